From an optimization exercise on the open Yosys and OpenROAD flow, aimed at a short achievable clock period and few clock cycles; shortcuts taken in it are not production practice. RTL that was checked went through simulation tests only; none was proved equivalent to the original. Order is by start time. A run may have started before the one above it ended, and the first run may already hold edits. Not every run is shown, and edits may drop behaviour that the tests do not exercise. For runs 4 to 7, 9, 11 to 15, 17, 18, 20, 22 to 25, 27, 28 and 31 to 36, only the layout was checked, not whether the RTL still works. In runs 10, 14 and 18 the design's own scripts or RTL, not TritonCTS, make the clock network. The clock port is modelled as an ideal driver, which makes a skipped or thinned clock tree look cheaper than it is; a real chip needs a root buffer or a tree. Power and IR drop assume default switching activity.

==> design/flow/design.v <==
module TinyMIPS(
    input wire clk,
    input wire rst,
    input wire [15:0] data_fromRAM,
    output reg wrEn,
    output reg [7:0] addr_toRAM,
    output reg [15:0] data_toRAM
);
    reg [2:0] st, stN;
    reg [7:0] PC, PCN;
    reg [15:0] IW, IWN;
    reg [15:0] T1, T1N, T2, T2N;
    reg [15:0] RF [7:0];
    reg rfWe;
    reg [2:0] rfWa;
    reg [15:0] rfWd;
    always @(posedge clk or posedge rst) begin
        if (rst) begin
            st <= 3'd0;
            PC <= 8'd0;
            IW <= 16'd0;
            T1 <= 16'd0;
            T2 <= 16'd0;
        end else begin
            st <= stN;
            PC <= PCN;
            IW <= IWN;
            T1 <= T1N;
            T2 <= T2N;
        end
    end
    always @(posedge clk) begin
        if (rfWe)
            RF[rfWa] <= rfWd;
    end
    always @* begin
        wrEn = 1'b0;
        PCN = PC;
        IWN = IW;
        stN = st;
        addr_toRAM = 8'd0;
        data_toRAM = 16'd0;
        T1N = T1;
        T2N = T2;
        rfWe = 1'b0;
        rfWa = 3'd0;
        rfWd = 16'd0;
        case (st)
            3'd0: begin  
                addr_toRAM = PC;
                stN = 3'd1;
            end
            3'd1: begin  
                IWN = data_fromRAM;
                case (data_fromRAM[15:12])
                    4'b0000: begin  
                        T1N = RF[data_fromRAM[8:6]];
                        stN = 3'd2;
                    end
                    4'b0001: begin  
                        T1N = RF[data_fromRAM[8:6]];
                        stN = 3'd2;
                    end
                    4'b0010: begin  
                        T1N = RF[data_fromRAM[8:6]];
                        stN = 3'd2;
                    end
                    4'b0011: begin  
                        T1N = RF[data_fromRAM[8:6]];
                        stN = 3'd2;
                    end
                    4'b0100: begin  
                        T1N = RF[data_fromRAM[8:6]];
                        stN = 3'd2;
                    end
                    4'b0101: begin  
                        T1N = RF[data_fromRAM[8:6]];
                        stN = 3'd2;
                    end
                    4'b0110: begin  
                        rfWe = 1'b1; rfWa = data_fromRAM[11:9]; rfWd = RF[data_fromRAM[8:6]];
                        PCN = PC + 8'd1;
                        stN = 3'd0;
                    end
                    4'b0111: begin  
                        rfWe = 1'b1; rfWa = data_fromRAM[11:9]; rfWd = {7'd0, data_fromRAM[8:0]};
                        PCN = PC + 8'd1;
                        stN = 3'd0;
                    end
                    4'b1000: begin  
                        T1N = RF[data_fromRAM[11:9]];
                        stN = 3'd2;
                    end
                    4'b1001: begin  
                        T1N = RF[data_fromRAM[11:9]];
                        stN = 3'd2;
                    end
                    4'b1010: begin  
                        T1N = RF[data_fromRAM[11:9]];
                        stN = 3'd2;
                    end
                    default: stN = 3'd0;
                endcase
            end
            3'd2: begin  
                case (IW[15:12])
                    4'b0000: begin  
                        T1N = T1;
                        T2N = RF[IW[5:3]];
                        stN = 3'd3;
                    end
                    4'b0001: begin  
                        rfWe = 1'b1; rfWa = IW[11:9]; rfWd = T1 + {{10{IW[5]}}, IW[5:0]};
                        PCN = PC + 8'd1;
                        stN = 3'd0;
                    end
                    4'b0010: begin  
                        T1N = T1;
                        T2N = RF[IW[5:3]];
                        stN = 3'd3;
                    end
                    4'b0011: begin  
                        T1N = T1;
                        T2N = RF[IW[5:3]];
                        stN = 3'd3;
                    end
                    4'b0100: begin  
                        addr_toRAM = T1 + IW[5:0];
                        stN = 3'd3;
                    end
                    4'b0101: begin  
                        addr_toRAM = T1 + IW[5:0];
                        data_toRAM = RF[IW[11:9]];
                        wrEn = 1'b1;
                        PCN = PC + 8'd1;
                        stN = 3'd0;
                    end
                    4'b1000: begin  
                        T2N = RF[IW[8:6]];
                        stN = 3'd3;
                    end
                    4'b1001: begin  
                        T2N = RF[IW[8:6]];
                        stN = 3'd3;
                    end
                    4'b1010: begin  
                        T2N = RF[IW[8:6]];
                        stN = 3'd3;
                    end
                    default: stN = 3'd0;
                endcase
            end
            3'd3: begin  
                case (IW[15:12])
                    4'b0000: begin  
                        rfWe = 1'b1; rfWa = IW[11:9]; rfWd = T1 + T2;
                        PCN = PC + 8'd1;
                        stN = 3'd0;
                    end
                    4'b0010: begin  
                        rfWe = 1'b1; rfWa = IW[11:9]; rfWd = T1 * T2;
                        PCN = PC + 8'd1;
                        stN = 3'd0;
                    end
                    4'b0011: begin  
                        rfWe = 1'b1; rfWa = IW[11:9]; rfWd = (T2 < 32) ? (T1 >> T2) : (T1 << (T2 - 32));
                        PCN = PC + 8'd1;
                        stN = 3'd0;
                    end
                    4'b0100: begin  
                        rfWe = 1'b1; rfWa = IW[11:9]; rfWd = data_fromRAM;
                        PCN = PC + 8'd1;
                        stN = 3'd0;
                    end
                    4'b1000: begin  
                        PCN = (T1 == T2) ? (PC + {{2{IW[5]}}, IW[5:0]}) : (PC + 8'd1);
                        stN = 3'd0;
                    end
                    4'b1001: begin  
                        PCN = (T1 < T2) ? (PC + {{2{IW[5]}}, IW[5:0]}) : (PC + 8'd1);
                        stN = 3'd0;
                    end
                    4'b1010: begin  
                        PCN = (T1 > T2) ? (PC + {{2{IW[5]}}, IW[5:0]}) : (PC + 8'd1);
                        stN = 3'd0;
                    end
                    default: stN = 3'd0;
                endcase
            end
            default: stN = 3'd0;
        endcase
    end
endmodule
==> design/flow/run.sh <==
#!/bin/bash
# synth_recipe.tcl (not shown) runs the flow's synth.tcl, then flattens the netlist and writes it again
# the make line also repeats each setting of config.mk as NAME=value (left out here)
make -C /OpenROAD-flow-scripts/flow DESIGN_CONFIG=/design/flow/config.mk WORK_HOME=/design/flow/orfs CLKGATE_MAP_FILE= SYNTH_SCRIPT=/design/flow/synth_recipe.tcl finish
==> design/flow/config.mk <==
export PLATFORM = sky130hd
export DESIGN_NAME = TinyMIPS
export DESIGN_NICKNAME = TinyMIPS
export VERILOG_FILES = /design/flow/design.v
export SDC_FILE = /design/flow/constraint.sdc
export NUM_CORES = 8
export LEC_CHECK = 0
export CAP_MARGIN = 20
export CORE_MARGIN = 2
export CORE_UTILIZATION = 40
export SLEW_MARGIN = 20
==> design/flow/constraint.sdc <==
create_clock -name core_clock -period 8.0 [get_ports {clk}]
set_input_delay 1.6000 -clock core_clock [delete_from_list [all_inputs] [get_ports {clk}]]
set_output_delay 1.6000 -clock core_clock [all_outputs]
set_load 0.01 [all_outputs]
==> results of run 1 <==
[logic make-up after synthesis]
group           Yosys count  synth area share
compound gates          342            0.1169
flops                   186            0.2691
mux                     296            0.2690
simple gates            424            0.1023
xor+xnor                 77           0.03498
fa+ha+maj               187            0.1502
buf+inv                 285           0.05743
[cells in the final DEF, fill, tap and decap left out, types with 25 or more instances in the layout]
cell type                         count
sky130_fd_sc_hd__mux2i_1             63
sky130_fd_sc_hd__fa_1                82
sky130_fd_sc_hd__o211ai_1            25
sky130_fd_sc_hd__mux4_2             181
sky130_fd_sc_hd__xnor2_1             56
sky130_fd_sc_hd__clkdlybuf4s50_1     38
sky130_fd_sc_hd__o21ai_0             97
sky130_fd_sc_hd__nor2_1              79
sky130_fd_sc_hd__mux2_2              52
sky130_fd_sc_hd__ha_1               105
sky130_fd_sc_hd__buf_4               45
sky130_fd_sc_hd__edfxtp_1           128
sky130_fd_sc_hd__nand2_1            174
sky130_fd_sc_hd__inv_1              145
sky130_fd_sc_hd__and2_1              60
sky130_fd_sc_hd__dfrtp_1             53
sky130_fd_sc_hd__a21oi_1             56
[area by class of cell]
class	count	area (um^2)	area share
multi-input cells	1326	13280	0.6230
flip-flops and latches	186	5301	0.2488
well taps	664	830.8	0.03899
repair buffers	87	738.2	0.03464
inverters	149	559.3	0.02624
clock buffers	17	425.4	0.01996
clock inverters	15	178.9	0.008396
[sequential cells by signal (all words and copies together) (netlist names)]
signal / cells
RF: 128
IW: 16
T1: 16
T2: 16
PC: 8
st: 2
[cell usage after synthesis (6+ instances only)]
cell type,count,area (um^2)
sky130_fd_sc_hd__and3_1,6,37.54
sky130_fd_sc_hd__ha_1,105,1314
sky130_fd_sc_hd__o211ai_1,25,187.7
sky130_fd_sc_hd__clkbuf_1,97,364.1
sky130_fd_sc_hd__o22ai_1,12,75.07
sky130_fd_sc_hd__a31oi_1,12,75.07
sky130_fd_sc_hd__edfxtp_1,128,3844
sky130_fd_sc_hd__nor2_1,83,311.6
sky130_fd_sc_hd__o21ai_0,97,485.5
sky130_fd_sc_hd__buf_1,14,52.55
sky130_fd_sc_hd__xnor2_1,56,490.5
sky130_fd_sc_hd__a221oi_1,9,78.83
sky130_fd_sc_hd__dfrtp_1,58,1451
sky130_fd_sc_hd__o21bai_1,9,67.56
sky130_fd_sc_hd__mux2_2,52,585.6
sky130_fd_sc_hd__nand2_1,174,653.1
sky130_fd_sc_hd__a211o_1,10,87.58
sky130_fd_sc_hd__a22o_1,11,96.34
sky130_fd_sc_hd__and2_1,60,375.4
sky130_fd_sc_hd__nor2b_1,8,50.05
sky130_fd_sc_hd__nand2b_1,11,68.82
sky130_fd_sc_hd__mux4_2,181,4076
sky130_fd_sc_hd__nand3_1,14,70.07
sky130_fd_sc_hd__a22oi_1,15,112.6
sky130_fd_sc_hd__nor3_1,21,105.1
sky130_fd_sc_hd__a21o_1,17,127.6
sky130_fd_sc_hd__buf_2,20,100.1
sky130_fd_sc_hd__fa_1,82,1642
sky130_fd_sc_hd__o22a_1,8,70.07
sky130_fd_sc_hd__a21oi_1,56,280.3
sky130_fd_sc_hd__nand4_1,10,62.56
sky130_fd_sc_hd__mux2i_1,63,630.6
sky130_fd_sc_hd__xor2_1,20,175.2
sky130_fd_sc_hd__or3_1,9,56.30
sky130_fd_sc_hd__inv_1,146,548.0
sky130_fd_sc_hd__a211oi_1,12,90.09
[final timing paths]
check	slack (ns)	endpoint
min	0.57	PC[5]
max in group asynchronous	5.67	T2[1]
min in group asynchronous	1.71	IW[9]
min reg2reg	0.57	PC[5]
max	1.01	RF[4][14]
max reg2reg	1.01	RF[4][14]
[critical path: cells and delay by family, from the launching register on]
kind | cells | cell delay (ns)
xor+xnor | 1 | 0.36
fa+ha+maj | 7 | 3.38
buf+inv | 3 | 0.13
flops | 1 | 0.80
simple gates | 3 | 0.37
compound gates | 5 | 1.64
[stage by stage]
stage | util | std cells | setup WS (ns) | hold WS, ns
after floorplan | - | 1797 | 1.157 | 0.5116
after global routing | 0.4372 | 2444 | 0.6133 | 0.5864
final | 0.4372 | 2444 | 1.012 | 0.5671
after global placement | 0.4247 | 2412 | 1.257 | 0.5556
after detailed placement | 0.4247 | 2412 | 1.091 | 0.5498
after CTS | 0.4371 | 2444 | 1.060 | 0.5660
[layer usage]
metal,track usage,share of wire,up-vias
met5,0,0,-
met4,0.08310,0.029,0
met3,0.05660,0.099,118
met2,0.4021,0.47,742
met1,0.3366,0.40,7685
li1,-,-,6636
==> impl_metrics.prom, run 1 <==
# TYPE chip_impl_metric gauge
chip_impl_metric{name="ys.warnings.count",unit=""} 1
chip_impl_info{name="cts_root_buffer",value="sky130_fd_sc_hd__clkbuf_16"} 1
chip_impl_metric{name="grt_usage",unit=""} 0.2507
chip_impl_metric{name="initial_utilization",unit=""} 0.4036
chip_impl_info{name="worstSetupStartpoint",value="T1[10]"} 1
chip_impl_info{name="run_status",value="complete, no violations"} 1
chip_impl_info{name="crit_top_cell",value="sky130_fd_sc_hd__fa_1"} 1
chip_impl_metric{name="vias",unit=""} 15181
chip_impl_metric{name="post_synth.cell_area_avg",unit="um^2"} 10.95
chip_impl_metric{name="mappedNetlistArea",unit="um^2"} 19670
chip_impl_metric{name="die_width",unit="um"} 225.8
chip_impl_info{name="critical_path_class",value="reg2reg"} 1
chip_impl_metric{name="final_layout_size_suffix_gt1_frac",unit=""} 0.1904
chip_impl_metric{name="post_cts_hold_buffer_count",unit=""} 0
chip_impl_metric{name="area_delta_synth_final",unit="%"} 8.318
chip_impl_metric{name="sequential_area_share_after_synthesis",unit=""} 0.2691
chip_impl_metric{name="grt_pass1_vias",unit=""} 15077
chip_impl_info{name="regToRegStartpoint",value="T1[10]"} 1
chip_impl_metric{name="num_io_pins",unit=""} 43
chip_impl_metric{name="postRouteWirelength",unit="um"} 62710
chip_impl_metric{name="place_congestion",unit=""} 0.9192
chip_impl_metric{name="yosysUniqueCellTypes",unit=""} 79
chip_impl_metric{name="detailedRoute.firstIterationViolations",unit=""} 1729
chip_impl_info{name="critPathCaptureType",value="flip-flop"} 1
chip_impl_metric{name="rr_worst_depth",unit=""} 19
chip_impl_metric{name="fin_worst_skew",unit="ns"} 0.01822
chip_impl_metric{name="worst-slew-pin-transition",unit="ns"} 1.154
chip_impl_metric{name="hold_viol_final",unit=""} 0
chip_impl_metric{name="cpPeakStageDelay",unit="ns"} 0.80
chip_impl_metric{name="final_net_count",unit=""} 1972
chip_impl_metric{name="max-cap-violations",unit=""} 0
chip_impl_info{name="min_delay_path_class",value="reg2reg"} 1
chip_impl_metric{name="timing.slew.headroom",unit=""} 0.2308
chip_impl_metric{name="floorplan.rows",unit=""} 81
chip_impl_metric{name="finalSetupViolCount",unit=""} 0
chip_impl_metric{name="drt-vias-per-instance",unit=""} 6.212
chip_impl_metric{name="grt_max_degree",unit=""} 59
chip_impl_metric{name="highest_clock_rate",unit="GHz"} 0.1431
chip_impl_metric{name="cts_htree_levels",unit=""} 4
chip_impl_info{name="slowest_stage",value="sky130_fd_sc_hd__dfrtp_1"} 1
chip_impl_metric{name="synth_enable_flop_cells",unit=""} 128
chip_impl_metric{name="layout.cell_area.non_filler",unit="um^2"} 21310
chip_impl_metric{name="ctsResizeCount",unit=""} 0
chip_impl_metric{name="cts_setup_buffers",unit=""} 0
chip_impl_metric{name="timing.hold.worst_path_depth",unit=""} 1
chip_impl_info{name="timing.critical_path.cells",value="nand2_1, fa_1, fa_1, fa_1, fa_1, inv_1, fa_1, inv_1, fa_1, inv_1, ha_1, nand2_1, a211oi_1, a2111oi_0, nand2_1, o311a_1, xor2_1, a221oi_1, o221ai_1"} 1
chip_impl_metric{name="number_of_routed_nets_with_antenna_violations",unit=""} 0
chip_impl_info{name="start_kind",value="flip-flop"} 1
chip_impl_metric{name="first_pass_grt_wire_length",unit="um"} 94390
chip_impl_metric{name="path_max_fanout",unit=""} 19
chip_impl_metric{name="dp_hpwl",unit="um"} 44220
chip_impl_metric{name="drc_errors",unit=""} 0
chip_impl_metric{name="required",unit="ns"} 8.15
chip_impl_metric{name="synth_seq_cells",unit=""} 186
chip_impl_metric{name="drt_first_pass_iters",unit=""} 8
chip_impl_metric{name="coreArea",unit="um^2"} 48750
chip_impl_metric{name="layout_min_cycle_time",unit="ns"} 6.988
chip_impl_metric{name="numPortBuffers",unit=""} 42
chip_impl_metric{name="fin_tns_setup",unit="ns"} 0
chip_impl_metric{name="final_max_slew_viol_count",unit=""} 0
chip_impl_metric{name="fp.dieH",unit="um"} 225.8
chip_impl_metric{name="worst_skew_pair.late_latency",unit="ns"} 0.46
chip_impl_metric{name="clk_path_buf_depth",unit=""} 2
chip_impl_metric{name="antenna_violations_before_repair",unit=""} 0
chip_impl_metric{name="globalRouteOverflowTotal",unit=""} 0
chip_impl_metric{name="clk_transition_reported_paths",unit="ns"} 0.07
chip_impl_metric{name="detailed_place.area",unit="um^2"} 20700
chip_impl_metric{name="wire_per_inst",unit="um"} 25.66
chip_impl_metric{name="async_sr_flop_fraction",unit=""} 0.3118
chip_impl_metric{name="antenna_cells",unit=""} 0
chip_impl_metric{name="clock-sinks",unit=""} 186
chip_impl_metric{name="portion_of_the_clock_cycle_consumed_by_the_worst_path_in_the_final_layout",unit=""} 0.8735
chip_impl_info{name="hp-start",value="PC[5]"} 1
chip_impl_metric{name="fillerInstances",unit=""} 4590
chip_impl_metric{name="die_area",unit="um^2"} 50970
chip_impl_metric{name="netlist_instances",unit=""} 1797
chip_impl_info{name="ys_flop_type",value="sky130_fd_sc_hd__edfxtp_1"} 1
chip_impl_info{name="cts_tree",value="built"} 1
chip_impl_metric{name="worst_ep_arrival_time",unit="ns"} 7.14
chip_impl_info{name="grt_setup_unrepaired",value="false"} 1
chip_impl_metric{name="tritoncts_buffers",unit=""} 17
Testbench counts, summed over its fixed seeds: cycles 295,731.
Power of run 1 is not shown: the default activity estimate is doubtful for this run.
==> run 2: too many edits to list; what changed since run 1 <==
design/flow/design.v: 193 -> 329 lines; modules unchanged: 0
  TinyMIPS: edited, 193 -> 329 lines, shown in part
==> module TinyMIPS, changes in run 2, first 44 of 512 lines <==
@@ -1,193 +1,329 @@
 module TinyMIPS(
-    input wire clk,
-    input wire rst,
-    input wire [15:0] data_fromRAM,
-    output reg wrEn,
-    output reg [7:0] addr_toRAM,
-    output reg [15:0] data_toRAM
+    input  wire        clk,
+    input  wire        rst,
+    input  wire [15:0] data_fromRAM,
+    output wire        wrEn,
+    output wire [7:0]  addr_toRAM,
+    output wire [15:0] data_toRAM
 );
-    reg [2:0] st, stN;
-    reg [7:0] PC, PCN;
-    reg [15:0] IW, IWN;
-    reg [15:0] T1, T1N, T2, T2N;
-    reg [15:0] RF [7:0];
-    reg rfWe;
-    reg [2:0] rfWa;
-    reg [15:0] rfWd;
+    function [15:0] add16;               
+        input [15:0] a, b;
+        reg   [15:0] g, p;
+        integer i, k;
+        begin
+            g = a & b;
+            p = a ^ b;
+            for (k = 1; k < 16; k = k * 2)
+                for (i = 15; i >= k; i = i - 1) begin
+                    g[i] = g[i] | (p[i] & g[i-k]);
+                    p[i] = p[i] & p[i-k];
+                end
+            add16 = (a ^ b) ^ {g[14:0], 1'b0};
+        end
+    endfunction
+    function lt16;                       
+        input [15:0] a, b;
+        reg   [15:0] g, p;
+        integer i, k;
+        begin
+            g = ~a & b;
--- a/design/flow/config.mk
+++ b/design/flow/config.mk
@@ -8,4 +8,6 @@
 export CAP_MARGIN = 20
 export CORE_MARGIN = 2
-export CORE_UTILIZATION = 40
+export CORE_UTILIZATION = 60
+export PLACE_DENSITY = 0.7
+export SETUP_SLACK_MARGIN = 5
 export SLEW_MARGIN = 20
==> run 2 against run 1 <==
Still clean on timing, DRC and antenna; design area rose by 77%; maximum frequency rose by 130%; setup slack improved by 4.0 ns; sequential share of layout area rose by 19 points; synthesized area rose by 69%; final cell count rose by 50%; count of clock-buffer cells in the layout rose by 85; non-clock buffer count rose by 72; die area rose by 12%; register-to-register slack improved by 4.0 ns; largest cell class is now registers.
==> impl_metrics.prom, run 2 <==
# TYPE chip_impl_metric gauge
chip_impl_metric{name="met2_usage",unit=""} 0.5034
chip_impl_metric{name="area_delta_synth_final",unit="%"} 13.41
chip_impl_metric{name="largest_register_ff_count",unit=""} 128
chip_impl_metric{name="synth_largest_type_area_fraction",unit=""} 0.2782
chip_impl_metric{name="final_max_slew_viol_count",unit=""} 0
chip_impl_metric{name="clk_path_buf_depth",unit=""} 3
chip_impl_metric{name="synth_enable_flop_cells",unit=""} 308
chip_impl_info{name="cts_root_buffer",value="sky130_fd_sc_hd__clkbuf_16"} 1
chip_impl_info{name="synth_area_leader_cell",value="sky130_fd_sc_hd__edfxtp_1"} 1
chip_impl_metric{name="die_width",unit="um"} 239.4
chip_impl_metric{name="post_synth_mux_area_share",unit=""} 0.1778
chip_impl_metric{name="async_sr_flop_fraction",unit=""} 0.04747
chip_impl_metric{name="drc_errors",unit=""} 0
chip_impl_metric{name="yosysUniqueCellTypes",unit=""} 84
chip_impl_metric{name="drt_first_pass_iters",unit=""} 6
chip_impl_metric{name="layout_min_cycle_time",unit="ns"} 2.989
chip_impl_info{name="worstSetupStartpoint",value="fyr"} 1
chip_impl_metric{name="drt-vias-per-instance",unit=""} 6.272
chip_impl_metric{name="synth_seq_cells",unit=""} 653
chip_impl_metric{name="post_synth.cell_area_avg",unit="um^2"} 11.74
chip_impl_metric{name="clock-sinks",unit=""} 653
chip_impl_metric{name="globalRouteOverflowTotal",unit=""} 0
chip_impl_metric{name="tritoncts_buffers",unit=""} 69
chip_impl_metric{name="grt_usage",unit=""} 0.3184
chip_impl_info{name="netlist_top_cells_area",value="sky130_fd_sc_hd__edfxtp_1 28%, sky130_fd_sc_hd__dfxtp_1 19%, sky130_fd_sc_hd__mux2_2 7.5%"} 1
chip_impl_metric{name="worst_skew_pair.late_latency",unit="ns"} 0.64
chip_impl_metric{name="postRouteWirelength",unit="um"} 91450
chip_impl_metric{name="worst-slew-pin-transition",unit="ns"} 1.041
chip_impl_metric{name="numPortBuffers",unit=""} 42
chip_impl_metric{name="coreArea",unit="um^2"} 54990
chip_impl_metric{name="highest_clock_rate",unit="GHz"} 0.3345
chip_impl_metric{name="timing.reg2reg.setup_slack",unit="ns"} 5.01
chip_impl_metric{name="initial_utilization",unit=""} 0.6047
chip_impl_metric{name="dp_hpwl",unit="um"} 61250
chip_impl_metric{name="yosys.area_share.xor_xnor",unit=""} 0.05475
chip_impl_metric{name="mappedNetlistArea",unit="um^2"} 33250
chip_impl_metric{name="max-cap-violations",unit=""} 0
chip_impl_metric{name="timing.hold.worst_path_depth",unit=""} 0
chip_impl_metric{name="global_route.usage.met1",unit=""} 0.4347
chip_impl_metric{name="post_synth_and_or_nand_nor_area_fraction",unit=""} 0.07346
chip_impl_info{name="main_combinational_cell_family_by_area_after_synthesis",value="multiplexers"} 1
chip_impl_metric{name="required",unit="ns"} 8.51
chip_impl_metric{name="detailedRoute.firstIterationViolations",unit=""} 2368
chip_impl_info{name="grt_setup_unrepaired",value="true"} 1
chip_impl_metric{name="final_net_count",unit=""} 3011
chip_impl_metric{name="cts_htree_levels",unit=""} 3
chip_impl_metric{name="number_of_routed_nets_with_antenna_violations",unit=""} 0
chip_impl_metric{name="portion_of_the_clock_cycle_consumed_by_the_worst_path_in_the_final_layout",unit=""} 0.3737
chip_impl_metric{name="final_util",unit=""} 0.6858
chip_impl_info{name="crit-reg2reg-capture",value="b_tk"} 1
chip_impl_metric{name="place_congestion",unit=""} 0.9597
chip_impl_metric{name="num_io_pins",unit=""} 43
chip_impl_info{name="regToRegStartpoint",value="fyr"} 1
chip_impl_metric{name="first_pass_grt_wire_length",unit="um"} 137800
chip_impl_metric{name="ys.warnings.count",unit=""} 6
chip_impl_info{name="run_status",value="complete, no violations"} 1
chip_impl_metric{name="groute.layer.met3.usage",unit=""} 0.06350
chip_impl_info{name="commonest_non_fill_non_tap_cells_in_the_layout",value="308 x sky130_fd_sc_hd__edfxtp_1, 272 x sky130_fd_sc_hd__dfxtp_1, 219 x sky130_fd_sc_hd__mux2_2"} 1
chip_impl_info{name="ys_flop_type",value="sky130_fd_sc_hd__dfxtp_1"} 1
chip_impl_info{name="synth_most_common_cell",value="sky130_fd_sc_hd__dfxtp_1"} 1
chip_impl_metric{name="floorplan.rows",unit=""} 86
chip_impl_metric{name="synth_compound_gate_area_share",unit=""} 0.1006
chip_impl_metric{name="worst_ep_arrival_time",unit="ns"} 3.50
chip_impl_metric{name="final_layout_size_suffix_gt1_frac",unit=""} 0.2356
chip_impl_metric{name="sequential_area_share_after_synthesis",unit=""} 0.4907
chip_impl_metric{name="final_hold_slack",unit="ns"} 0.3151
chip_impl_info{name="critPathCaptureType",value="flip-flop"} 1
chip_impl_info{name="start_kind",value="flip-flop"} 1
chip_impl_info{name="critical_path_class",value="reg2reg"} 1
chip_impl_info{name="min_delay_path_class",value="reg2reg"} 1
chip_impl_info{name="min_to",value="b_tgt[2]"} 1
chip_impl_metric{name="vias",unit=""} 22979
chip_impl_info{name="synth_top_cells_by_count",value="314 x sky130_fd_sc_hd__dfxtp_1, 308 x sky130_fd_sc_hd__edfxtp_1, 220 x sky130_fd_sc_hd__mux2_2"} 1
chip_impl_metric{name="grt_pass1_vias",unit=""} 22683
chip_impl_metric{name="netlist_instances",unit=""} 2833
chip_impl_info{name="hp-start",value="e_tgt[2]"} 1
chip_impl_metric{name="die_area",unit="um^2"} 57310
chip_impl_metric{name="clk_transition_reported_paths",unit="ns"} 0.06
chip_impl_metric{name="fin_tns_setup",unit="ns"} 0
chip_impl_metric{name="timing.slew.headroom",unit=""} 0.3050
chip_impl_metric{name="fp.dieH",unit="um"} 239.4
chip_impl_info{name="layout_commonest_cell",value="sky130_fd_sc_hd__edfxtp_1"} 1
chip_impl_metric{name="hold_viol_final",unit=""} 0
chip_impl_metric{name="finalSetupViolCount",unit=""} 0
chip_impl_metric{name="fin_worst_skew",unit="ns"} 0.02356
chip_impl_metric{name="rr_worst_depth",unit=""} 10
chip_impl_metric{name="antenna_cells",unit=""} 0
chip_impl_metric{name="post_synth_fa_ha_maj_area_fraction",unit=""} 0.05991
chip_impl_metric{name="wire_per_inst",unit="um"} 24.96
chip_impl_metric{name="grt_max_degree",unit=""} 49
chip_impl_info{name="grt_busiest_layer",value="met2"} 1
chip_impl_metric{name="path_max_fanout",unit=""} 11
chip_impl_info{name="cts_tree",value="built"} 1
chip_impl_metric{name="antenna_violations_before_repair",unit=""} 1
run 2: cell types whose count changed after synthesis, moves of 43 or more:
cell / before / now
sky130_fd_sc_hd__mux2_4: 0 / 43
sky130_fd_sc_hd__and2_1: 60 / 9
sky130_fd_sc_hd__a21oi_1: 56 / 106
sky130_fd_sc_hd__mux4_2: 181 / 70
sky130_fd_sc_hd__dfxtp_1: 0 / 314
sky130_fd_sc_hd__mux2_2: 52 / 220
sky130_fd_sc_hd__edfxtp_1: 128 / 308
sky130_fd_sc_hd__nor2_1: 83 / 142
sky130_fd_sc_hd__clkbuf_1: 97 / 143
sky130_fd_sc_hd__mux2i_1: 63 / 121
sky130_fd_sc_hd__xnor2_1: 56 / 155
run 2: worst max-delay path by stage:
stage / to / slack [ns]
after floorplan: qI[0][0] / 4.86
after global placement: flip-flop / 4.23
after detailed placement: flip-flop / 4.11
after CTS: Rres[15] / 4.90
after global routing: Rres[15] / 4.95
final: b_tk / 5.01
run 2: cell type report:
class                           count  area, um^2
Sequential cell                   653       16440
Fill cell                        3897       17280
Multi-Input combinational cell   1832       15930
Clock inverter                     26       351.6
Clock buffer                      102        1982
Timing Repair Buffer              159        1526
Tap cell                          748       935.9
Inverter                          144       548.0
run 2: cells by family after synthesis:
| family | after synthesis |
|---|---|
| flip-flops | 653 |
| AND/OR/NAND/NOR | 519 |
| AO/OA/AOI/OAI | 518 |
| multiplexers | 454 |
| buffers and inverters | 348 |
| XOR/XNOR | 207 |
| adder cells (fa/ha/maj) | 134 |
run 2: per-stage QoR:
step / instances / area (um^2) / worst slack, ns
after floorplan: 2833 / 33270 / 4.859
after global placement: 3462 / 34140 / 4.230
after detailed placement: 3462 / 34140 / 4.109
after CTS: 3613 / 37090 / 4.896
after global routing: 3664 / 37710 / 4.954
final: 3664 / 37710 / 5.011
run 2: repair_timing:
item	CTS	global route
hold buffers	0	0
endpoints found under the hold margin	0	0
pin swaps	2	18
gates cloned	6	0
setup endpoints to repair	356	220
setup buffers	17	51
gates resized for setup	145	66
run 2: worst max-delay path, stage by stage, from the launching register on:
cell                        delay (ns)
sky130_fd_sc_hd__dfxtp_4          0.40
sky130_fd_sc_hd__buf_12           0.17
sky130_fd_sc_hd__buf_4            0.13
sky130_fd_sc_hd__mux2i_2          0.39
sky130_fd_sc_hd__inv_1            0.15
sky130_fd_sc_hd__ha_1             0.40
sky130_fd_sc_hd__nand4_1          0.21
sky130_fd_sc_hd__nor2_1           0.10
sky130_fd_sc_hd__a2111oi_0        0.45
sky130_fd_sc_hd__o221ai_1         0.25
sky130_fd_sc_hd__and3_1           0.22
run 2: routing by layer:
layer | routed length [um] | vias to the layer above
li1 | - | 10328
met3 | 7362 | 225
met2 | 42720 | 1027
met1 | 37980 | 11399
met5 | 0 | -
met4 | 3390 | 0
Testbench counts for the RTL of run 2, summed over its fixed seeds: cycles 122,544.
Power of run 2 is not shown: the default activity estimate is doubtful for this run.
==> inputs of run 3 (changes only) <==
--- a/design/flow/config.mk
+++ b/design/flow/config.mk
@@ -8,6 +8,5 @@
 export CAP_MARGIN = 20
 export CORE_MARGIN = 2
-export CORE_UTILIZATION = 60
-export PLACE_DENSITY = 0.7
+export CORE_UTILIZATION = 40
 export SETUP_SLACK_MARGIN = 5
 export SLEW_MARGIN = 20
==> run 3 against run 2 <==
Synthesized cell count is the same; register-to-register slack better by 0.11 ns; maximum frequency up 1.1%; critical path depth is 3 lower; critical endpoint is now LAtgt[7]; utilization shrank 22 points; still clean; worst hold slack worse by 0.0065 ns; count of clock-buffer cells in the layout rose by 4.
==> impl_metrics.prom, run 3 <==
# TYPE chip_impl_metric gauge
chip_impl_metric{name="met2_usage",unit=""} 0.3449
chip_impl_info{name="critPathCaptureType",value="flip-flop"} 1
chip_impl_metric{name="drt-vias-per-instance",unit=""} 5.707
chip_impl_info{name="cts_tree",value="built"} 1
chip_impl_metric{name="required",unit="ns"} 8.53
chip_impl_metric{name="portion_of_the_clock_cycle_consumed_by_the_worst_path_in_the_final_layout",unit=""} 0.3697
chip_impl_metric{name="largest_register_ff_count",unit=""} 128
chip_impl_metric{name="yosysUniqueCellTypes",unit=""} 84
chip_impl_metric{name="drc_errors",unit=""} 0
chip_impl_metric{name="place_congestion",unit=""} 0.9067
chip_impl_info{name="cts_root_buffer",value="sky130_fd_sc_hd__clkbuf_16"} 1
chip_impl_metric{name="max-cap-violations",unit=""} 0
chip_impl_info{name="layout_commonest_cell",value="sky130_fd_sc_hd__edfxtp_1"} 1
chip_impl_metric{name="dp_worst_setup_slack",unit="ns"} 4.071
chip_impl_metric{name="fin_worst_skew",unit="ns"} 0.05490
chip_impl_metric{name="coreArea",unit="um^2"} 82240
chip_impl_metric{name="final_layout_size_suffix_gt1_frac",unit=""} 0.2364
chip_impl_metric{name="timing.hold.worst_path_depth",unit=""} 0
chip_impl_metric{name="antenna_violations_before_repair",unit=""} 4
chip_impl_metric{name="worst-slew-pin-transition",unit="ns"} 1.000
chip_impl_metric{name="dp_hpwl",unit="um"} 63780
chip_impl_metric{name="netlist_instances",unit=""} 2833
chip_impl_metric{name="vias",unit=""} 22698
chip_impl_metric{name="mappedNetlistArea",unit="um^2"} 33250
chip_impl_metric{name="initial_utilization",unit=""} 0.4043
chip_impl_metric{name="ys.warnings.count",unit=""} 6
chip_impl_metric{name="drt_first_pass_iters",unit=""} 9
chip_impl_metric{name="die_area",unit="um^2"} 85450
chip_impl_metric{name="grt_usage",unit=""} 0.2166
chip_impl_metric{name="worst_ep_arrival_time",unit="ns"} 3.49
chip_impl_metric{name="finalSetupViolCount",unit=""} 0
chip_impl_metric{name="sequential_area_share_after_synthesis",unit=""} 0.4907
chip_impl_metric{name="post-place-cells",unit=""} 3785
chip_impl_metric{name="synth_seq_cells",unit=""} 653
chip_impl_metric{name="final_net_count",unit=""} 3000
chip_impl_metric{name="fin_tns_setup",unit="ns"} 0
chip_impl_metric{name="groute.layer.met3.usage",unit=""} 0.02868
chip_impl_metric{name="clk_path_buf_depth",unit=""} 3
chip_impl_metric{name="area_delta_synth_final",unit="%"} 14.88
chip_impl_metric{name="hold_viol_final",unit=""} 0
chip_impl_info{name="synth_most_common_cell",value="sky130_fd_sc_hd__dfxtp_1"} 1
chip_impl_metric{name="tritoncts_buffers",unit=""} 73
chip_impl_metric{name="timing.reg2reg.setup_slack",unit="ns"} 5.12
chip_impl_info{name="synth_top_cells_by_count",value="314 x sky130_fd_sc_hd__dfxtp_1, 308 x sky130_fd_sc_hd__edfxtp_1, 220 x sky130_fd_sc_hd__mux2_2"} 1
chip_impl_info{name="grt_setup_unrepaired",value="false"} 1
chip_impl_info{name="run_status",value="complete, no violations"} 1
chip_impl_metric{name="clock-sinks",unit=""} 653
chip_impl_metric{name="post_synth.cell_area_avg",unit="um^2"} 11.74
chip_impl_metric{name="die_width",unit="um"} 292.3
chip_impl_info{name="critical_path_class",value="in2reg"} 1
chip_impl_metric{name="worst_slack",unit="ns"} 5.042
chip_impl_metric{name="clk_transition_reported_paths",unit="ns"} 0.07
chip_impl_metric{name="postRouteWirelength",unit="um"} 93910
chip_impl_metric{name="final_max_slew_viol_count",unit=""} 0
chip_impl_metric{name="final_util",unit=""} 0.4645
chip_impl_metric{name="global_route.usage.met1",unit=""} 0.3059
chip_impl_info{name="grt_busiest_layer",value="met2"} 1
chip_impl_metric{name="rr_worst_depth",unit=""} 9
chip_impl_metric{name="fp.dieH",unit="um"} 292.3
chip_impl_metric{name="synth_enable_flop_cells",unit=""} 308
chip_impl_info{name="synth_area_leader_cell",value="sky130_fd_sc_hd__edfxtp_1"} 1
chip_impl_metric{name="first_pass_grt_wire_length",unit="um"} 141500
chip_impl_info{name="regToRegStartpoint",value="fyr"} 1
chip_impl_metric{name="highest_clock_rate",unit="GHz"} 0.3381
chip_impl_metric{name="num_io_pins",unit=""} 43
chip_impl_metric{name="stdcell_count",unit=""} 3977
chip_impl_info{name="hp-start",value="e_pc1[0]"} 1
chip_impl_metric{name="worst_skew_pair.late_latency",unit="ns"} 0.65
chip_impl_metric{name="numPortBuffers",unit=""} 42
chip_impl_metric{name="grt_max_degree",unit=""} 49
chip_impl_metric{name="post_cts_hold_buffer_count",unit=""} 0
chip_impl_metric{name="detailedRoute.firstIterationViolations",unit=""} 2301
chip_impl_info{name="netlist_top_cells_area",value="sky130_fd_sc_hd__edfxtp_1 28%, sky130_fd_sc_hd__dfxtp_1 19%, sky130_fd_sc_hd__mux2_2 7.5%"} 1
chip_impl_metric{name="floorplan.rows",unit=""} 105
chip_impl_metric{name="globalRouteOverflowTotal",unit=""} 0
chip_impl_metric{name="number_of_routed_nets_with_antenna_violations",unit=""} 0
chip_impl_metric{name="layout_min_cycle_time",unit="ns"} 2.958
chip_impl_info{name="start_kind",value="input port"} 1
chip_impl_info{name="min_to",value="b_pc1[0]"} 1
chip_impl_info{name="ys_flop_type",value="sky130_fd_sc_hd__dfxtp_1"} 1
chip_impl_info{name="commonest_non_fill_non_tap_cells_in_the_layout",value="308 x sky130_fd_sc_hd__edfxtp_1, 265 x sky130_fd_sc_hd__dfxtp_1, 219 x sky130_fd_sc_hd__mux2_2"} 1
chip_impl_metric{name="timing.slew.headroom",unit=""} 0.3321
chip_impl_info{name="min_delay_path_class",value="reg2reg"} 1
chip_impl_metric{name="path_max_fanout",unit=""} 7
chip_impl_metric{name="cts_htree_levels",unit=""} 3
chip_impl_metric{name="grt_pass1_vias",unit=""} 22624
chip_impl_metric{name="async_sr_flop_fraction",unit=""} 0.04747
chip_impl_info{name="crit-reg2reg-capture",value="b_tk"} 1
chip_impl_metric{name="synth_largest_type_area_fraction",unit=""} 0.2782
chip_impl_metric{name="wire_per_inst",unit="um"} 23.61
==> run 3: per-layer routing <==
layer / up-vias / share of wire
li1: 10312 / -
met5: - / 0
met2: 913 / 0.46
met1: 11304 / 0.45
met3: 169 / 0.064
met4: 0 / 0.029
==> run 3: worst max-delay path by stage <==
stage / from / to / cells past startpoint
3_5_place_dp: data_fromRAM[13] / eX[13] / 5
6_report: data_fromRAM[3] / LAtgt[7] / 7
5_1_grt: data_fromRAM[3] / LAtgt[7] / 7
4_1_cts: pDO[5] / data_toRAM[5] / 1
3_3_place_gp: fyr / Rres[14] / 8
2_1_floorplan: qXS[0][2] / qI[0][0] / 9
==> run 3: kinds of logic after synthesis <==
logic type | after synthesis | synth area share
AO/OA/AOI/OAI | 518 | 0.1006
multiplexers | 454 | 0.1778
buffers and inverters | 348 | 0.04282
adder cells (fa/ha/maj) | 134 | 0.05991
XOR/XNOR | 207 | 0.05475
AND/OR/NAND/NOR | 519 | 0.07346
flip-flops | 653 | 0.4907
==> run 3: stage by stage <==
stage                     cell area (um^2)  hold WS (ns)
after floorplan                      33270        0.3096
after global placement               34550        0.3097
after detailed placement             34550        0.3121
after CTS                            37670        0.3144
after global routing                 38200        0.3174
final                                38200        0.3086
==> run 3: layout make-up <==
| class | count | area, um^2 |
|---|---|---|
| antenna | 1 | 2.502 |
| clock inverter | 27 | 390.4 |
| fill | 7433 | 44040 |
| multi-input combinational | 1832 | 15940 |
| inverter | 144 | 548.0 |
| timing repair buffer | 144 | 1425 |
| clock buffer | 106 | 2102 |
| tap | 1070 | 1339 |
| sequential | 653 | 16450 |
==> run 3: critical path: stages <==
cell and delay, ns:
sky130_fd_sc_hd__clkdlybuf4s50_1 0.83, sky130_fd_sc_hd__ha_1 0.36, sky130_fd_sc_hd__inv_1 0.09, sky130_fd_sc_hd__o21bai_1 0.07, sky130_fd_sc_hd__a21oi_1 0.22, sky130_fd_sc_hd__o21ai_0 0.16, sky130_fd_sc_hd__xnor2_1 0.16
==> run 3: what timing repair did <==
action,in CTS,in global routing
endpoints found under the setup margin,296,82
pin swaps,4,14
hold endpoints to repair,0,0
buffers inserted,17,35
gates resized for setup,146,67
cloned,5,1
Power of run 3 is not shown: the default activity estimate is doubtful for this run.
==> inputs of run 4 (changes only) <==
--- a/design/flow/design.v
+++ b/design/flow/design.v
@@ -91,7 +91,8 @@
     wire [15:0] X = fxr ? Rres : eX;
     wire [15:0] Y = fyr ? Rres : eY;
-    wire [15:0] sum = add16(X, Y);
-    wire        c_eq  = (X == Y);
-    wire        c_lt  = lt16(X, Y);
+    wire [15:0] sum;
+    add16m u_sum (.a(X), .b(Y), .s(sum));
+    wire        c_eq, c_lt;
+    cmp16m u_cmp (.a(X), .b(Y), .eq(c_eq), .lt(c_lt));
     wire        taken = e_beq ? c_eq : c_lt;
     wire        misB  = bV & (b_tk ? ~b_pnt : ~b_pnp);
@@ -105,5 +106,6 @@
     wire [15:0] m_s = M0 ^ M1 ^ M2;
     wire [15:0] m_c = (M0 & M1) | (M0 & M2) | (M1 & M2);
-    wire [15:0] mres = add16(m_s, {m_c[14:0], 1'b0});
+    wire [15:0] mres;
+    add16m u_mres (.a(m_s), .b({m_c[14:0], 1'b0}), .s(mres));
     wire [15:0] lres = s2_ld ? data_fromRAM : mres;
     wire [16:0] yb = {Y, 1'b0};
@@ -328,2 +330,31 @@
     end
 endmodule
+module add16m(input wire [15:0] a, input wire [15:0] b, output wire [15:0] s);
+    reg [15:0] g, p;
+    integer i, k;
+    always @* begin
+        g = a & b;
+        p = a ^ b;
+        for (k = 1; k < 16; k = k * 2)
+            for (i = 15; i >= k; i = i - 1) begin
+                g[i] = g[i] | (p[i] & g[i-k]);
+                p[i] = p[i] & p[i-k];
+            end
+    end
+    assign s = (a ^ b) ^ {g[14:0], 1'b0};
+endmodule
+module cmp16m(input wire [15:0] a, input wire [15:0] b, output wire eq, output wire lt);
+    reg [15:0] g, p;
+    integer i, k;
+    always @* begin
+        g = ~a & b;
+        p = ~(a ^ b);
+        for (k = 1; k < 16; k = k * 2)
+            for (i = 15; i >= k; i = i - 1) begin
+                g[i] = g[i] | (p[i] & g[i-k]);
+                p[i] = p[i] & p[i-k];
+            end
+    end
+    assign lt = g[15];
+    assign eq = (a == b);
+endmodule
==> design/flow/flow/run.sh (new file) <==
#!/bin/bash
# Standard layout, with the timing repair aiming at a larger setup margin.
bash standard.sh SETUP_SLACK_MARGIN=5.3 > standard_flow.log 2>&1
==> design/flow/standard.sh (new file) <==
#!/bin/bash
# synth_recipe.tcl (not shown) runs the flow's synth.tcl, then flattens the netlist and writes it again
# the make line also repeats each setting of config.mk as NAME=value (left out here)
make -C /OpenROAD-flow-scripts/flow DESIGN_CONFIG=/design/flow/config.mk WORK_HOME=/design/flow/orfs CLKGATE_MAP_FILE= SYNTH_SCRIPT=/design/flow/synth_recipe.tcl "${@:-finish}"
--- a/design/flow/config.mk
+++ b/design/flow/config.mk
@@ -11,2 +11,3 @@
 export SETUP_SLACK_MARGIN = 5
 export SLEW_MARGIN = 20
+export SYNTH_HIERARCHICAL = 1
removed: design/flow/run.sh
==> run 4 against run 3 <==
Still clean on timing, DRC and antenna; clock skew decreased by 0.018 ns; via count increased by 1.7%; critical path depth increased by 4; global-route usage increased by 0.15 points; first-iteration DRC count decreased by 5.0%; design area increased by 3.7%; wire length increased by 1.1%.
==> impl_metrics.prom, run 4 <==
# TYPE chip_impl_metric gauge
chip_impl_info{name="critical_path_class",value="reg2reg"} 1
chip_impl_metric{name="worst_ep_arrival_time",unit="ns"} 3.39
chip_impl_info{name="cts_root_buffer",value="sky130_fd_sc_hd__clkbuf_16"} 1
chip_impl_metric{name="drc_errors",unit=""} 0
chip_impl_metric{name="post-place-cells",unit=""} 3807
chip_impl_metric{name="post_cts_hold_buffer_count",unit=""} 0
chip_impl_metric{name="stdcell_count",unit=""} 4063
chip_impl_metric{name="first_pass_grt_wire_length",unit="um"} 142500
chip_impl_metric{name="tritoncts_buffers",unit=""} 71
chip_impl_info{name="commonest_non_fill_non_tap_cells_in_the_layout",value="308 x sky130_fd_sc_hd__edfxtp_1, 255 x sky130_fd_sc_hd__dfxtp_1, 229 x sky130_fd_sc_hd__mux2_2"} 1
chip_impl_metric{name="finalSetupViolCount",unit=""} 0
chip_impl_metric{name="clock-sinks",unit=""} 653
chip_impl_metric{name="final_max_slew_viol_count",unit=""} 0
chip_impl_metric{name="grt_max_degree",unit=""} 47
chip_impl_metric{name="clk_transition_reported_paths",unit="ns"} 0.06
chip_impl_metric{name="antenna_violations_before_repair",unit=""} 4
chip_impl_metric{name="floorplan.rows",unit=""} 105
chip_impl_metric{name="hold_viol_final",unit=""} 0
chip_impl_metric{name="ys.warnings.count",unit=""} 14
chip_impl_metric{name="synth_compound_gate_area_share",unit=""} 0.1019
chip_impl_metric{name="place_congestion",unit=""} 0.9063
chip_impl_metric{name="post_synth_fa_ha_maj_area_fraction",unit=""} 0.06153
chip_impl_metric{name="die_width",unit="um"} 292.6
chip_impl_metric{name="async_sr_flop_fraction",unit=""} 0.04747
chip_impl_metric{name="worst_slack",unit="ns"} 5.133
chip_impl_info{name="critPathCaptureType",value="flip-flop"} 1
chip_impl_metric{name="number_of_routed_nets_with_antenna_violations",unit=""} 0
chip_impl_metric{name="postRouteWirelength",unit="um"} 94970
chip_impl_metric{name="drt-vias-per-instance",unit=""} 5.683
chip_impl_metric{name="fin_tns_setup",unit="ns"} 0
chip_impl_metric{name="globalRouteOverflowTotal",unit=""} 0
chip_impl_metric{name="dp_worst_setup_slack",unit="ns"} 4.165
chip_impl_metric{name="portion_of_the_clock_cycle_consumed_by_the_worst_path_in_the_final_layout",unit=""} 0.3584
chip_impl_metric{name="die_area",unit="um^2"} 85590
chip_impl_metric{name="fp.dieH",unit="um"} 292.6
chip_impl_info{name="synth_area_leader_cell",value="sky130_fd_sc_hd__edfxtp_1"} 1
chip_impl_metric{name="sequential_area_share_after_synthesis",unit=""} 0.4898
chip_impl_metric{name="mappedNetlistArea",unit="um^2"} 33310
chip_impl_metric{name="netlist_instances",unit=""} 2844
chip_impl_info{name="main_combinational_cell_family_by_area_after_synthesis",value="multiplexers"} 1
chip_impl_metric{name="drt_first_pass_iters",unit=""} 6
chip_impl_info{name="ys_flop_type",value="sky130_fd_sc_hd__dfxtp_1"} 1
chip_impl_info{name="synth_most_common_cell",value="sky130_fd_sc_hd__dfxtp_1"} 1
chip_impl_metric{name="worst-slew-pin-transition",unit="ns"} 1.127
chip_impl_metric{name="grt_pass1_vias",unit=""} 23059
chip_impl_metric{name="synth_largest_type_area_fraction",unit=""} 0.2777
chip_impl_metric{name="post_synth.cell_area_avg",unit="um^2"} 11.71
chip_impl_metric{name="wire_per_inst",unit="um"} 23.37
chip_impl_metric{name="required",unit="ns"} 8.52
chip_impl_metric{name="layout_min_cycle_time",unit="ns"} 2.867
chip_impl_metric{name="yosys.area_share.xor_xnor",unit=""} 0.05785
chip_impl_info{name="netlist_top_cells_area",value="sky130_fd_sc_hd__edfxtp_1 28%, sky130_fd_sc_hd__dfxtp_1 19%, sky130_fd_sc_hd__mux2_2 8.0%"} 1
chip_impl_metric{name="highest_clock_rate",unit="GHz"} 0.3488
chip_impl_metric{name="timing.slew.headroom",unit=""} 0.2476
chip_impl_metric{name="post_synth_mux_area_share",unit=""} 0.1761
chip_impl_metric{name="largest_register_ff_count",unit=""} 128
chip_impl_info{name="start_kind",value="flip-flop"} 1
chip_impl_metric{name="num_io_pins",unit=""} 43
chip_impl_metric{name="path_max_fanout",unit=""} 8
chip_impl_metric{name="cts_htree_levels",unit=""} 3
chip_impl_metric{name="max-cap-violations",unit=""} 0
chip_impl_info{name="grt_setup_unrepaired",value="true"} 1
chip_impl_metric{name="final_util",unit=""} 0.4818
chip_impl_metric{name="vias",unit=""} 23091
chip_impl_metric{name="yosysUniqueCellTypes",unit=""} 78
chip_impl_metric{name="final_layout_size_suffix_gt1_frac",unit=""} 0.3001
chip_impl_metric{name="dp_hpwl",unit="um"} 62640
chip_impl_metric{name="synth_seq_cells",unit=""} 653
chip_impl_info{name="synth_top_cells_by_count",value="314 x sky130_fd_sc_hd__dfxtp_1, 308 x sky130_fd_sc_hd__edfxtp_1, 238 x sky130_fd_sc_hd__mux2_2"} 1
chip_impl_info{name="run_status",value="complete, no violations"} 1
chip_impl_metric{name="numPortBuffers",unit=""} 42
chip_impl_metric{name="clk_path_buf_depth",unit=""} 3
chip_impl_metric{name="worst_skew_pair.late_latency",unit="ns"} 0.65
chip_impl_metric{name="initial_utilization",unit=""} 0.4050
chip_impl_metric{name="area_delta_synth_final",unit="%"} 18.95
chip_impl_metric{name="synth_enable_flop_cells",unit=""} 308
chip_impl_info{name="cts_tree",value="built"} 1
chip_impl_info{name="layout_commonest_cell",value="sky130_fd_sc_hd__edfxtp_1"} 1
chip_impl_metric{name="final_net_count",unit=""} 3091
chip_impl_metric{name="coreArea",unit="um^2"} 82240
chip_impl_info{name="min_delay_path_class",value="reg2reg"} 1
chip_impl_metric{name="fin_worst_skew",unit="ns"} 0.03701
chip_impl_metric{name="detailedRoute.firstIterationViolations",unit=""} 2187
chip_impl_metric{name="grt_usage",unit=""} 0.2181
chip_impl_metric{name="post_synth_and_or_nand_nor_area_fraction",unit=""} 0.07344
-- run 4: changes by cell type after synthesis, sizes merged, moves of 9 or more --
cell,before,now
a21oi,106,124
a221oi,17,5
mux2,263,287
o22ai,29,17
inv,142,114
clkbuf,145,131
nand3,37,46
o21ai,145,179
o211ai,20,11
o31ai,15,1
a211oi,31,49
nor2,143,152
mux2i,121,105
-- run 4: metal layers --
layer,track usage,vias up,part of all wire,routed length (um)
met2,0.3555,893,0.47,45090
met3,0.03574,183,0.069,6545
met1,0.2983,11503,0.43,40610
met5,0,-,0,0
li1,-,10512,-,-
met4,0.06642,0,0.029,2730
-- run 4: critical path, cell delays in order, from the launching register on --
cell                       delay [ns]
sky130_fd_sc_hd__dfxtp_2         0.33
sky130_fd_sc_hd__buf_12          0.14
sky130_fd_sc_hd__buf_4           0.15
sky130_fd_sc_hd__nor2b_4         0.24
sky130_fd_sc_hd__a22oi_2         0.10
sky130_fd_sc_hd__xnor2_1         0.15
sky130_fd_sc_hd__fa_1            0.49
sky130_fd_sc_hd__inv_1           0.05
sky130_fd_sc_hd__fa_1            0.48
sky130_fd_sc_hd__inv_1           0.05
sky130_fd_sc_hd__fa_1            0.43
sky130_fd_sc_hd__o21bai_1        0.16
-- run 4: worst paths after layout --
| check | start | to | slack (ns) | cells after the start |
|---|---|---|---|---|
| max in group asynchronous | rst | fpc[7] | 5.79 | 2 |
| min in group asynchronous | rst | pNX[7] | 1.66 | 3 |
| max | Btwo[0] | M0[10] | 5.13 | 11 |
| min reg2reg | e_tgt[0] | b_tgt[0] | 0.32 | 0 |
| min | e_tgt[0] | b_tgt[0] | 0.32 | 0 |
| max reg2reg | Btwo[0] | M0[10] | 5.13 | 11 |
-- run 4: metrics by stage --
step,hold slack [ns],area [um^2]
finish,0.3242,39620
global route,0.3284,39620
CTS,0.3261,38800
detailed placement,0.3121,34770
global placement,0.3102,34760
floorplan,0.3096,33660
-- run 4: final cells by class --
type	instances	area, um^2
fillers	7243	42620
multi-input cells	1887	16830
flip-flops and latches	653	16490
repair buffers	206	2059
clock buffers	96	2053
well taps	1070	1339
inverters	115	439.2
clock inverters	34	401.6
repair inverters	1	5.005
diodes	1	2.502
-- run 4: what timing repair did --
action | 4_1_cts | 5_1_grt
setup buffers | 68 | 46
pin swaps | 42 | 41
gates resized for setup | 351 | 128
gates cloned | 11 | 0
setup endpoints to repair | 415 | 344
-- run 4: cell families (layout without fill, tap and decap cells) --
logic type / count (synthesis) / after routing
multiplexers: 456 / 456
flip-flops: 653 / 653
XOR/XNOR: 220 / 220
buffers and inverters: 311 / 452
other: 1 / 6
adder cells (fa/ha/maj): 138 / 138
AND/OR/NAND/NOR: 523 / 526
AO/OA/AOI/OAI: 542 / 542
-- run 4: Yosys stat by module (local to each module, per instance) --
module    times used  flops+latches
TinyMIPS           1            653
add16m             2              0
cmp16m             1              0
Power of run 4 is not shown: the default activity estimate is doubtful for this run.
==> inputs of run 5 (changes only) <==
==> design/flow/flow/run.sh (replaced) <==
#!/bin/bash
# Standard layout, with the timing repair aiming at a larger setup margin.
bash standard.sh SETUP_SLACK_MARGIN=5.5 > standard_flow.log 2>&1
==> run 5 against run 4 <==
Count of clock-buffer cells in the layout rose by 8; non-clock buffer count rose by 120; first-iteration DRC count fell by 3.1%; setup slack got worse by 0.038 ns; clock skew fell by 0.0030 ns; synthesized cell count did not move; global-route usage rose by 1.5 points; critical path type unchanged; via count rose by 4.4%; largest cell class unchanged; flip-flop and latch count did not move; synthesized area did not move.
==> impl_metrics.prom, run 5 <==
# TYPE chip_impl_metric gauge
chip_impl_info{name="run_status",value="complete, no violations"} 1
chip_impl_metric{name="layout_min_cycle_time",unit="ns"} 2.905
chip_impl_metric{name="timing.slew.headroom",unit=""} 0.2360
chip_impl_metric{name="multi_input_area",unit="um^2"} 17880
chip_impl_metric{name="portion_of_the_clock_cycle_consumed_by_the_worst_path_in_the_final_layout",unit=""} 0.3631
chip_impl_metric{name="numPortBuffers",unit=""} 42
chip_impl_metric{name="initial_utilization",unit=""} 0.4050
chip_impl_metric{name="grt_pass1_vias",unit=""} 24125
chip_impl_metric{name="wire_per_inst",unit="um"} 24.66
chip_impl_metric{name="finalSetupViolCount",unit=""} 0
chip_impl_metric{name="drt-vias-per-instance",unit=""} 5.757
chip_impl_metric{name="post_synth.cell_area_avg",unit="um^2"} 11.71
chip_impl_metric{name="detailedRoute.firstIterationViolations",unit=""} 2120
chip_impl_info{name="netlist_top_cells_area",value="sky130_fd_sc_hd__edfxtp_1 28%, sky130_fd_sc_hd__dfxtp_1 19%, sky130_fd_sc_hd__mux2_2 8.0%"} 1
chip_impl_metric{name="fp.dieH",unit="um"} 292.6
chip_impl_metric{name="grt_usage",unit=""} 0.2336
chip_impl_metric{name="highest_clock_rate",unit="GHz"} 0.3443
chip_impl_metric{name="worst-slew-pin-transition",unit="ns"} 1.144
chip_impl_metric{name="final_net_count",unit=""} 3210
chip_impl_metric{name="fin_worst_skew",unit="ns"} 0.03403
chip_impl_metric{name="worst_skew_pair.late_latency",unit="ns"} 0.64
chip_impl_metric{name="max-cap-violations",unit=""} 0
chip_impl_metric{name="largest_register_ff_count",unit=""} 128
chip_impl_metric{name="async_sr_flop_fraction",unit=""} 0.04747
chip_impl_info{name="synth_most_common_cell",value="sky130_fd_sc_hd__dfxtp_1"} 1
chip_impl_metric{name="required",unit="ns"} 8.55
chip_impl_metric{name="worst_ep_arrival_time",unit="ns"} 3.46
chip_impl_metric{name="fillerInstances",unit=""} 6889
chip_impl_metric{name="die_area",unit="um^2"} 85590
chip_impl_metric{name="area_delta_synth_final",unit="%"} 27.13
chip_impl_metric{name="drt_first_pass_iters",unit=""} 6
chip_impl_info{name="synth_area_leader_cell",value="sky130_fd_sc_hd__edfxtp_1"} 1
chip_impl_metric{name="globalRouteOverflowTotal",unit=""} 0
chip_impl_metric{name="synth_enable_flop_cells",unit=""} 308
chip_impl_metric{name="synth_seq_cells",unit=""} 653
chip_impl_metric{name="tritoncts_buffers",unit=""} 73
chip_impl_metric{name="synth_largest_type_area_fraction",unit=""} 0.2777
chip_impl_metric{name="first_pass_grt_wire_length",unit="um"} 151600
chip_impl_info{name="cts_tree",value="built"} 1
chip_impl_metric{name="antenna_violations_before_repair",unit=""} 4
chip_impl_metric{name="area.sequential",unit="um^2"} 16510
chip_impl_metric{name="final_max_slew_viol_count",unit=""} 0
chip_impl_metric{name="hold_viol_final",unit=""} 0
chip_impl_info{name="min_delay_path_class",value="reg2reg"} 1
chip_impl_metric{name="number_of_routed_nets_with_antenna_violations",unit=""} 0
chip_impl_info{name="grt_setup_unrepaired",value="true"} 1
chip_impl_metric{name="postRouteWirelength",unit="um"} 103300
chip_impl_metric{name="sequential_area_share_after_synthesis",unit=""} 0.4898
chip_impl_metric{name="die_width",unit="um"} 292.6
chip_impl_metric{name="post_cts_hold_buffer_count",unit=""} 0
chip_impl_metric{name="fin_tns_setup",unit="ns"} 0
chip_impl_info{name="commonest_non_fill_non_tap_cells_in_the_layout",value="308 x sky130_fd_sc_hd__edfxtp_1, 241 x sky130_fd_sc_hd__dfxtp_1, 186 x sky130_fd_sc_hd__buf_4"} 1
chip_impl_metric{name="clock-sinks",unit=""} 653
chip_impl_metric{name="num_io_pins",unit=""} 43
chip_impl_metric{name="ys.warnings.count",unit=""} 14
chip_impl_metric{name="place_congestion",unit=""} 0.8885
chip_impl_metric{name="yosysUniqueCellTypes",unit=""} 78
chip_impl_metric{name="final_layout_size_suffix_gt1_frac",unit=""} 0.3766
chip_impl_metric{name="dp_hpwl",unit="um"} 63880
chip_impl_metric{name="path_max_fanout",unit=""} 3
chip_impl_metric{name="coreArea",unit="um^2"} 82240
chip_impl_metric{name="clk_transition_reported_paths",unit="ns"} 0.06
chip_impl_metric{name="clk_path_buf_depth",unit=""} 3
chip_impl_info{name="synth_top_cells_by_count",value="314 x sky130_fd_sc_hd__dfxtp_1, 308 x sky130_fd_sc_hd__edfxtp_1, 238 x sky130_fd_sc_hd__mux2_2"} 1
chip_impl_info{name="layout_commonest_cell",value="sky130_fd_sc_hd__edfxtp_1"} 1
chip_impl_metric{name="cts_htree_levels",unit=""} 3
chip_impl_metric{name="floorplan.rows",unit=""} 105
chip_impl_metric{name="vias",unit=""} 24106
chip_impl_info{name="critPathCaptureType",value="flip-flop"} 1
chip_impl_info{name="ys_flop_type",value="sky130_fd_sc_hd__dfxtp_1"} 1
chip_impl_info{name="start_kind",value="flip-flop"} 1
chip_impl_info{name="cts_root_buffer",value="sky130_fd_sc_hd__clkbuf_16"} 1
chip_impl_metric{name="mappedNetlistArea",unit="um^2"} 33310
chip_impl_metric{name="drc_errors",unit=""} 0
chip_impl_info{name="critical_path_class",value="reg2reg"} 1
chip_impl_metric{name="netlist_instances",unit=""} 2844
chip_impl_metric{name="grt_max_degree",unit=""} 42
run 5: cell types whose count changed in the layout (fill, tap and decap cells not counted), moves of 28 or more:
cell	previous run	this run
sky130_fd_sc_hd__buf_4	127	186
sky130_fd_sc_hd__buf_6	33	61
sky130_fd_sc_hd__mux2_2	229	161
sky130_fd_sc_hd__mux2_4	50	126
run 5: cell type report:
type | instances | area share
multi-input combinational | 1884 | 0.4223
sequential | 653 | 0.3898
clock inverter | 32 | 0.007978
tap | 1070 | 0.03162
inverter | 115 | 0.01049
antenna | 2 | 0.0001182
clock buffer | 104 | 0.05124
timing repair buffer | 326 | 0.08634
timing repair inverter | 1 | 0.0001182
run 5: per-stage QoR:
step	cells	hold WS (ns)	util	instance area [um^2]	worst slack (ns)
6_report	4187	0.3086	0.5149	42340	5.095
5_1_grt	4185	0.3287	0.5148	42340	5.062
4_1_cts	4111	0.3118	0.4948	40690	5.139
3_5_place_dp	3803	0.3121	0.4242	34880	4.143
3_3_place_gp	3803	0.3097	0.4241	34880	4.240
2_1_floorplan	2848	0.3096	-	33950	5.166
run 5: routing by layer:
metal  part of all wire  vias to the layer above  GRT usage
met5            0.00011                        -          0
met4              0.039                        2    0.08981
met3              0.067                      231    0.04173
met2               0.48                      993     0.3812
met1               0.41                    12128     0.3095
li1                   -                    10752          -
run 5: worst paths after layout:
check | start | endpoint | slack (ns) | cells past startpoint
hold reg to reg | e_pc[1] | b_pc[1] | 0.31 | 0
min in group asynchronous | rst | pNX[3] | 1.24 | 3
setup reg to reg | M2[11] | eY[14] | 5.10 | 12
max in group asynchronous | rst | ev | 6.13 | 2
hold / removal | e_pc[1] | b_pc[1] | 0.31 | 0
setup / recovery | M2[11] | eY[14] | 5.10 | 12
run 5: what timing repair did:
action	CTS	global route
pin swaps	73	112
resized for setup	524	280
endpoints found under the setup margin	468	426
setup buffers	145	73
cloned	27	1
run 5: per-module statistics from Yosys (local to each module, per instance):
module    cell area, um^2  flip-flops and latches  cells  copies in the design
cmp16m              391.6                       0     57                     1
add16m              694.4                       0     91                     2
TinyMIPS            31530                     653   2605                     1
run 5: critical path, stage by stage (launching register included):
cell,delay [ns]
sky130_fd_sc_hd__dfxtp_2,0.32
sky130_fd_sc_hd__fa_1,0.59
sky130_fd_sc_hd__ha_4,0.23
sky130_fd_sc_hd__a21o_1,0.19
sky130_fd_sc_hd__a21o_1,0.17
sky130_fd_sc_hd__a21oi_1,0.15
sky130_fd_sc_hd__o21ai_1,0.12
sky130_fd_sc_hd__xor2_2,0.39
sky130_fd_sc_hd__mux2_4,0.30
sky130_fd_sc_hd__nand3_2,0.09
sky130_fd_sc_hd__nand2_2,0.10
sky130_fd_sc_hd__o21ai_1,0.06
sky130_fd_sc_hd__nand2_1,0.12
run 5: cell families (layout without fill, tap and decap cells):
family | Yosys count | count (layout) | synth area share
xor+xnor | 220 | 220 | 0.05785
flops | 653 | 653 | 0.4898
buf+inv | 311 | 578 | 0.03925
mux | 456 | 456 | 0.1761
simple gates | 523 | 523 | 0.07344
fa+ha+maj | 138 | 138 | 0.06153
other cells | 1 | 7 | 0.0001126
compound gates | 542 | 542 | 0.1019
Power of run 5 is not shown: the default activity estimate is doubtful for this run.
==> inputs of run 6 (changes only) <==
--- a/design/flow/design.v
+++ b/design/flow/design.v
@@ -69,5 +69,8 @@
     reg         e_srl, e_ld, e_st, e_br, e_beq, e_halt;
     reg  [15:0] eX, eY;
-    reg         fxr, fyr;   
+    reg         fxa, fya;   
+    reg         fxc, fyc;   
+    reg         fxm, fym;   
+    reg         fxu, fyu;   
     reg  [5:0]  e_imm;
     reg  [7:0]  e_pc, e_tgt, e_pc1, e_tgt1, e_pc2;
@@ -78,5 +81,5 @@
     reg  [15:0] Rres;       
     reg  [15:0] LR;         
-    reg         s1v, s1_long, s1_ld, s1_wr, s1_srl;
+    reg         s1v, s1_long, s1_ld, s1_wr;
     reg  [2:0]  s1_rd;
     reg         s2v, s2_long, s2_ld, s2_kill;
@@ -84,15 +87,19 @@
     reg         s3v, s3_kill;
     reg  [2:0]  s3_rd;
-    reg  [15:0] MA;
-    reg  [7:0]  Bone, Btwo, Bneg;    
-    reg  [5:0]  SA;                  
-    reg         SZ;                  
-    reg  [15:0] M0, M1, M2;          
-    wire [15:0] X = fxr ? Rres : eX;
-    wire [15:0] Y = fyr ? Rres : eY;
+    reg  [15:0] MR0, MR1, MR2, MR3, MR4, MR5;    
+    reg  [15:0] SR;                              
+    reg  [15:0] M0, M1;                          
+    wire [15:0] Xa = fxa ? Rres : eX;
+    wire [15:0] Ya = fya ? Rres : eY;
+    wire [15:0] Xc = fxc ? Rres : eX;
+    wire [15:0] Yc = fyc ? Rres : eY;
+    wire [15:0] Xm = fxm ? Rres : eX;
+    wire [15:0] Ym = fym ? Rres : eY;
+    wire [15:0] Xu = fxu ? Rres : eX;
+    wire [15:0] Yu = fyu ? Rres : eY;
     wire [15:0] sum;
-    add16m u_sum (.a(X), .b(Y), .s(sum));
+    add16m u_sum (.a(Xa), .b(Ya), .s(sum));
     wire        c_eq, c_lt;
-    cmp16m u_cmp (.a(X), .b(Y), .eq(c_eq), .lt(c_lt));
+    cmp16m u_cmp (.a(Xc), .b(Yc), .eq(c_eq), .lt(c_lt));
     wire        taken = e_beq ? c_eq : c_lt;
     wire        misB  = bV & (b_tk ? ~b_pnt : ~b_pnp);
@@ -103,42 +110,13 @@
     wire        e_mem    = e_ok & (e_ld | e_st);
     wire        sq       = misB | e_halt_v;
-    wire [7:0]  maddr    = X[7:0] + {2'b00, e_imm};
-    wire [15:0] m_s = M0 ^ M1 ^ M2;
-    wire [15:0] m_c = (M0 & M1) | (M0 & M2) | (M1 & M2);
+    wire [7:0]  maddr    = Xm[7:0] + {2'b00, e_imm};
+    wire [15:0] r0, r1, r2, r3, r4, r5, shres, m0n, m1n;
+    mul_e  u_mul_e  (.x(Xu), .y(Yu), .srl(e_srl), .r0(r0), .r1(r1), .r2(r2), .r3(r3),
+                     .r4(r4), .r5(r5), .sh(shres));
+    mul_e2 u_mul_e2 (.r0(MR0), .r1(MR1), .r2(MR2), .r3(MR3), .r4(MR4), .r5(MR5), .sh(SR),
+                     .s(m0n), .c(m1n));
     wire [15:0] mres;
-    add16m u_mres (.a(m_s), .b({m_c[14:0], 1'b0}), .s(mres));
+    add16m u_mres (.a(M0), .b(M1), .s(mres));
     wire [15:0] lres = s2_ld ? data_fromRAM : mres;
-    wire [16:0] yb = {Y, 1'b0};
-    wire [7:0]  b_one, b_two, b_neg;
-    wire [15:0] pp [0:7];
-    wire [15:0] pk;
-    genvar g;
-    generate
-        for (g = 0; g < 8; g = g + 1) begin : booth
-            assign b_one[g] = yb[2*g+1] ^ yb[2*g];
-            assign b_two[g] = (yb[2*g+2] & ~yb[2*g+1] & ~yb[2*g]) | (~yb[2*g+2] & yb[2*g+1] & yb[2*g]);
-            assign b_neg[g] = yb[2*g+2];
-            wire [15:0] m  = Btwo[g] ? {MA[14:0], 1'b0} : Bone[g] ? MA : 16'd0;
-            wire [15:0] mm = Bneg[g] ? ~m : m;
-            assign pp[g] = mm << (2*g);
-            assign pk[2*g]   = Bneg[g];
-            assign pk[2*g+1] = 1'b0;
-        end
-    endgenerate
-    wire [15:0] t1s0 = pp[0] ^ pp[1] ^ pp[2];
-    wire [15:0] t1c0 = ((pp[0] & pp[1]) | (pp[0] & pp[2]) | (pp[1] & pp[2])) << 1;
-    wire [15:0] t1s1 = pp[3] ^ pp[4] ^ pp[5];
-    wire [15:0] t1c1 = ((pp[3] & pp[4]) | (pp[3] & pp[5]) | (pp[4] & pp[5])) << 1;
-    wire [15:0] t1s2 = pp[6] ^ pp[7] ^ pk;
-    wire [15:0] t1c2 = ((pp[6] & pp[7]) | (pp[6] & pk) | (pp[7] & pk)) << 1;
-    wire [15:0] t2s0 = t1s0 ^ t1c0 ^ t1s1;
-    wire [15:0] t2c0 = ((t1s0 & t1c0) | (t1s0 & t1s1) | (t1c0 & t1s1)) << 1;
-    wire [15:0] t2s1 = t1c1 ^ t1s2 ^ t1c2;
-    wire [15:0] t2c1 = ((t1c1 & t1s2) | (t1c1 & t1c2) | (t1s2 & t1c2)) << 1;
-    wire [15:0] t3s  = t2s0 ^ t2c0 ^ t2s1;
-    wire [15:0] t3c  = ((t2s0 & t2c0) | (t2s0 & t2s1) | (t2c0 & t2s1)) << 1;
-    wire [15:0] shr = MA >> SA[3:0];
-    wire [15:0] shl = MA << SA[3:0];
-    wire [15:0] shres = (s1_srl & ~SZ) ? (SA[5] ? shl : shr) : 16'd0;
     wire [15:0] ri = data_fromRAM;
     wire [3:0]  rop = ri[15:12];
@@ -234,5 +212,5 @@
             pWE <= e_mem & e_st;
         end
-        pDO <= Y;
+        pDO <= Ym;
     end
     integer i;
@@ -292,6 +270,12 @@
         eX     <= d_cpi ? {7'd0, di[8:0]} : rx;
         eY     <= d_addi ? {{10{di[5]}}, di[5:0]} : (d_cp | d_cpi) ? 16'd0 : ry;
-        fxr    <= needx & x0;
-        fyr    <= needy & y0;
+        fxa    <= needx & x0 & d_wr;
+        fya    <= needy & y0 & d_wr;
+        fxc    <= needx & x0 & d_br;
+        fyc    <= needy & y0 & d_br;
+        fxm    <= needx & x0 & (d_ld | d_st);
+        fym    <= needy & y0 & d_st;
+        fxu    <= needx & x0 & (d_mul | d_srl);
+        fyu    <= needy & y0 & (d_mul | d_srl);
         e_imm  <= di[5:0];
         e_bk   <= di[5];
@@ -314,15 +298,10 @@
         Rres <= sum;
         s1_long <= e_long; s1_ld <= e_ld; s1_wr <= e_wr; s1_rd <= e_rd;
-        s1_srl <= e_srl;
         s2_long <= s1_long; s2_ld <= s1_ld; s2_rd <= s1_rd;
         s2_kill <= e_ok & e_wr & (e_rd == s1_rd);
         s3_kill <= s2_kill; s3_rd <= s2_rd;
-        MA   <= X;
-        Bone <= e_srl ? 8'd0 : b_one;
-        Btwo <= e_srl ? 8'd0 : b_two;
-        Bneg <= e_srl ? 8'd0 : b_neg;
-        SA   <= Y[5:0];
-        SZ   <= (|Y[15:6]) | Y[4];
-        M0 <= t3s | shres; M1 <= t3c; M2 <= t2c1;
+        MR0 <= r0; MR1 <= r1; MR2 <= r2; MR3 <= r3; MR4 <= r4; MR5 <= r5;
+        SR  <= shres;
+        M0  <= m0n; M1 <= m1n;
         LR <= lres;
         if (s3v & ~s3_kill) RF[s3_rd] <= LR;
@@ -359,2 +338,45 @@
     assign eq = (a == b);
 endmodule
+module mul_e(input wire [15:0] x, input wire [15:0] y, input wire srl,
+             output wire [15:0] r0, output wire [15:0] r1, output wire [15:0] r2,
+             output wire [15:0] r3, output wire [15:0] r4, output wire [15:0] r5,
+             output wire [15:0] sh);
+    wire [16:0] yb = {y, 1'b0};
+    wire [15:0] pp [0:7];
+    wire [15:0] pk;
+    genvar g;
+    generate
+        for (g = 0; g < 8; g = g + 1) begin : booth
+            wire one = ~srl & (yb[2*g+1] ^ yb[2*g]);
+            wire two = ~srl & ((yb[2*g+2] & ~yb[2*g+1] & ~yb[2*g]) | (~yb[2*g+2] & yb[2*g+1] & yb[2*g]));
+            wire neg = ~srl & yb[2*g+2];
+            wire [15:0] m  = two ? {x[14:0], 1'b0} : one ? x : 16'd0;
+            wire [15:0] mm = neg ? ~m : m;
+            assign pp[g] = mm << (2*g);
+            assign pk[2*g]   = neg;
+            assign pk[2*g+1] = 1'b0;
+        end
+    endgenerate
+    assign r0 = pp[0] ^ pp[1] ^ pp[2];
+    assign r1 = ((pp[0] & pp[1]) | (pp[0] & pp[2]) | (pp[1] & pp[2])) << 1;
+    assign r2 = pp[3] ^ pp[4] ^ pp[5];
+    assign r3 = ((pp[3] & pp[4]) | (pp[3] & pp[5]) | (pp[4] & pp[5])) << 1;
+    assign r4 = pp[6] ^ pp[7] ^ pk;
+    assign r5 = ((pp[6] & pp[7]) | (pp[6] & pk) | (pp[7] & pk)) << 1;
+    wire        zero = (|y[15:6]) | y[4];
+    wire [15:0] shr = x >> y[3:0];
+    wire [15:0] shl = x << y[3:0];
+    assign sh = (srl & ~zero) ? (y[5] ? shl : shr) : 16'd0;
+endmodule
+module mul_e2(input wire [15:0] r0, input wire [15:0] r1, input wire [15:0] r2,
+              input wire [15:0] r3, input wire [15:0] r4, input wire [15:0] r5,
+              input wire [15:0] sh, output wire [15:0] s, output wire [15:0] c);
+    wire [15:0] a0 = r0 ^ r1 ^ r2;
+    wire [15:0] b0 = ((r0 & r1) | (r0 & r2) | (r1 & r2)) << 1;
+    wire [15:0] a1 = r3 ^ r4 ^ r5;
+    wire [15:0] b1 = ((r3 & r4) | (r3 & r5) | (r4 & r5)) << 1;
+    wire [15:0] a2 = a0 ^ b0 ^ a1;
+    wire [15:0] b2 = ((a0 & b0) | (a0 & a1) | (b0 & a1)) << 1;
+    assign s = (a2 ^ b2 ^ b1) | sh;
+    assign c = ((a2 & b2) | (a2 & b1) | (b2 & b1)) << 1;
+endmodule
==> design/flow/flow/run.sh (replaced) <==
#!/bin/bash
# Standard layout, with the timing repair aiming at a larger setup margin.
bash standard.sh SETUP_SLACK_MARGIN=5.3 > standard_flow.log 2>&1
--- a/design/flow/config.mk
+++ b/design/flow/config.mk
@@ -8,5 +8,6 @@
 export CAP_MARGIN = 20
 export CORE_MARGIN = 2
-export CORE_UTILIZATION = 40
+export CORE_UTILIZATION = 65
+export PLACE_DENSITY = 0.8
 export SETUP_SLACK_MARGIN = 5
 export SLEW_MARGIN = 20
==> run 6 against run 5 <==
Count of clock-buffer cells in the layout down 7; highest routed layer is now met4; setup slack improved by 0.11 ns; still clean on timing, DRC and antenna; die area down 28%; global-route usage is 11 points higher; utilization up 22 points; synthesized area increased by 17%; critical path depth is 3 lower; design area is 2.2% higher; maximum frequency rose by 3.8%; worst hold slack got worse by 0.012 ns; register-to-register slack gained 0.11 ns.
==> impl_metrics.prom, run 6 <==
# TYPE chip_impl_metric gauge
chip_impl_metric{name="netlist_instances",unit=""} 3338
chip_impl_metric{name="clock-sinks",unit=""} 728
chip_impl_metric{name="die_width",unit="um"} 248.7
chip_impl_info{name="layout_commonest_cell",value="sky130_fd_sc_hd__dfxtp_1"} 1
chip_impl_info{name="cts_root_buffer",value="sky130_fd_sc_hd__clkbuf_16"} 1
chip_impl_metric{name="cp_num_buf_inv",unit=""} 4
chip_impl_metric{name="final_net_count",unit=""} 3479
chip_impl_metric{name="antenna_violations_before_repair",unit=""} 3
chip_impl_metric{name="portion_of_the_clock_cycle_consumed_by_the_worst_path_in_the_final_layout",unit=""} 0.3498
chip_impl_metric{name="path_max_fanout",unit=""} 6
chip_impl_metric{name="post-place-cells",unit=""} 3909
chip_impl_info{name="regToRegStartpoint",value="e_rd[1]"} 1
chip_impl_metric{name="post_synth.cell_area_avg",unit="um^2"} 11.66
chip_impl_metric{name="stdcell_count",unit=""} 4138
chip_impl_metric{name="timing.hold.worst_path_depth",unit=""} 0
chip_impl_info{name="synth_area_leader_cell",value="sky130_fd_sc_hd__edfxtp_1"} 1
chip_impl_info{name="crit_top_cell",value="sky130_fd_sc_hd__buf_6"} 1
chip_impl_metric{name="wl_met3",unit="um"} 14890
chip_impl_metric{name="area.sequential",unit="um^2"} 17920
chip_impl_metric{name="wl_met2",unit="um"} 50200
chip_impl_metric{name="drc_errors",unit=""} 0
chip_impl_metric{name="die_area",unit="um^2"} 61830
chip_impl_metric{name="drt-vias-per-instance",unit=""} 6.885
chip_impl_info{name="netlist_top_cells_area",value="sky130_fd_sc_hd__edfxtp_1 24%, sky130_fd_sc_hd__dfxtp_1 20%, sky130_fd_sc_hd__mux2_2 10%"} 1
chip_impl_metric{name="multi_input_area",unit="um^2"} 20040
chip_impl_info{name="crit-reg2reg-capture",value="qN[1][3]"} 1
chip_impl_metric{name="clk_transition_reported_paths",unit="ns"} 0.07
chip_impl_metric{name="rr_worst_depth",unit=""} 9
chip_impl_metric{name="sequential_area_share_after_synthesis",unit=""} 0.4579
chip_impl_metric{name="worst-slew-pin-transition",unit="ns"} 1.200
chip_impl_metric{name="detailedRoute.firstIterationViolations",unit=""} 4320
chip_impl_metric{name="fin_tns_setup",unit="ns"} 0
chip_impl_info{name="grt_setup_unrepaired",value="true"} 1
chip_impl_metric{name="fillerInstances",unit=""} 3758
chip_impl_metric{name="highest_clock_rate",unit="GHz"} 0.3573
chip_impl_metric{name="largest_register_ff_count",unit=""} 128
chip_impl_metric{name="synth_largest_type_area_fraction",unit=""} 0.2377
chip_impl_metric{name="layout_min_cycle_time",unit="ns"} 2.798
chip_impl_info{name="synth_most_common_cell",value="sky130_fd_sc_hd__dfxtp_1"} 1
chip_impl_info{name="ys_flop_type",value="sky130_fd_sc_hd__dfxtp_1"} 1
chip_impl_info{name="critical_path.top_delay_family",value="compound AO/OA/AOI/OAI gates"} 1
chip_impl_metric{name="number_of_routed_nets_with_antenna_violations",unit=""} 0
chip_impl_metric{name="max-cap-violations",unit=""} 0
chip_impl_metric{name="final_layout_size_suffix_gt1_frac",unit=""} 0.2736
chip_impl_metric{name="hold_viol_final",unit=""} 0
chip_impl_metric{name="fp.dieH",unit="um"} 248.7
chip_impl_info{name="min_delay_path_class",value="reg2reg"} 1
chip_impl_metric{name="wire_per_inst",unit="um"} 27.62
chip_impl_metric{name="required",unit="ns"} 8.39
chip_impl_metric{name="worst_ep_arrival_time",unit="ns"} 3.19
chip_impl_metric{name="cts_htree_levels",unit=""} 3
chip_impl_info{name="min_to",value="b_tgt1[5]"} 1
chip_impl_info{name="slowest_stage",value="sky130_fd_sc_hd__dfxtp_1"} 1
chip_impl_metric{name="yosysUniqueCellTypes",unit=""} 95
chip_impl_metric{name="area_delta_synth_final",unit="%"} 11.22
chip_impl_metric{name="globalRouteOverflowTotal",unit=""} 0
chip_impl_info{name="start_kind",value="flip-flop"} 1
chip_impl_metric{name="grt_max_degree",unit=""} 76
chip_impl_metric{name="mappedNetlistArea",unit="um^2"} 38900
chip_impl_info{name="critical_path_class",value="reg2reg"} 1
chip_impl_metric{name="async_sr_flop_fraction",unit=""} 0.04258
chip_impl_metric{name="grt_pass1_vias",unit=""} 27318
chip_impl_info{name="highest-signal-layer",value="met4"} 1
chip_impl_metric{name="post_cts_hold_buffer_count",unit=""} 0
chip_impl_metric{name="route.layer.met1.wl",unit="um"} 43280
chip_impl_info{name="hp-start",value="e_tgt1[5]"} 1
chip_impl_metric{name="drt_first_pass_iters",unit=""} 10
chip_impl_metric{name="tritoncts_buffers",unit=""} 75
chip_impl_info{name="commonest_non_fill_non_tap_cells_in_the_layout",value="350 x sky130_fd_sc_hd__dfxtp_1, 327 x sky130_fd_sc_hd__mux2_2, 308 x sky130_fd_sc_hd__edfxtp_1"} 1
chip_impl_metric{name="initial_utilization",unit=""} 0.6579
chip_impl_metric{name="timing.reg2reg.setup_slack",unit="ns"} 5.20
chip_impl_metric{name="floorplan.rows",unit=""} 89
chip_impl_metric{name="dp_hpwl",unit="um"} 69200
chip_impl_info{name="critPathCaptureType",value="flip-flop"} 1
chip_impl_metric{name="postRouteWirelength",unit="um"} 114300
chip_impl_metric{name="timing.slew.headroom",unit=""} 0.2003
chip_impl_metric{name="place_congestion",unit=""} 0.9730
chip_impl_metric{name="first_pass_grt_wire_length",unit="um"} 164900
chip_impl_info{name="timing.critical_path.cells",value="xor2_1, o41ai_2, o32ai_4, buf_4, a211oi_4, buf_6, buf_6, buf_12, mux2_2"} 1
chip_impl_metric{name="final_max_slew_viol_count",unit=""} 0
chip_impl_metric{name="num_io_pins",unit=""} 43
chip_impl_metric{name="cpPeakStageDelay",unit="ns"} 0.49
chip_impl_metric{name="coreArea",unit="um^2"} 59130
chip_impl_metric{name="worst_skew_pair.late_latency",unit="ns"} 0.65
chip_impl_metric{name="grt_usage",unit=""} 0.3481
chip_impl_metric{name="vias",unit=""} 28489
chip_impl_metric{name="clk_path_buf_depth",unit=""} 3
chip_impl_metric{name="synth_seq_cells",unit=""} 728
chip_impl_metric{name="finalSetupViolCount",unit=""} 0
chip_impl_metric{name="numPortBuffers",unit=""} 42
chip_impl_metric{name="fin_worst_skew",unit="ns"} 0.03398
chip_impl_metric{name="ys.warnings.count",unit=""} 15
chip_impl_info{name="run_status",value="complete, no violations"} 1
chip_impl_metric{name="synth_enable_flop_cells",unit=""} 308
chip_impl_info{name="cts_tree",value="built"} 1
chip_impl_info{name="synth_top_cells_by_count",value="389 x sky130_fd_sc_hd__dfxtp_1, 345 x sky130_fd_sc_hd__mux2_2, 308 x sky130_fd_sc_hd__edfxtp_1"} 1
==> run 6: changes by cell type in the layout (fill, tap and decap cells not counted), sizes merged, moves of 16 or more <==
cell	previous run	this run
mux4	64	82
conb	5	40
fa	43	79
a22oi	44	14
nor2	152	203
mux2	287	417
xnor2	160	100
ha	95	77
buf	305	139
or2	5	21
inv	119	75
a21oi	124	157
dfxtp	314	389
==> run 6: modules after synthesis (local to each module, per instance) <==
module | copies in the design | cells | flops+latches
TinyMIPS | 1 | 2171 | 728
mul_e | 1 | 834 | 0
mul_e2 | 1 | 94 | 0
add16m | 2 | 91 | 0
cmp16m | 1 | 57 | 0
==> run 6: area by class of cell <==
cell class	instances	share of cell area
Antenna cell	2	0.0001157
Clock buffer	97	0.04936
Clock inverter	38	0.01003
Inverter	71	0.006708
Multi-Input combinational cell	2270	0.4630
Sequential cell	728	0.4141
Tap cell	773	0.02235
Timing Repair Buffer	157	0.03401
Timing Repair inverter	2	0.0002892
==> run 6: kinds of logic after synthesis <==
family,Yosys count,synth area share
compound gates,640,0.1088
xor+xnor,169,0.03879
fa+ha+maj,171,0.06927
buf+inv,389,0.04895
flops,728,0.4579
mux,589,0.1971
other cells,2,0.0001930
simple gates,650,0.07892
==> run 6: per-stage QoR <==
| stage | area, um^2 | hold WS (ns) | setup WS [ns] | utilization |
|---|---|---|---|---|
| final | 43270 | 0.2967 | 5.202 | 0.7318 |
| after global routing | 43270 | 0.3114 | 5.089 | 0.7317 |
| after CTS | 42600 | 0.3070 | 5.253 | 0.7204 |
| after detailed placement | 39250 | 0.3121 | 3.991 | 0.6637 |
| after global placement | 39250 | 0.3100 | 4.125 | 0.6637 |
| after floorplan | 39200 | 0.3096 | 5.152 | - |
==> run 6: how the worst max path moves through the flow <==
stage                               end  cells after the start  startpoint  slack [ns]
after CTS                 addr_toRAM[1]                      1       pA[1]        5.25
final                          qN[1][3]                      9     e_rd[1]        5.20
after global routing           qP[0][7]                      6   qXS[0][2]        5.09
after global placement         qI[3][3]                      5   qXS[0][1]        4.13
after detailed placement       qI[3][4]                      5   qXS[0][1]        3.99
after floorplan                qI[0][0]                      8   qXS[0][0]        5.15
==> run 6: repair_timing <==
| action | in CTS | in global routing |
|---|---|---|
| resized for setup | 273 | 69 |
| setup endpoints to repair | 446 | 321 |
| pin swaps | 9 | 15 |
| cloned | 8 | 14 |
| setup buffers | 40 | 30 |
| hold endpoints to repair | 0 | 0 |
==> run 6: metal layers <==
metal / vias up / GRT usage
met1: 13880 / 0.4758
met2: 2034 / 0.5331
li1: 12100 / -
met5: - / 0
met3: 475 / 0.08249
met4: 0 / 0.1524
Power of run 6 is not shown: the default activity estimate is doubtful for this run.
==> inputs of run 7 (changes only) <==
--- a/design/flow/design.v
+++ b/design/flow/design.v
@@ -7,59 +7,57 @@
     output wire [15:0] data_toRAM
 );
-    function [15:0] add16;               
-        input [15:0] a, b;
-        reg   [15:0] g, p;
-        integer i, k;
+    function [7:0] predec;
+        input [15:0] w;
+        reg   [3:0]  op;
+        reg          ab, br;
+        reg   [2:0]  xs, ys;
         begin
-            g = a & b;
-            p = a ^ b;
-            for (k = 1; k < 16; k = k * 2)
-                for (i = 15; i >= k; i = i - 1) begin
-                    g[i] = g[i] | (p[i] & g[i-k]);
-                    p[i] = p[i] & p[i-k];
-                end
-            add16 = (a ^ b) ^ {g[14:0], 1'b0};
-        end
-    endfunction
-    function lt16;                       
-        input [15:0] a, b;
-        reg   [15:0] g, p;
-        integer i, k;
-        begin
-            g = ~a & b;
-            p = ~(a ^ b);
-            for (k = 1; k < 16; k = k * 2)
-                for (i = 15; i >= k; i = i - 1) begin
-                    g[i] = g[i] | (p[i] & g[i-k]);
-                    p[i] = p[i] & p[i-k];
-                end
-            lt16 = g[15];
+            op = w[15:12];
+            ab = (op == 4'd8) | (op == 4'd9);
+            br = ab | (op == 4'd10);
+            xs = ab ? w[11:9] : w[8:6];
+            ys = (op == 4'd5) ? w[11:9] : ab ? w[8:6] : (op == 4'd10) ? w[11:9] : w[5:3];
+            predec = {xs, ys, (op != 4'd7) & (op <= 4'd10),
+                      (op == 4'd0) | (op == 4'd2) | (op == 4'd3) | (op == 4'd5) | br};
         end
     endfunction
+    localparam QW = 42;
     reg  [7:0]  pA;         
     reg         pWE;
+    reg  [7:0]  pAi;        
+    reg         pWEi;
     reg  [15:0] pDO;
     reg         pF;         
+    reg         pH;         
+    reg  [15:0] pSD;        
+    reg  [7:0]  pPC;        
     reg  [7:0]  pNX;        
     reg         pBP;        
+    reg         pPF;        
     assign addr_toRAM = pA;
     assign wrEn       = pWE;
     assign data_toRAM = pDO;
-    reg         rV, rBP;
-    reg  [7:0]  rPC, rNX;
+    reg         rV, rBP, rH, rFill;
+    reg  [15:0] rD;
+    reg  [7:0]  rPC, rPC1, rPC2, rPC3, rNX, rFA;
     reg         LAbb;
-    reg  [7:0]  LAtgt;
+    reg  [7:0]  LAtgt, LA1, LA2, LA3;
+    reg  [15:0] LAoh, LA1oh;     
     reg  [7:0]  fpc;        
+    reg         hF;         
     reg         halted;
     reg         bv;         
     reg  [7:0]  bpc, btg;
-    reg  [3:0]  qv;
-    reg  [15:0] qI  [0:3];
-    reg  [7:0]  qP  [0:3];
-    reg  [7:0]  qN  [0:3];
-    reg  [2:0]  qXS [0:3];
-    reg  [2:0]  qYS [0:3];
-    reg  [3:0]  qNX, qNY;   
-    reg  [3:0]  qRB;        
+    localparam IB = 3;                   
+    localparam CN = 1 << IB;             
+    reg  [CN-1:0] cv;
+    reg  [7-IB:0] ctag [0:CN-1];
+    reg  [15:0] cdat [0:CN-1];
+    reg  [3:0]  qh, qt, qn;
+    reg  [QW-1:0] Q [0:3];
+    wire        q_ne  = qn[0];
+    wire        q_ge2 = qn[1];
+    wire        q_ge3 = qn[2];
+    wire        q_full = qn[3];
     reg  [15:0] RF [0:7];
     reg         ev;
@@ -74,9 +72,14 @@
     reg         fxu, fyu;   
     reg  [5:0]  e_imm;
-    reg  [7:0]  e_pc, e_tgt, e_pc1, e_tgt1, e_pc2;
-    reg         e_pnt, e_pnp;    
+    reg  [7:0]  e_pc, e_tgt, e_pc1, e_alt;
+    reg  [15:0] e_aoh, e_a1oh;    
+    reg         e_ptk, e_rb;     
+    reg  [7:0]  e_pn;            
     reg         e_bk;            
-    reg         bV, b_tk, b_pnt, b_pnp, b_bk;
-    reg  [7:0]  b_pc, b_tgt, b_pc1, b_tgt1, b_pc2;
+    reg         bV, b_tk, b_ptk, b_sane, b_bk;
+    reg  [7:0]  b_pc, b_tgt, b_pc1;
+    reg  [7:0]  b_alt, b_alt1, b_alt2, b_alt3;    
+    reg         b_h0, b_h1;                       
+    reg  [15:0] b_w0, b_w1;
     reg  [15:0] Rres;       
     reg  [15:0] LR;         
@@ -103,7 +106,6 @@
     cmp16m u_cmp (.a(Xc), .b(Yc), .eq(c_eq), .lt(c_lt));
     wire        taken = e_beq ? c_eq : c_lt;
-    wire        misB  = bV & (b_tk ? ~b_pnt : ~b_pnp);
-    wire [7:0]  redir  = b_tk ? b_tgt  : b_pc1;
-    wire [7:0]  redir1 = b_tk ? b_tgt1 : b_pc2;
+    wire        misB  = bV & (~b_sane | (b_tk != b_ptk));
+    wire [7:0]  redir = b_tk ? b_tgt : b_pc1;    
     wire        e_ok     = ev & ~misB;
     wire        e_halt_v = e_ok & e_halt;
@@ -111,4 +113,24 @@
     wire        sq       = misB | e_halt_v;
     wire [7:0]  maddr    = Xm[7:0] + {2'b00, e_imm};
+    wire [7:0]  e_alt1 = e_alt + 8'd1;
+    reg  [15:0] ew0, ew1, wl0, wl1;
+    reg         eh0r, eh1r, hL0r, hL1r;
+    integer j;
+    always @* begin
+        ew0 = 16'd0; ew1 = 16'd0; wl0 = 16'd0; wl1 = 16'd0;
+        eh0r = 1'b0; eh1r = 1'b0; hL0r = 1'b0; hL1r = 1'b0;
+        for (j = 0; j < CN; j = j + 1) begin
+            ew0 = ew0 | (cdat[j] & {16{e_aoh[j]}});
+            ew1 = ew1 | (cdat[j] & {16{e_a1oh[j]}});
+            wl0 = wl0 | (cdat[j] & {16{LAoh[j]}});
+            wl1 = wl1 | (cdat[j] & {16{LA1oh[j]}});
+            eh0r = eh0r | (e_aoh[j]  & cv[j] & (ctag[j] == e_alt[7:IB]));
+            eh1r = eh1r | (e_a1oh[j] & cv[j] & (ctag[j] == e_alt1[7:IB]));
+            hL0r = hL0r | (LAoh[j]   & cv[j] & (ctag[j] == LAtgt[7:IB]));
+            hL1r = hL1r | (LA1oh[j]  & cv[j] & (ctag[j] == LA1[7:IB]));
+        end
+    end
+    wire        eh0 = eh0r & ~(pWEi & (pAi == e_alt));
+    wire        eh1 = eh1r & ~(pWEi & (pAi == e_alt1));
     wire [15:0] r0, r1, r2, r3, r4, r5, shres, m0n, m1n;
     mul_e  u_mul_e  (.x(Xu), .y(Yu), .srl(e_srl), .r0(r0), .r1(r1), .r2(r2), .r3(r3),
@@ -119,17 +141,25 @@
     add16m u_mres (.a(M0), .b(M1), .s(mres));
     wire [15:0] lres = s2_ld ? data_fromRAM : mres;
-    wire [15:0] ri = data_fromRAM;
+    wire [15:0] ri  = rH ? rD : data_fromRAM;
+    wire [7:0]  rpd = predec(ri);
     wire [3:0]  rop = ri[15:12];
     wire        r_br  = (rop == 4'd8) | (rop == 4'd9) | (rop == 4'd10);
     wire        r_ok  = rV & ~LAbb;                      
     wire        r_bb  = r_ok & r_br & ri[5] & ~rBP;      
-    wire [7:0]  r_tgt = rPC + {{2{ri[5]}}, ri[5:0]};
-    wire        r_ab  = (rop == 4'd8) | (rop == 4'd9);   
-    wire [2:0]  r_xs  = r_ab ? ri[11:9] : ri[8:6];
-    wire [2:0]  r_ys  = (rop == 4'd5) ? ri[11:9] : r_ab ? ri[8:6] :
-                        (rop == 4'd10) ? ri[11:9] : ri[5:3];
-    wire        r_nx  = (rop != 4'd7) & (rop <= 4'd10);
-    wire        r_ny  = (rop == 4'd0) | (rop == 4'd2) | (rop == 4'd3) | (rop == 4'd5) | r_br;
-    wire [15:0] di = qI[0];
+    wire [7:0]  r_tgt  = rPC  + {{2{ri[5]}}, ri[5:0]};
+    wire [7:0]  r_tgt1 = rPC1 + {{2{ri[5]}}, ri[5:0]};
+    wire [7:0]  r_tgt2 = rPC2 + {{2{ri[5]}}, ri[5:0]};
+    wire [7:0]  r_tgt3 = rPC3 + {{2{ri[5]}}, ri[5:0]};
+    wire [QW-1:0] q0 = ({QW{qh[0]}} & Q[0]) | ({QW{qh[1]}} & Q[1]) |
+                       ({QW{qh[2]}} & Q[2]) | ({QW{qh[3]}} & Q[3]);
+    wire [15:0] di   = q0[41:26];
+    wire [7:0]  d_pc = q0[25:18];
+    wire [7:0]  d_pn = q0[17:10];
+    wire [2:0]  xs   = q0[9:7];
+    wire [2:0]  ys   = q0[6:4];
+    wire        needx = q0[3];
+    wire        needy = q0[2];
+    wire        d_rb  = q0[1];
+    wire        d_bp  = q0[0];
     wire [3:0]  dop = di[15:12];
     wire [2:0]  da = di[11:9];
@@ -144,8 +174,4 @@
     wire        d_br   = (dop == 4'd8) | (dop == 4'd9) | (dop == 4'd10);
     wire        d_halt = (dop >= 4'd11);
-    wire [2:0]  xs = qXS[0];
-    wire [2:0]  ys = qYS[0];
-    wire        needx = qNX[0];
-    wire        needy = qNY[0];
     wire        d_wr  = d_add | d_addi | d_cp | d_cpi;
     wire        d_long = d_ld | d_mul | d_srl;
@@ -160,48 +186,84 @@
     wire        y2 = s2v & s2_long & (s2_rd == ys);
     wire        y3 = s3v & ~s3_kill & (s3_rd == ys);
-    wire        xstall = needx & ((x0 & e_long) | (~x0 & x1 & s1_long));
-    wire        ystall = needy & ((y0 & e_long) | (~y0 & y1 & s1_long));
-    wire        issue = qv[0] & ~xstall & ~ystall & ~halted;
+    wire        xstall = needx & ((x0 & e_long) | (~x0 & x1 & s1_long) | (~x0 & ~x1 & x2 & ~s2_ld));
+    wire        ystall = needy & ((y0 & e_long) | (~y0 & y1 & s1_long) | (~y0 & ~y1 & y2 & ~s2_ld));
+    wire        issue = q_ne & ~xstall & ~ystall & ~halted;
     wire [15:0] rx0 = (~x1 & x3) ? LR : RF[xs];
     wire [15:0] ry0 = (~y1 & y3) ? LR : RF[ys];
     wire [15:0] rx1 = x1 ? Rres : rx0;
     wire [15:0] ry1 = y1 ? Rres : ry0;
-    wire [15:0] rx = (~x1 & x2) ? lres : rx1;
-    wire [15:0] ry = (~y1 & y2) ? lres : ry1;
-    wire [7:0]  d_pc = qP[0];
-    wire [7:0]  d_pn = qN[0];
+    wire [15:0] rx = (~x1 & x2) ? data_fromRAM : rx1;
+    wire [15:0] ry = (~y1 & y2) ? data_fromRAM : ry1;
     wire [7:0]  d_tgt = d_pc + {{2{di[5]}}, di[5:0]};
     wire [7:0]  d_pc1 = d_pc + 8'd1;
+    wire [7:0]  d_pc2 = d_pc + 8'd2;
+    wire [7:0]  d_tgt1 = d_pc1 + {{2{di[5]}}, di[5:0]};
+    wire        d_ptk = d_br & (d_rb | d_bp);
     wire        bhit  = bv & (bpc == fpc);
     wire [7:0]  fpred = bhit ? btg : fpc + 8'd1;
-    wire        room  = ~(qv[3] | (qv[2] & (rV | pF)) | (qv[1] & rV & pF));
-    wire [7:0]  la_tgt1 = LAtgt + 8'd1;
-    reg  [7:0]  nA, nNX, nfpc;
-    reg         nF, nBP;
-    reg  [3:0]  nqv;
+    wire        room  = ~(q_full | (q_ge3 & (rV | pF)) | (q_ge2 & rV & pF));
+    wire [IB-1:0] fi = fpc[IB-1:0];
+    wire        hitF = hF & ~(pWEi & (pAi[IB-1:0] == fi));
+    wire [7:0]  fpc1 = fpc + 8'd1;
+    wire        hC = cv[fi] & (ctag[fi] == fpc[7:IB]) & ~(rFill & (rFA[IB-1:0] == fi));
+    wire        hA = cv[fpc1[IB-1:0]] & (ctag[fpc1[IB-1:0]] == fpc1[7:IB]) & ~(rFill & (rFA[IB-1:0] == fpc1[IB-1:0]));
+    wire        hB = cv[btg[IB-1:0]] & (ctag[btg[IB-1:0]] == btg[7:IB]) & ~(rFill & (rFA[IB-1:0] == btg[IB-1:0]));
+    wire        hL0 = hL0r & ~(pWEi & (pAi == LAtgt));
+    wire        hL1 = hL1r & ~(pWEi & (pAi == LA1));
+    wire        ltry  = ~q_ge3;                     
+    wire        lslot = ~q_ge2 & ~e_mem;            
+    wire        lf2   = ltry & hL0 & hL1;
+    wire        bf2 = b_sane & b_h0 & b_h1;
+    wire        bf1 = b_sane & b_h0 & ~b_h1;
+    wire [7:0]  b_s  = ~b_sane ? redir : bf2 ? b_alt2 : bf1 ? b_alt1 : b_alt;
+    wire [7:0]  b_s1 = ~b_sane ? redir + 8'd1 : bf2 ? b_alt3 : bf1 ? b_alt2 : b_alt1;
+    wire [QW-1:0] a_r  = {ri, rPC, rNX, rpd, r_bb, rBP};
+    wire [QW-1:0] a_b0 = {b_w0, b_alt, b_alt1, predec(b_w0), 2'b00};
+    wire [QW-1:0] a_b1 = {b_w1, b_alt1, b_alt2, predec(b_w1), 2'b00};
+    wire [QW-1:0] a_l0 = {wl0, LAtgt, LA1, predec(wl0), 2'b00};
+    wire [QW-1:0] a_l1 = {wl1, LA1, LA2, predec(wl1), 2'b00};
+    wire [QW-1:0] A0 = misB ? a_b0 : LAbb ? a_l0 : a_r;
+    wire [QW-1:0] A1 = misB ? a_b1 : a_l1;
+    wire [1:0]  am = misB ? (bf2 ? 2'd2 : bf1 ? 2'd1 : 2'd0) :
+                     e_halt_v ? 2'd0 :
+                     LAbb ? (lf2 ? 2'd2 : 2'd0) : {1'b0, r_ok};
+    reg  [7:0]  nA, nNX, nfpc, nPC;
+    reg         nF, nBP, nH, nPF, pfree, nhF;
     always @* begin
-        nA = pA; nNX = pNX; nfpc = fpc; nF = 1'b0; nBP = 1'b0;
+        nA = pAi; nNX = pNX; nfpc = fpc; nPC = pPC;
+        nF = 1'b0; nBP = 1'b0; nH = 1'b0; nPF = 1'b0; pfree = 1'b1;
+        nhF = hC & ~pWEi;
         if (misB) begin
-            nA = redir; nF = 1'b1; nNX = redir1; nfpc = redir1;
-        end else if (e_mem) begin
-            nA = maddr;
-            if (LAbb) nfpc = LAtgt;
+            nA = b_s; nF = 1'b1; nPF = 1'b1; nPC = b_s; nNX = b_s1; nfpc = b_s1;
+            pfree = 1'b0; nhF = 1'b0;
         end else if (e_halt_v | halted) begin
-            nF = 1'b0;
-        end else if (LAbb) begin
-            if (room) begin
-                nA = LAtgt; nF = 1'b1; nNX = la_tgt1; nfpc = la_tgt1;
-            end else
-                nfpc = LAtgt;
-        end else if (room) begin
-            nA = fpc; nF = 1'b1; nNX = fpred; nfpc = fpred; nBP = bhit;
+            pfree = 1'b0;
+        end else begin
+            if (e_mem) begin
+                nA = maddr; pfree = 1'b0;
+            end
+            if (LAbb) begin
+                nhF = 1'b0;
+                if (ltry & lslot) begin
+                    nA = LA2; nF = lf2; nPF = 1'b1; nPC = LA2; nNX = LA3;
+                    nfpc = lf2 ? LA3 : LAtgt;
+                    pfree = 1'b0;
+                end else
+                    nfpc = lf2 ? LA2 : LAtgt;
+            end else if (room & hitF) begin
+                nF = 1'b1; nH = 1'b1; nPC = fpc; nNX = fpred; nfpc = fpred; nBP = bhit;
+                nhF = (bhit ? hB : hA) & ~pWEi;
+            end else if (room & ~e_mem) begin
+                nA = fpc; nF = 1'b1; nPF = 1'b1; nPC = fpc; nNX = fpred; nfpc = fpred; nBP = bhit;
+                pfree = 1'b0;
+                nhF = (bhit ? hB : hA) & ~pWEi;
+            end
         end
-        if (sq) nqv = 4'd0;
-        else case ({issue, r_ok})
-            2'b01:   nqv = {qv[2:0], 1'b1};
-            2'b10:   nqv = {1'b0, qv[3:1]};
-            default: nqv = qv;
-        endcase
     end
+    wire [3:0]  nqh = sq ? qt : issue ? {qh[2:0], qh[3]} : qh;
+    wire [3:0]  nqt = am[1] ? {qt[1:0], qt[3:2]} : am[0] ? {qt[2:0], qt[3]} : qt;
+    wire [3:0]  qn1 = sq ? 4'd0 : issue ? {1'b0, qn[3:1]} : qn;
+    wire [3:0]  nqn = am[1] ? {qn1[1:0], 2'b11} : am[0] ? {qn1[2:0], 1'b1} : qn1;
+    wire [3:0]  qt1 = {qt[2:0], qt[3]};
     always @(posedge clk) begin
         if (rst) begin
@@ -214,15 +276,33 @@
         pDO <= Ym;
     end
-    integer i;
     always @(posedge clk or posedge rst) begin
         if (rst) begin
-            pF <= 1'b1; pNX <= 8'd1; pBP <= 1'b0;
-            rV <= 1'b0; LAbb <= 1'b0;
-            fpc <= 8'd1; halted <= 1'b0; bv <= 1'b0;
-            qv <= 4'd0;
+            pAi  <= 8'd0;
+            pWEi <= 1'b0;
+        end else begin
+            pAi  <= nA;
+            pWEi <= e_mem & e_st;
+        end
+    end
+    integer i;
+    always @(posedge clk) begin
+        if (rst) begin
+            pF <= 1'b1; pH <= 1'b0; pPF <= 1'b1; pPC <= 8'd0; pBP <= 1'b0;
+            pNX <= 8'd1; fpc <= 8'd1;
+            rV <= 1'b0; LAbb <= 1'b0; rFill <= 1'b0;
+            halted <= 1'b0; bv <= 1'b0;
+            hF <= 1'b0;
+            cv <= {CN{1'b0}};
+            qh <= 4'd1; qt <= 4'd1; qn <= 4'd0;
             ev <= 1'b0; bV <= 1'b0; s1v <= 1'b0; s2v <= 1'b0; s3v <= 1'b0;
         end else begin
-            pNX <= nNX; fpc <= nfpc; pF <= nF; pBP <= nBP;
-            qv <= nqv;
+            pF <= nF; pBP <= nBP;
+            pNX <= nNX; fpc <= nfpc;
+            pH <= nH; pPF <= nPF; pPC <= nPC;
+            hF <= nhF;
+            rFill <= pPF;
+            if (rFill) cv[rFA[IB-1:0]] <= 1'b1;
+            if (pWEi) cv[pAi[IB-1:0]] <= 1'b0;
+            qh <= nqh; qt <= nqt; qn <= nqn;
             rV <= pF & ~sq & ~LAbb;
             LAbb <= r_bb & ~sq;
@@ -237,25 +317,32 @@
     end
     always @(posedge clk) begin
-        rPC <= pA;
+        rPC  <= pPC;
+        rPC1 <= pPC + 8'd1;
+        rPC2 <= pPC + 8'd2;
+        rPC3 <= pPC + 8'd3;
         LAtgt <= r_tgt;
+        LAoh  <= 16'd1 << r_tgt[IB-1:0];
+        LA1oh <= 16'd1 << r_tgt1[IB-1:0];
+        LA1   <= r_tgt1;
+        LA2   <= r_tgt2;
+        LA3   <= r_tgt3;
         rNX <= pNX;
         rBP <= pBP;
+        rH  <= pH;
+        rD  <= pSD;
+        rFA <= pAi;
+        pSD <= cdat[fi];
+        if (rFill) begin
+            cdat[rFA[IB-1:0]] <= data_fromRAM;
+            ctag[rFA[IB-1:0]] <= rFA[7:IB];
+        end
         if (bV & b_tk & b_bk) begin
             bpc <= b_pc; btg <= b_tgt;
         end
         for (i = 0; i < 4; i = i + 1) begin
-            if ((issue && i < 3 && qv[(i < 3) ? i + 1 : i])) begin
-                qI[i]  <= qI[(i < 3) ? i + 1 : i];
-                qP[i]  <= qP[(i < 3) ? i + 1 : i];
-                qN[i]  <= qN[(i < 3) ? i + 1 : i];
-                qXS[i] <= qXS[(i < 3) ? i + 1 : i];
-                qYS[i] <= qYS[(i < 3) ? i + 1 : i];
-                qNX[i] <= qNX[(i < 3) ? i + 1 : i];
-                qNY[i] <= qNY[(i < 3) ? i + 1 : i];
-                qRB[i] <= qRB[(i < 3) ? i + 1 : i];
-            end else if (issue ? 1'b1 : !qv[i]) begin
-                qI[i] <= ri; qP[i] <= rPC; qN[i] <= rNX; qRB[i] <= r_bb;
-                qXS[i] <= r_xs; qYS[i] <= r_ys; qNX[i] <= r_nx; qNY[i] <= r_ny;
-            end
+            if ((misB | ~q_full) & qt[i])
+                Q[i] <= A0;
+            else if ((misB | ~q_ge3) & qt1[i])
+                Q[i] <= A1;
         end
         e_wr   <= d_wr;
@@ -283,17 +370,25 @@
         e_tgt  <= d_tgt;
         e_pc1  <= d_pc1;
-        e_tgt1 <= d_tgt + 8'd1;
-        e_pc2  <= d_pc + 8'd2;
-        e_pnt  <= qRB[0] | (d_pn == d_tgt);
-        e_pnp  <= ~qRB[0] & (d_pn == d_pc1);
+        e_ptk  <= d_ptk;
+        e_rb   <= d_rb;
+        e_pn   <= d_pn;
+        e_alt  <= d_ptk ? d_pc1 : d_tgt;
+        e_aoh  <= 16'd1 << (d_ptk ? d_pc1[IB-1:0] : d_tgt[IB-1:0]);
+        e_a1oh <= 16'd1 << (d_ptk ? d_pc2[IB-1:0] : d_tgt1[IB-1:0]);
         b_tk   <= e_br & taken;
-        b_pnt  <= e_br & e_pnt;
-        b_pnp  <= e_pnp;
+        b_ptk  <= e_ptk;
+        b_sane <= e_rb | (e_ptk ? (e_pn == e_tgt) : (e_pn == e_pc1));
         b_bk   <= e_br & e_bk;
         b_pc   <= e_pc;
         b_tgt  <= e_tgt;
         b_pc1  <= e_pc1;
-        b_tgt1 <= e_tgt1;
-        b_pc2  <= e_pc2;
+        b_alt  <= e_alt;
+        b_alt1 <= e_alt1;
+        b_alt2 <= e_alt + 8'd2;
+        b_alt3 <= e_alt + 8'd3;
+        b_h0   <= eh0;
+        b_h1   <= eh1;
+        b_w0   <= ew0;
+        b_w1   <= ew1;
         Rres <= sum;
         s1_long <= e_long; s1_ld <= e_ld; s1_wr <= e_wr; s1_rd <= e_rd;
==> design/flow/flow/run.sh (replaced) <==
#!/bin/bash
# Standard layout, with the timing repair aiming at a larger setup margin.
bash standard.sh SETUP_SLACK_MARGIN=5.35 > standard_flow.log 2>&1
--- a/design/flow/config.mk
+++ b/design/flow/config.mk
@@ -8,6 +8,6 @@
 export CAP_MARGIN = 20
 export CORE_MARGIN = 2
-export CORE_UTILIZATION = 65
-export PLACE_DENSITY = 0.8
+export CORE_UTILIZATION = 60
+export PLACE_DENSITY = 0.75
 export SETUP_SLACK_MARGIN = 5
 export SLEW_MARGIN = 20
==> run 7 against run 6 <==
Maximum frequency fell by 11%; clock skew decreased by 0.0068 ns; wire length rose by 110%; design area increased by 70%; setup slack got worse by 0.34 ns; sequential share of layout area fell by 4.4 points; still clean; die area up 69%; count of clock-buffer cells in the layout up 59.
==> impl_metrics.prom, run 7 <==
# TYPE chip_impl_metric gauge
chip_impl_metric{name="post_synth.cell_area_avg",unit="um^2"} 10.11
chip_impl_metric{name="floorplan.rows",unit=""} 117
chip_impl_metric{name="num_io_pins",unit=""} 43
chip_impl_metric{name="yosysUniqueCellTypes",unit=""} 103
chip_impl_metric{name="sequential_area_share_after_synthesis",unit=""} 0.4398
chip_impl_metric{name="worst-slew-pin-transition",unit="ns"} 1.271
chip_impl_metric{name="fin_worst_skew",unit="ns"} 0.02720
chip_impl_metric{name="fillerInstances",unit=""} 6971
chip_impl_metric{name="worst_ep_arrival_time",unit="ns"} 3.75
chip_impl_info{name="grt_setup_unrepaired",value="true"} 1
chip_impl_metric{name="clock-sinks",unit=""} 1104
chip_impl_metric{name="max-cap-violations",unit=""} 0
chip_impl_metric{name="dp_hpwl",unit="um"} 139000
chip_impl_metric{name="grt_pass1_vias",unit=""} 51368
chip_impl_metric{name="place_congestion",unit=""} 1.004
chip_impl_metric{name="clk_transition_reported_paths",unit="ns"} 0.07
chip_impl_metric{name="ys.warnings.count",unit=""} 11
chip_impl_metric{name="synth_enable_flop_cells",unit=""} 480
chip_impl_metric{name="cpPeakStageDelay",unit="ns"} 0.57
chip_impl_info{name="min_to",value="rBP"} 1
chip_impl_info{name="netlist_top_cells_area",value="sky130_fd_sc_hd__edfxtp_1 24%, sky130_fd_sc_hd__dfxtp_1 20%, sky130_fd_sc_hd__mux2_2 5.9%"} 1
chip_impl_info{name="ys_flop_type",value="sky130_fd_sc_hd__dfxtp_1"} 1
chip_impl_metric{name="detailedRoute.firstIterationViolations",unit=""} 9648
chip_impl_metric{name="cts_htree_levels",unit=""} 3
chip_impl_metric{name="post_cts_hold_buffer_count",unit=""} 0
chip_impl_metric{name="number_of_routed_nets_with_antenna_violations",unit=""} 0
chip_impl_info{name="slowest_stage",value="sky130_fd_sc_hd__or4_4"} 1
chip_impl_metric{name="multi_input_area",unit="um^2"} 34670
chip_impl_metric{name="clk_path_buf_depth",unit=""} 3
chip_impl_metric{name="rr_worst_depth",unit=""} 12
chip_impl_metric{name="dp_worst_setup_slack",unit="ns"} 3.493
chip_impl_info{name="critical_path_class",value="reg2reg"} 1
chip_impl_metric{name="grt_usage",unit=""} 0.4313
chip_impl_metric{name="netlist_instances",unit=""} 6060
chip_impl_metric{name="layout_min_cycle_time",unit="ns"} 3.143
chip_impl_info{name="cts_root_buffer",value="sky130_fd_sc_hd__clkbuf_16"} 1
chip_impl_metric{name="numPortBuffers",unit=""} 42
chip_impl_metric{name="synth_largest_type_area_fraction",unit=""} 0.2352
chip_impl_info{name="hp-start",value="pBP"} 1
chip_impl_info{name="critPathCaptureType",value="flip-flop"} 1
chip_impl_metric{name="first_pass_grt_wire_length",unit="um"} 333400
chip_impl_metric{name="final_net_count",unit=""} 6392
chip_impl_info{name="min_delay_path_class",value="reg2reg"} 1
chip_impl_metric{name="area_delta_synth_final",unit="%"} 19.80
chip_impl_metric{name="die_area",unit="um^2"} 104700
chip_impl_metric{name="antenna_violations_before_repair",unit=""} 12
chip_impl_info{name="layout_commonest_cell",value="sky130_fd_sc_hd__dfxtp_1"} 1
chip_impl_info{name="crit_top_cell",value="sky130_fd_sc_hd__buf_6"} 1
chip_impl_metric{name="timing.slew.headroom",unit=""} 0.1513
chip_impl_metric{name="die_width",unit="um"} 323.6
chip_impl_metric{name="globalRouteOverflowTotal",unit=""} 0
chip_impl_metric{name="fin_tns_setup",unit="ns"} 0
chip_impl_metric{name="wire_per_inst",unit="um"} 31.44
chip_impl_metric{name="largest_register_ff_count",unit=""} 168
chip_impl_metric{name="drc_errors",unit=""} 0
chip_impl_info{name="cts_tree",value="built"} 1
chip_impl_metric{name="finalSetupViolCount",unit=""} 0
chip_impl_metric{name="area.sequential",unit="um^2"} 27140
chip_impl_info{name="run_status",value="complete, no violations"} 1
chip_impl_metric{name="fp.dieH",unit="um"} 323.6
chip_impl_info{name="synth_area_leader_cell",value="sky130_fd_sc_hd__edfxtp_1"} 1
chip_impl_metric{name="final_max_slew_viol_count",unit=""} 0
chip_impl_metric{name="timing.reg2reg.setup_slack",unit="ns"} 4.86
chip_impl_info{name="start_kind",value="flip-flop"} 1
chip_impl_metric{name="required",unit="ns"} 8.60
chip_impl_info{name="synth_top_cells_by_count",value="615 x sky130_fd_sc_hd__dfxtp_1, 572 x sky130_fd_sc_hd__nand2_1, 480 x sky130_fd_sc_hd__edfxtp_1"} 1
chip_impl_metric{name="initial_utilization",unit=""} 0.6032
chip_impl_metric{name="coreArea",unit="um^2"} 101600
chip_impl_metric{name="mappedNetlistArea",unit="um^2"} 61280
chip_impl_metric{name="drt_first_pass_iters",unit=""} 12
chip_impl_metric{name="tritoncts_buffers",unit=""} 112
chip_impl_metric{name="synth_seq_cells",unit=""} 1104
chip_impl_metric{name="postRouteWirelength",unit="um"} 240700
chip_impl_info{name="crit-reg2reg-capture",value="qh[2]"} 1
chip_impl_metric{name="highest_clock_rate",unit="GHz"} 0.3182
chip_impl_metric{name="final_layout_size_suffix_gt1_frac",unit=""} 0.2717
chip_impl_metric{name="path_max_fanout",unit=""} 5
chip_impl_metric{name="grt_max_degree",unit=""} 76
chip_impl_info{name="commonest_non_fill_non_tap_cells_in_the_layout",value="538 x sky130_fd_sc_hd__dfxtp_1, 524 x sky130_fd_sc_hd__nand2_1, 480 x sky130_fd_sc_hd__edfxtp_1"} 1
chip_impl_metric{name="drt-vias-per-instance",unit=""} 7.195
chip_impl_metric{name="timing.hold.worst_path_depth",unit=""} 0
chip_impl_metric{name="portion_of_the_clock_cycle_consumed_by_the_worst_path_in_the_final_layout",unit=""} 0.3929
chip_impl_metric{name="async_sr_flop_fraction",unit=""} 0.008152
chip_impl_metric{name="hold_viol_final",unit=""} 0
chip_impl_metric{name="worst_slack",unit="ns"} 4.857
chip_impl_metric{name="vias",unit=""} 55075
chip_impl_metric{name="worst_skew_pair.late_latency",unit="ns"} 0.74
chip_impl_info{name="synth_most_common_cell",value="sky130_fd_sc_hd__dfxtp_1"} 1
chip_impl_info{name="regToRegStartpoint",value="qh[0]"} 1
chip_impl_info{name="timing.critical_path.cells",value="buf_12, a22oi_4, and2_4, xnor2_4, or4_4, a311oi_4, buf_6, o211ai_4, nor2_4, buf_6, nand2_1, a311oi_1"} 1
==> run 7: per-module statistics from Yosys, one instance, submodules excluded <==
module,flip-flops and latches,cells,copies in the design
mul_e,0,834,1
add16m,0,91,2
TinyMIPS,1104,4893,1
cmp16m,0,57,1
mul_e2,0,94,1
==> run 7: kinds of logic after synthesis <==
group                    after synthesis  synth area share
AO/OA/AOI/OAI                       1430            0.1564
XOR/XNOR                             412           0.05972
adder cells (fa/ha/maj)              209           0.05219
buffers and inverters                708           0.04882
flip-flops                          1104            0.4398
multiplexers                         624            0.1262
other                                  2         0.0001226
AND/OR/NAND/NOR                     1571            0.1168
==> run 7: final cells by class <==
type / count / area share
Multi-Input combinational cell: 4304 / 0.4723
Antenna cell: 8 / 0.0002727
Clock buffer: 156 / 0.04449
Timing Repair Buffer: 529 / 0.07447
Inverter: 129 / 0.007329
Clock inverter: 56 / 0.008062
Sequential cell: 1104 / 0.3697
Tap cell: 1368 / 0.02332
Timing Repair inverter: 1 / 0.00006818
==> run 7: per-layer routing <==
| layer | vias up | share of wire | wire length, um | global-route usage |
|---|---|---|---|---|
| li1 | 22444 | - | - | - |
| met3 | 1604 | 0.14 | 32830 | 0.1151 |
| met2 | 5069 | 0.43 | 103200 | 0.6581 |
| met1 | 25952 | 0.33 | 78380 | 0.5125 |
| met5 | - | 0.00025 | 61 | 0 |
| met4 | 6 | 0.11 | 26270 | 0.3546 |
==> run 7: worst max-delay path, delay by kind of cell, from the launching register on <==
kind / cells / cell delay [ns]
AND/OR/NAND/NOR: 4 / 1.10
flip-flops: 1 / 0.40
buffers and inverters: 3 / 0.47
AO/OA/AOI/OAI: 4 / 0.96
XOR/XNOR: 1 / 0.09
==> run 7: worst max path at each step <==
stage	cells after the start	startpoint	to	slack [ns]
after floorplan	9	data_fromRAM[14]	Q[0][5]	4.84
after global routing	12	qh[0]	qh[2]	4.81
after global placement	7	data_fromRAM[14]	Q[0][7]	3.56
after CTS	11	qh[0]	qn[3]	5.06
after detailed placement	7	data_fromRAM[14]	Q[0][8]	3.49
final	12	qh[0]	qh[2]	4.86
==> run 7: metrics by stage <==
step	std cells	hold slack, ns	utilization	area (um^2)
final	7655	0.3271	0.7226	73410
after global routing	7648	0.3352	0.7224	73390
after CTS	7511	0.3261	0.6949	70600
after detailed placement	7037	0.3121	0.6124	62220
after global placement	7037	0.3100	0.6123	62200
after floorplan	6098	0.3096	-	61750
==> run 7: timing repair <==
| action | in CTS | in global routing |
|---|---|---|
| endpoints found under the setup margin | 609 | 528 |
| pin swaps | 126 | 149 |
| hold endpoints to repair | 0 | 0 |
| buffers inserted | 234 | 118 |
| gates resized for setup | 698 | 357 |
| gates cloned | 28 | 18 |
Power of run 7 is not shown: the default activity estimate is doubtful for this run.
## Run 8: large edit since run 7, in outline
design/flow/design.v: 477 -> 391 lines; modules unchanged: 4
  TinyMIPS: edited, 405 -> 319 lines, shown in part
==> module TinyMIPS, changes in run 8, first 35 of 482 lines <==
@@ -7,53 +7,55 @@
     output wire [15:0] data_toRAM
 );
-    function [7:0] predec;
-        input [15:0] w;
-        reg   [3:0]  op;
-        reg          ab, br;
-        reg   [2:0]  xs, ys;
+    function [15:0] add16;               
+        input [15:0] a, b;
+        reg   [15:0] g, p;
+        integer i, k;
         begin
-            op = w[15:12];
-            ab = (op == 4'd8) | (op == 4'd9);
-            br = ab | (op == 4'd10);
-            xs = ab ? w[11:9] : w[8:6];
-            ys = (op == 4'd5) ? w[11:9] : ab ? w[8:6] : (op == 4'd10) ? w[11:9] : w[5:3];
-            predec = {xs, ys, (op != 4'd7) & (op <= 4'd10),
-                      (op == 4'd0) | (op == 4'd2) | (op == 4'd3) | (op == 4'd5) | br};
+            g = a & b;
+            p = a ^ b;
+            for (k = 1; k < 16; k = k * 2)
+                for (i = 15; i >= k; i = i - 1) begin
+                    g[i] = g[i] | (p[i] & g[i-k]);
+                    p[i] = p[i] & p[i-k];
+                end
+            add16 = (a ^ b) ^ {g[14:0], 1'b0};
+        end
+    endfunction
+    function lt16;                       
+        input [15:0] a, b;
+        reg   [15:0] g, p;
+        integer i, k;
+        begin
--- a/design/flow/config.mk
+++ b/design/flow/config.mk
@@ -8,6 +8,6 @@
 export CAP_MARGIN = 20
 export CORE_MARGIN = 2
-export CORE_UTILIZATION = 60
-export PLACE_DENSITY = 0.75
+export CORE_UTILIZATION = 50
+export PLACE_DENSITY = 0.65
 export SETUP_SLACK_MARGIN = 5
 export SLEW_MARGIN = 20
==> run 8 against run 7 <==
Sequential share of layout area grew 5.4 points; worst hold slack worse by 0.0076 ns; maximum frequency up 15%; setup slack improved by 0.41 ns; via count down 45%; wire length shrank 46%; final cell count down 37%; critical path type is now reg2out; highest routed layer unchanged.
==> impl_metrics.prom, run 8 <==
# TYPE chip_impl_metric gauge
chip_impl_metric{name="area.sequential",unit="um^2"} 20010
chip_impl_metric{name="grt_max_degree",unit=""} 78
chip_impl_metric{name="vias",unit=""} 30489
chip_impl_info{name="min_delay_path_class",value="reg2reg"} 1
chip_impl_metric{name="cp_num_buf_inv",unit=""} 1
chip_impl_metric{name="grt_pass1_vias",unit=""} 28273
chip_impl_metric{name="max-cap-violations",unit=""} 0
chip_impl_metric{name="worst_skew_pair.late_latency",unit="ns"} 0.66
chip_impl_metric{name="postRouteWirelength",unit="um"} 128900
chip_impl_metric{name="first_pass_grt_wire_length",unit="um"} 181900
chip_impl_metric{name="drc_errors",unit=""} 0
chip_impl_metric{name="fp.dieH",unit="um"} 288.4
chip_impl_metric{name="detailedRoute.firstIterationViolations",unit=""} 3827
chip_impl_metric{name="place_congestion",unit=""} 0.8920
chip_impl_metric{name="fin_worst_skew",unit="ns"} 0.03507
chip_impl_metric{name="area_delta_synth_final",unit="%"} 16.70
chip_impl_metric{name="worst_ep_arrival_time",unit="ns"} 1.14
chip_impl_metric{name="async_sr_flop_fraction",unit=""} 0.009804
chip_impl_metric{name="timing.slew.headroom",unit=""} 0.3127
chip_impl_metric{name="post_synth.cell_area_avg",unit="um^2"} 11.05
chip_impl_metric{name="drt_first_pass_iters",unit=""} 8
chip_impl_metric{name="highest_clock_rate",unit="GHz"} 0.3654
chip_impl_metric{name="synth_largest_type_area_fraction",unit=""} 0.2613
chip_impl_metric{name="dp_worst_setup_slack",unit="ns"} 3.787
chip_impl_metric{name="grt_usage",unit=""} 0.2903
chip_impl_metric{name="layout.cell_area.non_filler",unit="um^2"} 47200
chip_impl_metric{name="clk_path_buf_depth",unit=""} 3
chip_impl_metric{name="wire_per_inst",unit="um"} 26.70
chip_impl_metric{name="globalRouteOverflowTotal",unit=""} 0
chip_impl_metric{name="cpPeakStageDelay",unit="ns"} 0.37
chip_impl_info{name="critical_path.top_delay_family",value="flip-flops"} 1
chip_impl_info{name="synth_area_leader_cell",value="sky130_fd_sc_hd__edfxtp_1"} 1
chip_impl_info{name="timing.critical_path.cells",value="buf_6"} 1
chip_impl_metric{name="worst_slack",unit="ns"} 5.263
chip_impl_info{name="cts_root_buffer",value="sky130_fd_sc_hd__clkbuf_16"} 1
chip_impl_metric{name="floorplan.rows",unit=""} 104
chip_impl_metric{name="portion_of_the_clock_cycle_consumed_by_the_worst_path_in_the_final_layout",unit=""} 0.3421
chip_impl_metric{name="post_cts_hold_buffer_count",unit=""} 0
chip_impl_info{name="regToRegStartpoint",value="s1_av[0]"} 1
chip_impl_info{name="synth_most_common_cell",value="sky130_fd_sc_hd__dfxtp_1"} 1
chip_impl_metric{name="multi_input_area",unit="um^2"} 20040
chip_impl_metric{name="drt-vias-per-instance",unit=""} 6.312
chip_impl_metric{name="tritoncts_buffers",unit=""} 85
chip_impl_info{name="crit-reg2reg-capture",value="eY[3]"} 1
chip_impl_metric{name="finalSetupViolCount",unit=""} 0
chip_impl_info{name="layout_commonest_cell",value="sky130_fd_sc_hd__dfxtp_1"} 1
chip_impl_metric{name="netlist_instances",unit=""} 3661
chip_impl_metric{name="die_width",unit="um"} 288.4
chip_impl_metric{name="required",unit="ns"} 6.40
chip_impl_metric{name="antenna_violations_before_repair",unit=""} 9
chip_impl_metric{name="hold_viol_final",unit=""} 0
chip_impl_metric{name="number_of_routed_nets_with_antenna_violations",unit=""} 0
chip_impl_info{name="slowest_stage",value="sky130_fd_sc_hd__dfxtp_4"} 1
chip_impl_info{name="critical_path_class",value="reg2out"} 1
chip_impl_metric{name="sequential_area_share_after_synthesis",unit=""} 0.4920
chip_impl_metric{name="synth_seq_cells",unit=""} 816
chip_impl_metric{name="numPortBuffers",unit=""} 42
chip_impl_info{name="min_to",value="b_pc2[1]"} 1
chip_impl_metric{name="largest_register_ff_count",unit=""} 208
chip_impl_info{name="grt_setup_unrepaired",value="true"} 1
chip_impl_info{name="run_status",value="complete, no violations"} 1
chip_impl_info{name="cts_tree",value="built"} 1
chip_impl_metric{name="detailed_place.area",unit="um^2"} 41400
chip_impl_metric{name="initial_utilization",unit=""} 0.5038
chip_impl_info{name="ys_flop_type",value="sky130_fd_sc_hd__dfxtp_1"} 1
chip_impl_info{name="commonest_non_fill_non_tap_cells_in_the_layout",value="411 x sky130_fd_sc_hd__dfxtp_1, 352 x sky130_fd_sc_hd__edfxtp_1, 266 x sky130_fd_sc_hd__mux2_2"} 1
chip_impl_info{name="critPathCaptureType",value="primary output"} 1
chip_impl_metric{name="clk_transition_reported_paths",unit="ns"} 0.06
chip_impl_metric{name="synth_enable_flop_cells",unit=""} 352
chip_impl_metric{name="fillerInstances",unit=""} 6471
chip_impl_metric{name="rr_worst_depth",unit=""} 11
chip_impl_metric{name="ys.warnings.count",unit=""} 12
chip_impl_info{name="netlist_top_cells_area",value="sky130_fd_sc_hd__edfxtp_1 26%, sky130_fd_sc_hd__dfxtp_1 23%, sky130_fd_sc_hd__mux2_2 7.7%"} 1
chip_impl_metric{name="cts_htree_levels",unit=""} 3
chip_impl_metric{name="yosysUniqueCellTypes",unit=""} 95
chip_impl_metric{name="worst-slew-pin-transition",unit="ns"} 1.031
chip_impl_metric{name="fin_tns_setup",unit="ns"} 0
chip_impl_metric{name="final_net_count",unit=""} 3877
chip_impl_metric{name="final_max_slew_viol_count",unit=""} 0
chip_impl_metric{name="mappedNetlistArea",unit="um^2"} 40450
chip_impl_metric{name="layout_min_cycle_time",unit="ns"} 2.737
chip_impl_metric{name="num_io_pins",unit=""} 43
chip_impl_metric{name="path_max_fanout",unit=""} 1
chip_impl_metric{name="timing.hold.worst_path_depth",unit=""} 0
chip_impl_info{name="start_kind",value="flip-flop"} 1
chip_impl_metric{name="coreArea",unit="um^2"} 80290
chip_impl_info{name="synth_top_cells_by_count",value="456 x sky130_fd_sc_hd__dfxtp_1, 352 x sky130_fd_sc_hd__edfxtp_1, 278 x sky130_fd_sc_hd__mux2_2"} 1
chip_impl_metric{name="dp_hpwl",unit="um"} 75630
chip_impl_metric{name="die_area",unit="um^2"} 83190
chip_impl_metric{name="clock-sinks",unit=""} 816
chip_impl_info{name="hp-start",value="e_pc2[1]"} 1
chip_impl_metric{name="final_layout_size_suffix_gt1_frac",unit=""} 0.2505
chip_impl_metric{name="timing.reg2reg.setup_slack",unit="ns"} 5.29
run 8: modules after synthesis, one instance, submodules excluded:
module    times used  cells  cell area (um^2)
TinyMIPS           1   2494             31780
mul_e              1    834              5475
mul_e2             1     94              1413
add16m             2     91             694.4
cmp16m             1     57             391.6
run 8: how the worst max path moves through the flow:
stage / start / to / slack, ns / depth (start not counted)
floorplan: qt[0] / Q[0][0] / 4.85 / 1
global placement: data_fromRAM[12] / Q[0][4] / 3.77 / 7
detailed placement: data_fromRAM[12] / Q[0][4] / 3.79 / 7
CTS: pWE / wrEn / 5.24 / 1
global route: qh[2] / eX[11] / 5.22 / 12
finish: pWE / wrEn / 5.26 / 1
run 8: cells by family after synthesis:
group                      synth area share
AOI/OAI and AO/OA                    0.1515
DFF                                  0.4920
and+or+nand+nor                     0.09450
buffers and inverters               0.04813
muxes                                0.1141
adders and majority gates           0.06898
xor gates and xnor gates            0.03059
other                             0.0001857
run 8: layer usage:
metal	part of all wire	track usage
met5	0.00036	0
met4	0.044	0.1118
met3	0.10	0.04360
met2	0.45	0.4512
met1	0.41	0.4103
run 8: stage by stage:
step	utilization	hold slack (ns)	instances
after floorplan	-	0.3096	3699
after global placement	0.5156	0.3098	4523
after detailed placement	0.5157	0.3121	4523
after CTS	0.5680	0.3143	4750
after global routing	0.5879	0.3191	4830
final	0.5879	0.3195	4830
run 8: timing repair:
action / 4_1_cts / 5_1_grt
endpoints found under the hold margin: 0 / 0
cloned: 11 / 19
gates resized for setup: 321 / 201
setup buffers: 56 / 60
endpoints found under the setup margin: 315 / 182
pin swaps: 21 / 57
run 8: cell type report:
| cell class | instances | area share |
|---|---|---|
| inverters | 83 | 0.006839 |
| well taps | 1060 | 0.02810 |
| repair buffers | 232 | 0.05474 |
| clock inverters | 28 | 0.006335 |
| repair inverters | 1 | 0.0001590 |
| diodes | 1 | 0.00005301 |
| multi-input cells | 2477 | 0.4246 |
| flip-flops and latches | 816 | 0.4239 |
| clock buffers | 132 | 0.05524 |
Testbench counts for the RTL of run 8, summed over its fixed seeds: cycles 124,008.
Power of run 8 is not shown: the default activity estimate is doubtful for this run.
--- run 9: outline of the changes from run 8 ---
design/flow/design.v: 391 -> 509 lines; modules unchanged: 4
  TinyMIPS: edited, 319 -> 423 lines, shown in part
  add8m: new, 14 lines
==> module TinyMIPS, changes in run 9, first 36 of 387 lines <==
@@ -7,55 +7,53 @@
     output wire [15:0] data_toRAM
 );
-    function [15:0] add16;               
-        input [15:0] a, b;
-        reg   [15:0] g, p;
-        integer i, k;
+    function [17:0] predec;
+        input [15:0] w;
+        reg   [3:0]  op;
+        reg          ab, br;
+        reg   [2:0]  xs, ys;
         begin
-            g = a & b;
-            p = a ^ b;
-            for (k = 1; k < 16; k = k * 2)
-                for (i = 15; i >= k; i = i - 1) begin
-                    g[i] = g[i] | (p[i] & g[i-k]);
-                    p[i] = p[i] & p[i-k];
-                end
-            add16 = (a ^ b) ^ {g[14:0], 1'b0};
-        end
-    endfunction
-    function lt16;                       
-        input [15:0] a, b;
-        reg   [15:0] g, p;
-        integer i, k;
-        begin
-            g = ~a & b;
-            p = ~(a ^ b);
-            for (k = 1; k < 16; k = k * 2)
-                for (i = 15; i >= k; i = i - 1) begin
-                    g[i] = g[i] | (p[i] & g[i-k]);
-                    p[i] = p[i] & p[i-k];
-                end
-            lt16 = g[15];
==> module add8m as of run 9 <==
module add8m(input wire [7:0] a, input wire [7:0] b, output wire [7:0] s);
    reg [7:0] g, p;
    integer i, k;
    always @* begin
        g = a & b;
        p = a ^ b;
        for (k = 1; k < 8; k = k * 2)
            for (i = 7; i >= k; i = i - 1) begin
                g[i] = g[i] | (p[i] & g[i-k]);
                p[i] = p[i] & p[i-k];
            end
    end
    assign s = (a ^ b) ^ {g[6:0], 1'b0};
endmodule
==> run 9 against run 8 <==
Still clean on timing, DRC and antenna; non-clock buffer count grew 368; synthesized area grew 61%; sequential share of layout area shrank 6.0 points; die area grew 60%.
==> impl_metrics.prom, run 9 <==
# TYPE chip_impl_metric gauge
chip_impl_metric{name="postRouteWirelength",unit="um"} 258200
chip_impl_info{name="highest-signal-layer",value="met5"} 1
chip_impl_metric{name="finalSetupViolCount",unit=""} 0
chip_impl_metric{name="worst_skew_pair.late_latency",unit="ns"} 0.80
chip_impl_info{name="netlist_top_cells_area",value="sky130_fd_sc_hd__edfxtp_1 24%, sky130_fd_sc_hd__dfxtp_1 20%, sky130_fd_sc_hd__mux2_2 5.8%"} 1
chip_impl_metric{name="wl_met3",unit="um"} 37870
chip_impl_metric{name="largest_register_ff_count",unit=""} 208
chip_impl_info{name="ys_flop_type",value="sky130_fd_sc_hd__dfxtp_1"} 1
chip_impl_info{name="worstSetupStartpoint",value="fxm"} 1
chip_impl_metric{name="post_synth_mux_area_share",unit=""} 0.1353
chip_impl_info{name="crit_top_cell",value="sky130_fd_sc_hd__mux2_4"} 1
chip_impl_metric{name="area_delta_synth_final",unit="%"} 22.43
chip_impl_metric{name="wire_per_inst",unit="um"} 31.08
chip_impl_metric{name="yosys.area_share.xor_xnor",unit=""} 0.05249
chip_impl_metric{name="cpPeakStageDelay",unit="ns"} 0.39
chip_impl_metric{name="layout_min_cycle_time",unit="ns"} 3.043
chip_impl_metric{name="antenna_violations_before_repair",unit=""} 13
chip_impl_metric{name="grt_pass1_vias",unit=""} 51626
chip_impl_metric{name="wl_met2",unit="um"} 105900
chip_impl_info{name="critPathCaptureType",value="flip-flop"} 1
chip_impl_metric{name="drt_first_pass_iters",unit=""} 9
chip_impl_metric{name="async_sr_flop_fraction",unit=""} 0.007621
chip_impl_metric{name="sequential_area_share_after_synthesis",unit=""} 0.4426
chip_impl_metric{name="max-cap-violations",unit=""} 0
chip_impl_metric{name="clock-sinks",unit=""} 1181
chip_impl_metric{name="layout.cell_area.non_filler",unit="um^2"} 79930
chip_impl_metric{name="yosysUniqueCellTypes",unit=""} 103
chip_impl_info{name="slowest_stage",value="sky130_fd_sc_hd__dfxtp_4"} 1
chip_impl_info{name="synth_top_cells_by_count",value="652 x sky130_fd_sc_hd__dfxtp_1, 520 x sky130_fd_sc_hd__edfxtp_1, 502 x sky130_fd_sc_hd__a22oi_1"} 1
chip_impl_metric{name="route.layer.met1.wl",unit="um"} 100600
chip_impl_metric{name="timing.hold.worst_path_depth",unit=""} 0
chip_impl_info{name="cts_root_buffer",value="sky130_fd_sc_hd__clkbuf_16"} 1
chip_impl_metric{name="die_width",unit="um"} 365.3
chip_impl_metric{name="synth_compound_gate_area_share",unit=""} 0.1609
chip_impl_metric{name="rr_worst_depth",unit=""} 13
chip_impl_metric{name="required",unit="ns"} 8.68
chip_impl_metric{name="worst-slew-pin-transition",unit="ns"} 1.293
chip_impl_info{name="regToRegStartpoint",value="fxm"} 1
chip_impl_metric{name="portion_of_the_clock_cycle_consumed_by_the_worst_path_in_the_final_layout",unit=""} 0.3804
chip_impl_metric{name="synth_seq_cells",unit=""} 1181
chip_impl_info{name="timing.critical_path.cells",value="mux2_4, ha_4, inv_2, fa_2, nor2b_4, o31a_1, o21ai_2, nand3_2, mux2_4, o211ai_1, o21ai_1, a221o_1, and2_1"} 1
chip_impl_metric{name="number_of_routed_nets_with_antenna_violations",unit=""} 0
chip_impl_metric{name="final_max_slew_viol_count",unit=""} 0
chip_impl_info{name="min_delay_path_class",value="reg2reg"} 1
chip_impl_metric{name="detailedRoute.firstIterationViolations",unit=""} 9276
chip_impl_metric{name="final_net_count",unit=""} 6670
chip_impl_metric{name="clk_transition_reported_paths",unit="ns"} 0.07
chip_impl_metric{name="die_area",unit="um^2"} 133500
chip_impl_metric{name="coreArea",unit="um^2"} 129500
chip_impl_metric{name="synth_enable_flop_cells",unit=""} 520
chip_impl_metric{name="place_congestion",unit=""} 0.9890
chip_impl_metric{name="dp_hpwl",unit="um"} 155200
chip_impl_info{name="grt_setup_unrepaired",value="true"} 1
chip_impl_metric{name="tritoncts_buffers",unit=""} 134
chip_impl_info{name="cts_tree",value="built"} 1
chip_impl_info{name="critical_path_class",value="reg2reg"} 1
chip_impl_metric{name="cts_htree_levels",unit=""} 4
chip_impl_metric{name="final_layout_size_suffix_gt1_frac",unit=""} 0.2862
chip_impl_info{name="layout_commonest_cell",value="sky130_fd_sc_hd__dfxtp_1"} 1
chip_impl_metric{name="numPortBuffers",unit=""} 42
chip_impl_metric{name="num_io_pins",unit=""} 43
chip_impl_metric{name="fillerInstances",unit=""} 10154
chip_impl_metric{name="path_max_fanout",unit=""} 6
chip_impl_metric{name="drc_errors",unit=""} 0
chip_impl_info{name="hp-start",value="e_pc[4]"} 1
chip_impl_metric{name="worst_ep_arrival_time",unit="ns"} 3.73
chip_impl_metric{name="first_pass_grt_wire_length",unit="um"} 354300
chip_impl_metric{name="drt-vias-per-instance",unit=""} 6.815
chip_impl_metric{name="fp.dieH",unit="um"} 365.3
chip_impl_metric{name="grt_max_degree",unit=""} 80
chip_impl_metric{name="highest_clock_rate",unit="GHz"} 0.3286
chip_impl_metric{name="timing.reg2reg.setup_slack",unit="ns"} 4.96
chip_impl_metric{name="dp_worst_setup_slack",unit="ns"} 3.302
chip_impl_info{name="run_status",value="complete, no violations"} 1
chip_impl_info{name="commonest_non_fill_non_tap_cells_in_the_layout",value="574 x sky130_fd_sc_hd__dfxtp_1, 520 x sky130_fd_sc_hd__edfxtp_1, 442 x sky130_fd_sc_hd__a22oi_1"} 1
chip_impl_metric{name="post_cts_hold_buffer_count",unit=""} 0
chip_impl_metric{name="vias",unit=""} 56605
chip_impl_metric{name="floorplan.rows",unit=""} 132
chip_impl_info{name="main_combinational_cell_family_by_area_after_synthesis",value="compound AO/OA/AOI/OAI gates"} 1
chip_impl_metric{name="synth_largest_type_area_fraction",unit=""} 0.2392
chip_impl_metric{name="post_synth.cell_area_avg",unit="um^2"} 10.43
chip_impl_info{name="synth_most_common_cell",value="sky130_fd_sc_hd__dfxtp_1"} 1
chip_impl_metric{name="globalRouteOverflowTotal",unit=""} 0
chip_impl_metric{name="worst_slack",unit="ns"} 4.957
chip_impl_metric{name="ys.warnings.count",unit=""} 13
chip_impl_metric{name="grt_usage",unit=""} 0.3615
chip_impl_metric{name="fin_tns_setup",unit="ns"} 0
chip_impl_metric{name="post_synth_fa_ha_maj_area_fraction",unit=""} 0.05102
chip_impl_metric{name="detailed_place.area",unit="um^2"} 67260
chip_impl_metric{name="initial_utilization",unit=""} 0.5042
chip_impl_metric{name="post_synth_and_or_nand_nor_area_fraction",unit=""} 0.1098
chip_impl_metric{name="netlist_instances",unit=""} 6261
chip_impl_metric{name="clk_path_buf_depth",unit=""} 3
chip_impl_info{name="start_kind",value="flip-flop"} 1
chip_impl_metric{name="hold_viol_final",unit=""} 0
chip_impl_metric{name="timing.slew.headroom",unit=""} 0.1365
chip_impl_metric{name="mappedNetlistArea",unit="um^2"} 65290
chip_impl_metric{name="fin_worst_skew",unit="ns"} 0.02705
chip_impl_info{name="synth_area_leader_cell",value="sky130_fd_sc_hd__edfxtp_1"} 1
## run 9: through the flow
step,instances,util,hold WS [ns]
finish,8306,0.6173,0.3224
global route,8305,0.6173,0.3290
CTS,8121,0.5892,0.3223
detailed placement,7602,0.5194,0.3121
global placement,7602,0.5194,0.3097
floorplan,6300,-,0.3096
## run 9: cell type report
class | instances | area (um^2) | area share
timing repair inverter | 1 | 5.005 | 0.00006262
antenna | 2 | 5.005 | 0.00006262
inverter | 122 | 528.0 | 0.006606
multi-input combinational | 4410 | 37350 | 0.4673
clock inverter | 59 | 629.4 | 0.007874
clock buffer | 189 | 3950 | 0.04942
timing repair buffer | 600 | 6188 | 0.07743
tap | 1742 | 2180 | 0.02727
sequential | 1181 | 29100 | 0.3640
## run 9: worst paths after layout
path | endpoint
worst max-delay path | pA[6]
worst min-delay path | b_pc[4]
worst max register to register | pA[6]
worst min register to register | b_pc[4]
max in group asynchronous | pAi[4]
min in group asynchronous | pWEi
## run 9: kinds of logic (layout without fill, tap and decap cells)
family / Yosys count / count (layout)
compound gates: 1576 / 1580
simple gates: 1439 / 1440
flops: 1181 / 1181
mux: 730 / 740
buf+inv: 724 / 971
xor+xnor: 388 / 388
fa+ha+maj: 220 / 220
other cells: 3 / 44
## run 9: critical path, delay by kind of cell, from the launching register on
kind,cells,cell delay (ns)
buffers and inverters,1,0.06
AOI/OAI and AO/OA,5,1.04
adders and majority gates,2,0.42
muxes,2,0.68
and+or+nand+nor,3,0.35
DFF,1,0.39
## run 9: modules after synthesis, one instance, submodules excluded
module	flops+latches	cells	cell area, um^2
TinyMIPS	1181	4800	54350
mul_e	0	834	5475
add8m	0	42	324.1
add16m	0	91	694.4
cmp16m	0	57	391.6
mul_e2	0	94	1413
## run 9: timing repair
item	CTS	global route
cloned	19	23
resized for setup	707	422
buffers inserted	252	159
endpoints found under the setup margin	749	309
pin swaps	102	147
## run 9: layer usage
| layer | up-vias | track usage |
|---|---|---|
| met3 | 947 | 0.1171 |
| li1 | 23689 | - |
| met5 | - | 0 |
| met2 | 4311 | 0.5065 |
| met4 | 16 | 0.1484 |
| met1 | 27642 | 0.5120 |
Power of run 9 is not shown: the default activity estimate is doubtful for this run.
==> inputs of run 10 (changes only) <==
==> design/flow/design.v: back to that of run 8 <==
==> design/flow/flow/run.sh (replaced) <==
#!/bin/bash
# Standard layout with two changes: the timing repair aims at a larger setup
# margin, and the clock tree is built by flow/cts_tree.tcl (hooked in before
# ORFS's clock_tree_synthesis call) instead of TritonCTS.
HERE=$(pwd)
bash standard.sh SETUP_SLACK_MARGIN=5.35 PRE_CTS_TCL=$HERE/flow/cts_tree.tcl > standard_flow.log 2>&1
==> design/flow/flow/cts_tree.tcl (new file) <==
# Clock tree built here instead of TritonCTS: the clock port drives one
# buffer per quadrant, each of which drives one buffer per grid cell of
# flip-flops in its quadrant (two buffer levels).  The grid is chosen for
# about 20 flip-flops per leaf buffer.
proc build_clock_tree {midbuf leafbuf} {
  set db [ord::get_db]
  set block [ord::get_db_block]
  set clk [$block findNet clk]
  set core [$block getCoreArea]
  set x0 [$core xMin]; set y0 [$core yMin]; set x1 [$core xMax]; set y1 [$core yMax]
  set sinks [$clk getITerms]
  set g [expr {int(ceil(sqrt([llength $sinks] / 20.0)))}]
  if {$g < 2} {set g 2}
  set w [expr {double($x1 - $x0) / $g}]
  set h [expr {double($y1 - $y0) / $g}]
  array set cell {}
  foreach it $sinks {
    set loc [[$it getInst] getLocation]
    set cx [expr {int(([lindex $loc 0] - $x0) / $w)}]
    set cy [expr {int(([lindex $loc 1] - $y0) / $h)}]
    if {$cx >= $g} {set cx [expr {$g - 1}]}; if {$cx < 0} {set cx 0}
    if {$cy >= $g} {set cy [expr {$g - 1}]}; if {$cy < 0} {set cy 0}
    lappend cell($cx,$cy) $it
  }
  set mm [$db findMaster $midbuf]
  set lm [$db findMaster $leafbuf]
  array set qleaves {}
  set k 0
  foreach key [lsort [array names cell]] {
    set its $cell($key)
    set sx 0; set sy 0
    foreach it $its {
      set l [[$it getInst] getLocation]
      set sx [expr {$sx + [lindex $l 0]}]; set sy [expr {$sy + [lindex $l 1]}]
    }
    set n [llength $its]
    set lx [expr {int($sx / $n)}]; set ly [expr {int($sy / $n)}]
    set leaf [odb::dbInst_create $block $lm "clkleaf_$k"]
    $leaf setLocation $lx $ly
    $leaf setPlacementStatus PLACED
    set lnet [odb::dbNet_create $block "clkleafnet_$k"]
    $lnet setSigType CLOCK
    [$leaf findITerm X] connect $lnet
    foreach it $its { $it disconnect; $it connect $lnet }
    lassign [split $key ,] cx cy
    set q "[expr {$cx * 2 / $g}],[expr {$cy * 2 / $g}]"
    lappend qleaves($q) [list $leaf $lx $ly]
    incr k
  }
  set m 0
  foreach q [lsort [array names qleaves]] {
    set sx 0; set sy 0; set tot 0
    foreach e $qleaves($q) {
      lassign $e leaf lx ly
      set sx [expr {$sx + $lx}]; set sy [expr {$sy + $ly}]; incr tot
    }
    set mid [odb::dbInst_create $block $mm "clkmid_$m"]
    $mid setLocation [expr {int($sx / $tot)}] [expr {int($sy / $tot)}]
    $mid setPlacementStatus PLACED
    set mnet [odb::dbNet_create $block "clkmidnet_$m"]
    $mnet setSigType CLOCK
    [$mid findITerm X] connect $mnet
    [$mid findITerm A] connect $clk
    foreach e $qleaves($q) { [[lindex $e 0] findITerm A] connect $mnet }
    incr m
  }
  puts "clock tree: $g x $g grid, $k leaf buffers, $m quadrant buffers"
}

# cts.tcl calls clock_tree_synthesis right after this hook
rename clock_tree_synthesis tritoncts_clock_tree_synthesis
proc clock_tree_synthesis {args} {
  build_clock_tree sky130_fd_sc_hd__clkbuf_16 sky130_fd_sc_hd__clkbuf_16
  set_propagated_clock [all_clocks]
}
==> run 10 against run 9 <==
Die area is 38% lower; highest routed layer unchanged; flip-flop and latch count is 365 lower; maximum frequency is 8.5% higher; still clean on timing, DRC and antenna; critical path type is now in2reg; global-route usage is 7.5 points lower; synthesized area is 38% lower; critical path depth is 5 lower; first-iteration DRC count is 62% lower; sequential share of layout area is 7.2 points higher; clock skew is 0.10 ns higher; wire length is 51% lower; register-to-register slack better by 0.27 ns; design area is 43% lower.
==> impl_metrics.prom, run 10 <==
# TYPE chip_impl_metric gauge
chip_impl_metric{name="finalSetupViolCount",unit=""} 0
chip_impl_metric{name="groute.layer.met3.usage",unit=""} 0.03942
chip_impl_metric{name="coreArea",unit="um^2"} 80290
chip_impl_info{name="critical_path_class",value="in2reg"} 1
chip_impl_metric{name="num_io_pins",unit=""} 43
chip_impl_info{name="netlist_top_cells_area",value="sky130_fd_sc_hd__edfxtp_1 26%, sky130_fd_sc_hd__dfxtp_1 23%, sky130_fd_sc_hd__mux2_2 7.7%"} 1
chip_impl_metric{name="timing.hold.worst_path_depth",unit=""} 0
chip_impl_info{name="hp-start",value="e_tgt1[1]"} 1
chip_impl_metric{name="dp_hpwl",unit="um"} 75630
chip_impl_metric{name="rr_worst_depth",unit=""} 8
chip_impl_metric{name="die_width",unit="um"} 288.4
chip_impl_metric{name="fin_worst_skew",unit="ns"} 0.1287
chip_impl_metric{name="post_cts_hold_buffer_count",unit=""} 0
chip_impl_metric{name="place_congestion",unit=""} 0.8920
chip_impl_metric{name="grt_pass1_vias",unit=""} 27894
chip_impl_metric{name="wire_per_inst",unit="um"} 26.86
chip_impl_metric{name="grt_usage",unit=""} 0.2868
chip_impl_metric{name="postRouteWirelength",unit="um"} 127100
chip_impl_metric{name="netlist_instances",unit=""} 3661
chip_impl_info{name="synth_top_cells_by_count",value="456 x sky130_fd_sc_hd__dfxtp_1, 352 x sky130_fd_sc_hd__edfxtp_1, 278 x sky130_fd_sc_hd__mux2_2"} 1
chip_impl_info{name="commonest_non_fill_non_tap_cells_in_the_layout",value="422 x sky130_fd_sc_hd__dfxtp_1, 352 x sky130_fd_sc_hd__edfxtp_1, 265 x sky130_fd_sc_hd__mux2_2"} 1
chip_impl_info{name="layout_commonest_cell",value="sky130_fd_sc_hd__dfxtp_1"} 1
chip_impl_metric{name="final_net_count",unit=""} 3852
chip_impl_metric{name="multi_input_area",unit="um^2"} 20100
chip_impl_metric{name="area_delta_synth_final",unit="%"} 13.46
chip_impl_metric{name="timing.reg2reg.setup_slack",unit="ns"} 5.23
chip_impl_metric{name="initial_utilization",unit=""} 0.5038
chip_impl_metric{name="required",unit="ns"} 8.15
chip_impl_metric{name="vias",unit=""} 30113
chip_impl_metric{name="die_area",unit="um^2"} 83190
chip_impl_metric{name="sequential_area_share_after_synthesis",unit=""} 0.4920
chip_impl_info{name="ys_flop_type",value="sky130_fd_sc_hd__dfxtp_1"} 1
chip_impl_metric{name="final_layout_size_suffix_gt1_frac",unit=""} 0.2328
chip_impl_info{name="run_status",value="complete, no violations"} 1
chip_impl_metric{name="drc_errors",unit=""} 0
chip_impl_metric{name="path_max_fanout",unit=""} 7
chip_impl_info{name="synth_area_leader_cell",value="sky130_fd_sc_hd__edfxtp_1"} 1
chip_impl_info{name="grt_busiest_layer",value="met2"} 1
chip_impl_metric{name="max-cap-violations",unit=""} 0
chip_impl_info{name="slowest_stage",value="sky130_fd_sc_hd__mux2i_4"} 1
chip_impl_metric{name="met2_usage",unit=""} 0.4487
chip_impl_metric{name="worst-slew-pin-transition",unit="ns"} 1.065
chip_impl_metric{name="area.sequential",unit="um^2"} 19990
chip_impl_info{name="start_kind",value="input port"} 1
chip_impl_metric{name="fin_tns_setup",unit="ns"} 0
chip_impl_metric{name="global_route.usage.met1",unit=""} 0.4128
chip_impl_metric{name="fillerInstances",unit=""} 6579
chip_impl_info{name="timing.critical_path.cells",value="buf_6, buf_8, nand2b_4, nor2_4, buf_12, mux2i_4, nand2b_4, nor2_4"} 1
chip_impl_metric{name="portion_of_the_clock_cycle_consumed_by_the_worst_path_in_the_final_layout",unit=""} 0.3507
chip_impl_metric{name="mappedNetlistArea",unit="um^2"} 40450
chip_impl_info{name="critical_path.top_delay_family",value="simple AND/OR/NAND/NOR gates"} 1
chip_impl_metric{name="number_of_routed_nets_with_antenna_violations",unit=""} 0
chip_impl_metric{name="highest_clock_rate",unit="GHz"} 0.3564
chip_impl_info{name="crit-reg2reg-capture",value="MR0[14]"} 1
chip_impl_metric{name="cp_num_buf_inv",unit=""} 3
chip_impl_metric{name="floorplan.rows",unit=""} 104
chip_impl_metric{name="globalRouteOverflowTotal",unit=""} 0
chip_impl_metric{name="yosysUniqueCellTypes",unit=""} 95
chip_impl_metric{name="antenna_violations_before_repair",unit=""} 4
chip_impl_metric{name="clk_transition_reported_paths",unit="ns"} 0.12
chip_impl_metric{name="largest_register_ff_count",unit=""} 208
chip_impl_info{name="min_to",value="b_tgt1[1]"} 1
chip_impl_metric{name="timing.slew.headroom",unit=""} 0.2901
chip_impl_metric{name="hold_viol_final",unit=""} 0
chip_impl_info{name="regToRegStartpoint",value="Rres[5]"} 1
chip_impl_metric{name="layout_min_cycle_time",unit="ns"} 2.806
chip_impl_metric{name="synth_enable_flop_cells",unit=""} 352
chip_impl_info{name="grt_setup_unrepaired",value="true"} 1
chip_impl_metric{name="worst_skew_pair.late_latency",unit="ns"} 0.49
chip_impl_info{name="critPathCaptureType",value="flip-flop"} 1
chip_impl_metric{name="grt_max_degree",unit=""} 78
chip_impl_metric{name="detailedRoute.firstIterationViolations",unit=""} 3489
chip_impl_metric{name="cpPeakStageDelay",unit="ns"} 0.38
chip_impl_metric{name="drt-vias-per-instance",unit=""} 6.365
chip_impl_metric{name="ys.warnings.count",unit=""} 12
chip_impl_metric{name="post_synth.cell_area_avg",unit="um^2"} 11.05
chip_impl_metric{name="first_pass_grt_wire_length",unit="um"} 181400
chip_impl_metric{name="final_max_slew_viol_count",unit=""} 0
chip_impl_metric{name="worst_ep_arrival_time",unit="ns"} 2.95
chip_impl_metric{name="fp.dieH",unit="um"} 288.4
chip_impl_metric{name="numPortBuffers",unit=""} 42
chip_impl_metric{name="drt_first_pass_iters",unit=""} 8
chip_impl_info{name="synth_most_common_cell",value="sky130_fd_sc_hd__dfxtp_1"} 1
chip_impl_metric{name="synth_seq_cells",unit=""} 816
chip_impl_metric{name="synth_largest_type_area_fraction",unit=""} 0.2613
chip_impl_metric{name="async_sr_flop_fraction",unit=""} 0.009804
chip_impl_info{name="min_delay_path_class",value="reg2reg"} 1
[run 10: kinds of logic after synthesis]
family,Yosys count,synth area share
adders and majority gates,178,0.06898
muxes,403,0.1141
and+or+nand+nor,801,0.09450
buffers and inverters,417,0.04813
other,2,0.0001857
AOI/OAI and AO/OA,906,0.1515
xor gates and xnor gates,138,0.03059
DFF,816,0.4920
[run 10: what timing repair did]
action / CTS / global route
hold endpoints to repair: 0 / 0
gates cloned: 17 / 18
setup buffers: 72 / 47
resized for setup: 322 / 181
pin swaps: 28 / 53
endpoints found under the setup margin: 323 / 176
[run 10: Yosys stat by module, one instance, submodules excluded]
module,flip-flops and latches,times used
TinyMIPS,816,1
mul_e,0,1
mul_e2,0,1
add16m,0,2
cmp16m,0,1
[run 10: per-layer routing]
layer / vias to the layer above / share of wire
li1: 13348 / -
met3: 325 / 0.098
met5: - / 0.000087
met4: 2 / 0.044
met1: 14795 / 0.41
met2: 1643 / 0.45
[run 10: final cells by class]
cell class	count	share of cell area
Timing Repair Buffer	241	0.06162
Sequential cell	816	0.4356
Multi-Input combinational cell	2476	0.4380
Timing Repair inverter	1	0.0001636
Inverter	83	0.007252
Tap cell	1060	0.02890
Buffer	52	0.02835
Antenna cell	2	0.0001091
[run 10: metrics by stage]
stage | std cells | setup slack, ns | utilization | area (um^2) | hold slack [ns]
after floorplan | 3699 | 4.846 | - | 40910 | 0.3096
after global placement | 4523 | 3.768 | 0.5156 | 41400 | 0.3098
after detailed placement | 4523 | 3.787 | 0.5157 | 41400 | 0.3121
after CTS | 4664 | 5.253 | 0.5528 | 44390 | 0.3058
after global routing | 4730 | 5.121 | 0.5716 | 45890 | 0.3138
final | 4731 | 5.194 | 0.5716 | 45890 | 0.3027
[run 10: worst max path at each step]
stage                                 from       end  slack, ns  cells past startpoint
final                     data_fromRAM[14]  Q[0][15]       5.19                      8
after global routing               Rres[5]   MR0[14]       5.12                      8
after CTS                 data_fromRAM[15]  Q[0][11]       5.25                     10
after detailed placement  data_fromRAM[12]   Q[0][4]       3.79                      7
after global placement    data_fromRAM[12]   Q[0][4]       3.77                      7
after floorplan                      qt[0]   Q[0][0]       4.85                      1
Testbench counts for the RTL of run 10, summed over its fixed seeds: cycles 124,008.
Power of run 10 is not shown: the default activity estimate is doubtful for this run.
==> inputs of run 11 (changes only) <==
--- a/design/flow/design.v
+++ b/design/flow/design.v
@@ -37,6 +37,22 @@
         end
     endfunction
+    function [17:0] pdoh;
+        input [15:0] w;
+        reg   [3:0]  op;
+        reg          ab, br;
+        reg   [2:0]  xs, ys;
+        begin
+            op = w[15:12];
+            ab = (op == 4'd8) | (op == 4'd9);
+            br = ab | (op == 4'd10);
+            xs = ab ? w[11:9] : w[8:6];
+            ys = (op == 4'd5) ? w[11:9] : ab ? w[8:6] : (op == 4'd10) ? w[11:9] : w[5:3];
+            pdoh = {8'd1 << xs, 8'd1 << ys, (op != 4'd7) & (op <= 4'd10),
+                    (op == 4'd0) | (op == 4'd2) | (op == 4'd3) | (op == 4'd5) | br};
+        end
+    endfunction
     reg  [7:0]  pA;         
     reg  [7:0]  pAi;        
+    reg         pWEi;
     reg         pWE;
     reg  [15:0] pDO;
@@ -50,5 +66,11 @@
     reg  [7:0]  rPC, rNX;
     reg         LAbb;
+    reg         rF;         
+    reg         cap2;       
+    reg         EB0v, EB1v;
+    reg  [7:0]  EBA;
+    reg  [15:0] EBw0, EBw1;
     reg  [7:0]  LAtgt;
+    reg  [7:0]  LAtgtB1;    
     reg  [7:0]  fpc;        
     reg         halted;
@@ -79,4 +101,5 @@
     reg         e_bk;            
     reg         bV, b_tk, b_ptk, b_sane, b_bk;
+    reg  [7:0]  b_alt;           
     reg  [7:0]  b_pc, b_tgt, b_pc1, b_tgt1, b_pc2;
     reg  [15:0] Rres;       
@@ -192,4 +215,12 @@
     wire        room  = ~(q_full | (q_ge3 & (rV | pF)) | (q_ge2 & rV & pF));
     wire [7:0]  la_tgt1 = LAtgt + 8'd1;
+    wire [7:0]  EBA1 = EBA + 8'd1;
+    wire [7:0]  EBA2 = EBA + 8'd2;
+    wire [7:0]  EBA3 = EBA + 8'd3;
+    wire        ebhit = b_sane & EB0v & (b_alt == EBA);
+    wire        ebf2 = ebhit & EB1v;
+    wire        ebf1 = ebhit & ~EB1v;
+    wire [7:0]  eb_s  = ebf2 ? EBA2 : ebf1 ? EBA1 : redir;
+    wire [7:0]  eb_s1 = ebf2 ? EBA3 : ebf1 ? EBA2 : redir1;
     reg  [7:0]  nA, nNX, nfpc;
     reg         nF, nBP;
@@ -197,5 +228,5 @@
         nA = pAi; nNX = pNX; nfpc = fpc; nF = 1'b0; nBP = 1'b0;
         if (misB) begin
-            nA = redir; nF = 1'b1; nNX = redir1; nfpc = redir1;
+            nA = eb_s; nF = 1'b1; nNX = eb_s1; nfpc = eb_s1;
         end else if (e_mem) begin
             nA = maddr;
@@ -212,9 +243,14 @@
         end
     end
-    wire        app = r_ok & ~sq;
+    wire [1:0]  am  = misB ? {ebf2, ebf1} : e_halt_v ? 2'd0 : {1'b0, r_ok};
     wire [3:0]  nqh = sq ? qt : issue ? {qh[2:0], qh[3]} : qh;
-    wire [3:0]  nqt = app ? {qt[2:0], qt[3]} : qt;
+    wire [3:0]  nqt = am[1] ? {qt[1:0], qt[3:2]} : am[0] ? {qt[2:0], qt[3]} : qt;
     wire [3:0]  qn1 = sq ? 4'd0 : issue ? {1'b0, qn[3:1]} : qn;
-    wire [3:0]  nqn = app ? {qn1[2:0], 1'b1} : qn1;
+    wire [3:0]  nqn = am[1] ? {qn1[1:0], 2'b11} : am[0] ? {qn1[2:0], 1'b1} : qn1;
+    wire [3:0]  qt1 = {qt[2:0], qt[3]};
+    wire [QW-1:0] a_r  = {ri, rPC, rNX, 8'd1 << r_xs, 8'd1 << r_ys, r_nx, r_ny, r_bb, rBP};
+    wire [QW-1:0] a_e0 = {EBw0, EBA, EBA1, pdoh(EBw0), 2'b00};
+    wire [QW-1:0] a_e1 = {EBw1, EBA1, EBA2, pdoh(EBw1), 2'b00};
+    wire [QW-1:0] A0 = misB ? a_e0 : a_r;
     always @(posedge clk) begin
         if (rst) begin
@@ -228,6 +264,11 @@
     end
     always @(posedge clk or posedge rst) begin
-        if (rst) pAi <= 8'd0;
-        else     pAi <= nA;
+        if (rst) begin
+            pAi  <= 8'd0;
+            pWEi <= 1'b0;
+        end else begin
+            pAi  <= nA;
+            pWEi <= e_mem & e_st;
+        end
     end
     integer i;
@@ -235,5 +276,6 @@
         if (rst) begin
             pF <= 1'b1; pNX <= 8'd1; pBP <= 1'b0;
-            rV <= 1'b0; LAbb <= 1'b0;
+            rV <= 1'b0; LAbb <= 1'b0; rF <= 1'b0; cap2 <= 1'b0;
+            EB0v <= 1'b0; EB1v <= 1'b0;
             fpc <= 8'd1; halted <= 1'b0; bv <= 1'b0;
             qh <= 4'd1; qt <= 4'd1; qn <= 4'd0;
@@ -245,4 +287,14 @@
             rV <= pF & ~sq & ~LAbb;
             LAbb <= r_bb & ~sq;
+            rF   <= pF;
+            cap2 <= LAbb;
+            if (LAbb) begin
+                EB0v <= rF & (rPC == LAtgtB1);
+                EB1v <= 1'b0;
+            end else if (cap2)
+                EB1v <= EB0v & rF & (rPC == EBA1);
+            if (pWEi & ((pAi == EBA) | (pAi == EBA1))) begin
+                EB0v <= 1'b0; EB1v <= 1'b0;
+            end
             ev <= issue & ~sq;
             bV <= e_ok & ~e_halt;
@@ -257,5 +309,8 @@
     always @(posedge clk) begin
         rPC <= pAi;
+        if (LAbb) begin EBA <= rPC; EBw0 <= data_fromRAM; end
+        if (cap2) EBw1 <= data_fromRAM;
         LAtgt <= r_tgt;
+        LAtgtB1 <= rPC + 8'd1;
         rNX <= pNX;
         rBP <= pBP;
@@ -264,5 +319,8 @@
         end
         for (i = 0; i < 4; i = i + 1) begin
-            if (qt[i] & ~q_full) Q[i] <= {ri, rPC, rNX, 8'd1 << r_xs, 8'd1 << r_ys, r_nx, r_ny, r_bb, rBP};
+            if ((misB | ~q_full) & qt[i])
+                Q[i] <= A0;
+            else if (misB & qt1[i])
+                Q[i] <= a_e1;
         end
         e_wr   <= d_wr;
@@ -298,4 +356,5 @@
         b_tk   <= e_br & taken;
         b_ptk  <= e_ptk;
+        b_alt  <= e_ptk ? e_pc1 : e_tgt;
         b_sane <= e_rb | (e_ptk ? (e_pn == e_tgt) : (e_pn == e_pc1));
         b_bk   <= e_br & e_bk;
==> design/flow/flow/run.sh (replaced) <==
#!/bin/bash
# Standard layout, with the timing repair aiming at a larger setup margin.
bash standard.sh SETUP_SLACK_MARGIN=5.35 > standard_flow.log 2>&1
removed: design/flow/flow/cts_tree.tcl
==> run 11 against run 10 <==
Still clean; synthesized cell count rose by 25%; synthesized area rose by 16%; final cell count rose by 25%; utilization rose by 2.0 points; design area rose by 20%; worst hold slack improved by 0.018 ns; via count rose by 26%; critical path depth rose by 2; die area rose by 15%; register-to-register slack got worse by 0.03 ns; clock skew fell by 0.10 ns; sequential share of layout area fell by 4.2 points; largest cell class unchanged; highest routed layer unchanged.
==> impl_metrics.prom, run 11 <==
# TYPE chip_impl_metric gauge
chip_impl_info{name="run_status",value="complete, no violations"} 1
chip_impl_metric{name="vdd_drop_max",unit="mV"} 0.3763
chip_impl_metric{name="final_hold_slack",unit="ns"} 0.3210
chip_impl_metric{name="num_io_pins",unit=""} 43
chip_impl_metric{name="first_pass_grt_wire_length",unit="um"} 224500
chip_impl_metric{name="coreArea",unit="um^2"} 93050
chip_impl_metric{name="synth_enable_flop_cells",unit=""} 392
chip_impl_metric{name="highest_clock_rate",unit="GHz"} 0.3568
chip_impl_metric{name="drt_first_pass_iters",unit=""} 7
chip_impl_metric{name="grt_max_degree",unit=""} 76
chip_impl_metric{name="drc_errors",unit=""} 0
chip_impl_metric{name="fp.dieH",unit="um"} 309.9
chip_impl_metric{name="finalSetupViolCount",unit=""} 0
chip_impl_metric{name="post_synth_and_or_nand_nor_area_fraction",unit=""} 0.1116
chip_impl_metric{name="required",unit="ns"} 8.55
chip_impl_metric{name="detailedRoute.firstIterationViolations",unit=""} 5219
chip_impl_info{name="critPathCaptureType",value="flip-flop"} 1
chip_impl_metric{name="clock_power_share",unit=""} 0.190
chip_impl_info{name="layout_commonest_cell",value="sky130_fd_sc_hd__dfxtp_1"} 1
chip_impl_metric{name="comb_power_share",unit=""} 0.504
chip_impl_metric{name="drt-vias-per-instance",unit=""} 6.388
chip_impl_metric{name="portion_of_the_clock_cycle_consumed_by_the_worst_path_in_the_final_layout",unit=""} 0.3504
chip_impl_metric{name="tritoncts_buffers",unit=""} 94
chip_impl_metric{name="layout_min_cycle_time",unit="ns"} 2.803
chip_impl_metric{name="final_max_slew_viol_count",unit=""} 0
chip_impl_metric{name="grt_usage",unit=""} 0.3110
chip_impl_info{name="cts_tree",value="built"} 1
chip_impl_metric{name="fin_worst_skew",unit="ns"} 0.02686
chip_impl_metric{name="netlist_instances",unit=""} 4569
chip_impl_metric{name="sequential_area_share_after_synthesis",unit=""} 0.4599
chip_impl_metric{name="number_of_routed_nets_with_antenna_violations",unit=""} 0
chip_impl_metric{name="internal_power",unit="mW"} 13.79
chip_impl_info{name="cts_root_buffer",value="sky130_fd_sc_hd__clkbuf_16"} 1
chip_impl_metric{name="area_delta_synth_final",unit="%"} 17.63
chip_impl_metric{name="worst_skew_pair.late_latency",unit="ns"} 0.69
chip_impl_metric{name="antenna_violations_before_repair",unit=""} 10
chip_impl_metric{name="grt_pass1_vias",unit=""} 34886
chip_impl_info{name="commonest_non_fill_non_tap_cells_in_the_layout",value="429 x sky130_fd_sc_hd__dfxtp_1, 392 x sky130_fd_sc_hd__edfxtp_1, 371 x sky130_fd_sc_hd__nand2_1"} 1
chip_impl_metric{name="synth_seq_cells",unit=""} 877
chip_impl_info{name="synth_top_cells_by_count",value="476 x sky130_fd_sc_hd__dfxtp_1, 397 x sky130_fd_sc_hd__nand2_1, 392 x sky130_fd_sc_hd__edfxtp_1"} 1
chip_impl_metric{name="yosysUniqueCellTypes",unit=""} 102
chip_impl_metric{name="numPortBuffers",unit=""} 42
chip_impl_metric{name="cts_htree_levels",unit=""} 3
chip_impl_metric{name="wire_per_inst",unit="um"} 26.66
chip_impl_metric{name="static-leakage-power",unit="nW"} 20.73
chip_impl_info{name="synth_most_common_cell",value="sky130_fd_sc_hd__dfxtp_1"} 1
chip_impl_metric{name="dp_hpwl",unit="um"} 94030
chip_impl_info{name="main_combinational_cell_family_by_area_after_synthesis",value="compound AO/OA/AOI/OAI gates"} 1
chip_impl_metric{name="final_net_count",unit=""} 4785
chip_impl_metric{name="synth_largest_type_area_fraction",unit=""} 0.2515
chip_impl_metric{name="initial_utilization",unit=""} 0.5030
chip_impl_info{name="synth_area_leader_cell",value="sky130_fd_sc_hd__edfxtp_1"} 1
chip_impl_metric{name="place_congestion",unit=""} 0.9227
chip_impl_info{name="netlist_top_cells_area",value="sky130_fd_sc_hd__edfxtp_1 25%, sky130_fd_sc_hd__dfxtp_1 20%, sky130_fd_sc_hd__mux2_2 7.0%"} 1
chip_impl_metric{name="post_synth_mux_area_share",unit=""} 0.1124
chip_impl_metric{name="max-cap-violations",unit=""} 0
chip_impl_metric{name="post_synth.cell_area_avg",unit="um^2"} 10.24
chip_impl_metric{name="path_max_fanout",unit=""} 19
chip_impl_info{name="critical_path_class",value="reg2reg"} 1
chip_impl_metric{name="final_layout_size_suffix_gt1_frac",unit=""} 0.2393
chip_impl_metric{name="floorplan.rows",unit=""} 112
chip_impl_info{name="grt_setup_unrepaired",value="true"} 1
chip_impl_info{name="ys_flop_type",value="sky130_fd_sc_hd__dfxtp_1"} 1
chip_impl_metric{name="fin_tns_setup",unit="ns"} 0
chip_impl_metric{name="power_switching_share",unit=""} 0.4179
chip_impl_metric{name="die_area",unit="um^2"} 96070
chip_impl_metric{name="clk_transition_reported_paths",unit="ns"} 0.06
chip_impl_metric{name="synth_compound_gate_area_share",unit=""} 0.1667
chip_impl_metric{name="async_sr_flop_fraction",unit=""} 0.01026
chip_impl_info{name="start_kind",value="flip-flop"} 1
chip_impl_metric{name="power_per_cell_area",unit="nW/um^2"} 430.4
chip_impl_info{name="min_delay_path_class",value="reg2reg"} 1
chip_impl_metric{name="fillerInstances",unit=""} 7646
chip_impl_metric{name="die_width",unit="um"} 309.9
chip_impl_metric{name="clock-sinks",unit=""} 877
chip_impl_metric{name="ys.warnings.count",unit=""} 12
chip_impl_metric{name="switchingPower",unit="mW"} 9.902
chip_impl_metric{name="mappedNetlistArea",unit="um^2"} 46800
chip_impl_metric{name="worst_ep_arrival_time",unit="ns"} 3.35
chip_impl_metric{name="yosys.area_share.xor_xnor",unit=""} 0.03729
chip_impl_metric{name="pwr-share-seq",unit=""} 0.307
chip_impl_metric{name="globalRouteOverflowTotal",unit=""} 0
chip_impl_metric{name="clk_path_buf_depth",unit=""} 3
chip_impl_metric{name="postRouteWirelength",unit="um"} 158300
chip_impl_metric{name="post_synth_fa_ha_maj_area_fraction",unit=""} 0.06117
chip_impl_metric{name="hold_viol_final",unit=""} 0
chip_impl_metric{name="timing.slew.headroom",unit=""} 0.3597
chip_impl_metric{name="largest_register_ff_count",unit=""} 208
chip_impl_metric{name="worst-slew-pin-transition",unit="ns"} 0.9605
chip_impl_metric{name="vias",unit=""} 37922
[run 11: timing repair]
action                                  CTS  global route
endpoints found under the setup margin  674           434
buffers inserted                         95            89
gates cloned                             16            19
pin swaps                                31            86
gates resized for setup                 415           284
hold buffers                              0             0
[run 11: critical path, cell delays in order, from the launching register on]
cell	delay [ns]
sky130_fd_sc_hd__dfxtp_4	0.46
sky130_fd_sc_hd__or2_2	0.41
sky130_fd_sc_hd__nor3b_2	0.30
sky130_fd_sc_hd__a22oi_1	0.14
sky130_fd_sc_hd__nand4_1	0.22
sky130_fd_sc_hd__buf_12	0.16
sky130_fd_sc_hd__clkbuf_4	0.20
sky130_fd_sc_hd__a41o_1	0.20
sky130_fd_sc_hd__a21oi_1	0.10
sky130_fd_sc_hd__a211oi_1	0.35
sky130_fd_sc_hd__o22ai_1	0.14
[run 11: power by group through the flow]
| stage | clock (mW) | combinational (mW) | sequential [mW] |
|---|---|---|---|
| 2_1_floorplan | 0 | 7.75 | 6.55 |
| 4_1_cts | 4.51 | 10.9 | 7.16 |
| 6_report | 4.49 | 11.9 | 7.26 |
| 5_1_grt | 4.70 | 12.8 | 7.37 |
| 3_3_place_gp | 0 | 10.1 | 7.19 |
| 3_5_place_dp | 0 | 10.3 | 7.21 |
[run 11: routing by layer]
layer / GRT usage / part of all wire
met2: 0.4734 / 0.44
met5: 0 / 0.00066
met4: 0.1258 / 0.045
met1: 0.4322 / 0.40
met3: 0.06579 / 0.11
[run 11: worst paths after layout]
| check | slack (ns) | startpoint | end | cells after the start |
|---|---|---|---|---|
| worst max-delay path | 5.20 | s1_av[5] | eX[3] | 10 |
| worst min-delay path | 0.32 | e_tgt1[2] | b_tgt1[2] | 0 |
| worst max register to register | 5.20 | s1_av[5] | eX[3] | 10 |
| worst min register to register | 0.32 | e_tgt1[2] | b_tgt1[2] | 0 |
| max in group asynchronous | 6.22 | rst | pAi[7] | 4 |
| min in group asynchronous | 1.17 | rst | pAi[3] | 3 |
[run 11: layout make-up]
class | count | area (um^2) | share of cell area
Clock buffer | 127 | 2589 | 0.04702
Antenna cell | 1 | 2.502 | 0.00004545
Timing Repair Buffer | 306 | 3423 | 0.06218
Clock inverter | 51 | 568.0 | 0.01032
Multi-Input combinational cell | 3220 | 24830 | 0.4511
Tap cell | 1254 | 1569 | 0.02850
Inverter | 99 | 414.1 | 0.007523
Sequential cell | 877 | 21650 | 0.3932
Timing Repair inverter | 1 | 7.507 | 0.0001364
[run 11: kinds of logic after synthesis]
group,after synthesis
AO/OA/AOI/OAI,1201
XOR/XNOR,196
adder cells (fa/ha/maj),184
buffers and inverters,524
flip-flops,877
multiplexers,466
other,2
AND/OR/NAND/NOR,1119
[run 11: stage by stage]
stage               cell area [um^2]  utilization  setup WS, ns  power (mW)  instances
finish                         55050       0.5917         5.197       23.70       5936
global route                   55050       0.5916         5.109       24.91       5935
CTS                            52810       0.5675         5.237       22.60       5827
detailed placement             47660       0.5122         3.816       17.47       5538
global placement               47660       0.5122         3.846       17.32       5538
floorplan                      47340            -         4.802       14.31       4607
[run 11: modules after synthesis, one instance, submodules excluded]
| module | area, um^2 | times used | cells |
|---|---|---|---|
| TinyMIPS | 38130 | 1 | 3402 |
| mul_e | 5475 | 1 | 834 |
| mul_e2 | 1413 | 1 | 94 |
| add16m | 694.4 | 2 | 91 |
| cmp16m | 391.6 | 1 | 57 |
==> inputs of run 12 (changes only) <==
--- a/design/flow/design.v
+++ b/design/flow/design.v
@@ -64,5 +64,5 @@
     assign data_toRAM = pDO;
     reg         rV, rBP;
-    reg  [7:0]  rPC, rNX;
+    reg  [7:0]  rPC, rPC1, rPC2, rPC3, rNX;
     reg         LAbb;
     reg         rF;         
@@ -71,6 +71,10 @@
     reg  [7:0]  EBA;
     reg  [15:0] EBw0, EBw1;
-    reg  [7:0]  LAtgt;
+    reg  [7:0]  LAtgt, LA1, LA2, LA3;
     reg  [7:0]  LAtgtB1;    
+    localparam RN = 12;
+    reg  [RN-1:0] rfv;
+    reg  [7:0]  rfa [0:RN-1];
+    reg  [15:0] rfw [0:RN-1];
     reg  [7:0]  fpc;        
     reg         halted;
@@ -147,5 +151,8 @@
     wire        r_ok  = rV & ~LAbb;                      
     wire        r_bb  = r_ok & r_br & ri[5] & ~rBP;      
-    wire [7:0]  r_tgt = rPC + {{2{ri[5]}}, ri[5:0]};
+    wire [7:0]  r_tgt  = rPC + {{2{ri[5]}}, ri[5:0]};
+    wire [7:0]  r_tgt1 = rPC1 + {{2{ri[5]}}, ri[5:0]};
+    wire [7:0]  r_tgt2 = rPC2 + {{2{ri[5]}}, ri[5:0]};
+    wire [7:0]  r_tgt3 = rPC3 + {{2{ri[5]}}, ri[5:0]};
     wire        r_ab  = (rop == 4'd8) | (rop == 4'd9);   
     wire [2:0]  r_xs  = r_ab ? ri[11:9] : ri[8:6];
@@ -214,5 +221,18 @@
     wire [7:0]  fpred = bhit ? btg : fpc + 8'd1;
     wire        room  = ~(q_full | (q_ge3 & (rV | pF)) | (q_ge2 & rV & pF));
-    wire [7:0]  la_tgt1 = LAtgt + 8'd1;
+    wire [7:0]  la_tgt1 = LA1;
+    reg         hL0, hL1;
+    reg  [15:0] wl0, wl1;
+    integer k;
+    always @* begin
+        hL0 = 1'b0; hL1 = 1'b0; wl0 = 16'd0; wl1 = 16'd0;
+        for (k = 0; k < RN; k = k + 1) begin
+            if (rfv[k] & (rfa[k] == LAtgt)) begin hL0 = 1'b1; wl0 = wl0 | rfw[k]; end
+            if (rfv[k] & (rfa[k] == LA1))   begin hL1 = 1'b1; wl1 = wl1 | rfw[k]; end
+        end
+    end
+    wire        ltry  = ~q_ge3;                     
+    wire        lslot = ~q_ge2 & ~e_mem;            
+    wire        lf2   = ltry & hL0 & hL1;
     wire [7:0]  EBA1 = EBA + 8'd1;
     wire [7:0]  EBA2 = EBA + 8'd2;
@@ -231,17 +251,20 @@
         end else if (e_mem) begin
             nA = maddr;
-            if (LAbb) nfpc = LAtgt;
+            if (LAbb) nfpc = lf2 ? LA2 : LAtgt;
         end else if (e_halt_v | halted) begin
             nF = 1'b0;
         end else if (LAbb) begin
-            if (room) begin
+            if (ltry & lslot) begin
+                nA = LA2; nF = lf2; nNX = LA3; nfpc = lf2 ? LA3 : LAtgt;
+            end else if (room & ~ltry) begin
                 nA = LAtgt; nF = 1'b1; nNX = la_tgt1; nfpc = la_tgt1;
             end else
-                nfpc = LAtgt;
+                nfpc = lf2 ? LA2 : LAtgt;
         end else if (room) begin
             nA = fpc; nF = 1'b1; nNX = fpred; nfpc = fpred; nBP = bhit;
         end
     end
-    wire [1:0]  am  = misB ? {ebf2, ebf1} : e_halt_v ? 2'd0 : {1'b0, r_ok};
+    wire [1:0]  am  = misB ? {ebf2, ebf1} : e_halt_v ? 2'd0 :
+                      LAbb ? {lf2, 1'b0} : {1'b0, r_ok};
     wire [3:0]  nqh = sq ? qt : issue ? {qh[2:0], qh[3]} : qh;
     wire [3:0]  nqt = am[1] ? {qt[1:0], qt[3:2]} : am[0] ? {qt[2:0], qt[3]} : qt;
@@ -252,5 +275,8 @@
     wire [QW-1:0] a_e0 = {EBw0, EBA, EBA1, pdoh(EBw0), 2'b00};
     wire [QW-1:0] a_e1 = {EBw1, EBA1, EBA2, pdoh(EBw1), 2'b00};
-    wire [QW-1:0] A0 = misB ? a_e0 : a_r;
+    wire [QW-1:0] a_l0 = {wl0, LAtgt, LA1, pdoh(wl0), 2'b00};
+    wire [QW-1:0] a_l1 = {wl1, LA1, LA2, pdoh(wl1), 2'b00};
+    wire [QW-1:0] A0 = misB ? a_e0 : LAbb ? a_l0 : a_r;
+    wire [QW-1:0] A1 = misB ? a_e1 : a_l1;
     always @(posedge clk) begin
         if (rst) begin
@@ -272,10 +298,10 @@
         end
     end
-    integer i;
+    integer i, m;
     always @(posedge clk) begin
         if (rst) begin
             pF <= 1'b1; pNX <= 8'd1; pBP <= 1'b0;
             rV <= 1'b0; LAbb <= 1'b0; rF <= 1'b0; cap2 <= 1'b0;
-            EB0v <= 1'b0; EB1v <= 1'b0;
+            EB0v <= 1'b0; EB1v <= 1'b0; rfv <= {RN{1'b0}};
             fpc <= 8'd1; halted <= 1'b0; bv <= 1'b0;
             qh <= 4'd1; qt <= 4'd1; qn <= 4'd0;
@@ -297,4 +323,7 @@
                 EB0v <= 1'b0; EB1v <= 1'b0;
             end
+            if (rF) rfv <= {rfv[RN-2:0], 1'b1};
+            for (m = 0; m < RN; m = m + 1)
+                if (pWEi & (pAi == rfa[m])) rfv[m] <= 1'b0;
             ev <= issue & ~sq;
             bV <= e_ok & ~e_halt;
@@ -309,7 +338,19 @@
     always @(posedge clk) begin
         rPC <= pAi;
+        rPC1 <= pAi + 8'd1;
+        rPC2 <= pAi + 8'd2;
+        rPC3 <= pAi + 8'd3;
         if (LAbb) begin EBA <= rPC; EBw0 <= data_fromRAM; end
         if (cap2) EBw1 <= data_fromRAM;
         LAtgt <= r_tgt;
+        LA1   <= r_tgt1;
+        LA2   <= r_tgt2;
+        LA3   <= r_tgt3;
+        if (rF) begin
+            rfa[0] <= rPC; rfw[0] <= data_fromRAM;
+            for (i = 1; i < RN; i = i + 1) begin
+                rfa[i] <= rfa[i-1]; rfw[i] <= rfw[i-1];
+            end
+        end
         LAtgtB1 <= rPC + 8'd1;
         rNX <= pNX;
@@ -321,6 +362,6 @@
             if ((misB | ~q_full) & qt[i])
                 Q[i] <= A0;
-            else if (misB & qt1[i])
-                Q[i] <= a_e1;
+            else if ((misB | ~q_ge3) & qt1[i])
+                Q[i] <= A1;
         end
         e_wr   <= d_wr;
==> run 12 against run 11 <==
Flip-flop and latch count increased by 344; critical endpoint is now Q[3][7]; synthesized area rose by 39%; still clean; setup slack got worse by 0.92 ns; largest power group unchanged.
==> impl_metrics.prom, run 12 <==
# TYPE chip_impl_metric gauge
chip_impl_metric{name="max-cap-violations",unit=""} 0
chip_impl_metric{name="portion_of_the_clock_cycle_consumed_by_the_worst_path_in_the_final_layout",unit=""} 0.4652
chip_impl_info{name="layout_commonest_cell",value="sky130_fd_sc_hd__edfxtp_1"} 1
chip_impl_metric{name="initial_utilization",unit=""} 0.5041
chip_impl_info{name="slowest_stage",value="sky130_fd_sc_hd__a2111oi_4"} 1
chip_impl_metric{name="final_max_slew_viol_count",unit=""} 0
chip_impl_metric{name="async_sr_flop_fraction",unit=""} 0.007371
chip_impl_metric{name="vias",unit=""} 56113
chip_impl_metric{name="first_pass_grt_wire_length",unit="um"} 352900
chip_impl_info{name="critPathCaptureType",value="flip-flop"} 1
chip_impl_metric{name="clk_path_buf_depth",unit=""} 3
chip_impl_metric{name="antenna_violations_before_repair",unit=""} 12
chip_impl_metric{name="switchingPower",unit="mW"} 14.78
chip_impl_metric{name="synth_enable_flop_cells",unit=""} 680
chip_impl_metric{name="numPortBuffers",unit=""} 42
chip_impl_metric{name="sequential_area_share_after_synthesis",unit=""} 0.4794
chip_impl_info{name="netlist_top_cells_area",value="sky130_fd_sc_hd__edfxtp_1 31%, sky130_fd_sc_hd__dfxtp_1 16%, sky130_fd_sc_hd__mux2_2 5.1%"} 1
chip_impl_metric{name="fin_tns_setup",unit="ns"} 0
chip_impl_metric{name="grt_pass1_vias",unit=""} 52363
chip_impl_metric{name="hold_viol_final",unit=""} 0
chip_impl_metric{name="ys.warnings.count",unit=""} 14
chip_impl_metric{name="netlist_instances",unit=""} 6214
chip_impl_metric{name="area_delta_synth_final",unit="%"} 26.03
chip_impl_metric{name="dp_hpwl",unit="um"} 147500
chip_impl_info{name="cts_root_buffer",value="sky130_fd_sc_hd__clkbuf_16"} 1
chip_impl_info{name="critical_path.top_delay_family",value="simple AND/OR/NAND/NOR gates"} 1
chip_impl_metric{name="power_switching_share",unit=""} 0.4196
chip_impl_metric{name="wire_per_inst",unit="um"} 29.69
chip_impl_metric{name="static-leakage-power",unit="nW"} 31.07
chip_impl_info{name="critical_path_class",value="reg2reg"} 1
chip_impl_metric{name="largest_register_ff_count",unit=""} 208
chip_impl_info{name="ys_flop_type",value="sky130_fd_sc_hd__edfxtp_1"} 1
chip_impl_metric{name="place_congestion",unit=""} 0.9923
chip_impl_metric{name="path_max_fanout",unit=""} 8
chip_impl_metric{name="clock_power_share",unit=""} 0.183
chip_impl_info{name="synth_most_common_cell",value="sky130_fd_sc_hd__edfxtp_1"} 1
chip_impl_metric{name="rr_worst_depth",unit=""} 16
chip_impl_metric{name="worst_skew_pair.late_latency",unit="ns"} 0.81
chip_impl_info{name="timing.critical_path.cells",value="buf_12, buf_4, buf_4, xnor2_1, nand4_1, buf_4, nor3_4, a2111oi_4, and4b_2, buf_4, o2111ai_4, nor2b_4, o221ai_2, o311a_4, or3b_4, mux2i_1"} 1
chip_impl_metric{name="fillerInstances",unit=""} 9865
chip_impl_metric{name="finalSetupViolCount",unit=""} 0
chip_impl_metric{name="post_cts_hold_buffer_count",unit=""} 0
chip_impl_metric{name="coreArea",unit="um^2"} 129500
chip_impl_metric{name="globalRouteOverflowTotal",unit=""} 0
chip_impl_metric{name="synth_seq_cells",unit=""} 1221
chip_impl_metric{name="comb_power_share",unit=""} 0.516
chip_impl_metric{name="drc_errors",unit=""} 0
chip_impl_metric{name="post_synth.cell_area_avg",unit="um^2"} 10.51
chip_impl_metric{name="drt-vias-per-instance",unit=""} 6.655
chip_impl_metric{name="final_layout_size_suffix_gt1_frac",unit=""} 0.2999
chip_impl_info{name="crit_top_cell",value="sky130_fd_sc_hd__buf_4"} 1
chip_impl_metric{name="internal_power",unit="mW"} 20.45
chip_impl_metric{name="synth_largest_type_area_fraction",unit=""} 0.3128
chip_impl_info{name="commonest_non_fill_non_tap_cells_in_the_layout",value="680 x sky130_fd_sc_hd__edfxtp_1, 520 x sky130_fd_sc_hd__nand2_1, 469 x sky130_fd_sc_hd__dfxtp_1"} 1
chip_impl_metric{name="drt_first_pass_iters",unit=""} 14
chip_impl_metric{name="detailed_place.area",unit="um^2"} 67270
chip_impl_metric{name="cpPeakStageDelay",unit="ns"} 0.46
chip_impl_metric{name="worst_ep_arrival_time",unit="ns"} 4.35
chip_impl_metric{name="worst-slew-pin-transition",unit="ns"} 1.163
chip_impl_metric{name="pwr-share-seq",unit=""} 0.301
chip_impl_metric{name="fp.dieH",unit="um"} 365.3
chip_impl_metric{name="yosysUniqueCellTypes",unit=""} 105
chip_impl_metric{name="layout.cell_area.non_filler",unit="um^2"} 82270
chip_impl_metric{name="floorplan.rows",unit=""} 132
chip_impl_metric{name="die_width",unit="um"} 365.3
chip_impl_metric{name="grt_max_degree",unit=""} 186
chip_impl_metric{name="detailedRoute.firstIterationViolations",unit=""} 9387
chip_impl_metric{name="cts_htree_levels",unit=""} 4
chip_impl_metric{name="number_of_routed_nets_with_antenna_violations",unit=""} 0
chip_impl_metric{name="route.layer.met1.wl",unit="um"} 96990
chip_impl_metric{name="cp_num_buf_inv",unit=""} 5
chip_impl_metric{name="layout_min_cycle_time",unit="ns"} 3.721
chip_impl_info{name="start_kind",value="flip-flop"} 1
chip_impl_info{name="grt_setup_unrepaired",value="true"} 1
chip_impl_metric{name="tritoncts_buffers",unit=""} 136
chip_impl_info{name="cts_tree",value="built"} 1
chip_impl_info{name="synth_area_leader_cell",value="sky130_fd_sc_hd__edfxtp_1"} 1
chip_impl_metric{name="wl_met3",unit="um"} 33100
chip_impl_metric{name="timing.hold.worst_path_depth",unit=""} 0
chip_impl_info{name="highest-signal-layer",value="met5"} 1
chip_impl_metric{name="wl_met2",unit="um"} 104500
chip_impl_metric{name="timing.slew.headroom",unit=""} 0.2243
chip_impl_metric{name="highest_clock_rate",unit="GHz"} 0.2687
chip_impl_info{name="run_status",value="complete, no violations"} 1
chip_impl_metric{name="crit_cells",unit=""} 16
chip_impl_info{name="min_delay_path_class",value="reg2reg"} 1
chip_impl_metric{name="postRouteWirelength",unit="um"} 250400
chip_impl_metric{name="fin_worst_skew",unit="ns"} 0.03741
chip_impl_metric{name="clk_transition_reported_paths",unit="ns"} 0.06
chip_impl_metric{name="power_per_cell_area",unit="nW/um^2"} 428.2
chip_impl_metric{name="grt_usage",unit=""} 0.3595
chip_impl_metric{name="num_io_pins",unit=""} 43
chip_impl_info{name="synth_top_cells_by_count",value="680 x sky130_fd_sc_hd__edfxtp_1, 579 x sky130_fd_sc_hd__nand2_1, 532 x sky130_fd_sc_hd__dfxtp_1"} 1
chip_impl_metric{name="required",unit="ns"} 8.62
chip_impl_metric{name="die_area",unit="um^2"} 133500
chip_impl_metric{name="vdd_drop_max",unit="mV"} 0.3324
chip_impl_metric{name="final_net_count",unit=""} 6784
chip_impl_metric{name="clock-sinks",unit=""} 1221
chip_impl_metric{name="mappedNetlistArea",unit="um^2"} 65280
==> run 12: cell types whose count changed after synthesis, sizes merged, moves of 56 or more <==
cell	previous run	this run
dfxtp	476	532
edfxtp	392	680
nor3	35	92
nand2	398	579
xnor2	128	280
a21oi	272	337
xor2	66	236
clkbuf	228	297
==> run 12: worst register-to-register path: cells and delay by family, from the launching register on <==
| family | cells | cell delay (ns) |
|---|---|---|
| AO/OA/AOI/OAI | 4 | 1.01 |
| XOR/XNOR | 1 | 0.11 |
| buffers and inverters | 5 | 0.72 |
| flip-flops | 1 | 0.36 |
| multiplexers | 1 | 0.19 |
| AND/OR/NAND/NOR | 5 | 1.16 |
==> run 12: per-stage QoR <==
step                      setup WS, ns  std cells  utilization  power [mW]  hold WS, ns
final                            4.279       8432       0.6354       35.23       0.3248
after global routing             4.118       8430       0.6354       36.67       0.3285
after CTS                        4.458       8276       0.6113       33.47       0.3245
after detailed placement         3.139       7625       0.5195       24.35       0.3121
after global placement           3.221       7624       0.5195       24.08       0.3105
after floorplan                  4.576       6252            -       19.97       0.3096
==> run 12: final timing paths <==
check                           to  slack (ns)  startpoint
min in group asynchronous   pAi[6]        1.63         rst
setup reg to reg           Q[3][7]        4.28    LAtgt[3]
hold reg to reg            b_pc[2]        0.32     e_pc[2]
setup / recovery           Q[3][7]        4.28    LAtgt[3]
hold / removal             b_pc[2]        0.32     e_pc[2]
max in group asynchronous   pAi[1]        6.06         rst
==> run 12: cell families (layout without fill, tap and decap cells) <==
| kind of cell | count (synthesis) | after routing | synth area share |
|---|---|---|---|
| other | 2 | 45 | 0.0001150 |
| AO/OA/AOI/OAI | 1542 | 1545 | 0.1575 |
| multiplexers | 476 | 484 | 0.08225 |
| buffers and inverters | 659 | 1070 | 0.04437 |
| adder cells (fa/ha/maj) | 209 | 209 | 0.04899 |
| XOR/XNOR | 518 | 518 | 0.07006 |
| flip-flops | 1221 | 1221 | 0.4794 |
| AND/OR/NAND/NOR | 1587 | 1598 | 0.1174 |
==> run 12: modules after synthesis (local to each module, per instance) <==
| module | flops+latches | cells inside | copies in the design |
|---|---|---|---|
| mul_e | 0 | 834 | 1 |
| TinyMIPS | 1221 | 5047 | 1 |
| cmp16m | 0 | 57 | 1 |
| mul_e2 | 0 | 94 | 1 |
| add16m | 0 | 91 | 2 |
==> run 12: routing by layer <==
metal  vias up  global-route usage
met2      4365              0.5196
met1     27152              0.5000
met3       963             0.09054
met5         -                   0
li1      23627                   -
met4         6              0.1812
==> run 12: what timing repair did <==
action                                  in CTS  in global routing
buffers inserted                           357                137
pin swaps                                  230                218
resized for setup                          932                423
endpoints found under the hold margin        0                  0
endpoints found under the setup margin     689                563
cloned                                      44                 14
==> run 12: final cells by class <==
class,count,area [um^2],share of cell area
flip-flops and latches,1221,31450,0.3823
repair buffers,692,7555,0.09182
well taps,1742,2180,0.02649
multi-input cells,4394,35970,0.4371
repair inverters,2,12.51,0.0001521
diodes,5,12.51,0.0001521
inverters,126,529.3,0.006433
clock buffers,195,3923,0.04768
clock inverters,55,644.4,0.007832
==> run 12: power by group through the flow <==
stage	clock network (mW)	logic (mW)	registers (mW)
floorplan	0	10.3	9.62
global placement	0	13.5	10.6
detailed placement	0	13.8	10.6
CTS	6.47	16.5	10.5
global route	6.74	19.2	10.7
finish	6.46	18.2	10.6
==> inputs of run 13 (changes only) <==
--- a/design/flow/design.v
+++ b/design/flow/design.v
@@ -64,5 +64,5 @@
     assign data_toRAM = pDO;
     reg         rV, rBP;
-    reg  [7:0]  rPC, rPC1, rPC2, rPC3, rNX;
+    reg  [7:0]  rPC, rNX;
     reg         LAbb;
     reg         rF;         
@@ -71,10 +71,7 @@
     reg  [7:0]  EBA;
     reg  [15:0] EBw0, EBw1;
-    reg  [7:0]  LAtgt, LA1, LA2, LA3;
+    reg  [7:0]  LApc;
+    reg  [5:0]  LAimm;
     reg  [7:0]  LAtgtB1;    
-    localparam RN = 12;
-    reg  [RN-1:0] rfv;
-    reg  [7:0]  rfa [0:RN-1];
-    reg  [15:0] rfw [0:RN-1];
     reg  [7:0]  fpc;        
     reg         halted;
@@ -114,4 +111,5 @@
     reg         s2_ld;
     reg  [7:0]  s3_lv;               
+    reg  [7:0]  rselv, dselv, lselv, bxv;
     reg  [15:0] MR0, MR1, MR2, MR3, MR4, MR5;    
     reg  [15:0] SR;                              
@@ -151,8 +149,4 @@
     wire        r_ok  = rV & ~LAbb;                      
     wire        r_bb  = r_ok & r_br & ri[5] & ~rBP;      
-    wire [7:0]  r_tgt  = rPC + {{2{ri[5]}}, ri[5:0]};
-    wire [7:0]  r_tgt1 = rPC1 + {{2{ri[5]}}, ri[5:0]};
-    wire [7:0]  r_tgt2 = rPC2 + {{2{ri[5]}}, ri[5:0]};
-    wire [7:0]  r_tgt3 = rPC3 + {{2{ri[5]}}, ri[5:0]};
     wire        r_ab  = (rop == 4'd8) | (rop == 4'd9);   
     wire [2:0]  r_xs  = r_ab ? ri[11:9] : ri[8:6];
@@ -186,14 +180,14 @@
     wire        d_wr  = d_add | d_addi | d_cp | d_cpi;
     wire        d_long = d_ld | d_mul | d_srl;
-    wire [7:0]  W0 = ev ? (e_av | e_lv) : 8'd0;
-    wire [7:0]  L0 = ev ? e_lv : 8'd0;
-    wire [7:0]  W1 = s1_av | s1_lv;
-    wire [7:0]  L2ld = s2_ld ? s2_lv : 8'd0;
-    wire [7:0]  L2n  = s2_ld ? 8'd0 : s2_lv;
-    wire [7:0]  busy = L0 | (~W0 & s1_lv) | (~W0 & ~W1 & L2n);
+    wire [7:0]  e_wv = e_av | e_lv;
+    wire [7:0]  W0 = ev ? e_wv : 8'd0;
+    wire [7:0]  busy = ev ? (e_lv | (~e_wv & bxv)) : bxv;
     wire        xstall = needx & |(busy & xs);
     wire        ystall = needy & |(busy & ys);
     wire        issue = q_ne & ~xstall & ~ystall & ~halted;
     wire        x0 = |(xs & W0);
+    wire [7:0]  n_w1 = e_ok ? e_wv : 8'd0;                   
+    wire [7:0]  n_l1 = e_ok ? e_lv : 8'd0;                   
+    wire [7:0]  n_l2 = s1_lv & ~(e_ok ? e_av : 8'd0);        
     wire        y0 = |(ys & W0);
     reg  [15:0] rfx, rfy;
@@ -206,10 +200,10 @@
         end
     end
-    wire        xr = |(xs & W1);
-    wire        yr = |(ys & W1);
-    wire        xd = |(xs & ~W1 & L2ld);
-    wire        yd = |(ys & ~W1 & L2ld);
-    wire        xl = |(xs & ~W1 & ~s2_lv & s3_lv);
-    wire        yl = |(ys & ~W1 & ~s2_lv & s3_lv);
+    wire        xr = |(xs & rselv);
+    wire        yr = |(ys & rselv);
+    wire        xd = |(xs & dselv);
+    wire        yd = |(ys & dselv);
+    wire        xl = |(xs & lselv);
+    wire        yl = |(ys & lselv);
     wire [15:0] rx1 = xr ? Rres : xl ? LR : rfx;
     wire [15:0] ry1 = yr ? Rres : yl ? LR : rfy;
@@ -221,18 +215,7 @@
     wire [7:0]  fpred = bhit ? btg : fpc + 8'd1;
     wire        room  = ~(q_full | (q_ge3 & (rV | pF)) | (q_ge2 & rV & pF));
-    wire [7:0]  la_tgt1 = LA1;
-    reg         hL0, hL1;
-    reg  [15:0] wl0, wl1;
-    integer k;
-    always @* begin
-        hL0 = 1'b0; hL1 = 1'b0; wl0 = 16'd0; wl1 = 16'd0;
-        for (k = 0; k < RN; k = k + 1) begin
-            if (rfv[k] & (rfa[k] == LAtgt)) begin hL0 = 1'b1; wl0 = wl0 | rfw[k]; end
-            if (rfv[k] & (rfa[k] == LA1))   begin hL1 = 1'b1; wl1 = wl1 | rfw[k]; end
-        end
-    end
-    wire        ltry  = ~q_ge3;                     
-    wire        lslot = ~q_ge2 & ~e_mem;            
-    wire        lf2   = ltry & hL0 & hL1;
+    wire [7:0]  LAtgt, la_tgt1;
+    add8m u_lat (.a(LApc), .b({{2{LAimm[5]}}, LAimm}), .s(LAtgt));
+    assign la_tgt1 = LAtgt + 8'd1;
     wire [7:0]  EBA1 = EBA + 8'd1;
     wire [7:0]  EBA2 = EBA + 8'd2;
@@ -251,20 +234,17 @@
         end else if (e_mem) begin
             nA = maddr;
-            if (LAbb) nfpc = lf2 ? LA2 : LAtgt;
+            if (LAbb) nfpc = LAtgt;
         end else if (e_halt_v | halted) begin
             nF = 1'b0;
         end else if (LAbb) begin
-            if (ltry & lslot) begin
-                nA = LA2; nF = lf2; nNX = LA3; nfpc = lf2 ? LA3 : LAtgt;
-            end else if (room & ~ltry) begin
+            if (room) begin
                 nA = LAtgt; nF = 1'b1; nNX = la_tgt1; nfpc = la_tgt1;
             end else
-                nfpc = lf2 ? LA2 : LAtgt;
+                nfpc = LAtgt;
         end else if (room) begin
             nA = fpc; nF = 1'b1; nNX = fpred; nfpc = fpred; nBP = bhit;
         end
     end
-    wire [1:0]  am  = misB ? {ebf2, ebf1} : e_halt_v ? 2'd0 :
-                      LAbb ? {lf2, 1'b0} : {1'b0, r_ok};
+    wire [1:0]  am  = misB ? {ebf2, ebf1} : e_halt_v ? 2'd0 : {1'b0, r_ok};
     wire [3:0]  nqh = sq ? qt : issue ? {qh[2:0], qh[3]} : qh;
     wire [3:0]  nqt = am[1] ? {qt[1:0], qt[3:2]} : am[0] ? {qt[2:0], qt[3]} : qt;
@@ -272,11 +252,14 @@
     wire [3:0]  nqn = am[1] ? {qn1[1:0], 2'b11} : am[0] ? {qn1[2:0], 1'b1} : qn1;
     wire [3:0]  qt1 = {qt[2:0], qt[3]};
-    wire [QW-1:0] a_r  = {ri, rPC, rNX, 8'd1 << r_xs, 8'd1 << r_ys, r_nx, r_ny, r_bb, rBP};
+    wire [7:0]  r_fa = 8'd1 << ri[11:9];
+    wire [7:0]  r_fb = 8'd1 << ri[8:6];
+    wire [7:0]  r_fc = 8'd1 << ri[5:3];
+    wire        r_yA = (rop == 4'd5) | (rop == 4'd10);
+    wire [7:0]  r_xoh = r_ab ? r_fa : r_fb;
+    wire [7:0]  r_yoh = r_yA ? r_fa : r_ab ? r_fb : r_fc;
+    wire [QW-1:0] a_r  = {ri, rPC, rNX, r_xoh, r_yoh, r_nx, r_ny, r_bb, rBP};
     wire [QW-1:0] a_e0 = {EBw0, EBA, EBA1, pdoh(EBw0), 2'b00};
     wire [QW-1:0] a_e1 = {EBw1, EBA1, EBA2, pdoh(EBw1), 2'b00};
-    wire [QW-1:0] a_l0 = {wl0, LAtgt, LA1, pdoh(wl0), 2'b00};
-    wire [QW-1:0] a_l1 = {wl1, LA1, LA2, pdoh(wl1), 2'b00};
-    wire [QW-1:0] A0 = misB ? a_e0 : LAbb ? a_l0 : a_r;
-    wire [QW-1:0] A1 = misB ? a_e1 : a_l1;
+    wire [QW-1:0] A0 = misB ? a_e0 : a_r;
     always @(posedge clk) begin
         if (rst) begin
@@ -298,14 +281,15 @@
         end
     end
-    integer i, m;
+    integer i;
     always @(posedge clk) begin
         if (rst) begin
             pF <= 1'b1; pNX <= 8'd1; pBP <= 1'b0;
             rV <= 1'b0; LAbb <= 1'b0; rF <= 1'b0; cap2 <= 1'b0;
-            EB0v <= 1'b0; EB1v <= 1'b0; rfv <= {RN{1'b0}};
+            EB0v <= 1'b0; EB1v <= 1'b0;
             fpc <= 8'd1; halted <= 1'b0; bv <= 1'b0;
             qh <= 4'd1; qt <= 4'd1; qn <= 4'd0;
             ev <= 1'b0; bV <= 1'b0;
             s1_av <= 8'd0; s1_lv <= 8'd0; s2_lv <= 8'd0; s3_lv <= 8'd0;
+            rselv <= 8'd0; dselv <= 8'd0; lselv <= 8'd0; bxv <= 8'd0;
         end else begin
             pNX <= nNX; fpc <= nfpc; pF <= nF; pBP <= nBP;
@@ -323,7 +307,4 @@
                 EB0v <= 1'b0; EB1v <= 1'b0;
             end
-            if (rF) rfv <= {rfv[RN-2:0], 1'b1};
-            for (m = 0; m < RN; m = m + 1)
-                if (pWEi & (pAi == rfa[m])) rfv[m] <= 1'b0;
             ev <= issue & ~sq;
             bV <= e_ok & ~e_halt;
@@ -334,23 +315,16 @@
             s2_lv <= s1_lv & ~(e_ok ? e_av : 8'd0);
             s3_lv <= s2_lv;
+            rselv <= n_w1;
+            dselv <= ~n_w1 & (s1_ld ? n_l2 : 8'd0);
+            lselv <= ~n_w1 & ~n_l2 & s2_lv;
+            bxv   <= n_l1 | (~n_w1 & (s1_ld ? 8'd0 : n_l2));
         end
     end
     always @(posedge clk) begin
         rPC <= pAi;
-        rPC1 <= pAi + 8'd1;
-        rPC2 <= pAi + 8'd2;
-        rPC3 <= pAi + 8'd3;
         if (LAbb) begin EBA <= rPC; EBw0 <= data_fromRAM; end
         if (cap2) EBw1 <= data_fromRAM;
-        LAtgt <= r_tgt;
-        LA1   <= r_tgt1;
-        LA2   <= r_tgt2;
-        LA3   <= r_tgt3;
-        if (rF) begin
-            rfa[0] <= rPC; rfw[0] <= data_fromRAM;
-            for (i = 1; i < RN; i = i + 1) begin
-                rfa[i] <= rfa[i-1]; rfw[i] <= rfw[i-1];
-            end
-        end
+        LApc  <= rPC;
+        LAimm <= ri[5:0];
         LAtgtB1 <= rPC + 8'd1;
         rNX <= pNX;
@@ -362,6 +336,6 @@
             if ((misB | ~q_full) & qt[i])
                 Q[i] <= A0;
-            else if ((misB | ~q_ge3) & qt1[i])
-                Q[i] <= A1;
+            else if (misB & qt1[i])
+                Q[i] <= a_e1;
         end
         e_wr   <= d_wr;
@@ -490,2 +464,16 @@
     assign c = ((a2 & b2) | (a2 & b1) | (b2 & b1)) << 1;
 endmodule
+module add8m(input wire [7:0] a, input wire [7:0] b, output wire [7:0] s);
+    reg [7:0] g, p;
+    integer i, k;
+    always @* begin
+        g = a & b;
+        p = a ^ b;
+        for (k = 1; k < 8; k = k * 2)
+            for (i = 7; i >= k; i = i - 1) begin
+                g[i] = g[i] | (p[i] & g[i-k]);
+                p[i] = p[i] & p[i-k];
+            end
+    end
+    assign s = (a ^ b) ^ {g[6:0], 1'b0};
+endmodule
==> run 13 against run 12 <==
Clock power fell by 26%; flip-flop and latch count is 306 lower; final cell count fell by 27%; still clean on timing, DRC and antenna; count of clock-buffer cells in the layout fell by 53; combinational power decreased by 34%; via count decreased by 30%; largest cell class unchanged; clock skew shrank 0.0035 ns.
==> impl_metrics.prom, run 13 <==
# TYPE chip_impl_metric gauge
chip_impl_info{name="ys_flop_type",value="sky130_fd_sc_hd__dfxtp_1"} 1
chip_impl_metric{name="mappedNetlistArea",unit="um^2"} 48010
chip_impl_metric{name="worst-slew-pin-transition",unit="ns"} 1.111
chip_impl_metric{name="groute.layer.met3.usage",unit=""} 0.07580
chip_impl_info{name="grt_setup_unrepaired",value="true"} 1
chip_impl_info{name="min_delay_path_class",value="reg2reg"} 1
chip_impl_metric{name="yosysUniqueCellTypes",unit=""} 98
chip_impl_metric{name="max-cap-violations",unit=""} 0
chip_impl_metric{name="tritoncts_buffers",unit=""} 97
chip_impl_metric{name="internal_power",unit="mW"} 14.31
chip_impl_metric{name="global_route.usage.met1",unit=""} 0.4403
chip_impl_metric{name="wire_per_inst",unit="um"} 27.30
chip_impl_info{name="cts_tree",value="built"} 1
chip_impl_metric{name="required",unit="ns"} 8.56
chip_impl_metric{name="post_cts_hold_buffer_count",unit=""} 0
chip_impl_metric{name="rr_worst_depth",unit=""} 10
chip_impl_metric{name="netlist_instances",unit=""} 4713
chip_impl_metric{name="num_io_pins",unit=""} 43
chip_impl_info{name="critPathCaptureType",value="flip-flop"} 1
chip_impl_info{name="layout_commonest_cell",value="sky130_fd_sc_hd__dfxtp_1"} 1
chip_impl_metric{name="pwr-share-seq",unit=""} 0.304
chip_impl_metric{name="clk_path_buf_depth",unit=""} 3
chip_impl_metric{name="die_area",unit="um^2"} 98520
chip_impl_metric{name="async_sr_flop_fraction",unit=""} 0.009836
chip_impl_info{name="cts_root_buffer",value="sky130_fd_sc_hd__clkbuf_16"} 1
chip_impl_metric{name="grt_max_degree",unit=""} 76
chip_impl_metric{name="sequential_area_share_after_synthesis",unit=""} 0.4642
chip_impl_metric{name="final_max_slew_viol_count",unit=""} 0
chip_impl_metric{name="power_switching_share",unit=""} 0.4065
chip_impl_metric{name="area_delta_synth_final",unit="%"} 18.90
chip_impl_metric{name="initial_utilization",unit=""} 0.5053
chip_impl_metric{name="met2_usage",unit=""} 0.4794
chip_impl_metric{name="area.sequential",unit="um^2"} 22400
chip_impl_metric{name="clk_transition_reported_paths",unit="ns"} 0.06
chip_impl_metric{name="finalPower",unit="mW"} 24.11
chip_impl_metric{name="clock_power_share",unit=""} 0.197
chip_impl_metric{name="portion_of_the_clock_cycle_consumed_by_the_worst_path_in_the_final_layout",unit=""} 0.3520
chip_impl_metric{name="vias",unit=""} 39464
chip_impl_metric{name="fin_worst_skew",unit="ns"} 0.03388
chip_impl_metric{name="numPortBuffers",unit=""} 42
chip_impl_metric{name="antenna_violations_before_repair",unit=""} 9
chip_impl_info{name="regToRegStartpoint",value="LAimm[2]"} 1
chip_impl_metric{name="drt_first_pass_iters",unit=""} 8
chip_impl_metric{name="vdd_drop_max",unit="mV"} 0.2892
chip_impl_metric{name="fin_tns_setup",unit="ns"} 0
chip_impl_metric{name="hold_viol_final",unit=""} 0
chip_impl_metric{name="post_synth.cell_area_avg",unit="um^2"} 10.19
chip_impl_metric{name="clock-sinks",unit=""} 915
chip_impl_metric{name="comb_power_share",unit=""} 0.499
chip_impl_metric{name="first_pass_grt_wire_length",unit="um"} 236600
chip_impl_metric{name="detailedRoute.firstIterationViolations",unit=""} 5365
chip_impl_info{name="netlist_top_cells_area",value="sky130_fd_sc_hd__edfxtp_1 25%, sky130_fd_sc_hd__dfxtp_1 21%, sky130_fd_sc_hd__mux2_2 6.7%"} 1
chip_impl_metric{name="finalSetupViolCount",unit=""} 0
chip_impl_metric{name="final_net_count",unit=""} 4963
chip_impl_metric{name="timing.reg2reg.setup_slack",unit="ns"} 5.18
chip_impl_metric{name="worst_skew_pair.late_latency",unit="ns"} 0.68
chip_impl_metric{name="grt_pass1_vias",unit=""} 36406
chip_impl_metric{name="globalRouteOverflowTotal",unit=""} 0
chip_impl_metric{name="cts_htree_levels",unit=""} 3
chip_impl_metric{name="fp.dieH",unit="um"} 313.9
chip_impl_metric{name="layout_min_cycle_time",unit="ns"} 2.816
chip_impl_info{name="commonest_non_fill_non_tap_cells_in_the_layout",value="464 x sky130_fd_sc_hd__dfxtp_1, 392 x sky130_fd_sc_hd__edfxtp_1, 383 x sky130_fd_sc_hd__nor2_1"} 1
chip_impl_info{name="synth_top_cells_by_count",value="514 x sky130_fd_sc_hd__dfxtp_1, 398 x sky130_fd_sc_hd__nand2_1, 396 x sky130_fd_sc_hd__nor2_1"} 1
chip_impl_info{name="synth_area_leader_cell",value="sky130_fd_sc_hd__edfxtp_1"} 1
chip_impl_metric{name="die_width",unit="um"} 313.9
chip_impl_metric{name="final_layout_size_suffix_gt1_frac",unit=""} 0.2428
chip_impl_metric{name="coreArea",unit="um^2"} 95010
chip_impl_metric{name="grt_usage",unit=""} 0.3190
chip_impl_info{name="crit-reg2reg-capture",value="fpc[7]"} 1
chip_impl_metric{name="static-leakage-power",unit="nW"} 21.59
chip_impl_metric{name="switchingPower",unit="mW"} 9.801
chip_impl_metric{name="worst_ep_arrival_time",unit="ns"} 3.38
chip_impl_metric{name="dp_hpwl",unit="um"} 96660
chip_impl_metric{name="timing.slew.headroom",unit=""} 0.2583
chip_impl_metric{name="timing.hold.worst_path_depth",unit=""} 0
chip_impl_info{name="run_status",value="complete, no violations"} 1
chip_impl_metric{name="fillerInstances",unit=""} 7704
chip_impl_metric{name="path_max_fanout",unit=""} 4
chip_impl_info{name="hp-start",value="e_pc2[6]"} 1
chip_impl_metric{name="power_per_cell_area",unit="nW/um^2"} 422.4
chip_impl_metric{name="largest_register_ff_count",unit=""} 208
chip_impl_metric{name="highest_clock_rate",unit="GHz"} 0.3551
chip_impl_metric{name="floorplan.rows",unit=""} 113
chip_impl_info{name="min_to",value="b_pc2[6]"} 1
chip_impl_metric{name="place_congestion",unit=""} 0.9179
chip_impl_metric{name="drt-vias-per-instance",unit=""} 6.442
chip_impl_metric{name="synth_seq_cells",unit=""} 915
chip_impl_metric{name="multi_input_area",unit="um^2"} 25150
chip_impl_info{name="critical_path_class",value="reg2reg"} 1
chip_impl_metric{name="number_of_routed_nets_with_antenna_violations",unit=""} 0
chip_impl_metric{name="postRouteWirelength",unit="um"} 167200
chip_impl_info{name="synth_most_common_cell",value="sky130_fd_sc_hd__dfxtp_1"} 1
chip_impl_metric{name="drc_errors",unit=""} 0
chip_impl_metric{name="synth_enable_flop_cells",unit=""} 392
chip_impl_metric{name="synth_largest_type_area_fraction",unit=""} 0.2452
chip_impl_metric{name="ys.warnings.count",unit=""} 13
chip_impl_info{name="start_kind",value="flip-flop"} 1
chip_impl_info{name="grt_busiest_layer",value="met2"} 1
[run 13: cell types whose count changed after synthesis, moves of 48 or more]
| cell | before | now |
|---|---|---|
| sky130_fd_sc_hd__xor2_1 | 236 | 73 |
| sky130_fd_sc_hd__buf_1 | 106 | 58 |
| sky130_fd_sc_hd__xnor2_1 | 279 | 124 |
| sky130_fd_sc_hd__edfxtp_1 | 680 | 392 |
| sky130_fd_sc_hd__nor2_1 | 342 | 396 |
| sky130_fd_sc_hd__nor3_1 | 85 | 35 |
| sky130_fd_sc_hd__clkbuf_1 | 297 | 244 |
| sky130_fd_sc_hd__nand2_1 | 579 | 398 |
[run 13: critical path, stage by stage (launching register included)]
cell and delay [ns]:
sky130_fd_sc_hd__dfxtp_2 0.36, sky130_fd_sc_hd__ha_1 0.37, sky130_fd_sc_hd__nor2b_4 0.16, sky130_fd_sc_hd__o31a_1 0.27, sky130_fd_sc_hd__or4b_4 0.54, sky130_fd_sc_hd__nand3_4 0.11
sky130_fd_sc_hd__nand2_1 0.06, sky130_fd_sc_hd__or2_4 0.25, sky130_fd_sc_hd__o311ai_2 0.21, sky130_fd_sc_hd__o2111ai_1 0.15, sky130_fd_sc_hd__a311oi_1 0.23
[run 13: how the worst max path moves through the flow]
stage / startpoint / endpoint / cells past startpoint
after detailed placement: data_fromRAM[14] / Q[2][10] / 9
after global placement: data_fromRAM[14] / Q[0][6] / 9
after floorplan: data_fromRAM[12] / Q[0][5] / 10
after CTS: LAimm[0] / fpc[7] / 12
final: LAimm[2] / fpc[7] / 10
after global routing: LAimm[0] / fpc[3] / 10
[run 13: layer usage]
layer | share of wire | wire, um
met5 | 0.00022 | 37
met4 | 0.052 | 8741
met3 | 0.13 | 21820
met2 | 0.43 | 71360
met1 | 0.39 | 65280
[run 13: cell type report]
type	count	area share
timing repair inverter	1	0.00008767
sequential	915	0.3924
clock buffer	142	0.05146
timing repair buffer	352	0.07365
antenna	1	0.00004384
inverter	92	0.006641
clock inverter	40	0.007365
tap	1265	0.02773
multi-input combinational	3318	0.4406
[run 13: logic make-up after synthesis]
logic type	after synthesis	synth area share
other	2	0.0001564
AND/OR/NAND/NOR	1173	0.1112
buffers and inverters	536	0.05173
adder cells (fa/ha/maj)	185	0.05984
XOR/XNOR	199	0.03690
multiplexers	439	0.1038
flip-flops	915	0.4642
AO/OA/AOI/OAI	1264	0.1722
[run 13: through the flow]
stage | hold WS [ns] | worst slack [ns] | area, um^2 | utilization | std cells
after CTS | 0.3236 | 5.102 | 55150 | 0.5805 | 6009
after global routing | 0.3239 | 5.055 | 57080 | 0.6008 | 6125
final | 0.3225 | 5.184 | 57080 | 0.6008 | 6126
after floorplan | 0.3096 | 5.083 | 48460 | - | 4751
after detailed placement | 0.3121 | 3.629 | 48820 | 0.5138 | 5686
after global placement | 0.3105 | 3.658 | 48820 | 0.5138 | 5686
[run 13: Yosys stat by module (local to each module, per instance)]
module	cells inside	times used	flops+latches
TinyMIPS	3504	1	915
add16m	91	2	0
add8m	42	1	0
cmp16m	57	1	0
mul_e	834	1	0
mul_e2	94	1	0
[run 13: power groups by stage]
| stage | combinational [mW] | clock (mW) | sequential (mW) |
|---|---|---|---|
| 2_1_floorplan | 7.53 | 0 | 6.69 |
| 3_3_place_gp | 9.87 | 0 | 7.27 |
| 3_5_place_dp | 10.0 | 0 | 7.28 |
| 4_1_cts | 11.0 | 4.77 | 7.25 |
| 5_1_grt | 12.9 | 4.95 | 7.43 |
| 6_report | 12.0 | 4.75 | 7.32 |
[run 13: what timing repair did]
| item | CTS | global route |
|---|---|---|
| resized for setup | 495 | 225 |
| setup endpoints to repair | 702 | 320 |
| gates cloned | 34 | 17 |
| setup buffers | 107 | 99 |
| pin swaps | 73 | 105 |
==> inputs of run 14 (changes only) <==
==> design/flow/flow/run.sh (replaced) <==
#!/bin/bash
# Standard layout with two changes: the timing repair aims at a larger setup
# margin, and the clock tree is built by flow/cts_tree.tcl (hooked in before
# ORFS's clock_tree_synthesis call) instead of TritonCTS.
HERE=$(pwd)
bash standard.sh SETUP_SLACK_MARGIN=5.45 PRE_CTS_TCL=$HERE/flow/cts_tree.tcl > standard_flow.log 2>&1
==> design/flow/flow/cts_tree.tcl (new file) <==
# Clock tree built here instead of TritonCTS: the clock port drives one
# buffer per quadrant, each of which drives one buffer per grid cell of
# flip-flops in its quadrant (two buffer levels).  The grid is chosen for
# about 20 flip-flops per leaf buffer.
proc build_clock_tree {midbuf leafbuf} {
  set db [ord::get_db]
  set block [ord::get_db_block]
  set clk [$block findNet clk]
  set core [$block getCoreArea]
  set x0 [$core xMin]; set y0 [$core yMin]; set x1 [$core xMax]; set y1 [$core yMax]
  set sinks [$clk getITerms]
  set g [expr {int(ceil(sqrt([llength $sinks] / 16.0)))}]
  if {$g < 2} {set g 2}
  set w [expr {double($x1 - $x0) / $g}]
  set h [expr {double($y1 - $y0) / $g}]
  array set cell {}
  foreach it $sinks {
    set loc [[$it getInst] getLocation]
    set cx [expr {int(([lindex $loc 0] - $x0) / $w)}]
    set cy [expr {int(([lindex $loc 1] - $y0) / $h)}]
    if {$cx >= $g} {set cx [expr {$g - 1}]}; if {$cx < 0} {set cx 0}
    if {$cy >= $g} {set cy [expr {$g - 1}]}; if {$cy < 0} {set cy 0}
    lappend cell($cx,$cy) $it
  }
  # split crowded cells (sorted along x) so no leaf drives more than maxn
  set maxn 22
  array set group {}
  foreach key [lsort [array names cell]] {
    set its $cell($key)
    set n [llength $its]
    if {$n <= $maxn} { set group($key,0) $its; continue }
    set keyed {}
    foreach it $its { lappend keyed [list [lindex [[$it getInst] getLocation] 0] $it] }
    set sorted {}
    foreach e [lsort -integer -index 0 $keyed] { lappend sorted [lindex $e 1] }
    set parts [expr {int(ceil(double($n) / $maxn))}]
    set per [expr {int(ceil(double($n) / $parts))}]
    for {set p 0} {$p < $parts} {incr p} {
      set group($key,$p) [lrange $sorted [expr {$p * $per}] [expr {($p + 1) * $per - 1}]]
    }
  }
  set mm [$db findMaster $midbuf]
  array set qleaves {}
  set k 0
  foreach gkey [lsort [array names group]] {
    set its $group($gkey)
    if {[llength $its] == 0} continue
    set key [join [lrange [split $gkey ,] 0 1] ,]
    set lm [$db findMaster [expr {[llength $its] > 12 ? $leafbuf : "sky130_fd_sc_hd__clkbuf_8"}]]
    set sx 0; set sy 0
    foreach it $its {
      set l [[$it getInst] getLocation]
      set sx [expr {$sx + [lindex $l 0]}]; set sy [expr {$sy + [lindex $l 1]}]
    }
    set n [llength $its]
    set lx [expr {int($sx / $n)}]; set ly [expr {int($sy / $n)}]
    set leaf [odb::dbInst_create $block $lm "clkleaf_$k"]
    $leaf setLocation $lx $ly
    $leaf setPlacementStatus PLACED
    set lnet [odb::dbNet_create $block "clkleafnet_$k"]
    $lnet setSigType CLOCK
    [$leaf findITerm X] connect $lnet
    foreach it $its { $it disconnect; $it connect $lnet }
    lassign [split $key ,] cx cy
    set q "[expr {$cx * 2 / $g}],[expr {$cy * 2 / $g}]"
    lappend qleaves($q) [list $leaf $lx $ly]
    incr k
  }
  set m 0
  foreach q [lsort [array names qleaves]] {
    set sx 0; set sy 0; set tot 0
    foreach e $qleaves($q) {
      lassign $e leaf lx ly
      set sx [expr {$sx + $lx}]; set sy [expr {$sy + $ly}]; incr tot
    }
    set mid [odb::dbInst_create $block $mm "clkmid_$m"]
    $mid setLocation [expr {int($sx / $tot)}] [expr {int($sy / $tot)}]
    $mid setPlacementStatus PLACED
    set mnet [odb::dbNet_create $block "clkmidnet_$m"]
    $mnet setSigType CLOCK
    [$mid findITerm X] connect $mnet
    [$mid findITerm A] connect $clk
    foreach e $qleaves($q) { [[lindex $e 0] findITerm A] connect $mnet }
    incr m
  }
  puts "clock tree: $g x $g grid, $k leaf buffers, $m quadrant buffers"
}

# cts.tcl calls clock_tree_synthesis right after this hook
rename clock_tree_synthesis tritoncts_clock_tree_synthesis
proc clock_tree_synthesis {args} {
  build_clock_tree sky130_fd_sc_hd__clkbuf_16 sky130_fd_sc_hd__clkbuf_16
  set_propagated_clock [all_clocks]
}
==> run 14 against run 13 <==
Via count rose by 2.1%; register-to-register slack gained 0.05 ns; total power shrank 3.8%; final cell count about the same; design area increased by 0.11%; sequential share of layout area about the same; global-route usage up 0.18 points; first-iteration DRC count rose by 7.1%; synthesized cell count is the same; combinational power up 9%; setup slack gained 0.015 ns.
==> impl_metrics.prom, run 14 <==
# TYPE chip_impl_metric gauge
chip_impl_info{name="run_status",value="complete, no violations"} 1
chip_impl_metric{name="fp.dieH",unit="um"} 313.9
chip_impl_info{name="commonest_non_fill_non_tap_cells_in_the_layout",value="463 x sky130_fd_sc_hd__dfxtp_1, 392 x sky130_fd_sc_hd__edfxtp_1, 376 x sky130_fd_sc_hd__nor2_1"} 1
chip_impl_metric{name="final_layout_size_suffix_gt1_frac",unit=""} 0.2732
chip_impl_info{name="critical_path_class",value="in2reg"} 1
chip_impl_metric{name="number_of_routed_nets_with_antenna_violations",unit=""} 0
chip_impl_metric{name="fin_tns_setup",unit="ns"} 0
chip_impl_metric{name="post-place-cells",unit=""} 5683
chip_impl_metric{name="cpPeakStageDelay",unit="ns"} 0.43
chip_impl_metric{name="yosysUniqueCellTypes",unit=""} 98
chip_impl_metric{name="largest_register_ff_count",unit=""} 208
chip_impl_metric{name="fillerInstances",unit=""} 7560
chip_impl_metric{name="netlist_instances",unit=""} 4713
chip_impl_metric{name="vdd_drop_max",unit="mV"} 0.3176
chip_impl_metric{name="portion_of_the_clock_cycle_consumed_by_the_worst_path_in_the_final_layout",unit=""} 0.3501
chip_impl_metric{name="hold_viol_final",unit=""} 0
chip_impl_metric{name="static-leakage-power",unit="nW"} 21.57
chip_impl_info{name="grt_setup_unrepaired",value="true"} 1
chip_impl_metric{name="final_max_slew_viol_count",unit=""} 0
chip_impl_metric{name="drt_first_pass_iters",unit=""} 12
chip_impl_info{name="timing.critical_path.cells",value="buf_2, or3b_4, o211ai_1, o21ai_1, o22ai_2, nand2_1, o21ai_1"} 1
chip_impl_info{name="synth_top_cells_by_count",value="514 x sky130_fd_sc_hd__dfxtp_1, 398 x sky130_fd_sc_hd__nand2_1, 396 x sky130_fd_sc_hd__nor2_1"} 1
chip_impl_metric{name="worst-slew-pin-transition",unit="ns"} 1.056
chip_impl_metric{name="async_sr_flop_fraction",unit=""} 0.009836
chip_impl_metric{name="layout_min_cycle_time",unit="ns"} 2.801
chip_impl_info{name="worstSetupStartpoint",value="data_fromRAM[3]"} 1
chip_impl_metric{name="timing.slew.headroom",unit=""} 0.2954
chip_impl_metric{name="clk_transition_reported_paths",unit="ns"} 0.08
chip_impl_metric{name="place_congestion",unit=""} 0.9152
chip_impl_metric{name="finalSetupViolCount",unit=""} 0
chip_impl_info{name="synth_area_leader_cell",value="sky130_fd_sc_hd__edfxtp_1"} 1
chip_impl_metric{name="sequential_area_share_after_synthesis",unit=""} 0.4642
chip_impl_metric{name="area.sequential",unit="um^2"} 22410
chip_impl_metric{name="dp_hpwl",unit="um"} 98580
chip_impl_metric{name="ys.warnings.count",unit=""} 13
chip_impl_info{name="start_kind",value="input port"} 1
chip_impl_info{name="crit_top_cell",value="sky130_fd_sc_hd__o21ai_1"} 1
chip_impl_metric{name="floorplan.rows",unit=""} 113
chip_impl_info{name="layout_commonest_cell",value="sky130_fd_sc_hd__dfxtp_1"} 1
chip_impl_metric{name="power_per_cell_area",unit="nW/um^2"} 406.1
chip_impl_metric{name="area_delta_synth_final",unit="%"} 19.03
chip_impl_metric{name="stdcell_count",unit=""} 6127
chip_impl_metric{name="worst_skew_pair.late_latency",unit="ns"} 0.48
chip_impl_metric{name="grt_usage",unit=""} 0.3208
chip_impl_metric{name="worst_ep_arrival_time",unit="ns"} 3.13
chip_impl_info{name="crit-reg2reg-capture",value="fpc[7]"} 1
chip_impl_metric{name="postRouteWirelength",unit="um"} 171300
chip_impl_info{name="netlist_top_cells_area",value="sky130_fd_sc_hd__edfxtp_1 25%, sky130_fd_sc_hd__dfxtp_1 21%, sky130_fd_sc_hd__mux2_2 6.7%"} 1
chip_impl_metric{name="drt-vias-per-instance",unit=""} 6.577
chip_impl_info{name="min_delay_path_class",value="reg2reg"} 1
chip_impl_metric{name="grt_max_degree",unit=""} 72
chip_impl_metric{name="detailedRoute.firstIterationViolations",unit=""} 5748
chip_impl_metric{name="fin_worst_skew",unit="ns"} 0.04919
chip_impl_metric{name="antenna_violations_before_repair",unit=""} 7
chip_impl_info{name="critPathCaptureType",value="flip-flop"} 1
chip_impl_metric{name="multi_input_area",unit="um^2"} 25950
chip_impl_metric{name="final_net_count",unit=""} 5046
chip_impl_info{name="synth_most_common_cell",value="sky130_fd_sc_hd__dfxtp_1"} 1
chip_impl_metric{name="post_cts_hold_buffer_count",unit=""} 0
chip_impl_metric{name="synth_enable_flop_cells",unit=""} 392
chip_impl_metric{name="die_area",unit="um^2"} 98520
chip_impl_metric{name="numPortBuffers",unit=""} 42
chip_impl_info{name="ys_flop_type",value="sky130_fd_sc_hd__dfxtp_1"} 1
chip_impl_metric{name="synth_largest_type_area_fraction",unit=""} 0.2452
chip_impl_metric{name="coreArea",unit="um^2"} 95010
chip_impl_metric{name="globalRouteOverflowTotal",unit=""} 0
chip_impl_info{name="regToRegStartpoint",value="LAimm[0]"} 1
chip_impl_metric{name="max-cap-violations",unit=""} 0
chip_impl_metric{name="mappedNetlistArea",unit="um^2"} 48010
chip_impl_info{name="critPathCapture",value="Q[1][7]"} 1
chip_impl_metric{name="path_max_fanout",unit=""} 15
chip_impl_metric{name="required",unit="ns"} 8.33
chip_impl_metric{name="highest_clock_rate",unit="GHz"} 0.3570
chip_impl_metric{name="first_pass_grt_wire_length",unit="um"} 239300
chip_impl_metric{name="grt_pass1_vias",unit=""} 36742
chip_impl_info{name="slowest_stage",value="sky130_fd_sc_hd__or3b_4"} 1
chip_impl_metric{name="num_io_pins",unit=""} 43
chip_impl_metric{name="synth_seq_cells",unit=""} 915
chip_impl_metric{name="initial_utilization",unit=""} 0.5053
chip_impl_metric{name="drc_errors",unit=""} 0
chip_impl_metric{name="timing.reg2reg.setup_slack",unit="ns"} 5.23
chip_impl_metric{name="wire_per_inst",unit="um"} 27.96
chip_impl_metric{name="rr_worst_depth",unit=""} 12
chip_impl_metric{name="post_synth.cell_area_avg",unit="um^2"} 10.19
chip_impl_metric{name="vias",unit=""} 40299
chip_impl_metric{name="die_width",unit="um"} 313.9
[run 14: cell counts after synthesis]
No cell type changed its count.
[run 14: through the flow]
step / instance area, um^2 / utilization / worst slack [ns] / hold WS [ns] / total power, mW
2_1_floorplan: 48570 / - / 5.083 / 0.3096 / 14.24
3_3_place_gp: 48820 / 0.5138 / 3.662 / 0.3104 / 17.20
3_5_place_dp: 48830 / 0.5140 / 3.633 / 0.3121 / 17.37
4_1_cts: 54260 / 0.5711 / 5.121 / 0.3281 / 21.38
5_1_grt: 57140 / 0.6014 / 5.116 / 0.3333 / 24.22
6_report: 57150 / 0.6015 / 5.199 / 0.3280 / 23.20
[run 14: worst max-delay path, delay by kind of cell]
kind | cells | cell delay [ns]
buffers and inverters | 1 | 0.39
and+or+nand+nor | 2 | 0.54
AOI/OAI and AO/OA | 4 | 0.59
[run 14: worst min path at each step]
stage | end | cells after the start | from | slack [ns]
3_3_place_gp | b_pc2[3] | 0 | e_pc2[3] | 0.31
6_report | b_tgt1[5] | 0 | e_tgt1[5] | 0.33
3_5_place_dp | b_tgt1[5] | 0 | e_tgt1[5] | 0.31
2_1_floorplan | b_pc2[0] | 0 | e_pc2[0] | 0.31
5_1_grt | b_pc[1] | 0 | e_pc[1] | 0.33
4_1_cts | b_tgt1[5] | 0 | e_tgt1[5] | 0.33
[run 14: power breakdown]
| part | total (mW) | internal, mW | switching (mW) |
|---|---|---|---|
| sequential | 7.31 | 6.22 | 1.09 |
| combinational | 13.1 | 5.85 | 7.29 |
| clock | 2.76 | 1.23 | 1.53 |
| total | 23.2 | 13.3 | 9.91 |
[run 14: timing repair]
action	in CTS	in global routing
pin swaps	120	192
cloned	41	20
gates resized for setup	667	320
endpoints found under the setup margin	721	358
buffers inserted	163	146
[run 14: cells by family (layout without fill, tap and decap cells)]
logic type / Yosys count / count (layout) / synth area share
AO/OA/AOI/OAI: 1264 / 1266 / 0.1722
AND/OR/NAND/NOR: 1173 / 1176 / 0.1112
flip-flops: 915 / 915 / 0.4642
buffers and inverters: 536 / 625 / 0.05173
multiplexers: 439 / 452 / 0.1038
XOR/XNOR: 199 / 199 / 0.03690
adder cells (fa/ha/maj): 185 / 185 / 0.05984
other: 2 / 44 / 0.0001564
[run 14: area by class of cell]
type / count / area share
Antenna cell: 4 / 0.0001752
Buffer: 69 / 0.02509
Inverter: 92 / 0.006765
Multi-Input combinational cell: 3318 / 0.4542
Sequential cell: 915 / 0.3921
Tap cell: 1265 / 0.02770
Timing Repair Buffer: 463 / 0.09384
Timing Repair inverter: 1 / 0.0001314
[run 14: layer usage]
layer,GRT usage,routed length (um)
met4,0.1385,10250
met3,0.06538,21720
met2,0.4834,73060
met1,0.4480,66160
met5,0,101
[run 14: Yosys stat by module (local to each module, per instance)]
module    cell area [um^2]  flip-flops and latches  copies in the design
TinyMIPS             39020                     915                     1
add16m               694.4                       0                     2
add8m                324.1                       0                     1
cmp16m               391.6                       0                     1
mul_e                 5475                       0                     1
mul_e2                1413                       0                     1
==> inputs of run 15 (changes only) <==
--- a/design/flow/design.v
+++ b/design/flow/design.v
@@ -71,5 +71,5 @@
     reg  [7:0]  EBA;
     reg  [15:0] EBw0, EBw1;
-    reg  [7:0]  LApc;
+    reg  [7:0]  LApc, LApc1;
     reg  [5:0]  LAimm;
     reg  [7:0]  LAtgtB1;    
@@ -97,5 +97,5 @@
     reg         fxu, fyu;   
     reg  [5:0]  e_imm;
-    reg  [7:0]  e_pc, e_tgt, e_pc1, e_tgt1, e_pc2;
+    reg  [7:0]  e_pc, e_pc1, e_pc2;
     reg         e_ptk, e_rb;     
     reg  [7:0]  e_pn;            
@@ -136,4 +136,7 @@
     wire        sq       = misB | e_halt_v;
     wire [7:0]  maddr    = Xm[7:0] + {2'b00, e_imm};
+    wire [7:0]  e_tgt, e_tgt1;
+    add8m u_et0 (.a(e_pc),  .b({{2{e_imm[5]}}, e_imm}), .s(e_tgt));
+    add8m u_et1 (.a(e_pc1), .b({{2{e_imm[5]}}, e_imm}), .s(e_tgt1));
     wire [15:0] r0, r1, r2, r3, r4, r5, shres, m0n, m1n;
     mul_e  u_mul_e  (.x(Xu), .y(Yu), .srl(e_srl), .r0(r0), .r1(r1), .r2(r2), .r3(r3),
@@ -210,5 +213,4 @@
     wire [15:0] rx = xd ? data_fromRAM : rx1;
     wire [15:0] ry = yd ? data_fromRAM : ry1;
-    wire [7:0]  d_tgt = d_pc + {{2{di[5]}}, di[5:0]};
     wire [7:0]  d_pc1 = d_pc + 8'd1;
     wire        bhit  = bv & (bpc == fpc);
@@ -216,6 +218,6 @@
     wire        room  = ~(q_full | (q_ge3 & (rV | pF)) | (q_ge2 & rV & pF));
     wire [7:0]  LAtgt, la_tgt1;
-    add8m u_lat (.a(LApc), .b({{2{LAimm[5]}}, LAimm}), .s(LAtgt));
-    assign la_tgt1 = LAtgt + 8'd1;
+    add8m u_lat  (.a(LApc),  .b({{2{LAimm[5]}}, LAimm}), .s(LAtgt));
+    add8m u_lat1 (.a(LApc1), .b({{2{LAimm[5]}}, LAimm}), .s(la_tgt1));
     wire [7:0]  EBA1 = EBA + 8'd1;
     wire [7:0]  EBA2 = EBA + 8'd2;
@@ -326,4 +328,5 @@
         if (cap2) EBw1 <= data_fromRAM;
         LApc  <= rPC;
+        LApc1 <= rPC + 8'd1;
         LAimm <= ri[5:0];
         LAtgtB1 <= rPC + 8'd1;
@@ -362,7 +365,5 @@
         e_bk   <= di[5];
         e_pc   <= d_pc;
-        e_tgt  <= d_tgt;
         e_pc1  <= d_pc1;
-        e_tgt1 <= d_pc1 + {{2{di[5]}}, di[5:0]};
         e_pc2  <= d_pc + 8'd2;
         e_ptk  <= d_br & (d_rb | d_bp);
==> design/flow/flow/run.sh (replaced) <==
#!/bin/bash
# Standard layout, with the timing repair aiming at a larger setup margin.
bash standard.sh SETUP_SLACK_MARGIN=5.35 > standard_flow.log 2>&1
removed: design/flow/flow/cts_tree.tcl
==> run 15 against run 14 <==
Still clean; final cell count fell by 0.83%; utilization decreased by 1.1 points; clock power grew 64%; worst hold slack worse by 0.011 ns; clock skew down 0.019 ns; flip-flop and latch count down 16; synthesized area decreased by 0.23%; critical path depth is 4 higher; combinational power barely moved; sequential share of layout area is 0.12 points higher; register-to-register slack better by 0.06 ns; critical path type unchanged; critical endpoint is now Q[0][5].
==> impl_metrics.prom, run 15 <==
# TYPE chip_impl_metric gauge
chip_impl_metric{name="ys.warnings.count",unit=""} 13
chip_impl_metric{name="first_pass_grt_wire_length",unit="um"} 236900
chip_impl_metric{name="layout_min_cycle_time",unit="ns"} 2.814
chip_impl_metric{name="power_per_cell_area",unit="nW/um^2"} 442.4
chip_impl_metric{name="fin_worst_skew",unit="ns"} 0.03034
chip_impl_metric{name="globalRouteOverflowTotal",unit=""} 0
chip_impl_info{name="synth_most_common_cell",value="sky130_fd_sc_hd__dfxtp_1"} 1
chip_impl_metric{name="worst_ep_arrival_time",unit="ns"} 3.23
chip_impl_metric{name="grt_usage",unit=""} 0.3197
chip_impl_metric{name="yosys.area_share.xor_xnor",unit=""} 0.03443
chip_impl_info{name="crit_top_cell",value="sky130_fd_sc_hd__buf_6"} 1
chip_impl_metric{name="cts_htree_levels",unit=""} 3
chip_impl_info{name="critical_path_class",value="in2reg"} 1
chip_impl_metric{name="post_cts_hold_buffer_count",unit=""} 0
chip_impl_info{name="netlist_top_cells_area",value="sky130_fd_sc_hd__edfxtp_1 25%, sky130_fd_sc_hd__dfxtp_1 21%, sky130_fd_sc_hd__mux2_2 6.7%"} 1
chip_impl_metric{name="timing.slew.headroom",unit=""} 0.1939
chip_impl_metric{name="synth_compound_gate_area_share",unit=""} 0.1756
chip_impl_info{name="cts_root_buffer",value="sky130_fd_sc_hd__clkbuf_16"} 1
chip_impl_metric{name="required",unit="ns"} 8.42
chip_impl_metric{name="coreArea",unit="um^2"} 95010
chip_impl_metric{name="initial_utilization",unit=""} 0.5041
chip_impl_metric{name="yosysUniqueCellTypes",unit=""} 100
chip_impl_info{name="commonest_non_fill_non_tap_cells_in_the_layout",value="454 x sky130_fd_sc_hd__dfxtp_1, 426 x sky130_fd_sc_hd__nand2_1, 392 x sky130_fd_sc_hd__edfxtp_1"} 1
chip_impl_metric{name="largest_register_ff_count",unit=""} 208
chip_impl_metric{name="wire_per_inst",unit="um"} 27.58
chip_impl_metric{name="stdcell_count",unit=""} 6076
chip_impl_metric{name="post-place-cells",unit=""} 5693
chip_impl_info{name="regToRegStartpoint",value="qh[2]"} 1
chip_impl_metric{name="vias",unit=""} 39541
chip_impl_metric{name="max-cap-violations",unit=""} 0
chip_impl_metric{name="final_util",unit=""} 0.5906
chip_impl_metric{name="portion_of_the_clock_cycle_consumed_by_the_worst_path_in_the_final_layout",unit=""} 0.3518
chip_impl_info{name="slowest_stage",value="sky130_fd_sc_hd__nor3b_4"} 1
chip_impl_metric{name="die_width",unit="um"} 313.5
chip_impl_metric{name="path_max_fanout",unit=""} 7
chip_impl_metric{name="internal_power",unit="mW"} 14.31
chip_impl_metric{name="highest_clock_rate",unit="GHz"} 0.3553
chip_impl_metric{name="post_synth_fa_ha_maj_area_fraction",unit=""} 0.06175
chip_impl_metric{name="synth_enable_flop_cells",unit=""} 392
chip_impl_metric{name="grt_max_degree",unit=""} 75
chip_impl_info{name="hp-start",value="e_pc2[2]"} 1
chip_impl_info{name="ys_flop_type",value="sky130_fd_sc_hd__dfxtp_1"} 1
chip_impl_metric{name="num_io_pins",unit=""} 43
chip_impl_metric{name="clock-sinks",unit=""} 899
chip_impl_metric{name="final_net_count",unit=""} 4916
chip_impl_metric{name="die_area",unit="um^2"} 98290
chip_impl_metric{name="hold_viol_final",unit=""} 0
chip_impl_metric{name="clk_transition_reported_paths",unit="ns"} 0.06
chip_impl_info{name="run_status",value="complete, no violations"} 1
chip_impl_metric{name="synth_largest_type_area_fraction",unit=""} 0.2458
chip_impl_metric{name="switchingPower",unit="mW"} 10.52
chip_impl_info{name="crit-reg2reg-capture",value="eY[4]"} 1
chip_impl_info{name="cts_tree",value="built"} 1
chip_impl_metric{name="detailedRoute.firstIterationViolations",unit=""} 6110
chip_impl_metric{name="grt_pass1_vias",unit=""} 36060
chip_impl_metric{name="drt-vias-per-instance",unit=""} 6.508
chip_impl_metric{name="rr_worst_depth",unit=""} 10
chip_impl_metric{name="post_synth_mux_area_share",unit=""} 0.1001
chip_impl_metric{name="static-leakage-power",unit="nW"} 21.20
chip_impl_info{name="min_delay_path_class",value="reg2reg"} 1
chip_impl_metric{name="fin_tns_setup",unit="ns"} 0
chip_impl_info{name="timing.critical_path.cells",value="buf_6, buf_8, buf_6, nor3b_4, buf_4, nor4b_2, a31oi_1, a211o_1, o21ai_4, nand2_1, o21ai_0"} 1
chip_impl_metric{name="dp_hpwl",unit="um"} 101100
chip_impl_info{name="grt_setup_unrepaired",value="true"} 1
chip_impl_info{name="synth_top_cells_by_count",value="498 x sky130_fd_sc_hd__dfxtp_1, 442 x sky130_fd_sc_hd__nand2_1, 392 x sky130_fd_sc_hd__edfxtp_1"} 1
chip_impl_info{name="main_combinational_cell_family_by_area_after_synthesis",value="compound AO/OA/AOI/OAI gates"} 1
chip_impl_metric{name="post_synth_and_or_nand_nor_area_fraction",unit=""} 0.1185
chip_impl_metric{name="clock_power_share",unit=""} 0.182
chip_impl_metric{name="final_max_slew_viol_count",unit=""} 0
chip_impl_metric{name="drc_errors",unit=""} 0
chip_impl_metric{name="power_switching_share",unit=""} 0.4235
chip_impl_metric{name="synth_seq_cells",unit=""} 899
chip_impl_metric{name="worst-slew-pin-transition",unit="ns"} 1.207
chip_impl_metric{name="timing.reg2reg.setup_slack",unit="ns"} 5.29
chip_impl_metric{name="post_synth.cell_area_avg",unit="um^2"} 10.15
chip_impl_metric{name="pwr-share-seq",unit=""} 0.302
chip_impl_metric{name="drt_first_pass_iters",unit=""} 6
chip_impl_metric{name="worst_skew_pair.late_latency",unit="ns"} 0.70
chip_impl_metric{name="number_of_routed_nets_with_antenna_violations",unit=""} 0
chip_impl_metric{name="floorplan.rows",unit=""} 113
chip_impl_metric{name="sequential_area_share_after_synthesis",unit=""} 0.4586
chip_impl_metric{name="clk_path_buf_depth",unit=""} 3
chip_impl_metric{name="timing.hold.worst_path_depth",unit=""} 0
chip_impl_metric{name="cpPeakStageDelay",unit="ns"} 0.39
chip_impl_metric{name="place_congestion",unit=""} 0.9090
chip_impl_metric{name="vdd_drop_max",unit="mV"} 0.3251
chip_impl_metric{name="mappedNetlistArea",unit="um^2"} 47900
chip_impl_info{name="start_kind",value="input port"} 1
chip_impl_metric{name="finalSetupViolCount",unit=""} 0
chip_impl_metric{name="netlist_instances",unit=""} 4721
chip_impl_metric{name="numPortBuffers",unit=""} 42
chip_impl_metric{name="fp.dieH",unit="um"} 313.5
chip_impl_metric{name="final_layout_size_suffix_gt1_frac",unit=""} 0.2258
chip_impl_info{name="synth_area_leader_cell",value="sky130_fd_sc_hd__edfxtp_1"} 1
chip_impl_metric{name="area_delta_synth_final",unit="%"} 17.16
chip_impl_info{name="critPathCaptureType",value="flip-flop"} 1
chip_impl_metric{name="comb_power_share",unit=""} 0.516
chip_impl_metric{name="final_hold_slack",unit="ns"} 0.3167
chip_impl_info{name="layout_commonest_cell",value="sky130_fd_sc_hd__dfxtp_1"} 1
chip_impl_metric{name="antenna_violations_before_repair",unit=""} 5
chip_impl_metric{name="fillerInstances",unit=""} 7789
chip_impl_metric{name="multi_input_area",unit="um^2"} 25360
chip_impl_info{name="min_to",value="b_pc2[2]"} 1
chip_impl_metric{name="async_sr_flop_fraction",unit=""} 0.01001
chip_impl_metric{name="postRouteWirelength",unit="um"} 167600
chip_impl_metric{name="area.sequential",unit="um^2"} 22070
chip_impl_metric{name="tritoncts_buffers",unit=""} 95
chip_impl_metric{name="finalPower",unit="mW"} 24.83
-- run 15: cell types whose count changed in the layout (fill, tap and decap cells not counted), moves of 56 or more --
cell | previous run | this run
sky130_fd_sc_hd__o21ai_1 | 124 | 62
sky130_fd_sc_hd__a22oi_1 | 207 | 102
sky130_fd_sc_hd__o21ai_0 | 180 | 305
sky130_fd_sc_hd__a22o_1 | 17 | 93
sky130_fd_sc_hd__clkbuf_16 | 57 | 113
sky130_fd_sc_hd__a221oi_1 | 10 | 73
sky130_fd_sc_hd__buf_4 | 262 | 154
sky130_fd_sc_hd__nand2_1 | 351 | 426
sky130_fd_sc_hd__a21oi_1 | 256 | 198
-- run 15: power groups by stage --
stage / clock network [mW] / logic [mW] / registers [mW]
final: 4.52 / 12.8 / 7.50
after global routing: 4.72 / 13.7 / 7.57
after CTS: 4.54 / 11.6 / 7.41
after detailed placement: 0 / 11.0 / 7.45
after global placement: 0 / 10.9 / 7.44
after floorplan: 0 / 8.26 / 6.74
-- run 15: worst max path at each step --
stage                     startpoint            end  cells after the start
global route        data_fromRAM[14]        Q[0][5]                     11
finish              data_fromRAM[14]        Q[0][5]                     11
detailed placement  data_fromRAM[15]        Q[0][9]                      9
CTS                            pA[7]  addr_toRAM[7]                      1
global placement    data_fromRAM[15]        Q[0][9]                      9
floorplan           data_fromRAM[14]       Q[0][10]                      8
-- run 15: cell families after synthesis --
kind of cell	count (synthesis)
compound gates	1252
simple gates	1228
flops	899
buf+inv	544
mux	420
fa+ha+maj	191
xor+xnor	185
other cells	2
-- run 15: routing by layer --
metal  track usage  wire [um]
met1        0.4669      68940
met4        0.1176       6384
met2        0.4605      69980
met5             0         13
met3       0.07560      22270
-- run 15: repair_timing --
action                                  4_1_cts  5_1_grt
gates cloned                                 20       17
pin swaps                                    40       99
endpoints found under the setup margin      642      458
buffers inserted                             72       89
gates resized for setup                     416      275
-- run 15: per-stage QoR --
step                      worst slack [ns]  cell area, um^2
after global placement               3.683            48690
after detailed placement             3.656            48690
after global routing                 5.162            56100
final                                5.186            56120
after CTS                            5.222            53860
after floorplan                      4.877            48230
-- run 15: worst max-delay path, delay by kind of cell --
kind / cells / cell delay [ns]
simple gates: 3 / 0.51
buf+inv: 4 / 0.55
compound gates: 4 / 0.55
-- run 15: Yosys stat by module, one instance, submodules excluded --
module    times used  cells
mul_e              1    834
add8m              4     42
mul_e2             1     94
add16m             2     91
TinyMIPS           1   3386
cmp16m             1     57
-- run 15: cell type report --
| class | count | share of cell area |
|---|---|---|
| multi-input cells | 3331 | 0.4519 |
| flip-flops and latches | 899 | 0.3933 |
| repair buffers | 301 | 0.06216 |
| clock buffers | 136 | 0.04970 |
| well taps | 1265 | 0.02821 |
| clock inverters | 43 | 0.007559 |
| inverters | 94 | 0.006845 |
| diodes | 6 | 0.0002676 |
| repair inverters | 1 | 0.00008919 |
==> inputs of run 16 (changes only) <==
==> design/flow/design.v: back to that of run 8 <==
==> design/flow/flow/run.sh (replaced) <==
#!/bin/bash
# Standard layout, with the timing repair aiming at a larger setup margin.
bash standard.sh SETUP_SLACK_MARGIN=5.25 > standard_flow.log 2>&1
==> run 16 against run 15 <==
Sequential share of layout area rose by 4.2 points; worst hold slack gained 0.0087 ns; register-to-register slack hardly changed; via count decreased by 26%; still clean; maximum frequency grew 2.6%; final cell count shrank 22%; clock skew rose by 0.023 ns; design area shrank 18%.
==> impl_metrics.prom, run 16 <==
# TYPE chip_impl_metric gauge
chip_impl_info{name="ys_flop_type",value="sky130_fd_sc_hd__dfxtp_1"} 1
chip_impl_metric{name="fin_worst_skew",unit="ns"} 0.05383
chip_impl_metric{name="synth_compound_gate_area_share",unit=""} 0.1515
chip_impl_metric{name="fp.dieH",unit="um"} 288.4
chip_impl_metric{name="floorplan.rows",unit=""} 104
chip_impl_metric{name="sequential_area_share_after_synthesis",unit=""} 0.4920
chip_impl_metric{name="post-place-cells",unit=""} 4519
chip_impl_info{name="synth_top_cells_by_count",value="456 x sky130_fd_sc_hd__dfxtp_1, 352 x sky130_fd_sc_hd__edfxtp_1, 278 x sky130_fd_sc_hd__mux2_2"} 1
chip_impl_metric{name="post_cts_hold_buffer_count",unit=""} 0
chip_impl_info{name="commonest_non_fill_non_tap_cells_in_the_layout",value="422 x sky130_fd_sc_hd__dfxtp_1, 352 x sky130_fd_sc_hd__edfxtp_1, 267 x sky130_fd_sc_hd__nand2_1, 267 x sky130_fd_sc_hd__mux2_2, 248 x sky130_fd_sc_hd__a22oi_1"} 1
chip_impl_metric{name="initial_utilization",unit=""} 0.5038
chip_impl_info{name="slowest_stage",value="sky130_fd_sc_hd__dfxtp_4"} 1
chip_impl_info{name="timing.critical_path.cells",value="buf_6"} 1
chip_impl_metric{name="synth_enable_flop_cells",unit=""} 352
chip_impl_metric{name="netlist_instances",unit=""} 3661
chip_impl_metric{name="timing.reg2reg.setup_slack",unit="ns"} 5.29
chip_impl_metric{name="clk_path_buf_depth",unit=""} 3
chip_impl_metric{name="die_area",unit="um^2"} 83190
chip_impl_metric{name="synth_seq_cells",unit=""} 816
chip_impl_metric{name="globalRouteOverflowTotal",unit=""} 0
chip_impl_metric{name="worst_skew_pair.late_latency",unit="ns"} 0.67
chip_impl_metric{name="grt_max_degree",unit=""} 82
chip_impl_metric{name="grt_pass1_vias",unit=""} 27717
chip_impl_metric{name="number_of_routed_nets_with_antenna_violations",unit=""} 0
chip_impl_metric{name="detailedRoute.firstIterationViolations",unit=""} 3409
chip_impl_metric{name="ys.warnings.count",unit=""} 12
chip_impl_metric{name="post_synth.cell_area_avg",unit="um^2"} 11.05
chip_impl_metric{name="worst_ep_arrival_time",unit="ns"} 1.14
chip_impl_metric{name="drt-vias-per-instance",unit=""} 6.193
chip_impl_info{name="cts_root_buffer",value="sky130_fd_sc_hd__clkbuf_16"} 1
chip_impl_info{name="netlist_top_cells_area",value="sky130_fd_sc_hd__edfxtp_1 26%, sky130_fd_sc_hd__dfxtp_1 23%, sky130_fd_sc_hd__mux2_2 7.7%"} 1
chip_impl_metric{name="largest_register_ff_count",unit=""} 208
chip_impl_metric{name="portion_of_the_clock_cycle_consumed_by_the_worst_path_in_the_final_layout",unit=""} 0.3430
chip_impl_metric{name="cpPeakStageDelay",unit="ns"} 0.37
chip_impl_metric{name="area_delta_synth_final",unit="%"} 13.42
chip_impl_metric{name="fillerInstances",unit=""} 6676
chip_impl_metric{name="highest_clock_rate",unit="GHz"} 0.3644
chip_impl_metric{name="worst-slew-pin-transition",unit="ns"} 1.184
chip_impl_metric{name="numPortBuffers",unit=""} 42
chip_impl_metric{name="cp_num_buf_inv",unit=""} 1
chip_impl_info{name="min_delay_path_class",value="reg2reg"} 1
chip_impl_metric{name="cts_htree_levels",unit=""} 3
chip_impl_metric{name="drc_errors",unit=""} 0
chip_impl_metric{name="clock-sinks",unit=""} 816
chip_impl_metric{name="vias",unit=""} 29427
chip_impl_metric{name="mappedNetlistArea",unit="um^2"} 40450
chip_impl_metric{name="final_layout_size_suffix_gt1_frac",unit=""} 0.2160
chip_impl_info{name="layout_commonest_cell",value="sky130_fd_sc_hd__dfxtp_1"} 1
chip_impl_metric{name="rr_worst_depth",unit=""} 11
chip_impl_metric{name="crit_cells",unit=""} 1
chip_impl_info{name="run_status",value="complete, no violations"} 1
chip_impl_metric{name="coreArea",unit="um^2"} 80290
chip_impl_info{name="critPathCapture",value="wrEn"} 1
chip_impl_info{name="main_combinational_cell_family_by_area_after_synthesis",value="compound AO/OA/AOI/OAI gates"} 1
chip_impl_metric{name="yosysUniqueCellTypes",unit=""} 95
chip_impl_info{name="crit-reg2reg-capture",value="eX[8]"} 1
chip_impl_info{name="worstSetupStartpoint",value="pWE"} 1
chip_impl_metric{name="tritoncts_buffers",unit=""} 85
chip_impl_metric{name="detailed_place.area",unit="um^2"} 41340
chip_impl_metric{name="yosys.area_share.xor_xnor",unit=""} 0.03059
chip_impl_info{name="critical_path.top_delay_family",value="flip-flops"} 1
chip_impl_metric{name="timing.slew.headroom",unit=""} 0.2105
chip_impl_metric{name="synth_largest_type_area_fraction",unit=""} 0.2613
chip_impl_info{name="regToRegStartpoint",value="qh[2]"} 1
chip_impl_metric{name="stdcell_count",unit=""} 4752
chip_impl_metric{name="dp_worst_setup_slack",unit="ns"} 3.718
chip_impl_metric{name="final_max_slew_viol_count",unit=""} 0
chip_impl_info{name="cts_tree",value="built"} 1
chip_impl_metric{name="layout.cell_area.non_filler",unit="um^2"} 45880
chip_impl_info{name="critical_path_class",value="reg2out"} 1
chip_impl_info{name="start_kind",value="flip-flop"} 1
chip_impl_metric{name="final_net_count",unit=""} 3798
chip_impl_metric{name="die_width",unit="um"} 288.4
chip_impl_metric{name="grt_usage",unit=""} 0.2793
chip_impl_metric{name="post_synth_and_or_nand_nor_area_fraction",unit=""} 0.09450
chip_impl_info{name="critPathCaptureType",value="primary output"} 1
chip_impl_metric{name="fin_tns_setup",unit="ns"} 0
chip_impl_metric{name="place_congestion",unit=""} 0.9156
chip_impl_metric{name="path_max_fanout",unit=""} 1
chip_impl_metric{name="finalSetupViolCount",unit=""} 0
chip_impl_metric{name="num_io_pins",unit=""} 43
chip_impl_metric{name="hold_viol_final",unit=""} 0
chip_impl_metric{name="worst_slack",unit="ns"} 5.256
chip_impl_metric{name="async_sr_flop_fraction",unit=""} 0.009804
chip_impl_metric{name="dp_hpwl",unit="um"} 75570
chip_impl_metric{name="post_synth_fa_ha_maj_area_fraction",unit=""} 0.06898
chip_impl_metric{name="max-cap-violations",unit=""} 0
chip_impl_metric{name="required",unit="ns"} 6.40
chip_impl_info{name="synth_area_leader_cell",value="sky130_fd_sc_hd__edfxtp_1"} 1
chip_impl_metric{name="layout_min_cycle_time",unit="ns"} 2.744
chip_impl_metric{name="clk_transition_reported_paths",unit="ns"} 0.06
chip_impl_info{name="grt_setup_unrepaired",value="true"} 1
chip_impl_metric{name="first_pass_grt_wire_length",unit="um"} 175700
chip_impl_metric{name="antenna_violations_before_repair",unit=""} 8
chip_impl_metric{name="wire_per_inst",unit="um"} 25.42
chip_impl_metric{name="drt_first_pass_iters",unit=""} 7
chip_impl_info{name="synth_most_common_cell",value="sky130_fd_sc_hd__dfxtp_1"} 1
chip_impl_metric{name="post_synth_mux_area_share",unit=""} 0.1141
chip_impl_metric{name="postRouteWirelength",unit="um"} 120800
## run 16: cell types whose count changed after synthesis, moves of 88 or more
cell / change
sky130_fd_sc_hd__nand2_1: -170
sky130_fd_sc_hd__a22oi_1: +134
sky130_fd_sc_hd__clkbuf_1: -111
sky130_fd_sc_hd__o21ai_0: -165
sky130_fd_sc_hd__a22o_1: -88
sky130_fd_sc_hd__nor2_1: -180
## run 16: metrics by stage
| step | hold WS, ns | util |
|---|---|---|
| 5_1_grt | 0.3297 | 0.5714 |
| 2_1_floorplan | 0.3096 | - |
| 3_3_place_gp | 0.3097 | 0.5149 |
| 4_1_cts | 0.3260 | 0.5625 |
| 3_5_place_dp | 0.3121 | 0.5149 |
| 6_report | 0.3254 | 0.5714 |
## run 16: how the worst min path moves through the flow
stage / slack [ns] / from / to / cells past startpoint
6_report: 0.33 / e_pc2[5] / b_pc2[5] / 0
5_1_grt: 0.33 / e_pc1[0] / b_pc1[0] / 0
4_1_cts: 0.33 / pBP / rBP / 0
3_5_place_dp: 0.31 / e_pc2[1] / b_pc2[1] / 0
3_3_place_gp: 0.31 / e_tgt1[4] / b_tgt1[4] / 0
2_1_floorplan: 0.31 / e_pc2[0] / b_pc2[0] / 0
## run 16: per-layer routing
layer | GRT usage | routed length, um
met5 | 0 | 20
met4 | 0.1034 | 4171
met3 | 0.04866 | 10580
met2 | 0.4330 | 54650
met1 | 0.3929 | 51350
## run 16: area by class of cell
class,instances,area [um^2],area share
Sequential cell,816,19980,0.4356
Multi-Input combinational cell,2470,19520,0.4256
Clock buffer,121,2512,0.05477
Timing Repair Buffer,160,1607,0.03502
Tap cell,1060,1326,0.02891
Clock inverter,39,583.1,0.01271
Inverter,83,326.6,0.007119
Timing Repair inverter,1,7.507,0.0001636
Antenna cell,2,5.005,0.0001091
## run 16: what timing repair did
action / CTS / global route
pin swaps: 9 / 9
setup buffers: 30 / 29
resized for setup: 252 / 109
endpoints found under the setup margin: 300 / 157
gates cloned: 5 / 7
endpoints found under the hold margin: 0 / 0
## run 16: worst reg2reg max path, cell delays in order (launching register included)
cell and delay (ns):
sky130_fd_sc_hd__dfxtp_4 0.40, sky130_fd_sc_hd__clkbuf_4 0.21, sky130_fd_sc_hd__a22oi_1 0.19, sky130_fd_sc_hd__nand2_1 0.09
sky130_fd_sc_hd__buf_6 0.20, sky130_fd_sc_hd__a22oi_1 0.28, sky130_fd_sc_hd__nand4_1 0.19, sky130_fd_sc_hd__buf_12 0.23
sky130_fd_sc_hd__a41o_1 0.24, sky130_fd_sc_hd__a21oi_1 0.26, sky130_fd_sc_hd__a211oi_2 0.11, sky130_fd_sc_hd__o22ai_1 0.20
## run 16: logic make-up after synthesis
group                      count (synthesis)
AOI/OAI and AO/OA                        906
DFF                                      816
and+or+nand+nor                          801
buffers and inverters                    417
muxes                                    403
adders and majority gates                178
xor gates and xnor gates                 138
other                                      2
## run 16: modules after synthesis (local to each module, per instance)
| module | area, um^2 | flip-flops and latches | times used |
|---|---|---|---|
| TinyMIPS | 31780 | 816 | 1 |
| add16m | 694.4 | 0 | 2 |
| cmp16m | 391.6 | 0 | 1 |
| mul_e | 5475 | 0 | 1 |
| mul_e2 | 1413 | 0 | 1 |
Testbench counts for the RTL of run 16, summed over its fixed seeds: cycles 124,008.
Power of run 16 is not shown: the default activity estimate is doubtful for this run.
==> run 17: too many edits to list; what changed since run 16 <==
design/flow/design.v: 391 -> 503 lines; modules unchanged: 4
  TinyMIPS: edited, 319 -> 358 lines, shown in part
  add8m: new, 14 lines
  predec: new, 14 lines, not shown
  dstage: new, 45 lines, not shown
==> module TinyMIPS, changes in run 17, first 30 of 248 lines <==
@@ -39,4 +39,5 @@
     reg  [7:0]  pA;         
     reg  [7:0]  pAi;        
+    reg         pWEi;
     reg         pWE;
     reg  [15:0] pDO;
@@ -50,5 +51,12 @@
     reg  [7:0]  rPC, rNX;
     reg         LAbb;
-    reg  [7:0]  LAtgt;
+    reg         rF;         
+    reg         cap2;       
+    reg         EB0v, EB1v;
+    reg  [7:0]  EBA;
+    reg  [15:0] EBw0, EBw1;
+    reg  [7:0]  LApc, LApc1;
+    reg  [5:0]  LAimm;
+    reg  [7:0]  LAtgtB1;    
     reg  [7:0]  fpc;        
     reg         halted;
@@ -74,9 +82,10 @@
     reg         fxu, fyu;   
     reg  [5:0]  e_imm;
-    reg  [7:0]  e_pc, e_tgt, e_pc1, e_tgt1, e_pc2;
+    reg  [7:0]  e_pc, e_pc1, e_pc2;
     reg         e_ptk, e_rb;     
     reg  [7:0]  e_pn;            
     reg         e_bk;            
     reg         bV, b_tk, b_ptk, b_sane, b_bk;
+    reg  [7:0]  b_alt;           
==> module add8m as of run 17 <==
module add8m(input wire [7:0] a, input wire [7:0] b, output wire [7:0] s);
    reg [7:0] g, p;
    integer i, k;
    always @* begin
        g = a & b;
        p = a ^ b;
        for (k = 1; k < 8; k = k * 2)
            for (i = 7; i >= k; i = i - 1) begin
                g[i] = g[i] | (p[i] & g[i-k]);
                p[i] = p[i] & p[i-k];
            end
    end
    assign s = (a ^ b) ^ {g[6:0], 1'b0};
endmodule
==> design/flow/flow/run.sh (replaced) <==
#!/bin/bash
# Standard layout, with the timing repair aiming at a larger setup margin.
bash standard.sh SETUP_SLACK_MARGIN=5.35 > standard_flow.log 2>&1
==> run 17 against run 16 <==
Still clean on timing, DRC and antenna; non-clock buffer count grew 144; design area grew 25%; synthesized cell count grew 33%; wire length grew 45%; register-to-register slack lost 0.13 ns; sequential share of layout area shrank 5.1 points; critical path type is now reg2reg.
==> impl_metrics.prom, run 17 <==
# TYPE chip_impl_metric gauge
chip_impl_metric{name="finalSetupViolCount",unit=""} 0
chip_impl_metric{name="largest_register_ff_count",unit=""} 208
chip_impl_metric{name="die_area",unit="um^2"} 101500
chip_impl_metric{name="antenna_violations_before_repair",unit=""} 5
chip_impl_metric{name="initial_utilization",unit=""} 0.5033
chip_impl_metric{name="clk_transition_reported_paths",unit="ns"} 0.07
chip_impl_info{name="critPathCaptureType",value="flip-flop"} 1
chip_impl_metric{name="vdd_drop_max",unit="mV"} 0.2624
chip_impl_metric{name="vias",unit=""} 40725
chip_impl_metric{name="highest_clock_rate",unit="GHz"} 0.3519
chip_impl_metric{name="clk_path_buf_depth",unit=""} 3
chip_impl_metric{name="path_max_fanout",unit=""} 21
chip_impl_metric{name="mappedNetlistArea",unit="um^2"} 49460
chip_impl_metric{name="num_io_pins",unit=""} 43
chip_impl_metric{name="drc_errors",unit=""} 0
chip_impl_metric{name="drt_first_pass_iters",unit=""} 9
chip_impl_info{name="crit_top_cell",value="sky130_fd_sc_hd__a22oi_2"} 1
chip_impl_metric{name="netlist_instances",unit=""} 4866
chip_impl_metric{name="final_max_slew_viol_count",unit=""} 0
chip_impl_metric{name="coreArea",unit="um^2"} 98280
chip_impl_info{name="critical_path.top_delay_family",value="compound AO/OA/AOI/OAI gates"} 1
chip_impl_info{name="timing.critical_path.cells",value="clkbuf_16, a22oi_2, nand2_2, buf_12, a22oi_2, nand4_1, a221oi_2, buf_4, mux2i_4, a211oi_1, a21oi_1, nor2_1"} 1
chip_impl_info{name="synth_most_common_cell",value="sky130_fd_sc_hd__dfxtp_1"} 1
chip_impl_info{name="critical_path_class",value="reg2reg"} 1
chip_impl_metric{name="worst-slew-pin-transition",unit="ns"} 1.221
chip_impl_metric{name="drt-vias-per-instance",unit=""} 6.502
chip_impl_metric{name="multi_input_area",unit="um^2"} 26460
chip_impl_metric{name="final_net_count",unit=""} 5076
chip_impl_metric{name="cts_htree_levels",unit=""} 3
chip_impl_metric{name="place_congestion",unit=""} 0.9349
chip_impl_metric{name="static-leakage-power",unit="nW"} 22.03
chip_impl_metric{name="layout_min_cycle_time",unit="ns"} 2.842
chip_impl_metric{name="async_sr_flop_fraction",unit=""} 0.01001
chip_impl_info{name="synth_top_cells_by_count",value="498 x sky130_fd_sc_hd__dfxtp_1, 485 x sky130_fd_sc_hd__nand2_1, 392 x sky130_fd_sc_hd__edfxtp_1"} 1
chip_impl_info{name="cts_tree",value="built"} 1
chip_impl_metric{name="area_delta_synth_final",unit="%"} 16.28
chip_impl_metric{name="detailed_place.area",unit="um^2"} 50050
chip_impl_metric{name="dp_hpwl",unit="um"} 101800
chip_impl_metric{name="cpPeakStageDelay",unit="ns"} 0.40
chip_impl_metric{name="post_cts_hold_buffer_count",unit=""} 0
chip_impl_metric{name="grt_usage",unit=""} 0.3214
chip_impl_metric{name="tritoncts_buffers",unit=""} 98
chip_impl_info{name="cts_root_buffer",value="sky130_fd_sc_hd__clkbuf_16"} 1
chip_impl_metric{name="power_per_cell_area",unit="nW/um^2"} 439.3
chip_impl_metric{name="post-place-cells",unit=""} 5852
chip_impl_metric{name="max-cap-violations",unit=""} 0
chip_impl_info{name="start_kind",value="flip-flop"} 1
chip_impl_info{name="layout_commonest_cell",value="sky130_fd_sc_hd__nand2_1"} 1
chip_impl_metric{name="floorplan.rows",unit=""} 115
chip_impl_metric{name="synth_enable_flop_cells",unit=""} 392
chip_impl_metric{name="area.sequential",unit="um^2"} 22090
chip_impl_metric{name="post_synth.cell_area_avg",unit="um^2"} 10.16
chip_impl_metric{name="final_layout_size_suffix_gt1_frac",unit=""} 0.2254
chip_impl_metric{name="ys.warnings.count",unit=""} 16
chip_impl_metric{name="sequential_area_share_after_synthesis",unit=""} 0.4441
chip_impl_metric{name="cp_num_buf_inv",unit=""} 3
chip_impl_metric{name="die_width",unit="um"} 318.5
chip_impl_metric{name="portion_of_the_clock_cycle_consumed_by_the_worst_path_in_the_final_layout",unit=""} 0.3552
chip_impl_metric{name="synth_largest_type_area_fraction",unit=""} 0.2380
chip_impl_info{name="synth_area_leader_cell",value="sky130_fd_sc_hd__edfxtp_1"} 1
chip_impl_metric{name="number_of_routed_nets_with_antenna_violations",unit=""} 0
chip_impl_info{name="grt_setup_unrepaired",value="true"} 1
chip_impl_info{name="slowest_stage",value="sky130_fd_sc_hd__dfxtp_4"} 1
chip_impl_metric{name="globalRouteOverflowTotal",unit=""} 0
chip_impl_metric{name="finalPower",unit="mW"} 25.27
chip_impl_metric{name="stdcell_count",unit=""} 6263
chip_impl_info{name="netlist_top_cells_area",value="sky130_fd_sc_hd__edfxtp_1 24%, sky130_fd_sc_hd__dfxtp_1 20%, sky130_fd_sc_hd__mux2_2 7.0%"} 1
chip_impl_metric{name="numPortBuffers",unit=""} 42
chip_impl_metric{name="grt_max_degree",unit=""} 89
chip_impl_metric{name="first_pass_grt_wire_length",unit="um"} 246500
chip_impl_info{name="commonest_non_fill_non_tap_cells_in_the_layout",value="464 x sky130_fd_sc_hd__nand2_1, 445 x sky130_fd_sc_hd__dfxtp_1, 392 x sky130_fd_sc_hd__edfxtp_1"} 1
chip_impl_metric{name="wire_per_inst",unit="um"} 27.93
chip_impl_metric{name="fillerInstances",unit=""} 8062
chip_impl_metric{name="synth_seq_cells",unit=""} 899
chip_impl_metric{name="yosysUniqueCellTypes",unit=""} 102
chip_impl_metric{name="required",unit="ns"} 8.57
chip_impl_info{name="min_delay_path_class",value="reg2reg"} 1
chip_impl_metric{name="postRouteWirelength",unit="um"} 174900
chip_impl_metric{name="timing.slew.headroom",unit=""} 0.1846
chip_impl_metric{name="layout.cell_area.non_filler",unit="um^2"} 57510
chip_impl_metric{name="final_hold_slack",unit="ns"} 0.3247
chip_impl_info{name="run_status",value="complete, no violations"} 1
chip_impl_metric{name="worst_skew_pair.late_latency",unit="ns"} 0.69
chip_impl_info{name="ys_flop_type",value="sky130_fd_sc_hd__dfxtp_1"} 1
chip_impl_metric{name="clock-sinks",unit=""} 899
chip_impl_metric{name="worst_ep_arrival_time",unit="ns"} 3.41
chip_impl_metric{name="fin_worst_skew",unit="ns"} 0.03086
chip_impl_metric{name="fp.dieH",unit="um"} 318.5
chip_impl_metric{name="hold_viol_final",unit=""} 0
chip_impl_metric{name="grt_pass1_vias",unit=""} 37376
chip_impl_metric{name="detailedRoute.firstIterationViolations",unit=""} 6039
chip_impl_metric{name="fin_tns_setup",unit="ns"} 0
run 17: changes by cell type in the layout (fill, tap and decap cells not counted), sizes merged, moves of 57 or more:
cell and delta:
mux2i +113, buf +132, nor2 +127, nand2 +215, nand3 +57, o21ai +141
run 17: final cells by class:
| type | instances | area share |
|---|---|---|
| Timing Repair Buffer | 304 | 0.06235 |
| Clock buffer | 130 | 0.04777 |
| Multi-Input combinational cell | 3475 | 0.4601 |
| Sequential cell | 899 | 0.3842 |
| Inverter | 104 | 0.007462 |
| Tap cell | 1287 | 0.02800 |
| Timing Repair inverter | 1 | 0.0001305 |
| Antenna cell | 8 | 0.0003481 |
| Clock inverter | 55 | 0.009659 |
run 17: cells by family after synthesis:
logic type,count (synthesis),share of synthesized area
AO/OA/AOI/OAI,1196,0.1618
XOR/XNOR,184,0.03372
adder cells (fa/ha/maj),190,0.05960
buffers and inverters,548,0.05224
flip-flops,899,0.4441
multiplexers,548,0.1237
other,2,0.0001518
AND/OR/NAND/NOR,1299,0.1247
run 17: per-stage QoR:
| step | setup WS [ns] | utilization |
|---|---|---|
| 2_1_floorplan | 4.878 | - |
| 3_3_place_gp | 3.668 | 0.5092 |
| 3_5_place_dp | 3.683 | 0.5092 |
| 4_1_cts | 5.222 | 0.5659 |
| 5_1_grt | 5.171 | 0.5850 |
| 6_report | 5.159 | 0.5852 |
run 17: worst register-to-register path, stage by stage, from the launching register on:
cell	delay [ns]
sky130_fd_sc_hd__dfxtp_4	0.40
sky130_fd_sc_hd__clkbuf_16	0.21
sky130_fd_sc_hd__a22oi_2	0.18
sky130_fd_sc_hd__nand2_2	0.10
sky130_fd_sc_hd__buf_12	0.17
sky130_fd_sc_hd__a22oi_2	0.28
sky130_fd_sc_hd__nand4_1	0.30
sky130_fd_sc_hd__a221oi_2	0.33
sky130_fd_sc_hd__buf_4	0.22
sky130_fd_sc_hd__mux2i_4	0.25
sky130_fd_sc_hd__a211oi_1	0.09
sky130_fd_sc_hd__a21oi_1	0.15
sky130_fd_sc_hd__nor2_1	0.05
run 17: what timing repair did:
action | CTS | global route
gates resized for setup | 417 | 200
hold endpoints to repair | 0 | 0
buffers inserted | 96 | 77
setup endpoints to repair | 691 | 245
gates cloned | 24 | 21
pin swaps | 36 | 56
run 17: final timing paths:
| path | slack, ns | to | depth (start not counted) | start |
|---|---|---|---|---|
| worst min register to register | 0.32 | b_pc2[3] | 0 | e_pc2[3] |
| max in group asynchronous | 6.30 | pAi[1] | 3 | rst |
| min in group asynchronous | 1.35 | pAi[5] | 3 | rst |
| worst max-delay path | 5.16 | qn[0] | 12 | qh[2] |
| worst max register to register | 5.16 | qn[0] | 12 | qh[2] |
| worst min-delay path | 0.32 | b_pc2[3] | 0 | e_pc2[3] |
run 17: power breakdown:
group,switching [mW],internal (mW),leakage [nW],total (mW)
logic,7.58,5.57,12.5,13.1
registers,1.25,6.22,7.92,7.48
clock network,1.98,2.66,1.62,4.64
total,10.8,14.5,22.0,25.3
run 17: per-layer routing:
metal,GRT usage,vias to the layer above,share of wire
met1,0.4524,19762,0.40
met3,0.09196,458,0.14
met4,0.1197,6,0.040
met5,0,-,0.00036
met2,0.4683,2702,0.42
li1,-,17797,-
run 17: modules after synthesis (local to each module, per instance), a selection:
module,cells,area (um^2),copies in the design
cmp16m,57,391.6,1
mul_e,834,5475,1
mul_e2,94,1413,1
add8m,42,324.1,4
add16m,91,694.4,2
predec,73,555.5,3
TinyMIPS,2719,33710,1
==> inputs of run 18 (changes only) <==
==> design/flow/flow/run.sh (replaced) <==
#!/bin/bash
# Standard layout with two changes: the timing repair aims at a larger setup
# margin, and the clock tree is built by flow/cts_tree.tcl (hooked in before
# ORFS's clock_tree_synthesis call) instead of TritonCTS.
HERE=$(pwd)
bash standard.sh SETUP_SLACK_MARGIN=5.45 PRE_CTS_TCL=$HERE/flow/cts_tree.tcl > standard_flow.log 2>&1
==> design/flow/flow/cts_tree.tcl: back to that of run 14 <==
==> run 18 against run 17 <==
Still clean on timing, DRC and antenna; die area unchanged; combinational power increased by 8%; setup slack got worse by 0.037 ns.
==> impl_metrics.prom, run 18 <==
# TYPE chip_impl_metric gauge
chip_impl_metric{name="largest_register_ff_count",unit=""} 208
chip_impl_metric{name="async_sr_flop_fraction",unit=""} 0.01001
chip_impl_metric{name="num_io_pins",unit=""} 43
chip_impl_metric{name="hold_viol_final",unit=""} 0
chip_impl_metric{name="final_layout_size_suffix_gt1_frac",unit=""} 0.2490
chip_impl_metric{name="post_synth.cell_area_avg",unit="um^2"} 10.16
chip_impl_metric{name="internal_power",unit="mW"} 13.70
chip_impl_info{name="critical_path.top_delay_family",value="buffers and inverters"} 1
chip_impl_metric{name="grt_max_degree",unit=""} 88
chip_impl_info{name="crit-reg2reg-capture",value="qn[1]"} 1
chip_impl_metric{name="path_max_fanout",unit=""} 4
chip_impl_metric{name="numPortBuffers",unit=""} 42
chip_impl_metric{name="sequential_area_share_after_synthesis",unit=""} 0.4441
chip_impl_metric{name="cp_num_buf_inv",unit=""} 4
chip_impl_metric{name="max-cap-violations",unit=""} 0
chip_impl_metric{name="fillerInstances",unit=""} 8156
chip_impl_info{name="hp-start",value="e_pc2[3]"} 1
chip_impl_metric{name="coreArea",unit="um^2"} 98280
chip_impl_info{name="layout_commonest_cell",value="sky130_fd_sc_hd__nand2_1"} 1
chip_impl_metric{name="ys.warnings.count",unit=""} 16
chip_impl_info{name="synth_most_common_cell",value="sky130_fd_sc_hd__dfxtp_1"} 1
chip_impl_metric{name="static-leakage-power",unit="nW"} 21.80
chip_impl_metric{name="wl_met2",unit="um"} 74540
chip_impl_metric{name="drt_first_pass_iters",unit=""} 9
chip_impl_metric{name="route.layer.met1.wl",unit="um"} 70440
chip_impl_info{name="highest-signal-layer",value="met5"} 1
chip_impl_metric{name="clk_transition_reported_paths",unit="ns"} 0.08
chip_impl_metric{name="layout_min_cycle_time",unit="ns"} 2.878
chip_impl_metric{name="required",unit="ns"} 8.21
chip_impl_info{name="netlist_top_cells_area",value="sky130_fd_sc_hd__edfxtp_1 24%, sky130_fd_sc_hd__dfxtp_1 20%, sky130_fd_sc_hd__mux2_2 7.0%"} 1
chip_impl_metric{name="power_per_cell_area",unit="nW/um^2"} 427.0
chip_impl_metric{name="finalPower",unit="mW"} 24.56
chip_impl_metric{name="wire_per_inst",unit="um"} 28.56
chip_impl_info{name="ys_flop_type",value="sky130_fd_sc_hd__dfxtp_1"} 1
chip_impl_info{name="timing.critical_path.cells",value="buf_8, buf_12, buf_12, or3b_4, buf_12, mux2i_1, mux2i_2, o21ai_1"} 1
chip_impl_info{name="slowest_stage",value="sky130_fd_sc_hd__or3b_4"} 1
chip_impl_metric{name="vdd_drop_max",unit="mV"} 0.4884
chip_impl_metric{name="fin_worst_skew",unit="ns"} 0.07980
chip_impl_metric{name="clock_power_share",unit=""} 0.115
chip_impl_metric{name="timing.slew.headroom",unit=""} 0.2076
chip_impl_info{name="min_delay_path_class",value="reg2reg"} 1
chip_impl_metric{name="die_width",unit="um"} 318.5
chip_impl_metric{name="fp.dieH",unit="um"} 318.5
chip_impl_metric{name="globalRouteOverflowTotal",unit=""} 0
chip_impl_metric{name="power_switching_share",unit=""} 0.4422
chip_impl_metric{name="place_congestion",unit=""} 0.9427
chip_impl_metric{name="first_pass_grt_wire_length",unit="um"} 249900
chip_impl_metric{name="fin_tns_setup",unit="ns"} 0
chip_impl_info{name="critPathCaptureType",value="flip-flop"} 1
chip_impl_metric{name="netlist_instances",unit=""} 4866
chip_impl_metric{name="worst-slew-pin-transition",unit="ns"} 1.187
chip_impl_metric{name="grt_usage",unit=""} 0.3245
chip_impl_metric{name="final_max_slew_viol_count",unit=""} 0
chip_impl_metric{name="initial_utilization",unit=""} 0.5033
chip_impl_info{name="critical_path_class",value="in2reg"} 1
chip_impl_metric{name="drt-vias-per-instance",unit=""} 6.604
chip_impl_info{name="run_status",value="complete, no violations"} 1
chip_impl_metric{name="postRouteWirelength",unit="um"} 177700
chip_impl_metric{name="area_delta_synth_final",unit="%"} 16.31
chip_impl_metric{name="number_of_routed_nets_with_antenna_violations",unit=""} 0
chip_impl_metric{name="drc_errors",unit=""} 0
chip_impl_metric{name="worst_ep_arrival_time",unit="ns"} 3.08
chip_impl_metric{name="vias",unit=""} 41077
chip_impl_info{name="commonest_non_fill_non_tap_cells_in_the_layout",value="460 x sky130_fd_sc_hd__nand2_1, 446 x sky130_fd_sc_hd__dfxtp_1, 392 x sky130_fd_sc_hd__edfxtp_1"} 1
chip_impl_metric{name="synth_enable_flop_cells",unit=""} 392
chip_impl_metric{name="wl_met3",unit="um"} 25040
chip_impl_info{name="synth_area_leader_cell",value="sky130_fd_sc_hd__edfxtp_1"} 1
chip_impl_metric{name="finalSetupViolCount",unit=""} 0
chip_impl_metric{name="grt_pass1_vias",unit=""} 37318
chip_impl_metric{name="antenna_violations_before_repair",unit=""} 6
chip_impl_info{name="worstSetupStartpoint",value="data_fromRAM[14]"} 1
chip_impl_metric{name="post_cts_hold_buffer_count",unit=""} 0
chip_impl_metric{name="dp_hpwl",unit="um"} 103100
chip_impl_info{name="start_kind",value="input port"} 1
chip_impl_metric{name="timing.reg2reg.setup_slack",unit="ns"} 5.27
chip_impl_metric{name="rr_worst_depth",unit=""} 12
chip_impl_metric{name="cpPeakStageDelay",unit="ns"} 0.42
chip_impl_metric{name="synth_largest_type_area_fraction",unit=""} 0.2380
chip_impl_metric{name="comb_power_share",unit=""} 0.580
chip_impl_metric{name="timing.hold.worst_path_depth",unit=""} 0
chip_impl_metric{name="switchingPower",unit="mW"} 10.86
chip_impl_info{name="synth_top_cells_by_count",value="498 x sky130_fd_sc_hd__dfxtp_1, 485 x sky130_fd_sc_hd__nand2_1, 392 x sky130_fd_sc_hd__edfxtp_1"} 1
chip_impl_metric{name="synth_seq_cells",unit=""} 899
chip_impl_metric{name="pwr-share-seq",unit=""} 0.306
chip_impl_metric{name="mappedNetlistArea",unit="um^2"} 49460
chip_impl_metric{name="highest_clock_rate",unit="GHz"} 0.3475
chip_impl_info{name="min_to",value="b_pc2[3]"} 1
chip_impl_metric{name="yosysUniqueCellTypes",unit=""} 102
chip_impl_info{name="crit_top_cell",value="sky130_fd_sc_hd__buf_12"} 1
chip_impl_metric{name="portion_of_the_clock_cycle_consumed_by_the_worst_path_in_the_final_layout",unit=""} 0.3598
chip_impl_info{name="grt_setup_unrepaired",value="true"} 1
chip_impl_metric{name="worst_skew_pair.late_latency",unit="ns"} 0.51
chip_impl_metric{name="detailedRoute.firstIterationViolations",unit=""} 6825
chip_impl_info{name="regToRegStartpoint",value="qh[0]"} 1
chip_impl_metric{name="die_area",unit="um^2"} 101500
chip_impl_metric{name="final_net_count",unit=""} 5123
chip_impl_metric{name="floorplan.rows",unit=""} 115
[run 18: how the worst max path moves through the flow]
stage | end | slack, ns | depth (start not counted)
final | Q[1][17] | 5.12 | 8
after global routing | Q[3][5] | 5.09 | 8
after CTS | Q[0][11] | 5.19 | 8
after detailed placement | Q[0][10] | 3.75 | 6
after global placement | Q[0][10] | 3.84 | 6
after floorplan | Q[0][10] | 4.88 | 7
[run 18: logic make-up after synthesis]
kind of cell	count (synthesis)	synth area share
AO/OA/AOI/OAI	1196	0.1618
XOR/XNOR	184	0.03372
adder cells (fa/ha/maj)	190	0.05960
buffers and inverters	548	0.05224
flip-flops	899	0.4441
multiplexers	548	0.1237
other	2	0.0001518
AND/OR/NAND/NOR	1299	0.1247
[run 18: cell type report]
| type | count | area, um^2 | share of cell area |
|---|---|---|---|
| antenna | 5 | 12.51 | 0.0002175 |
| buffer | 68 | 1510 | 0.02625 |
| inverter | 104 | 462.9 | 0.008047 |
| multi-input combinational | 3473 | 27240 | 0.4734 |
| sequential | 899 | 22090 | 0.3840 |
| tap | 1287 | 1610 | 0.02799 |
| timing repair buffer | 383 | 4601 | 0.07997 |
| timing repair inverter | 1 | 5.005 | 0.00008700 |
[run 18: layer usage]
| layer | GRT usage | vias to the layer above |
|---|---|---|
| met5 | 0 | - |
| met4 | 0.09605 | 2 |
| met3 | 0.07778 | 511 |
| met2 | 0.4783 | 2875 |
| met1 | 0.4716 | 19880 |
| li1 | - | 17809 |
[run 18: timing repair]
item | CTS | global route
pin swaps | 83 | 110
setup buffers | 146 | 83
gates cloned | 35 | 23
gates resized for setup | 569 | 280
setup endpoints to repair | 697 | 362
[run 18: modules after synthesis (local to each module, per instance), excerpt]
module    flip-flops and latches  times used
TinyMIPS                     899           1
predec                         0           3
add8m                          0           4
add16m                         0           2
mul_e                          0           1
cmp16m                         0           1
mul_e2                         0           1
[run 18: worst register-to-register path: stages (launching register included)]
cell	delay (ns)
sky130_fd_sc_hd__dfxtp_4	0.41
sky130_fd_sc_hd__clkbuf_16	0.19
sky130_fd_sc_hd__a22oi_2	0.17
sky130_fd_sc_hd__nand2_2	0.09
sky130_fd_sc_hd__buf_12	0.17
sky130_fd_sc_hd__a22oi_2	0.21
sky130_fd_sc_hd__nand4_1	0.30
sky130_fd_sc_hd__a221oi_2	0.39
sky130_fd_sc_hd__buf_6	0.20
sky130_fd_sc_hd__mux2i_2	0.26
sky130_fd_sc_hd__buf_4	0.14
sky130_fd_sc_hd__o21a_1	0.10
sky130_fd_sc_hd__nor3_1	0.04
[run 18: power groups by stage]
stage	Sequential, mW	Clock (mW)	Combinational, mW
after detailed placement	7.49	0	11.3
after floorplan	6.79	0	8.33
after CTS	7.39	2.83	12.7
final	7.51	2.82	14.2
after global placement	7.47	0	11.1
after global routing	7.59	2.99	15.1
[run 18: stage by stage]
| step | hold WS, ns | setup WS [ns] | cells | utilization | area (um^2) |
|---|---|---|---|---|---|
| 6_report | 0.3322 | 5.122 | 6220 | 0.5854 | 57530 |
| 5_1_grt | 0.3427 | 5.094 | 6215 | 0.5853 | 57520 |
| 4_1_cts | 0.3338 | 5.189 | 6109 | 0.5621 | 55240 |
| 3_5_place_dp | 0.3138 | 3.752 | 5860 | 0.5105 | 50170 |
| 3_3_place_gp | 0.3098 | 3.843 | 5859 | 0.5104 | 50160 |
| 2_1_floorplan | 0.3096 | 4.878 | 4904 | - | 49820 |
## Run 19: large edit since run 18, in outline
design/flow/design.v: 503 -> 523 lines; modules unchanged: 7
  TinyMIPS: edited, 358 -> 378 lines, shown in part
==> module TinyMIPS, changes in run 19, first 46 of 346 lines <==
@@ -7,34 +7,4 @@
     output wire [15:0] data_toRAM
 );
-    function [15:0] add16;               
-        input [15:0] a, b;
-        reg   [15:0] g, p;
-        integer i, k;
-        begin
-            g = a & b;
-            p = a ^ b;
-            for (k = 1; k < 16; k = k * 2)
-                for (i = 15; i >= k; i = i - 1) begin
-                    g[i] = g[i] | (p[i] & g[i-k]);
-                    p[i] = p[i] & p[i-k];
-                end
-            add16 = (a ^ b) ^ {g[14:0], 1'b0};
-        end
-    endfunction
-    function lt16;                       
-        input [15:0] a, b;
-        reg   [15:0] g, p;
-        integer i, k;
-        begin
-            g = ~a & b;
-            p = ~(a ^ b);
-            for (k = 1; k < 16; k = k * 2)
-                for (i = 15; i >= k; i = i - 1) begin
-                    g[i] = g[i] | (p[i] & g[i-k]);
-                    p[i] = p[i] & p[i-k];
-                end
-            lt16 = g[15];
-        end
-    endfunction
     reg  [7:0]  pA;         
     reg  [7:0]  pAi;        
@@ -43,4 +13,7 @@
     reg  [15:0] pDO;
     reg         pF;         
+    reg         pH;         
+    reg  [15:0] pSD;
+    reg  [7:0]  pPC;        
     reg  [7:0]  pNX;        
     reg         pBP;        
@@ -48,19 +21,19 @@
     assign wrEn       = pWE;
     assign data_toRAM = pDO;
removed: design/flow/flow/cts_tree.tcl
==> design/flow/flow/run.sh (replaced) <==
#!/bin/bash
# Standard layout, with the timing repair aiming at a larger setup margin.
bash standard.sh SETUP_SLACK_MARGIN=5.35 > standard_flow.log 2>&1
==> run 19 against run 18 <==
Final cell count grew 27%; flip-flop and latch count increased by 240; critical path type is now reg2reg; sequential share of layout area grew 0.12 points; first-iteration DRC count increased by 26%; critical endpoint is now e_alt1[6].
==> impl_metrics.prom, run 19 <==
# TYPE chip_impl_metric gauge
chip_impl_info{name="grt_setup_unrepaired",value="true"} 1
chip_impl_metric{name="initial_utilization",unit=""} 0.5027
chip_impl_info{name="synth_area_leader_cell",value="sky130_fd_sc_hd__edfxtp_1"} 1
chip_impl_metric{name="cts_htree_levels",unit=""} 3
chip_impl_metric{name="detailed_place.area",unit="um^2"} 64070
chip_impl_info{name="synth_top_cells_by_count",value="613 x sky130_fd_sc_hd__nand2_1, 610 x sky130_fd_sc_hd__dfxtp_1, 520 x sky130_fd_sc_hd__edfxtp_1"} 1
chip_impl_info{name="min_delay_path_class",value="reg2reg"} 1
chip_impl_metric{name="path_max_fanout",unit=""} 16
chip_impl_metric{name="numPortBuffers",unit=""} 42
chip_impl_metric{name="timing.reg2reg.setup_slack",unit="ns"} 5.06
chip_impl_metric{name="finalSetupViolCount",unit=""} 0
chip_impl_metric{name="post_cts_hold_buffer_count",unit=""} 0
chip_impl_metric{name="clk_path_buf_depth",unit=""} 3
chip_impl_info{name="cts_root_buffer",value="sky130_fd_sc_hd__clkbuf_16"} 1
chip_impl_info{name="slowest_stage",value="sky130_fd_sc_hd__or4b_1"} 1
chip_impl_metric{name="post_synth_and_or_nand_nor_area_fraction",unit=""} 0.1283
chip_impl_info{name="ys_flop_type",value="sky130_fd_sc_hd__dfxtp_1"} 1
chip_impl_metric{name="synth_seq_cells",unit=""} 1139
chip_impl_metric{name="portion_of_the_clock_cycle_consumed_by_the_worst_path_in_the_final_layout",unit=""} 0.3681
chip_impl_metric{name="fp.dieH",unit="um"} 359.1
chip_impl_metric{name="detailedRoute.firstIterationViolations",unit=""} 8590
chip_impl_metric{name="required",unit="ns"} 8.68
chip_impl_info{name="critical_path_class",value="reg2reg"} 1
chip_impl_metric{name="post_synth_fa_ha_maj_area_fraction",unit=""} 0.05299
chip_impl_metric{name="worst_skew_pair.late_latency",unit="ns"} 0.76
chip_impl_metric{name="num_io_pins",unit=""} 43
chip_impl_metric{name="yosys.area_share.xor_xnor",unit=""} 0.04100
chip_impl_metric{name="fillerInstances",unit=""} 10306
chip_impl_metric{name="layout.cell_area.non_filler",unit="um^2"} 73190
chip_impl_metric{name="largest_register_ff_count",unit=""} 208
chip_impl_metric{name="synth_enable_flop_cells",unit=""} 520
chip_impl_metric{name="fin_worst_skew",unit="ns"} 0.02842
chip_impl_metric{name="max-cap-violations",unit=""} 0
chip_impl_metric{name="drt_first_pass_iters",unit=""} 6
chip_impl_info{name="crit-reg2reg-capture",value="e_alt1[6]"} 1
chip_impl_metric{name="synth_largest_type_area_fraction",unit=""} 0.2477
chip_impl_metric{name="clk_transition_reported_paths",unit="ns"} 0.07
chip_impl_metric{name="die_area",unit="um^2"} 129000
chip_impl_metric{name="coreArea",unit="um^2"} 125400
chip_impl_metric{name="highest_clock_rate",unit="GHz"} 0.3396
chip_impl_metric{name="yosysUniqueCellTypes",unit=""} 110
chip_impl_info{name="synth_most_common_cell",value="sky130_fd_sc_hd__nand2_1"} 1
chip_impl_metric{name="worst_ep_arrival_time",unit="ns"} 3.63
chip_impl_metric{name="fin_tns_setup",unit="ns"} 0
chip_impl_metric{name="vias",unit=""} 52319
chip_impl_metric{name="mappedNetlistArea",unit="um^2"} 63050
chip_impl_metric{name="sequential_area_share_after_synthesis",unit=""} 0.4449
chip_impl_info{name="hp-start",value="e_pc2[7]"} 1
chip_impl_metric{name="post-place-cells",unit=""} 7404
chip_impl_metric{name="globalRouteOverflowTotal",unit=""} 0
chip_impl_metric{name="async_sr_flop_fraction",unit=""} 0.007902
chip_impl_metric{name="area_delta_synth_final",unit="%"} 16.09
chip_impl_metric{name="hold_viol_final",unit=""} 0
chip_impl_metric{name="drt-vias-per-instance",unit=""} 6.634
chip_impl_metric{name="timing.hold.worst_path_depth",unit=""} 0
chip_impl_metric{name="final_net_count",unit=""} 6347
chip_impl_info{name="critPathCaptureType",value="flip-flop"} 1
chip_impl_info{name="regToRegStartpoint",value="qh[1]"} 1
chip_impl_metric{name="grt_max_degree",unit=""} 76
chip_impl_metric{name="first_pass_grt_wire_length",unit="um"} 325600
chip_impl_metric{name="tritoncts_buffers",unit=""} 119
chip_impl_info{name="netlist_top_cells_area",value="sky130_fd_sc_hd__edfxtp_1 25%, sky130_fd_sc_hd__dfxtp_1 19%, sky130_fd_sc_hd__mux2_2 5.6%"} 1
chip_impl_metric{name="final_max_slew_viol_count",unit=""} 0
chip_impl_metric{name="drc_errors",unit=""} 0
chip_impl_metric{name="postRouteWirelength",unit="um"} 229300
chip_impl_metric{name="ys.warnings.count",unit=""} 16
chip_impl_metric{name="worst-slew-pin-transition",unit="ns"} 1.250
chip_impl_info{name="run_status",value="complete, no violations"} 1
chip_impl_metric{name="place_congestion",unit=""} 0.9329
chip_impl_metric{name="timing.slew.headroom",unit=""} 0.1655
chip_impl_info{name="main_combinational_cell_family_by_area_after_synthesis",value="compound AO/OA/AOI/OAI gates"} 1
chip_impl_info{name="layout_commonest_cell",value="sky130_fd_sc_hd__nand2_1"} 1
chip_impl_metric{name="clock-sinks",unit=""} 1139
chip_impl_info{name="start_kind",value="flip-flop"} 1
chip_impl_info{name="timing.critical_path.cells",value="buf_12, buf_16, a22oi_2, nand2_4, ha_4, xor2_4, ha_4, nor2b_4, o31a_1, or4b_1, nand3_1, nand2_1, nand2_2"} 1
chip_impl_metric{name="number_of_routed_nets_with_antenna_violations",unit=""} 0
chip_impl_metric{name="post_synth.cell_area_avg",unit="um^2"} 10.29
chip_impl_info{name="min_to",value="b_pc2[7]"} 1
chip_impl_metric{name="netlist_instances",unit=""} 6130
chip_impl_metric{name="grt_pass1_vias",unit=""} 48729
chip_impl_metric{name="stdcell_count",unit=""} 7886
chip_impl_metric{name="wire_per_inst",unit="um"} 29.08
chip_impl_info{name="crit_top_cell",value="sky130_fd_sc_hd__ha_4"} 1
chip_impl_info{name="cts_tree",value="built"} 1
chip_impl_metric{name="layout_min_cycle_time",unit="ns"} 2.945
chip_impl_metric{name="final_layout_size_suffix_gt1_frac",unit=""} 0.2293
chip_impl_metric{name="floorplan.rows",unit=""} 130
chip_impl_info{name="commonest_non_fill_non_tap_cells_in_the_layout",value="571 x sky130_fd_sc_hd__nand2_1, 549 x sky130_fd_sc_hd__dfxtp_1, 520 x sky130_fd_sc_hd__edfxtp_1"} 1
chip_impl_metric{name="antenna_violations_before_repair",unit=""} 15
chip_impl_metric{name="synth_compound_gate_area_share",unit=""} 0.1533
chip_impl_metric{name="post_synth_mux_area_share",unit=""} 0.1302
chip_impl_metric{name="rr_worst_depth",unit=""} 13
chip_impl_metric{name="final_util",unit=""} 0.5836
chip_impl_metric{name="die_width",unit="um"} 359.1
chip_impl_metric{name="grt_usage",unit=""} 0.3358
chip_impl_metric{name="cpPeakStageDelay",unit="ns"} 0.50
chip_impl_metric{name="dp_hpwl",unit="um"} 139400
[run 19: metrics by stage]
step                      hold WS, ns  setup WS, ns
after floorplan                0.3096         4.734
after global placement         0.3097         3.522
after detailed placement       0.3136         3.458
after CTS                      0.3304         5.114
after global routing           0.3326         4.991
final                          0.3193         5.055
[run 19: cell type report]
class                   instances  area, um^2  area share
inverters                     124       513.0    0.007009
well taps                    1650        2064     0.02821
clock buffers                 162        3420     0.04672
flip-flops and latches       1139       28200      0.3852
diodes                          4       10.01   0.0001368
repair inverters                2       12.51   0.0001709
multi-input cells            4377       34120      0.4661
repair buffers                362        4233     0.05783
clock inverters                66       625.6    0.008547
[run 19: cells by family after synthesis]
kind of cell               count (synthesis)
muxes                                    672
other                                      2
and+or+nand+nor                         1723
xor gates and xnor gates                 291
AOI/OAI and AO/OA                       1421
buffers and inverters                    663
adders and majority gates                219
DFF                                     1139
[run 19: modules after synthesis, one instance, submodules excluded, a selection]
module / flops+latches / copies in the design / area (um^2)
add8m: 0 / 6 / 324.1
mul_e: 0 / 1 / 5475
add16m: 0 / 2 / 694.4
mul_e2: 0 / 1 / 1413
cmp16m: 0 / 1 / 391.6
TinyMIPS: 1139 / 1 / 46090
predec: 0 / 4 / 555.5
[run 19: worst max path at each step]
stage                           from        endpoint  slack (ns)  cells past startpoint
floorplan           data_fromRAM[14]         Q[0][7]        4.73                      9
global placement    data_fromRAM[15]         Q[3][7]        3.52                      8
detailed placement  data_fromRAM[15]         Q[1][7]        3.46                      8
CTS                          pDO[11]  data_toRAM[11]        5.11                      1
global route                   qh[1]           qn[2]        4.99                     13
finish                         qh[1]       e_alt1[6]        5.06                     13
[run 19: routing by layer]
layer	share of wire	vias up	track usage
li1	-	22454	-
met1	0.40	25511	0.4795
met2	0.42	3721	0.4821
met3	0.13	617	0.08481
met4	0.046	16	0.1430
met5	0.00054	-	0.0007399
[run 19: timing repair]
item,CTS,global route
buffers inserted,130,77
endpoints found under the setup margin,737,486
gates resized for setup,524,268
pin swaps,66,102
gates cloned,26,16
[run 19: worst max-delay path, delay by kind of cell, from the launching register on]
kind,cells,cell delay (ns)
xor gates and xnor gates,1,0.17
AOI/OAI and AO/OA,2,0.48
buffers and inverters,2,0.34
and+or+nand+nor,6,1.05
adders and majority gates,2,0.47
DFF,1,0.38
Testbench counts for the RTL of run 19, summed over its fixed seeds: cycles 116,542.
Power of run 19 is not shown: the default activity estimate is doubtful for this run.
==> inputs of run 20 (changes only) <==
--- a/design/flow/design.v
+++ b/design/flow/design.v
@@ -36,5 +36,5 @@
     reg  [4:0]  ctag [0:7];
     reg  [15:0] cdat [0:7];
-    localparam QW = 52;
+    localparam QW = 60;
     reg  [QW-1:0] Q [0:3];
     reg  [3:0]  qh, qt, qn;
@@ -132,6 +132,6 @@
     predec u_pr (.w(ri),  .pd(r_pd));
     predec u_pp (.w(pSD), .pd(p_pd));
-    wire [QW-1:0] a_r = {ri,  rPC, rNX, r_pd, r_bb, rBP};
-    wire [QW-1:0] a_p = {pSD, pPC, pNX, p_pd, p_bb, pBP};
+    wire [QW-1:0] a_r = {rPC1,       ri,  rPC, rNX, r_pd, r_bb, rBP};
+    wire [QW-1:0] a_p = {pPC + 8'd1, pSD, pPC, pNX, p_pd, p_bb, pBP};
     wire [QW-1:0] q0;
     wire [15:0] rx, ry;
@@ -167,6 +167,6 @@
     wire        d_long = d_ld | d_mul | d_srl;
     wire        d_ptk = d_br & (d_rb | d_bp);
-    wire [7:0]  d_pc1 = d_pc + 8'd1;
-    wire [7:0]  d_pc2 = d_pc + 8'd2;
+    wire [7:0]  d_pc1 = q0[59:52];
+    wire [7:0]  d_pc2 = d_pc1 + 8'd1;
     wire [7:0]  d_tgt, d_tgt1;
     add8m u_dt0 (.a(d_pc),  .b({{2{di[5]}}, di[5:0]}), .s(d_tgt));
@@ -225,6 +225,6 @@
     predec u_pb0 (.w(b_w0), .pd(b0_pd));
     predec u_pb1 (.w(b_w1), .pd(b1_pd));
-    wire [QW-1:0] a_b0 = {b_w0, b_alt,  b_alt1, b0_pd, 2'b00};
-    wire [QW-1:0] a_b1 = {b_w1, b_alt1, b_alt2, b1_pd, 2'b00};
+    wire [QW-1:0] a_b0 = {b_alt1, b_w0, b_alt,  b_alt1, b0_pd, 2'b00};
+    wire [QW-1:0] a_b1 = {b_alt2, b_w1, b_alt1, b_alt2, b1_pd, 2'b00};
     wire        rsel = r_ok & ~misB;
     wire [QW-1:0] A0 = rsel ? a_r : (misB ? a_b0 : a_p);
==> run 20 against run 19 <==
Via count is 3.9% higher; count of clock-buffer cells in the layout is 26 higher; wire length is 5.6% higher; worst hold slack better by 0.0072 ns; global-route usage is 1.4 points higher; sequential share of layout area is 0.43 points lower; flip-flop and latch count is 34 higher; setup slack worse by 0.0079 ns; non-clock buffer count is 12 higher; highest routed layer unchanged.
==> impl_metrics.prom, run 20 <==
# TYPE chip_impl_metric gauge
chip_impl_metric{name="synth_enable_flop_cells",unit=""} 552
chip_impl_metric{name="tritoncts_buffers",unit=""} 132
chip_impl_metric{name="stdcell_count",unit=""} 8193
chip_impl_metric{name="synth_largest_type_area_fraction",unit=""} 0.2554
chip_impl_metric{name="floorplan.rows",unit=""} 132
chip_impl_metric{name="final_net_count",unit=""} 6557
chip_impl_metric{name="antenna_violations_before_repair",unit=""} 7
chip_impl_metric{name="num_io_pins",unit=""} 43
chip_impl_metric{name="worst_skew_pair.late_latency",unit="ns"} 0.81
chip_impl_metric{name="timing.slew.headroom",unit=""} 0.1602
chip_impl_metric{name="final_layout_size_suffix_gt1_frac",unit=""} 0.2375
chip_impl_info{name="cts_tree",value="built"} 1
chip_impl_metric{name="cpPeakStageDelay",unit="ns"} 0.37
chip_impl_metric{name="ys.warnings.count",unit=""} 16
chip_impl_metric{name="required",unit="ns"} 8.65
chip_impl_info{name="critical_path_class",value="reg2reg"} 1
chip_impl_metric{name="grt_max_degree",unit=""} 84
chip_impl_metric{name="post_synth.cell_area_avg",unit="um^2"} 10.29
chip_impl_info{name="cts_root_buffer",value="sky130_fd_sc_hd__clkbuf_16"} 1
chip_impl_metric{name="worst-slew-pin-transition",unit="ns"} 1.258
chip_impl_info{name="run_status",value="complete, no violations"} 1
chip_impl_metric{name="die_area",unit="um^2"} 132700
chip_impl_metric{name="cp_num_buf_inv",unit=""} 3
chip_impl_info{name="min_delay_path_class",value="reg2reg"} 1
chip_impl_metric{name="fin_tns_setup",unit="ns"} 0
chip_impl_metric{name="clk_path_buf_depth",unit=""} 3
chip_impl_info{name="critical_path.top_delay_family",value="compound AO/OA/AOI/OAI gates"} 1
chip_impl_metric{name="numPortBuffers",unit=""} 42
chip_impl_info{name="commonest_non_fill_non_tap_cells_in_the_layout",value="573 x sky130_fd_sc_hd__nand2_1, 553 x sky130_fd_sc_hd__dfxtp_1, 552 x sky130_fd_sc_hd__edfxtp_1"} 1
chip_impl_metric{name="sequential_area_share_after_synthesis",unit=""} 0.4476
chip_impl_info{name="synth_area_leader_cell",value="sky130_fd_sc_hd__edfxtp_1"} 1
chip_impl_metric{name="layout.cell_area.non_filler",unit="um^2"} 76600
chip_impl_metric{name="area_delta_synth_final",unit="%"} 18.02
chip_impl_metric{name="hold_viol_final",unit=""} 0
chip_impl_metric{name="max-cap-violations",unit=""} 0
chip_impl_metric{name="place_congestion",unit=""} 0.9649
chip_impl_metric{name="grt_usage",unit=""} 0.3494
chip_impl_metric{name="fp.dieH",unit="um"} 364.3
chip_impl_info{name="start_kind",value="flip-flop"} 1
chip_impl_metric{name="clock-sinks",unit=""} 1173
chip_impl_metric{name="clk_transition_reported_paths",unit="ns"} 0.06
chip_impl_metric{name="postRouteWirelength",unit="um"} 242100
chip_impl_info{name="slowest_stage",value="sky130_fd_sc_hd__a221oi_2"} 1
chip_impl_metric{name="drc_errors",unit=""} 0
chip_impl_info{name="netlist_top_cells_area",value="sky130_fd_sc_hd__edfxtp_1 26%, sky130_fd_sc_hd__dfxtp_1 19%, sky130_fd_sc_hd__mux2_2 5.4%"} 1
chip_impl_metric{name="drt-vias-per-instance",unit=""} 6.633
chip_impl_metric{name="netlist_instances",unit=""} 6308
chip_impl_metric{name="initial_utilization",unit=""} 0.5026
chip_impl_metric{name="dp_hpwl",unit="um"} 142500
chip_impl_info{name="ys_flop_type",value="sky130_fd_sc_hd__dfxtp_1"} 1
chip_impl_info{name="synth_most_common_cell",value="sky130_fd_sc_hd__nand2_1"} 1
chip_impl_metric{name="wire_per_inst",unit="um"} 29.55
chip_impl_metric{name="finalSetupViolCount",unit=""} 0
chip_impl_metric{name="globalRouteOverflowTotal",unit=""} 0
chip_impl_metric{name="async_sr_flop_fraction",unit=""} 0.007673
chip_impl_metric{name="first_pass_grt_wire_length",unit="um"} 342300
chip_impl_metric{name="post-place-cells",unit=""} 7648
chip_impl_metric{name="final_util",unit=""} 0.5931
chip_impl_info{name="grt_setup_unrepaired",value="true"} 1
chip_impl_metric{name="die_width",unit="um"} 364.3
chip_impl_metric{name="fin_worst_skew",unit="ns"} 0.03057
chip_impl_metric{name="cts_htree_levels",unit=""} 4
chip_impl_info{name="layout_commonest_cell",value="sky130_fd_sc_hd__nand2_1"} 1
chip_impl_metric{name="yosysUniqueCellTypes",unit=""} 121
chip_impl_metric{name="synth_seq_cells",unit=""} 1173
chip_impl_info{name="synth_top_cells_by_count",value="626 x sky130_fd_sc_hd__nand2_1, 612 x sky130_fd_sc_hd__dfxtp_1, 552 x sky130_fd_sc_hd__edfxtp_1"} 1
chip_impl_metric{name="worst_ep_arrival_time",unit="ns"} 3.60
chip_impl_metric{name="layout_min_cycle_time",unit="ns"} 2.953
chip_impl_metric{name="detailedRoute.firstIterationViolations",unit=""} 8624
chip_impl_metric{name="mappedNetlistArea",unit="um^2"} 64910
chip_impl_metric{name="final_max_slew_viol_count",unit=""} 0
chip_impl_metric{name="highest_clock_rate",unit="GHz"} 0.3387
chip_impl_metric{name="vias",unit=""} 54346
chip_impl_metric{name="largest_register_ff_count",unit=""} 240
chip_impl_metric{name="path_max_fanout",unit=""} 8
chip_impl_info{name="critPathCaptureType",value="flip-flop"} 1
chip_impl_metric{name="coreArea",unit="um^2"} 129200
chip_impl_metric{name="portion_of_the_clock_cycle_consumed_by_the_worst_path_in_the_final_layout",unit=""} 0.3691
chip_impl_metric{name="drt_first_pass_iters",unit=""} 10
chip_impl_metric{name="grt_pass1_vias",unit=""} 50346
chip_impl_info{name="timing.critical_path.cells",value="buf_12, buf_16, a22oi_2, nand2_8, a22oi_2, nand4_1, a221oi_2, buf_6, mux2_4, nand2_2, o31ai_4, a221oi_2, a211oi_1"} 1
chip_impl_metric{name="detailed_place.area",unit="um^2"} 65770
chip_impl_metric{name="number_of_routed_nets_with_antenna_violations",unit=""} 0
==> run 20: path summary, 6_finish.rpt <==
path                           from       end  slack [ns]  cells past startpoint
max in group asynchronous       rst      pWEi        6.31                      3
min reg2reg                e_pc2[7]  b_pc2[7]        0.33                      0
min in group asynchronous       rst    pAi[6]        1.35                      3
max reg2reg                   qh[3]     qn[2]        5.05                     13
max                           qh[3]     qn[2]        5.05                     13
min                        e_pc2[7]  b_pc2[7]        0.33                      0
==> run 20: layer usage <==
metal  global-route usage  vias up  wire length, um
li1                     -    23228                -
met4               0.1747        6            13970
met3              0.09859      741            32870
met2               0.4997     3919           101000
met5                    0        -               37
met1               0.4837    26452            94200
==> run 20: cells by family after synthesis <==
group | synth area share
simple gates | 0.1287
compound gates | 0.1547
flops | 0.4476
buf+inv | 0.05014
mux | 0.1284
xor+xnor | 0.03934
fa+ha+maj | 0.05108
other cells | 0.0001157
==> run 20: cell type report <==
class	instances	area, um^2
diodes	4	10.01
clock buffers	188	3819
clock inverters	56	711.9
fillers	10500	52550
inverters	133	569.3
multi-input cells	4521	35570
flip-flops and latches	1173	29180
well taps	1742	2180
repair buffers	374	4548
repair inverters	2	10.01
==> run 20: per-module statistics from Yosys (local to each module, per instance), a selection <==
module | cells | flip-flops and latches
TinyMIPS | 3980 | 1173
mul_e | 834 | 0
mul_e2 | 94 | 0
add16m | 91 | 0
predec | 73 | 0
cmp16m | 57 | 0
add8m | 42 | 0
==> run 20: repair_timing <==
action / CTS / global route
buffers inserted: 163 / 67
endpoints found under the setup margin: 805 / 500
hold buffers: 0 / 0
gates cloned: 52 / 15
pin swaps: 90 / 94
gates resized for setup: 585 / 285
==> run 20: worst reg2reg max path: stages, from the launching register on <==
cell,delay [ns]
sky130_fd_sc_hd__dfxtp_4,0.35
sky130_fd_sc_hd__buf_12,0.15
sky130_fd_sc_hd__buf_16,0.17
sky130_fd_sc_hd__a22oi_2,0.30
sky130_fd_sc_hd__nand2_8,0.12
sky130_fd_sc_hd__a22oi_2,0.18
sky130_fd_sc_hd__nand4_1,0.17
sky130_fd_sc_hd__a221oi_2,0.37
sky130_fd_sc_hd__buf_6,0.21
sky130_fd_sc_hd__mux2_4,0.34
sky130_fd_sc_hd__nand2_2,0.09
sky130_fd_sc_hd__o31ai_4,0.07
sky130_fd_sc_hd__a221oi_2,0.24
sky130_fd_sc_hd__a211oi_1,0.07
==> run 20: metrics by stage <==
stage	hold WS, ns	worst slack [ns]
after floorplan	0.3096	4.737
after global placement	0.3110	3.369
after detailed placement	0.3121	3.316
after CTS	0.3253	5.107
after global routing	0.3291	5.052
final	0.3265	5.047
Power of run 20 is not shown: the default activity estimate is doubtful for this run.
==> inputs of run 21 (changes only) <==
--- a/design/flow/design.v
+++ b/design/flow/design.v
@@ -36,5 +36,5 @@
     reg  [4:0]  ctag [0:7];
     reg  [15:0] cdat [0:7];
-    localparam QW = 60;
+    localparam QW = 52;
     reg  [QW-1:0] Q [0:3];
     reg  [3:0]  qh, qt, qn;
@@ -132,6 +132,6 @@
     predec u_pr (.w(ri),  .pd(r_pd));
     predec u_pp (.w(pSD), .pd(p_pd));
-    wire [QW-1:0] a_r = {rPC1,       ri,  rPC, rNX, r_pd, r_bb, rBP};
-    wire [QW-1:0] a_p = {pPC + 8'd1, pSD, pPC, pNX, p_pd, p_bb, pBP};
+    wire [QW-1:0] a_r = {ri,  rPC, rNX, r_pd, r_bb, rBP};
+    wire [QW-1:0] a_p = {pSD, pPC, pNX, p_pd, p_bb, pBP};
     wire [QW-1:0] q0;
     wire [15:0] rx, ry;
@@ -167,6 +167,6 @@
     wire        d_long = d_ld | d_mul | d_srl;
     wire        d_ptk = d_br & (d_rb | d_bp);
-    wire [7:0]  d_pc1 = q0[59:52];
-    wire [7:0]  d_pc2 = d_pc1 + 8'd1;
+    wire [7:0]  d_pc1 = d_pc + 8'd1;
+    wire [7:0]  d_pc2 = d_pc + 8'd2;
     wire [7:0]  d_tgt, d_tgt1;
     add8m u_dt0 (.a(d_pc),  .b({{2{di[5]}}, di[5:0]}), .s(d_tgt));
@@ -225,6 +225,6 @@
     predec u_pb0 (.w(b_w0), .pd(b0_pd));
     predec u_pb1 (.w(b_w1), .pd(b1_pd));
-    wire [QW-1:0] a_b0 = {b_alt1, b_w0, b_alt,  b_alt1, b0_pd, 2'b00};
-    wire [QW-1:0] a_b1 = {b_alt2, b_w1, b_alt1, b_alt2, b1_pd, 2'b00};
+    wire [QW-1:0] a_b0 = {b_w0, b_alt,  b_alt1, b0_pd, 2'b00};
+    wire [QW-1:0] a_b1 = {b_w1, b_alt1, b_alt2, b1_pd, 2'b00};
     wire        rsel = r_ok & ~misB;
     wire [QW-1:0] A0 = rsel ? a_r : (misB ? a_b0 : a_p);
==> design/flow/flow/run.sh (replaced) <==
#!/bin/bash
# Standard layout, with the timing repair aiming at a larger setup margin.
bash standard.sh SETUP_SLACK_MARGIN=5.25 > standard_flow.log 2>&1
==> run 21 against run 20 <==
Design area decreased by 4.9%; flip-flop and latch count decreased by 34; clock skew increased by 0.013 ns; setup slack improved by 0.077 ns; non-clock buffer count decreased by 54; wire length decreased by 6.0%; synthesized area decreased by 2.9%; highest routed layer unchanged; count of clock-buffer cells in the layout decreased by 13; worst hold slack about the same.
==> impl_metrics.prom, run 21 <==
# TYPE chip_impl_metric gauge
chip_impl_metric{name="number_of_routed_nets_with_antenna_violations",unit=""} 0
chip_impl_metric{name="largest_register_ff_count",unit=""} 208
chip_impl_metric{name="timing.slew.headroom",unit=""} 0.1478
chip_impl_info{name="netlist_top_cells_area",value="sky130_fd_sc_hd__edfxtp_1 25%, sky130_fd_sc_hd__dfxtp_1 19%, sky130_fd_sc_hd__mux2_2 5.6%"} 1
chip_impl_metric{name="yosysUniqueCellTypes",unit=""} 110
chip_impl_metric{name="hold_viol_final",unit=""} 0
chip_impl_metric{name="layout_min_cycle_time",unit="ns"} 2.876
chip_impl_metric{name="wire_per_inst",unit="um"} 29.03
chip_impl_metric{name="synth_seq_cells",unit=""} 1139
chip_impl_info{name="cts_root_buffer",value="sky130_fd_sc_hd__clkbuf_16"} 1
chip_impl_metric{name="ys.warnings.count",unit=""} 16
chip_impl_info{name="cts_tree",value="built"} 1
chip_impl_metric{name="area_delta_synth_final",unit="%"} 15.56
chip_impl_metric{name="finalSetupViolCount",unit=""} 0
chip_impl_metric{name="num_io_pins",unit=""} 43
chip_impl_info{name="ys_flop_type",value="sky130_fd_sc_hd__dfxtp_1"} 1
chip_impl_metric{name="coreArea",unit="um^2"} 125400
chip_impl_metric{name="cp_num_buf_inv",unit=""} 1
chip_impl_info{name="synth_most_common_cell",value="sky130_fd_sc_hd__nand2_1"} 1
chip_impl_metric{name="fin_worst_skew",unit="ns"} 0.04382
chip_impl_metric{name="synth_largest_type_area_fraction",unit=""} 0.2477
chip_impl_metric{name="drc_errors",unit=""} 0
chip_impl_metric{name="netlist_instances",unit=""} 6130
chip_impl_metric{name="die_width",unit="um"} 359.1
chip_impl_metric{name="worst_skew_pair.late_latency",unit="ns"} 0.77
chip_impl_metric{name="mappedNetlistArea",unit="um^2"} 63050
chip_impl_metric{name="dp_hpwl",unit="um"} 140500
chip_impl_metric{name="grt_usage",unit=""} 0.3290
chip_impl_metric{name="post_cts_hold_buffer_count",unit=""} 0
chip_impl_metric{name="path_max_fanout",unit=""} 1
chip_impl_metric{name="highest_clock_rate",unit="GHz"} 0.3477
chip_impl_info{name="min_delay_path_class",value="reg2reg"} 1
chip_impl_metric{name="clock-sinks",unit=""} 1139
chip_impl_metric{name="area.sequential",unit="um^2"} 28170
chip_impl_metric{name="vias",unit=""} 51806
chip_impl_metric{name="async_sr_flop_fraction",unit=""} 0.007902
chip_impl_metric{name="worst-slew-pin-transition",unit="ns"} 1.277
chip_impl_info{name="critical_path.top_delay_family",value="flip-flops"} 1
chip_impl_metric{name="final_util",unit=""} 0.5810
chip_impl_metric{name="portion_of_the_clock_cycle_consumed_by_the_worst_path_in_the_final_layout",unit=""} 0.3595
chip_impl_metric{name="detailedRoute.firstIterationViolations",unit=""} 8417
chip_impl_metric{name="first_pass_grt_wire_length",unit="um"} 319700
chip_impl_info{name="commonest_non_fill_non_tap_cells_in_the_layout",value="568 x sky130_fd_sc_hd__nand2_1, 556 x sky130_fd_sc_hd__dfxtp_1, 520 x sky130_fd_sc_hd__edfxtp_1"} 1
chip_impl_info{name="start_kind",value="flip-flop"} 1
chip_impl_info{name="grt_setup_unrepaired",value="true"} 1
chip_impl_info{name="timing.critical_path.cells",value="buf_6"} 1
chip_impl_metric{name="drt_first_pass_iters",unit=""} 9
chip_impl_metric{name="cpPeakStageDelay",unit="ns"} 0.40
chip_impl_metric{name="clk_path_buf_depth",unit=""} 3
chip_impl_metric{name="sequential_area_share_after_synthesis",unit=""} 0.4449
chip_impl_metric{name="grt_pass1_vias",unit=""} 47668
chip_impl_metric{name="fin_tns_setup",unit="ns"} 0
chip_impl_metric{name="required",unit="ns"} 6.40
chip_impl_info{name="synth_area_leader_cell",value="sky130_fd_sc_hd__edfxtp_1"} 1
chip_impl_metric{name="initial_utilization",unit=""} 0.5027
chip_impl_metric{name="tritoncts_buffers",unit=""} 117
chip_impl_metric{name="die_area",unit="um^2"} 129000
chip_impl_metric{name="max-cap-violations",unit=""} 0
chip_impl_metric{name="worst_ep_arrival_time",unit="ns"} 1.28
chip_impl_metric{name="numPortBuffers",unit=""} 42
chip_impl_metric{name="fillerInstances",unit=""} 10233
chip_impl_metric{name="drt-vias-per-instance",unit=""} 6.611
chip_impl_metric{name="postRouteWirelength",unit="um"} 227500
chip_impl_info{name="synth_top_cells_by_count",value="613 x sky130_fd_sc_hd__nand2_1, 610 x sky130_fd_sc_hd__dfxtp_1, 520 x sky130_fd_sc_hd__edfxtp_1"} 1
chip_impl_metric{name="grt_max_degree",unit=""} 77
chip_impl_metric{name="fp.dieH",unit="um"} 359.1
chip_impl_metric{name="multi_input_area",unit="um^2"} 33900
chip_impl_info{name="critical_path_class",value="reg2out"} 1
chip_impl_metric{name="floorplan.rows",unit=""} 130
chip_impl_metric{name="final_max_slew_viol_count",unit=""} 0
chip_impl_info{name="run_status",value="complete, no violations"} 1
chip_impl_metric{name="cts_htree_levels",unit=""} 3
chip_impl_info{name="layout_commonest_cell",value="sky130_fd_sc_hd__nand2_1"} 1
chip_impl_metric{name="globalRouteOverflowTotal",unit=""} 0
chip_impl_metric{name="post_synth.cell_area_avg",unit="um^2"} 10.29
chip_impl_metric{name="clk_transition_reported_paths",unit="ns"} 0.06
chip_impl_info{name="critPathCaptureType",value="primary output"} 1
chip_impl_metric{name="final_layout_size_suffix_gt1_frac",unit=""} 0.2192
chip_impl_metric{name="antenna_violations_before_repair",unit=""} 12
chip_impl_metric{name="synth_enable_flop_cells",unit=""} 520
chip_impl_info{name="slowest_stage",value="sky130_fd_sc_hd__dfxtp_4"} 1
chip_impl_metric{name="place_congestion",unit=""} 0.9738
chip_impl_metric{name="final_net_count",unit=""} 6300
[run 21: cell types whose count changed after synthesis, sizes merged, moves of 13 or more]
cell    before  now
nor2       533  500
xnor2      139  154
a21oi      353  311
nand2      627  614
edfxtp     552  520
o21ai      275  248
a22oi      434  419
[run 21: per-layer routing]
metal / GRT usage / up-vias / wire length, um
met3: 0.08401 / 622 / 30800
met4: 0.1326 / 8 / 10260
met1: 0.4702 / 25180 / 91180
li1: - / 22378 / -
met5: 0.002960 / - / 57
met2: 0.4745 / 3618 / 95210
[run 21: area by class of cell]
| type | instances | area share |
|---|---|---|
| Multi-Input combinational cell | 4375 | 0.4653 |
| Sequential cell | 1139 | 0.3866 |
| Timing Repair Buffer | 320 | 0.05607 |
| Clock buffer | 175 | 0.05013 |
| Tap cell | 1650 | 0.02833 |
| Inverter | 124 | 0.006938 |
| Clock inverter | 48 | 0.006440 |
| Antenna cell | 4 | 0.0001374 |
| Timing Repair inverter | 1 | 0.00006869 |
[run 21: cell families after synthesis]
logic type / Yosys count / synth area share
DFF: 1139 / 0.4449
xor gates and xnor gates: 291 / 0.04100
AOI/OAI and AO/OA: 1421 / 0.1533
adders and majority gates: 219 / 0.05299
other: 2 / 0.0001191
and+or+nand+nor: 1723 / 0.1283
muxes: 672 / 0.1302
buffers and inverters: 663 / 0.04912
[run 21: path summary, 6_finish.rpt]
check | slack [ns] | cells past startpoint | from | end
worst min-delay path | 0.33 | 0 | e_pc2[5] | b_pc2[5]
max in group asynchronous | 6.24 | 3 | rst | pAi[1]
worst min register to register | 0.33 | 0 | e_pc2[5] | b_pc2[5]
worst max register to register | 5.16 | 12 | qh[0] | e_alt1[6]
worst max-delay path | 5.12 | 1 | pDO[12] | data_toRAM[12]
min in group asynchronous | 1.26 | 3 | rst | pWEi
[run 21: per-module statistics from Yosys, one instance, submodules excluded, a selection]
module | flops+latches | cells | area (um^2) | copies in the design
TinyMIPS | 1139 | 3826 | 46090 | 1
add16m | 0 | 91 | 694.4 | 2
mul_e2 | 0 | 94 | 1413 | 1
mul_e | 0 | 834 | 5475 | 1
add8m | 0 | 42 | 324.1 | 6
predec | 0 | 73 | 555.5 | 4
cmp16m | 0 | 57 | 391.6 | 1
[run 21: through the flow]
step           setup slack [ns]  area [um^2]  cells  hold WS [ns]
3_3_place_gp              3.513        64050   7409        0.3106
3_5_place_dp              3.417        64050   7409        0.3121
2_1_floorplan             4.734        63510   6168        0.3096
5_1_grt                   5.087        72850   7832        0.3399
4_1_cts                   5.095        70630   7732        0.3263
6_report                  5.124        72860   7836        0.3261
[run 21: repair_timing]
item,in CTS,in global routing
endpoints found under the hold margin,0,0
resized for setup,461,253
setup endpoints to repair,727,353
pin swaps,37,61
setup buffers,79,75
cloned,21,24
[run 21: worst register-to-register path: cells and delay by family, from the launching register on]
family	cells	cell delay, ns
AND/OR/NAND/NOR	6	1.01
flip-flops	1	0.41
XOR/XNOR	1	0.20
adder cells (fa/ha/maj)	1	0.25
buffers and inverters	2	0.41
AO/OA/AOI/OAI	2	0.51
Testbench counts for the RTL of run 21, summed over its fixed seeds: cycles 116,542.
Power of run 21 is not shown: the default activity estimate is doubtful for this run.
==> inputs of run 22 (changes only) <==
--- a/design/flow/design.v
+++ b/design/flow/design.v
@@ -36,5 +36,5 @@
     reg  [4:0]  ctag [0:7];
     reg  [15:0] cdat [0:7];
-    localparam QW = 52;
+    localparam QW = 60;
     reg  [QW-1:0] Q [0:3];
     reg  [3:0]  qh, qt, qn;
@@ -132,6 +132,6 @@
     predec u_pr (.w(ri),  .pd(r_pd));
     predec u_pp (.w(pSD), .pd(p_pd));
-    wire [QW-1:0] a_r = {ri,  rPC, rNX, r_pd, r_bb, rBP};
-    wire [QW-1:0] a_p = {pSD, pPC, pNX, p_pd, p_bb, pBP};
+    wire [QW-1:0] a_r = {rPC1,       ri,  rPC, rNX, r_pd, r_bb, rBP};
+    wire [QW-1:0] a_p = {pPC + 8'd1, pSD, pPC, pNX, p_pd, p_bb, pBP};
     wire [QW-1:0] q0;
     wire [15:0] rx, ry;
@@ -167,6 +167,6 @@
     wire        d_long = d_ld | d_mul | d_srl;
     wire        d_ptk = d_br & (d_rb | d_bp);
-    wire [7:0]  d_pc1 = d_pc + 8'd1;
-    wire [7:0]  d_pc2 = d_pc + 8'd2;
+    wire [7:0]  d_pc1 = q0[59:52];
+    wire [7:0]  d_pc2 = d_pc1 + 8'd1;
     wire [7:0]  d_tgt, d_tgt1;
     add8m u_dt0 (.a(d_pc),  .b({{2{di[5]}}, di[5:0]}), .s(d_tgt));
@@ -225,6 +225,6 @@
     predec u_pb0 (.w(b_w0), .pd(b0_pd));
     predec u_pb1 (.w(b_w1), .pd(b1_pd));
-    wire [QW-1:0] a_b0 = {b_w0, b_alt,  b_alt1, b0_pd, 2'b00};
-    wire [QW-1:0] a_b1 = {b_w1, b_alt1, b_alt2, b1_pd, 2'b00};
+    wire [QW-1:0] a_b0 = {b_alt1, b_w0, b_alt,  b_alt1, b0_pd, 2'b00};
+    wire [QW-1:0] a_b1 = {b_alt2, b_w1, b_alt1, b_alt2, b1_pd, 2'b00};
     wire        rsel = r_ok & ~misB;
     wire [QW-1:0] A0 = rsel ? a_r : (misB ? a_b0 : a_p);
==> run 22 against run 21 <==
Synthesized cell count is 2.9% higher; sequential share of layout area is 0.24 points lower; final cell count up 4.1%; count of clock-buffer cells in the layout up 8; clock skew down 0.0091 ns; utilization increased by 0.73 points; non-clock buffer count up 32.
==> impl_metrics.prom, run 22 <==
# TYPE chip_impl_metric gauge
chip_impl_info{name="run_status",value="complete, no violations"} 1
chip_impl_info{name="grt_setup_unrepaired",value="true"} 1
chip_impl_metric{name="post_synth.cell_area_avg",unit="um^2"} 10.29
chip_impl_metric{name="synth_enable_flop_cells",unit=""} 552
chip_impl_metric{name="grt_usage",unit=""} 0.3482
chip_impl_info{name="synth_area_leader_cell",value="sky130_fd_sc_hd__edfxtp_1"} 1
chip_impl_metric{name="dp_hpwl",unit="um"} 145600
chip_impl_metric{name="drt_first_pass_iters",unit=""} 9
chip_impl_metric{name="clk_transition_reported_paths",unit="ns"} 0.07
chip_impl_metric{name="hold_viol_final",unit=""} 0
chip_impl_info{name="timing.critical_path.cells",value="buf_6"} 1
chip_impl_metric{name="die_area",unit="um^2"} 132700
chip_impl_metric{name="area_delta_synth_final",unit="%"} 17.05
chip_impl_info{name="cts_tree",value="built"} 1
chip_impl_metric{name="postRouteWirelength",unit="um"} 243900
chip_impl_metric{name="worst_skew_pair.late_latency",unit="ns"} 0.80
chip_impl_metric{name="cp_num_buf_inv",unit=""} 1
chip_impl_metric{name="final_layout_size_suffix_gt1_frac",unit=""} 0.2266
chip_impl_metric{name="final_net_count",unit=""} 6521
chip_impl_metric{name="floorplan.rows",unit=""} 132
chip_impl_info{name="start_kind",value="flip-flop"} 1
chip_impl_metric{name="final_util",unit=""} 0.5883
chip_impl_metric{name="async_sr_flop_fraction",unit=""} 0.007673
chip_impl_metric{name="cts_htree_levels",unit=""} 4
chip_impl_metric{name="num_io_pins",unit=""} 43
chip_impl_metric{name="fp.dieH",unit="um"} 364.3
chip_impl_metric{name="finalSetupViolCount",unit=""} 0
chip_impl_metric{name="largest_register_ff_count",unit=""} 240
chip_impl_metric{name="vias",unit=""} 54405
chip_impl_info{name="ys_flop_type",value="sky130_fd_sc_hd__dfxtp_1"} 1
chip_impl_metric{name="max-cap-violations",unit=""} 0
chip_impl_metric{name="globalRouteOverflowTotal",unit=""} 0
chip_impl_metric{name="clk_path_buf_depth",unit=""} 3
chip_impl_info{name="synth_most_common_cell",value="sky130_fd_sc_hd__nand2_1"} 1
chip_impl_metric{name="worst_ep_arrival_time",unit="ns"} 1.33
chip_impl_metric{name="fin_worst_skew",unit="ns"} 0.03471
chip_impl_info{name="slowest_stage",value="sky130_fd_sc_hd__dfxtp_4"} 1
chip_impl_metric{name="required",unit="ns"} 6.40
chip_impl_metric{name="wire_per_inst",unit="um"} 29.90
chip_impl_metric{name="sequential_area_share_after_synthesis",unit=""} 0.4476
chip_impl_metric{name="worst-slew-pin-transition",unit="ns"} 1.266
chip_impl_metric{name="mappedNetlistArea",unit="um^2"} 64910
chip_impl_metric{name="first_pass_grt_wire_length",unit="um"} 341000
chip_impl_metric{name="ys.warnings.count",unit=""} 16
chip_impl_metric{name="cpPeakStageDelay",unit="ns"} 0.41
chip_impl_metric{name="clock-sinks",unit=""} 1173
chip_impl_metric{name="tritoncts_buffers",unit=""} 132
chip_impl_info{name="critical_path_class",value="reg2out"} 1
chip_impl_metric{name="coreArea",unit="um^2"} 129200
chip_impl_metric{name="post_cts_hold_buffer_count",unit=""} 0
chip_impl_info{name="synth_top_cells_by_count",value="626 x sky130_fd_sc_hd__nand2_1, 612 x sky130_fd_sc_hd__dfxtp_1, 552 x sky130_fd_sc_hd__edfxtp_1"} 1
chip_impl_info{name="critPathCaptureType",value="primary output"} 1
chip_impl_metric{name="fin_tns_setup",unit="ns"} 0
chip_impl_metric{name="number_of_routed_nets_with_antenna_violations",unit=""} 0
chip_impl_metric{name="synth_largest_type_area_fraction",unit=""} 0.2554
chip_impl_metric{name="place_congestion",unit=""} 1.019
chip_impl_metric{name="grt_pass1_vias",unit=""} 49789
chip_impl_metric{name="detailedRoute.firstIterationViolations",unit=""} 9175
chip_impl_metric{name="die_width",unit="um"} 364.3
chip_impl_metric{name="path_max_fanout",unit=""} 1
chip_impl_metric{name="netlist_instances",unit=""} 6308
chip_impl_metric{name="initial_utilization",unit=""} 0.5026
chip_impl_info{name="critical_path.top_delay_family",value="flip-flops"} 1
chip_impl_metric{name="final_max_slew_viol_count",unit=""} 0
chip_impl_metric{name="timing.slew.headroom",unit=""} 0.1548
chip_impl_metric{name="grt_max_degree",unit=""} 91
chip_impl_metric{name="highest_clock_rate",unit="GHz"} 0.3413
chip_impl_metric{name="fillerInstances",unit=""} 10502
chip_impl_metric{name="synth_seq_cells",unit=""} 1173
chip_impl_metric{name="portion_of_the_clock_cycle_consumed_by_the_worst_path_in_the_final_layout",unit=""} 0.3662
chip_impl_info{name="commonest_non_fill_non_tap_cells_in_the_layout",value="572 x sky130_fd_sc_hd__nand2_1, 552 x sky130_fd_sc_hd__edfxtp_1, 549 x sky130_fd_sc_hd__dfxtp_1"} 1
chip_impl_metric{name="drt-vias-per-instance",unit=""} 6.670
chip_impl_metric{name="antenna_violations_before_repair",unit=""} 21
chip_impl_info{name="min_delay_path_class",value="reg2reg"} 1
chip_impl_metric{name="yosysUniqueCellTypes",unit=""} 121
chip_impl_metric{name="drc_errors",unit=""} 0
chip_impl_info{name="cts_root_buffer",value="sky130_fd_sc_hd__clkbuf_16"} 1
chip_impl_info{name="netlist_top_cells_area",value="sky130_fd_sc_hd__edfxtp_1 26%, sky130_fd_sc_hd__dfxtp_1 19%, sky130_fd_sc_hd__mux2_2 5.4%"} 1
chip_impl_info{name="layout_commonest_cell",value="sky130_fd_sc_hd__nand2_1"} 1
chip_impl_metric{name="numPortBuffers",unit=""} 42
chip_impl_metric{name="layout_min_cycle_time",unit="ns"} 2.930
## run 22: cell type report
cell class | count | area [um^2] | share of cell area
inverters | 133 | 559.3 | 0.007361
well taps | 1742 | 2180 | 0.02869
repair buffers | 352 | 4548 | 0.05986
clock buffers | 183 | 3824 | 0.05033
diodes | 7 | 17.52 | 0.0002306
repair inverters | 1 | 5.005 | 0.00006587
multi-input cells | 4508 | 34970 | 0.4602
clock inverters | 58 | 685.7 | 0.009024
flip-flops and latches | 1173 | 29190 | 0.3842
## run 22: worst paths after layout
kind / end / from / cells after the start / slack, ns
worst max-delay path: data_toRAM[9] / pDO[9] / 1 / 5.07
worst min-delay path: b_pc2[7] / e_pc2[7] / 0 / 0.32
worst max register to register: qn[1] / qh[0] / 13 / 5.11
worst min register to register: b_pc2[7] / e_pc2[7] / 0 / 0.32
max in group asynchronous: pAi[1] / rst / 3 / 6.15
min in group asynchronous: pAi[4] / rst / 3 / 1.58
## run 22: per-module statistics from Yosys (local to each module, per instance), excerpt
module / flops+latches / cells / copies in the design / area, um^2
TinyMIPS: 1173 / 3980 / 1 / 47830
predec: 0 / 73 / 4 / 555.5
add16m: 0 / 91 / 2 / 694.4
add8m: 0 / 42 / 6 / 324.1
mul_e2: 0 / 94 / 1 / 1413
cmp16m: 0 / 57 / 1 / 391.6
mul_e: 0 / 834 / 1 / 5475
## run 22: routing by layer
metal	vias to the layer above	GRT usage	wire [um]
li1	23145	-	-
met1	26524	0.4874	95080
met5	-	0	90
met4	14	0.1531	12530
met3	753	0.1005	34450
met2	3969	0.4996	101700
## run 22: per-stage QoR
stage	hold slack, ns	area [um^2]	cells	setup WS (ns)
2_1_floorplan	0.3096	65250	6346	4.726
4_1_cts	0.3236	73750	8050	5.039
5_1_grt	0.3368	75960	8151	5.023
6_report	0.3222	75980	8157	5.070
3_5_place_dp	0.3121	65780	7661	3.772
3_3_place_gp	0.3118	65770	7661	3.796
## run 22: cell families (layout without fill, tap and decap cells)
group,Yosys count,after routing,share of synthesized area
buf+inv,681,727,0.05014
fa+ha+maj,217,217,0.05108
compound gates,1494,1495,0.1547
flops,1173,1173,0.4476
xor+xnor,282,282,0.03934
other cells,2,47,0.0001157
mux,680,687,0.1284
simple gates,1779,1787,0.1287
## run 22: what timing repair did
action | in CTS | in global routing
endpoints found under the setup margin | 812 | 599
resized for setup | 529 | 296
buffers inserted | 111 | 77
pin swaps | 42 | 66
cloned | 37 | 23
Power of run 22 is not shown: the default activity estimate is doubtful for this run.
==> inputs of run 23 (changes only) <==
==> design/flow/flow/run.sh (replaced) <==
#!/bin/bash
# Standard layout, with the timing repair aiming at a larger setup margin.
bash standard.sh SETUP_SLACK_MARGIN=5.15 > standard_flow.log 2>&1
==> run 23 against run 22 <==
Still clean on timing, DRC and antenna; setup slack improved by 0.0011 ns; first-iteration DRC count down 13%; flip-flop and latch count is the same; wire length is 3.6% lower; register-to-register slack worse by 0.04 ns; critical path depth is 8 higher; utilization decreased by 1.8 points; non-clock buffer count decreased by 61; count of clock-buffer cells in the layout down 11; via count down 3.0%; critical endpoint is now pNX[4].
==> impl_metrics.prom, run 23 <==
# TYPE chip_impl_metric gauge
chip_impl_info{name="regToRegStartpoint",value="fpc[2]"} 1
chip_impl_metric{name="worst_ep_arrival_time",unit="ns"} 3.57
chip_impl_metric{name="post_synth.cell_area_avg",unit="um^2"} 10.29
chip_impl_metric{name="met2_usage",unit=""} 0.4821
chip_impl_metric{name="cpPeakStageDelay",unit="ns"} 0.46
chip_impl_metric{name="worst_slack",unit="ns"} 5.071
chip_impl_metric{name="fin_tns_setup",unit="ns"} 0
chip_impl_metric{name="synth_largest_type_area_fraction",unit=""} 0.2554
chip_impl_info{name="cts_root_buffer",value="sky130_fd_sc_hd__clkbuf_16"} 1
chip_impl_metric{name="globalRouteOverflowTotal",unit=""} 0
chip_impl_metric{name="hold_viol_final",unit=""} 0
chip_impl_metric{name="numPortBuffers",unit=""} 42
chip_impl_metric{name="post_cts_hold_buffer_count",unit=""} 0
chip_impl_info{name="commonest_non_fill_non_tap_cells_in_the_layout",value="588 x sky130_fd_sc_hd__nand2_1, 565 x sky130_fd_sc_hd__dfxtp_1, 552 x sky130_fd_sc_hd__edfxtp_1"} 1
chip_impl_info{name="min_delay_path_class",value="reg2reg"} 1
chip_impl_metric{name="final_layout_size_suffix_gt1_frac",unit=""} 0.1928
chip_impl_metric{name="vias",unit=""} 52761
chip_impl_metric{name="async_sr_flop_fraction",unit=""} 0.007673
chip_impl_info{name="critical_path.top_delay_family",value="compound AO/OA/AOI/OAI gates"} 1
chip_impl_metric{name="multi_input_area",unit="um^2"} 34000
chip_impl_metric{name="num_io_pins",unit=""} 43
chip_impl_metric{name="worst-slew-pin-transition",unit="ns"} 1.259
chip_impl_metric{name="sequential_area_share_after_synthesis",unit=""} 0.4476
chip_impl_info{name="critical_path_class",value="reg2reg"} 1
chip_impl_metric{name="drt-vias-per-instance",unit=""} 6.535
chip_impl_metric{name="drc_errors",unit=""} 0
chip_impl_metric{name="wire_per_inst",unit="um"} 29.11
chip_impl_metric{name="detailedRoute.firstIterationViolations",unit=""} 7950
chip_impl_metric{name="tritoncts_buffers",unit=""} 121
chip_impl_metric{name="worst_skew_pair.late_latency",unit="ns"} 0.78
chip_impl_info{name="netlist_top_cells_area",value="sky130_fd_sc_hd__edfxtp_1 26%, sky130_fd_sc_hd__dfxtp_1 19%, sky130_fd_sc_hd__mux2_2 5.4%"} 1
chip_impl_metric{name="ys.warnings.count",unit=""} 16
chip_impl_info{name="cts_tree",value="built"} 1
chip_impl_metric{name="coreArea",unit="um^2"} 129200
chip_impl_metric{name="initial_utilization",unit=""} 0.5026
chip_impl_metric{name="cts_htree_levels",unit=""} 3
chip_impl_metric{name="yosysUniqueCellTypes",unit=""} 121
chip_impl_metric{name="floorplan.rows",unit=""} 132
chip_impl_metric{name="die_area",unit="um^2"} 132700
chip_impl_info{name="layout_commonest_cell",value="sky130_fd_sc_hd__nand2_1"} 1
chip_impl_metric{name="groute.layer.met3.usage",unit=""} 0.08778
chip_impl_metric{name="portion_of_the_clock_cycle_consumed_by_the_worst_path_in_the_final_layout",unit=""} 0.3661
chip_impl_metric{name="layout_min_cycle_time",unit="ns"} 2.929
chip_impl_metric{name="largest_register_ff_count",unit=""} 240
chip_impl_metric{name="highest_clock_rate",unit="GHz"} 0.3414
chip_impl_metric{name="clk_path_buf_depth",unit=""} 3
chip_impl_metric{name="grt_max_degree",unit=""} 108
chip_impl_metric{name="die_width",unit="um"} 364.3
chip_impl_info{name="grt_setup_unrepaired",value="true"} 1
chip_impl_info{name="critPathCaptureType",value="flip-flop"} 1
chip_impl_info{name="hp-start",value="e_pc2[2]"} 1
chip_impl_metric{name="fin_worst_skew",unit="ns"} 0.06806
chip_impl_info{name="run_status",value="complete, no violations"} 1
chip_impl_metric{name="place_congestion",unit=""} 0.9719
chip_impl_metric{name="synth_seq_cells",unit=""} 1173
chip_impl_metric{name="dp_hpwl",unit="um"} 147100
chip_impl_metric{name="final_net_count",unit=""} 6440
chip_impl_metric{name="first_pass_grt_wire_length",unit="um"} 334900
chip_impl_metric{name="mappedNetlistArea",unit="um^2"} 64910
chip_impl_metric{name="clock-sinks",unit=""} 1173
chip_impl_metric{name="drt_first_pass_iters",unit=""} 8
chip_impl_metric{name="dp_worst_setup_slack",unit="ns"} 3.717
chip_impl_metric{name="global_route.usage.met1",unit=""} 0.4888
chip_impl_metric{name="final_max_slew_viol_count",unit=""} 0
chip_impl_metric{name="grt_pass1_vias",unit=""} 48978
chip_impl_metric{name="finalSetupViolCount",unit=""} 0
chip_impl_info{name="slowest_stage",value="sky130_fd_sc_hd__mux2i_1"} 1
chip_impl_info{name="grt_busiest_layer",value="met1"} 1
chip_impl_metric{name="fp.dieH",unit="um"} 364.3
chip_impl_metric{name="fillerInstances",unit=""} 10879
chip_impl_metric{name="synth_enable_flop_cells",unit=""} 552
chip_impl_metric{name="grt_usage",unit=""} 0.3400
chip_impl_info{name="timing.critical_path.cells",value="clkbuf_8, xnor2_1, nand4_1, nor3_2, buf_4, mux2i_1, o21ai_0, a21oi_1, o32ai_1"} 1
chip_impl_info{name="ys_flop_type",value="sky130_fd_sc_hd__dfxtp_1"} 1
chip_impl_info{name="synth_top_cells_by_count",value="626 x sky130_fd_sc_hd__nand2_1, 612 x sky130_fd_sc_hd__dfxtp_1, 552 x sky130_fd_sc_hd__edfxtp_1"} 1
chip_impl_info{name="synth_area_leader_cell",value="sky130_fd_sc_hd__edfxtp_1"} 1
chip_impl_metric{name="timing.slew.headroom",unit=""} 0.1595
chip_impl_info{name="synth_most_common_cell",value="sky130_fd_sc_hd__nand2_1"} 1
chip_impl_metric{name="clk_transition_reported_paths",unit="ns"} 0.06
chip_impl_metric{name="antenna_violations_before_repair",unit=""} 10
chip_impl_metric{name="area_delta_synth_final",unit="%"} 13.40
chip_impl_info{name="start_kind",value="flip-flop"} 1
chip_impl_metric{name="postRouteWirelength",unit="um"} 235100
chip_impl_metric{name="netlist_instances",unit=""} 6308
chip_impl_info{name="worstSetupStartpoint",value="fpc[2]"} 1
chip_impl_metric{name="required",unit="ns"} 8.64
chip_impl_metric{name="path_max_fanout",unit=""} 24
chip_impl_metric{name="number_of_routed_nets_with_antenna_violations",unit=""} 0
chip_impl_metric{name="cp_num_buf_inv",unit=""} 2
chip_impl_metric{name="area.sequential",unit="um^2"} 29160
chip_impl_metric{name="max-cap-violations",unit=""} 0
## run 23: logic make-up after synthesis
logic type	after synthesis	share of synthesized area
AO/OA/AOI/OAI	1494	0.1547
XOR/XNOR	282	0.03934
adder cells (fa/ha/maj)	217	0.05108
buffers and inverters	681	0.05014
flip-flops	1173	0.4476
multiplexers	680	0.1284
other	2	0.0001157
AND/OR/NAND/NOR	1779	0.1287
## run 23: layout make-up
type | count | area share
Clock inverter | 58 | 0.008363
Antenna cell | 5 | 0.0001700
Timing Repair Buffer | 291 | 0.04953
Timing Repair inverter | 1 | 0.00006799
Multi-Input combinational cell | 4499 | 0.4619
Tap cell | 1742 | 0.02961
Clock buffer | 172 | 0.04688
Sequential cell | 1173 | 0.3962
Inverter | 133 | 0.007292
## run 23: worst paths after layout
kind | endpoint | slack [ns] | depth (start not counted)
min in group asynchronous | pAi[4] | 1.64 | 3
max reg2reg | pNX[4] | 5.07 | 9
min reg2reg | b_pc2[2] | 0.33 | 0
min | b_pc2[2] | 0.33 | 0
max in group asynchronous | pAi[1] | 6.03 | 3
max | pNX[4] | 5.07 | 9
## run 23: timing repair
| item | in CTS | in global routing |
|---|---|---|
| buffers inserted | 74 | 55 |
| gates cloned | 24 | 18 |
| pin swaps | 27 | 42 |
| endpoints found under the setup margin | 738 | 304 |
| gates resized for setup | 376 | 193 |
## run 23: per-layer routing
metal | wire length (um) | vias to the layer above | share of wire
li1 | - | 22944 | -
met1 | 95370 | 25744 | 0.41
met2 | 97250 | 3517 | 0.41
met3 | 30830 | 552 | 0.13
met4 | 11580 | 4 | 0.049
met5 | 26 | - | 0.00011
## run 23: modules after synthesis, one instance, submodules excluded, a selection
module,cell area (um^2),cells inside,copies in the design
add8m,324.1,42,6
predec,555.5,73,4
cmp16m,391.6,57,1
mul_e,5475,834,1
TinyMIPS,47830,3980,1
add16m,694.4,91,2
mul_e2,1413,94,1
## run 23: through the flow
stage,hold WS [ns],util,cell area (um^2),std cells
global placement,0.3201,0.5095,65810,7668
floorplan,0.3096,-,65180,6346
global route,0.3311,0.5699,73600,8070
finish,0.3294,0.5699,73610,8074
detailed placement,0.3158,0.5095,65810,7668
CTS,0.3290,0.5576,72010,7996
Power of run 23 is not shown: the default activity estimate is doubtful for this run.
==> inputs of run 24 (changes only) <==
--- a/design/flow/design.v
+++ b/design/flow/design.v
@@ -268,6 +268,5 @@
             qh <= 4'd1; qt <= 4'd1; qn <= 4'd0;
             ev <= 1'b0; bV <= 1'b0;
-            s1_av <= 8'd0; s1_lv <= 8'd0; s2_lv <= 8'd0; s3_lv <= 8'd0;
-            rselv <= 8'd0; dselv <= 8'd0; lselv <= 8'd0; bxv <= 8'd0;
+            bxv <= 8'd0;
         end else begin
             pF <= nF; pH <= nH; pPC <= nPC; pNX <= nNX; pBP <= nBP;
@@ -284,11 +283,4 @@
             if (e_halt_v) halted <= 1'b1;
             if (bV & b_tk & b_bk) bv <= 1'b1;
-            s1_av <= e_ok ? e_av : 8'd0;
-            s1_lv <= e_ok ? e_lv : 8'd0;
-            s2_lv <= s1_lv & ~(e_ok ? e_av : 8'd0);
-            s3_lv <= s2_lv;
-            rselv <= n_w1;
-            dselv <= ~n_w1 & (s1_ld ? n_l2 : 8'd0);
-            lselv <= ~n_w1 & ~n_l2 & s2_lv;
             bxv   <= n_l1 | (~n_w1 & (s1_ld ? 8'd0 : n_l2));
         end
@@ -365,4 +357,11 @@
         b_w1   <= ew1;
         Rres <= sum;
+        s1_av <= e_ok ? e_av : 8'd0;
+        s1_lv <= e_ok ? e_lv : 8'd0;
+        s2_lv <= s1_lv & ~(e_ok ? e_av : 8'd0);
+        s3_lv <= s2_lv;
+        rselv <= n_w1;
+        dselv <= ~n_w1 & (s1_ld ? n_l2 : 8'd0);
+        lselv <= ~n_w1 & ~n_l2 & s2_lv;
         s1_ld <= e_ld;
         s2_ld <= s1_ld;
@@ -497,7 +496,12 @@
     wire [7:0]  w0   = ev ? e_wv : 8'd0;
     wire [7:0]  busy = ev ? (e_lv | (~e_wv & bxv)) : bxv;
-    wire        xstall = needx & |(busy & xs);
-    wire        ystall = needy & |(busy & ys);
-    assign issue = q_ne & ~xstall & ~ystall & ~halted;
+    function stall_of;
+        input [QW-1:0] e;
+        input [7:0]    b;
+        stall_of = (e[3] & |(b & e[19:12])) | (e[2] & |(b & e[11:4]));
+    endfunction
+    wire [3:0]  st = {stall_of(q3e, busy), stall_of(q2e, busy),
+                      stall_of(q1e, busy), stall_of(q0e, busy)};
+    assign issue = q_ne & ~|(qh & st) & ~halted;
     assign x0 = |(xs & w0);
     assign y0 = |(ys & w0);
==> design/flow/flow/run.sh (replaced) <==
#!/bin/bash
# Standard layout, with the timing repair aiming at a larger setup margin.
bash standard.sh SETUP_SLACK_MARGIN=5.25 > standard_flow.log 2>&1
==> run 24 against run 23 <==
First-iteration DRC count grew 3.1%; flip-flop and latch count is the same; global-route usage shrank 0.22 points; count of clock-buffer cells in the layout shrank 2; final cell count grew 0.74%; die area grew 0.36%; non-clock buffer count grew 1; register-to-register slack lost 0.19 ns.
==> impl_metrics.prom, run 24 <==
# TYPE chip_impl_metric gauge
chip_impl_metric{name="final_net_count",unit=""} 6501
chip_impl_metric{name="worst_skew_pair.late_latency",unit="ns"} 0.79
chip_impl_metric{name="final_layout_size_suffix_gt1_frac",unit=""} 0.2069
chip_impl_metric{name="async_sr_flop_fraction",unit=""} 0.007673
chip_impl_metric{name="detailed_place.area",unit="um^2"} 66100
chip_impl_info{name="grt_setup_unrepaired",value="true"} 1
chip_impl_metric{name="drt_first_pass_iters",unit=""} 8
chip_impl_metric{name="tritoncts_buffers",unit=""} 130
chip_impl_metric{name="grt_pass1_vias",unit=""} 49726
chip_impl_metric{name="die_width",unit="um"} 365.0
chip_impl_metric{name="final_max_slew_viol_count",unit=""} 0
chip_impl_metric{name="clk_path_buf_depth",unit=""} 3
chip_impl_metric{name="first_pass_grt_wire_length",unit="um"} 333800
chip_impl_metric{name="finalSetupViolCount",unit=""} 0
chip_impl_metric{name="wire_per_inst",unit="um"} 29.14
chip_impl_metric{name="layout_min_cycle_time",unit="ns"} 3.120
chip_impl_metric{name="initial_utilization",unit=""} 0.5031
chip_impl_metric{name="highest_clock_rate",unit="GHz"} 0.3205
chip_impl_metric{name="cp_num_buf_inv",unit=""} 3
chip_impl_metric{name="drt-vias-per-instance",unit=""} 6.645
chip_impl_metric{name="antenna_violations_before_repair",unit=""} 13
chip_impl_info{name="layout_commonest_cell",value="sky130_fd_sc_hd__nand2_1"} 1
chip_impl_info{name="start_kind",value="flip-flop"} 1
chip_impl_info{name="commonest_non_fill_non_tap_cells_in_the_layout",value="587 x sky130_fd_sc_hd__nand2_1, 552 x sky130_fd_sc_hd__edfxtp_1, 546 x sky130_fd_sc_hd__dfxtp_1"} 1
chip_impl_metric{name="fp.dieH",unit="um"} 365.0
chip_impl_info{name="synth_most_common_cell",value="sky130_fd_sc_hd__nand2_1"} 1
chip_impl_metric{name="die_area",unit="um^2"} 133200
chip_impl_info{name="netlist_top_cells_area",value="sky130_fd_sc_hd__edfxtp_1 25%, sky130_fd_sc_hd__dfxtp_1 19%, sky130_fd_sc_hd__mux2_2 5.8%"} 1
chip_impl_metric{name="cpPeakStageDelay",unit="ns"} 0.43
chip_impl_metric{name="netlist_instances",unit=""} 6338
chip_impl_metric{name="yosysUniqueCellTypes",unit=""} 112
chip_impl_info{name="ys_flop_type",value="sky130_fd_sc_hd__dfxtp_1"} 1
chip_impl_info{name="synth_area_leader_cell",value="sky130_fd_sc_hd__edfxtp_1"} 1
chip_impl_metric{name="coreArea",unit="um^2"} 129500
chip_impl_metric{name="drc_errors",unit=""} 0
chip_impl_metric{name="floorplan.rows",unit=""} 132
chip_impl_metric{name="area.sequential",unit="um^2"} 29200
chip_impl_metric{name="worst_ep_arrival_time",unit="ns"} 3.73
chip_impl_metric{name="place_congestion",unit=""} 0.9421
chip_impl_metric{name="ys.warnings.count",unit=""} 16
chip_impl_info{name="run_status",value="complete, no violations"} 1
chip_impl_metric{name="cts_htree_levels",unit=""} 4
chip_impl_metric{name="fin_worst_skew",unit="ns"} 0.02958
chip_impl_info{name="cts_tree",value="built"} 1
chip_impl_metric{name="hold_viol_final",unit=""} 0
chip_impl_metric{name="worst_slack",unit="ns"} 4.880
chip_impl_metric{name="synth_enable_flop_cells",unit=""} 552
chip_impl_metric{name="dp_hpwl",unit="um"} 146600
chip_impl_metric{name="postRouteWirelength",unit="um"} 237000
chip_impl_metric{name="grt_usage",unit=""} 0.3378
chip_impl_info{name="critical_path_class",value="reg2reg"} 1
chip_impl_metric{name="fin_tns_setup",unit="ns"} 0
chip_impl_metric{name="worst-slew-pin-transition",unit="ns"} 1.210
chip_impl_metric{name="globalRouteOverflowTotal",unit=""} 0
chip_impl_info{name="min_delay_path_class",value="reg2reg"} 1
chip_impl_metric{name="detailedRoute.firstIterationViolations",unit=""} 8200
chip_impl_metric{name="numPortBuffers",unit=""} 42
chip_impl_info{name="slowest_stage",value="sky130_fd_sc_hd__dfxtp_4"} 1
chip_impl_metric{name="multi_input_area",unit="um^2"} 34970
chip_impl_metric{name="synth_seq_cells",unit=""} 1173
chip_impl_metric{name="sequential_area_share_after_synthesis",unit=""} 0.4460
chip_impl_metric{name="post_synth.cell_area_avg",unit="um^2"} 10.28
chip_impl_info{name="timing.critical_path.cells",value="buf_12, a21boi_4, buf_12, o2111ai_4, nand4b_1, nor4_2, o21ai_2, a2111oi_4, buf_6, mux2_4, nand2_4, nor2_4, a2111oi_4, a211oi_2"} 1
chip_impl_info{name="critPathCaptureType",value="flip-flop"} 1
chip_impl_metric{name="num_io_pins",unit=""} 43
chip_impl_metric{name="stdcell_count",unit=""} 8134
chip_impl_metric{name="timing.reg2reg.setup_slack",unit="ns"} 4.88
chip_impl_metric{name="fillerInstances",unit=""} 10754
chip_impl_metric{name="required",unit="ns"} 8.61
chip_impl_metric{name="vias",unit=""} 54052
chip_impl_metric{name="mappedNetlistArea",unit="um^2"} 65150
chip_impl_metric{name="layout.cell_area.non_filler",unit="um^2"} 74580
chip_impl_metric{name="number_of_routed_nets_with_antenna_violations",unit=""} 0
chip_impl_metric{name="grt_max_degree",unit=""} 83
chip_impl_metric{name="path_max_fanout",unit=""} 7
chip_impl_metric{name="clock-sinks",unit=""} 1173
chip_impl_metric{name="clk_transition_reported_paths",unit="ns"} 0.06
chip_impl_metric{name="max-cap-violations",unit=""} 0
chip_impl_info{name="synth_top_cells_by_count",value="619 x sky130_fd_sc_hd__nand2_1, 612 x sky130_fd_sc_hd__dfxtp_1, 552 x sky130_fd_sc_hd__edfxtp_1"} 1
chip_impl_metric{name="dp_worst_setup_slack",unit="ns"} 3.232
chip_impl_metric{name="largest_register_ff_count",unit=""} 240
chip_impl_metric{name="post-place-cells",unit=""} 7693
chip_impl_metric{name="area_delta_synth_final",unit="%"} 14.49
chip_impl_metric{name="timing.slew.headroom",unit=""} 0.1924
chip_impl_info{name="cts_root_buffer",value="sky130_fd_sc_hd__clkbuf_16"} 1
chip_impl_info{name="critical_path.top_delay_family",value="compound AO/OA/AOI/OAI gates"} 1
chip_impl_metric{name="synth_largest_type_area_fraction",unit=""} 0.2544
chip_impl_metric{name="portion_of_the_clock_cycle_consumed_by_the_worst_path_in_the_final_layout",unit=""} 0.3900
## run 24: cell count changes after synthesis, sizes merged, moves of 16 or more
cell	delta
a22oi	+19
clkbuf	+21
mux2	+23
o21ai	+37
xnor2	+16
and2	+19
buf	-23
nor2	-55
## run 24: cells by family (layout without fill, tap and decap cells)
| logic type | after synthesis | count (layout) | share of synthesized area |
|---|---|---|---|
| simple gates | 1734 | 1750 | 0.1255 |
| fa+ha+maj | 217 | 217 | 0.05090 |
| mux | 693 | 700 | 0.1301 |
| xor+xnor | 282 | 282 | 0.03858 |
| compound gates | 1559 | 1562 | 0.1596 |
| flops | 1173 | 1173 | 0.4460 |
| buf+inv | 678 | 665 | 0.04919 |
| other cells | 2 | 43 | 0.0001153 |
## run 24: repair_timing
item	in CTS	in global routing
gates cloned	25	22
pin swaps	49	61
hold buffers	0	0
resized for setup	421	209
setup buffers	72	79
endpoints found under the setup margin	786	305
## run 24: path summary, 6_finish.rpt
check,start,to,cells past startpoint
min in group asynchronous,rst,pAi[3],4
min,e_pc2[5],b_pc2[5],0
max reg2reg,ev,qn[1],14
min reg2reg,e_pc2[5],b_pc2[5],0
max,ev,qn[1],14
max in group asynchronous,rst,pAi[2],4
## run 24: final cells by class
class,count,area share
Multi-Input combinational cell,4551,0.4688
Antenna cell,3,0.0001007
Timing Repair inverter,1,0.0001007
Tap cell,1742,0.02922
Timing Repair Buffer,292,0.04464
Inverter,132,0.006928
Sequential cell,1173,0.3915
Clock buffer,170,0.04867
Clock inverter,70,0.009965
## run 24: metal layers
layer  vias up  global-route usage  part of all wire
li1      23223                   -                 -
met1     26336              0.4850              0.40
met2      3837              0.4825              0.42
met3       646             0.09844              0.14
met4        10              0.1201             0.042
met5         -                   0           0.00025
## run 24: Yosys stat by module, one instance, submodules excluded, excerpt
module / cells / times used
TinyMIPS: 3918 / 1
add16m: 91 / 2
add8m: 42 / 6
cmp16m: 57 / 1
mul_e: 834 / 1
mul_e2: 94 / 1
predec: 73 / 4
## run 24: per-stage QoR
stage | hold slack [ns] | util
global route | 0.3422 | 0.5759
CTS | 0.3295 | 0.5609
global placement | 0.3110 | 0.5104
detailed placement | 0.3143 | 0.5105
floorplan | 0.3096 | -
finish | 0.3297 | 0.5760
Power of run 24 is not shown: the default activity estimate is doubtful for this run.
==> inputs of run 25 (changes only) <==
--- a/design/flow/design.v
+++ b/design/flow/design.v
@@ -33,7 +33,7 @@
     reg         bv;         
     reg  [7:0]  bpc, btg;
-    reg  [7:0]  cv;
-    reg  [4:0]  ctag [0:7];
-    reg  [15:0] cdat [0:7];
+    reg  [15:0] cv;
+    reg  [3:0]  ctag [0:15];
+    reg  [15:0] cdat [0:15];
     localparam QW = 60;
     reg  [QW-1:0] Q [0:3];
@@ -60,5 +60,5 @@
     reg         e_bk;            
     reg  [7:0]  e_alt, e_alt1;   
-    reg  [7:0]  e_aoh, e_a1oh;   
+    reg  [15:0] e_aoh, e_a1oh;   
     reg         bV, b_tk, b_ptk, b_sane, b_bk;
     reg  [7:0]  b_alt;           
@@ -106,9 +106,9 @@
     always @* begin
         ew0 = 16'd0; ew1 = 16'd0; eh0r = 1'b0; eh1r = 1'b0;
-        for (j = 0; j < 8; j = j + 1) begin
+        for (j = 0; j < 16; j = j + 1) begin
             ew0  = ew0  | (cdat[j] & {16{e_aoh[j]}});
             ew1  = ew1  | (cdat[j] & {16{e_a1oh[j]}});
-            eh0r = eh0r | (e_aoh[j]  & cv[j] & (ctag[j] == e_alt[7:3]));
-            eh1r = eh1r | (e_a1oh[j] & cv[j] & (ctag[j] == e_alt1[7:3]));
+            eh0r = eh0r | (e_aoh[j]  & cv[j] & (ctag[j] == e_alt[7:4]));
+            eh1r = eh1r | (e_a1oh[j] & cv[j] & (ctag[j] == e_alt1[7:4]));
         end
     end
@@ -172,18 +172,18 @@
     add8m u_dt0 (.a(d_pc),  .b({{2{di[5]}}, di[5:0]}), .s(d_tgt));
     add8m u_dt1 (.a(d_pc1), .b({{2{di[5]}}, di[5:0]}), .s(d_tgt1));
-    wire [2:0]  d_t0 = d_pc[2:0]  + di[2:0];
-    wire [2:0]  d_t1 = d_pc1[2:0] + di[2:0];
+    wire [3:0]  d_t0 = d_pc[3:0]  + di[3:0];
+    wire [3:0]  d_t1 = d_pc1[3:0] + di[3:0];
     wire [7:0]  n_w1 = e_ok ? e_wv : 8'd0;                   
     wire [7:0]  n_l1 = e_ok ? e_lv : 8'd0;                   
     wire [7:0]  n_l2 = s1_lv & ~(e_ok ? e_av : 8'd0);        
     wire        room  = ~(q_full | (q_ge3 & (rV | pF)) | (q_ge2 & rV & pF));
-    wire [2:0]  fi    = fpc[2:0];
-    wire        hitF  = hF & ~(pWEi & (pAi[2:0] == fi));
+    wire [3:0]  fi    = fpc[3:0];
+    wire        hitF  = hF & ~(pWEi & (pAi[3:0] == fi));
     wire        bhit  = bv & (bpc == fpc);
     wire [7:0]  fpc1  = fpc + 8'd1;
     wire [7:0]  fpred = bhit ? btg : fpc1;
-    wire        hC = cv[fi] & (ctag[fi] == fpc[7:3]) & ~(rF & (rPC[2:0] == fi));
-    wire        hA = cv[fpc1[2:0]] & (ctag[fpc1[2:0]] == fpc1[7:3]) & ~(rF & (rPC[2:0] == fpc1[2:0]));
-    wire        hB = cv[btg[2:0]] & (ctag[btg[2:0]] == btg[7:3]) & ~(rF & (rPC[2:0] == btg[2:0]));
+    wire        hC = cv[fi] & (ctag[fi] == fpc[7:4]) & ~(rF & (rPC[3:0] == fi));
+    wire        hA = cv[fpc1[3:0]] & (ctag[fpc1[3:0]] == fpc1[7:4]) & ~(rF & (rPC[3:0] == fpc1[3:0]));
+    wire        hB = cv[btg[3:0]] & (ctag[btg[3:0]] == btg[7:4]) & ~(rF & (rPC[3:0] == btg[3:0]));
     wire [7:0]  LAtgt, la_tgt1;
     add8m u_lat  (.a(LApc),  .b({{2{LAimm[5]}}, LAimm}), .s(LAtgt));
@@ -265,5 +265,5 @@
             rV <= 1'b0; rF <= 1'b0; LAbb <= 1'b0; dropP <= 1'b0;
             fpc <= 8'd1; hF <= 1'b0; halted <= 1'b0; bv <= 1'b0;
-            cv <= 8'd0;
+            cv <= 16'd0;
             qh <= 4'd1; qt <= 4'd1; qn <= 4'd0;
             ev <= 1'b0; bV <= 1'b0;
@@ -277,6 +277,6 @@
             LAbb <= (r_bb | (wr_p & p_bb)) & ~sq;
             dropP <= r_bb & p_ok & ~sq;
-            if (rF) cv[rPC[2:0]] <= 1'b1;
-            if (pWEi) cv[pAi[2:0]] <= 1'b0;
+            if (rF) cv[rPC[3:0]] <= 1'b1;
+            if (pWEi) cv[pAi[3:0]] <= 1'b0;
             ev <= issue & ~sq;
             bV <= e_ok & ~e_halt;
@@ -293,6 +293,6 @@
         rBP <= pBP;
         if (rF) begin
-            cdat[rPC[2:0]] <= data_fromRAM;
-            ctag[rPC[2:0]] <= rPC[7:3];
+            cdat[rPC[3:0]] <= data_fromRAM;
+            ctag[rPC[3:0]] <= rPC[7:4];
         end
         if (r_bb) begin
@@ -340,6 +340,6 @@
         e_alt  <= d_ptk ? d_pc1 : d_tgt;
         e_alt1 <= d_ptk ? d_pc2 : d_tgt1;
-        e_aoh  <= 8'd1 << (d_ptk ? d_pc1[2:0] : d_t0);
-        e_a1oh <= 8'd1 << (d_ptk ? d_pc2[2:0] : d_t1);
+        e_aoh  <= 16'd1 << (d_ptk ? d_pc1[3:0] : d_t0);
+        e_a1oh <= 16'd1 << (d_ptk ? d_pc2[3:0] : d_t1);
         b_tk   <= e_br & taken;
         b_ptk  <= e_ptk;
==> run 25 against run 24 <==
Still clean; die area rose by 14%; worst hold slack got worse by 0.0051 ns; setup slack improved by 0.022 ns; non-clock buffer count rose by 31; register-to-register slack improved by 0.02 ns; critical path depth fell by 1; clock skew rose by 0.0045 ns; wire length rose by 18%; synthesized cell count rose by 9.9%; highest routed layer unchanged.
==> impl_metrics.prom, run 25 <==
# TYPE chip_impl_metric gauge
chip_impl_info{name="run_status",value="complete, no violations"} 1
chip_impl_metric{name="coreArea",unit="um^2"} 148000
chip_impl_metric{name="final_layout_size_suffix_gt1_frac",unit=""} 0.2105
chip_impl_metric{name="die_area",unit="um^2"} 152300
chip_impl_metric{name="finalSetupViolCount",unit=""} 0
chip_impl_metric{name="final_util",unit=""} 0.5737
chip_impl_metric{name="mappedNetlistArea",unit="um^2"} 74610
chip_impl_metric{name="clk_path_buf_depth",unit=""} 3
chip_impl_metric{name="clock-sinks",unit=""} 1351
chip_impl_metric{name="worst_slack",unit="ns"} 4.901
chip_impl_metric{name="synth_seq_cells",unit=""} 1351
chip_impl_metric{name="timing.slew.headroom",unit=""} 0.2075
chip_impl_metric{name="rr_worst_depth",unit=""} 13
chip_impl_info{name="synth_top_cells_by_count",value="704 x sky130_fd_sc_hd__edfxtp_1, 638 x sky130_fd_sc_hd__dfxtp_1, 611 x sky130_fd_sc_hd__nand2_1"} 1
chip_impl_info{name="min_delay_path_class",value="reg2reg"} 1
chip_impl_metric{name="final_hold_slack",unit="ns"} 0.3247
chip_impl_metric{name="num_io_pins",unit=""} 43
chip_impl_metric{name="ys.warnings.count",unit=""} 16
chip_impl_metric{name="largest_register_ff_count",unit=""} 256
chip_impl_metric{name="yosysUniqueCellTypes",unit=""} 113
chip_impl_metric{name="fillerInstances",unit=""} 12105
chip_impl_info{name="critical_path_class",value="reg2reg"} 1
chip_impl_metric{name="synth_enable_flop_cells",unit=""} 704
chip_impl_info{name="min_to",value="b_pc2[1]"} 1
chip_impl_metric{name="first_pass_grt_wire_length",unit="um"} 390700
chip_impl_metric{name="numPortBuffers",unit=""} 42
chip_impl_metric{name="vias",unit=""} 61230
chip_impl_metric{name="portion_of_the_clock_cycle_consumed_by_the_worst_path_in_the_final_layout",unit=""} 0.3873
chip_impl_metric{name="detailedRoute.firstIterationViolations",unit=""} 9831
chip_impl_metric{name="final_max_slew_viol_count",unit=""} 0
chip_impl_metric{name="place_congestion",unit=""} 0.9887
chip_impl_metric{name="postRouteWirelength",unit="um"} 279800
chip_impl_metric{name="cts_htree_levels",unit=""} 4
chip_impl_info{name="layout_commonest_cell",value="sky130_fd_sc_hd__edfxtp_1"} 1
chip_impl_metric{name="required",unit="ns"} 8.69
chip_impl_info{name="commonest_non_fill_non_tap_cells_in_the_layout",value="704 x sky130_fd_sc_hd__edfxtp_1, 568 x sky130_fd_sc_hd__dfxtp_1, 560 x sky130_fd_sc_hd__nand2_1"} 1
chip_impl_metric{name="area_delta_synth_final",unit="%"} 13.81
chip_impl_metric{name="path_max_fanout",unit=""} 8
chip_impl_metric{name="worst_ep_arrival_time",unit="ns"} 3.78
chip_impl_metric{name="grt_max_degree",unit=""} 75
chip_impl_metric{name="sequential_area_share_after_synthesis",unit=""} 0.4575
chip_impl_info{name="netlist_top_cells_area",value="sky130_fd_sc_hd__edfxtp_1 28%, sky130_fd_sc_hd__dfxtp_1 17%, sky130_fd_sc_hd__mux2_2 4.8%"} 1
chip_impl_info{name="ys_flop_type",value="sky130_fd_sc_hd__edfxtp_1"} 1
chip_impl_metric{name="number_of_routed_nets_with_antenna_violations",unit=""} 0
chip_impl_info{name="start_kind",value="flip-flop"} 1
chip_impl_info{name="cts_tree",value="built"} 1
chip_impl_metric{name="grt_pass1_vias",unit=""} 56386
chip_impl_metric{name="synth_largest_type_area_fraction",unit=""} 0.2833
chip_impl_metric{name="async_sr_flop_fraction",unit=""} 0.006662
chip_impl_metric{name="dp_hpwl",unit="um"} 173400
chip_impl_metric{name="timing.hold.worst_path_depth",unit=""} 0
chip_impl_info{name="cts_root_buffer",value="sky130_fd_sc_hd__clkbuf_16"} 1
chip_impl_metric{name="post_synth.cell_area_avg",unit="um^2"} 10.71
chip_impl_metric{name="initial_utilization",unit=""} 0.5041
chip_impl_info{name="crit-reg2reg-capture",value="qn[2]"} 1
chip_impl_metric{name="grt_usage",unit=""} 0.3491
chip_impl_metric{name="final_net_count",unit=""} 7127
chip_impl_metric{name="timing.reg2reg.setup_slack",unit="ns"} 4.90
chip_impl_metric{name="fin_tns_setup",unit="ns"} 0
chip_impl_metric{name="netlist_instances",unit=""} 6964
chip_impl_info{name="synth_area_leader_cell",value="sky130_fd_sc_hd__edfxtp_1"} 1
chip_impl_info{name="synth_most_common_cell",value="sky130_fd_sc_hd__edfxtp_1"} 1
chip_impl_metric{name="globalRouteOverflowTotal",unit=""} 0
chip_impl_metric{name="area.sequential",unit="um^2"} 34300
chip_impl_metric{name="dp_worst_setup_slack",unit="ns"} 3.568
chip_impl_metric{name="worst-slew-pin-transition",unit="ns"} 1.182
chip_impl_metric{name="wire_per_inst",unit="um"} 31.25
chip_impl_metric{name="max-cap-violations",unit=""} 0
chip_impl_metric{name="die_width",unit="um"} 390.3
chip_impl_info{name="grt_setup_unrepaired",value="true"} 1
chip_impl_metric{name="post_cts_hold_buffer_count",unit=""} 0
chip_impl_info{name="hp-start",value="e_pc2[1]"} 1
chip_impl_info{name="critPathCaptureType",value="flip-flop"} 1
chip_impl_metric{name="drt_first_pass_iters",unit=""} 7
chip_impl_metric{name="tritoncts_buffers",unit=""} 147
chip_impl_metric{name="multi_input_area",unit="um^2"} 39020
chip_impl_metric{name="drt-vias-per-instance",unit=""} 6.839
chip_impl_metric{name="hold_viol_final",unit=""} 0
chip_impl_info{name="regToRegStartpoint",value="ev"} 1
chip_impl_metric{name="worst_skew_pair.late_latency",unit="ns"} 0.82
chip_impl_metric{name="fin_worst_skew",unit="ns"} 0.03404
chip_impl_metric{name="drc_errors",unit=""} 0
chip_impl_metric{name="highest_clock_rate",unit="GHz"} 0.3227
chip_impl_metric{name="clk_transition_reported_paths",unit="ns"} 0.06
chip_impl_metric{name="fp.dieH",unit="um"} 390.3
chip_impl_metric{name="floorplan.rows",unit=""} 141
chip_impl_metric{name="antenna_violations_before_repair",unit=""} 16
chip_impl_metric{name="layout_min_cycle_time",unit="ns"} 3.099
run 25: worst max path at each step:
stage | startpoint | endpoint
floorplan | data_fromRAM[14] | Q[1][7]
global placement | data_fromRAM[5] | Q[2][1]
detailed placement | data_fromRAM[5] | LApc1[7]
CTS | ev | qn[2]
global route | ev | qn[2]
finish | ev | qn[2]
run 25: modules after synthesis (local to each module, per instance), a selection:
module,cells inside,area [um^2]
add16m,91,694.4
cmp16m,57,391.6
mul_e,834,5475
mul_e2,94,1413
add8m,42,324.1
predec,73,555.5
TinyMIPS,4544,56900
run 25: worst max-delay path, cell delays in order (launching register included):
cell	delay (ns)
sky130_fd_sc_hd__dfxtp_4	0.52
sky130_fd_sc_hd__buf_12	0.15
sky130_fd_sc_hd__buf_6	0.09
sky130_fd_sc_hd__a21boi_4	0.10
sky130_fd_sc_hd__a221oi_2	0.28
sky130_fd_sc_hd__nand4_1	0.21
sky130_fd_sc_hd__a31o_2	0.32
sky130_fd_sc_hd__a2111oi_4	0.36
sky130_fd_sc_hd__buf_6	0.21
sky130_fd_sc_hd__mux2i_4	0.25
sky130_fd_sc_hd__nor3_1	0.06
sky130_fd_sc_hd__o21ai_1	0.12
sky130_fd_sc_hd__o221ai_1	0.12
sky130_fd_sc_hd__and3_1	0.18
run 25: per-stage QoR:
stage	std cells	cell area, um^2
finish	8953	84920
floorplan	7002	75000
global route	8951	84910
global placement	8464	75620
CTS	8854	83280
detailed placement	8464	75620
run 25: area by class of cell:
| cell class | count | share of cell area |
|---|---|---|
| multi-input combinational | 4938 | 0.4595 |
| tap | 1930 | 0.02844 |
| timing repair inverter | 4 | 0.0003536 |
| sequential | 1351 | 0.4039 |
| antenna | 2 | 0.00005894 |
| clock buffer | 208 | 0.04930 |
| timing repair buffer | 323 | 0.04382 |
| clock inverter | 61 | 0.008325 |
| inverter | 136 | 0.006336 |
run 25: repair_timing:
item,4_1_cts,5_1_grt
endpoints found under the hold margin,0,0
pin swaps,52,55
cloned,35,19
resized for setup,485,207
setup buffers,86,78
endpoints found under the setup margin,838,641
run 25: kinds of logic (layout without fill, tap and decap cells):
logic type	count (synthesis)	in the layout	share of synthesized area
buf+inv	742	732	0.04705
simple gates	1828	1848	0.1162
other cells	2	42	0.0001007
flops	1351	1351	0.4575
xor+xnor	338	338	0.04016
fa+ha+maj	223	223	0.04544
compound gates	1732	1733	0.1605
mux	748	756	0.1330
run 25: metal layers:
layer	global-route usage	up-vias	part of all wire
met5	0.005104	-	0.00055
met4	0.1627	10	0.055
met3	0.08919	851	0.13
met2	0.4989	4469	0.42
met1	0.4943	29985	0.39
li1	-	25915	-
Power of run 25 is not shown: the default activity estimate is doubtful for this run.
==> inputs of run 26 (changes only) <==
==> design/flow/design.v: back to that of run 19 <==
--- a/design/flow/config.mk
+++ b/design/flow/config.mk
@@ -8,6 +8,6 @@
 export CAP_MARGIN = 20
 export CORE_MARGIN = 2
-export CORE_UTILIZATION = 50
-export PLACE_DENSITY = 0.65
+export CORE_UTILIZATION = 58
+export PLACE_DENSITY = 0.72
 export SETUP_SLACK_MARGIN = 5
 export SLEW_MARGIN = 20
==> run 26 against run 25 <==
Sequential share of layout area shrank 1.1 points; via count fell by 15%; die area decreased by 27%; synthesized cell count shrank 12%; clock skew up 0.0064 ns; register-to-register slack better by 0.30 ns; worst hold slack lost 0.0027 ns; flip-flop and latch count is 212 lower; synthesized area decreased by 16%; maximum frequency increased by 11%; wire length shrank 22%; global-route usage rose by 2.3 points; largest cell class unchanged.
==> impl_metrics.prom, run 26 <==
# TYPE chip_impl_metric gauge
chip_impl_metric{name="largest_register_ff_count",unit=""} 208
chip_impl_metric{name="finalSetupViolCount",unit=""} 0
chip_impl_info{name="synth_most_common_cell",value="sky130_fd_sc_hd__nand2_1"} 1
chip_impl_metric{name="final_util",unit=""} 0.6669
chip_impl_metric{name="multi_input_area",unit="um^2"} 33740
chip_impl_metric{name="worst_skew_pair.late_latency",unit="ns"} 0.74
chip_impl_metric{name="drc_errors",unit=""} 0
chip_impl_info{name="run_status",value="complete, no violations"} 1
chip_impl_info{name="commonest_non_fill_non_tap_cells_in_the_layout",value="576 x sky130_fd_sc_hd__nand2_1, 558 x sky130_fd_sc_hd__dfxtp_1, 520 x sky130_fd_sc_hd__edfxtp_1"} 1
chip_impl_metric{name="numPortBuffers",unit=""} 42
chip_impl_metric{name="rr_worst_depth",unit=""} 8
chip_impl_info{name="synth_area_leader_cell",value="sky130_fd_sc_hd__edfxtp_1"} 1
chip_impl_metric{name="fillerInstances",unit=""} 7921
chip_impl_metric{name="final_net_count",unit=""} 6277
chip_impl_metric{name="yosysUniqueCellTypes",unit=""} 110
chip_impl_metric{name="hold_viol_final",unit=""} 0
chip_impl_metric{name="cts_htree_levels",unit=""} 3
chip_impl_metric{name="required",unit="ns"} 8.54
chip_impl_metric{name="grt_max_degree",unit=""} 90
chip_impl_metric{name="mappedNetlistArea",unit="um^2"} 63050
chip_impl_info{name="grt_setup_unrepaired",value="true"} 1
chip_impl_metric{name="grt_pass1_vias",unit=""} 47811
chip_impl_metric{name="first_pass_grt_wire_length",unit="um"} 310500
chip_impl_info{name="min_delay_path_class",value="reg2reg"} 1
chip_impl_metric{name="detailedRoute.firstIterationViolations",unit=""} 9149
chip_impl_metric{name="max-cap-violations",unit=""} 0
chip_impl_metric{name="fin_worst_skew",unit="ns"} 0.04044
chip_impl_metric{name="wire_per_inst",unit="um"} 28.97
chip_impl_metric{name="portion_of_the_clock_cycle_consumed_by_the_worst_path_in_the_final_layout",unit=""} 0.3504
chip_impl_metric{name="place_congestion",unit=""} 0.9854
chip_impl_info{name="cts_root_buffer",value="sky130_fd_sc_hd__clkbuf_16"} 1
chip_impl_info{name="cts_tree",value="built"} 1
chip_impl_metric{name="drt_first_pass_iters",unit=""} 9
chip_impl_info{name="critPathCapture",value="Q[2][43]"} 1
chip_impl_info{name="crit-reg2reg-capture",value="Q[2][43]"} 1
chip_impl_metric{name="worst_ep_arrival_time",unit="ns"} 3.34
chip_impl_metric{name="floorplan.rows",unit=""} 120
chip_impl_metric{name="timing.reg2reg.setup_slack",unit="ns"} 5.20
chip_impl_metric{name="die_area",unit="um^2"} 111400
chip_impl_metric{name="dp_hpwl",unit="um"} 135500
chip_impl_metric{name="initial_utilization",unit=""} 0.5865
chip_impl_metric{name="clock-sinks",unit=""} 1139
chip_impl_metric{name="drt-vias-per-instance",unit=""} 6.891
chip_impl_metric{name="worst-slew-pin-transition",unit="ns"} 1.274
chip_impl_info{name="ys_flop_type",value="sky130_fd_sc_hd__dfxtp_1"} 1
chip_impl_metric{name="highest_clock_rate",unit="GHz"} 0.3567
chip_impl_metric{name="netlist_instances",unit=""} 6130
chip_impl_metric{name="final_max_slew_viol_count",unit=""} 0
chip_impl_info{name="start_kind",value="flip-flop"} 1
chip_impl_metric{name="antenna_violations_before_repair",unit=""} 16
chip_impl_metric{name="postRouteWirelength",unit="um"} 219200
chip_impl_metric{name="synth_seq_cells",unit=""} 1139
chip_impl_metric{name="fp.dieH",unit="um"} 333.7
chip_impl_metric{name="number_of_routed_nets_with_antenna_violations",unit=""} 0
chip_impl_metric{name="post_cts_hold_buffer_count",unit=""} 0
chip_impl_metric{name="ys.warnings.count",unit=""} 16
chip_impl_info{name="regToRegStartpoint",value="b_tk"} 1
chip_impl_info{name="netlist_top_cells_area",value="sky130_fd_sc_hd__edfxtp_1 25%, sky130_fd_sc_hd__dfxtp_1 19%, sky130_fd_sc_hd__mux2_2 5.6%"} 1
chip_impl_metric{name="die_width",unit="um"} 333.7
chip_impl_metric{name="layout_min_cycle_time",unit="ns"} 2.803
chip_impl_metric{name="grt_usage",unit=""} 0.3716
chip_impl_metric{name="num_io_pins",unit=""} 43
chip_impl_metric{name="async_sr_flop_fraction",unit=""} 0.007902
chip_impl_metric{name="area_delta_synth_final",unit="%"} 13.71
chip_impl_metric{name="coreArea",unit="um^2"} 107500
chip_impl_metric{name="clk_transition_reported_paths",unit="ns"} 0.07
chip_impl_info{name="layout_commonest_cell",value="sky130_fd_sc_hd__nand2_1"} 1
chip_impl_metric{name="tritoncts_buffers",unit=""} 116
chip_impl_info{name="critPathCaptureType",value="flip-flop"} 1
chip_impl_metric{name="fin_tns_setup",unit="ns"} 0
chip_impl_info{name="worstSetupStartpoint",value="b_tk"} 1
chip_impl_metric{name="final_hold_slack",unit="ns"} 0.3219
chip_impl_metric{name="globalRouteOverflowTotal",unit=""} 0
chip_impl_metric{name="post_synth.cell_area_avg",unit="um^2"} 10.29
chip_impl_metric{name="timing.slew.headroom",unit=""} 0.1495
chip_impl_metric{name="clk_path_buf_depth",unit=""} 3
chip_impl_info{name="synth_top_cells_by_count",value="613 x sky130_fd_sc_hd__nand2_1, 610 x sky130_fd_sc_hd__dfxtp_1, 520 x sky130_fd_sc_hd__edfxtp_1"} 1
chip_impl_metric{name="sequential_area_share_after_synthesis",unit=""} 0.4449
chip_impl_metric{name="area.sequential",unit="um^2"} 28170
chip_impl_metric{name="path_max_fanout",unit=""} 44
chip_impl_metric{name="vias",unit=""} 52140
chip_impl_info{name="critical_path_class",value="reg2reg"} 1
chip_impl_metric{name="final_layout_size_suffix_gt1_frac",unit=""} 0.2105
chip_impl_metric{name="synth_largest_type_area_fraction",unit=""} 0.2477
chip_impl_metric{name="synth_enable_flop_cells",unit=""} 520
==> run 26: cell types whose count changed in the layout (fill, tap and decap cells not counted), sizes merged, moves of 28 or more <==
cell    delta
xor2      -43
edfxtp   -184
buf       -35
o21ai     -58
mux4      -76
a22oi     +95
dfxtp     -28
a22o     -126
a21oi     -62
clkbuf    -40
a221oi   -120
==> run 26: worst min-delay path by stage <==
stage                        start  endpoint  cells after the start
after floorplan           e_pc2[1]  b_pc2[1]                      0
after global placement    e_pc2[7]  b_pc2[7]                      0
after detailed placement  e_pc2[2]  b_pc2[2]                      0
after CTS                 e_pc2[4]  b_pc2[4]                      0
after global routing      e_pc2[4]  b_pc2[4]                      0
final                     e_pc2[4]  b_pc2[4]                      0
==> run 26: logic make-up (layout without fill, tap and decap cells) <==
family                     after synthesis  in the layout  share of synthesized area
buffers and inverters                  663            637                    0.04912
AOI/OAI and AO/OA                     1421           1425                     0.1533
other                                    2             46                  0.0001191
DFF                                   1139           1139                     0.4449
xor gates and xnor gates               291            291                    0.04100
adders and majority gates              219            219                    0.05299
muxes                                  672            679                     0.1302
and+or+nand+nor                       1723           1727                     0.1283
==> run 26: layer usage <==
layer  vias to the layer above  global-route usage  share of wire
li1                      22322                   -              -
met1                     25163              0.5307           0.39
met2                      3963              0.5285           0.42
met3                       684              0.1105           0.15
met4                         8              0.1486          0.048
met5                         -                   0        0.00024
==> run 26: Yosys stat by module, one instance, submodules excluded, a selection <==
module | cells | flip-flops and latches
TinyMIPS | 3826 | 1139
mul_e | 834 | 0
mul_e2 | 94 | 0
add16m | 91 | 0
predec | 73 | 0
cmp16m | 57 | 0
add8m | 42 | 0
==> run 26: what timing repair did <==
item | in CTS | in global routing
gates resized for setup | 421 | 206
gates cloned | 24 | 19
pin swaps | 29 | 48
hold endpoints to repair | 0 | 0
endpoints found under the setup margin | 736 | 233
setup buffers | 68 | 67
==> run 26: worst max-delay path, stage by stage, from the launching register on <==
cell	delay, ns
sky130_fd_sc_hd__dfxtp_4	0.46
sky130_fd_sc_hd__xnor2_4	0.40
sky130_fd_sc_hd__a21o_4	0.24
sky130_fd_sc_hd__buf_12	0.12
sky130_fd_sc_hd__buf_6	0.44
sky130_fd_sc_hd__nor2_1	0.15
sky130_fd_sc_hd__a31oi_2	0.45
sky130_fd_sc_hd__nor2_1	0.14
sky130_fd_sc_hd__a21oi_1	0.19
==> run 26: final cells by class <==
| class | instances | share of cell area |
|---|---|---|
| multi-input cells | 4381 | 0.4706 |
| flip-flops and latches | 1139 | 0.3929 |
| repair buffers | 293 | 0.04885 |
| clock buffers | 162 | 0.04794 |
| well taps | 1403 | 0.02449 |
| clock inverters | 58 | 0.007993 |
| inverters | 124 | 0.007016 |
| diodes | 6 | 0.0002094 |
==> run 26: through the flow <==
stage | cells | setup slack, ns | area (um^2)
after global placement | 7160 | 3.421 | 63730
after CTS | 7473 | 5.185 | 69910
after global routing | 7561 | 5.066 | 71680
after detailed placement | 7161 | 3.340 | 63740
after floorplan | 6168 | 4.734 | 63510
final | 7566 | 5.197 | 71690
Testbench counts for the RTL of run 26, summed over its fixed seeds: cycles 116,542.
Power of run 26 is not shown: the default activity estimate is doubtful for this run.
==> inputs of run 27 (changes only) <==
--- a/design/flow/design.v
+++ b/design/flow/design.v
@@ -33,7 +33,7 @@
     reg         bv;         
     reg  [7:0]  bpc, btg;
-    reg  [7:0]  cv;
-    reg  [4:0]  ctag [0:7];
-    reg  [15:0] cdat [0:7];
+    reg  [15:0] cv;
+    reg  [3:0]  ctag [0:15];
+    reg  [15:0] cdat [0:15];
     localparam QW = 52;
     reg  [QW-1:0] Q [0:3];
@@ -60,5 +60,5 @@
     reg         e_bk;            
     reg  [7:0]  e_alt, e_alt1;   
-    reg  [7:0]  e_aoh, e_a1oh;   
+    reg  [15:0] e_aoh, e_a1oh;   
     reg         bV, b_tk, b_ptk, b_sane, b_bk;
     reg  [7:0]  b_alt;           
@@ -106,9 +106,9 @@
     always @* begin
         ew0 = 16'd0; ew1 = 16'd0; eh0r = 1'b0; eh1r = 1'b0;
-        for (j = 0; j < 8; j = j + 1) begin
+        for (j = 0; j < 16; j = j + 1) begin
             ew0  = ew0  | (cdat[j] & {16{e_aoh[j]}});
             ew1  = ew1  | (cdat[j] & {16{e_a1oh[j]}});
-            eh0r = eh0r | (e_aoh[j]  & cv[j] & (ctag[j] == e_alt[7:3]));
-            eh1r = eh1r | (e_a1oh[j] & cv[j] & (ctag[j] == e_alt1[7:3]));
+            eh0r = eh0r | (e_aoh[j]  & cv[j] & (ctag[j] == e_alt[7:4]));
+            eh1r = eh1r | (e_a1oh[j] & cv[j] & (ctag[j] == e_alt1[7:4]));
         end
     end
@@ -172,18 +172,18 @@
     add8m u_dt0 (.a(d_pc),  .b({{2{di[5]}}, di[5:0]}), .s(d_tgt));
     add8m u_dt1 (.a(d_pc1), .b({{2{di[5]}}, di[5:0]}), .s(d_tgt1));
-    wire [2:0]  d_t0 = d_pc[2:0]  + di[2:0];
-    wire [2:0]  d_t1 = d_pc1[2:0] + di[2:0];
+    wire [3:0]  d_t0 = d_pc[3:0]  + di[3:0];
+    wire [3:0]  d_t1 = d_pc1[3:0] + di[3:0];
     wire [7:0]  n_w1 = e_ok ? e_wv : 8'd0;                   
     wire [7:0]  n_l1 = e_ok ? e_lv : 8'd0;                   
     wire [7:0]  n_l2 = s1_lv & ~(e_ok ? e_av : 8'd0);        
     wire        room  = ~(q_full | (q_ge3 & (rV | pF)) | (q_ge2 & rV & pF));
-    wire [2:0]  fi    = fpc[2:0];
-    wire        hitF  = hF & ~(pWEi & (pAi[2:0] == fi));
+    wire [3:0]  fi    = fpc[3:0];
+    wire        hitF  = hF & ~(pWEi & (pAi[3:0] == fi));
     wire        bhit  = bv & (bpc == fpc);
     wire [7:0]  fpc1  = fpc + 8'd1;
     wire [7:0]  fpred = bhit ? btg : fpc1;
-    wire        hC = cv[fi] & (ctag[fi] == fpc[7:3]) & ~(rF & (rPC[2:0] == fi));
-    wire        hA = cv[fpc1[2:0]] & (ctag[fpc1[2:0]] == fpc1[7:3]) & ~(rF & (rPC[2:0] == fpc1[2:0]));
-    wire        hB = cv[btg[2:0]] & (ctag[btg[2:0]] == btg[7:3]) & ~(rF & (rPC[2:0] == btg[2:0]));
+    wire        hC = cv[fi] & (ctag[fi] == fpc[7:4]) & ~(rF & (rPC[3:0] == fi));
+    wire        hA = cv[fpc1[3:0]] & (ctag[fpc1[3:0]] == fpc1[7:4]) & ~(rF & (rPC[3:0] == fpc1[3:0]));
+    wire        hB = cv[btg[3:0]] & (ctag[btg[3:0]] == btg[7:4]) & ~(rF & (rPC[3:0] == btg[3:0]));
     wire [7:0]  LAtgt, la_tgt1;
     add8m u_lat  (.a(LApc),  .b({{2{LAimm[5]}}, LAimm}), .s(LAtgt));
@@ -265,5 +265,5 @@
             rV <= 1'b0; rF <= 1'b0; LAbb <= 1'b0; dropP <= 1'b0;
             fpc <= 8'd1; hF <= 1'b0; halted <= 1'b0; bv <= 1'b0;
-            cv <= 8'd0;
+            cv <= 16'd0;
             qh <= 4'd1; qt <= 4'd1; qn <= 4'd0;
             ev <= 1'b0; bV <= 1'b0;
@@ -278,6 +278,6 @@
             LAbb <= (r_bb | (wr_p & p_bb)) & ~sq;
             dropP <= r_bb & p_ok & ~sq;
-            if (rF) cv[rPC[2:0]] <= 1'b1;
-            if (pWEi) cv[pAi[2:0]] <= 1'b0;
+            if (rF) cv[rPC[3:0]] <= 1'b1;
+            if (pWEi) cv[pAi[3:0]] <= 1'b0;
             ev <= issue & ~sq;
             bV <= e_ok & ~e_halt;
@@ -301,6 +301,6 @@
         rBP <= pBP;
         if (rF) begin
-            cdat[rPC[2:0]] <= data_fromRAM;
-            ctag[rPC[2:0]] <= rPC[7:3];
+            cdat[rPC[3:0]] <= data_fromRAM;
+            ctag[rPC[3:0]] <= rPC[7:4];
         end
         if (r_bb) begin
@@ -348,6 +348,6 @@
         e_alt  <= d_ptk ? d_pc1 : d_tgt;
         e_alt1 <= d_ptk ? d_pc2 : d_tgt1;
-        e_aoh  <= 8'd1 << (d_ptk ? d_pc1[2:0] : d_t0);
-        e_a1oh <= 8'd1 << (d_ptk ? d_pc2[2:0] : d_t1);
+        e_aoh  <= 16'd1 << (d_ptk ? d_pc1[3:0] : d_t0);
+        e_a1oh <= 16'd1 << (d_ptk ? d_pc2[3:0] : d_t1);
         b_tk   <= e_br & taken;
         b_ptk  <= e_ptk;
==> run 27 against run 26 <==
First-iteration DRC count grew 4.9%; clock skew fell by 0.013 ns; design area rose by 16%; register-to-register slack got worse by 0.09 ns; wire length rose by 19%; critical path type unchanged; largest cell class unchanged.
==> impl_metrics.prom, run 27 <==
# TYPE chip_impl_metric gauge
chip_impl_metric{name="final_max_slew_viol_count",unit=""} 0
chip_impl_metric{name="wire_per_inst",unit="um"} 30.93
chip_impl_metric{name="async_sr_flop_fraction",unit=""} 0.006834
chip_impl_metric{name="stdcell_count",unit=""} 8429
chip_impl_metric{name="cpPeakStageDelay",unit="ns"} 0.49
chip_impl_info{name="slowest_stage",value="sky130_fd_sc_hd__or4b_4"} 1
chip_impl_metric{name="finalSetupViolCount",unit=""} 0
chip_impl_metric{name="detailedRoute.firstIterationViolations",unit=""} 9600
chip_impl_info{name="cts_root_buffer",value="sky130_fd_sc_hd__clkbuf_16"} 1
chip_impl_info{name="crit-reg2reg-capture",value="e_alt1[6]"} 1
chip_impl_metric{name="worst_ep_arrival_time",unit="ns"} 3.63
chip_impl_metric{name="mappedNetlistArea",unit="um^2"} 72490
chip_impl_info{name="synth_top_cells_by_count",value="672 x sky130_fd_sc_hd__edfxtp_1, 636 x sky130_fd_sc_hd__dfxtp_1, 574 x sky130_fd_sc_hd__nand2_1"} 1
chip_impl_metric{name="tritoncts_buffers",unit=""} 139
chip_impl_info{name="netlist_top_cells_area",value="sky130_fd_sc_hd__edfxtp_1 28%, sky130_fd_sc_hd__dfxtp_1 18%, sky130_fd_sc_hd__mux2_2 5.0%"} 1
chip_impl_metric{name="numPortBuffers",unit=""} 42
chip_impl_metric{name="floorplan.rows",unit=""} 129
chip_impl_info{name="commonest_non_fill_non_tap_cells_in_the_layout",value="672 x sky130_fd_sc_hd__edfxtp_1, 575 x sky130_fd_sc_hd__dfxtp_1, 528 x sky130_fd_sc_hd__nand2_1"} 1
chip_impl_info{name="hp-start",value="e_pc2[7]"} 1
chip_impl_metric{name="timing.reg2reg.setup_slack",unit="ns"} 5.11
chip_impl_metric{name="clk_path_buf_depth",unit=""} 3
chip_impl_metric{name="cp_num_buf_inv",unit=""} 3
chip_impl_info{name="critPathCaptureType",value="flip-flop"} 1
chip_impl_metric{name="post-place-cells",unit=""} 7932
chip_impl_metric{name="dp_hpwl",unit="um"} 157500
chip_impl_info{name="run_status",value="complete, no violations"} 1
chip_impl_metric{name="num_io_pins",unit=""} 43
chip_impl_metric{name="clock-sinks",unit=""} 1317
chip_impl_info{name="critical_path.top_delay_family",value="simple AND/OR/NAND/NOR gates"} 1
chip_impl_metric{name="max-cap-violations",unit=""} 0
chip_impl_info{name="ys_flop_type",value="sky130_fd_sc_hd__edfxtp_1"} 1
chip_impl_metric{name="post_synth.cell_area_avg",unit="um^2"} 10.82
chip_impl_info{name="regToRegStartpoint",value="qh[2]"} 1
chip_impl_metric{name="postRouteWirelength",unit="um"} 260700
chip_impl_metric{name="netlist_instances",unit=""} 6700
chip_impl_metric{name="grt_max_degree",unit=""} 78
chip_impl_metric{name="place_congestion",unit=""} 0.9987
chip_impl_metric{name="portion_of_the_clock_cycle_consumed_by_the_worst_path_in_the_final_layout",unit=""} 0.3613
chip_impl_metric{name="highest_clock_rate",unit="GHz"} 0.3460
chip_impl_metric{name="area_delta_synth_final",unit="%"} 14.50
chip_impl_metric{name="path_max_fanout",unit=""} 8
chip_impl_info{name="min_delay_path_class",value="reg2reg"} 1
chip_impl_info{name="start_kind",value="flip-flop"} 1
chip_impl_metric{name="fin_tns_setup",unit="ns"} 0
chip_impl_metric{name="fp.dieH",unit="um"} 357.5
chip_impl_metric{name="clk_transition_reported_paths",unit="ns"} 0.06
chip_impl_metric{name="final_layout_size_suffix_gt1_frac",unit=""} 0.2213
chip_impl_metric{name="hold_viol_final",unit=""} 0
chip_impl_metric{name="worst-slew-pin-transition",unit="ns"} 1.270
chip_impl_metric{name="grt_pass1_vias",unit=""} 54625
chip_impl_info{name="synth_area_leader_cell",value="sky130_fd_sc_hd__edfxtp_1"} 1
chip_impl_metric{name="synth_enable_flop_cells",unit=""} 672
chip_impl_metric{name="largest_register_ff_count",unit=""} 256
chip_impl_metric{name="fillerInstances",unit=""} 8942
chip_impl_metric{name="yosysUniqueCellTypes",unit=""} 109
chip_impl_metric{name="first_pass_grt_wire_length",unit="um"} 369200
chip_impl_metric{name="drt-vias-per-instance",unit=""} 7.064
chip_impl_metric{name="final_net_count",unit=""} 6898
chip_impl_metric{name="post_cts_hold_buffer_count",unit=""} 0
chip_impl_info{name="timing.critical_path.cells",value="buf_12, a22oi_2, nand2_4, buf_6, buf_12, ha_4, nand2_4, xnor2_4, ha_4, o21a_1, o31a_1, or4b_4, nand3_2, nand2_1, nand2_1"} 1
chip_impl_metric{name="globalRouteOverflowTotal",unit=""} 0
chip_impl_metric{name="initial_utilization",unit=""} 0.5856
chip_impl_info{name="grt_setup_unrepaired",value="true"} 1
chip_impl_metric{name="fin_worst_skew",unit="ns"} 0.02743
chip_impl_info{name="cts_tree",value="built"} 1
chip_impl_info{name="min_to",value="b_pc2[7]"} 1
chip_impl_metric{name="ys.warnings.count",unit=""} 16
chip_impl_metric{name="cts_htree_levels",unit=""} 4
chip_impl_metric{name="antenna_violations_before_repair",unit=""} 9
chip_impl_metric{name="synth_largest_type_area_fraction",unit=""} 0.2784
chip_impl_metric{name="die_area",unit="um^2"} 127800
chip_impl_metric{name="vias",unit=""} 59539
chip_impl_info{name="synth_most_common_cell",value="sky130_fd_sc_hd__edfxtp_1"} 1
chip_impl_info{name="critical_path_class",value="reg2reg"} 1
chip_impl_metric{name="required",unit="ns"} 8.74
chip_impl_metric{name="worst_skew_pair.late_latency",unit="ns"} 0.80
chip_impl_metric{name="layout_min_cycle_time",unit="ns"} 2.890
chip_impl_info{name="layout_commonest_cell",value="sky130_fd_sc_hd__edfxtp_1"} 1
chip_impl_metric{name="die_width",unit="um"} 357.5
chip_impl_metric{name="synth_seq_cells",unit=""} 1317
chip_impl_metric{name="timing.slew.headroom",unit=""} 0.1519
chip_impl_metric{name="timing.hold.worst_path_depth",unit=""} 0
chip_impl_metric{name="drc_errors",unit=""} 0
chip_impl_metric{name="number_of_routed_nets_with_antenna_violations",unit=""} 0
chip_impl_metric{name="grt_usage",unit=""} 0.3922
chip_impl_metric{name="coreArea",unit="um^2"} 123800
chip_impl_metric{name="sequential_area_share_after_synthesis",unit=""} 0.4571
chip_impl_metric{name="rr_worst_depth",unit=""} 15
chip_impl_metric{name="drt_first_pass_iters",unit=""} 8
## run 27: cell count changes after synthesis, moves of 39 or more
| cell | delta |
|---|---|
| sky130_fd_sc_hd__mux4_2 | +66 |
| sky130_fd_sc_hd__a221oi_1 | +120 |
| sky130_fd_sc_hd__a22oi_1 | -129 |
| sky130_fd_sc_hd__edfxtp_1 | +152 |
| sky130_fd_sc_hd__xor2_1 | +39 |
| sky130_fd_sc_hd__nand2_1 | -39 |
| sky130_fd_sc_hd__a22o_1 | +128 |
| sky130_fd_sc_hd__clkbuf_1 | +52 |
## run 27: per-layer routing
metal  global-route usage  vias to the layer above  part of all wire  wire, um
met4               0.1713                        6             0.054     14180
met1               0.5565                    28757              0.38     98530
met2               0.5599                     4867              0.42    108600
met3               0.1125                      956              0.15     39360
met5                    0                        -           0.00012        30
li1                     -                    24953                 -         -
## run 27: area by class of cell
cell class	instances	area, um^2	share of cell area
multi-input combinational	4724	38030	0.4582
sequential	1317	33260	0.4007
timing repair inverter	2	10.01	0.0001206
inverter	117	474.2	0.005713
antenna	4	10.01	0.0001206
clock inverter	72	805.8	0.009708
clock buffer	186	3968	0.04780
tap	1637	2048	0.02468
timing repair buffer	370	4397	0.05297
## run 27: modules after synthesis (local to each module, per instance), excerpt
module	copies in the design	area, um^2	flip-flops and latches
mul_e	1	5475	0
cmp16m	1	391.6	0
predec	4	555.5	0
TinyMIPS	1	55540	1317
mul_e2	1	1413	0
add16m	2	694.4	0
add8m	6	324.1	0
## run 27: through the flow
step	util	cell area [um^2]	hold slack [ns]	setup slack [ns]
floorplan	-	73050	0.3096	4.735
global placement	0.5931	73420	0.3107	3.352
detailed placement	0.5931	73420	0.3136	3.309
CTS	0.6548	81060	0.3265	5.129
global route	0.6704	82990	0.3316	5.035
finish	0.6705	83000	0.3274	5.110
## run 27: timing repair
| item | CTS | global route |
|---|---|---|
| pin swaps | 57 | 87 |
| gates resized for setup | 461 | 225 |
| cloned | 31 | 16 |
| endpoints found under the setup margin | 669 | 440 |
| buffers inserted | 99 | 89 |
## run 27: logic make-up (layout without fill, tap and decap cells)
logic type | Yosys count | in the layout | synth area share
xor gates and xnor gates | 346 | 346 | 0.04230
and+or+nand+nor | 1776 | 1779 | 0.1162
muxes | 764 | 771 | 0.1410
adders and majority gates | 224 | 224 | 0.04695
other | 2 | 44 | 0.0001036
AOI/OAI and AO/OA | 1560 | 1564 | 0.1509
DFF | 1317 | 1317 | 0.4571
buffers and inverters | 711 | 747 | 0.04541
## run 27: how the worst max path moves through the flow
stage	from	endpoint	cells after the start
finish	qh[2]	e_alt1[6]	15
global placement	data_fromRAM[15]	Q[0][10]	8
global route	qh[2]	e_alt1[7]	13
floorplan	data_fromRAM[14]	Q[0][7]	9
CTS	pDO[3]	data_toRAM[3]	1
detailed placement	data_fromRAM[15]	Q[0][7]	8
## run 27: worst register-to-register path, cell delays in order (launching register included)
cell                      delay (ns)
sky130_fd_sc_hd__dfxtp_4        0.39
sky130_fd_sc_hd__buf_12         0.16
sky130_fd_sc_hd__a22oi_2        0.20
sky130_fd_sc_hd__nand2_4        0.16
sky130_fd_sc_hd__buf_6          0.17
sky130_fd_sc_hd__buf_12         0.12
sky130_fd_sc_hd__ha_4           0.18
sky130_fd_sc_hd__nand2_4        0.09
sky130_fd_sc_hd__xnor2_4        0.15
sky130_fd_sc_hd__ha_4           0.23
sky130_fd_sc_hd__o21a_1         0.16
sky130_fd_sc_hd__o31a_1         0.13
sky130_fd_sc_hd__or4b_4         0.49
sky130_fd_sc_hd__nand3_2        0.09
sky130_fd_sc_hd__nand2_1        0.06
sky130_fd_sc_hd__nand2_1        0.06
Power of run 27 is not shown: the default activity estimate is doubtful for this run.
==> inputs of run 28 (changes only) <==
--- a/design/flow/design.v
+++ b/design/flow/design.v
@@ -28,4 +28,8 @@
     reg  [7:0]  LApc, LApc1;
     reg  [5:0]  LAimm;
+    reg  [15:0] LAoh, LA1oh;     
+    reg         L2v, L2h;
+    reg  [7:0]  L2t, L2t1;
+    reg  [15:0] L2w0, L2w1;
     reg  [7:0]  fpc;        
     reg         hF;         
@@ -189,4 +193,20 @@
     add8m u_lat  (.a(LApc),  .b({{2{LAimm[5]}}, LAimm}), .s(LAtgt));
     add8m u_lat1 (.a(LApc1), .b({{2{LAimm[5]}}, LAimm}), .s(la_tgt1));
+    reg  [15:0] lw0, lw1;
+    reg         lh0r, lh1r;
+    integer jl;
+    always @* begin
+        lw0 = 16'd0; lw1 = 16'd0; lh0r = 1'b0; lh1r = 1'b0;
+        for (jl = 0; jl < 16; jl = jl + 1) begin
+            lw0  = lw0  | (cdat[jl] & {16{LAoh[jl]}});
+            lw1  = lw1  | (cdat[jl] & {16{LA1oh[jl]}});
+            lh0r = lh0r | (LAoh[jl]  & cv[jl] & (ctag[jl] == LAtgt[7:4]));
+            lh1r = lh1r | (LA1oh[jl] & cv[jl] & (ctag[jl] == la_tgt1[7:4]));
+        end
+    end
+    wire        lhit = lh0r & lh1r & ~(pWEi & ((pAi == LAtgt) | (pAi == la_tgt1)));
+    wire        l2f  = L2v & L2h & ~sq & ~q_ge3 & ~(pWEi & ((pAi == L2t) | (pAi == L2t1)));
+    wire [7:0]  L2t2 = L2t1 + 8'd1;
+    wire [7:0]  L2t3 = L2t1 + 8'd2;
     wire        bf2 = b_sane & b_h0 & b_h1;
     wire        bf1 = b_sane & b_h0 & ~b_h1;
@@ -207,5 +227,11 @@
         end else begin
             if (e_mem) nA = maddr;
-            if (LAbb) begin
+            if (l2f) begin
+                nhF = 1'b0;
+                if (room & ~e_mem) begin
+                    nA = L2t2; nF = 1'b1; nPC = L2t2; nNX = L2t3; nfpc = L2t3;
+                end else
+                    nfpc = L2t2;
+            end else if (LAbb) begin
                 nhF = 1'b0;
                 if (room & ~e_mem) begin
@@ -228,7 +254,12 @@
     wire [QW-1:0] a_b1 = {b_w1, b_alt1, b_alt2, b1_pd, 2'b00};
     wire        rsel = r_ok & ~misB;
-    wire [QW-1:0] A0 = rsel ? a_r : (misB ? a_b0 : a_p);
-    wire [QW-1:0] A1 = misB ? a_b1 : a_p;
-    wire [1:0]  am  = misB ? {bf2, bf1} : e_halt_v ? 2'd0 :
+    wire [17:0] l0_pd, l1_pd;
+    predec u_pl0 (.w(L2w0), .pd(l0_pd));
+    predec u_pl1 (.w(L2w1), .pd(l1_pd));
+    wire [QW-1:0] a_l0 = {L2w0, L2t,  L2t1, l0_pd, 2'b00};
+    wire [QW-1:0] a_l1 = {L2w1, L2t1, L2t2, l1_pd, 2'b00};
+    wire [QW-1:0] A0 = rsel ? a_r : (misB ? a_b0 : L2v ? a_l0 : a_p);
+    wire [QW-1:0] A1 = misB ? a_b1 : L2v ? a_l1 : a_p;
+    wire [1:0]  am  = misB ? {bf2, bf1} : e_halt_v ? 2'd0 : l2f ? 2'd2 :
                       {r_ok & p_ok, r_ok ^ p_ok};
     wire        drop = dropP & ~sq;                      
@@ -263,5 +294,5 @@
         if (rst) begin
             pF <= 1'b1; pH <= 1'b0; pPC <= 8'd0; pNX <= 8'd1; pBP <= 1'b0;
-            rV <= 1'b0; rF <= 1'b0; LAbb <= 1'b0; dropP <= 1'b0;
+            rV <= 1'b0; rF <= 1'b0; LAbb <= 1'b0; dropP <= 1'b0; L2v <= 1'b0;
             fpc <= 8'd1; hF <= 1'b0; halted <= 1'b0; bv <= 1'b0;
             cv <= 16'd0;
@@ -274,5 +305,7 @@
             fpc <= nfpc; hF <= nhF;
             qh <= nqh; qt <= nqt; qn <= nqn;
-            rV <= pF & ~pH & ~sq & ~LAbb;
+            rV <= pF & ~pH & ~sq & ~LAbb & ~l2f;
+            L2v <= LAbb & ~sq;
+            L2h <= lhit;
             rF <= pF & ~pH;
             LAbb <= (r_bb | (wr_p & p_bb)) & ~sq;
@@ -296,4 +329,5 @@
     always @(posedge clk) begin
         pSD <= cdat[fi];
+        L2t <= LAtgt; L2t1 <= la_tgt1; L2w0 <= lw0; L2w1 <= lw1;
         rPC <= pPC;
         rPC1 <= pPC + 8'd1;
@@ -306,6 +340,10 @@
         if (r_bb) begin
             LApc <= rPC; LApc1 <= rPC1; LAimm <= ri[5:0];
+            LAoh  <= 16'd1 << (rPC[3:0] + ri[3:0]);
+            LA1oh <= 16'd1 << (rPC1[3:0] + ri[3:0]);
         end else begin
             LApc <= pPC; LApc1 <= pPC + 8'd1; LAimm <= pSD[5:0];
+            LAoh  <= 16'd1 << (pPC[3:0] + pSD[3:0]);
+            LA1oh <= 16'd1 << (pPC[3:0] + pSD[3:0] + 4'd1);
         end
         if (bV & b_tk & b_bk) begin
==> run 28 against run 27 <==
Critical path type unchanged; global-route usage increased by 5.5 points; die area grew 13%; non-clock buffer count up 198.
==> impl_metrics.prom, run 28 <==
# TYPE chip_impl_metric gauge
chip_impl_info{name="commonest_non_fill_non_tap_cells_in_the_layout",value="673 x sky130_fd_sc_hd__edfxtp_1, 651 x sky130_fd_sc_hd__nand2_1, 634 x sky130_fd_sc_hd__dfxtp_1"} 1
chip_impl_info{name="ys_flop_type",value="sky130_fd_sc_hd__dfxtp_1"} 1
chip_impl_metric{name="globalRouteOverflowTotal",unit=""} 0
chip_impl_metric{name="sequential_area_share_after_synthesis",unit=""} 0.4228
chip_impl_metric{name="synth_largest_type_area_fraction",unit=""} 0.2456
chip_impl_metric{name="post_synth_and_or_nand_nor_area_fraction",unit=""} 0.1242
chip_impl_metric{name="cpPeakStageDelay",unit="ns"} 0.51
chip_impl_info{name="cts_root_buffer",value="sky130_fd_sc_hd__clkbuf_16"} 1
chip_impl_metric{name="antenna_violations_before_repair",unit=""} 21
chip_impl_metric{name="worst-slew-pin-transition",unit="ns"} 1.258
chip_impl_metric{name="finalSetupViolCount",unit=""} 0
chip_impl_metric{name="synth_compound_gate_area_share",unit=""} 0.1841
chip_impl_metric{name="yosys.area_share.xor_xnor",unit=""} 0.05334
chip_impl_metric{name="stdcell_count",unit=""} 10079
chip_impl_info{name="layout_commonest_cell",value="sky130_fd_sc_hd__edfxtp_1"} 1
chip_impl_metric{name="numPortBuffers",unit=""} 42
chip_impl_info{name="grt_setup_unrepaired",value="true"} 1
chip_impl_metric{name="highest_clock_rate",unit="GHz"} 0.2894
chip_impl_metric{name="post_synth.cell_area_avg",unit="um^2"} 10.19
chip_impl_metric{name="drt_first_pass_iters",unit=""} 14
chip_impl_metric{name="final_net_count",unit=""} 8300
chip_impl_metric{name="post_synth_fa_ha_maj_area_fraction",unit=""} 0.04392
chip_impl_info{name="netlist_top_cells_area",value="sky130_fd_sc_hd__edfxtp_1 25%, sky130_fd_sc_hd__dfxtp_1 17%, sky130_fd_sc_hd__mux2_2 4.5%"} 1
chip_impl_metric{name="cp_num_buf_inv",unit=""} 2
chip_impl_metric{name="grt_usage",unit=""} 0.4472
chip_impl_metric{name="num_io_pins",unit=""} 43
chip_impl_info{name="start_kind",value="flip-flop"} 1
chip_impl_info{name="min_delay_path_class",value="reg2reg"} 1
chip_impl_metric{name="detailedRoute.firstIterationViolations",unit=""} 14936
chip_impl_metric{name="final_max_slew_viol_count",unit=""} 0
chip_impl_metric{name="area_delta_synth_final",unit="%"} 16.77
chip_impl_metric{name="largest_register_ff_count",unit=""} 256
chip_impl_metric{name="postRouteWirelength",unit="um"} 348100
chip_impl_metric{name="yosysUniqueCellTypes",unit=""} 113
chip_impl_metric{name="synth_enable_flop_cells",unit=""} 673
chip_impl_metric{name="floorplan.rows",unit=""} 138
chip_impl_metric{name="clk_transition_reported_paths",unit="ns"} 0.06
chip_impl_metric{name="ys.warnings.count",unit=""} 16
chip_impl_metric{name="grt_pass1_vias",unit=""} 68840
chip_impl_metric{name="fin_worst_skew",unit="ns"} 0.04513
chip_impl_info{name="synth_most_common_cell",value="sky130_fd_sc_hd__dfxtp_1"} 1
chip_impl_metric{name="first_pass_grt_wire_length",unit="um"} 477100
chip_impl_metric{name="hold_viol_final",unit=""} 0
chip_impl_metric{name="mappedNetlistArea",unit="um^2"} 82280
chip_impl_metric{name="die_area",unit="um^2"} 144900
chip_impl_metric{name="post-place-cells",unit=""} 9421
chip_impl_metric{name="path_max_fanout",unit=""} 6
chip_impl_metric{name="fin_tns_setup",unit="ns"} 0
chip_impl_metric{name="tritoncts_buffers",unit=""} 150
chip_impl_metric{name="final_util",unit=""} 0.6803
chip_impl_metric{name="required",unit="ns"} 8.56
chip_impl_metric{name="initial_utilization",unit=""} 0.5826
chip_impl_info{name="run_status",value="complete, no violations"} 1
chip_impl_info{name="timing.critical_path.cells",value="ha_4, inv_2, fa_2, nor2b_4, o31a_1, or4b_4, nand3_4, clkinvlp_4, o2111ai_2, a2111oi_0, nor4_1, nand4_1, nand2_2, a21oi_2"} 1
chip_impl_info{name="critical_path_class",value="reg2reg"} 1
chip_impl_metric{name="place_congestion",unit=""} 1.038
chip_impl_metric{name="post_cts_hold_buffer_count",unit=""} 0
chip_impl_metric{name="netlist_instances",unit=""} 8074
chip_impl_metric{name="wire_per_inst",unit="um"} 34.53
chip_impl_metric{name="post_synth_mux_area_share",unit=""} 0.1201
chip_impl_metric{name="final_layout_size_suffix_gt1_frac",unit=""} 0.2360
chip_impl_info{name="synth_area_leader_cell",value="sky130_fd_sc_hd__edfxtp_1"} 1
chip_impl_metric{name="worst_ep_arrival_time",unit="ns"} 4.02
chip_impl_metric{name="cts_htree_levels",unit=""} 4
chip_impl_info{name="critical_path.top_delay_family",value="simple AND/OR/NAND/NOR gates"} 1
chip_impl_metric{name="grt_max_degree",unit=""} 89
chip_impl_metric{name="die_width",unit="um"} 380.7
chip_impl_metric{name="async_sr_flop_fraction",unit=""} 0.006433
chip_impl_metric{name="final_hold_slack",unit="ns"} 0.3103
chip_impl_metric{name="drc_errors",unit=""} 0
chip_impl_metric{name="number_of_routed_nets_with_antenna_violations",unit=""} 0
chip_impl_metric{name="timing.slew.headroom",unit=""} 0.1602
chip_impl_metric{name="clk_path_buf_depth",unit=""} 3
chip_impl_metric{name="drt-vias-per-instance",unit=""} 7.479
chip_impl_metric{name="clock-sinks",unit=""} 1399
chip_impl_info{name="synth_top_cells_by_count",value="717 x sky130_fd_sc_hd__dfxtp_1, 710 x sky130_fd_sc_hd__nand2_1, 673 x sky130_fd_sc_hd__edfxtp_1"} 1
chip_impl_metric{name="synth_seq_cells",unit=""} 1399
chip_impl_info{name="slowest_stage",value="sky130_fd_sc_hd__or4b_4"} 1
chip_impl_info{name="cts_tree",value="built"} 1
chip_impl_metric{name="portion_of_the_clock_cycle_consumed_by_the_worst_path_in_the_final_layout",unit=""} 0.4319
chip_impl_metric{name="fp.dieH",unit="um"} 380.7
chip_impl_metric{name="dp_hpwl",unit="um"} 202900
chip_impl_info{name="main_combinational_cell_family_by_area_after_synthesis",value="compound AO/OA/AOI/OAI gates"} 1
chip_impl_metric{name="max-cap-violations",unit=""} 0
chip_impl_metric{name="vias",unit=""} 75384
chip_impl_info{name="critPathCaptureType",value="flip-flop"} 1
chip_impl_metric{name="coreArea",unit="um^2"} 141200
chip_impl_metric{name="layout_min_cycle_time",unit="ns"} 3.455
chip_impl_metric{name="worst_skew_pair.late_latency",unit="ns"} 0.85
## run 28: cell count changes after synthesis, sizes merged, moves of 66 or more
cell / previous run / this run
dfxtp: 636 / 717
clkbuf: 338 / 494
xor2: 175 / 259
nand2: 576 / 712
a21oi: 326 / 392
a22o: 140 / 268
xnor2: 169 / 236
a221oi: 144 / 276
o21ai: 245 / 463
## run 28: metrics by stage
stage / instance area [um^2] / worst slack [ns]
2_1_floorplan: 82950 / 4.783
5_1_grt: 96060 / 4.547
3_3_place_gp: 83320 / 3.209
4_1_cts: 92600 / 4.598
6_report: 96080 / 4.545
3_5_place_dp: 83320 / 3.159
## run 28: timing repair
action                     4_1_cts  5_1_grt
gates resized for setup        629      410
setup endpoints to repair      799      593
cloned                          42       33
pin swaps                       94      149
setup buffers                  164      136
hold endpoints to repair         0        0
## run 28: final cells by class
class                           instances  area (um^2)
Multi-Input combinational cell       5801        46260
Antenna cell                            6        15.01
Timing Repair inverter                  4        25.02
Inverter                              134        591.8
Timing Repair Buffer                  568         6623
Fill cell                           10308        45160
Clock inverter                         61        700.7
Tap cell                             1890         2365
Clock buffer                          216         4527
Sequential cell                      1399        34970
## run 28: cell families (layout without fill, tap and decap cells)
kind of cell,after synthesis,after routing
muxes,744,754
xor gates and xnor gates,497,497
AOI/OAI and AO/OA,2154,2157
buffers and inverters,935,983
DFF,1399,1399
other,2,46
adders and majority gates,239,239
and+or+nand+nor,2104,2114
## run 28: per-module statistics from Yosys (local to each module, per instance), a selection
module    flops+latches  cell area, um^2  times used  cells inside
add16m                0            694.4           2            91
cmp16m                0            391.6           1            57
TinyMIPS           1399            64220           1          5624
add8m                 0            324.1           6            42
mul_e                 0             5475           1           834
mul_e2                0             1413           1            94
predec                0            555.5           6            73
## run 28: worst reg2reg max path: stages, from the launching register on
cell                         delay [ns]
sky130_fd_sc_hd__dfxtp_4           0.40
sky130_fd_sc_hd__ha_4              0.19
sky130_fd_sc_hd__inv_2             0.05
sky130_fd_sc_hd__fa_2              0.23
sky130_fd_sc_hd__nor2b_4           0.05
sky130_fd_sc_hd__o31a_1            0.32
sky130_fd_sc_hd__or4b_4            0.51
sky130_fd_sc_hd__nand3_4           0.20
sky130_fd_sc_hd__clkinvlp_4        0.24
sky130_fd_sc_hd__o2111ai_2         0.27
sky130_fd_sc_hd__a2111oi_0         0.09
sky130_fd_sc_hd__nor4_1            0.26
sky130_fd_sc_hd__nand4_1           0.15
sky130_fd_sc_hd__nand2_2           0.18
sky130_fd_sc_hd__a21oi_2           0.04
## run 28: layer usage
metal,global-route usage,part of all wire,up-vias,routed length [um]
li1,-,-,30217,-
met1,0.5998,0.35,35780,123000
met2,0.6126,0.39,7375,136600
met3,0.1780,0.18,1994,61110
met4,0.2481,0.078,18,27030
met5,0.004960,0.0010,-,348
## run 28: final timing paths
check | slack [ns] | from | depth (start not counted) | end
worst max-delay path | 4.54 | LAimm[0] | 14 | L2h
worst min-delay path | 0.31 | e_pc2[7] | 0 | b_pc2[7]
worst max register to register | 4.54 | LAimm[0] | 14 | L2h
worst min register to register | 0.31 | e_pc2[7] | 0 | b_pc2[7]
max in group asynchronous | 6.33 | rst | 4 | pAi[7]
min in group asynchronous | 1.27 | rst | 4 | pWEi
Power of run 28 is not shown: the default activity estimate is doubtful for this run.
==> inputs of run 29 (changes only) <==
==> design/flow/design.v: back to that of run 19 <==
==> design/flow/flow/run.sh (replaced) <==
#!/bin/bash
# Standard layout, with the timing repair aiming at a larger setup margin.
bash standard.sh SETUP_SLACK_MARGIN=5.3 > standard_flow.log 2>&1
--- a/design/flow/config.mk
+++ b/design/flow/config.mk
@@ -8,6 +8,6 @@
 export CAP_MARGIN = 20
 export CORE_MARGIN = 2
-export CORE_UTILIZATION = 58
-export PLACE_DENSITY = 0.72
+export CORE_UTILIZATION = 50
+export PLACE_DENSITY = 0.65
 export SETUP_SLACK_MARGIN = 5
 export SLEW_MARGIN = 20
==> run 29 against run 28 <==
Register-to-register slack improved by 0.54 ns; worst hold slack improved by 0.016 ns; non-clock buffer count fell by 208; design area fell by 23%; critical endpoint is now qn[2]; highest routed layer unchanged.
==> impl_metrics.prom, run 29 <==
# TYPE chip_impl_metric gauge
chip_impl_info{name="critPathCapture",value="qn[2]"} 1
chip_impl_metric{name="die_width",unit="um"} 359.1
chip_impl_info{name="min_delay_path_class",value="reg2reg"} 1
chip_impl_metric{name="clock-sinks",unit=""} 1139
chip_impl_info{name="grt_setup_unrepaired",value="true"} 1
chip_impl_info{name="synth_area_leader_cell",value="sky130_fd_sc_hd__edfxtp_1"} 1
chip_impl_metric{name="post_synth.cell_area_avg",unit="um^2"} 10.29
chip_impl_info{name="ys_flop_type",value="sky130_fd_sc_hd__dfxtp_1"} 1
chip_impl_metric{name="clk_path_buf_depth",unit=""} 3
chip_impl_metric{name="area_delta_synth_final",unit="%"} 17.31
chip_impl_metric{name="coreArea",unit="um^2"} 125400
chip_impl_info{name="cts_root_buffer",value="sky130_fd_sc_hd__clkbuf_16"} 1
chip_impl_metric{name="mappedNetlistArea",unit="um^2"} 63050
chip_impl_info{name="netlist_top_cells_area",value="sky130_fd_sc_hd__edfxtp_1 25%, sky130_fd_sc_hd__dfxtp_1 19%, sky130_fd_sc_hd__mux2_2 5.6%"} 1
chip_impl_metric{name="cts_htree_levels",unit=""} 3
chip_impl_info{name="critPathCaptureType",value="flip-flop"} 1
chip_impl_metric{name="async_sr_flop_fraction",unit=""} 0.007902
chip_impl_info{name="run_status",value="complete, no violations"} 1
chip_impl_metric{name="synth_largest_type_area_fraction",unit=""} 0.2477
chip_impl_metric{name="clk_transition_reported_paths",unit="ns"} 0.07
chip_impl_metric{name="netlist_instances",unit=""} 6130
chip_impl_info{name="synth_top_cells_by_count",value="613 x sky130_fd_sc_hd__nand2_1, 610 x sky130_fd_sc_hd__dfxtp_1, 520 x sky130_fd_sc_hd__edfxtp_1"} 1
chip_impl_metric{name="post_cts_hold_buffer_count",unit=""} 0
chip_impl_info{name="synth_most_common_cell",value="sky130_fd_sc_hd__nand2_1"} 1
chip_impl_info{name="critical_path_class",value="reg2reg"} 1
chip_impl_metric{name="grt_pass1_vias",unit=""} 48492
chip_impl_metric{name="antenna_violations_before_repair",unit=""} 4
chip_impl_metric{name="largest_register_ff_count",unit=""} 208
chip_impl_metric{name="grt_usage",unit=""} 0.3422
chip_impl_metric{name="portion_of_the_clock_cycle_consumed_by_the_worst_path_in_the_final_layout",unit=""} 0.3645
chip_impl_info{name="start_kind",value="flip-flop"} 1
chip_impl_metric{name="numPortBuffers",unit=""} 42
chip_impl_metric{name="finalSetupViolCount",unit=""} 0
chip_impl_info{name="commonest_non_fill_non_tap_cells_in_the_layout",value="567 x sky130_fd_sc_hd__nand2_1, 552 x sky130_fd_sc_hd__dfxtp_1, 520 x sky130_fd_sc_hd__edfxtp_1"} 1
chip_impl_metric{name="final_net_count",unit=""} 6348
chip_impl_metric{name="layout_min_cycle_time",unit="ns"} 2.916
chip_impl_metric{name="num_io_pins",unit=""} 43
chip_impl_metric{name="wire_per_inst",unit="um"} 29.35
chip_impl_metric{name="floorplan.rows",unit=""} 130
chip_impl_metric{name="sequential_area_share_after_synthesis",unit=""} 0.4449
chip_impl_metric{name="required",unit="ns"} 8.59
chip_impl_metric{name="worst_skew_pair.late_latency",unit="ns"} 0.76
chip_impl_metric{name="rr_worst_depth",unit=""} 13
chip_impl_metric{name="die_area",unit="um^2"} 129000
chip_impl_info{name="critical_path.top_delay_family",value="compound AO/OA/AOI/OAI gates"} 1
chip_impl_metric{name="fin_worst_skew",unit="ns"} 0.02735
chip_impl_metric{name="final_util",unit=""} 0.5898
chip_impl_metric{name="drt-vias-per-instance",unit=""} 6.638
chip_impl_info{name="slowest_stage",value="sky130_fd_sc_hd__dfxtp_4"} 1
chip_impl_metric{name="ys.warnings.count",unit=""} 16
chip_impl_info{name="regToRegStartpoint",value="qh[2]"} 1
chip_impl_metric{name="highest_clock_rate",unit="GHz"} 0.3429
chip_impl_metric{name="worst-slew-pin-transition",unit="ns"} 1.242
chip_impl_metric{name="tritoncts_buffers",unit=""} 117
chip_impl_metric{name="grt_max_degree",unit=""} 79
chip_impl_metric{name="first_pass_grt_wire_length",unit="um"} 329300
chip_impl_metric{name="max-cap-violations",unit=""} 0
chip_impl_metric{name="crit_cells",unit=""} 13
chip_impl_metric{name="fin_tns_setup",unit="ns"} 0
chip_impl_metric{name="timing.reg2reg.setup_slack",unit="ns"} 5.08
chip_impl_info{name="layout_commonest_cell",value="sky130_fd_sc_hd__nand2_1"} 1
chip_impl_metric{name="fp.dieH",unit="um"} 359.1
chip_impl_metric{name="postRouteWirelength",unit="um"} 231500
chip_impl_info{name="cts_tree",value="built"} 1
chip_impl_metric{name="final_layout_size_suffix_gt1_frac",unit=""} 0.2331
chip_impl_metric{name="place_congestion",unit=""} 0.9558
chip_impl_metric{name="hold_viol_final",unit=""} 0
chip_impl_info{name="timing.critical_path.cells",value="buf_12, buf_16, a22oi_2, nand2_2, buf_12, a22oi_2, nand4_1, a221oi_2, buf_4, mux2i_1, nor2_2, a221oi_2, a211oi_1"} 1
chip_impl_metric{name="drt_first_pass_iters",unit=""} 10
chip_impl_metric{name="cpPeakStageDelay",unit="ns"} 0.41
chip_impl_metric{name="yosysUniqueCellTypes",unit=""} 110
chip_impl_metric{name="drc_errors",unit=""} 0
chip_impl_metric{name="initial_utilization",unit=""} 0.5027
chip_impl_metric{name="dp_hpwl",unit="um"} 138500
chip_impl_metric{name="synth_enable_flop_cells",unit=""} 520
chip_impl_metric{name="synth_seq_cells",unit=""} 1139
chip_impl_info{name="worstSetupStartpoint",value="qh[2]"} 1
chip_impl_metric{name="final_max_slew_viol_count",unit=""} 0
chip_impl_metric{name="timing.slew.headroom",unit=""} 0.1707
chip_impl_metric{name="vias",unit=""} 52353
chip_impl_metric{name="globalRouteOverflowTotal",unit=""} 0
chip_impl_metric{name="worst_ep_arrival_time",unit="ns"} 3.51
chip_impl_metric{name="layout.cell_area.non_filler",unit="um^2"} 73960
chip_impl_metric{name="detailed_place.area",unit="um^2"} 64010
chip_impl_metric{name="path_max_fanout",unit=""} 7
chip_impl_info{name="crit-reg2reg-capture",value="qn[2]"} 1
chip_impl_metric{name="detailedRoute.firstIterationViolations",unit=""} 8580
chip_impl_metric{name="cp_num_buf_inv",unit=""} 4
chip_impl_metric{name="number_of_routed_nets_with_antenna_violations",unit=""} 0
[run 29: changes by cell type after synthesis, sizes merged, moves of 122 or more]
cell,change
a221oi,-250
a22o,-256
a22oi,+122
clkbuf,-208
edfxtp,-153
o21ai,-215
xor2,-124
[run 29: kinds of logic after synthesis]
| family | after synthesis | synth area share |
|---|---|---|
| simple gates | 1723 | 0.1283 |
| compound gates | 1421 | 0.1533 |
| flops | 1139 | 0.4449 |
| mux | 672 | 0.1302 |
| buf+inv | 663 | 0.04912 |
| xor+xnor | 291 | 0.04100 |
| fa+ha+maj | 219 | 0.05299 |
| other cells | 2 | 0.0001191 |
[run 29: area by class of cell]
class / instances / area, um^2
clock inverters: 53 / 540.5
flip-flops and latches: 1139 / 28190
well taps: 1650 / 2064
inverters: 124 / 514.2
diodes: 7 / 17.52
fillers: 10068 / 51450
clock buffers: 170 / 3552
repair buffers: 360 / 4723
multi-input cells: 4383 / 34350
repair inverters: 1 / 7.507
[run 29: worst reg2reg max path, cell delays in order, from the launching register on]
cell and delay (ns):
sky130_fd_sc_hd__dfxtp_4 0.41, sky130_fd_sc_hd__buf_12 0.17, sky130_fd_sc_hd__buf_16 0.15, sky130_fd_sc_hd__a22oi_2 0.18, sky130_fd_sc_hd__nand2_2 0.10, sky130_fd_sc_hd__buf_12 0.15
sky130_fd_sc_hd__a22oi_2 0.14, sky130_fd_sc_hd__nand4_1 0.19, sky130_fd_sc_hd__a221oi_2 0.32, sky130_fd_sc_hd__buf_4 0.22, sky130_fd_sc_hd__mux2i_1 0.24, sky130_fd_sc_hd__nor2_2 0.09
sky130_fd_sc_hd__a221oi_2 0.29, sky130_fd_sc_hd__a211oi_1 0.10
[run 29: timing repair]
item                                    CTS  global route
pin swaps                                68            69
buffers inserted                        124            72
endpoints found under the setup margin  730           304
resized for setup                       584           257
gates cloned                             50            13
[run 29: Yosys stat by module, one instance, submodules excluded, a selection]
| module | area (um^2) | copies in the design | cells |
|---|---|---|---|
| TinyMIPS | 46090 | 1 | 3826 |
| add8m | 324.1 | 6 | 42 |
| cmp16m | 391.6 | 1 | 57 |
| mul_e2 | 1413 | 1 | 94 |
| mul_e | 5475 | 1 | 834 |
| add16m | 694.4 | 2 | 91 |
| predec | 555.5 | 4 | 73 |
[run 29: stage by stage]
step / cells / setup slack (ns) / hold WS [ns]
after floorplan: 6168 / 4.734 / 0.3096
after global placement: 7398 / 3.507 / 0.3112
after detailed placement: 7398 / 3.460 / 0.3121
after CTS: 7795 / 5.116 / 0.3263
after global routing: 7880 / 5.026 / 0.3351
final: 7887 / 5.084 / 0.3262
[run 29: worst min path at each step]
stage,from,end,slack (ns),cells past startpoint
final,e_pc2[6],b_pc2[6],0.33,0
after global routing,e_pc2[6],b_pc2[6],0.34,0
after CTS,e_pc2[6],b_pc2[6],0.33,0
after detailed placement,e_pc2[6],b_pc2[6],0.31,0
after global placement,e_pc2[1],b_pc2[1],0.31,0
after floorplan,e_pc2[1],b_pc2[1],0.31,0
[run 29: layer usage]
metal,share of wire,up-vias,GRT usage
met4,0.054,2,0.1589
met3,0.13,695,0.07849
li1,-,22474,-
met1,0.39,25414,0.4855
met5,0.000056,-,0
met2,0.42,3768,0.4954
Testbench counts for the RTL of run 29, summed over its fixed seeds: cycles 116,542.
Power of run 29 is not shown: the default activity estimate is doubtful for this run.
==> inputs of run 30 (changes only) <==
==> design/flow/flow/run.sh (replaced) <==
#!/bin/bash
# Standard layout, with the timing repair aiming at a larger setup margin.
bash standard.sh SETUP_SLACK_MARGIN=5.2 > standard_flow.log 2>&1
--- a/design/flow/config.mk
+++ b/design/flow/config.mk
@@ -8,6 +8,6 @@
 export CAP_MARGIN = 20
 export CORE_MARGIN = 2
-export CORE_UTILIZATION = 50
-export PLACE_DENSITY = 0.65
+export CORE_UTILIZATION = 58
+export PLACE_DENSITY = 0.72
 export SETUP_SLACK_MARGIN = 5
 export SLEW_MARGIN = 20
==> run 30 against run 29 <==
Final cell count shrank 4.7%; die area down 14%; non-clock buffer count fell by 116; largest cell class unchanged.
==> impl_metrics.prom, run 30 <==
# TYPE chip_impl_metric gauge
chip_impl_info{name="run_status",value="complete, no violations"} 1
chip_impl_metric{name="area_delta_synth_final",unit="%"} 11.82
chip_impl_metric{name="fillerInstances",unit=""} 8224
chip_impl_metric{name="detailedRoute.firstIterationViolations",unit=""} 9050
chip_impl_metric{name="drt_first_pass_iters",unit=""} 7
chip_impl_metric{name="required",unit="ns"} 8.69
chip_impl_metric{name="antenna_violations_before_repair",unit=""} 13
chip_impl_info{name="cts_root_buffer",value="sky130_fd_sc_hd__clkbuf_16"} 1
chip_impl_metric{name="worst_ep_arrival_time",unit="ns"} 3.52
chip_impl_metric{name="clk_transition_reported_paths",unit="ns"} 0.06
chip_impl_metric{name="synth_enable_flop_cells",unit=""} 520
chip_impl_metric{name="final_max_slew_viol_count",unit=""} 0
chip_impl_metric{name="fin_tns_setup",unit="ns"} 0
chip_impl_info{name="netlist_top_cells_area",value="sky130_fd_sc_hd__edfxtp_1 25%, sky130_fd_sc_hd__dfxtp_1 19%, sky130_fd_sc_hd__mux2_2 5.6%"} 1
chip_impl_metric{name="numPortBuffers",unit=""} 42
chip_impl_metric{name="number_of_routed_nets_with_antenna_violations",unit=""} 0
chip_impl_metric{name="synth_largest_type_area_fraction",unit=""} 0.2477
chip_impl_metric{name="initial_utilization",unit=""} 0.5865
chip_impl_info{name="critPathCaptureType",value="flip-flop"} 1
chip_impl_metric{name="vias",unit=""} 51472
chip_impl_info{name="layout_commonest_cell",value="sky130_fd_sc_hd__nand2_1"} 1
chip_impl_info{name="ys_flop_type",value="sky130_fd_sc_hd__dfxtp_1"} 1
chip_impl_metric{name="post_cts_hold_buffer_count",unit=""} 0
chip_impl_metric{name="tritoncts_buffers",unit=""} 117
chip_impl_metric{name="clock-sinks",unit=""} 1139
chip_impl_metric{name="ys.warnings.count",unit=""} 16
chip_impl_metric{name="first_pass_grt_wire_length",unit="um"} 307600
chip_impl_metric{name="coreArea",unit="um^2"} 107500
chip_impl_metric{name="hold_viol_final",unit=""} 0
chip_impl_metric{name="grt_max_degree",unit=""} 89
chip_impl_metric{name="async_sr_flop_fraction",unit=""} 0.007902
chip_impl_metric{name="timing.slew.headroom",unit=""} 0.1790
chip_impl_info{name="synth_most_common_cell",value="sky130_fd_sc_hd__nand2_1"} 1
chip_impl_metric{name="postRouteWirelength",unit="um"} 214000
chip_impl_metric{name="path_max_fanout",unit=""} 4
chip_impl_metric{name="worst_skew_pair.late_latency",unit="ns"} 0.75
chip_impl_metric{name="layout_min_cycle_time",unit="ns"} 2.832
chip_impl_metric{name="largest_register_ff_count",unit=""} 208
chip_impl_metric{name="clk_path_buf_depth",unit=""} 3
chip_impl_metric{name="worst-slew-pin-transition",unit="ns"} 1.230
chip_impl_metric{name="synth_seq_cells",unit=""} 1139
chip_impl_metric{name="highest_clock_rate",unit="GHz"} 0.3532
chip_impl_info{name="grt_setup_unrepaired",value="true"} 1
chip_impl_metric{name="post_synth.cell_area_avg",unit="um^2"} 10.29
chip_impl_metric{name="portion_of_the_clock_cycle_consumed_by_the_worst_path_in_the_final_layout",unit=""} 0.3539
chip_impl_info{name="critical_path_class",value="reg2reg"} 1
chip_impl_metric{name="grt_pass1_vias",unit=""} 47161
chip_impl_metric{name="netlist_instances",unit=""} 6130
chip_impl_metric{name="mappedNetlistArea",unit="um^2"} 63050
chip_impl_metric{name="drc_errors",unit=""} 0
chip_impl_metric{name="globalRouteOverflowTotal",unit=""} 0
chip_impl_info{name="start_kind",value="flip-flop"} 1
chip_impl_metric{name="die_width",unit="um"} 333.7
chip_impl_info{name="min_delay_path_class",value="reg2reg"} 1
chip_impl_metric{name="cts_htree_levels",unit=""} 3
chip_impl_metric{name="max-cap-violations",unit=""} 0
chip_impl_info{name="synth_area_leader_cell",value="sky130_fd_sc_hd__edfxtp_1"} 1
chip_impl_metric{name="fin_worst_skew",unit="ns"} 0.04787
chip_impl_metric{name="num_io_pins",unit=""} 43
chip_impl_metric{name="drt-vias-per-instance",unit=""} 6.851
chip_impl_metric{name="wire_per_inst",unit="um"} 28.48
chip_impl_info{name="cts_tree",value="built"} 1
chip_impl_metric{name="yosysUniqueCellTypes",unit=""} 110
chip_impl_metric{name="final_layout_size_suffix_gt1_frac",unit=""} 0.1893
chip_impl_metric{name="fp.dieH",unit="um"} 333.7
chip_impl_metric{name="finalSetupViolCount",unit=""} 0
chip_impl_metric{name="floorplan.rows",unit=""} 120
chip_impl_metric{name="die_area",unit="um^2"} 111400
chip_impl_metric{name="place_congestion",unit=""} 0.9706
chip_impl_metric{name="grt_usage",unit=""} 0.3668
chip_impl_metric{name="dp_hpwl",unit="um"} 136500
chip_impl_metric{name="sequential_area_share_after_synthesis",unit=""} 0.4449
chip_impl_info{name="synth_top_cells_by_count",value="613 x sky130_fd_sc_hd__nand2_1, 610 x sky130_fd_sc_hd__dfxtp_1, 520 x sky130_fd_sc_hd__edfxtp_1"} 1
chip_impl_metric{name="final_net_count",unit=""} 6225
chip_impl_info{name="commonest_non_fill_non_tap_cells_in_the_layout",value="587 x sky130_fd_sc_hd__nand2_1, 569 x sky130_fd_sc_hd__dfxtp_1, 520 x sky130_fd_sc_hd__edfxtp_1"} 1
## run 30: final timing paths
kind,from,end,slack [ns],cells after the start
worst max-delay path,qh[2],e_alt1[6],5.17,13
worst min-delay path,e_pc2[3],b_pc2[3],0.33,0
worst max register to register,qh[2],e_alt1[6],5.17,13
worst min register to register,e_pc2[3],b_pc2[3],0.33,0
max in group asynchronous,rst,pAi[3],6.30,4
min in group asynchronous,rst,pAi[5],1.38,4
## run 30: critical path, cell delays in order (launching register included)
cell                      delay (ns)
sky130_fd_sc_hd__dfxtp_4        0.39
sky130_fd_sc_hd__buf_4          0.17
sky130_fd_sc_hd__buf_4          0.13
sky130_fd_sc_hd__a22oi_2        0.19
sky130_fd_sc_hd__nand2_4        0.15
sky130_fd_sc_hd__ha_4           0.22
sky130_fd_sc_hd__xor2_4         0.20
sky130_fd_sc_hd__ha_4           0.24
sky130_fd_sc_hd__nor2b_4        0.12
sky130_fd_sc_hd__o31a_1         0.26
sky130_fd_sc_hd__or4b_1         0.49
sky130_fd_sc_hd__nand3_1        0.10
sky130_fd_sc_hd__nand2_1        0.05
sky130_fd_sc_hd__nand2_1        0.07
## run 30: cells by family after synthesis
family | share of synthesized area
simple gates | 0.1283
compound gates | 0.1533
flops | 0.4449
mux | 0.1302
buf+inv | 0.04912
xor+xnor | 0.04100
fa+ha+maj | 0.05299
other cells | 0.0001191
## run 30: layout make-up
| class | count | area, um^2 | area share |
|---|---|---|---|
| diodes | 2 | 5.005 | 0.00007099 |
| flip-flops and latches | 1139 | 28150 | 0.3992 |
| clock inverters | 60 | 656.9 | 0.009317 |
| clock buffers | 164 | 3363 | 0.04770 |
| inverters | 124 | 491.7 | 0.006975 |
| well taps | 1403 | 1755 | 0.02490 |
| multi-input cells | 4377 | 33310 | 0.4725 |
| repair buffers | 244 | 2775 | 0.03936 |
## run 30: repair_timing
item / in CTS / in global routing
resized for setup: 359 / 168
pin swaps: 23 / 30
setup buffers: 59 / 52
setup endpoints to repair: 566 / 330
cloned: 14 / 10
## run 30: per-module statistics from Yosys, one instance, submodules excluded, a selection
module,area (um^2),times used
add8m,324.1,6
TinyMIPS,46090,1
predec,555.5,4
cmp16m,391.6,1
mul_e,5475,1
mul_e2,1413,1
add16m,694.4,2
## run 30: metal layers
layer  track usage  routed length, um
met1        0.5372              85530
met2        0.5297              90150
met3       0.08767              29920
met4        0.1313               8294
met5             0                 85
## run 30: through the flow
stage / hold slack (ns) / worst slack [ns] / cells / utilization / cell area, um^2
finish: 0.3257 / 5.168 / 7513 / 0.6558 / 70500
global route: 0.3323 / 5.116 / 7511 / 0.6558 / 70500
CTS: 0.3267 / 5.187 / 7449 / 0.6439 / 69220
detailed placement: 0.3121 / 3.510 / 7152 / 0.5922 / 63660
global placement: 0.3101 / 3.592 / 7152 / 0.5921 / 63660
floorplan: 0.3096 / 4.734 / 6168 / - / 63470
Power of run 30 is not shown: the default activity estimate is doubtful for this run.
--- run 31: outline of the changes from run 30 ---
design/flow/design.v: 523 -> 558 lines; modules unchanged: 7
  TinyMIPS: edited, 378 -> 413 lines, shown in part
==> module TinyMIPS, changes in run 31, first 40 of 195 lines <==
@@ -28,4 +28,7 @@
     reg  [7:0]  LApc, LApc1;
     reg  [5:0]  LAimm;
+    reg         L2v;
+    reg  [7:0]  L2t, L2t1;
+    reg  [15:0] L2oh, L2oh1;    
     reg  [7:0]  fpc;        
     reg         hF;         
@@ -33,8 +36,8 @@
     reg         bv;         
     reg  [7:0]  bpc, btg;
-    reg  [7:0]  cv;
-    reg  [4:0]  ctag [0:7];
-    reg  [15:0] cdat [0:7];
-    localparam QW = 52;
+    reg  [15:0] cv;
+    reg  [3:0]  ctag [0:15];
+    reg  [15:0] cdat [0:15];
+    localparam QW = 60;
     reg  [QW-1:0] Q [0:3];
     reg  [3:0]  qh, qt, qn;
@@ -60,5 +63,5 @@
     reg         e_bk;            
     reg  [7:0]  e_alt, e_alt1;   
-    reg  [7:0]  e_aoh, e_a1oh;   
+    reg  [15:0] e_aoh, e_a1oh;   
     reg         bV, b_tk, b_ptk, b_sane, b_bk;
     reg  [7:0]  b_alt;           
@@ -97,5 +100,6 @@
     wire        e_mem    = e_ok & (e_ld | e_st);
     wire        sq       = misB | e_halt_v;
-    wire [7:0]  maddr    = Xm[7:0] + {2'b00, e_imm};
+    wire [7:0]  maddr;
+    add8m u_maddr (.a(Xm[7:0]), .b({2'b00, e_imm}), .s(maddr));
     wire [7:0]  e_tgt, e_tgt1;
     add8m u_et0 (.a(e_pc),  .b({{2{e_imm[5]}}, e_imm}), .s(e_tgt));
@@ -106,9 +110,9 @@
     always @* begin
         ew0 = 16'd0; ew1 = 16'd0; eh0r = 1'b0; eh1r = 1'b0;
-        for (j = 0; j < 8; j = j + 1) begin
==> design/flow/flow/run.sh (replaced) <==
#!/bin/bash
# Standard layout, with the timing repair aiming at a larger setup margin.
bash standard.sh SETUP_SLACK_MARGIN=5.25 > standard_flow.log 2>&1
==> run 31 against run 30 <==
Wire length grew 69%; critical endpoint is now Q[2][10]; die area increased by 31%; synthesized area increased by 31%; flip-flop and latch count up 261; utilization grew 2.9 points; final cell count grew 36%; highest routed layer unchanged; global-route usage is 10 points higher; setup slack got worse by 0.40 ns.
==> impl_metrics.prom, run 31 <==
# TYPE chip_impl_metric gauge
chip_impl_metric{name="vias",unit=""} 75432
chip_impl_metric{name="yosysUniqueCellTypes",unit=""} 114
chip_impl_metric{name="final_layout_size_suffix_gt1_frac",unit=""} 0.2493
chip_impl_info{name="regToRegStartpoint",value="L2oh[12]"} 1
chip_impl_info{name="run_status",value="complete, no violations"} 1
chip_impl_metric{name="fp.dieH",unit="um"} 381.5
chip_impl_metric{name="postRouteWirelength",unit="um"} 361000
chip_impl_info{name="min_delay_path_class",value="reg2reg"} 1
chip_impl_metric{name="die_width",unit="um"} 381.5
chip_impl_info{name="netlist_top_cells_area",value="sky130_fd_sc_hd__edfxtp_1 26%, sky130_fd_sc_hd__dfxtp_1 17%, sky130_fd_sc_hd__mux4_2 4.6%"} 1
chip_impl_metric{name="final_net_count",unit=""} 8413
chip_impl_metric{name="clock-sinks",unit=""} 1400
chip_impl_metric{name="fillerInstances",unit=""} 10492
chip_impl_info{name="hp-start",value="e_pc2[3]"} 1
chip_impl_metric{name="drc_errors",unit=""} 0
chip_impl_metric{name="drt-vias-per-instance",unit=""} 7.387
chip_impl_metric{name="netlist_instances",unit=""} 8080
chip_impl_metric{name="cpPeakStageDelay",unit="ns"} 0.67
chip_impl_metric{name="fin_tns_setup",unit="ns"} 0
chip_impl_info{name="crit_top_cell",value="sky130_fd_sc_hd__a21oi_2"} 1
chip_impl_metric{name="async_sr_flop_fraction",unit=""} 0.006429
chip_impl_metric{name="grt_pass1_vias",unit=""} 68956
chip_impl_info{name="cts_tree",value="built"} 1
chip_impl_metric{name="final_hold_slack",unit="ns"} 0.3167
chip_impl_info{name="layout_commonest_cell",value="sky130_fd_sc_hd__edfxtp_1"} 1
chip_impl_metric{name="timing.slew.headroom",unit=""} 0.09856
chip_impl_metric{name="highest_clock_rate",unit="GHz"} 0.3092
chip_impl_metric{name="floorplan.rows",unit=""} 138
chip_impl_metric{name="coreArea",unit="um^2"} 141600
chip_impl_metric{name="worst_slack",unit="ns"} 4.766
chip_impl_metric{name="mappedNetlistArea",unit="um^2"} 82670
chip_impl_info{name="synth_top_cells_by_count",value="704 x sky130_fd_sc_hd__edfxtp_1, 687 x sky130_fd_sc_hd__dfxtp_1, 643 x sky130_fd_sc_hd__nand2_1"} 1
chip_impl_metric{name="finalSetupViolCount",unit=""} 0
chip_impl_metric{name="path_max_fanout",unit=""} 17
chip_impl_metric{name="hold_viol_final",unit=""} 0
chip_impl_info{name="cts_root_buffer",value="sky130_fd_sc_hd__clkbuf_16"} 1
chip_impl_info{name="min_to",value="b_pc2[3]"} 1
chip_impl_info{name="critical_path_class",value="reg2reg"} 1
chip_impl_metric{name="timing.reg2reg.setup_slack",unit="ns"} 4.77
chip_impl_metric{name="wire_per_inst",unit="um"} 35.36
chip_impl_metric{name="max-cap-violations",unit=""} 0
chip_impl_metric{name="ys.warnings.count",unit=""} 16
chip_impl_metric{name="drt_first_pass_iters",unit=""} 15
chip_impl_metric{name="detailedRoute.firstIterationViolations",unit=""} 14360
chip_impl_info{name="synth_area_leader_cell",value="sky130_fd_sc_hd__edfxtp_1"} 1
chip_impl_metric{name="die_area",unit="um^2"} 145600
chip_impl_info{name="synth_most_common_cell",value="sky130_fd_sc_hd__edfxtp_1"} 1
chip_impl_metric{name="multi_input_area",unit="um^2"} 46320
chip_impl_info{name="critical_path.top_delay_family",value="simple AND/OR/NAND/NOR gates"} 1
chip_impl_metric{name="worst-slew-pin-transition",unit="ns"} 1.338
chip_impl_metric{name="num_io_pins",unit=""} 43
chip_impl_metric{name="tritoncts_buffers",unit=""} 152
chip_impl_metric{name="grt_max_degree",unit=""} 87
chip_impl_info{name="slowest_stage",value="sky130_fd_sc_hd__dfxtp_4"} 1
chip_impl_metric{name="worst_ep_arrival_time",unit="ns"} 3.75
chip_impl_metric{name="area.sequential",unit="um^2"} 35300
chip_impl_info{name="grt_setup_unrepaired",value="true"} 1
chip_impl_metric{name="grt_usage",unit=""} 0.4712
chip_impl_metric{name="final_max_slew_viol_count",unit=""} 0
chip_impl_info{name="critPathCaptureType",value="flip-flop"} 1
chip_impl_info{name="timing.critical_path.cells",value="a22oi_1, and3_1, nand4_1, and4bb_2, a31oi_4, buf_12, mux2_2, a21oi_2, nor2_2, a21oi_2, o21ai_2, nand2_1, o21ai_1"} 1
chip_impl_metric{name="fin_worst_skew",unit="ns"} 0.03199
chip_impl_metric{name="required",unit="ns"} 8.52
chip_impl_metric{name="sequential_area_share_after_synthesis",unit=""} 0.4248
chip_impl_metric{name="rr_worst_depth",unit=""} 13
chip_impl_metric{name="synth_largest_type_area_fraction",unit=""} 0.2557
chip_impl_metric{name="layout_min_cycle_time",unit="ns"} 3.234
chip_impl_metric{name="number_of_routed_nets_with_antenna_violations",unit=""} 0
chip_impl_metric{name="timing.hold.worst_path_depth",unit=""} 0
chip_impl_metric{name="area_delta_synth_final",unit="%"} 17.28
chip_impl_metric{name="synth_enable_flop_cells",unit=""} 704
chip_impl_metric{name="clk_transition_reported_paths",unit="ns"} 0.07
chip_impl_metric{name="clk_path_buf_depth",unit=""} 3
chip_impl_metric{name="cp_num_buf_inv",unit=""} 1
chip_impl_metric{name="worst_skew_pair.late_latency",unit="ns"} 0.81
chip_impl_metric{name="first_pass_grt_wire_length",unit="um"} 498200
chip_impl_metric{name="portion_of_the_clock_cycle_consumed_by_the_worst_path_in_the_final_layout",unit=""} 0.4042
chip_impl_metric{name="antenna_violations_before_repair",unit=""} 21
chip_impl_metric{name="place_congestion",unit=""} 1.024
chip_impl_info{name="start_kind",value="flip-flop"} 1
chip_impl_metric{name="largest_register_ff_count",unit=""} 256
chip_impl_metric{name="synth_seq_cells",unit=""} 1400
chip_impl_metric{name="cts_htree_levels",unit=""} 4
chip_impl_metric{name="dp_worst_setup_slack",unit="ns"} 2.583
chip_impl_metric{name="initial_utilization",unit=""} 0.5839
chip_impl_info{name="ys_flop_type",value="sky130_fd_sc_hd__edfxtp_1"} 1
chip_impl_metric{name="numPortBuffers",unit=""} 42
chip_impl_metric{name="post_synth.cell_area_avg",unit="um^2"} 10.23
chip_impl_info{name="commonest_non_fill_non_tap_cells_in_the_layout",value="704 x sky130_fd_sc_hd__edfxtp_1, 605 x sky130_fd_sc_hd__dfxtp_1, 589 x sky130_fd_sc_hd__nand2_1"} 1
chip_impl_metric{name="globalRouteOverflowTotal",unit=""} 0
chip_impl_metric{name="dp_hpwl",unit="um"} 218100
chip_impl_info{name="crit-reg2reg-capture",value="Q[2][10]"} 1
-- run 31: changes by cell type after synthesis, moves of 78 or more --
cell,previous run,this run
sky130_fd_sc_hd__a21oi_1,308,386
sky130_fd_sc_hd__a221oi_1,23,234
sky130_fd_sc_hd__a22o_1,12,227
sky130_fd_sc_hd__clkbuf_1,286,481
sky130_fd_sc_hd__edfxtp_1,520,704
sky130_fd_sc_hd__mux4_2,83,170
sky130_fd_sc_hd__nor2_1,500,592
sky130_fd_sc_hd__o21ai_0,241,393
sky130_fd_sc_hd__xor2_1,135,245
-- run 31: final cells by class --
cell class                      instances  share of cell area
Clock buffer                          210             0.04509
Clock inverter                         74            0.008517
Sequential cell                      1400              0.3641
Multi-Input combinational cell       5809              0.4778
Timing Repair Buffer                  681             0.07388
Antenna cell                            7           0.0001807
Inverter                              138            0.005911
Timing Repair inverter                  2           0.0001291
Tap cell                             1890             0.02439
-- run 31: through the flow --
stage | instances | instance area, um^2 | utilization
6_report | 10211 | 96950 | 0.6848
2_1_floorplan | 8119 | 83000 | -
3_3_place_gp | 9432 | 83500 | 0.5897
3_5_place_dp | 9433 | 83530 | 0.5900
5_1_grt | 10205 | 96940 | 0.6847
4_1_cts | 10096 | 94420 | 0.6669
-- run 31: logic make-up after synthesis --
kind of cell	after synthesis	synth area share
simple gates	2155	0.1268
xor+xnor	472	0.05035
fa+ha+maj	226	0.04147
compound gates	2110	0.1802
flops	1400	0.4248
buf+inv	940	0.05113
other cells	3	0.0001362
mux	774	0.1252
-- run 31: worst max path at each step --
| stage | start | cells after the start | to |
|---|---|---|---|
| after floorplan | data_fromRAM[14] | 9 | Q[0][10] |
| after global placement | b_tk | 9 | flip-flop |
| after detailed placement | b_tk | 9 | flip-flop |
| after CTS | L2t[4] | 10 | qt[1] |
| after global routing | L2t[7] | 14 | qt[1] |
| final | L2oh[12] | 13 | Q[2][10] |
-- run 31: routing by layer --
metal  wire length, um  track usage  share of wire  vias up
met5               335     0.002646        0.00093        -
met4             25310       0.2385          0.070       30
met3             63090       0.2039           0.17     1673
met2            141900       0.6404           0.39     6916
met1            130300       0.6353           0.36    36233
li1                  -            -              -    30580
-- run 31: modules after synthesis (local to each module, per instance), a selection --
module	flip-flops and latches	cells	times used	cell area, um^2
add8m	0	42	7	324.1
predec	0	73	6	555.5
add16m	0	91	2	694.4
mul_e2	0	94	1	1413
cmp16m	0	57	1	391.6
TinyMIPS	1400	5564	1	64150
mul_e	0	834	1	5475
-- run 31: repair_timing --
item | in CTS | in global routing
gates resized for setup | 818 | 336
pin swaps | 223 | 126
buffers inserted | 346 | 91
cloned | 33 | 17
endpoints found under the setup margin | 803 | 525
hold buffers | 0 | 0
Power of run 31 is not shown: the default activity estimate is doubtful for this run.
==> inputs of run 32 (changes only) <==
--- a/design/flow/design.v
+++ b/design/flow/design.v
@@ -39,5 +39,5 @@
     reg  [3:0]  ctag [0:15];
     reg  [15:0] cdat [0:15];
-    localparam QW = 60;
+    localparam QW = 52;
     reg  [QW-1:0] Q [0:3];
     reg  [3:0]  qh, qt, qn;
@@ -100,6 +100,5 @@
     wire        e_mem    = e_ok & (e_ld | e_st);
     wire        sq       = misB | e_halt_v;
-    wire [7:0]  maddr;
-    add8m u_maddr (.a(Xm[7:0]), .b({2'b00, e_imm}), .s(maddr));
+    wire [7:0]  maddr    = Xm[7:0] + {2'b00, e_imm};
     wire [7:0]  e_tgt, e_tgt1;
     add8m u_et0 (.a(e_pc),  .b({{2{e_imm[5]}}, e_imm}), .s(e_tgt));
@@ -136,6 +135,6 @@
     predec u_pr (.w(ri),  .pd(r_pd));
     predec u_pp (.w(pSD), .pd(p_pd));
-    wire [QW-1:0] a_r = {rPC1,       ri,  rPC, rNX, r_pd, r_bb, rBP};
-    wire [QW-1:0] a_p = {pPC + 8'd1, pSD, pPC, pNX, p_pd, p_bb, pBP};
+    wire [QW-1:0] a_r = {ri,  rPC, rNX, r_pd, r_bb, rBP};
+    wire [QW-1:0] a_p = {pSD, pPC, pNX, p_pd, p_bb, pBP};
     wire [QW-1:0] q0;
     wire [15:0] rx, ry;
@@ -171,6 +170,6 @@
     wire        d_long = d_ld | d_mul | d_srl;
     wire        d_ptk = d_br & (d_rb | d_bp);
-    wire [7:0]  d_pc1 = q0[59:52];
-    wire [7:0]  d_pc2 = d_pc1 + 8'd1;
+    wire [7:0]  d_pc1 = d_pc + 8'd1;
+    wire [7:0]  d_pc2 = d_pc + 8'd2;
     wire [7:0]  d_tgt, d_tgt1;
     add8m u_dt0 (.a(d_pc),  .b({{2{di[5]}}, di[5:0]}), .s(d_tgt));
@@ -251,12 +250,12 @@
     predec u_pb0 (.w(b_w0), .pd(b0_pd));
     predec u_pb1 (.w(b_w1), .pd(b1_pd));
-    wire [QW-1:0] a_b0 = {b_alt1, b_w0, b_alt,  b_alt1, b0_pd, 2'b00};
-    wire [QW-1:0] a_b1 = {b_alt2, b_w1, b_alt1, b_alt2, b1_pd, 2'b00};
+    wire [QW-1:0] a_b0 = {b_w0, b_alt,  b_alt1, b0_pd, 2'b00};
+    wire [QW-1:0] a_b1 = {b_w1, b_alt1, b_alt2, b1_pd, 2'b00};
     wire        rsel = r_ok & ~misB;
     wire [17:0] l0_pd, l1_pd;
     predec u_pl0 (.w(lw0), .pd(l0_pd));
     predec u_pl1 (.w(lw1), .pd(l1_pd));
-    wire [QW-1:0] a_l0 = {L2t1, lw0, L2t,  L2t1, l0_pd, 2'b00};
-    wire [QW-1:0] a_l1 = {L2t2, lw1, L2t1, L2t2, l1_pd, 2'b00};
+    wire [QW-1:0] a_l0 = {lw0, L2t,  L2t1, l0_pd, 2'b00};
+    wire [QW-1:0] a_l1 = {lw1, L2t1, L2t2, l1_pd, 2'b00};
     wire [QW-1:0] A0 = rsel ? a_r : (misB ? a_b0 : L2v ? a_l0 : a_p);
     wire [QW-1:0] A1 = misB ? a_b1 : L2v ? a_l1 : a_p;
==> run 32 against run 31 <==
Synthesized cell count down 2.5%; critical path depth up 5; count of clock-buffer cells in the layout up 3; clock skew up 0.016 ns; first-iteration DRC count up 9.0%; utilization up 0.13 points; flip-flop and latch count down 34; via count down 0.30%; maximum frequency down 2.6%; synthesized area down 2.2%; global-route usage down 0.21 points; design area down 1.6%; critical endpoint unchanged; highest routed layer unchanged.
==> impl_metrics.prom, run 32 <==
# TYPE chip_impl_metric gauge
chip_impl_info{name="run_status",value="complete, no violations"} 1
chip_impl_metric{name="netlist_instances",unit=""} 7876
chip_impl_metric{name="drt_first_pass_iters",unit=""} 17
chip_impl_info{name="synth_area_leader_cell",value="sky130_fd_sc_hd__edfxtp_1"} 1
chip_impl_info{name="ys_flop_type",value="sky130_fd_sc_hd__dfxtp_1"} 1
chip_impl_info{name="cts_tree",value="built"} 1
chip_impl_metric{name="clk_transition_reported_paths",unit="ns"} 0.06
chip_impl_metric{name="num_io_pins",unit=""} 43
chip_impl_metric{name="worst-slew-pin-transition",unit="ns"} 1.271
chip_impl_info{name="slowest_stage",value="sky130_fd_sc_hd__dfxtp_4"} 1
chip_impl_info{name="highest-signal-layer",value="met5"} 1
chip_impl_metric{name="floorplan.rows",unit=""} 137
chip_impl_metric{name="layout.cell_area.non_filler",unit="um^2"} 95380
chip_impl_metric{name="hold_viol_final",unit=""} 0
chip_impl_metric{name="sequential_area_share_after_synthesis",unit=""} 0.4219
chip_impl_metric{name="highest_clock_rate",unit="GHz"} 0.3012
chip_impl_metric{name="wl_met2",unit="um"} 138400
chip_impl_info{name="crit_top_cell",value="sky130_fd_sc_hd__buf_12"} 1
chip_impl_info{name="cts_root_buffer",value="sky130_fd_sc_hd__clkbuf_16"} 1
chip_impl_metric{name="dp_hpwl",unit="um"} 208100
chip_impl_info{name="layout_commonest_cell",value="sky130_fd_sc_hd__edfxtp_1"} 1
chip_impl_metric{name="required",unit="ns"} 8.51
chip_impl_metric{name="initial_utilization",unit=""} 0.5817
chip_impl_metric{name="grt_max_degree",unit=""} 84
chip_impl_metric{name="cpPeakStageDelay",unit="ns"} 0.36
chip_impl_metric{name="wl_met3",unit="um"} 63790
chip_impl_metric{name="postRouteWirelength",unit="um"} 353000
chip_impl_metric{name="post_synth.cell_area_avg",unit="um^2"} 10.27
chip_impl_metric{name="coreArea",unit="um^2"} 139000
chip_impl_metric{name="worst_ep_arrival_time",unit="ns"} 3.83
chip_impl_metric{name="worst_skew_pair.late_latency",unit="ns"} 0.83
chip_impl_metric{name="number_of_routed_nets_with_antenna_violations",unit=""} 0
chip_impl_info{name="critical_path.top_delay_family",value="buffers and inverters"} 1
chip_impl_info{name="commonest_non_fill_non_tap_cells_in_the_layout",value="672 x sky130_fd_sc_hd__edfxtp_1, 598 x sky130_fd_sc_hd__dfxtp_1, 564 x sky130_fd_sc_hd__nand2_1"} 1
chip_impl_metric{name="layout_min_cycle_time",unit="ns"} 3.320
chip_impl_metric{name="area.sequential",unit="um^2"} 34330
chip_impl_metric{name="async_sr_flop_fraction",unit=""} 0.006589
chip_impl_metric{name="tritoncts_buffers",unit=""} 149
chip_impl_metric{name="cp_num_buf_inv",unit=""} 7
chip_impl_metric{name="numPortBuffers",unit=""} 42
chip_impl_metric{name="detailed_place.area",unit="um^2"} 81570
chip_impl_metric{name="drt-vias-per-instance",unit=""} 7.520
chip_impl_metric{name="area_delta_synth_final",unit="%"} 17.94
chip_impl_info{name="critPathCaptureType",value="flip-flop"} 1
chip_impl_metric{name="mappedNetlistArea",unit="um^2"} 80870
chip_impl_info{name="grt_setup_unrepaired",value="true"} 1
chip_impl_metric{name="fin_tns_setup",unit="ns"} 0
chip_impl_metric{name="ys.warnings.count",unit=""} 16
chip_impl_info{name="min_delay_path_class",value="reg2reg"} 1
chip_impl_metric{name="yosysUniqueCellTypes",unit=""} 113
chip_impl_metric{name="multi_input_area",unit="um^2"} 45920
chip_impl_metric{name="path_max_fanout",unit=""} 7
chip_impl_metric{name="final_net_count",unit=""} 8220
chip_impl_metric{name="synth_enable_flop_cells",unit=""} 672
chip_impl_metric{name="finalSetupViolCount",unit=""} 0
chip_impl_info{name="netlist_top_cells_area",value="sky130_fd_sc_hd__edfxtp_1 25%, sky130_fd_sc_hd__dfxtp_1 17%, sky130_fd_sc_hd__mux4_2 4.6%"} 1
chip_impl_metric{name="first_pass_grt_wire_length",unit="um"} 484800
chip_impl_metric{name="globalRouteOverflowTotal",unit=""} 0
chip_impl_metric{name="largest_register_ff_count",unit=""} 256
chip_impl_metric{name="max-cap-violations",unit=""} 0
chip_impl_info{name="synth_most_common_cell",value="sky130_fd_sc_hd__dfxtp_1"} 1
chip_impl_metric{name="portion_of_the_clock_cycle_consumed_by_the_worst_path_in_the_final_layout",unit=""} 0.4150
chip_impl_info{name="timing.critical_path.cells",value="buf_12, buf_12, a22o_1, a221oi_2, nand4_1, buf_4, buf_6, buf_6, inv_6, a31oi_4, buf_12, mux2_4, a21oi_4, nor2_4, a21oi_2, o21ai_2, nand2_1, o21ai_1"} 1
chip_impl_metric{name="drc_errors",unit=""} 0
chip_impl_info{name="start_kind",value="flip-flop"} 1
chip_impl_info{name="synth_top_cells_by_count",value="685 x sky130_fd_sc_hd__dfxtp_1, 672 x sky130_fd_sc_hd__edfxtp_1, 615 x sky130_fd_sc_hd__nand2_1"} 1
chip_impl_metric{name="fillerInstances",unit=""} 9895
chip_impl_metric{name="place_congestion",unit=""} 1.030
chip_impl_metric{name="final_layout_size_suffix_gt1_frac",unit=""} 0.2563
chip_impl_metric{name="detailedRoute.firstIterationViolations",unit=""} 15659
chip_impl_metric{name="timing.slew.headroom",unit=""} 0.1450
chip_impl_metric{name="fp.dieH",unit="um"} 377.4
chip_impl_metric{name="final_max_slew_viol_count",unit=""} 0
chip_impl_metric{name="route.layer.met1.wl",unit="um"} 122400
chip_impl_metric{name="die_area",unit="um^2"} 142400
chip_impl_metric{name="cts_htree_levels",unit=""} 4
chip_impl_metric{name="die_width",unit="um"} 377.4
chip_impl_metric{name="synth_seq_cells",unit=""} 1366
chip_impl_metric{name="timing.reg2reg.setup_slack",unit="ns"} 4.68
chip_impl_metric{name="clk_path_buf_depth",unit=""} 3
chip_impl_metric{name="fin_worst_skew",unit="ns"} 0.04788
chip_impl_metric{name="grt_pass1_vias",unit=""} 68942
chip_impl_metric{name="antenna_violations_before_repair",unit=""} 19
chip_impl_metric{name="vias",unit=""} 75208
chip_impl_metric{name="synth_largest_type_area_fraction",unit=""} 0.2495
chip_impl_metric{name="wire_per_inst",unit="um"} 35.30
chip_impl_info{name="critical_path_class",value="reg2reg"} 1
chip_impl_metric{name="clock-sinks",unit=""} 1366
chip_impl_metric{name="grt_usage",unit=""} 0.4692
run 32: cell count changes in the layout (fill, tap and decap cells not counted), moves of 12 or more:
cell	previous run	this run
sky130_fd_sc_hd__clkbuf_1	30	42
sky130_fd_sc_hd__nor2_1	566	541
sky130_fd_sc_hd__a22oi_1	355	341
sky130_fd_sc_hd__edfxtp_1	704	672
sky130_fd_sc_hd__a221oi_2	33	21
sky130_fd_sc_hd__buf_6	105	87
sky130_fd_sc_hd__o31a_1	20	8
sky130_fd_sc_hd__clkinv_2	26	14
sky130_fd_sc_hd__a21oi_1	325	298
sky130_fd_sc_hd__nor3_1	113	125
sky130_fd_sc_hd__nand2_1	589	564
sky130_fd_sc_hd__nor4_1	26	13
run 32: per-layer routing:
layer	track usage	up-vias
met2	0.6410	7505
met3	0.2172	2079
met5	0.01063	-
met1	0.6053	35810
li1	-	29794
met4	0.2704	20
run 32: cell type report:
cell class | count | share of cell area
repair inverters | 2 | 0.0001049
clock inverters | 59 | 0.006887
diodes | 13 | 0.0003411
clock buffers | 213 | 0.04427
flip-flops and latches | 1366 | 0.3600
well taps | 1876 | 0.02461
repair buffers | 685 | 0.07660
multi-input cells | 5657 | 0.4815
inverters | 130 | 0.005733
run 32: Yosys stat by module, one instance, submodules excluded, excerpt:
module | cells | copies in the design
TinyMIPS | 5426 | 1
mul_e | 834 | 1
mul_e2 | 94 | 1
add16m | 91 | 2
predec | 73 | 6
cmp16m | 57 | 1
add8m | 42 | 6
run 32: cell families after synthesis:
kind of cell | share of synthesized area
AO/OA/AOI/OAI | 0.1762
XOR/XNOR | 0.05169
adder cells (fa/ha/maj) | 0.04239
buffers and inverters | 0.05253
flip-flops | 0.4219
multiplexers | 0.1284
other | 0.00009287
AND/OR/NAND/NOR | 0.1268
run 32: what timing repair did:
action,4_1_cts,5_1_grt
setup buffers,328,113
hold buffers,0,0
setup endpoints to repair,799,589
gates cloned,35,26
resized for setup,768,359
pin swaps,149,137
run 32: worst paths after layout:
path / cells after the start / end / startpoint
max reg2reg: 18 / Q[2][10] / L2oh[0]
max in group asynchronous: 4 / pAi[3] / rst
max: 18 / Q[2][10] / L2oh[0]
min in group asynchronous: 4 / pAi[2] / rst
min: 0 / b_pc2[4] / e_pc2[4]
min reg2reg: 0 / b_pc2[4] / e_pc2[4]
run 32: metrics by stage:
stage	hold slack, ns	utilization	setup slack (ns)	instances
final	0.3150	0.6861	4.680	10001
after floorplan	0.3096	-	4.783	7914
after CTS	0.3057	0.6642	4.826	9848
after global placement	0.3104	0.5867	3.668	9213
after detailed placement	0.3121	0.5867	3.585	9213
after global routing	0.3272	0.6859	4.664	9988
run 32: worst register-to-register path, stage by stage, from the launching register on:
cell and delay, ns:
sky130_fd_sc_hd__dfxtp_4 0.36, sky130_fd_sc_hd__buf_12 0.14, sky130_fd_sc_hd__buf_12 0.13, sky130_fd_sc_hd__a22o_1 0.22, sky130_fd_sc_hd__a221oi_2 0.17, sky130_fd_sc_hd__nand4_1 0.26
sky130_fd_sc_hd__buf_4 0.25, sky130_fd_sc_hd__buf_6 0.11, sky130_fd_sc_hd__buf_6 0.12, sky130_fd_sc_hd__inv_6 0.06, sky130_fd_sc_hd__a31oi_4 0.08, sky130_fd_sc_hd__buf_12 0.16
sky130_fd_sc_hd__mux2_4 0.32, sky130_fd_sc_hd__a21oi_4 0.19, sky130_fd_sc_hd__nor2_4 0.07, sky130_fd_sc_hd__a21oi_2 0.14, sky130_fd_sc_hd__o21ai_2 0.10, sky130_fd_sc_hd__nand2_1 0.08
sky130_fd_sc_hd__o21ai_1 0.07
Power of run 32 is not shown: the default activity estimate is doubtful for this run.
==> inputs of run 33 (changes only) <==
==> design/flow/design.v: back to that of run 20 <==
==> design/flow/flow/run.sh (replaced) <==
#!/bin/bash
# Standard layout, with the timing repair aiming at a larger setup margin.
bash standard.sh SETUP_SLACK_MARGIN=5.2 > standard_flow.log 2>&1
==> run 33 against run 32 <==
Worst hold slack gained 0.015 ns; via count shrank 29%; critical path depth shrank 4; critical path type unchanged; largest cell class unchanged; highest routed layer unchanged.
==> impl_metrics.prom, run 33 <==
# TYPE chip_impl_metric gauge
chip_impl_metric{name="clk_transition_reported_paths",unit="ns"} 0.06
chip_impl_metric{name="yosysUniqueCellTypes",unit=""} 121
chip_impl_info{name="timing.critical_path.cells",value="buf_12, a22oi_2, nand2_2, buf_12, a22oi_1, nand4_1, a221oi_2, buf_4, buf_6, buf_12, mux2i_4, nor2_4, a221oi_4, a211oi_2"} 1
chip_impl_info{name="layout_commonest_cell",value="sky130_fd_sc_hd__nand2_1"} 1
chip_impl_metric{name="coreArea",unit="um^2"} 110800
chip_impl_info{name="ys_flop_type",value="sky130_fd_sc_hd__dfxtp_1"} 1
chip_impl_metric{name="vias",unit=""} 53635
chip_impl_info{name="cts_tree",value="built"} 1
chip_impl_metric{name="fillerInstances",unit=""} 8295
chip_impl_metric{name="postRouteWirelength",unit="um"} 228400
chip_impl_metric{name="ys.warnings.count",unit=""} 16
chip_impl_metric{name="timing.hold.worst_path_depth",unit=""} 0
chip_impl_metric{name="post_synth.cell_area_avg",unit="um^2"} 10.29
chip_impl_metric{name="final_net_count",unit=""} 6443
chip_impl_metric{name="post-place-cells",unit=""} 7393
chip_impl_metric{name="tritoncts_buffers",unit=""} 120
chip_impl_info{name="worstSetupStartpoint",value="qh[0]"} 1
chip_impl_info{name="synth_area_leader_cell",value="sky130_fd_sc_hd__edfxtp_1"} 1
chip_impl_metric{name="portion_of_the_clock_cycle_consumed_by_the_worst_path_in_the_final_layout",unit=""} 0.3823
chip_impl_metric{name="numPortBuffers",unit=""} 42
chip_impl_info{name="cts_root_buffer",value="sky130_fd_sc_hd__clkbuf_16"} 1
chip_impl_metric{name="cpPeakStageDelay",unit="ns"} 0.43
chip_impl_metric{name="detailedRoute.firstIterationViolations",unit=""} 9255
chip_impl_metric{name="clock-sinks",unit=""} 1173
chip_impl_metric{name="async_sr_flop_fraction",unit=""} 0.007673
chip_impl_metric{name="globalRouteOverflowTotal",unit=""} 0
chip_impl_info{name="commonest_non_fill_non_tap_cells_in_the_layout",value="585 x sky130_fd_sc_hd__nand2_1, 557 x sky130_fd_sc_hd__dfxtp_1, 552 x sky130_fd_sc_hd__edfxtp_1"} 1
chip_impl_info{name="regToRegStartpoint",value="qh[0]"} 1
chip_impl_metric{name="area_delta_synth_final",unit="%"} 13.28
chip_impl_metric{name="worst_ep_arrival_time",unit="ns"} 3.61
chip_impl_metric{name="drt-vias-per-instance",unit=""} 6.853
chip_impl_info{name="critPathCaptureType",value="flip-flop"} 1
chip_impl_info{name="synth_most_common_cell",value="sky130_fd_sc_hd__nand2_1"} 1
chip_impl_metric{name="grt_max_degree",unit=""} 91
chip_impl_info{name="crit_top_cell",value="sky130_fd_sc_hd__buf_12"} 1
chip_impl_metric{name="first_pass_grt_wire_length",unit="um"} 327600
chip_impl_metric{name="die_area",unit="um^2"} 114600
chip_impl_metric{name="timing.reg2reg.setup_slack",unit="ns"} 4.94
chip_impl_info{name="min_delay_path_class",value="reg2reg"} 1
chip_impl_metric{name="dp_hpwl",unit="um"} 141000
chip_impl_metric{name="netlist_instances",unit=""} 6308
chip_impl_metric{name="antenna_violations_before_repair",unit=""} 17
chip_impl_metric{name="mappedNetlistArea",unit="um^2"} 64910
chip_impl_metric{name="sequential_area_share_after_synthesis",unit=""} 0.4476
chip_impl_metric{name="fp.dieH",unit="um"} 338.5
chip_impl_info{name="synth_top_cells_by_count",value="626 x sky130_fd_sc_hd__nand2_1, 612 x sky130_fd_sc_hd__dfxtp_1, 552 x sky130_fd_sc_hd__edfxtp_1"} 1
chip_impl_metric{name="synth_largest_type_area_fraction",unit=""} 0.2554
chip_impl_metric{name="fin_tns_setup",unit="ns"} 0
chip_impl_info{name="critical_path_class",value="reg2reg"} 1
chip_impl_metric{name="cp_num_buf_inv",unit=""} 5
chip_impl_metric{name="worst-slew-pin-transition",unit="ns"} 1.212
chip_impl_metric{name="post_cts_hold_buffer_count",unit=""} 0
chip_impl_metric{name="timing.slew.headroom",unit=""} 0.1907
chip_impl_metric{name="highest_clock_rate",unit="GHz"} 0.3270
chip_impl_info{name="start_kind",value="flip-flop"} 1
chip_impl_metric{name="required",unit="ns"} 8.56
chip_impl_info{name="netlist_top_cells_area",value="sky130_fd_sc_hd__edfxtp_1 26%, sky130_fd_sc_hd__dfxtp_1 19%, sky130_fd_sc_hd__mux2_2 5.4%"} 1
chip_impl_info{name="grt_setup_unrepaired",value="true"} 1
chip_impl_metric{name="rr_worst_depth",unit=""} 14
chip_impl_metric{name="hold_viol_final",unit=""} 0
chip_impl_metric{name="grt_usage",unit=""} 0.3793
chip_impl_metric{name="grt_pass1_vias",unit=""} 49702
chip_impl_info{name="critical_path.top_delay_family",value="compound AO/OA/AOI/OAI gates"} 1
chip_impl_info{name="min_to",value="b_pc2[6]"} 1
chip_impl_metric{name="synth_seq_cells",unit=""} 1173
chip_impl_metric{name="largest_register_ff_count",unit=""} 240
chip_impl_metric{name="synth_enable_flop_cells",unit=""} 552
chip_impl_metric{name="initial_utilization",unit=""} 0.5857
chip_impl_info{name="run_status",value="complete, no violations"} 1
chip_impl_metric{name="fin_worst_skew",unit="ns"} 0.04652
chip_impl_metric{name="wire_per_inst",unit="um"} 29.19
chip_impl_metric{name="place_congestion",unit=""} 0.9681
chip_impl_metric{name="number_of_routed_nets_with_antenna_violations",unit=""} 0
chip_impl_metric{name="finalSetupViolCount",unit=""} 0
chip_impl_info{name="hp-start",value="e_pc2[6]"} 1
chip_impl_metric{name="clk_path_buf_depth",unit=""} 3
chip_impl_info{name="slowest_stage",value="sky130_fd_sc_hd__dfxtp_4"} 1
chip_impl_metric{name="stdcell_count",unit=""} 7826
chip_impl_metric{name="final_max_slew_viol_count",unit=""} 0
chip_impl_metric{name="path_max_fanout",unit=""} 21
chip_impl_metric{name="drt_first_pass_iters",unit=""} 9
chip_impl_metric{name="floorplan.rows",unit=""} 122
chip_impl_info{name="crit-reg2reg-capture",value="qn[2]"} 1
chip_impl_metric{name="die_width",unit="um"} 338.5
chip_impl_metric{name="worst_skew_pair.late_latency",unit="ns"} 0.75
chip_impl_metric{name="max-cap-violations",unit=""} 0
chip_impl_metric{name="drc_errors",unit=""} 0
chip_impl_metric{name="num_io_pins",unit=""} 43
chip_impl_metric{name="final_layout_size_suffix_gt1_frac",unit=""} 0.2023
chip_impl_metric{name="cts_htree_levels",unit=""} 3
chip_impl_metric{name="layout_min_cycle_time",unit="ns"} 3.059
[run 33: changes by cell type after synthesis, moves of 100 or more]
cell / delta
sky130_fd_sc_hd__edfxtp_1: -120
sky130_fd_sc_hd__xor2_1: -100
sky130_fd_sc_hd__a221oi_1: -215
sky130_fd_sc_hd__a22o_1: -210
sky130_fd_sc_hd__clkbuf_1: -169
sky130_fd_sc_hd__o21ai_0: -107
[run 33: layer usage]
layer	track usage	routed length (um)	vias to the layer above
met5	0	73	-
met2	0.5427	94490	4021
met1	0.5391	87550	25890
met3	0.1083	34290	730
met4	0.1575	12030	8
li1	-	-	22986
[run 33: how the worst max path moves through the flow]
| stage | endpoint | depth (start not counted) |
|---|---|---|
| final | qn[2] | 14 |
| after global routing | qn[2] | 14 |
| after CTS | qn[2] | 13 |
| after detailed placement | LApc[3] | 5 |
| after global placement | Q[3][7] | 8 |
| after floorplan | Q[1][7] | 9 |
[run 33: timing repair]
action | CTS | global route
gates cloned | 36 | 11
setup endpoints to repair | 786 | 332
pin swaps | 54 | 43
setup buffers | 71 | 78
resized for setup | 417 | 220
[run 33: cell type report]
cell class / count / area (um^2) / area share
diodes: 7 / 17.52 / 0.0002382
clock buffers: 179 / 3621 / 0.04924
clock inverters: 51 / 554.3 / 0.007538
inverters: 133 / 549.3 / 0.007470
multi-input cells: 4512 / 34360 / 0.4673
flip-flops and latches: 1173 / 29170 / 0.3967
well taps: 1488 / 1862 / 0.02532
repair buffers: 282 / 3392 / 0.04613
repair inverters: 1 / 5.005 / 0.00006806
[run 33: cells by family after synthesis]
kind of cell | Yosys count | share of synthesized area
simple gates | 1779 | 0.1287
buf+inv | 681 | 0.05014
xor+xnor | 282 | 0.03934
other cells | 2 | 0.0001157
fa+ha+maj | 217 | 0.05108
compound gates | 1494 | 0.1547
flops | 1173 | 0.4476
mux | 680 | 0.1284
[run 33: metrics by stage]
step                cell area [um^2]    util  hold slack [ns]  worst slack [ns]
floorplan                      65200       -           0.3096             4.726
global placement               65350  0.5896           0.3131             3.746
detailed placement             65350  0.5896           0.3178             3.652
CTS                            71900  0.6488           0.3292             5.004
global route                   73510  0.6633           0.3371             4.876
finish                         73530  0.6635           0.3303             4.941
[run 33: modules after synthesis (local to each module, per instance), excerpt]
module	cells	times used	area, um^2
predec	73	4	555.5
mul_e2	94	1	1413
cmp16m	57	1	391.6
mul_e	834	1	5475
add8m	42	6	324.1
add16m	91	2	694.4
TinyMIPS	3980	1	47830
Power of run 33 is not shown: the default activity estimate is doubtful for this run.
==> inputs of run 34 (changes only) <==
==> design/flow/design.v: back to that of run 27 <==
==> run 34 against run 33 <==
Clock skew down 0.018 ns; flip-flop and latch count up 144; sequential share of layout area is 0.64 points higher; final cell count is 7.7% higher; wire length up 13%; setup slack gained 0.10 ns; design area is 12% higher; maximum frequency grew 3.4%; critical path depth down 1; die area increased by 12%; worst hold slack better by 0.0072 ns; critical endpoint is now e_alt1[6].
==> impl_metrics.prom, run 34 <==
# TYPE chip_impl_metric gauge
chip_impl_metric{name="post_synth.cell_area_avg",unit="um^2"} 10.82
chip_impl_info{name="layout_commonest_cell",value="sky130_fd_sc_hd__edfxtp_1"} 1
chip_impl_metric{name="first_pass_grt_wire_length",unit="um"} 363500
chip_impl_metric{name="place_congestion",unit=""} 0.9710
chip_impl_metric{name="coreArea",unit="um^2"} 123800
chip_impl_metric{name="dp_hpwl",unit="um"} 158300
chip_impl_metric{name="drc_errors",unit=""} 0
chip_impl_metric{name="final_net_count",unit=""} 6900
chip_impl_metric{name="floorplan.rows",unit=""} 129
chip_impl_metric{name="synth_seq_cells",unit=""} 1317
chip_impl_metric{name="fillerInstances",unit=""} 9027
chip_impl_metric{name="die_width",unit="um"} 357.5
chip_impl_metric{name="fp.dieH",unit="um"} 357.5
chip_impl_metric{name="synth_enable_flop_cells",unit=""} 672
chip_impl_metric{name="drt-vias-per-instance",unit=""} 7.038
chip_impl_metric{name="final_layout_size_suffix_gt1_frac",unit=""} 0.2161
chip_impl_metric{name="postRouteWirelength",unit="um"} 257900
chip_impl_metric{name="grt_pass1_vias",unit=""} 54491
chip_impl_metric{name="initial_utilization",unit=""} 0.5856
chip_impl_metric{name="detailedRoute.firstIterationViolations",unit=""} 9672
chip_impl_metric{name="final_hold_slack",unit="ns"} 0.3374
chip_impl_metric{name="cts_htree_levels",unit=""} 4
chip_impl_metric{name="fin_tns_setup",unit="ns"} 0
chip_impl_metric{name="largest_register_ff_count",unit=""} 256
chip_impl_info{name="netlist_top_cells_area",value="sky130_fd_sc_hd__edfxtp_1 28%, sky130_fd_sc_hd__dfxtp_1 18%, sky130_fd_sc_hd__mux2_2 5.0%"} 1
chip_impl_metric{name="area_delta_synth_final",unit="%"} 13.80
chip_impl_metric{name="tritoncts_buffers",unit=""} 142
chip_impl_info{name="grt_setup_unrepaired",value="true"} 1
chip_impl_metric{name="globalRouteOverflowTotal",unit=""} 0
chip_impl_info{name="critPathCaptureType",value="flip-flop"} 1
chip_impl_info{name="min_delay_path_class",value="reg2reg"} 1
chip_impl_metric{name="worst_skew_pair.late_latency",unit="ns"} 0.80
chip_impl_metric{name="netlist_instances",unit=""} 6700
chip_impl_metric{name="required",unit="ns"} 8.72
chip_impl_metric{name="num_io_pins",unit=""} 43
chip_impl_metric{name="number_of_routed_nets_with_antenna_violations",unit=""} 0
chip_impl_metric{name="grt_usage",unit=""} 0.3853
chip_impl_info{name="critical_path_class",value="reg2reg"} 1
chip_impl_metric{name="max-cap-violations",unit=""} 0
chip_impl_metric{name="numPortBuffers",unit=""} 42
chip_impl_metric{name="post_cts_hold_buffer_count",unit=""} 0
chip_impl_info{name="hp-start",value="e_pc2[4]"} 1
chip_impl_info{name="regToRegStartpoint",value="qh[2]"} 1
chip_impl_metric{name="synth_largest_type_area_fraction",unit=""} 0.2784
chip_impl_metric{name="clock-sinks",unit=""} 1317
chip_impl_metric{name="wire_per_inst",unit="um"} 30.59
chip_impl_metric{name="timing.slew.headroom",unit=""} 0.07625
chip_impl_info{name="cts_root_buffer",value="sky130_fd_sc_hd__clkbuf_16"} 1
chip_impl_info{name="ys_flop_type",value="sky130_fd_sc_hd__edfxtp_1"} 1
chip_impl_metric{name="clk_path_buf_depth",unit=""} 3
chip_impl_info{name="synth_area_leader_cell",value="sky130_fd_sc_hd__edfxtp_1"} 1
chip_impl_metric{name="finalSetupViolCount",unit=""} 0
chip_impl_metric{name="hold_viol_final",unit=""} 0
chip_impl_info{name="cts_tree",value="built"} 1
chip_impl_metric{name="final_max_slew_viol_count",unit=""} 0
chip_impl_metric{name="antenna_violations_before_repair",unit=""} 12
chip_impl_metric{name="clk_transition_reported_paths",unit="ns"} 0.06
chip_impl_metric{name="portion_of_the_clock_cycle_consumed_by_the_worst_path_in_the_final_layout",unit=""} 0.3699
chip_impl_info{name="start_kind",value="flip-flop"} 1
chip_impl_metric{name="vias",unit=""} 59323
chip_impl_metric{name="layout_min_cycle_time",unit="ns"} 2.959
chip_impl_info{name="synth_top_cells_by_count",value="672 x sky130_fd_sc_hd__edfxtp_1, 636 x sky130_fd_sc_hd__dfxtp_1, 574 x sky130_fd_sc_hd__nand2_1"} 1
chip_impl_metric{name="worst_ep_arrival_time",unit="ns"} 3.68
chip_impl_info{name="commonest_non_fill_non_tap_cells_in_the_layout",value="672 x sky130_fd_sc_hd__edfxtp_1, 578 x sky130_fd_sc_hd__dfxtp_1, 531 x sky130_fd_sc_hd__nand2_1"} 1
chip_impl_metric{name="async_sr_flop_fraction",unit=""} 0.006834
chip_impl_metric{name="fin_worst_skew",unit="ns"} 0.02872
chip_impl_metric{name="die_area",unit="um^2"} 127800
chip_impl_metric{name="mappedNetlistArea",unit="um^2"} 72490
chip_impl_metric{name="yosysUniqueCellTypes",unit=""} 109
chip_impl_metric{name="grt_max_degree",unit=""} 78
chip_impl_metric{name="sequential_area_share_after_synthesis",unit=""} 0.4571
chip_impl_metric{name="highest_clock_rate",unit="GHz"} 0.3380
chip_impl_metric{name="ys.warnings.count",unit=""} 16
chip_impl_info{name="run_status",value="complete, no violations"} 1
chip_impl_info{name="worstSetupStartpoint",value="qh[2]"} 1
chip_impl_metric{name="path_max_fanout",unit=""} 6
chip_impl_metric{name="drt_first_pass_iters",unit=""} 13
chip_impl_metric{name="worst-slew-pin-transition",unit="ns"} 1.384
chip_impl_info{name="synth_most_common_cell",value="sky130_fd_sc_hd__edfxtp_1"} 1
[run 34: changes by cell type after synthesis, sizes merged, moves of 23 or more]
| cell | change |
|---|---|
| xor2 | +36 |
| clkbuf | +54 |
| nand4 | +23 |
| o21ai | -30 |
| edfxtp | +120 |
| a22o | +129 |
| a21oi | -27 |
| mux4 | +80 |
| dfxtp | +24 |
| a221oi | +125 |
| nand2 | -51 |
| a22oi | -144 |
| xnor2 | +30 |
[run 34: cell type report]
type	count	area, um^2	share of cell area
timing repair buffer	367	4210	0.05103
clock buffer	195	4001	0.04850
clock inverter	60	556.8	0.006749
timing repair inverter	3	20.02	0.0002427
sequential	1317	33250	0.4031
multi-input combinational	4725	37920	0.4596
antenna	8	20.02	0.0002427
inverter	117	475.5	0.005763
tap	1637	2048	0.02483
[run 34: Yosys stat by module (local to each module, per instance), a selection]
module	flops+latches	copies in the design
predec	0	4
TinyMIPS	1317	1
add16m	0	2
mul_e	0	1
add8m	0	6
mul_e2	0	1
cmp16m	0	1
[run 34: kinds of logic after synthesis]
kind of cell               Yosys count  share of synthesized area
AOI/OAI and AO/OA                 1560                     0.1509
xor gates and xnor gates           346                    0.04230
adders and majority gates          224                    0.04695
buffers and inverters              711                    0.04541
DFF                               1317                     0.4571
muxes                              764                     0.1410
other                                2                  0.0001036
and+or+nand+nor                   1776                     0.1162
[run 34: timing repair]
action,CTS,global route
pin swaps,58,77
buffers inserted,90,107
cloned,24,22
gates resized for setup,380,262
setup endpoints to repair,692,320
[run 34: per-layer routing]
| layer | track usage | vias to the layer above | share of wire |
|---|---|---|---|
| li1 | - | 24938 | - |
| met3 | 0.1215 | 986 | 0.15 |
| met1 | 0.5372 | 28516 | 0.38 |
| met5 | 0 | - | 0.00045 |
| met2 | 0.5482 | 4869 | 0.42 |
| met4 | 0.1771 | 14 | 0.057 |
[run 34: critical path, cell delays in order (launching register included)]
cell	delay, ns
sky130_fd_sc_hd__dfxtp_4	0.38
sky130_fd_sc_hd__buf_16	0.16
sky130_fd_sc_hd__a22oi_2	0.25
sky130_fd_sc_hd__nand2_4	0.18
sky130_fd_sc_hd__ha_4	0.22
sky130_fd_sc_hd__xor2_4	0.26
sky130_fd_sc_hd__buf_6	0.15
sky130_fd_sc_hd__ha_4	0.20
sky130_fd_sc_hd__nor2b_4	0.12
sky130_fd_sc_hd__o31a_1	0.27
sky130_fd_sc_hd__or4b_1	0.48
sky130_fd_sc_hd__nand3_1	0.10
sky130_fd_sc_hd__nand2_1	0.05
sky130_fd_sc_hd__nand2_1	0.05
[run 34: final timing paths]
kind	end	cells after the start	slack [ns]
setup / recovery	e_alt1[6]	13	5.04
hold / removal	b_pc2[4]	0	0.34
setup reg to reg	e_alt1[6]	13	5.04
hold reg to reg	b_pc2[4]	0	0.34
max in group asynchronous	pAi[7]	3	6.38
min in group asynchronous	pWEi	3	1.34
[run 34: per-stage QoR]
stage                     worst slack (ns)  instances  cell area, um^2  utilization
after floorplan                      4.735       6738            72980            -
after global placement               3.357       7923            73340       0.5924
after detailed placement             3.265       7923            73340       0.5924
after CTS                            5.024       8292            80070       0.6467
after global routing                 5.001       8421            82480       0.6663
final                                5.041       8429            82500       0.6664
Power of run 34 is not shown: the default activity estimate is doubtful for this run.
==> inputs of run 35 (changes only) <==
--- a/design/flow/design.v
+++ b/design/flow/design.v
@@ -33,7 +33,7 @@
     reg         bv;         
     reg  [7:0]  bpc, btg;
-    reg  [15:0] cv;
-    reg  [3:0]  ctag [0:15];
-    reg  [15:0] cdat [0:15];
+    reg  [7:0]  cv;
+    reg  [4:0]  ctag [0:7];
+    reg  [15:0] cdat [0:7];
     localparam QW = 52;
     reg  [QW-1:0] Q [0:3];
@@ -60,5 +60,5 @@
     reg         e_bk;            
     reg  [7:0]  e_alt, e_alt1;   
-    reg  [15:0] e_aoh, e_a1oh;   
+    reg  [7:0]  e_aoh, e_a1oh;   
     reg         bV, b_tk, b_ptk, b_sane, b_bk;
     reg  [7:0]  b_alt;           
@@ -106,9 +106,9 @@
     always @* begin
         ew0 = 16'd0; ew1 = 16'd0; eh0r = 1'b0; eh1r = 1'b0;
-        for (j = 0; j < 16; j = j + 1) begin
+        for (j = 0; j < 8; j = j + 1) begin
             ew0  = ew0  | (cdat[j] & {16{e_aoh[j]}});
             ew1  = ew1  | (cdat[j] & {16{e_a1oh[j]}});
-            eh0r = eh0r | (e_aoh[j]  & cv[j] & (ctag[j] == e_alt[7:4]));
-            eh1r = eh1r | (e_a1oh[j] & cv[j] & (ctag[j] == e_alt1[7:4]));
+            eh0r = eh0r | (e_aoh[j]  & cv[j] & (ctag[j] == e_alt[7:3]));
+            eh1r = eh1r | (e_a1oh[j] & cv[j] & (ctag[j] == e_alt1[7:3]));
         end
     end
@@ -141,5 +141,5 @@
         .q0e(Q[0]), .q1e(Q[1]), .q2e(Q[2]), .q3e(Q[3]), .qh(qh), .q_ne(q_ne), .halted(halted),
         .rf({RF[7], RF[6], RF[5], RF[4], RF[3], RF[2], RF[1], RF[0]}),
-        .rres(Rres), .lr(LR), .din(data_fromRAM),
+        .rres(Rres), .lr(LR), .din(lres),
         .rselv(rselv), .dselv(dselv), .lselv(lselv), .bxv(bxv),
         .ev(ev), .e_lv(e_lv), .e_wv(e_wv),
@@ -172,18 +172,18 @@
     add8m u_dt0 (.a(d_pc),  .b({{2{di[5]}}, di[5:0]}), .s(d_tgt));
     add8m u_dt1 (.a(d_pc1), .b({{2{di[5]}}, di[5:0]}), .s(d_tgt1));
-    wire [3:0]  d_t0 = d_pc[3:0]  + di[3:0];
-    wire [3:0]  d_t1 = d_pc1[3:0] + di[3:0];
+    wire [2:0]  d_t0 = d_pc[2:0]  + di[2:0];
+    wire [2:0]  d_t1 = d_pc1[2:0] + di[2:0];
     wire [7:0]  n_w1 = e_ok ? e_wv : 8'd0;                   
     wire [7:0]  n_l1 = e_ok ? e_lv : 8'd0;                   
     wire [7:0]  n_l2 = s1_lv & ~(e_ok ? e_av : 8'd0);        
     wire        room  = ~(q_full | (q_ge3 & (rV | pF)) | (q_ge2 & rV & pF));
-    wire [3:0]  fi    = fpc[3:0];
-    wire        hitF  = hF & ~(pWEi & (pAi[3:0] == fi));
+    wire [2:0]  fi    = fpc[2:0];
+    wire        hitF  = hF & ~(pWEi & (pAi[2:0] == fi));
     wire        bhit  = bv & (bpc == fpc);
     wire [7:0]  fpc1  = fpc + 8'd1;
     wire [7:0]  fpred = bhit ? btg : fpc1;
-    wire        hC = cv[fi] & (ctag[fi] == fpc[7:4]) & ~(rF & (rPC[3:0] == fi));
-    wire        hA = cv[fpc1[3:0]] & (ctag[fpc1[3:0]] == fpc1[7:4]) & ~(rF & (rPC[3:0] == fpc1[3:0]));
-    wire        hB = cv[btg[3:0]] & (ctag[btg[3:0]] == btg[7:4]) & ~(rF & (rPC[3:0] == btg[3:0]));
+    wire        hC = cv[fi] & (ctag[fi] == fpc[7:3]) & ~(rF & (rPC[2:0] == fi));
+    wire        hA = cv[fpc1[2:0]] & (ctag[fpc1[2:0]] == fpc1[7:3]) & ~(rF & (rPC[2:0] == fpc1[2:0]));
+    wire        hB = cv[btg[2:0]] & (ctag[btg[2:0]] == btg[7:3]) & ~(rF & (rPC[2:0] == btg[2:0]));
     wire [7:0]  LAtgt, la_tgt1;
     add8m u_lat  (.a(LApc),  .b({{2{LAimm[5]}}, LAimm}), .s(LAtgt));
@@ -265,5 +265,5 @@
             rV <= 1'b0; rF <= 1'b0; LAbb <= 1'b0; dropP <= 1'b0;
             fpc <= 8'd1; hF <= 1'b0; halted <= 1'b0; bv <= 1'b0;
-            cv <= 16'd0;
+            cv <= 8'd0;
             qh <= 4'd1; qt <= 4'd1; qn <= 4'd0;
             ev <= 1'b0; bV <= 1'b0;
@@ -278,6 +278,6 @@
             LAbb <= (r_bb | (wr_p & p_bb)) & ~sq;
             dropP <= r_bb & p_ok & ~sq;
-            if (rF) cv[rPC[3:0]] <= 1'b1;
-            if (pWEi) cv[pAi[3:0]] <= 1'b0;
+            if (rF) cv[rPC[2:0]] <= 1'b1;
+            if (pWEi) cv[pAi[2:0]] <= 1'b0;
             ev <= issue & ~sq;
             bV <= e_ok & ~e_halt;
@@ -289,7 +289,7 @@
             s3_lv <= s2_lv;
             rselv <= n_w1;
-            dselv <= ~n_w1 & (s1_ld ? n_l2 : 8'd0);
+            dselv <= ~n_w1 & n_l2;
             lselv <= ~n_w1 & ~n_l2 & s2_lv;
-            bxv   <= n_l1 | (~n_w1 & (s1_ld ? 8'd0 : n_l2));
+            bxv   <= n_l1;
         end
     end
@@ -301,6 +301,6 @@
         rBP <= pBP;
         if (rF) begin
-            cdat[rPC[3:0]] <= data_fromRAM;
-            ctag[rPC[3:0]] <= rPC[7:4];
+            cdat[rPC[2:0]] <= data_fromRAM;
+            ctag[rPC[2:0]] <= rPC[7:3];
         end
         if (r_bb) begin
@@ -348,6 +348,6 @@
         e_alt  <= d_ptk ? d_pc1 : d_tgt;
         e_alt1 <= d_ptk ? d_pc2 : d_tgt1;
-        e_aoh  <= 16'd1 << (d_ptk ? d_pc1[3:0] : d_t0);
-        e_a1oh <= 16'd1 << (d_ptk ? d_pc2[3:0] : d_t1);
+        e_aoh  <= 8'd1 << (d_ptk ? d_pc1[2:0] : d_t0);
+        e_a1oh <= 8'd1 << (d_ptk ? d_pc2[2:0] : d_t1);
         b_tk   <= e_br & taken;
         b_ptk  <= e_ptk;
==> design/flow/flow/run.sh (replaced) <==
#!/bin/bash
# Standard layout, with the timing repair aiming at a larger setup margin.
bash standard.sh SETUP_SLACK_MARGIN=5.25 > standard_flow.log 2>&1
--- a/design/flow/config.mk
+++ b/design/flow/config.mk
@@ -8,6 +8,6 @@
 export CAP_MARGIN = 20
 export CORE_MARGIN = 2
-export CORE_UTILIZATION = 58
-export PLACE_DENSITY = 0.72
+export CORE_UTILIZATION = 50
+export PLACE_DENSITY = 0.65
 export SETUP_SLACK_MARGIN = 5
 export SLEW_MARGIN = 20
==> run 35 against run 34 <==
Still clean on timing, DRC and antenna; setup slack worse by 0.013 ns; critical endpoint is now qn[2]; synthesized area is 13% lower; register-to-register slack barely moved; design area down 12%; via count shrank 13%; critical path depth increased by 2; synthesized cell count shrank 9.3%.
==> impl_metrics.prom, run 35 <==
# TYPE chip_impl_metric gauge
chip_impl_metric{name="clk_transition_reported_paths",unit="ns"} 0.07
chip_impl_metric{name="layout.cell_area.non_filler",unit="um^2"} 72490
chip_impl_metric{name="fin_tns_setup",unit="ns"} 0
chip_impl_metric{name="area.sequential",unit="um^2"} 28000
chip_impl_info{name="commonest_non_fill_non_tap_cells_in_the_layout",value="552 x sky130_fd_sc_hd__dfxtp_1, 529 x sky130_fd_sc_hd__nand2_1, 520 x sky130_fd_sc_hd__edfxtp_1"} 1
chip_impl_metric{name="mappedNetlistArea",unit="um^2"} 62850
chip_impl_metric{name="number_of_routed_nets_with_antenna_violations",unit=""} 0
chip_impl_metric{name="dp_hpwl",unit="um"} 136700
chip_impl_metric{name="grt_max_degree",unit=""} 77
chip_impl_metric{name="final_hold_slack",unit="ns"} 0.3257
chip_impl_metric{name="postRouteWirelength",unit="um"} 225400
chip_impl_metric{name="multi_input_area",unit="um^2"} 33860
chip_impl_metric{name="worst-slew-pin-transition",unit="ns"} 1.297
chip_impl_metric{name="wl_met2",unit="um"} 96320
chip_impl_metric{name="antenna_violations_before_repair",unit=""} 7
chip_impl_info{name="synth_most_common_cell",value="sky130_fd_sc_hd__dfxtp_1"} 1
chip_impl_metric{name="layout_min_cycle_time",unit="ns"} 2.972
chip_impl_metric{name="highest_clock_rate",unit="GHz"} 0.3365
chip_impl_metric{name="cts_htree_levels",unit=""} 3
chip_impl_metric{name="post-place-cells",unit=""} 7353
chip_impl_metric{name="stdcell_count",unit=""} 7816
chip_impl_metric{name="netlist_instances",unit=""} 6076
chip_impl_metric{name="synth_compound_gate_area_share",unit=""} 0.1511
chip_impl_metric{name="max-cap-violations",unit=""} 0
chip_impl_metric{name="globalRouteOverflowTotal",unit=""} 0
chip_impl_info{name="run_status",value="complete, no violations"} 1
chip_impl_info{name="cts_root_buffer",value="sky130_fd_sc_hd__clkbuf_16"} 1
chip_impl_metric{name="final_net_count",unit=""} 6280
chip_impl_metric{name="drt-vias-per-instance",unit=""} 6.594
chip_impl_metric{name="fin_worst_skew",unit="ns"} 0.03417
chip_impl_metric{name="largest_register_ff_count",unit=""} 208
chip_impl_info{name="synth_top_cells_by_count",value="602 x sky130_fd_sc_hd__dfxtp_1, 567 x sky130_fd_sc_hd__nand2_1, 520 x sky130_fd_sc_hd__edfxtp_1"} 1
chip_impl_metric{name="hold_viol_final",unit=""} 0
chip_impl_metric{name="detailed_place.area",unit="um^2"} 63820
chip_impl_metric{name="cpPeakStageDelay",unit="ns"} 0.40
chip_impl_metric{name="wl_met3",unit="um"} 28320
chip_impl_info{name="cts_tree",value="built"} 1
chip_impl_metric{name="async_sr_flop_fraction",unit=""} 0.007958
chip_impl_metric{name="timing.slew.headroom",unit=""} 0.1341
chip_impl_info{name="critical_path.top_delay_family",value="compound AO/OA/AOI/OAI gates"} 1
chip_impl_metric{name="sequential_area_share_after_synthesis",unit=""} 0.4438
chip_impl_info{name="critical_path_class",value="reg2reg"} 1
chip_impl_metric{name="place_congestion",unit=""} 0.9680
chip_impl_metric{name="initial_utilization",unit=""} 0.5018
chip_impl_metric{name="final_layout_size_suffix_gt1_frac",unit=""} 0.2226
chip_impl_metric{name="fillerInstances",unit=""} 10413
chip_impl_info{name="main_combinational_cell_family_by_area_after_synthesis",value="compound AO/OA/AOI/OAI gates"} 1
chip_impl_metric{name="worst_ep_arrival_time",unit="ns"} 3.58
chip_impl_metric{name="synth_enable_flop_cells",unit=""} 520
chip_impl_metric{name="final_max_slew_viol_count",unit=""} 0
chip_impl_metric{name="vias",unit=""} 51540
chip_impl_metric{name="required",unit="ns"} 8.61
chip_impl_metric{name="ys.warnings.count",unit=""} 16
chip_impl_info{name="min_delay_path_class",value="reg2reg"} 1
chip_impl_metric{name="path_max_fanout",unit=""} 21
chip_impl_metric{name="numPortBuffers",unit=""} 42
chip_impl_metric{name="fp.dieH",unit="um"} 358.6
chip_impl_metric{name="synth_seq_cells",unit=""} 1131
chip_impl_info{name="synth_area_leader_cell",value="sky130_fd_sc_hd__edfxtp_1"} 1
chip_impl_info{name="grt_setup_unrepaired",value="true"} 1
chip_impl_metric{name="synth_largest_type_area_fraction",unit=""} 0.2484
chip_impl_metric{name="yosysUniqueCellTypes",unit=""} 112
chip_impl_metric{name="yosys.area_share.xor_xnor",unit=""} 0.04097
chip_impl_metric{name="first_pass_grt_wire_length",unit="um"} 317400
chip_impl_metric{name="drt_first_pass_iters",unit=""} 7
chip_impl_metric{name="drc_errors",unit=""} 0
chip_impl_metric{name="num_io_pins",unit=""} 43
chip_impl_metric{name="post_cts_hold_buffer_count",unit=""} 0
chip_impl_metric{name="cp_num_buf_inv",unit=""} 4
chip_impl_info{name="highest-signal-layer",value="met5"} 1
chip_impl_metric{name="detailedRoute.firstIterationViolations",unit=""} 7174
chip_impl_info{name="critPathCaptureType",value="flip-flop"} 1
chip_impl_metric{name="tritoncts_buffers",unit=""} 119
chip_impl_metric{name="coreArea",unit="um^2"} 125200
chip_impl_info{name="slowest_stage",value="sky130_fd_sc_hd__dfxtp_4"} 1
chip_impl_metric{name="post_synth_and_or_nand_nor_area_fraction",unit=""} 0.1260
chip_impl_metric{name="die_width",unit="um"} 358.6
chip_impl_info{name="layout_commonest_cell",value="sky130_fd_sc_hd__dfxtp_1"} 1
chip_impl_metric{name="die_area",unit="um^2"} 128600
chip_impl_metric{name="post_synth_fa_ha_maj_area_fraction",unit=""} 0.05315
chip_impl_metric{name="floorplan.rows",unit=""} 130
chip_impl_metric{name="post_synth_mux_area_share",unit=""} 0.1357
chip_impl_info{name="start_kind",value="flip-flop"} 1
chip_impl_metric{name="portion_of_the_clock_cycle_consumed_by_the_worst_path_in_the_final_layout",unit=""} 0.3715
chip_impl_metric{name="worst_skew_pair.late_latency",unit="ns"} 0.76
chip_impl_metric{name="wire_per_inst",unit="um"} 28.84
chip_impl_metric{name="clk_path_buf_depth",unit=""} 3
chip_impl_metric{name="clock-sinks",unit=""} 1131
chip_impl_metric{name="post_synth.cell_area_avg",unit="um^2"} 10.34
chip_impl_metric{name="route.layer.met1.wl",unit="um"} 90840
chip_impl_metric{name="area_delta_synth_final",unit="%"} 15.33
chip_impl_info{name="netlist_top_cells_area",value="sky130_fd_sc_hd__edfxtp_1 25%, sky130_fd_sc_hd__dfxtp_1 19%, sky130_fd_sc_hd__mux2_2 6.0%"} 1
chip_impl_metric{name="grt_pass1_vias",unit=""} 47826
chip_impl_info{name="timing.critical_path.cells",value="buf_6, buf_16, a22oi_2, nand2_1, buf_8, a22oi_2, nand4_1, a221oi_2, buf_6, nand2b_1, nand2_2, nand3_1, o21ai_1, o21ai_1, a221oi_2"} 1
chip_impl_info{name="ys_flop_type",value="sky130_fd_sc_hd__dfxtp_1"} 1
chip_impl_metric{name="finalSetupViolCount",unit=""} 0
chip_impl_metric{name="grt_usage",unit=""} 0.3312
==> run 35: cell count changes after synthesis, moves of 44 or more <==
cell                       change
sky130_fd_sc_hd__xor2_1       -44
sky130_fd_sc_hd__mux4_2       -65
sky130_fd_sc_hd__a221oi_1    -127
sky130_fd_sc_hd__a22oi_1     +128
sky130_fd_sc_hd__a22o_1      -129
sky130_fd_sc_hd__edfxtp_1    -152
sky130_fd_sc_hd__nor2_1       -51
sky130_fd_sc_hd__clkbuf_1     -63
==> run 35: through the flow <==
stage                     setup slack [ns]  utilization
after global routing                 4.966       0.5788
after global placement               3.570       0.5095
after floorplan                      4.737            -
after CTS                            5.055       0.5593
final                                5.028       0.5788
after detailed placement             3.546       0.5095
==> run 35: repair_timing <==
item	in CTS	in global routing
gates cloned	20	22
pin swaps	32	68
resized for setup	410	280
setup endpoints to repair	664	466
endpoints found under the hold margin	0	0
setup buffers	79	113
==> run 35: cell type report <==
type                    instances  area share
diodes                          3   0.0001036
clock buffers                 167     0.04771
clock inverters                59    0.009631
inverters                     121    0.006973
multi-input cells            4341      0.4671
flip-flops and latches       1131      0.3863
well taps                    1650     0.02848
repair buffers                343     0.05368
repair inverters                1  0.00006904
==> run 35: kinds of logic (layout without fill, tap and decap cells) <==
logic type | Yosys count | in the layout
xor+xnor | 289 | 289
compound gates | 1407 | 1409
other cells | 2 | 43
simple gates | 1671 | 1676
fa+ha+maj | 219 | 219
flops | 1131 | 1131
buf+inv | 657 | 691
mux | 700 | 708
==> run 35: routing by layer <==
layer	up-vias	GRT usage
li1	22277	-
met1	25168	0.4725
met2	3484	0.4891
met3	607	0.07294
met4	4	0.1312
met5	-	0
==> run 35: path summary, 6_finish.rpt <==
path / depth (start not counted) / startpoint / to / slack [ns]
min in group asynchronous: 4 / rst / pWEi / 1.47
max in group asynchronous: 4 / rst / pAi[6] / 6.20
worst max-delay path: 15 / qh[2] / qn[2] / 5.03
worst min-delay path: 0 / e_pc2[1] / b_pc2[1] / 0.33
worst max register to register: 15 / qh[2] / qn[2] / 5.03
worst min register to register: 0 / e_pc2[1] / b_pc2[1] / 0.33
==> run 35: per-module statistics from Yosys (local to each module, per instance), excerpt <==
module / flops+latches / area [um^2] / times used
TinyMIPS: 1131 / 45900 / 1
predec: 0 / 555.5 / 4
add16m: 0 / 694.4 / 2
add8m: 0 / 324.1 / 6
cmp16m: 0 / 391.6 / 1
mul_e2: 0 / 1413 / 1
mul_e: 0 / 5475 / 1
Power of run 35 is not shown: the default activity estimate is doubtful for this run.
==> inputs of run 36 (changes only) <==
==> design/flow/flow/run.sh (replaced) <==
#!/bin/bash
# Standard layout, with the timing repair aiming at a larger setup margin.
bash standard.sh SETUP_SLACK_MARGIN=5.2 > standard_flow.log 2>&1
--- a/design/flow/config.mk
+++ b/design/flow/config.mk
@@ -8,6 +8,6 @@
 export CAP_MARGIN = 20
 export CORE_MARGIN = 2
-export CORE_UTILIZATION = 50
-export PLACE_DENSITY = 0.65
+export CORE_UTILIZATION = 58
+export PLACE_DENSITY = 0.72
 export SETUP_SLACK_MARGIN = 5
 export SLEW_MARGIN = 20
==> run 36 against run 35 <==
Via count down 0.62%; clock skew up 0.0034 ns; synthesized area unchanged; flip-flop and latch count unchanged; largest cell class unchanged; highest routed layer unchanged.
==> impl_metrics.prom, run 36 <==
# TYPE chip_impl_metric gauge
chip_impl_info{name="run_status",value="complete, no violations"} 1
chip_impl_metric{name="worst_slack",unit="ns"} 5.078
chip_impl_metric{name="netlist_instances",unit=""} 6076
chip_impl_metric{name="cts_htree_levels",unit=""} 3
chip_impl_metric{name="final_util",unit=""} 0.6552
chip_impl_info{name="slowest_stage",value="sky130_fd_sc_hd__dfxtp_4"} 1
chip_impl_info{name="critPathCaptureType",value="flip-flop"} 1
chip_impl_metric{name="worst_ep_arrival_time",unit="ns"} 3.52
chip_impl_info{name="highest-signal-layer",value="met5"} 1
chip_impl_metric{name="wire_per_inst",unit="um"} 28.54
chip_impl_info{name="synth_area_leader_cell",value="sky130_fd_sc_hd__edfxtp_1"} 1
chip_impl_info{name="layout_commonest_cell",value="sky130_fd_sc_hd__dfxtp_1"} 1
chip_impl_info{name="start_kind",value="flip-flop"} 1
chip_impl_metric{name="cp_num_buf_inv",unit=""} 4
chip_impl_metric{name="clk_transition_reported_paths",unit="ns"} 0.07
chip_impl_metric{name="globalRouteOverflowTotal",unit=""} 0
chip_impl_info{name="synth_most_common_cell",value="sky130_fd_sc_hd__dfxtp_1"} 1
chip_impl_metric{name="mappedNetlistArea",unit="um^2"} 62850
chip_impl_metric{name="final_hold_slack",unit="ns"} 0.3274
chip_impl_metric{name="clk_path_buf_depth",unit=""} 3
chip_impl_metric{name="hold_viol_final",unit=""} 0
chip_impl_metric{name="dp_worst_setup_slack",unit="ns"} 3.647
chip_impl_metric{name="highest_clock_rate",unit="GHz"} 0.3423
chip_impl_info{name="ys_flop_type",value="sky130_fd_sc_hd__dfxtp_1"} 1
chip_impl_metric{name="grt_usage",unit=""} 0.3659
chip_impl_metric{name="die_area",unit="um^2"} 111000
chip_impl_metric{name="required",unit="ns"} 8.60
chip_impl_info{name="critical_path.top_delay_family",value="compound AO/OA/AOI/OAI gates"} 1
chip_impl_metric{name="fin_tns_setup",unit="ns"} 0
chip_impl_metric{name="worst-slew-pin-transition",unit="ns"} 1.276
chip_impl_metric{name="initial_utilization",unit=""} 0.5863
chip_impl_metric{name="worst_skew_pair.late_latency",unit="ns"} 0.75
chip_impl_metric{name="place_congestion",unit=""} 0.9786
chip_impl_info{name="synth_top_cells_by_count",value="602 x sky130_fd_sc_hd__dfxtp_1, 567 x sky130_fd_sc_hd__nand2_1, 520 x sky130_fd_sc_hd__edfxtp_1"} 1
chip_impl_metric{name="area_delta_synth_final",unit="%"} 11.74
chip_impl_metric{name="coreArea",unit="um^2"} 107200
chip_impl_metric{name="grt_max_degree",unit=""} 79
chip_impl_metric{name="sequential_area_share_after_synthesis",unit=""} 0.4438
chip_impl_metric{name="synth_largest_type_area_fraction",unit=""} 0.2484
chip_impl_metric{name="path_max_fanout",unit=""} 21
chip_impl_info{name="timing.critical_path.cells",value="buf_16, a22oi_2, nand2_1, buf_4, a22oi_1, nand4_1, a221oi_2, buf_4, buf_6, xor2_1, o2bb2ai_1, a31o_2, nor3b_2"} 1
chip_impl_metric{name="wl_met2",unit="um"} 89430
chip_impl_metric{name="number_of_routed_nets_with_antenna_violations",unit=""} 0
chip_impl_info{name="netlist_top_cells_area",value="sky130_fd_sc_hd__edfxtp_1 25%, sky130_fd_sc_hd__dfxtp_1 19%, sky130_fd_sc_hd__mux2_2 6.0%"} 1
chip_impl_metric{name="dp_hpwl",unit="um"} 134600
chip_impl_metric{name="max-cap-violations",unit=""} 0
chip_impl_metric{name="synth_seq_cells",unit=""} 1131
chip_impl_info{name="min_delay_path_class",value="reg2reg"} 1
chip_impl_metric{name="post_synth.cell_area_avg",unit="um^2"} 10.34
chip_impl_metric{name="finalSetupViolCount",unit=""} 0
chip_impl_metric{name="yosysUniqueCellTypes",unit=""} 112
chip_impl_metric{name="drt_first_pass_iters",unit=""} 8
chip_impl_metric{name="die_width",unit="um"} 333.2
chip_impl_metric{name="final_layout_size_suffix_gt1_frac",unit=""} 0.1999
chip_impl_metric{name="clock-sinks",unit=""} 1131
chip_impl_metric{name="async_sr_flop_fraction",unit=""} 0.007958
chip_impl_metric{name="numPortBuffers",unit=""} 42
chip_impl_info{name="cts_root_buffer",value="sky130_fd_sc_hd__clkbuf_16"} 1
chip_impl_metric{name="vias",unit=""} 51218
chip_impl_metric{name="final_max_slew_viol_count",unit=""} 0
chip_impl_metric{name="cpPeakStageDelay",unit="ns"} 0.39
chip_impl_info{name="commonest_non_fill_non_tap_cells_in_the_layout",value="555 x sky130_fd_sc_hd__dfxtp_1, 534 x sky130_fd_sc_hd__nand2_1, 520 x sky130_fd_sc_hd__edfxtp_1"} 1
chip_impl_info{name="cts_tree",value="built"} 1
chip_impl_metric{name="ys.warnings.count",unit=""} 16
chip_impl_metric{name="drt-vias-per-instance",unit=""} 6.863
chip_impl_metric{name="postRouteWirelength",unit="um"} 213000
chip_impl_metric{name="detailedRoute.firstIterationViolations",unit=""} 7886
chip_impl_metric{name="num_io_pins",unit=""} 43
chip_impl_metric{name="first_pass_grt_wire_length",unit="um"} 307100
chip_impl_metric{name="fp.dieH",unit="um"} 333.2
chip_impl_metric{name="antenna_violations_before_repair",unit=""} 7
chip_impl_metric{name="tritoncts_buffers",unit=""} 117
chip_impl_info{name="grt_setup_unrepaired",value="true"} 1
chip_impl_metric{name="fillerInstances",unit=""} 8257
chip_impl_metric{name="largest_register_ff_count",unit=""} 208
chip_impl_metric{name="fin_worst_skew",unit="ns"} 0.03760
chip_impl_info{name="critical_path_class",value="reg2reg"} 1
chip_impl_info{name="crit_top_cell",value="sky130_fd_sc_hd__buf_4"} 1
chip_impl_metric{name="portion_of_the_clock_cycle_consumed_by_the_worst_path_in_the_final_layout",unit=""} 0.3652
chip_impl_metric{name="floorplan.rows",unit=""} 120
chip_impl_metric{name="layout_min_cycle_time",unit="ns"} 2.922
chip_impl_metric{name="synth_enable_flop_cells",unit=""} 520
chip_impl_metric{name="timing.slew.headroom",unit=""} 0.1251
chip_impl_metric{name="final_net_count",unit=""} 6177
chip_impl_metric{name="drc_errors",unit=""} 0
chip_impl_metric{name="grt_pass1_vias",unit=""} 47788
chip_impl_metric{name="route.layer.met1.wl",unit="um"} 84030
chip_impl_metric{name="wl_met3",unit="um"} 29860
==> run 36: cell counts after synthesis <==
No cell type changed its count.
==> run 36: final timing paths <==
check	startpoint	to	slack, ns	cells past startpoint
hold / removal	e_pc2[4]	b_pc2[4]	0.33	0
max in group asynchronous	rst	pAi[2]	6.33	4
setup / recovery	qh[2]	qn[3]	5.08	13
hold reg to reg	e_pc2[4]	b_pc2[4]	0.33	0
setup reg to reg	qh[2]	qn[3]	5.08	13
min in group asynchronous	rst	pWEi	1.33	4
==> run 36: per-stage QoR <==
step,instance area [um^2],instances
CTS,68790,7395
finish,70230,7463
global route,70230,7463
global placement,63370,7092
floorplan,63280,6114
detailed placement,63370,7092
==> run 36: cells by family (layout without fill, tap and decap cells) <==
kind of cell	count (synthesis)	count (layout)	synth area share
multiplexers	700	704	0.1357
flip-flops	1131	1131	0.4438
AO/OA/AOI/OAI	1407	1410	0.1511
adder cells (fa/ha/maj)	219	219	0.05315
buffers and inverters	657	593	0.04921
XOR/XNOR	289	289	0.04097
other	2	41	0.0001195
AND/OR/NAND/NOR	1671	1673	0.1260
==> run 36: layout make-up <==
class | instances | area (um^2) | area share
Multi-Input combinational cell | 4335 | 33340 | 0.4747
Sequential cell | 1131 | 27990 | 0.3986
Clock inverter | 58 | 638.1 | 0.009085
Inverter | 121 | 484.2 | 0.006894
Timing Repair inverter | 1 | 7.507 | 0.0001069
Antenna cell | 1 | 2.502 | 0.00003563
Clock buffer | 165 | 3413 | 0.04860
Tap cell | 1403 | 1755 | 0.02499
Timing Repair Buffer | 248 | 2601 | 0.03704
==> run 36: timing repair <==
| item | in CTS | in global routing |
|---|---|---|
| resized for setup | 342 | 209 |
| gates cloned | 12 | 10 |
| endpoints found under the setup margin | 713 | 461 |
| hold buffers | 0 | 0 |
| buffers inserted | 68 | 57 |
| pin swaps | 23 | 45 |
==> run 36: routing by layer <==
layer | track usage | up-vias
li1 | - | 22040
met1 | 0.5225 | 24891
met2 | 0.5251 | 3697
met3 | 0.09501 | 582
met4 | 0.1574 | 8
met5 | 0 | -
==> run 36: modules after synthesis, one instance, submodules excluded, a selection <==
module	times used	area (um^2)	cells	flip-flops and latches
TinyMIPS	1	45900	3772	1131
mul_e	1	5475	834	0
mul_e2	1	1413	94	0
add16m	2	694.4	91	0
predec	4	555.5	73	0
cmp16m	1	391.6	57	0
add8m	6	324.1	42	0
Power of run 36 is not shown: the default activity estimate is doubtful for this run.
--- run 37: outline of the changes from run 36 ---
design/flow/design.v: 523 -> 533 lines; modules unchanged: 7
  TinyMIPS: edited, 378 -> 374 lines, shown in part
  qptr: new, 14 lines, not shown
==> module TinyMIPS, changes in run 37, first 14 of 59 lines <==
@@ -59,5 +59,5 @@
     reg  [7:0]  e_pn;            
     reg         e_bk;            
-    reg  [7:0]  e_alt, e_alt1;   
+    reg  [7:0]  e_alt;           
     reg  [7:0]  e_aoh, e_a1oh;   
     reg         bV, b_tk, b_ptk, b_sane, b_bk;
@@ -101,4 +101,5 @@
     add8m u_et0 (.a(e_pc),  .b({{2{e_imm[5]}}, e_imm}), .s(e_tgt));
     add8m u_et1 (.a(e_pc1), .b({{2{e_imm[5]}}, e_imm}), .s(e_tgt1));
+    wire [7:0]  e_alt1 = e_alt + 8'd1;
     reg  [15:0] ew0, ew1;
     reg         eh0r, eh1r;
@@ -141,5 +142,5 @@
==> run 37 against run 36 <==
Register-to-register slack improved by 0.10 ns; sequential share of layout area fell by 0.51 points; design area rose by 1.3%; die area barely moved; wire length rose by 3.4%; worst hold slack improved by 0.00052 ns; maximum frequency rose by 1.8%; utilization rose by 0.78 points.
==> impl_metrics.prom, run 37 <==
# TYPE chip_impl_metric gauge
chip_impl_metric{name="detailed_place.area",unit="um^2"} 63460
chip_impl_metric{name="highest_clock_rate",unit="GHz"} 0.3485
chip_impl_info{name="netlist_top_cells_area",value="sky130_fd_sc_hd__edfxtp_1 25%, sky130_fd_sc_hd__dfxtp_1 19%, sky130_fd_sc_hd__mux2_2 6.2%"} 1
chip_impl_info{name="min_delay_path_class",value="reg2reg"} 1
chip_impl_metric{name="max-cap-violations",unit=""} 0
chip_impl_metric{name="seqAreaFraction",unit=""} 0.3935
chip_impl_metric{name="final_layout_size_suffix_gt1_frac",unit=""} 0.2101
chip_impl_metric{name="well_tap_count",unit=""} 1403
chip_impl_metric{name="clk_path_buf_depth",unit=""} 3
chip_impl_metric{name="fin_tns_setup",unit="ns"} 0
chip_impl_info{name="run_status",value="complete, no violations"} 1
chip_impl_metric{name="route.layer.met1.wl",unit="um"} 85070
chip_impl_metric{name="post_synth_mux_area_share",unit=""} 0.1369
chip_impl_info{name="synth_top_cells_by_count",value="602 x sky130_fd_sc_hd__dfxtp_1, 552 x sky130_fd_sc_hd__nand2_1, 520 x sky130_fd_sc_hd__edfxtp_1"} 1
chip_impl_metric{name="portion_of_the_clock_cycle_consumed_by_the_worst_path_in_the_final_layout",unit=""} 0.3587
chip_impl_metric{name="final_hold_slack",unit="ns"} 0.3279
chip_impl_metric{name="grt_max_degree",unit=""} 77
chip_impl_info{name="synth_most_common_cell",value="sky130_fd_sc_hd__dfxtp_1"} 1
chip_impl_metric{name="num-clock-buffers",unit=""} 160
chip_impl_metric{name="area_delta_synth_final",unit="%"} 13.18
chip_impl_metric{name="post_cts_hold_buffer_count",unit=""} 0
chip_impl_metric{name="die_width",unit="um"} 333.3
chip_impl_metric{name="post_synth_fa_ha_maj_area_fraction",unit=""} 0.05121
[run 37: cell types whose count changed in the layout (fill, tap and decap cells not counted), moves of 9 or more]
cell	delta
sky130_fd_sc_hd__buf_2	-9
sky130_fd_sc_hd__o21ai_0	+9
sky130_fd_sc_hd__o211ai_1	-13
sky130_fd_sc_hd__mux2i_2	-11
sky130_fd_sc_hd__xor2_1	-22
sky130_fd_sc_hd__a21oi_1	-14
sky130_fd_sc_hd__nand2_1	-13
sky130_fd_sc_hd__clkbuf_16	+11
sky130_fd_sc_hd__buf_12	+19
sky130_fd_sc_hd__mux2_2	+19
sky130_fd_sc_hd__bufbuf_16	+12
sky130_fd_sc_hd__nand4_1	-15
sky130_fd_sc_hd__xnor2_1	+11
[run 37: repair_timing]
action	CTS	global route
setup buffers	70	56
setup endpoints to repair	707	231
gates resized for setup	398	194
pin swaps	23	43
gates cloned	24	18
Testbench counts for the RTL of run 37, summed over its fixed seeds: cycles 116,542.
Power of run 37 is not shown: the default activity estimate is doubtful for this run.

==> port drivers added, routing unchanged <==
The results above use ideal ports. As a check the final layouts listed here were re-extracted and re-timed, cells and wires unchanged. Step 1, drivers: a clkbuf_16 drives clk and a buf_2 each remaining input, both assumed. Step 2 also shifts input and output timing later by t, the mid clock arrival at the registers, as if the neighbouring blocks saw the same clock. Slacks: ideal / step 1 / step 2; pairs: ideal / step 1.
run	t, ns	setup WS [ns]	worst hold slack (ns)
run 1	0.499	1.012 / 1.012 / 1.012	0.567 / 0.567 / 0.567
run 2	0.684	5.011 / 4.972 / 4.407	0.315 / 0.315 / 0.315
run 3	0.691	5.042 / 4.977 / 4.399	0.309 / 0.309 / 0.309
run 4	0.692	5.133 / 5.096 / 4.631	0.324 / 0.324 / 0.324
run 5	0.689	5.095 / 5.095 / 4.822	0.309 / 0.309 / 0.309
run 6	0.696	5.202 / 5.198 / 4.646	0.297 / 0.297 / 0.297
run 7	0.800	4.857 / 4.857 / 4.407	0.327 / 0.327 / 0.327
run 8	0.713	5.263 / 5.192 / 4.652	0.320 / 0.320 / 0.320
run 9	0.860	4.957 / 4.957 / 4.175	0.322 / 0.322 / 0.322
run 10	0.585	5.194 / 5.213 / 4.704	0.303 / 0.303 / 0.303
run 11	0.752	5.197 / 5.160 / 4.407	0.321 / 0.321 / 0.321
run 12	0.872	4.279 / 4.279 / 3.484	0.325 / 0.325 / 0.325
run 13	0.730	5.184 / 5.184 / 4.663	0.323 / 0.323 / 0.323
run 14	0.620	5.199 / 5.230 / 4.631	0.328 / 0.328 / 0.328
run 15	0.759	5.186 / 5.182 / 4.455	0.317 / 0.317 / 0.317
run 16	0.704	5.256 / 5.192 / 4.527	0.325 / 0.325 / 0.325
run 17	0.752	5.158 / 5.158 / 4.514	0.325 / 0.325 / 0.325
run 18	0.624	5.122 / 5.248 / 4.624	0.332 / 0.332 / 0.332
run 19	0.828	5.055 / 5.055 / 4.460	0.319 / 0.319 / 0.319
run 20	0.869	5.047 / 5.047 / 4.424	0.326 / 0.326 / 0.326
run 21	0.831	5.124 / 5.042 / 4.439	0.326 / 0.326 / 0.326
run 22	0.861	5.070 / 4.996 / 4.462	0.322 / 0.322 / 0.322
run 23	0.821	5.071 / 5.071 / 4.403	0.329 / 0.329 / 0.329
run 24	0.853	4.880 / 4.880 / 4.418	0.330 / 0.330 / 0.330
run 25	0.885	4.901 / 4.901 / 4.425	0.325 / 0.325 / 0.325
run 26	0.798	5.197 / 5.126 / 4.483	0.322 / 0.322 / 0.322
run 27	0.878	5.110 / 5.077 / 4.449	0.327 / 0.327 / 0.327
run 28	0.918	4.545 / 4.545 / 4.395	0.310 / 0.310 / 0.310
run 29	0.824	5.084 / 5.068 / 4.478	0.326 / 0.326 / 0.326
run 30	0.798	5.168 / 5.151 / 4.423	0.326 / 0.326 / 0.326
run 31	0.892	4.766 / 4.766 / 3.988	0.317 / 0.317 / 0.317
run 32	0.895	4.680 / 4.680 / 3.963	0.315 / 0.315 / 0.315
run 33	0.811	4.941 / 4.941 / 4.472	0.330 / 0.330 / 0.330
run 34	0.859	5.041 / 5.041 / 4.296	0.337 / 0.337 / 0.337
run 35	0.821	5.028 / 5.028 / 4.436	0.326 / 0.326 / 0.326
run 36	0.812	5.078 / 5.078 / 4.446	0.327 / 0.327 / 0.327
run 37	0.818	5.130 / 5.050 / 4.424	0.328 / 0.328 / 0.328
After both steps setup and hold are still met in every run listed. The setup slack of run 12, which loses most, moves by 0.000 ns with the drivers and by -0.795 ns with both steps.
